This design comes from an exercise in tuning for small area and a short achievable clock period on the open sky130 flow, not from production work. The RTL was checked by simulation tests, not by an equivalence proof against the original design. Runs are listed by start time; runs that overlapped did not see each other's results, and the first one shown may already differ from the original design. The series may have gaps, and a smaller design here may also do less where the tests do not look.

--- config.mk ---
export PLATFORM = sky130hd
export DESIGN_NAME = day1_solver
export DESIGN_NICKNAME = day1_solver
export VERILOG_FILES = /design/flow/design.v
export SDC_FILE = /design/flow/constraint.sdc
export NUM_CORES = 4
export LEC_CHECK = 0
export CAP_MARGIN = 20
export CORE_MARGIN = 2
export CORE_UTILIZATION = 40
export SLEW_MARGIN = 20
--- constraint.sdc ---
create_clock -name core_clock -period 50.0 [get_ports {clk}]
set_input_delay 10.0000 -clock core_clock [delete_from_list [all_inputs] [get_ports {clk}]]
set_output_delay 10.0000 -clock core_clock [all_outputs]
set_load 0.01 [all_outputs]
--- design.v ---
module day1_solver #(
    parameter W = 8
) (
    input wire clk,
    input wire reset,
    input wire valid_in,
    input wire [W*17-1:0] flat_data,  
    input wire [W-1:0] valid_mask,  
    output reg [31:0] part1_count,
    output reg [31:0] part2_count
);
    wire [16:0] items [0:W-1];
    genvar i;
    generate
        for (i=0; i<W; i=i+1) begin : unpack
            assign items[i] = flat_data[i*17 +: 17];
        end
    endgenerate
    reg [6:0] current_pos;  
    localparam OFFSET = 1100000;
    function [20:0] div100;
        input [31:0] x;
        begin
            div100 = x[20:0] / 21'd100;
        end
    endfunction
    function [6:0] mod100;
        input [31:0] x;
        begin
            mod100 = x[20:0] % 21'd100;
        end
    endfunction
    reg signed [31:0] displacements [0:W-1];
    integer j;
    always @(*) begin
        for (j=0; j<W; j=j+1) begin
            if (items[j][16]) begin  
                displacements[j] = {16'b0, items[j][15:0]};
            end else begin  
                displacements[j] = -{16'b0, items[j][15:0]};
            end
        end
    end
    reg signed [31:0] prefix_disp [0:W-1];
    always @(*) begin
        prefix_disp[0] = displacements[0];
        for (j=1; j<W; j=j+1) begin
            prefix_disp[j] = prefix_disp[j-1] + displacements[j];
        end
    end
    reg [4:0] batch_zeros;
    reg signed [31:0] batch_wraps;
    reg signed [31:0] abs_pos;
    reg signed [31:0] start_pos_ext;
    reg signed [31:0] prev_offset_sum;  
    reg signed [31:0] step_target;
    always @(*) begin
        batch_zeros = 0;
        start_pos_ext = current_pos;  
        for (j=0; j<W; j=j+1) begin
            step_target = start_pos_ext + prefix_disp[j];
            if (mod100(step_target + OFFSET) == 0) begin
                batch_zeros = batch_zeros + 1;
            end
        end
    end
    reg signed [31:0] p2_start;
    reg signed [31:0] p2_end;
    reg signed [31:0] dist_val;
    reg dir_right;
    always @(*) begin
        batch_wraps = 0;
        for (j=0; j<W; j=j+1) begin
             if (j == 0) p2_start = current_pos;
             else p2_start = current_pos + prefix_disp[j-1];
             p2_end = current_pos + prefix_disp[j];
             dist_val = displacements[j];  
             if (dist_val >= 0) begin  
                 batch_wraps = batch_wraps + ( div100(p2_end + OFFSET) - div100(p2_start + OFFSET) );
             end else begin  
                 batch_wraps = batch_wraps + ( div100(p2_start - 1 + OFFSET) - div100(p2_end - 1 + OFFSET) );
             end
        end
    end
    reg signed [31:0] next_target;
    always @(*) begin
        next_target = current_pos + prefix_disp[W-1];
    end
    always @(posedge clk or posedge reset) begin
        if (reset) begin
            current_pos <= 50;
            part1_count <= 0;
            part2_count <= 0;
        end else if (valid_in) begin
            part1_count <= part1_count + batch_zeros;
            part2_count <= part2_count + batch_wraps;
            current_pos <= mod100(next_target + OFFSET);
        end
    end
endmodule
--- run.sh ---
#!/bin/bash
# synth_recipe.tcl (not shown) runs the flow's synth.tcl, then flattens the netlist and writes it again
# the make line also repeats each setting of config.mk as NAME=value (left out here)
make -C /OpenROAD-flow-scripts/flow DESIGN_CONFIG=/design/flow/config.mk WORK_HOME=/design/flow/orfs CLKGATE_MAP_FILE= SYNTH_SCRIPT=/design/flow/synth_recipe.tcl finish
==> metrics.log, run 1 <==
[metrics] total count of max-transition violations in the final report: 0
[metrics] maximum number of pins on one net before global-route repair: 52
[metrics] kind of end point of the critical path: flop
[metrics] vias in the first global route: 123300
[metrics] Congestion Overflow GR: 0
[metrics] slowest cell on the critical path: xnor2_1
[metrics] count of nets left with antenna violations after detail routing: 0
[metrics] average cell area after synthesis: 6.78 um^2
[metrics] startpoint of the worst register-to-register path: current_pos[1]
[metrics] post-synth top area share: 9.09%
[metrics] post-synthesis cell count: 17871
[metrics] Reg2Reg Capture Point: part2_count[31]
[metrics] starting density of the core: 40.1%
[metrics] asr flop ratio synth: 100%
[metrics] top cells by area, synth: xnor2_1 9.1%, ha_1 8.9%, a21oi_1 5.8%, nor2_1 4.8%, o21ai_0 4.5%
[metrics] CP Launch Type: input port
[metrics] cell count of the worst reg-to-reg path: 109
[metrics] count of fill cells added during filler insertion: 31705
[metrics] cell count after placement: 21747
[metrics] FP Rows: 202
[metrics] share of layout cells above drive strength 1: 6.08%
[metrics] clock sink total: 71
[metrics] leading area contributor after synthesis: xnor2_1
[metrics] most instantiated cells after synthesis: 1538 x nor2_1, 1407 x a21oi_1, 1328 x nand2_1, 1257 x xnor2_1, 1084 x o21ai_0
[metrics] Post-CTS Setup Repair Bufs: 0
[metrics] detailed-route wire length per cell: 20.3 um
[metrics] Max Root-Sink Buffers: 2
[metrics] final hold vios: 0
[metrics] detailed-route vias per instance: 6.47
[metrics] Buffers on Ports: 202
[metrics] post-placement setup slack: 4.08 ns
[metrics] post-route worst setup slack: ~3.6 ns
[metrics] count of distinct cell types in the synthesized netlist: roughly 170
[metrics] count leader, synth: nor2_1
[metrics] main flop type after synthesis: dfrtp_1
[metrics] clock skew after layout: between 0.01 and 0.015 ns
[metrics] later-pin clock latency in the skew report: 0.36 ns
[metrics] final worst-path cycle share: 92.9%
[metrics] worst min-delay path startpoint: part1_count[31]
[metrics] overall fraction of global-route tracks in use: between 20 and 30%
[metrics] Synth Cell Area: ~0.12 mm^2
[metrics] worst slew margin relative to its limit: 20.4%
[metrics] Worst path max stage delay: slightly below 0.9 ns
[metrics] achievable frequency: roughly 0.022 GHz
[metrics] IO Count: between 200 and 250
[metrics] wire length of the first global-routing pass: slightly below 700000 um
[metrics] area of the die: 0.307 mm^2
[metrics] H-tree Lvls: 3
[metrics] Worst EP required: 50.24 ns
[metrics] number of nets at the end of the flow: roughly 19000
[metrics] Area Overhead vs Synth: 5.44%
[metrics] initial DRC count: approximately 14000
[metrics] arrival time at the worst endpoint: about 47 ns
[metrics] RSZ-0062 raised after global routing: false
[metrics] Least-Margin Pin Slew: 1.19 ns
[metrics] final setup violation count: 0
[metrics] detailed-router iteration count before antenna repair: 12
[metrics] kind of cell with the highest combined delay on the critical path: compound AO/OA/AOI/OAI gates
[metrics] Fin Hold WS: 0.483 ns
[metrics] non-filler cells in the finished layout: 21774
[metrics] MaxCap Viol Count: 0
[metrics] clock tree from TritonCTS: built
[metrics] crit-path max FO: 15
[metrics] count of yosys warnings during synthesis: 3
[metrics] EDFF count, synth: 0
[metrics] aggregate routed wire length: roughly 440000 um
[metrics] post-CTS resize count: 0
[metrics] Hold Path Sink: part1_count[31]
[metrics] sequential area share after synthesis: 1.47%
[metrics] final critical path time including I/O delays and setup: 46.43 ns
[metrics] synthesis-stage register bit count: 71
[metrics] status: timing/DRC/antenna clean
[metrics] clock transition at the registers of the reported paths: 0.07 ns
[metrics] Sum Neg Setup Slack: 0 ns
[metrics] residual DRC count: 0
[metrics] Crit path buffers/inverters: 9
[metrics] die width: 554 um
[metrics] hold-fix buffer count after cts: 0
[metrics] number of antenna violations at the first check in global routing: 18
[metrics] Worst Hold Depth: 1
[metrics] DP Wirelength: approximately 360000 um
[metrics] floorplan die height: 554 um
[metrics] clock tree root driver cell: clkbuf_16
[metrics] critical path start-end classification: in -> reg
[metrics] clock buffers created by TritonCTS: 9
[metrics] path type of the worst min-delay path: reg -> reg
[metrics] via total after detailed routing: 140849
[metrics] routability congestion estimate from global placement: between 0.9 and 1
[metrics] core outline area: 0.302 mm^2
[metrics] worst reg-to-reg setup slack: 20.45 ns
cell usage in the layout, fill, tap and decap left out, types with 192 or more instances in the layout:
| master | instances |
|---|---|
| or2_2 | 195 |
| o21a_1 | 245 |
| or3_1 | 255 |
| nor2_1 | 1535 |
| a31oi_1 | 336 |
| inv_1 | 913 |
| nand2b_1 | 260 |
| o21ai_0 | 1084 |
| nand4_1 | 192 |
| and2_1 | 408 |
| a21o_1 | 287 |
| a21oi_1 | 1407 |
| xor2_1 | 376 |
| xnor2_1 | 1254 |
| o211ai_1 | 331 |
| mux2i_1 | 241 |
| a211oi_1 | 330 |
| nand3_1 | 554 |
| o21bai_1 | 273 |
| o31ai_1 | 200 |
| nand2_1 | 1328 |
| nor3_1 | 632 |
| clkdlybuf4s50_1 | 201 |
| ha_1 | 858 |
final cells by class:
type,count,area [um^2],share of cell area (%)
Clock inverter,7,96.3,0.0754
Inverter,981,3680,2.88
Clock buffer,9,225,0.176
Antenna cell,9,22.5,0.0176
Sequential cell,71,1790,1.40
Multi-Input combinational cell,16358,114000,89.0
Tap cell,3978,4980,3.90
Timing Repair Buffer,361,3210,2.51
how the worst max path moves through the flow:
stage	start	to	slack, ns	cells past startpoint
2_1_floorplan	flat_data[33]	part2_count[31]	10.53	137
3_3_place_gp	flat_data[0]	part2_count[31]	4.19	132
3_5_place_dp	flat_data[0]	part2_count[31]	4.08	126
4_1_cts	flat_data[0]	part2_count[31]	4.31	130
5_1_grt	flat_data[0]	part2_count[31]	0.52	132
6_report	flat_data[0]	part2_count[31]	3.57	128
metrics by stage:
stage	util (%)	instance area (um^2)
6_report	42.3	128000
5_1_grt	42.3	128000
4_1_cts	42.3	128000
3_5_place_dp	42.2	127000
3_3_place_gp	42.2	127000
2_1_floorplan	-	121000
cells by family (layout without fill, tap and decap cells):
logic type | after synthesis | count (layout) | synth area share, %
other | 2 | 20 | 0.00620
multiplexers | 425 | 425 | 3.72
XOR/XNOR | 1680 | 1680 | 12.6
buffers and inverters | 1451 | 1358 | 4.76
AND/OR/NAND/NOR | 6287 | 6287 | 26.2
flip-flops | 71 | 71 | 1.47
adder cells (fa/ha/maj) | 1016 | 1016 | 10.8
AO/OA/AOI/OAI | 6939 | 6939 | 40.5
sequential cells by signal, summed over array words and instances (netlist names):
name and cells:
current_pos 7, part1_count 32, part2_count 32
routing by layer:
layer / up-vias / share of wire [%] / global-route usage, % / wire [um]
met5: - / 0.030 / 0 / 132
met4: 20 / 4.2 / 10.2 / 18500
met3: 582 / 7.5 / 2.77 / 32900
met2: 5196 / 43 / 42.0 / 190000
met1: 66427 / 45 / 37.3 / 200000
li1: 68624 / - / - / -
Power of run 1 is left out: the tool's default activity adds up to more than one toggle a clock period on the data nets, which glitch-free logic cannot reach.
==> run 2, diff against run 1 <==
==> design.v (replaced) <==
module day1_solver #(
    parameter W = 8
) (
    input wire clk,
    input wire reset,
    input wire valid_in,
    input wire [W*17-1:0] flat_data,
    input wire [W-1:0] valid_mask,
    output wire [31:0] part1_count,
    output wire [31:0] part2_count
);
    reg [31:0] tot1;             
    reg [31:0] tot2;             
    reg        vld;              
    reg [6:0]  xm;               
    reg        wm;               
    reg [12:0] yq;               
    reg [6:0]  rbq4;
    reg        dirq4;
    reg [6:0]  rbq5;
    reg        dirq5;
    reg [6:0]  rbq6;
    reg        dirq6;
    reg [6:0]  rbq7;
    reg        dirq7;
    reg        zq0;
    reg        cq0;
    reg        zq1;
    reg        cq1;
    reg        zq2;
    reg        cq2;
    reg        zq3;
    reg        cq3;
    wire t_0 = flat_data[2] ^ ~flat_data[6];
    wire t_1 = flat_data[2] & ~flat_data[6];
    wire t_2 = flat_data[3] ^ flat_data[7] ^ ~flat_data[8];
    wire t_3 = (flat_data[3] & flat_data[7]) | (flat_data[3] & ~flat_data[8]) | (flat_data[7] & ~flat_data[8]);
    wire t_4 = flat_data[4] ^ flat_data[7];
    wire t_5 = flat_data[4] & flat_data[7];
    wire t_6 = flat_data[5] ^ ~flat_data[6];
    wire t_7 = flat_data[5] & ~flat_data[6];
    wire t_8 = flat_data[7] ^ ~flat_data[8] ^ flat_data[9];
    wire t_9 = (flat_data[7] & ~flat_data[8]) | (flat_data[7] & flat_data[9]) | (~flat_data[8] & flat_data[9]);
    wire t_10 = flat_data[9] ^ flat_data[10] ^ ~flat_data[13];
    wire t_11 = (flat_data[9] & flat_data[10]) | (flat_data[9] & ~flat_data[13]) | (flat_data[10] & ~flat_data[13]);
    wire t_12 = 1'b1 ^ t_2;
    wire t_13 = 1'b1 & t_2;
    wire t_14 = flat_data[10] ^ flat_data[11] ^ ~flat_data[14];
    wire t_15 = (flat_data[10] & flat_data[11]) | (flat_data[10] & ~flat_data[14]) | (flat_data[11] & ~flat_data[14]);
    wire t_16 = 1'b1 ^ t_4 ^ t_3;
    wire t_17 = (1'b1 & t_4) | (1'b1 & t_3) | (t_4 & t_3);
    wire t_18 = ~flat_data[8] ^ flat_data[11] ^ ~flat_data[15];
    wire t_19 = (~flat_data[8] & flat_data[11]) | (~flat_data[8] & ~flat_data[15]) | (flat_data[11] & ~flat_data[15]);
    wire t_20 = 1'b1 ^ t_6 ^ t_5;
    wire t_21 = (1'b1 & t_6) | (1'b1 & t_5) | (t_6 & t_5);
    wire t_22 = ~flat_data[12] ^ 1'b1;
    wire t_23 = ~flat_data[12] & 1'b1;
    wire t_24 = t_1 ^ t_10 ^ t_12;
    wire t_25 = (t_1 & t_10) | (t_1 & t_12) | (t_10 & t_12);
    wire t_26 = t_14 ^ t_16 ^ t_11;
    wire t_27 = (t_14 & t_16) | (t_14 & t_11) | (t_16 & t_11);
    wire t_28 = t_18 ^ t_20 ^ t_15;
    wire t_29 = (t_18 & t_20) | (t_18 & t_15) | (t_20 & t_15);
    wire t_30 = t_7 ^ t_19;
    wire t_31 = t_7 & t_19;
    wire t_32 = t_0 ^ t_8;
    wire t_33 = t_0 & t_8;
    wire t_34 = t_9 ^ t_24 ^ t_23;
    wire t_35 = (t_9 & t_24) | (t_9 & t_23) | (t_24 & t_23);
    wire t_36 = t_13 ^ t_26 ^ t_25;
    wire t_37 = (t_13 & t_26) | (t_13 & t_25) | (t_26 & t_25);
    wire t_38 = t_17 ^ t_28 ^ t_27;
    wire t_39 = (t_17 & t_28) | (t_17 & t_27) | (t_28 & t_27);
    wire t_40 = t_21 ^ t_30 ^ t_29;
    wire t_41 = (t_21 & t_30) | (t_21 & t_29) | (t_30 & t_29);
    wire t_42 = t_22 ^ t_32;
    wire t_43 = t_22 & t_32;
    wire t_44 = t_34 ^ t_33 ^ t_43;
    wire t_45 = (t_34 & t_33) | (t_34 & t_43) | (t_33 & t_43);
    wire t_46 = t_36 ^ t_35 ^ t_45;
    wire t_47 = (t_36 & t_35) | (t_36 & t_45) | (t_35 & t_45);
    wire t_48 = t_38 ^ t_37 ^ t_47;
    wire t_49 = (t_38 & t_37) | (t_38 & t_47) | (t_37 & t_47);
    wire t_50 = t_40 ^ t_39 ^ t_49;
    wire t_51 = (t_40 & t_39) | (t_40 & t_49) | (t_39 & t_49);
    wire t_52 = t_31 ^ t_41 ^ t_51;
    wire t_53 = (t_31 & t_41) | (t_31 & t_51) | (t_41 & t_51);
    wire t_54 = 1'b0 ^ t_53;
    wire t_55 = 1'b0 & t_53;
    wire t_56 = s0[0] ^ kk0[0];
    wire t_57 = s0[0] & kk0[0];
    wire t_58 = s0[1] ^ kk0[1] ^ t_57;
    wire t_59 = (s0[1] & kk0[1]) | (s0[1] & t_57) | (kk0[1] & t_57);
    wire t_60 = s0[2] ^ kk0[2] ^ t_59;
    wire t_61 = (s0[2] & kk0[2]) | (s0[2] & t_59) | (kk0[2] & t_59);
    wire t_62 = s0[3] ^ kk0[3] ^ t_61;
    wire t_63 = (s0[3] & kk0[3]) | (s0[3] & t_61) | (kk0[3] & t_61);
    wire t_64 = s0[4] ^ kk0[4] ^ t_63;
    wire t_65 = (s0[4] & kk0[4]) | (s0[4] & t_63) | (kk0[4] & t_63);
    wire t_66 = rx0[0] ^ ld0;
    wire t_67 = rx0[0] & ld0;
    wire t_68 = rx0[1] ^ t_67;
    wire t_69 = rx0[1] & t_67;
    wire t_70 = rx0[2] ^ ld0 ^ t_69;
    wire t_71 = (rx0[2] & ld0) | (rx0[2] & t_69) | (ld0 & t_69);
    wire t_72 = rx0[3] ^ t_71;
    wire t_73 = rx0[3] & t_71;
    wire t_74 = rx0[4] ^ t_73;
    wire t_75 = rx0[4] & t_73;
    wire t_76 = rx0[5] ^ ld0 ^ t_75;
    wire t_77 = (rx0[5] & ld0) | (rx0[5] & t_75) | (ld0 & t_75);
    wire t_78 = rx0[6] ^ ld0 ^ t_77;
    wire t_79 = (rx0[6] & ld0) | (rx0[6] & t_77) | (ld0 & t_77);
    wire [6:0] s0 = {t_54, t_52, t_50, t_48, t_46, t_44, t_42};
    wire ge25_0 = (s0[6] | (s0[5] | (s0[4] & (s0[3] & (s0[2] | (s0[1] | s0[0]))))));
    wire ge50_0 = (s0[6] | (s0[5] & (s0[4] & (s0[3] | (s0[2] | s0[1])))));
    wire ge75_0 = (s0[6] & (s0[5] | (s0[4] | (s0[3] & (s0[2] | (s0[1] & s0[0]))))));
    wire k1_0 = ge50_0;
    wire k0_0 = ge75_0 | (ge25_0 & ~ge50_0);
    wire [4:0] kk0 = {k1_0 & k0_0, k1_0 & ~k0_0, k1_0 | k0_0, k1_0 ^ k0_0, k0_0};
    wire [4:0] m0 = {t_64, t_62, t_60, t_58, t_56};
    wire dir0 = flat_data[16];
    wire [1:0] v0 = flat_data[1:0];
    wire [6:0] rx0 = {m0, v0} ^ {7{~dir0}};
    wire ld0 = ~dir0;
    wire [6:0] rb0 = {t_78, t_76, t_74, t_72, t_70, t_68, t_66};
    wire t_80 = flat_data[19] ^ ~flat_data[23];
    wire t_81 = flat_data[19] & ~flat_data[23];
    wire t_82 = flat_data[20] ^ flat_data[24] ^ ~flat_data[25];
    wire t_83 = (flat_data[20] & flat_data[24]) | (flat_data[20] & ~flat_data[25]) | (flat_data[24] & ~flat_data[25]);
    wire t_84 = flat_data[21] ^ flat_data[24];
    wire t_85 = flat_data[21] & flat_data[24];
    wire t_86 = flat_data[22] ^ ~flat_data[23];
    wire t_87 = flat_data[22] & ~flat_data[23];
    wire t_88 = flat_data[24] ^ ~flat_data[25] ^ flat_data[26];
    wire t_89 = (flat_data[24] & ~flat_data[25]) | (flat_data[24] & flat_data[26]) | (~flat_data[25] & flat_data[26]);
    wire t_90 = flat_data[26] ^ flat_data[27] ^ ~flat_data[30];
    wire t_91 = (flat_data[26] & flat_data[27]) | (flat_data[26] & ~flat_data[30]) | (flat_data[27] & ~flat_data[30]);
    wire t_92 = 1'b1 ^ t_82;
    wire t_93 = 1'b1 & t_82;
    wire t_94 = flat_data[27] ^ flat_data[28] ^ ~flat_data[31];
    wire t_95 = (flat_data[27] & flat_data[28]) | (flat_data[27] & ~flat_data[31]) | (flat_data[28] & ~flat_data[31]);
    wire t_96 = 1'b1 ^ t_84 ^ t_83;
    wire t_97 = (1'b1 & t_84) | (1'b1 & t_83) | (t_84 & t_83);
    wire t_98 = ~flat_data[25] ^ flat_data[28] ^ ~flat_data[32];
    wire t_99 = (~flat_data[25] & flat_data[28]) | (~flat_data[25] & ~flat_data[32]) | (flat_data[28] & ~flat_data[32]);
    wire t_100 = 1'b1 ^ t_86 ^ t_85;
    wire t_101 = (1'b1 & t_86) | (1'b1 & t_85) | (t_86 & t_85);
    wire t_102 = ~flat_data[29] ^ 1'b1;
    wire t_103 = ~flat_data[29] & 1'b1;
    wire t_104 = t_81 ^ t_90 ^ t_92;
    wire t_105 = (t_81 & t_90) | (t_81 & t_92) | (t_90 & t_92);
    wire t_106 = t_94 ^ t_96 ^ t_91;
    wire t_107 = (t_94 & t_96) | (t_94 & t_91) | (t_96 & t_91);
    wire t_108 = t_98 ^ t_100 ^ t_95;
    wire t_109 = (t_98 & t_100) | (t_98 & t_95) | (t_100 & t_95);
    wire t_110 = t_87 ^ t_99;
    wire t_111 = t_87 & t_99;
    wire t_112 = t_80 ^ t_88;
    wire t_113 = t_80 & t_88;
    wire t_114 = t_89 ^ t_104 ^ t_103;
    wire t_115 = (t_89 & t_104) | (t_89 & t_103) | (t_104 & t_103);
    wire t_116 = t_93 ^ t_106 ^ t_105;
    wire t_117 = (t_93 & t_106) | (t_93 & t_105) | (t_106 & t_105);
    wire t_118 = t_97 ^ t_108 ^ t_107;
    wire t_119 = (t_97 & t_108) | (t_97 & t_107) | (t_108 & t_107);
    wire t_120 = t_101 ^ t_110 ^ t_109;
    wire t_121 = (t_101 & t_110) | (t_101 & t_109) | (t_110 & t_109);
    wire t_122 = t_102 ^ t_112;
    wire t_123 = t_102 & t_112;
    wire t_124 = t_114 ^ t_113 ^ t_123;
    wire t_125 = (t_114 & t_113) | (t_114 & t_123) | (t_113 & t_123);
    wire t_126 = t_116 ^ t_115 ^ t_125;
    wire t_127 = (t_116 & t_115) | (t_116 & t_125) | (t_115 & t_125);
    wire t_128 = t_118 ^ t_117 ^ t_127;
    wire t_129 = (t_118 & t_117) | (t_118 & t_127) | (t_117 & t_127);
    wire t_130 = t_120 ^ t_119 ^ t_129;
    wire t_131 = (t_120 & t_119) | (t_120 & t_129) | (t_119 & t_129);
    wire t_132 = t_111 ^ t_121 ^ t_131;
    wire t_133 = (t_111 & t_121) | (t_111 & t_131) | (t_121 & t_131);
    wire t_134 = 1'b0 ^ t_133;
    wire t_135 = 1'b0 & t_133;
    wire t_136 = s1[0] ^ kk1[0];
    wire t_137 = s1[0] & kk1[0];
    wire t_138 = s1[1] ^ kk1[1] ^ t_137;
    wire t_139 = (s1[1] & kk1[1]) | (s1[1] & t_137) | (kk1[1] & t_137);
    wire t_140 = s1[2] ^ kk1[2] ^ t_139;
    wire t_141 = (s1[2] & kk1[2]) | (s1[2] & t_139) | (kk1[2] & t_139);
    wire t_142 = s1[3] ^ kk1[3] ^ t_141;
    wire t_143 = (s1[3] & kk1[3]) | (s1[3] & t_141) | (kk1[3] & t_141);
    wire t_144 = s1[4] ^ kk1[4] ^ t_143;
    wire t_145 = (s1[4] & kk1[4]) | (s1[4] & t_143) | (kk1[4] & t_143);
    wire t_146 = rx1[0] ^ ld1;
    wire t_147 = rx1[0] & ld1;
    wire t_148 = rx1[1] ^ t_147;
    wire t_149 = rx1[1] & t_147;
    wire t_150 = rx1[2] ^ ld1 ^ t_149;
    wire t_151 = (rx1[2] & ld1) | (rx1[2] & t_149) | (ld1 & t_149);
    wire t_152 = rx1[3] ^ t_151;
    wire t_153 = rx1[3] & t_151;
    wire t_154 = rx1[4] ^ t_153;
    wire t_155 = rx1[4] & t_153;
    wire t_156 = rx1[5] ^ ld1 ^ t_155;
    wire t_157 = (rx1[5] & ld1) | (rx1[5] & t_155) | (ld1 & t_155);
    wire t_158 = rx1[6] ^ ld1 ^ t_157;
    wire t_159 = (rx1[6] & ld1) | (rx1[6] & t_157) | (ld1 & t_157);
    wire [6:0] s1 = {t_134, t_132, t_130, t_128, t_126, t_124, t_122};
    wire ge25_1 = (s1[6] | (s1[5] | (s1[4] & (s1[3] & (s1[2] | (s1[1] | s1[0]))))));
    wire ge50_1 = (s1[6] | (s1[5] & (s1[4] & (s1[3] | (s1[2] | s1[1])))));
    wire ge75_1 = (s1[6] & (s1[5] | (s1[4] | (s1[3] & (s1[2] | (s1[1] & s1[0]))))));
    wire k1_1 = ge50_1;
    wire k0_1 = ge75_1 | (ge25_1 & ~ge50_1);
    wire [4:0] kk1 = {k1_1 & k0_1, k1_1 & ~k0_1, k1_1 | k0_1, k1_1 ^ k0_1, k0_1};
    wire [4:0] m1 = {t_144, t_142, t_140, t_138, t_136};
    wire dir1 = flat_data[33];
    wire [1:0] v1 = flat_data[18:17];
    wire [6:0] rx1 = {m1, v1} ^ {7{~dir1}};
    wire ld1 = ~dir1;
    wire [6:0] rb1 = {t_158, t_156, t_154, t_152, t_150, t_148, t_146};
    wire t_160 = flat_data[36] ^ ~flat_data[40];
    wire t_161 = flat_data[36] & ~flat_data[40];
    wire t_162 = flat_data[37] ^ flat_data[41] ^ ~flat_data[42];
    wire t_163 = (flat_data[37] & flat_data[41]) | (flat_data[37] & ~flat_data[42]) | (flat_data[41] & ~flat_data[42]);
    wire t_164 = flat_data[38] ^ flat_data[41];
    wire t_165 = flat_data[38] & flat_data[41];
    wire t_166 = flat_data[39] ^ ~flat_data[40];
    wire t_167 = flat_data[39] & ~flat_data[40];
    wire t_168 = flat_data[41] ^ ~flat_data[42] ^ flat_data[43];
    wire t_169 = (flat_data[41] & ~flat_data[42]) | (flat_data[41] & flat_data[43]) | (~flat_data[42] & flat_data[43]);
    wire t_170 = flat_data[43] ^ flat_data[44] ^ ~flat_data[47];
    wire t_171 = (flat_data[43] & flat_data[44]) | (flat_data[43] & ~flat_data[47]) | (flat_data[44] & ~flat_data[47]);
    wire t_172 = 1'b1 ^ t_162;
    wire t_173 = 1'b1 & t_162;
    wire t_174 = flat_data[44] ^ flat_data[45] ^ ~flat_data[48];
    wire t_175 = (flat_data[44] & flat_data[45]) | (flat_data[44] & ~flat_data[48]) | (flat_data[45] & ~flat_data[48]);
    wire t_176 = 1'b1 ^ t_164 ^ t_163;
    wire t_177 = (1'b1 & t_164) | (1'b1 & t_163) | (t_164 & t_163);
    wire t_178 = ~flat_data[42] ^ flat_data[45] ^ ~flat_data[49];
    wire t_179 = (~flat_data[42] & flat_data[45]) | (~flat_data[42] & ~flat_data[49]) | (flat_data[45] & ~flat_data[49]);
    wire t_180 = 1'b1 ^ t_166 ^ t_165;
    wire t_181 = (1'b1 & t_166) | (1'b1 & t_165) | (t_166 & t_165);
    wire t_182 = ~flat_data[46] ^ 1'b1;
    wire t_183 = ~flat_data[46] & 1'b1;
    wire t_184 = t_161 ^ t_170 ^ t_172;
    wire t_185 = (t_161 & t_170) | (t_161 & t_172) | (t_170 & t_172);
    wire t_186 = t_174 ^ t_176 ^ t_171;
    wire t_187 = (t_174 & t_176) | (t_174 & t_171) | (t_176 & t_171);
    wire t_188 = t_178 ^ t_180 ^ t_175;
    wire t_189 = (t_178 & t_180) | (t_178 & t_175) | (t_180 & t_175);
    wire t_190 = t_167 ^ t_179;
    wire t_191 = t_167 & t_179;
    wire t_192 = t_160 ^ t_168;
    wire t_193 = t_160 & t_168;
    wire t_194 = t_169 ^ t_184 ^ t_183;
    wire t_195 = (t_169 & t_184) | (t_169 & t_183) | (t_184 & t_183);
    wire t_196 = t_173 ^ t_186 ^ t_185;
    wire t_197 = (t_173 & t_186) | (t_173 & t_185) | (t_186 & t_185);
    wire t_198 = t_177 ^ t_188 ^ t_187;
    wire t_199 = (t_177 & t_188) | (t_177 & t_187) | (t_188 & t_187);
    wire t_200 = t_181 ^ t_190 ^ t_189;
    wire t_201 = (t_181 & t_190) | (t_181 & t_189) | (t_190 & t_189);
    wire t_202 = t_182 ^ t_192;
    wire t_203 = t_182 & t_192;
    wire t_204 = t_194 ^ t_193 ^ t_203;
    wire t_205 = (t_194 & t_193) | (t_194 & t_203) | (t_193 & t_203);
    wire t_206 = t_196 ^ t_195 ^ t_205;
    wire t_207 = (t_196 & t_195) | (t_196 & t_205) | (t_195 & t_205);
    wire t_208 = t_198 ^ t_197 ^ t_207;
    wire t_209 = (t_198 & t_197) | (t_198 & t_207) | (t_197 & t_207);
    wire t_210 = t_200 ^ t_199 ^ t_209;
    wire t_211 = (t_200 & t_199) | (t_200 & t_209) | (t_199 & t_209);
    wire t_212 = t_191 ^ t_201 ^ t_211;
    wire t_213 = (t_191 & t_201) | (t_191 & t_211) | (t_201 & t_211);
    wire t_214 = 1'b0 ^ t_213;
    wire t_215 = 1'b0 & t_213;
    wire t_216 = s2[0] ^ kk2[0];
    wire t_217 = s2[0] & kk2[0];
    wire t_218 = s2[1] ^ kk2[1] ^ t_217;
    wire t_219 = (s2[1] & kk2[1]) | (s2[1] & t_217) | (kk2[1] & t_217);
    wire t_220 = s2[2] ^ kk2[2] ^ t_219;
    wire t_221 = (s2[2] & kk2[2]) | (s2[2] & t_219) | (kk2[2] & t_219);
    wire t_222 = s2[3] ^ kk2[3] ^ t_221;
    wire t_223 = (s2[3] & kk2[3]) | (s2[3] & t_221) | (kk2[3] & t_221);
    wire t_224 = s2[4] ^ kk2[4] ^ t_223;
    wire t_225 = (s2[4] & kk2[4]) | (s2[4] & t_223) | (kk2[4] & t_223);
    wire t_226 = rx2[0] ^ ld2;
    wire t_227 = rx2[0] & ld2;
    wire t_228 = rx2[1] ^ t_227;
    wire t_229 = rx2[1] & t_227;
    wire t_230 = rx2[2] ^ ld2 ^ t_229;
    wire t_231 = (rx2[2] & ld2) | (rx2[2] & t_229) | (ld2 & t_229);
    wire t_232 = rx2[3] ^ t_231;
    wire t_233 = rx2[3] & t_231;
    wire t_234 = rx2[4] ^ t_233;
    wire t_235 = rx2[4] & t_233;
    wire t_236 = rx2[5] ^ ld2 ^ t_235;
    wire t_237 = (rx2[5] & ld2) | (rx2[5] & t_235) | (ld2 & t_235);
    wire t_238 = rx2[6] ^ ld2 ^ t_237;
    wire t_239 = (rx2[6] & ld2) | (rx2[6] & t_237) | (ld2 & t_237);
    wire [6:0] s2 = {t_214, t_212, t_210, t_208, t_206, t_204, t_202};
    wire ge25_2 = (s2[6] | (s2[5] | (s2[4] & (s2[3] & (s2[2] | (s2[1] | s2[0]))))));
    wire ge50_2 = (s2[6] | (s2[5] & (s2[4] & (s2[3] | (s2[2] | s2[1])))));
    wire ge75_2 = (s2[6] & (s2[5] | (s2[4] | (s2[3] & (s2[2] | (s2[1] & s2[0]))))));
    wire k1_2 = ge50_2;
    wire k0_2 = ge75_2 | (ge25_2 & ~ge50_2);
    wire [4:0] kk2 = {k1_2 & k0_2, k1_2 & ~k0_2, k1_2 | k0_2, k1_2 ^ k0_2, k0_2};
    wire [4:0] m2 = {t_224, t_222, t_220, t_218, t_216};
    wire dir2 = flat_data[50];
    wire [1:0] v2 = flat_data[35:34];
    wire [6:0] rx2 = {m2, v2} ^ {7{~dir2}};
    wire ld2 = ~dir2;
    wire [6:0] rb2 = {t_238, t_236, t_234, t_232, t_230, t_228, t_226};
    wire t_240 = flat_data[53] ^ ~flat_data[57];
    wire t_241 = flat_data[53] & ~flat_data[57];
    wire t_242 = flat_data[54] ^ flat_data[58] ^ ~flat_data[59];
    wire t_243 = (flat_data[54] & flat_data[58]) | (flat_data[54] & ~flat_data[59]) | (flat_data[58] & ~flat_data[59]);
    wire t_244 = flat_data[55] ^ flat_data[58];
    wire t_245 = flat_data[55] & flat_data[58];
    wire t_246 = flat_data[56] ^ ~flat_data[57];
    wire t_247 = flat_data[56] & ~flat_data[57];
    wire t_248 = flat_data[58] ^ ~flat_data[59] ^ flat_data[60];
    wire t_249 = (flat_data[58] & ~flat_data[59]) | (flat_data[58] & flat_data[60]) | (~flat_data[59] & flat_data[60]);
    wire t_250 = flat_data[60] ^ flat_data[61] ^ ~flat_data[64];
    wire t_251 = (flat_data[60] & flat_data[61]) | (flat_data[60] & ~flat_data[64]) | (flat_data[61] & ~flat_data[64]);
    wire t_252 = 1'b1 ^ t_242;
    wire t_253 = 1'b1 & t_242;
    wire t_254 = flat_data[61] ^ flat_data[62] ^ ~flat_data[65];
    wire t_255 = (flat_data[61] & flat_data[62]) | (flat_data[61] & ~flat_data[65]) | (flat_data[62] & ~flat_data[65]);
    wire t_256 = 1'b1 ^ t_244 ^ t_243;
    wire t_257 = (1'b1 & t_244) | (1'b1 & t_243) | (t_244 & t_243);
    wire t_258 = ~flat_data[59] ^ flat_data[62] ^ ~flat_data[66];
    wire t_259 = (~flat_data[59] & flat_data[62]) | (~flat_data[59] & ~flat_data[66]) | (flat_data[62] & ~flat_data[66]);
    wire t_260 = 1'b1 ^ t_246 ^ t_245;
    wire t_261 = (1'b1 & t_246) | (1'b1 & t_245) | (t_246 & t_245);
    wire t_262 = ~flat_data[63] ^ 1'b1;
    wire t_263 = ~flat_data[63] & 1'b1;
    wire t_264 = t_241 ^ t_250 ^ t_252;
    wire t_265 = (t_241 & t_250) | (t_241 & t_252) | (t_250 & t_252);
    wire t_266 = t_254 ^ t_256 ^ t_251;
    wire t_267 = (t_254 & t_256) | (t_254 & t_251) | (t_256 & t_251);
    wire t_268 = t_258 ^ t_260 ^ t_255;
    wire t_269 = (t_258 & t_260) | (t_258 & t_255) | (t_260 & t_255);
    wire t_270 = t_247 ^ t_259;
    wire t_271 = t_247 & t_259;
    wire t_272 = t_240 ^ t_248;
    wire t_273 = t_240 & t_248;
    wire t_274 = t_249 ^ t_264 ^ t_263;
    wire t_275 = (t_249 & t_264) | (t_249 & t_263) | (t_264 & t_263);
    wire t_276 = t_253 ^ t_266 ^ t_265;
    wire t_277 = (t_253 & t_266) | (t_253 & t_265) | (t_266 & t_265);
    wire t_278 = t_257 ^ t_268 ^ t_267;
    wire t_279 = (t_257 & t_268) | (t_257 & t_267) | (t_268 & t_267);
    wire t_280 = t_261 ^ t_270 ^ t_269;
    wire t_281 = (t_261 & t_270) | (t_261 & t_269) | (t_270 & t_269);
    wire t_282 = t_262 ^ t_272;
    wire t_283 = t_262 & t_272;
    wire t_284 = t_274 ^ t_273 ^ t_283;
    wire t_285 = (t_274 & t_273) | (t_274 & t_283) | (t_273 & t_283);
    wire t_286 = t_276 ^ t_275 ^ t_285;
    wire t_287 = (t_276 & t_275) | (t_276 & t_285) | (t_275 & t_285);
    wire t_288 = t_278 ^ t_277 ^ t_287;
    wire t_289 = (t_278 & t_277) | (t_278 & t_287) | (t_277 & t_287);
    wire t_290 = t_280 ^ t_279 ^ t_289;
    wire t_291 = (t_280 & t_279) | (t_280 & t_289) | (t_279 & t_289);
    wire t_292 = t_271 ^ t_281 ^ t_291;
    wire t_293 = (t_271 & t_281) | (t_271 & t_291) | (t_281 & t_291);
    wire t_294 = 1'b0 ^ t_293;
    wire t_295 = 1'b0 & t_293;
    wire t_296 = s3[0] ^ kk3[0];
    wire t_297 = s3[0] & kk3[0];
    wire t_298 = s3[1] ^ kk3[1] ^ t_297;
    wire t_299 = (s3[1] & kk3[1]) | (s3[1] & t_297) | (kk3[1] & t_297);
    wire t_300 = s3[2] ^ kk3[2] ^ t_299;
    wire t_301 = (s3[2] & kk3[2]) | (s3[2] & t_299) | (kk3[2] & t_299);
    wire t_302 = s3[3] ^ kk3[3] ^ t_301;
    wire t_303 = (s3[3] & kk3[3]) | (s3[3] & t_301) | (kk3[3] & t_301);
    wire t_304 = s3[4] ^ kk3[4] ^ t_303;
    wire t_305 = (s3[4] & kk3[4]) | (s3[4] & t_303) | (kk3[4] & t_303);
    wire t_306 = rx3[0] ^ ld3;
    wire t_307 = rx3[0] & ld3;
    wire t_308 = rx3[1] ^ t_307;
    wire t_309 = rx3[1] & t_307;
    wire t_310 = rx3[2] ^ ld3 ^ t_309;
    wire t_311 = (rx3[2] & ld3) | (rx3[2] & t_309) | (ld3 & t_309);
    wire t_312 = rx3[3] ^ t_311;
    wire t_313 = rx3[3] & t_311;
    wire t_314 = rx3[4] ^ t_313;
    wire t_315 = rx3[4] & t_313;
    wire t_316 = rx3[5] ^ ld3 ^ t_315;
    wire t_317 = (rx3[5] & ld3) | (rx3[5] & t_315) | (ld3 & t_315);
    wire t_318 = rx3[6] ^ ld3 ^ t_317;
    wire t_319 = (rx3[6] & ld3) | (rx3[6] & t_317) | (ld3 & t_317);
    wire [6:0] s3 = {t_294, t_292, t_290, t_288, t_286, t_284, t_282};
    wire ge25_3 = (s3[6] | (s3[5] | (s3[4] & (s3[3] & (s3[2] | (s3[1] | s3[0]))))));
    wire ge50_3 = (s3[6] | (s3[5] & (s3[4] & (s3[3] | (s3[2] | s3[1])))));
    wire ge75_3 = (s3[6] & (s3[5] | (s3[4] | (s3[3] & (s3[2] | (s3[1] & s3[0]))))));
    wire k1_3 = ge50_3;
    wire k0_3 = ge75_3 | (ge25_3 & ~ge50_3);
    wire [4:0] kk3 = {k1_3 & k0_3, k1_3 & ~k0_3, k1_3 | k0_3, k1_3 ^ k0_3, k0_3};
    wire [4:0] m3 = {t_304, t_302, t_300, t_298, t_296};
    wire dir3 = flat_data[67];
    wire [1:0] v3 = flat_data[52:51];
    wire [6:0] rx3 = {m3, v3} ^ {7{~dir3}};
    wire ld3 = ~dir3;
    wire [6:0] rb3 = {t_318, t_316, t_314, t_312, t_310, t_308, t_306};
    wire t_320 = flat_data[70] ^ ~flat_data[74];
    wire t_321 = flat_data[70] & ~flat_data[74];
    wire t_322 = flat_data[71] ^ flat_data[75] ^ ~flat_data[76];
    wire t_323 = (flat_data[71] & flat_data[75]) | (flat_data[71] & ~flat_data[76]) | (flat_data[75] & ~flat_data[76]);
    wire t_324 = flat_data[72] ^ flat_data[75];
    wire t_325 = flat_data[72] & flat_data[75];
    wire t_326 = flat_data[73] ^ ~flat_data[74];
    wire t_327 = flat_data[73] & ~flat_data[74];
    wire t_328 = flat_data[75] ^ ~flat_data[76] ^ flat_data[77];
    wire t_329 = (flat_data[75] & ~flat_data[76]) | (flat_data[75] & flat_data[77]) | (~flat_data[76] & flat_data[77]);
    wire t_330 = flat_data[77] ^ flat_data[78] ^ ~flat_data[81];
    wire t_331 = (flat_data[77] & flat_data[78]) | (flat_data[77] & ~flat_data[81]) | (flat_data[78] & ~flat_data[81]);
    wire t_332 = 1'b1 ^ t_322;
    wire t_333 = 1'b1 & t_322;
    wire t_334 = flat_data[78] ^ flat_data[79] ^ ~flat_data[82];
    wire t_335 = (flat_data[78] & flat_data[79]) | (flat_data[78] & ~flat_data[82]) | (flat_data[79] & ~flat_data[82]);
    wire t_336 = 1'b1 ^ t_324 ^ t_323;
    wire t_337 = (1'b1 & t_324) | (1'b1 & t_323) | (t_324 & t_323);
    wire t_338 = ~flat_data[76] ^ flat_data[79] ^ ~flat_data[83];
    wire t_339 = (~flat_data[76] & flat_data[79]) | (~flat_data[76] & ~flat_data[83]) | (flat_data[79] & ~flat_data[83]);
    wire t_340 = 1'b1 ^ t_326 ^ t_325;
    wire t_341 = (1'b1 & t_326) | (1'b1 & t_325) | (t_326 & t_325);
    wire t_342 = ~flat_data[80] ^ 1'b1;
    wire t_343 = ~flat_data[80] & 1'b1;
    wire t_344 = t_321 ^ t_330 ^ t_332;
    wire t_345 = (t_321 & t_330) | (t_321 & t_332) | (t_330 & t_332);
    wire t_346 = t_334 ^ t_336 ^ t_331;
    wire t_347 = (t_334 & t_336) | (t_334 & t_331) | (t_336 & t_331);
    wire t_348 = t_338 ^ t_340 ^ t_335;
    wire t_349 = (t_338 & t_340) | (t_338 & t_335) | (t_340 & t_335);
    wire t_350 = t_327 ^ t_339;
    wire t_351 = t_327 & t_339;
    wire t_352 = t_320 ^ t_328;
    wire t_353 = t_320 & t_328;
    wire t_354 = t_329 ^ t_344 ^ t_343;
    wire t_355 = (t_329 & t_344) | (t_329 & t_343) | (t_344 & t_343);
    wire t_356 = t_333 ^ t_346 ^ t_345;
    wire t_357 = (t_333 & t_346) | (t_333 & t_345) | (t_346 & t_345);
    wire t_358 = t_337 ^ t_348 ^ t_347;
    wire t_359 = (t_337 & t_348) | (t_337 & t_347) | (t_348 & t_347);
    wire t_360 = t_341 ^ t_350 ^ t_349;
    wire t_361 = (t_341 & t_350) | (t_341 & t_349) | (t_350 & t_349);
    wire t_362 = t_342 ^ t_352;
    wire t_363 = t_342 & t_352;
    wire t_364 = t_354 ^ t_353 ^ t_363;
    wire t_365 = (t_354 & t_353) | (t_354 & t_363) | (t_353 & t_363);
    wire t_366 = t_356 ^ t_355 ^ t_365;
    wire t_367 = (t_356 & t_355) | (t_356 & t_365) | (t_355 & t_365);
    wire t_368 = t_358 ^ t_357 ^ t_367;
    wire t_369 = (t_358 & t_357) | (t_358 & t_367) | (t_357 & t_367);
    wire t_370 = t_360 ^ t_359 ^ t_369;
    wire t_371 = (t_360 & t_359) | (t_360 & t_369) | (t_359 & t_369);
    wire t_372 = t_351 ^ t_361 ^ t_371;
    wire t_373 = (t_351 & t_361) | (t_351 & t_371) | (t_361 & t_371);
    wire t_374 = 1'b0 ^ t_373;
    wire t_375 = 1'b0 & t_373;
    wire t_376 = s4[0] ^ kk4[0];
    wire t_377 = s4[0] & kk4[0];
    wire t_378 = s4[1] ^ kk4[1] ^ t_377;
    wire t_379 = (s4[1] & kk4[1]) | (s4[1] & t_377) | (kk4[1] & t_377);
    wire t_380 = s4[2] ^ kk4[2] ^ t_379;
    wire t_381 = (s4[2] & kk4[2]) | (s4[2] & t_379) | (kk4[2] & t_379);
    wire t_382 = s4[3] ^ kk4[3] ^ t_381;
    wire t_383 = (s4[3] & kk4[3]) | (s4[3] & t_381) | (kk4[3] & t_381);
    wire t_384 = s4[4] ^ kk4[4] ^ t_383;
    wire t_385 = (s4[4] & kk4[4]) | (s4[4] & t_383) | (kk4[4] & t_383);
    wire t_386 = rx4[0] ^ ld4;
    wire t_387 = rx4[0] & ld4;
    wire t_388 = rx4[1] ^ t_387;
    wire t_389 = rx4[1] & t_387;
    wire t_390 = rx4[2] ^ ld4 ^ t_389;
    wire t_391 = (rx4[2] & ld4) | (rx4[2] & t_389) | (ld4 & t_389);
    wire t_392 = rx4[3] ^ t_391;
    wire t_393 = rx4[3] & t_391;
    wire t_394 = rx4[4] ^ t_393;
    wire t_395 = rx4[4] & t_393;
    wire t_396 = rx4[5] ^ ld4 ^ t_395;
    wire t_397 = (rx4[5] & ld4) | (rx4[5] & t_395) | (ld4 & t_395);
    wire t_398 = rx4[6] ^ ld4 ^ t_397;
    wire t_399 = (rx4[6] & ld4) | (rx4[6] & t_397) | (ld4 & t_397);
    wire [6:0] s4 = {t_374, t_372, t_370, t_368, t_366, t_364, t_362};
    wire ge25_4 = (s4[6] | (s4[5] | (s4[4] & (s4[3] & (s4[2] | (s4[1] | s4[0]))))));
    wire ge50_4 = (s4[6] | (s4[5] & (s4[4] & (s4[3] | (s4[2] | s4[1])))));
    wire ge75_4 = (s4[6] & (s4[5] | (s4[4] | (s4[3] & (s4[2] | (s4[1] & s4[0]))))));
    wire k1_4 = ge50_4;
    wire k0_4 = ge75_4 | (ge25_4 & ~ge50_4);
    wire [4:0] kk4 = {k1_4 & k0_4, k1_4 & ~k0_4, k1_4 | k0_4, k1_4 ^ k0_4, k0_4};
    wire [4:0] m4 = {t_384, t_382, t_380, t_378, t_376};
    wire dir4 = flat_data[84];
    wire [1:0] v4 = flat_data[69:68];
    wire [6:0] rx4 = {m4, v4} ^ {7{~dir4}};
    wire ld4 = ~dir4;
    wire [6:0] rb4 = {t_398, t_396, t_394, t_392, t_390, t_388, t_386};
    wire t_400 = flat_data[87] ^ ~flat_data[91];
    wire t_401 = flat_data[87] & ~flat_data[91];
    wire t_402 = flat_data[88] ^ flat_data[92] ^ ~flat_data[93];
    wire t_403 = (flat_data[88] & flat_data[92]) | (flat_data[88] & ~flat_data[93]) | (flat_data[92] & ~flat_data[93]);
    wire t_404 = flat_data[89] ^ flat_data[92];
    wire t_405 = flat_data[89] & flat_data[92];
    wire t_406 = flat_data[90] ^ ~flat_data[91];
    wire t_407 = flat_data[90] & ~flat_data[91];
    wire t_408 = flat_data[92] ^ ~flat_data[93] ^ flat_data[94];
    wire t_409 = (flat_data[92] & ~flat_data[93]) | (flat_data[92] & flat_data[94]) | (~flat_data[93] & flat_data[94]);
    wire t_410 = flat_data[94] ^ flat_data[95] ^ ~flat_data[98];
    wire t_411 = (flat_data[94] & flat_data[95]) | (flat_data[94] & ~flat_data[98]) | (flat_data[95] & ~flat_data[98]);
    wire t_412 = 1'b1 ^ t_402;
    wire t_413 = 1'b1 & t_402;
    wire t_414 = flat_data[95] ^ flat_data[96] ^ ~flat_data[99];
    wire t_415 = (flat_data[95] & flat_data[96]) | (flat_data[95] & ~flat_data[99]) | (flat_data[96] & ~flat_data[99]);
    wire t_416 = 1'b1 ^ t_404 ^ t_403;
    wire t_417 = (1'b1 & t_404) | (1'b1 & t_403) | (t_404 & t_403);
    wire t_418 = ~flat_data[93] ^ flat_data[96] ^ ~flat_data[100];
    wire t_419 = (~flat_data[93] & flat_data[96]) | (~flat_data[93] & ~flat_data[100]) | (flat_data[96] & ~flat_data[100]);
    wire t_420 = 1'b1 ^ t_406 ^ t_405;
    wire t_421 = (1'b1 & t_406) | (1'b1 & t_405) | (t_406 & t_405);
    wire t_422 = ~flat_data[97] ^ 1'b1;
    wire t_423 = ~flat_data[97] & 1'b1;
    wire t_424 = t_401 ^ t_410 ^ t_412;
    wire t_425 = (t_401 & t_410) | (t_401 & t_412) | (t_410 & t_412);
    wire t_426 = t_414 ^ t_416 ^ t_411;
    wire t_427 = (t_414 & t_416) | (t_414 & t_411) | (t_416 & t_411);
    wire t_428 = t_418 ^ t_420 ^ t_415;
    wire t_429 = (t_418 & t_420) | (t_418 & t_415) | (t_420 & t_415);
    wire t_430 = t_407 ^ t_419;
    wire t_431 = t_407 & t_419;
    wire t_432 = t_400 ^ t_408;
    wire t_433 = t_400 & t_408;
    wire t_434 = t_409 ^ t_424 ^ t_423;
    wire t_435 = (t_409 & t_424) | (t_409 & t_423) | (t_424 & t_423);
    wire t_436 = t_413 ^ t_426 ^ t_425;
    wire t_437 = (t_413 & t_426) | (t_413 & t_425) | (t_426 & t_425);
    wire t_438 = t_417 ^ t_428 ^ t_427;
    wire t_439 = (t_417 & t_428) | (t_417 & t_427) | (t_428 & t_427);
    wire t_440 = t_421 ^ t_430 ^ t_429;
    wire t_441 = (t_421 & t_430) | (t_421 & t_429) | (t_430 & t_429);
    wire t_442 = t_422 ^ t_432;
    wire t_443 = t_422 & t_432;
    wire t_444 = t_434 ^ t_433 ^ t_443;
    wire t_445 = (t_434 & t_433) | (t_434 & t_443) | (t_433 & t_443);
    wire t_446 = t_436 ^ t_435 ^ t_445;
    wire t_447 = (t_436 & t_435) | (t_436 & t_445) | (t_435 & t_445);
    wire t_448 = t_438 ^ t_437 ^ t_447;
    wire t_449 = (t_438 & t_437) | (t_438 & t_447) | (t_437 & t_447);
    wire t_450 = t_440 ^ t_439 ^ t_449;
    wire t_451 = (t_440 & t_439) | (t_440 & t_449) | (t_439 & t_449);
    wire t_452 = t_431 ^ t_441 ^ t_451;
    wire t_453 = (t_431 & t_441) | (t_431 & t_451) | (t_441 & t_451);
    wire t_454 = 1'b0 ^ t_453;
    wire t_455 = 1'b0 & t_453;
    wire t_456 = s5[0] ^ kk5[0];
    wire t_457 = s5[0] & kk5[0];
    wire t_458 = s5[1] ^ kk5[1] ^ t_457;
    wire t_459 = (s5[1] & kk5[1]) | (s5[1] & t_457) | (kk5[1] & t_457);
    wire t_460 = s5[2] ^ kk5[2] ^ t_459;
    wire t_461 = (s5[2] & kk5[2]) | (s5[2] & t_459) | (kk5[2] & t_459);
    wire t_462 = s5[3] ^ kk5[3] ^ t_461;
    wire t_463 = (s5[3] & kk5[3]) | (s5[3] & t_461) | (kk5[3] & t_461);
    wire t_464 = s5[4] ^ kk5[4] ^ t_463;
    wire t_465 = (s5[4] & kk5[4]) | (s5[4] & t_463) | (kk5[4] & t_463);
    wire t_466 = rx5[0] ^ ld5;
    wire t_467 = rx5[0] & ld5;
    wire t_468 = rx5[1] ^ t_467;
    wire t_469 = rx5[1] & t_467;
    wire t_470 = rx5[2] ^ ld5 ^ t_469;
    wire t_471 = (rx5[2] & ld5) | (rx5[2] & t_469) | (ld5 & t_469);
    wire t_472 = rx5[3] ^ t_471;
    wire t_473 = rx5[3] & t_471;
    wire t_474 = rx5[4] ^ t_473;
    wire t_475 = rx5[4] & t_473;
    wire t_476 = rx5[5] ^ ld5 ^ t_475;
    wire t_477 = (rx5[5] & ld5) | (rx5[5] & t_475) | (ld5 & t_475);
    wire t_478 = rx5[6] ^ ld5 ^ t_477;
    wire t_479 = (rx5[6] & ld5) | (rx5[6] & t_477) | (ld5 & t_477);
    wire [6:0] s5 = {t_454, t_452, t_450, t_448, t_446, t_444, t_442};
    wire ge25_5 = (s5[6] | (s5[5] | (s5[4] & (s5[3] & (s5[2] | (s5[1] | s5[0]))))));
    wire ge50_5 = (s5[6] | (s5[5] & (s5[4] & (s5[3] | (s5[2] | s5[1])))));
    wire ge75_5 = (s5[6] & (s5[5] | (s5[4] | (s5[3] & (s5[2] | (s5[1] & s5[0]))))));
    wire k1_5 = ge50_5;
    wire k0_5 = ge75_5 | (ge25_5 & ~ge50_5);
    wire [4:0] kk5 = {k1_5 & k0_5, k1_5 & ~k0_5, k1_5 | k0_5, k1_5 ^ k0_5, k0_5};
    wire [4:0] m5 = {t_464, t_462, t_460, t_458, t_456};
    wire dir5 = flat_data[101];
    wire [1:0] v5 = flat_data[86:85];
    wire [6:0] rx5 = {m5, v5} ^ {7{~dir5}};
    wire ld5 = ~dir5;
    wire [6:0] rb5 = {t_478, t_476, t_474, t_472, t_470, t_468, t_466};
    wire t_480 = flat_data[104] ^ ~flat_data[108];
    wire t_481 = flat_data[104] & ~flat_data[108];
    wire t_482 = flat_data[105] ^ flat_data[109] ^ ~flat_data[110];
    wire t_483 = (flat_data[105] & flat_data[109]) | (flat_data[105] & ~flat_data[110]) | (flat_data[109] & ~flat_data[110]);
    wire t_484 = flat_data[106] ^ flat_data[109];
    wire t_485 = flat_data[106] & flat_data[109];
    wire t_486 = flat_data[107] ^ ~flat_data[108];
    wire t_487 = flat_data[107] & ~flat_data[108];
    wire t_488 = flat_data[109] ^ ~flat_data[110] ^ flat_data[111];
    wire t_489 = (flat_data[109] & ~flat_data[110]) | (flat_data[109] & flat_data[111]) | (~flat_data[110] & flat_data[111]);
    wire t_490 = flat_data[111] ^ flat_data[112] ^ ~flat_data[115];
    wire t_491 = (flat_data[111] & flat_data[112]) | (flat_data[111] & ~flat_data[115]) | (flat_data[112] & ~flat_data[115]);
    wire t_492 = 1'b1 ^ t_482;
    wire t_493 = 1'b1 & t_482;
    wire t_494 = flat_data[112] ^ flat_data[113] ^ ~flat_data[116];
    wire t_495 = (flat_data[112] & flat_data[113]) | (flat_data[112] & ~flat_data[116]) | (flat_data[113] & ~flat_data[116]);
    wire t_496 = 1'b1 ^ t_484 ^ t_483;
    wire t_497 = (1'b1 & t_484) | (1'b1 & t_483) | (t_484 & t_483);
    wire t_498 = ~flat_data[110] ^ flat_data[113] ^ ~flat_data[117];
    wire t_499 = (~flat_data[110] & flat_data[113]) | (~flat_data[110] & ~flat_data[117]) | (flat_data[113] & ~flat_data[117]);
    wire t_500 = 1'b1 ^ t_486 ^ t_485;
    wire t_501 = (1'b1 & t_486) | (1'b1 & t_485) | (t_486 & t_485);
    wire t_502 = ~flat_data[114] ^ 1'b1;
    wire t_503 = ~flat_data[114] & 1'b1;
    wire t_504 = t_481 ^ t_490 ^ t_492;
    wire t_505 = (t_481 & t_490) | (t_481 & t_492) | (t_490 & t_492);
    wire t_506 = t_494 ^ t_496 ^ t_491;
    wire t_507 = (t_494 & t_496) | (t_494 & t_491) | (t_496 & t_491);
    wire t_508 = t_498 ^ t_500 ^ t_495;
    wire t_509 = (t_498 & t_500) | (t_498 & t_495) | (t_500 & t_495);
    wire t_510 = t_487 ^ t_499;
    wire t_511 = t_487 & t_499;
    wire t_512 = t_480 ^ t_488;
    wire t_513 = t_480 & t_488;
    wire t_514 = t_489 ^ t_504 ^ t_503;
    wire t_515 = (t_489 & t_504) | (t_489 & t_503) | (t_504 & t_503);
    wire t_516 = t_493 ^ t_506 ^ t_505;
    wire t_517 = (t_493 & t_506) | (t_493 & t_505) | (t_506 & t_505);
    wire t_518 = t_497 ^ t_508 ^ t_507;
    wire t_519 = (t_497 & t_508) | (t_497 & t_507) | (t_508 & t_507);
    wire t_520 = t_501 ^ t_510 ^ t_509;
    wire t_521 = (t_501 & t_510) | (t_501 & t_509) | (t_510 & t_509);
    wire t_522 = t_502 ^ t_512;
    wire t_523 = t_502 & t_512;
    wire t_524 = t_514 ^ t_513 ^ t_523;
    wire t_525 = (t_514 & t_513) | (t_514 & t_523) | (t_513 & t_523);
    wire t_526 = t_516 ^ t_515 ^ t_525;
    wire t_527 = (t_516 & t_515) | (t_516 & t_525) | (t_515 & t_525);
    wire t_528 = t_518 ^ t_517 ^ t_527;
    wire t_529 = (t_518 & t_517) | (t_518 & t_527) | (t_517 & t_527);
    wire t_530 = t_520 ^ t_519 ^ t_529;
    wire t_531 = (t_520 & t_519) | (t_520 & t_529) | (t_519 & t_529);
    wire t_532 = t_511 ^ t_521 ^ t_531;
    wire t_533 = (t_511 & t_521) | (t_511 & t_531) | (t_521 & t_531);
    wire t_534 = 1'b0 ^ t_533;
    wire t_535 = 1'b0 & t_533;
    wire t_536 = s6[0] ^ kk6[0];
    wire t_537 = s6[0] & kk6[0];
    wire t_538 = s6[1] ^ kk6[1] ^ t_537;
    wire t_539 = (s6[1] & kk6[1]) | (s6[1] & t_537) | (kk6[1] & t_537);
    wire t_540 = s6[2] ^ kk6[2] ^ t_539;
    wire t_541 = (s6[2] & kk6[2]) | (s6[2] & t_539) | (kk6[2] & t_539);
    wire t_542 = s6[3] ^ kk6[3] ^ t_541;
    wire t_543 = (s6[3] & kk6[3]) | (s6[3] & t_541) | (kk6[3] & t_541);
    wire t_544 = s6[4] ^ kk6[4] ^ t_543;
    wire t_545 = (s6[4] & kk6[4]) | (s6[4] & t_543) | (kk6[4] & t_543);
    wire t_546 = rx6[0] ^ ld6;
    wire t_547 = rx6[0] & ld6;
    wire t_548 = rx6[1] ^ t_547;
    wire t_549 = rx6[1] & t_547;
    wire t_550 = rx6[2] ^ ld6 ^ t_549;
    wire t_551 = (rx6[2] & ld6) | (rx6[2] & t_549) | (ld6 & t_549);
    wire t_552 = rx6[3] ^ t_551;
    wire t_553 = rx6[3] & t_551;
    wire t_554 = rx6[4] ^ t_553;
    wire t_555 = rx6[4] & t_553;
    wire t_556 = rx6[5] ^ ld6 ^ t_555;
    wire t_557 = (rx6[5] & ld6) | (rx6[5] & t_555) | (ld6 & t_555);
    wire t_558 = rx6[6] ^ ld6 ^ t_557;
    wire t_559 = (rx6[6] & ld6) | (rx6[6] & t_557) | (ld6 & t_557);
    wire [6:0] s6 = {t_534, t_532, t_530, t_528, t_526, t_524, t_522};
    wire ge25_6 = (s6[6] | (s6[5] | (s6[4] & (s6[3] & (s6[2] | (s6[1] | s6[0]))))));
    wire ge50_6 = (s6[6] | (s6[5] & (s6[4] & (s6[3] | (s6[2] | s6[1])))));
    wire ge75_6 = (s6[6] & (s6[5] | (s6[4] | (s6[3] & (s6[2] | (s6[1] & s6[0]))))));
    wire k1_6 = ge50_6;
    wire k0_6 = ge75_6 | (ge25_6 & ~ge50_6);
    wire [4:0] kk6 = {k1_6 & k0_6, k1_6 & ~k0_6, k1_6 | k0_6, k1_6 ^ k0_6, k0_6};
    wire [4:0] m6 = {t_544, t_542, t_540, t_538, t_536};
    wire dir6 = flat_data[118];
    wire [1:0] v6 = flat_data[103:102];
    wire [6:0] rx6 = {m6, v6} ^ {7{~dir6}};
    wire ld6 = ~dir6;
    wire [6:0] rb6 = {t_558, t_556, t_554, t_552, t_550, t_548, t_546};
    wire t_560 = flat_data[121] ^ ~flat_data[125];
    wire t_561 = flat_data[121] & ~flat_data[125];
    wire t_562 = flat_data[122] ^ flat_data[126] ^ ~flat_data[127];
    wire t_563 = (flat_data[122] & flat_data[126]) | (flat_data[122] & ~flat_data[127]) | (flat_data[126] & ~flat_data[127]);
    wire t_564 = flat_data[123] ^ flat_data[126];
    wire t_565 = flat_data[123] & flat_data[126];
    wire t_566 = flat_data[124] ^ ~flat_data[125];
    wire t_567 = flat_data[124] & ~flat_data[125];
    wire t_568 = flat_data[126] ^ ~flat_data[127] ^ flat_data[128];
    wire t_569 = (flat_data[126] & ~flat_data[127]) | (flat_data[126] & flat_data[128]) | (~flat_data[127] & flat_data[128]);
    wire t_570 = flat_data[128] ^ flat_data[129] ^ ~flat_data[132];
    wire t_571 = (flat_data[128] & flat_data[129]) | (flat_data[128] & ~flat_data[132]) | (flat_data[129] & ~flat_data[132]);
    wire t_572 = 1'b1 ^ t_562;
    wire t_573 = 1'b1 & t_562;
    wire t_574 = flat_data[129] ^ flat_data[130] ^ ~flat_data[133];
    wire t_575 = (flat_data[129] & flat_data[130]) | (flat_data[129] & ~flat_data[133]) | (flat_data[130] & ~flat_data[133]);
    wire t_576 = 1'b1 ^ t_564 ^ t_563;
    wire t_577 = (1'b1 & t_564) | (1'b1 & t_563) | (t_564 & t_563);
    wire t_578 = ~flat_data[127] ^ flat_data[130] ^ ~flat_data[134];
    wire t_579 = (~flat_data[127] & flat_data[130]) | (~flat_data[127] & ~flat_data[134]) | (flat_data[130] & ~flat_data[134]);
    wire t_580 = 1'b1 ^ t_566 ^ t_565;
    wire t_581 = (1'b1 & t_566) | (1'b1 & t_565) | (t_566 & t_565);
    wire t_582 = ~flat_data[131] ^ 1'b1;
    wire t_583 = ~flat_data[131] & 1'b1;
    wire t_584 = t_561 ^ t_570 ^ t_572;
    wire t_585 = (t_561 & t_570) | (t_561 & t_572) | (t_570 & t_572);
    wire t_586 = t_574 ^ t_576 ^ t_571;
    wire t_587 = (t_574 & t_576) | (t_574 & t_571) | (t_576 & t_571);
    wire t_588 = t_578 ^ t_580 ^ t_575;
    wire t_589 = (t_578 & t_580) | (t_578 & t_575) | (t_580 & t_575);
    wire t_590 = t_567 ^ t_579;
    wire t_591 = t_567 & t_579;
    wire t_592 = t_560 ^ t_568;
    wire t_593 = t_560 & t_568;
    wire t_594 = t_569 ^ t_584 ^ t_583;
    wire t_595 = (t_569 & t_584) | (t_569 & t_583) | (t_584 & t_583);
    wire t_596 = t_573 ^ t_586 ^ t_585;
    wire t_597 = (t_573 & t_586) | (t_573 & t_585) | (t_586 & t_585);
    wire t_598 = t_577 ^ t_588 ^ t_587;
    wire t_599 = (t_577 & t_588) | (t_577 & t_587) | (t_588 & t_587);
    wire t_600 = t_581 ^ t_590 ^ t_589;
    wire t_601 = (t_581 & t_590) | (t_581 & t_589) | (t_590 & t_589);
    wire t_602 = t_582 ^ t_592;
    wire t_603 = t_582 & t_592;
    wire t_604 = t_594 ^ t_593 ^ t_603;
    wire t_605 = (t_594 & t_593) | (t_594 & t_603) | (t_593 & t_603);
    wire t_606 = t_596 ^ t_595 ^ t_605;
    wire t_607 = (t_596 & t_595) | (t_596 & t_605) | (t_595 & t_605);
    wire t_608 = t_598 ^ t_597 ^ t_607;
    wire t_609 = (t_598 & t_597) | (t_598 & t_607) | (t_597 & t_607);
    wire t_610 = t_600 ^ t_599 ^ t_609;
    wire t_611 = (t_600 & t_599) | (t_600 & t_609) | (t_599 & t_609);
    wire t_612 = t_591 ^ t_601 ^ t_611;
    wire t_613 = (t_591 & t_601) | (t_591 & t_611) | (t_601 & t_611);
    wire t_614 = 1'b0 ^ t_613;
    wire t_615 = 1'b0 & t_613;
    wire t_616 = s7[0] ^ kk7[0];
    wire t_617 = s7[0] & kk7[0];
    wire t_618 = s7[1] ^ kk7[1] ^ t_617;
    wire t_619 = (s7[1] & kk7[1]) | (s7[1] & t_617) | (kk7[1] & t_617);
    wire t_620 = s7[2] ^ kk7[2] ^ t_619;
    wire t_621 = (s7[2] & kk7[2]) | (s7[2] & t_619) | (kk7[2] & t_619);
    wire t_622 = s7[3] ^ kk7[3] ^ t_621;
    wire t_623 = (s7[3] & kk7[3]) | (s7[3] & t_621) | (kk7[3] & t_621);
    wire t_624 = s7[4] ^ kk7[4] ^ t_623;
    wire t_625 = (s7[4] & kk7[4]) | (s7[4] & t_623) | (kk7[4] & t_623);
    wire t_626 = rx7[0] ^ ld7;
    wire t_627 = rx7[0] & ld7;
    wire t_628 = rx7[1] ^ t_627;
    wire t_629 = rx7[1] & t_627;
    wire t_630 = rx7[2] ^ ld7 ^ t_629;
    wire t_631 = (rx7[2] & ld7) | (rx7[2] & t_629) | (ld7 & t_629);
    wire t_632 = rx7[3] ^ t_631;
    wire t_633 = rx7[3] & t_631;
    wire t_634 = rx7[4] ^ t_633;
    wire t_635 = rx7[4] & t_633;
    wire t_636 = rx7[5] ^ ld7 ^ t_635;
    wire t_637 = (rx7[5] & ld7) | (rx7[5] & t_635) | (ld7 & t_635);
    wire t_638 = rx7[6] ^ ld7 ^ t_637;
    wire t_639 = (rx7[6] & ld7) | (rx7[6] & t_637) | (ld7 & t_637);
    wire [6:0] s7 = {t_614, t_612, t_610, t_608, t_606, t_604, t_602};
    wire ge25_7 = (s7[6] | (s7[5] | (s7[4] & (s7[3] & (s7[2] | (s7[1] | s7[0]))))));
    wire ge50_7 = (s7[6] | (s7[5] & (s7[4] & (s7[3] | (s7[2] | s7[1])))));
    wire ge75_7 = (s7[6] & (s7[5] | (s7[4] | (s7[3] & (s7[2] | (s7[1] & s7[0]))))));
    wire k1_7 = ge50_7;
    wire k0_7 = ge75_7 | (ge25_7 & ~ge50_7);
    wire [4:0] kk7 = {k1_7 & k0_7, k1_7 & ~k0_7, k1_7 | k0_7, k1_7 ^ k0_7, k0_7};
    wire [4:0] m7 = {t_624, t_622, t_620, t_618, t_616};
    wire dir7 = flat_data[135];
    wire [1:0] v7 = flat_data[120:119];
    wire [6:0] rx7 = {m7, v7} ^ {7{~dir7}};
    wire ld7 = ~dir7;
    wire [6:0] rb7 = {t_638, t_636, t_634, t_632, t_630, t_628, t_626};
    wire t_640 = flat_data[2] ^ ~m0[0] ^ flat_data[19];
    wire t_641 = (flat_data[2] & ~m0[0]) | (flat_data[2] & flat_data[19]) | (~m0[0] & flat_data[19]);
    wire t_642 = ~m1[0] ^ flat_data[36];
    wire t_643 = ~m1[0] & flat_data[36];
    wire t_644 = flat_data[3] ^ ~m0[1] ^ flat_data[20];
    wire t_645 = (flat_data[3] & ~m0[1]) | (flat_data[3] & flat_data[20]) | (~m0[1] & flat_data[20]);
    wire t_646 = ~m1[1] ^ flat_data[37] ^ ~m2[1];
    wire t_647 = (~m1[1] & flat_data[37]) | (~m1[1] & ~m2[1]) | (flat_data[37] & ~m2[1]);
    wire t_648 = flat_data[54] ^ ~m3[1];
    wire t_649 = flat_data[54] & ~m3[1];
    wire t_650 = flat_data[4] ^ ~m0[2] ^ flat_data[21];
    wire t_651 = (flat_data[4] & ~m0[2]) | (flat_data[4] & flat_data[21]) | (~m0[2] & flat_data[21]);
    wire t_652 = ~m1[2] ^ flat_data[38] ^ ~m2[2];
    wire t_653 = (~m1[2] & flat_data[38]) | (~m1[2] & ~m2[2]) | (flat_data[38] & ~m2[2]);
    wire t_654 = flat_data[55] ^ ~m3[2] ^ flat_data[72];
    wire t_655 = (flat_data[55] & ~m3[2]) | (flat_data[55] & flat_data[72]) | (~m3[2] & flat_data[72]);
    wire t_656 = flat_data[5] ^ ~m0[3] ^ flat_data[22];
    wire t_657 = (flat_data[5] & ~m0[3]) | (flat_data[5] & flat_data[22]) | (~m0[3] & flat_data[22]);
    wire t_658 = ~m1[3] ^ flat_data[39] ^ ~m2[3];
    wire t_659 = (~m1[3] & flat_data[39]) | (~m1[3] & ~m2[3]) | (flat_data[39] & ~m2[3]);
    wire t_660 = flat_data[56] ^ ~m3[3] ^ flat_data[73];
    wire t_661 = (flat_data[56] & ~m3[3]) | (flat_data[56] & flat_data[73]) | (~m3[3] & flat_data[73]);
    wire t_662 = ~m4[3] ^ flat_data[90];
    wire t_663 = ~m4[3] & flat_data[90];
    wire t_664 = flat_data[6] ^ ~m0[4] ^ flat_data[23];
    wire t_665 = (flat_data[6] & ~m0[4]) | (flat_data[6] & flat_data[23]) | (~m0[4] & flat_data[23]);
    wire t_666 = ~m1[4] ^ flat_data[40] ^ ~m2[4];
    wire t_667 = (~m1[4] & flat_data[40]) | (~m1[4] & ~m2[4]) | (flat_data[40] & ~m2[4]);
    wire t_668 = flat_data[57] ^ ~m3[4] ^ flat_data[74];
    wire t_669 = (flat_data[57] & ~m3[4]) | (flat_data[57] & flat_data[74]) | (~m3[4] & flat_data[74]);
    wire t_670 = ~m4[4] ^ flat_data[91];
    wire t_671 = ~m4[4] & flat_data[91];
    wire t_672 = ~m2[0] ^ flat_data[53] ^ ~m3[0];
    wire t_673 = (~m2[0] & flat_data[53]) | (~m2[0] & ~m3[0]) | (flat_data[53] & ~m3[0]);
    wire t_674 = flat_data[70] ^ ~m4[0] ^ flat_data[87];
    wire t_675 = (flat_data[70] & ~m4[0]) | (flat_data[70] & flat_data[87]) | (~m4[0] & flat_data[87]);
    wire t_676 = flat_data[71] ^ ~m4[1] ^ flat_data[88];
    wire t_677 = (flat_data[71] & ~m4[1]) | (flat_data[71] & flat_data[88]) | (~m4[1] & flat_data[88]);
    wire t_678 = ~m5[1] ^ flat_data[105] ^ ~m6[1];
    wire t_679 = (~m5[1] & flat_data[105]) | (~m5[1] & ~m6[1]) | (flat_data[105] & ~m6[1]);
    wire t_680 = flat_data[122] ^ ~m7[1] ^ t_644;
    wire t_681 = (flat_data[122] & ~m7[1]) | (flat_data[122] & t_644) | (~m7[1] & t_644);
    wire t_682 = ~m4[2] ^ flat_data[89] ^ ~m5[2];
    wire t_683 = (~m4[2] & flat_data[89]) | (~m4[2] & ~m5[2]) | (flat_data[89] & ~m5[2]);
    wire t_684 = flat_data[106] ^ ~m6[2] ^ flat_data[123];
    wire t_685 = (flat_data[106] & ~m6[2]) | (flat_data[106] & flat_data[123]) | (~m6[2] & flat_data[123]);
    wire t_686 = ~m7[2] ^ t_650 ^ t_652;
    wire t_687 = (~m7[2] & t_650) | (~m7[2] & t_652) | (t_650 & t_652);
    wire t_688 = t_654 ^ t_645;
    wire t_689 = t_654 & t_645;
    wire t_690 = ~m5[3] ^ flat_data[107] ^ ~m6[3];
    wire t_691 = (~m5[3] & flat_data[107]) | (~m5[3] & ~m6[3]) | (flat_data[107] & ~m6[3]);
    wire t_692 = flat_data[124] ^ ~m7[3] ^ 1'b1;
    wire t_693 = (flat_data[124] & ~m7[3]) | (flat_data[124] & 1'b1) | (~m7[3] & 1'b1);
    wire t_694 = t_656 ^ t_658 ^ t_660;
    wire t_695 = (t_656 & t_658) | (t_656 & t_660) | (t_658 & t_660);
    wire t_696 = t_662 ^ t_651 ^ t_653;
    wire t_697 = (t_662 & t_651) | (t_662 & t_653) | (t_651 & t_653);
    wire t_698 = ~m5[4] ^ flat_data[108] ^ ~m6[4];
    wire t_699 = (~m5[4] & flat_data[108]) | (~m5[4] & ~m6[4]) | (flat_data[108] & ~m6[4]);
    wire t_700 = flat_data[125] ^ ~m7[4] ^ t_664;
    wire t_701 = (flat_data[125] & ~m7[4]) | (flat_data[125] & t_664) | (~m7[4] & t_664);
    wire t_702 = t_666 ^ t_668 ^ t_670;
    wire t_703 = (t_666 & t_668) | (t_666 & t_670) | (t_668 & t_670);
    wire t_704 = t_657 ^ t_659 ^ t_661;
    wire t_705 = (t_657 & t_659) | (t_657 & t_661) | (t_659 & t_661);
    wire t_706 = flat_data[7] ^ flat_data[24] ^ flat_data[41];
    wire t_707 = (flat_data[7] & flat_data[24]) | (flat_data[7] & flat_data[41]) | (flat_data[24] & flat_data[41]);
    wire t_708 = flat_data[58] ^ flat_data[75] ^ flat_data[92];
    wire t_709 = (flat_data[58] & flat_data[75]) | (flat_data[58] & flat_data[92]) | (flat_data[75] & flat_data[92]);
    wire t_710 = flat_data[109] ^ flat_data[126] ^ t_665;
    wire t_711 = (flat_data[109] & flat_data[126]) | (flat_data[109] & t_665) | (flat_data[126] & t_665);
    wire t_712 = t_667 ^ t_669;
    wire t_713 = t_667 & t_669;
    wire t_714 = flat_data[8] ^ flat_data[25] ^ flat_data[42];
    wire t_715 = (flat_data[8] & flat_data[25]) | (flat_data[8] & flat_data[42]) | (flat_data[25] & flat_data[42]);
    wire t_716 = flat_data[59] ^ flat_data[76];
    wire t_717 = flat_data[59] & flat_data[76];
    wire t_718 = flat_data[9] ^ flat_data[26];
    wire t_719 = flat_data[9] & flat_data[26];
    wire t_720 = flat_data[10] ^ flat_data[27];
    wire t_721 = flat_data[10] & flat_data[27];
    wire t_722 = flat_data[11] ^ flat_data[28];
    wire t_723 = flat_data[11] & flat_data[28];
    wire t_724 = flat_data[12] ^ flat_data[29];
    wire t_725 = flat_data[12] & flat_data[29];
    wire t_726 = flat_data[13] ^ flat_data[30];
    wire t_727 = flat_data[13] & flat_data[30];
    wire t_728 = flat_data[14] ^ flat_data[31];
    wire t_729 = flat_data[14] & flat_data[31];
    wire t_730 = ~m5[0] ^ flat_data[104] ^ ~m6[0];
    wire t_731 = (~m5[0] & flat_data[104]) | (~m5[0] & ~m6[0]) | (flat_data[104] & ~m6[0]);
    wire t_732 = flat_data[121] ^ ~m7[0];
    wire t_733 = flat_data[121] & ~m7[0];
    wire t_734 = t_646 ^ t_648 ^ t_641;
    wire t_735 = (t_646 & t_648) | (t_646 & t_641) | (t_648 & t_641);
    wire t_736 = t_643 ^ t_676 ^ t_678;
    wire t_737 = (t_643 & t_676) | (t_643 & t_678) | (t_676 & t_678);
    wire t_738 = t_680 ^ t_673;
    wire t_739 = t_680 & t_673;
    wire t_740 = t_647 ^ t_649 ^ t_682;
    wire t_741 = (t_647 & t_649) | (t_647 & t_682) | (t_649 & t_682);
    wire t_742 = t_684 ^ t_686 ^ t_688;
    wire t_743 = (t_684 & t_686) | (t_684 & t_688) | (t_686 & t_688);
    wire t_744 = t_677 ^ t_679 ^ t_681;
    wire t_745 = (t_677 & t_679) | (t_677 & t_681) | (t_679 & t_681);
    wire t_746 = t_655 ^ t_690 ^ t_692;
    wire t_747 = (t_655 & t_690) | (t_655 & t_692) | (t_690 & t_692);
    wire t_748 = t_694 ^ t_696 ^ t_683;
    wire t_749 = (t_694 & t_696) | (t_694 & t_683) | (t_696 & t_683);
    wire t_750 = t_685 ^ t_687 ^ t_689;
    wire t_751 = (t_685 & t_687) | (t_685 & t_689) | (t_687 & t_689);
    wire t_752 = t_663 ^ t_698 ^ t_700;
    wire t_753 = (t_663 & t_698) | (t_663 & t_700) | (t_698 & t_700);
    wire t_754 = t_702 ^ t_704 ^ t_691;
    wire t_755 = (t_702 & t_704) | (t_702 & t_691) | (t_704 & t_691);
    wire t_756 = t_693 ^ t_695 ^ t_697;
    wire t_757 = (t_693 & t_695) | (t_693 & t_697) | (t_695 & t_697);
    wire t_758 = t_671 ^ t_706 ^ t_708;
    wire t_759 = (t_671 & t_706) | (t_671 & t_708) | (t_706 & t_708);
    wire t_760 = t_710 ^ t_712 ^ t_699;
    wire t_761 = (t_710 & t_712) | (t_710 & t_699) | (t_712 & t_699);
    wire t_762 = t_701 ^ t_703 ^ t_705;
    wire t_763 = (t_701 & t_703) | (t_701 & t_705) | (t_703 & t_705);
    wire t_764 = flat_data[93] ^ flat_data[110] ^ flat_data[127];
    wire t_765 = (flat_data[93] & flat_data[110]) | (flat_data[93] & flat_data[127]) | (flat_data[110] & flat_data[127]);
    wire t_766 = t_714 ^ t_716 ^ t_707;
    wire t_767 = (t_714 & t_716) | (t_714 & t_707) | (t_716 & t_707);
    wire t_768 = t_709 ^ t_711 ^ t_713;
    wire t_769 = (t_709 & t_711) | (t_709 & t_713) | (t_711 & t_713);
    wire t_770 = flat_data[43] ^ flat_data[60] ^ flat_data[77];
    wire t_771 = (flat_data[43] & flat_data[60]) | (flat_data[43] & flat_data[77]) | (flat_data[60] & flat_data[77]);
    wire t_772 = flat_data[94] ^ flat_data[111] ^ flat_data[128];
    wire t_773 = (flat_data[94] & flat_data[111]) | (flat_data[94] & flat_data[128]) | (flat_data[111] & flat_data[128]);
    wire t_774 = t_718 ^ t_715 ^ t_717;
    wire t_775 = (t_718 & t_715) | (t_718 & t_717) | (t_715 & t_717);
    wire t_776 = flat_data[44] ^ flat_data[61] ^ flat_data[78];
    wire t_777 = (flat_data[44] & flat_data[61]) | (flat_data[44] & flat_data[78]) | (flat_data[61] & flat_data[78]);
    wire t_778 = flat_data[95] ^ flat_data[112] ^ flat_data[129];
    wire t_779 = (flat_data[95] & flat_data[112]) | (flat_data[95] & flat_data[129]) | (flat_data[112] & flat_data[129]);
    wire t_780 = 1'b1 ^ t_720 ^ t_719;
    wire t_781 = (1'b1 & t_720) | (1'b1 & t_719) | (t_720 & t_719);
    wire t_782 = flat_data[45] ^ flat_data[62] ^ flat_data[79];
    wire t_783 = (flat_data[45] & flat_data[62]) | (flat_data[45] & flat_data[79]) | (flat_data[62] & flat_data[79]);
    wire t_784 = flat_data[96] ^ flat_data[113] ^ flat_data[130];
    wire t_785 = (flat_data[96] & flat_data[113]) | (flat_data[96] & flat_data[130]) | (flat_data[113] & flat_data[130]);
    wire t_786 = 1'b1 ^ t_722 ^ t_721;
    wire t_787 = (1'b1 & t_722) | (1'b1 & t_721) | (t_722 & t_721);
    wire t_788 = flat_data[46] ^ flat_data[63] ^ flat_data[80];
    wire t_789 = (flat_data[46] & flat_data[63]) | (flat_data[46] & flat_data[80]) | (flat_data[63] & flat_data[80]);
    wire t_790 = flat_data[97] ^ flat_data[114] ^ flat_data[131];
    wire t_791 = (flat_data[97] & flat_data[114]) | (flat_data[97] & flat_data[131]) | (flat_data[114] & flat_data[131]);
    wire t_792 = 1'b1 ^ t_724 ^ t_723;
    wire t_793 = (1'b1 & t_724) | (1'b1 & t_723) | (t_724 & t_723);
    wire t_794 = flat_data[47] ^ flat_data[64] ^ flat_data[81];
    wire t_795 = (flat_data[47] & flat_data[64]) | (flat_data[47] & flat_data[81]) | (flat_data[64] & flat_data[81]);
    wire t_796 = flat_data[98] ^ flat_data[115] ^ flat_data[132];
    wire t_797 = (flat_data[98] & flat_data[115]) | (flat_data[98] & flat_data[132]) | (flat_data[115] & flat_data[132]);
    wire t_798 = 1'b1 ^ t_726 ^ t_725;
    wire t_799 = (1'b1 & t_726) | (1'b1 & t_725) | (t_726 & t_725);
    wire t_800 = flat_data[48] ^ flat_data[65] ^ flat_data[82];
    wire t_801 = (flat_data[48] & flat_data[65]) | (flat_data[48] & flat_data[82]) | (flat_data[65] & flat_data[82]);
    wire t_802 = flat_data[99] ^ flat_data[116] ^ flat_data[133];
    wire t_803 = (flat_data[99] & flat_data[116]) | (flat_data[99] & flat_data[133]) | (flat_data[116] & flat_data[133]);
    wire t_804 = 1'b1 ^ t_728 ^ t_727;
    wire t_805 = (1'b1 & t_728) | (1'b1 & t_727) | (t_728 & t_727);
    wire t_806 = t_640 ^ t_642 ^ t_672;
    wire t_807 = (t_640 & t_642) | (t_640 & t_672) | (t_642 & t_672);
    wire t_808 = t_675 ^ t_734 ^ t_736;
    wire t_809 = (t_675 & t_734) | (t_675 & t_736) | (t_734 & t_736);
    wire t_810 = t_738 ^ t_731;
    wire t_811 = t_738 & t_731;
    wire t_812 = t_740 ^ t_742 ^ t_744;
    wire t_813 = (t_740 & t_742) | (t_740 & t_744) | (t_742 & t_744);
    wire t_814 = t_735 ^ t_737 ^ t_739;
    wire t_815 = (t_735 & t_737) | (t_735 & t_739) | (t_737 & t_739);
    wire t_816 = t_746 ^ t_748 ^ t_750;
    wire t_817 = (t_746 & t_748) | (t_746 & t_750) | (t_748 & t_750);
    wire t_818 = t_741 ^ t_743 ^ t_745;
    wire t_819 = (t_741 & t_743) | (t_741 & t_745) | (t_743 & t_745);
    wire t_820 = t_752 ^ t_754 ^ t_756;
    wire t_821 = (t_752 & t_754) | (t_752 & t_756) | (t_754 & t_756);
    wire t_822 = t_747 ^ t_749 ^ t_751;
    wire t_823 = (t_747 & t_749) | (t_747 & t_751) | (t_749 & t_751);
    wire t_824 = t_758 ^ t_760 ^ t_762;
    wire t_825 = (t_758 & t_760) | (t_758 & t_762) | (t_760 & t_762);
    wire t_826 = t_753 ^ t_755 ^ t_757;
    wire t_827 = (t_753 & t_755) | (t_753 & t_757) | (t_755 & t_757);
    wire t_828 = t_764 ^ t_766 ^ t_768;
    wire t_829 = (t_764 & t_766) | (t_764 & t_768) | (t_766 & t_768);
    wire t_830 = t_759 ^ t_761 ^ t_763;
    wire t_831 = (t_759 & t_761) | (t_759 & t_763) | (t_761 & t_763);
    wire t_832 = t_770 ^ t_772 ^ t_774;
    wire t_833 = (t_770 & t_772) | (t_770 & t_774) | (t_772 & t_774);
    wire t_834 = t_765 ^ t_767 ^ t_769;
    wire t_835 = (t_765 & t_767) | (t_765 & t_769) | (t_767 & t_769);
    wire t_836 = t_776 ^ t_778 ^ t_780;
    wire t_837 = (t_776 & t_778) | (t_776 & t_780) | (t_778 & t_780);
    wire t_838 = t_771 ^ t_773 ^ t_775;
    wire t_839 = (t_771 & t_773) | (t_771 & t_775) | (t_773 & t_775);
    wire t_840 = t_782 ^ t_784 ^ t_786;
    wire t_841 = (t_782 & t_784) | (t_782 & t_786) | (t_784 & t_786);
    wire t_842 = t_777 ^ t_779 ^ t_781;
    wire t_843 = (t_777 & t_779) | (t_777 & t_781) | (t_779 & t_781);
    wire t_844 = t_788 ^ t_790 ^ t_792;
    wire t_845 = (t_788 & t_790) | (t_788 & t_792) | (t_790 & t_792);
    wire t_846 = t_783 ^ t_785 ^ t_787;
    wire t_847 = (t_783 & t_785) | (t_783 & t_787) | (t_785 & t_787);
    wire t_848 = t_794 ^ t_796 ^ t_798;
    wire t_849 = (t_794 & t_796) | (t_794 & t_798) | (t_796 & t_798);
    wire t_850 = t_789 ^ t_791 ^ t_793;
    wire t_851 = (t_789 & t_791) | (t_789 & t_793) | (t_791 & t_793);
    wire t_852 = t_800 ^ t_802 ^ t_804;
    wire t_853 = (t_800 & t_802) | (t_800 & t_804) | (t_802 & t_804);
    wire t_854 = t_795 ^ t_797 ^ t_799;
    wire t_855 = (t_795 & t_797) | (t_795 & t_799) | (t_797 & t_799);
    wire t_856 = t_674 ^ t_730;
    wire t_857 = t_674 & t_730;
    wire t_858 = t_733 ^ t_808 ^ t_810;
    wire t_859 = (t_733 & t_808) | (t_733 & t_810) | (t_808 & t_810);
    wire t_860 = t_812 ^ t_814 ^ t_809;
    wire t_861 = (t_812 & t_814) | (t_812 & t_809) | (t_814 & t_809);
    wire t_862 = t_816 ^ t_818 ^ t_813;
    wire t_863 = (t_816 & t_818) | (t_816 & t_813) | (t_818 & t_813);
    wire t_864 = t_820 ^ t_822 ^ t_817;
    wire t_865 = (t_820 & t_822) | (t_820 & t_817) | (t_822 & t_817);
    wire t_866 = t_824 ^ t_826 ^ t_821;
    wire t_867 = (t_824 & t_826) | (t_824 & t_821) | (t_826 & t_821);
    wire t_868 = t_828 ^ t_830 ^ t_825;
    wire t_869 = (t_828 & t_830) | (t_828 & t_825) | (t_830 & t_825);
    wire t_870 = t_832 ^ t_834 ^ t_829;
    wire t_871 = (t_832 & t_834) | (t_832 & t_829) | (t_834 & t_829);
    wire t_872 = t_836 ^ t_838 ^ t_833;
    wire t_873 = (t_836 & t_838) | (t_836 & t_833) | (t_838 & t_833);
    wire t_874 = t_840 ^ t_842 ^ t_837;
    wire t_875 = (t_840 & t_842) | (t_840 & t_837) | (t_842 & t_837);
    wire t_876 = t_844 ^ t_846 ^ t_841;
    wire t_877 = (t_844 & t_846) | (t_844 & t_841) | (t_846 & t_841);
    wire t_878 = t_848 ^ t_850 ^ t_845;
    wire t_879 = (t_848 & t_850) | (t_848 & t_845) | (t_850 & t_845);
    wire t_880 = t_852 ^ t_854 ^ t_849;
    wire t_881 = (t_852 & t_854) | (t_852 & t_849) | (t_854 & t_849);
    wire t_882 = t_732 ^ t_806;
    wire t_883 = t_732 & t_806;
    wire t_884 = t_807 ^ t_858 ^ t_857;
    wire t_885 = (t_807 & t_858) | (t_807 & t_857) | (t_858 & t_857);
    wire t_886 = t_811 ^ t_860 ^ t_859;
    wire t_887 = (t_811 & t_860) | (t_811 & t_859) | (t_860 & t_859);
    wire t_888 = t_815 ^ t_862 ^ t_861;
    wire t_889 = (t_815 & t_862) | (t_815 & t_861) | (t_862 & t_861);
    wire t_890 = t_819 ^ t_864 ^ t_863;
    wire t_891 = (t_819 & t_864) | (t_819 & t_863) | (t_864 & t_863);
    wire t_892 = t_823 ^ t_866 ^ t_865;
    wire t_893 = (t_823 & t_866) | (t_823 & t_865) | (t_866 & t_865);
    wire t_894 = t_827 ^ t_868 ^ t_867;
    wire t_895 = (t_827 & t_868) | (t_827 & t_867) | (t_868 & t_867);
    wire t_896 = t_831 ^ t_870 ^ t_869;
    wire t_897 = (t_831 & t_870) | (t_831 & t_869) | (t_870 & t_869);
    wire t_898 = t_835 ^ t_872 ^ t_871;
    wire t_899 = (t_835 & t_872) | (t_835 & t_871) | (t_872 & t_871);
    wire t_900 = t_839 ^ t_874 ^ t_873;
    wire t_901 = (t_839 & t_874) | (t_839 & t_873) | (t_874 & t_873);
    wire t_902 = t_843 ^ t_876 ^ t_875;
    wire t_903 = (t_843 & t_876) | (t_843 & t_875) | (t_876 & t_875);
    wire t_904 = t_847 ^ t_878 ^ t_877;
    wire t_905 = (t_847 & t_878) | (t_847 & t_877) | (t_878 & t_877);
    wire t_906 = t_851 ^ t_880 ^ t_879;
    wire t_907 = (t_851 & t_880) | (t_851 & t_879) | (t_880 & t_879);
    wire t_908 = t_856 ^ t_882;
    wire t_909 = t_856 & t_882;
    wire t_910 = t_884 ^ t_883 ^ t_909;
    wire t_911 = (t_884 & t_883) | (t_884 & t_909) | (t_883 & t_909);
    wire t_912 = t_886 ^ t_885 ^ t_911;
    wire t_913 = (t_886 & t_885) | (t_886 & t_911) | (t_885 & t_911);
    wire t_914 = t_888 ^ t_887 ^ t_913;
    wire t_915 = (t_888 & t_887) | (t_888 & t_913) | (t_887 & t_913);
    wire t_916 = t_890 ^ t_889 ^ t_915;
    wire t_917 = (t_890 & t_889) | (t_890 & t_915) | (t_889 & t_915);
    wire t_918 = t_892 ^ t_891 ^ t_917;
    wire t_919 = (t_892 & t_891) | (t_892 & t_917) | (t_891 & t_917);
    wire t_920 = t_894 ^ t_893 ^ t_919;
    wire t_921 = (t_894 & t_893) | (t_894 & t_919) | (t_893 & t_919);
    wire t_922 = t_896 ^ t_895 ^ t_921;
    wire t_923 = (t_896 & t_895) | (t_896 & t_921) | (t_895 & t_921);
    wire t_924 = t_898 ^ t_897 ^ t_923;
    wire t_925 = (t_898 & t_897) | (t_898 & t_923) | (t_897 & t_923);
    wire t_926 = t_900 ^ t_899 ^ t_925;
    wire t_927 = (t_900 & t_899) | (t_900 & t_925) | (t_899 & t_925);
    wire t_928 = t_902 ^ t_901 ^ t_927;
    wire t_929 = (t_902 & t_901) | (t_902 & t_927) | (t_901 & t_927);
    wire t_930 = t_904 ^ t_903 ^ t_929;
    wire t_931 = (t_904 & t_903) | (t_904 & t_929) | (t_903 & t_929);
    wire t_932 = t_906 ^ t_905 ^ t_931;
    wire t_933 = (t_906 & t_905) | (t_906 & t_931) | (t_905 & t_931);
    wire [12:0] y = {t_932, t_930, t_928, t_926, t_924, t_922, t_920, t_918, t_916, t_914, t_912, t_910, t_908};
    wire zm = wm ? (xm == 7'd0) : (xm == 7'd28);
    wire t_934 = xm[2] ^ rbq4[2];
    wire t_935 = xm[2] & rbq4[2];
    wire t_936 = xm[3] ^ rbq4[3] ^ wm;
    wire t_937 = (xm[3] & rbq4[3]) | (xm[3] & wm) | (rbq4[3] & wm);
    wire t_938 = xm[4] ^ rbq4[4] ^ wm;
    wire t_939 = (xm[4] & rbq4[4]) | (xm[4] & wm) | (rbq4[4] & wm);
    wire t_940 = xm[5] ^ rbq4[5];
    wire t_941 = xm[5] & rbq4[5];
    wire t_942 = xm[6] ^ rbq4[6];
    wire t_943 = xm[6] & rbq4[6];
    wire [7:0] oX4 = {t_943, t_942, t_940, t_938, t_936, wm, xm[1], xm[0]} + {1'b0, t_941, t_939, t_937, t_935, t_934, rbq4[1], rbq4[0]};
    wire [6:0] ox5 = oX4[6:0];
    wire ow5 = oX4[7];
    wire oz5 = ow5 ? (ox5 == 7'd0) : (ox5 == 7'd28);
    wire oc4 = dirq4 ? ow5 : (~zm & (~ow5 | oz5));
    wire t_944 = ox5[2] ^ rbq5[2];
    wire t_945 = ox5[2] & rbq5[2];
    wire t_946 = ox5[3] ^ rbq5[3] ^ ow5;
    wire t_947 = (ox5[3] & rbq5[3]) | (ox5[3] & ow5) | (rbq5[3] & ow5);
    wire t_948 = ox5[4] ^ rbq5[4] ^ ow5;
    wire t_949 = (ox5[4] & rbq5[4]) | (ox5[4] & ow5) | (rbq5[4] & ow5);
    wire t_950 = ox5[5] ^ rbq5[5];
    wire t_951 = ox5[5] & rbq5[5];
    wire t_952 = ox5[6] ^ rbq5[6];
    wire t_953 = ox5[6] & rbq5[6];
    wire [7:0] oX5 = {t_953, t_952, t_950, t_948, t_946, ow5, ox5[1], ox5[0]} + {1'b0, t_951, t_949, t_947, t_945, t_944, rbq5[1], rbq5[0]};
    wire [6:0] ox6 = oX5[6:0];
    wire ow6 = oX5[7];
    wire oz6 = ow6 ? (ox6 == 7'd0) : (ox6 == 7'd28);
    wire oc5 = dirq5 ? ow6 : (~oz5 & (~ow6 | oz6));
    wire t_954 = ox6[2] ^ rbq6[2];
    wire t_955 = ox6[2] & rbq6[2];
    wire t_956 = ox6[3] ^ rbq6[3] ^ ow6;
    wire t_957 = (ox6[3] & rbq6[3]) | (ox6[3] & ow6) | (rbq6[3] & ow6);
    wire t_958 = ox6[4] ^ rbq6[4] ^ ow6;
    wire t_959 = (ox6[4] & rbq6[4]) | (ox6[4] & ow6) | (rbq6[4] & ow6);
    wire t_960 = ox6[5] ^ rbq6[5];
    wire t_961 = ox6[5] & rbq6[5];
    wire t_962 = ox6[6] ^ rbq6[6];
    wire t_963 = ox6[6] & rbq6[6];
    wire [7:0] oX6 = {t_963, t_962, t_960, t_958, t_956, ow6, ox6[1], ox6[0]} + {1'b0, t_961, t_959, t_957, t_955, t_954, rbq6[1], rbq6[0]};
    wire [6:0] ox7 = oX6[6:0];
    wire ow7 = oX6[7];
    wire oz7 = ow7 ? (ox7 == 7'd0) : (ox7 == 7'd28);
    wire oc6 = dirq6 ? ow7 : (~oz6 & (~ow7 | oz7));
    wire t_964 = ox7[2] ^ rbq7[2];
    wire t_965 = ox7[2] & rbq7[2];
    wire t_966 = ox7[3] ^ rbq7[3] ^ ow7;
    wire t_967 = (ox7[3] & rbq7[3]) | (ox7[3] & ow7) | (rbq7[3] & ow7);
    wire t_968 = ox7[4] ^ rbq7[4] ^ ow7;
    wire t_969 = (ox7[4] & rbq7[4]) | (ox7[4] & ow7) | (rbq7[4] & ow7);
    wire t_970 = ox7[5] ^ rbq7[5];
    wire t_971 = ox7[5] & rbq7[5];
    wire t_972 = ox7[6] ^ rbq7[6];
    wire t_973 = ox7[6] & rbq7[6];
    wire [7:0] oX7 = {t_973, t_972, t_970, t_968, t_966, ow7, ox7[1], ox7[0]} + {1'b0, t_971, t_969, t_967, t_965, t_964, rbq7[1], rbq7[0]};
    wire [6:0] ox8 = oX7[6:0];
    wire ow8 = oX7[7];
    wire oz8 = ow8 ? (ox8 == 7'd0) : (ox8 == 7'd28);
    wire oc7 = dirq7 ? ow8 : (~oz7 & (~ow8 | oz8));
    wire [6:0] xc = vld ? ox8 : xm;
    wire wc = vld ? ow8 : wm;
    wire zc = vld ? oz8 : zm;
    wire t_974 = xc[2] ^ rb0[2];
    wire t_975 = xc[2] & rb0[2];
    wire t_976 = xc[3] ^ rb0[3] ^ wc;
    wire t_977 = (xc[3] & rb0[3]) | (xc[3] & wc) | (rb0[3] & wc);
    wire t_978 = xc[4] ^ rb0[4] ^ wc;
    wire t_979 = (xc[4] & rb0[4]) | (xc[4] & wc) | (rb0[4] & wc);
    wire t_980 = xc[5] ^ rb0[5];
    wire t_981 = xc[5] & rb0[5];
    wire t_982 = xc[6] ^ rb0[6];
    wire t_983 = xc[6] & rb0[6];
    wire [7:0] iX0 = {t_983, t_982, t_980, t_978, t_976, wc, xc[1], xc[0]} + {1'b0, t_981, t_979, t_977, t_975, t_974, rb0[1], rb0[0]};
    wire [6:0] ix1 = iX0[6:0];
    wire iw1 = iX0[7];
    wire iz1 = iw1 ? (ix1 == 7'd0) : (ix1 == 7'd28);
    wire ic0 = dir0 ? iw1 : (~zc & (~iw1 | iz1));
    wire t_984 = ix1[2] ^ rb1[2];
    wire t_985 = ix1[2] & rb1[2];
    wire t_986 = ix1[3] ^ rb1[3] ^ iw1;
    wire t_987 = (ix1[3] & rb1[3]) | (ix1[3] & iw1) | (rb1[3] & iw1);
    wire t_988 = ix1[4] ^ rb1[4] ^ iw1;
    wire t_989 = (ix1[4] & rb1[4]) | (ix1[4] & iw1) | (rb1[4] & iw1);
    wire t_990 = ix1[5] ^ rb1[5];
    wire t_991 = ix1[5] & rb1[5];
    wire t_992 = ix1[6] ^ rb1[6];
    wire t_993 = ix1[6] & rb1[6];
    wire [7:0] iX1 = {t_993, t_992, t_990, t_988, t_986, iw1, ix1[1], ix1[0]} + {1'b0, t_991, t_989, t_987, t_985, t_984, rb1[1], rb1[0]};
    wire [6:0] ix2 = iX1[6:0];
    wire iw2 = iX1[7];
    wire iz2 = iw2 ? (ix2 == 7'd0) : (ix2 == 7'd28);
    wire ic1 = dir1 ? iw2 : (~iz1 & (~iw2 | iz2));
    wire t_994 = ix2[2] ^ rb2[2];
    wire t_995 = ix2[2] & rb2[2];
    wire t_996 = ix2[3] ^ rb2[3] ^ iw2;
    wire t_997 = (ix2[3] & rb2[3]) | (ix2[3] & iw2) | (rb2[3] & iw2);
    wire t_998 = ix2[4] ^ rb2[4] ^ iw2;
    wire t_999 = (ix2[4] & rb2[4]) | (ix2[4] & iw2) | (rb2[4] & iw2);
    wire t_1000 = ix2[5] ^ rb2[5];
    wire t_1001 = ix2[5] & rb2[5];
    wire t_1002 = ix2[6] ^ rb2[6];
    wire t_1003 = ix2[6] & rb2[6];
    wire [7:0] iX2 = {t_1003, t_1002, t_1000, t_998, t_996, iw2, ix2[1], ix2[0]} + {1'b0, t_1001, t_999, t_997, t_995, t_994, rb2[1], rb2[0]};
    wire [6:0] ix3 = iX2[6:0];
    wire iw3 = iX2[7];
    wire iz3 = iw3 ? (ix3 == 7'd0) : (ix3 == 7'd28);
    wire ic2 = dir2 ? iw3 : (~iz2 & (~iw3 | iz3));
    wire t_1004 = ix3[2] ^ rb3[2];
    wire t_1005 = ix3[2] & rb3[2];
    wire t_1006 = ix3[3] ^ rb3[3] ^ iw3;
    wire t_1007 = (ix3[3] & rb3[3]) | (ix3[3] & iw3) | (rb3[3] & iw3);
    wire t_1008 = ix3[4] ^ rb3[4] ^ iw3;
    wire t_1009 = (ix3[4] & rb3[4]) | (ix3[4] & iw3) | (rb3[4] & iw3);
    wire t_1010 = ix3[5] ^ rb3[5];
    wire t_1011 = ix3[5] & rb3[5];
    wire t_1012 = ix3[6] ^ rb3[6];
    wire t_1013 = ix3[6] & rb3[6];
    wire [7:0] iX3 = {t_1013, t_1012, t_1010, t_1008, t_1006, iw3, ix3[1], ix3[0]} + {1'b0, t_1011, t_1009, t_1007, t_1005, t_1004, rb3[1], rb3[0]};
    wire [6:0] ix4 = iX3[6:0];
    wire iw4 = iX3[7];
    wire iz4 = iw4 ? (ix4 == 7'd0) : (ix4 == 7'd28);
    wire ic3 = dir3 ? iw4 : (~iz3 & (~iw4 | iz4));
    wire t_1014 = zq0 ^ zq1 ^ zq2;
    wire t_1015 = (zq0 & zq1) | (zq0 & zq2) | (zq1 & zq2);
    wire t_1016 = zq3 ^ oz5 ^ oz6;
    wire t_1017 = (zq3 & oz5) | (zq3 & oz6) | (oz5 & oz6);
    wire t_1018 = oz7 ^ oz8;
    wire t_1019 = oz7 & oz8;
    wire t_1020 = t_1014 ^ t_1016;
    wire t_1021 = t_1014 & t_1016;
    wire t_1022 = t_1015 ^ t_1017 ^ t_1019;
    wire t_1023 = (t_1015 & t_1017) | (t_1015 & t_1019) | (t_1017 & t_1019);
    wire t_1024 = t_1018 ^ t_1020;
    wire t_1025 = t_1018 & t_1020;
    wire t_1026 = t_1022 ^ t_1021 ^ t_1025;
    wire t_1027 = (t_1022 & t_1021) | (t_1022 & t_1025) | (t_1021 & t_1025);
    wire t_1028 = t_1023 ^ t_1027;
    wire t_1029 = t_1023 & t_1027;
    wire t_1030 = 1'b0 ^ t_1029;
    wire t_1031 = 1'b0 & t_1029;
    wire [3:0] n1 = {t_1030, t_1028, t_1026, t_1024};
    wire t_1032 = yq[0] ^ cq0 ^ cq1;
    wire t_1033 = (yq[0] & cq0) | (yq[0] & cq1) | (cq0 & cq1);
    wire t_1034 = cq2 ^ cq3;
    wire t_1035 = cq2 & cq3;
    wire t_1036 = oc4 ^ oc5 ^ oc6;
    wire t_1037 = (oc4 & oc5) | (oc4 & oc6) | (oc5 & oc6);
    wire t_1038 = yq[10] ^ yq[7];
    wire t_1039 = yq[10] & yq[7];
    wire t_1040 = yq[11] ^ yq[8];
    wire t_1041 = yq[11] & yq[8];
    wire t_1042 = yq[12] ^ yq[9];
    wire t_1043 = yq[12] & yq[9];
    wire t_1044 = oc7 ^ t_1032;
    wire t_1045 = oc7 & t_1032;
    wire t_1046 = yq[1] ^ t_1033 ^ t_1035;
    wire t_1047 = (yq[1] & t_1033) | (yq[1] & t_1035) | (t_1033 & t_1035);
    wire t_1048 = yq[5] ^ ~yq[0];
    wire t_1049 = yq[5] & ~yq[0];
    wire t_1050 = yq[6] ^ ~yq[1] ^ t_1040;
    wire t_1051 = (yq[6] & ~yq[1]) | (yq[6] & t_1040) | (~yq[1] & t_1040);
    wire t_1052 = yq[7] ^ ~yq[2] ^ t_1042;
    wire t_1053 = (yq[7] & ~yq[2]) | (yq[7] & t_1042) | (~yq[2] & t_1042);
    wire t_1054 = t_1034 ^ t_1036;
    wire t_1055 = t_1034 & t_1036;
    wire t_1056 = t_1037 ^ t_1046 ^ t_1045;
    wire t_1057 = (t_1037 & t_1046) | (t_1037 & t_1045) | (t_1046 & t_1045);
    wire t_1058 = yq[2] ^ t_1047;
    wire t_1059 = yq[2] & t_1047;
    wire t_1060 = yq[3] ^ yq[0];
    wire t_1061 = yq[3] & yq[0];
    wire t_1062 = yq[4] ^ yq[1];
    wire t_1063 = yq[4] & yq[1];
    wire t_1064 = yq[5] ^ yq[2] ^ yq[0];
    wire t_1065 = (yq[5] & yq[2]) | (yq[5] & yq[0]) | (yq[2] & yq[0]);
    wire t_1066 = yq[6] ^ yq[3] ^ yq[1];
    wire t_1067 = (yq[6] & yq[3]) | (yq[6] & yq[1]) | (yq[3] & yq[1]);
    wire t_1068 = yq[7] ^ yq[4] ^ yq[2];
    wire t_1069 = (yq[7] & yq[4]) | (yq[7] & yq[2]) | (yq[4] & yq[2]);
    wire t_1070 = yq[8] ^ yq[5] ^ yq[3];
    wire t_1071 = (yq[8] & yq[5]) | (yq[8] & yq[3]) | (yq[5] & yq[3]);
    wire t_1072 = yq[9] ^ yq[6] ^ yq[4];
    wire t_1073 = (yq[9] & yq[6]) | (yq[9] & yq[4]) | (yq[6] & yq[4]);
    wire t_1074 = 1'b1 ^ t_1038 ^ t_1048;
    wire t_1075 = (1'b1 & t_1038) | (1'b1 & t_1048) | (t_1038 & t_1048);
    wire t_1076 = t_1039 ^ t_1050 ^ t_1049;
    wire t_1077 = (t_1039 & t_1050) | (t_1039 & t_1049) | (t_1050 & t_1049);
    wire t_1078 = t_1041 ^ t_1052 ^ t_1051;
    wire t_1079 = (t_1041 & t_1052) | (t_1041 & t_1051) | (t_1052 & t_1051);
    wire t_1080 = t_1044 ^ t_1054;
    wire t_1081 = t_1044 & t_1054;
    wire t_1082 = t_1056 ^ t_1055 ^ t_1081;
    wire t_1083 = (t_1056 & t_1055) | (t_1056 & t_1081) | (t_1055 & t_1081);
    wire t_1084 = t_1058 ^ t_1057 ^ t_1083;
    wire t_1085 = (t_1058 & t_1057) | (t_1058 & t_1083) | (t_1057 & t_1083);
    wire t_1086 = t_1060 ^ t_1059 ^ t_1085;
    wire t_1087 = (t_1060 & t_1059) | (t_1060 & t_1085) | (t_1059 & t_1085);
    wire t_1088 = t_1062 ^ t_1061 ^ t_1087;
    wire t_1089 = (t_1062 & t_1061) | (t_1062 & t_1087) | (t_1061 & t_1087);
    wire t_1090 = t_1064 ^ t_1063 ^ t_1089;
    wire t_1091 = (t_1064 & t_1063) | (t_1064 & t_1089) | (t_1063 & t_1089);
    wire t_1092 = t_1066 ^ t_1065 ^ t_1091;
    wire t_1093 = (t_1066 & t_1065) | (t_1066 & t_1091) | (t_1065 & t_1091);
    wire t_1094 = t_1068 ^ t_1067 ^ t_1093;
    wire t_1095 = (t_1068 & t_1067) | (t_1068 & t_1093) | (t_1067 & t_1093);
    wire t_1096 = t_1070 ^ t_1069 ^ t_1095;
    wire t_1097 = (t_1070 & t_1069) | (t_1070 & t_1095) | (t_1069 & t_1095);
    wire t_1098 = t_1072 ^ t_1071 ^ t_1097;
    wire t_1099 = (t_1072 & t_1071) | (t_1072 & t_1097) | (t_1071 & t_1097);
    wire t_1100 = t_1074 ^ t_1073 ^ t_1099;
    wire t_1101 = (t_1074 & t_1073) | (t_1074 & t_1099) | (t_1073 & t_1099);
    wire t_1102 = t_1076 ^ t_1075 ^ t_1101;
    wire t_1103 = (t_1076 & t_1075) | (t_1076 & t_1101) | (t_1075 & t_1101);
    wire t_1104 = t_1078 ^ t_1077 ^ t_1103;
    wire t_1105 = (t_1078 & t_1077) | (t_1078 & t_1103) | (t_1077 & t_1103);
    wire [12:0] n2 = {t_1104, t_1102, t_1100, t_1098, t_1096, t_1094, t_1092, t_1090, t_1088, t_1086, t_1084, t_1082, t_1080};
    wire [3:0] n1v = vld ? n1 : 4'd0;
    wire [12:0] n2v = vld ? n2 : 13'd0;
    wire t_1106 = tot1[0] ^ n1v[0];
    wire t_1107 = tot1[0] & n1v[0];
    wire t_1108 = tot1[1] ^ n1v[1] ^ t_1107;
    wire t_1109 = (tot1[1] & n1v[1]) | (tot1[1] & t_1107) | (n1v[1] & t_1107);
    wire t_1110 = tot1[2] ^ n1v[2] ^ t_1109;
    wire t_1111 = (tot1[2] & n1v[2]) | (tot1[2] & t_1109) | (n1v[2] & t_1109);
    wire t_1112 = tot1[3] ^ n1v[3] ^ t_1111;
    wire t_1113 = (tot1[3] & n1v[3]) | (tot1[3] & t_1111) | (n1v[3] & t_1111);
    wire [3:0] part1_count_lo = {t_1112, t_1110, t_1108, t_1106};
    wire part1_count_c = t_1113;
    wire [27:0] part1_count_all;
    assign part1_count_all[0] = 1'b1;
    genvar part1_count_i;
    generate for (part1_count_i = 1; part1_count_i < 28; part1_count_i = part1_count_i + 1) begin : part1_count_g
        assign part1_count_all[part1_count_i] = part1_count_all[part1_count_i - 1] & tot1[4 + part1_count_i - 1];
    end endgenerate
    assign part1_count = {tot1[31:4] ^ (part1_count_all & {28{part1_count_c}}), part1_count_lo};
    wire t_1114 = tot2[0] ^ n2v[0];
    wire t_1115 = tot2[0] & n2v[0];
    wire t_1116 = tot2[1] ^ n2v[1] ^ t_1115;
    wire t_1117 = (tot2[1] & n2v[1]) | (tot2[1] & t_1115) | (n2v[1] & t_1115);
    wire t_1118 = tot2[2] ^ n2v[2] ^ t_1117;
    wire t_1119 = (tot2[2] & n2v[2]) | (tot2[2] & t_1117) | (n2v[2] & t_1117);
    wire t_1120 = tot2[3] ^ n2v[3] ^ t_1119;
    wire t_1121 = (tot2[3] & n2v[3]) | (tot2[3] & t_1119) | (n2v[3] & t_1119);
    wire t_1122 = tot2[4] ^ n2v[4] ^ t_1121;
    wire t_1123 = (tot2[4] & n2v[4]) | (tot2[4] & t_1121) | (n2v[4] & t_1121);
    wire t_1124 = tot2[5] ^ n2v[5] ^ t_1123;
    wire t_1125 = (tot2[5] & n2v[5]) | (tot2[5] & t_1123) | (n2v[5] & t_1123);
    wire t_1126 = tot2[6] ^ n2v[6] ^ t_1125;
    wire t_1127 = (tot2[6] & n2v[6]) | (tot2[6] & t_1125) | (n2v[6] & t_1125);
    wire t_1128 = tot2[7] ^ n2v[7] ^ t_1127;
    wire t_1129 = (tot2[7] & n2v[7]) | (tot2[7] & t_1127) | (n2v[7] & t_1127);
    wire t_1130 = tot2[8] ^ n2v[8] ^ t_1129;
    wire t_1131 = (tot2[8] & n2v[8]) | (tot2[8] & t_1129) | (n2v[8] & t_1129);
    wire t_1132 = tot2[9] ^ n2v[9] ^ t_1131;
    wire t_1133 = (tot2[9] & n2v[9]) | (tot2[9] & t_1131) | (n2v[9] & t_1131);
    wire t_1134 = tot2[10] ^ n2v[10] ^ t_1133;
    wire t_1135 = (tot2[10] & n2v[10]) | (tot2[10] & t_1133) | (n2v[10] & t_1133);
    wire t_1136 = tot2[11] ^ n2v[11] ^ t_1135;
    wire t_1137 = (tot2[11] & n2v[11]) | (tot2[11] & t_1135) | (n2v[11] & t_1135);
    wire t_1138 = tot2[12] ^ n2v[12] ^ t_1137;
    wire t_1139 = (tot2[12] & n2v[12]) | (tot2[12] & t_1137) | (n2v[12] & t_1137);
    wire [12:0] part2_count_lo = {t_1138, t_1136, t_1134, t_1132, t_1130, t_1128, t_1126, t_1124, t_1122, t_1120, t_1118, t_1116, t_1114};
    wire part2_count_c = t_1139;
    wire [18:0] part2_count_all;
    assign part2_count_all[0] = 1'b1;
    genvar part2_count_i;
    generate for (part2_count_i = 1; part2_count_i < 19; part2_count_i = part2_count_i + 1) begin : part2_count_g
        assign part2_count_all[part2_count_i] = part2_count_all[part2_count_i - 1] & tot2[13 + part2_count_i - 1];
    end endgenerate
    assign part2_count = {tot2[31:13] ^ (part2_count_all & {19{part2_count_c}}), part2_count_lo};
    always @(posedge clk or posedge reset) begin
        if (reset) begin
            tot1 <= 32'd0;
            tot2 <= 32'd0;
            vld <= 1'b0;
            xm <= 7'd78;
            wm <= 1'b0;
        end else begin
            tot1 <= part1_count;
            tot2 <= part2_count;
            vld <= valid_in;
            xm <= valid_in ? ix4 : xc;
            wm <= valid_in ? iw4 : wc;
        end
    end
    always @(posedge clk) begin
        yq <= y;
        rbq4 <= rb4;
        dirq4 <= dir4;
        rbq5 <= rb5;
        dirq5 <= dir5;
        rbq6 <= rb6;
        dirq6 <= dir6;
        rbq7 <= rb7;
        dirq7 <= dir7;
        zq0 <= iz1;
        cq0 <= ic0;
        zq1 <= iz2;
        cq1 <= ic1;
        zq2 <= iz3;
        cq2 <= ic2;
        zq3 <= iz4;
        cq3 <= ic3;
    end
endmodule
==> metrics.log, run 2 <==
[metrics] core outline area: 0.0474 mm^2
[metrics] count of fill cells added during filler insertion: 4424
[metrics] post-synth top area share: between 30% and 40%
[metrics] post-CTS resize count: 0
[metrics] residual DRC count: 0
[metrics] clock sink total: ~130
[metrics] clock tree from TritonCTS: built
[metrics] cell count after placement: around 2700
[metrics] kind of end point of the critical path: output pin
[metrics] clock transition at the registers of the reported paths: 0.06 ns
[metrics] asr flop ratio synth: roughly 58%
[metrics] Seq. cell area: just under 0.003 mm^2
[metrics] synthesis-stage register bit count: 126
[metrics] Multi-input gate area: 0.0140 mm^2
[metrics] count of distinct cell types in the synthesized netlist: 60
[metrics] average cell area after synthesis: 10.2 um^2
[metrics] Least-Margin Pin Slew: 0.920 ns
[metrics] most instantiated cells after synthesis: 521 x inv_1, 334 x fa_1, 252 x ha_1, 109 x xnor2_1, 77 x xor2_1
[metrics] worst slew margin relative to its limit: between 30% and 40%
[metrics] Fin Hold WS: 0.471 ns
[metrics] status: timing/DRC/antenna clean
[metrics] floorplan die height: between 200 and 250 um
[metrics] detailed-router iteration count before antenna repair: 5
[metrics] sequential area share after synthesis: between 10% and 20%
[metrics] final setup violation count: 0
[metrics] via total after detailed routing: 12648
[metrics] die width: 222 um
[metrics] Max Root-Sink Buffers: 2
[metrics] clock buffers created by TritonCTS: 17
[metrics] EDFF count, synth: 0
[metrics] commonest non-fill, non-tap cell in the layout: inv_1
[metrics] crit-path max FO: 11
[metrics] Synth Cell Area: about 0.019 mm^2
[metrics] Diodes inserted: 0
[metrics] non-filler cells in the finished layout: between 2000 and 3000
[metrics] final critical path time including I/O delays and setup: roughly 27 ns
[metrics] Worst path max stage delay: 0.62 ns
[metrics] later-pin clock latency in the skew report: 0.42 ns
[metrics] arrival time at the worst endpoint: 16.73 ns
[metrics] slowest cell on the critical path: nor2_1
[metrics] number of antenna violations at the first check in global routing: 2
[metrics] initial DRC count: 388
[metrics] Sum Neg Setup Slack: 0 ns
[metrics] achievable frequency: around 0.037 GHz
[metrics] maximum number of pins on one net before global-route repair: 74
[metrics] count of yosys warnings during synthesis: 1
[metrics] leading area contributor after synthesis: fa_1
[metrics] total count of max-transition violations in the final report: 0
[metrics] final worst-path cycle share: 53.5%
[metrics] FP Rows: 80
[metrics] path type of the worst min-delay path: reg -> reg
[metrics] detailed-route wire length per cell: 16.4 um
[metrics] starting density of the core: 40.2%
[metrics] number of nets at the end of the flow: roughly 2800
[metrics] RSZ-0062 raised after global routing: false
[metrics] top cells by area, synth: fa_1 35%, ha_1 17%, inv_1 10%, dfrtp_1 9.1%, dfxtp_1 5.6%
[metrics] H-tree Lvls: 4
[metrics] detailed-route vias per instance: roughly 4.7
[metrics] clock tree root driver cell: clkbuf_16
[metrics] Largest regs: tot1 x32, tot2 x32, yq x13
[metrics] post-synthesis cell count: between 1500 and 2000
[metrics] share of layout cells above drive strength 1: under 10%
[metrics] most used cells in the layout excluding fill and tap cells: 520 x inv_1, 334 x fa_1, 252 x ha_1, 202 x clkdlybuf4s50_1, 109 x xnor2_1
[metrics] critical path start-end classification: reg -> out
[metrics] IO Count: 211
[metrics] worst min-delay path startpoint: tot2[31]
[metrics] DP Wirelength: 40400 um
[metrics] Area Overhead vs Synth: 17.0%
[metrics] Buffers on Ports: 202
[metrics] vias in the first global route: 13917
[metrics] area of the die: 0.0495 mm^2
[metrics] Congestion Overflow GR: 0
[metrics] count leader, synth: inv_1
[metrics] overall fraction of global-route tracks in use: 18.8%
[metrics] routability congestion estimate from global placement: ~0.88
[metrics] final standard cell utilization of the core: 47.1%
[metrics] main flop type after synthesis: dfrtp_1
[metrics] wire length of the first global-routing pass: roughly 72000 um
[metrics] clock skew after layout: between 0.01 and 0.015 ns
[metrics] CP Launch Type: flop
[metrics] Post-CTS Setup Repair Bufs: 0
[metrics] final hold vios: 0
[metrics] most frequent cell on the critical path: fa_1
[metrics] MaxCap Viol Count: 0
[metrics] origin of the worst setup path: xm[3]
[metrics] hold-fix buffer count after cts: 0
[metrics] startpoint of the worst register-to-register path: xm[3]
[metrics] Worst EP required: around 40 ns
[metrics] count of nets left with antenna violations after detail routing: 0
[metrics] aggregate routed wire length: 44200 um
[run 2: changes by cell type after synthesis, moves of 323 or more]
cell,previous run,this run
o211ai_1,331,8
nor3_1,633,16
nor2_1,1538,37
ha_1,858,252
a21oi_1,1407,40
and2_1,408,16
o21ai_0,1084,47
inv_1,920,521
xnor2_1,1257,109
nand3_1,554,14
a31oi_1,336,3
nand2_1,1328,70
a211oi_1,333,2
[run 2: final timing paths]
path	to	slack [ns]	cells after the start
min reg2reg	tot2[31]	0.47	1
max in group asynchronous	tot1[9]	39.22	3
min	tot2[31]	0.47	1
max	part2_count[27]	23.27	57
min in group asynchronous	tot2[18]	10.20	3
max reg2reg	cq3	33.33	59
[run 2: per-stage QoR]
step	instance area, um^2	worst slack [ns]
floorplan	19100	25.61
global placement	21700	23.76
detailed placement	21700	23.70
CTS	22300	23.15
global route	22300	22.30
finish	22300	23.27
[run 2: area by class of cell]
class,count,share of cell area [%]
Clock buffer,21,2.06
Clock inverter,11,0.734
Inverter,522,8.78
Multi-Input combinational cell,1200,62.9
Sequential cell,126,13.0
Tap cell,615,3.45
Timing Repair Buffer,203,9.09
[run 2: per-layer routing]
layer	track usage (%)	vias to the layer above	wire length [um]
met2	33.5	271	22000
met5	0	-	0
met3	1.89	41	1420
met1	24.6	6228	20100
met4	4.44	0	778
li1	-	6108	-
[run 2: worst max-delay path, delay by kind of cell, from the launching register on]
kind | cells | cell delay [ns]
adders and majority gates | 20 | 7.96
DFF | 1 | 0.57
xor gates and xnor gates | 6 | 1.37
and+or+nand+nor | 13 | 3.20
AOI/OAI and AO/OA | 13 | 2.29
buffers and inverters | 5 | 0.90
[run 2: kinds of logic (layout without fill, tap and decap cells)]
kind of cell	Yosys count	count (layout)	share of synthesized area [%]
multiplexers	17	17	0.944
buffers and inverters	551	757	11.2
flip-flops	126	126	15.2
adder cells (fa/ha/maj)	586	586	51.6
AO/OA/AOI/OAI	162	162	5.54
XOR/XNOR	188	188	8.71
AND/OR/NAND/NOR	247	247	6.87
Power of run 2 is left out for the same reason.
--- run 3: outline of the changes from run 2 ---
design.v: 1379 -> 1297 lines; modules unchanged: 0
  day1_solver: edited, 1379 -> 1289 lines, shown in part
  fa3: new, 4 lines
  ha2: new, 4 lines
==> module day1_solver, changes in run 3, first 42 of 2521 lines <==
@@ -15,1118 +15,1023 @@
     reg [6:0]  xm;               
     reg        wm;               
     reg [12:0] yq;               
-    reg [6:0]  rbq4;
+    reg [6:0]  rbq4;           
     reg        dirq4;
-    reg [6:0]  rbq5;
+    reg [6:0]  rbq5;           
     reg        dirq5;
-    reg [6:0]  rbq6;
+    reg [6:0]  rbq6;           
     reg        dirq6;
-    reg [6:0]  rbq7;
+    reg [6:0]  rbq7;           
     reg        dirq7;
-    reg        zq0;
-    reg        cq0;
-    reg        zq1;
-    reg        cq1;
-    reg        zq2;
-    reg        cq2;
-    reg        zq3;
-    reg        cq3;
-    wire t_0 = flat_data[2] ^ ~flat_data[6];
-    wire t_1 = flat_data[2] & ~flat_data[6];
-    wire t_2 = flat_data[3] ^ flat_data[7] ^ ~flat_data[8];
-    wire t_3 = (flat_data[3] & flat_data[7]) | (flat_data[3] & ~flat_data[8]) | (flat_data[7] & ~flat_data[8]);
-    wire t_4 = flat_data[4] ^ flat_data[7];
-    wire t_5 = flat_data[4] & flat_data[7];
-    wire t_6 = flat_data[5] ^ ~flat_data[6];
-    wire t_7 = flat_data[5] & ~flat_data[6];
-    wire t_8 = flat_data[7] ^ ~flat_data[8] ^ flat_data[9];
-    wire t_9 = (flat_data[7] & ~flat_data[8]) | (flat_data[7] & flat_data[9]) | (~flat_data[8] & flat_data[9]);
-    wire t_10 = flat_data[9] ^ flat_data[10] ^ ~flat_data[13];
-    wire t_11 = (flat_data[9] & flat_data[10]) | (flat_data[9] & ~flat_data[13]) | (flat_data[10] & ~flat_data[13]);
-    wire t_12 = 1'b1 ^ t_2;
-    wire t_13 = 1'b1 & t_2;
-    wire t_14 = flat_data[10] ^ flat_data[11] ^ ~flat_data[14];
-    wire t_15 = (flat_data[10] & flat_data[11]) | (flat_data[10] & ~flat_data[14]) | (flat_data[11] & ~flat_data[14]);
-    wire t_16 = 1'b1 ^ t_4 ^ t_3;
-    wire t_17 = (1'b1 & t_4) | (1'b1 & t_3) | (t_4 & t_3);
==> module fa3 as of run 3 <==
module fa3 (input wire a, input wire b, input wire c, output wire s, output wire co);
    assign s = a ^ b ^ c;
    assign co = (a & b) | (a & c) | (b & c);
endmodule
==> module ha2 as of run 3 <==
module ha2 (input wire a, input wire b, output wire s, output wire co);
    assign s = a ^ b;
    assign co = a & b;
endmodule
--- a/config.mk
+++ b/config.mk
@@ -9,3 +9,4 @@
 export CORE_MARGIN = 2
 export CORE_UTILIZATION = 40
 export SLEW_MARGIN = 20
+export SYNTH_HIERARCHICAL = 1
==> metrics.log, run 3 <==
[metrics] Largest regs: tot1 x32, tot2 x32, yq x13
[metrics] asr flop ratio synth: 57.9%
[metrics] cell count of the worst reg-to-reg path: 53
[metrics] Buffers on Ports: between 200 and 250
[metrics] cell count after placement: 2397
[metrics] Area Overhead vs Synth: 17.7%
[metrics] final worst-path cycle share: 48.5%
[metrics] most used cells in the layout excluding fill and tap cells: 356 x fa_1, 213 x ha_1, 202 x clkdlybuf4s50_1, 159 x inv_1, 120 x xnor2_1
[metrics] residual DRC count: 0
[metrics] via total after detailed routing: ~12000
[metrics] Worst EP required: 50.30 ns
[metrics] average cell area after synthesis: 11.3 um^2
[metrics] hold-fix buffer count after cts: 0
[metrics] number of nets at the end of the flow: 2532
[metrics] total count of max-transition violations in the final report: 0
[metrics] non-filler cells in the finished layout: 2429
[metrics] FP Rows: 78
[metrics] Sum Neg Setup Slack: 0 ns
[metrics] post-synthesis cell count: 1610
[metrics] worst min-delay path startpoint: tot2[31]
[metrics] count of nets left with antenna violations after detail routing: 0
[metrics] crit-path max FO: 5
[metrics] clock transition at the registers of the reported paths: ~0.060 ns
[metrics] wire length of the first global-routing pass: 71200 um
[metrics] most frequent cell on the critical path: fa_1
[metrics] post-CTS resize count: 0
[metrics] count leader, synth: fa_1
[metrics] aggregate routed wire length: 44000 um
[metrics] core outline area: 0.0452 mm^2
[metrics] clock tree root driver cell: clkbuf_16
[metrics] Diodes inserted: 0
[metrics] detailed-router iteration count before antenna repair: 5
[metrics] count of fill cells added during filler insertion: 4124
[metrics] final setup violation count: 0
[metrics] kind of cell with the highest combined delay on the critical path: adder cells
[metrics] RSZ-0062 raised after global routing: false
[metrics] number of antenna violations at the first check in global routing: 0
[metrics] Synth Cell Area: 0.0183 mm^2
[metrics] Worst Hold Depth: 1
[metrics] Post-CTS Setup Repair Bufs: 0
[metrics] starting density of the core: 40.4%
[metrics] count of yosys warnings during synthesis: 7
[metrics] IO Count: 211
[metrics] arrival time at the worst endpoint: 24.54 ns
[metrics] count of distinct cell types in the synthesized netlist: 75
[metrics] floorplan die height: 218 um
[metrics] Crit path buffers/inverters: 2
[metrics] die width: 218 um
[metrics] CP Launch Type: input port
[metrics] top cells by area, synth: fa_1 39%, ha_1 15%, dfrtp_1 9.5%, dfxtp_1 5.8%, xnor2_1 5.8%
[metrics] Reg2Reg Capture Point: cq3
[metrics] EDFF count, synth: 0
[metrics] clock tree from TritonCTS: built
[metrics] maximum number of pins on one net before global-route repair: 74
[metrics] final critical path time including I/O delays and setup: 24.23 ns
[metrics] H-tree Lvls: 4
[metrics] clock buffers created by TritonCTS: 17
[metrics] main flop type after synthesis: dfrtp_1
[metrics] leading area contributor after synthesis: fa_1
[metrics] detailed-route vias per instance: between 5 and 6
[metrics] initial DRC count: 530
[metrics] MaxCap Viol Count: 0
[metrics] worst reg-to-reg setup slack: roughly 33 ns
[metrics] slowest cell on the critical path: clkdlybuf4s50_1
[metrics] sequential area share after synthesis: 15.8%
[metrics] area of the die: about 0.047 mm^2
[metrics] path type of the worst min-delay path: reg -> reg
[metrics] Hold Path Sink: tot2[31]
[metrics] vias in the first global route: 13456
[metrics] Congestion Overflow GR: 0
[metrics] detailed-route wire length per cell: 18.1 um
[metrics] status: timing/DRC/antenna clean
[metrics] worst slew margin relative to its limit: between 30% and 40%
[metrics] most instantiated cells after synthesis: 356 x fa_1, 213 x ha_1, 160 x inv_1, 120 x xnor2_1, 76 x nor2_1
[metrics] Max Root-Sink Buffers: 2
[metrics] commonest non-fill, non-tap cell in the layout: fa_1
[metrics] routability congestion estimate from global placement: 0.905
[metrics] final standard cell utilization of the core: 47.6%
[metrics] critical path start-end classification: in -> reg
[metrics] post-synth top area share: 39.0%
[metrics] clock sink total: 126
[metrics] DP Wirelength: ~40000 um
[metrics] startpoint of the worst register-to-register path: xm[3]
[metrics] share of layout cells above drive strength 1: 3.66%
[metrics] achievable frequency: about 0.041 GHz
[metrics] final hold vios: 0
[metrics] clock skew after layout: 0.0181 ns
[metrics] Fin Hold WS: 0.468 ns
[metrics] later-pin clock latency in the skew report: between 0.4 and 0.5 ns
[metrics] kind of end point of the critical path: flop
[metrics] synthesis-stage register bit count: 126
[metrics] Least-Margin Pin Slew: 0.934 ns
[metrics] Worst path max stage delay: 0.67 ns
[metrics] overall fraction of global-route tracks in use: 19.4%
-- run 3: cell type report --
| cell class | instances | area [um^2] | area share [%] |
|---|---|---|---|
| Multi-Input combinational cell | 1306 | 14700 | 68.2 |
| Clock buffer | 18 | 429 | 2.00 |
| Clock inverter | 14 | 106 | 0.495 |
| Tap cell | 600 | 751 | 3.49 |
| Timing Repair Buffer | 205 | 2040 | 9.51 |
| Inverter | 160 | 601 | 2.79 |
| Sequential cell | 126 | 2890 | 13.5 |
-- run 3: Yosys stat by module, one instance, submodules excluded --
module,flip-flops and latches,area [um^2],cells inside,times used
day1_solver,126,10100,1162,1
fa3,0,20.0,1,342
ha2,0,12.5,1,106
-- run 3: cell families after synthesis --
family / share of synthesized area, %
fa+ha+maj: 53.7
flops: 15.8
mux: 1.25
xor+xnor: 8.25
buf+inv: 3.97
compound gates: 7.99
other cells: 0.0205
simple gates: 8.99
-- run 3: how the worst max path moves through the flow --
stage,startpoint,endpoint,slack [ns],cells after the start
6_report,flat_data[58],yq[12],25.77,33
5_1_grt,flat_data[58],yq[12],25.26,33
4_1_cts,flat_data[58],yq[12],25.69,33
3_5_place_dp,flat_data[58],yq[12],25.29,33
3_3_place_gp,flat_data[58],yq[12],25.39,33
2_1_floorplan,flat_data[54],yq[12],26.76,32
-- run 3: routing by layer --
layer,vias to the layer above,global-route usage [%],wire [um]
li1,5777,-,-
met1,6116,25.7,19600
met2,352,32.7,20800
met3,57,2.51,2130
met4,0,7.19,1470
met5,-,0,0
-- run 3: worst reg2reg max path, delay by kind of cell, from the launching register on --
kind            cells  cell delay, ns
flops               1            0.57
mux                 1            0.23
fa+ha+maj          16            7.12
xor+xnor            7            3.10
compound gates     24            4.91
simple gates        5            1.06
-- run 3: metrics by stage --
step / setup slack [ns] / cell area (um^2)
after floorplan: 26.76 / 18300
after global placement: 25.39 / 21000
after detailed placement: 25.29 / 21000
after CTS: 25.69 / 21500
after global routing: 25.26 / 21500
final: 25.77 / 21500
Power of run 3 is left out for the same reason.
==> run 4: too many edits to list; what changed since run 3 <==
design.v: 1297 -> 1005 lines; modules unchanged: 2
  day1_solver: edited, 1289 -> 997 lines, shown in part
==> module day1_solver, changes in run 4, first 41 of 1990 lines <==
@@ -12,8 +12,7 @@
     reg [31:0] tot1;             
     reg [31:0] tot2;             
     reg        vld;              
-    reg [6:0]  xm;               
-    reg        wm;               
+    reg [6:0]  pm;               
     reg [12:0] yq;               
     reg [6:0]  rbq4;           
     reg        dirq4;
@@ -31,1240 +30,949 @@
     reg        cq2;             
     reg        zq3;             
     reg        cq3;             
-    wire t_0, t_1;
-    fa3 ut_0 (.a(flat_data[6]), .b(flat_data[8]), .c(flat_data[12]), .s(t_0), .co(t_1));
-    wire t_2, t_3;
-    fa3 ut_2 (.a(flat_data[3]), .b(flat_data[7]), .c(flat_data[9]), .s(t_2), .co(t_3));
-    wire t_4 = flat_data[8] ^ flat_data[13];
-    wire t_5 = flat_data[8] | flat_data[13];
+    wire t_0 = ~flat_data[6];
+    wire t_1, t_2;
+    fa3 ut_1 (.a(flat_data[2]), .b(t_0), .c(flat_data[7]), .s(t_1), .co(t_2));
+    wire t_3 = ~flat_data[9];
+    wire t_4, t_5;
+    fa3 ut_4 (.a(flat_data[8]), .b(t_3), .c(flat_data[12]), .s(t_4), .co(t_5));
     wire t_6, t_7;
-    fa3 ut_6 (.a(flat_data[4]), .b(flat_data[7]), .c(flat_data[10]), .s(t_6), .co(t_7));
-    wire t_8, t_9;
-    ha2 ut_8 (.a(flat_data[11]), .b(t_6), .s(t_8), .co(t_9));
-    wire t_10, t_11;
-    fa3 ut_10 (.a(flat_data[6]), .b(flat_data[8]), .c(flat_data[15]), .s(t_10), .co(t_11));
+    fa3 ut_6 (.a(flat_data[3]), .b(flat_data[7]), .c(flat_data[9]), .s(t_6), .co(t_7));
+    wire t_8 = ~flat_data[10];
+    wire t_9, t_10;
+    fa3 ut_9 (.a(flat_data[8]), .b(t_8), .c(flat_data[13]), .s(t_9), .co(t_10));
+    wire t_11 = ~t_5;
     wire t_12, t_13;
-    ha2 ut_12 (.a(flat_data[5]), .b(flat_data[11]), .s(t_12), .co(t_13));
+    fa3 ut_12 (.a(t_6), .b(t_2), .c(t_11), .s(t_12), .co(t_13));
     wire t_14, t_15;
removed: run.sh
==> flow/run.sh (new file) <==
#!/bin/bash
# Layout flow: the standard flow (standard.sh, with config.mk's settings),
# except that the port buffers use the smallest buffer cell
# (sky130_fd_sc_hd__buf_1) rather than the delay buffer buffer_ports picks.
# Every input and output port still gets its own buffer. The make output is
# kept in standard_flow.log; ORFS keeps each step's log under orfs/logs/.
set -euo pipefail
bash standard.sh "BUFFER_PORTS_ARGS=-buffer_cell sky130_fd_sc_hd__buf_1" finish > standard_flow.log 2>&1
==> standard.sh (new file) <==
#!/bin/bash
# synth_recipe.tcl (not shown) runs the flow's synth.tcl, then flattens the netlist and writes it again
# the make line also repeats each setting of config.mk as NAME=value (left out here)
make -C /OpenROAD-flow-scripts/flow DESIGN_CONFIG=/design/flow/config.mk WORK_HOME=/design/flow/orfs CLKGATE_MAP_FILE= SYNTH_SCRIPT=/design/flow/synth_recipe.tcl "${@:-finish}"
--- a/config.mk
+++ b/config.mk
@@ -8,5 +8,6 @@
 export CAP_MARGIN = 20
 export CORE_MARGIN = 2
 export CORE_UTILIZATION = 40
+export CTS_BUF_LIST = sky130_fd_sc_hd__clkbuf_8
 export SLEW_MARGIN = 20
 export SYNTH_HIERARCHICAL = 1
==> metrics.log, run 4 <==
[metrics] count leader, synth: fa_1
[metrics] kind of end point of the critical path: flop
[metrics] detailed-route vias per instance: between 4 and 5
[metrics] startpoint of the worst register-to-register path: pm[2]
[metrics] cell count after placement: 2838
[metrics] later-pin clock latency in the skew report: between 0.4 and 0.5 ns
[metrics] count of yosys warnings during synthesis: 7
[metrics] worst slew margin relative to its limit: 39.4%
[metrics] count of nets left with antenna violations after detail routing: 0
[metrics] Post-CTS Setup Repair Bufs: 0
[metrics] most frequent cell on the critical path: fa_1
[metrics] average cell area after synthesis: 9.95 um^2
[metrics] most instantiated cells after synthesis: 327 x fa_1, 291 x inv_1, 178 x ha_1, 175 x xnor2_1, 112 x a21oi_1
[metrics] Area Overhead vs Synth: 9.40%
[metrics] Max Root-Sink Buffers: 2
[metrics] Sum Neg Setup Slack: 0 ns
[metrics] sequential area share after synthesis: about 14%
[metrics] vias in the first global route: 14885
[metrics] detailed-route wire length per cell: 17.3 um
[metrics] area of the die: 0.0513 mm^2
[metrics] final critical path time including I/O delays and setup: roughly 20 ns
[metrics] routability congestion estimate from global placement: 0.929
[metrics] Hold Path Sink: tot1[31]
[metrics] EDFF count, synth: 0
[metrics] Reg2Reg Capture Point: pm[6]
[metrics] achievable frequency: 0.0502 GHz
[metrics] asr flop ratio synth: 57.6%
[metrics] number of nets at the end of the flow: 2845
[metrics] hold-fix buffer count after cts: 0
[metrics] commonest non-fill, non-tap cell in the layout: fa_1
[metrics] initial DRC count: roughly 760
[metrics] overall fraction of global-route tracks in use: between 10% and 20%
[metrics] DP Wirelength: 44800 um
[metrics] arrival time at the worst endpoint: between 20 and 25 ns
[metrics] post-CTS resize count: 0
[metrics] Synth Cell Area: approximately 0.02 mm^2
[metrics] most used cells in the layout excluding fill and tap cells: 327 x fa_1, 290 x inv_1, 202 x buf_1, 178 x ha_1, 175 x xnor2_1
[metrics] wire length of the first global-routing pass: around 80000 um
[metrics] non-filler cells in the finished layout: between 2000 and 3000
[metrics] clock skew after layout: 0.0129 ns
[metrics] MaxCap Viol Count: 0
[metrics] final setup violation count: 0
[metrics] residual DRC count: 0
[metrics] critical path start-end classification: in -> reg
[metrics] count of distinct cell types in the synthesized netlist: 96
[metrics] Congestion Overflow GR: 0
[metrics] Diodes inserted: 0
[metrics] cell count of the worst reg-to-reg path: 40
[metrics] clock transition at the registers of the reported paths: 0.08 ns
[metrics] clock tree root driver cell: clkbuf_8
[metrics] clock sink total: between 100 and 150
[metrics] Worst Hold Depth: 1
[metrics] detailed-router iteration count before antenna repair: 6
[metrics] crit-path max FO: 7
[metrics] Buffers on Ports: 202
[metrics] H-tree Lvls: 4
[metrics] maximum number of pins on one net before global-route repair: 73
[metrics] synthesis-stage register bit count: 125
[metrics] FP Rows: 81
[metrics] die width: roughly 230 um
[metrics] post-placement setup slack: 29.66 ns
[metrics] Largest regs: tot1 x32, tot2 x32, yq x13
[metrics] CP Launch Type: input port
[metrics] Worst path max stage delay: 0.56 ns
[metrics] via total after detailed routing: 14232
[metrics] IO Count: 211
[metrics] post-synthesis cell count: 1989
[metrics] leading area contributor after synthesis: fa_1
[metrics] slowest cell on the critical path: fa_1
[metrics] final standard cell utilization of the core: 44.3%
[metrics] total count of max-transition violations in the final report: 0
[metrics] status: timing/DRC/antenna clean
[metrics] floorplan die height: 226 um
[metrics] Least-Margin Pin Slew: 0.909 ns
[metrics] final worst-path cycle share: 39.9%
[metrics] share of layout cells above drive strength 1: 3.63%
[metrics] path type of the worst min-delay path: reg -> reg
[metrics] clock buffers created by TritonCTS: 17
[metrics] top cells by area, synth: fa_1 33%, ha_1 11%, dfrtp_1 8.7%, xnor2_1 7.7%, inv_1 5.5%
[metrics] Worst EP required: 50.32 ns
[metrics] post-route worst setup slack: 30.07 ns
[metrics] final hold vios: 0
[metrics] starting density of the core: 40.5%
[metrics] worst reg-to-reg setup slack: 39.65 ns
[metrics] clock tree from TritonCTS: built
[metrics] core outline area: 0.0488 mm^2
[metrics] aggregate routed wire length: 49700 um
[metrics] post-synth top area share: around 33%
[metrics] count of fill cells added during filler insertion: 4838
[metrics] number of antenna violations at the first check in global routing: 0
[metrics] RSZ-0062 raised after global routing: false
[metrics] main flop type after synthesis: dfrtp_1
[metrics] worst min-delay path startpoint: tot1[31]
run 4: cell type report:
type / count / area (um^2) / share of cell area [%]
Clock inverter: 14 / 135 / 0.624
Inverter: 291 / 1090 / 5.05
Sequential cell: 125 / 2870 / 13.2
Multi-Input combinational cell: 1554 / 15700 / 72.6
Clock buffer: 17 / 234 / 1.08
Tap cell: 664 / 831 / 3.84
Timing Repair Buffer: 204 / 773 / 3.57
run 4: Yosys stat by module, one instance, submodules excluded:
module       cells inside  times used  cell area, um^2  flip-flops and latches
ha2                     1           5             12.5                       0
day1_solver          1689           1            13800                     125
fa3                     1         295             20.0                       0
run 4: cell families after synthesis:
| logic type | Yosys count | synth area share (%) |
|---|---|---|
| muxes | 20 | 1.09 |
| adders and majority gates | 506 | 44.4 |
| DFF | 125 | 14.5 |
| AOI/OAI and AO/OA | 338 | 11.2 |
| other | 1 | 0.0189 |
| and+or+nand+nor | 429 | 11.2 |
| xor gates and xnor gates | 255 | 11.5 |
| buffers and inverters | 315 | 6.18 |
run 4: worst max-delay path: cells and delay by family:
family	cells	cell delay, ns
xor gates and xnor gates	5	1.40
buffers and inverters	5	0.50
and+or+nand+nor	4	0.56
adders and majority gates	12	4.67
AOI/OAI and AO/OA	13	3.12
run 4: how the worst max path moves through the flow:
| stage | from | end | cells after the start |
|---|---|---|---|
| finish | flat_data[7] | pm[6] | 39 |
| global route | flat_data[7] | pm[6] | 39 |
| CTS | flat_data[7] | pm[6] | 38 |
| detailed placement | flat_data[7] | pm[6] | 38 |
| global placement | flat_data[7] | pm[6] | 38 |
| floorplan | flat_data[4] | pm[6] | 38 |
run 4: stage by stage:
| stage | hold WS (ns) | area, um^2 |
|---|---|---|
| 3_5_place_dp | 0.463 | 21300 |
| 3_3_place_gp | 0.458 | 21300 |
| 5_1_grt | 0.500 | 21600 |
| 2_1_floorplan | 0.478 | 19800 |
| 6_report | 0.473 | 21600 |
| 4_1_cts | 0.476 | 21600 |
run 4: per-layer routing:
layer / GRT usage [%] / part of all wire (%)
met4: 5.98 / 2.9
met1: 25.8 / 45
met3: 2.16 / 3.4
met2: 34.7 / 49
met5: 0 / 0
Power of run 4 is left out for the same reason.
## Run 5: large edit since run 4, in outline
design.v: 1005 -> 1109 lines; modules unchanged: 2
  day1_solver: edited, 997 -> 1101 lines, shown in part
==> module day1_solver, changes in run 5, first 34 of 1307 lines <==
@@ -259,7 +259,23 @@
     wire t_162 = ~t_155;
     wire t_163, t_164;
     fa3 ut_163 (.a(t_162), .b(t_158), .c(t_161), .s(t_163), .co(t_164));
-    wire [6:0] s4 = {1'b0, t_164, t_163, ~t_152, t_145, ~t_141, t_133} + {1'b0, 1'b0, 1'b0, t_160, ~t_151, t_144, ~t_136};
+    wire t_165 = ~t_136;
+    wire t_166, t_167;
+    ha2 ut_166 (.a(t_133), .b(t_165), .s(t_166), .co(t_167));
+    wire t_168 = ~t_141;
+    wire t_169, t_170;
+    fa3 ut_169 (.a(t_168), .b(t_144), .c(t_167), .s(t_169), .co(t_170));
+    wire t_171 = ~t_151;
+    wire t_172, t_173;
+    fa3 ut_172 (.a(t_145), .b(t_171), .c(t_170), .s(t_172), .co(t_173));
+    wire t_174 = ~t_152;
+    wire t_175, t_176;
+    fa3 ut_175 (.a(t_174), .b(t_160), .c(t_173), .s(t_175), .co(t_176));
+    wire t_177, t_178;
+    ha2 ut_177 (.a(t_163), .b(t_176), .s(t_177), .co(t_178));
+    wire t_179, t_180;
+    ha2 ut_179 (.a(t_164), .b(t_178), .s(t_179), .co(t_180));
+    wire [6:0] s4 = {t_180, t_179, t_177, t_175, t_172, t_169, t_166};
     wire g10_4 = (s4[6] | (s4[5] | (s4[4] | (s4[3] & (s4[2] | s4[1])))));
     wire g35_4 = (s4[6] | (s4[5] & (s4[4] | (s4[3] | (s4[2] | (s4[1] & s4[0]))))));
     wire g60_4 = (s4[6] | (s4[5] & (s4[4] & (s4[3] & s4[2]))));
@@ -272,43 +288,69 @@
     wire [4:0] kb4 = {(g35_4 & ~g60_4 | g60_4), (~g10_4 | g35_4 & ~g60_4), (g35_4 & ~g60_4 | g60_4), (~g10_4 | g10_4 & ~g35_4), (g10_4 & ~g35_4 | g60_4)};
     wire [4:0] kx4 = dir4 ? kr4 : (vz4 ? ka4 : kb4);
     wire [4:0] sx4 = s4[4:0] ^ {5{~dir4}};
-    wire [4:0] rh4 = {sx4[4], sx4[3], sx4[2], sx4[1], sx4[0]} + {kx4[4], kx4[3], kx4[2], kx4[1], kx4[0]};
-    wire [1:0] rl4 = {flat_data[69] ^ (~dir4 & flat_data[68]), flat_data[68]};
-    wire [6:0] rb4 = {rh4, rl4};    
-    wire t_165 = ~flat_data[91];
-    wire t_166, t_167;
==> metrics.log, run 5 <==
[metrics] sequential area share after synthesis: 14.8%
[metrics] post-placement setup slack: 29.95 ns
[metrics] main flop type after synthesis: dfrtp_1
[metrics] starting density of the core: 40.6%
[metrics] post-synth top area share: 35.8%
[metrics] most frequent cell on the critical path: fa_1
[metrics] MaxCap Viol Count: 0
[metrics] count of distinct cell types in the synthesized netlist: 84
[metrics] average cell area after synthesis: a little over 10 um^2
[metrics] RSZ-0062 raised after global routing: false
[metrics] leading area contributor after synthesis: fa_1
[metrics] Area Overhead vs Synth: 9.55%
[metrics] commonest non-fill, non-tap cell in the layout: fa_1
[metrics] routability congestion estimate from global placement: 0.917
[metrics] detailed-router iteration count before antenna repair: 6
[metrics] top cells by area, synth: fa_1 36%, ha_1 11%, dfrtp_1 8.9%, xnor2_1 6.9%, dfxtp_1 5.5%
[metrics] aggregate routed wire length: 48400 um
[metrics] worst slew margin relative to its limit: 28.0%
[metrics] Buffers on Ports: 202
[metrics] GR Util met1: a little over a quarter
[metrics] Worst EP required: 40.00 ns
[metrics] detailed-route wire length per cell: 17.8 um
[metrics] post-synthesis cell count: 1889
[metrics] overall fraction of global-route tracks in use: 19.7%
[metrics] critical path start-end classification: reg -> out
[metrics] EDFF count, synth: 0
[metrics] achievable frequency: 0.0504 GHz
[metrics] cell count of the worst reg-to-reg path: 38
[metrics] count of yosys warnings during synthesis: 7
[metrics] number of antenna violations at the first check in global routing: 1
[metrics] met3 Resource Use GR: approximately 2.2%
[metrics] H-tree Lvls: 4
[metrics] hold-fix buffer count after cts: 0
[metrics] kind of end point of the critical path: output pin
[metrics] final hold vios: 0
[metrics] residual DRC count: 0
[metrics] total count of max-transition violations in the final report: 0
[metrics] clock skew after layout: approximately 0.016 ns
[metrics] Max Root-Sink Buffers: 2
[metrics] startpoint of the worst register-to-register path: pm[2]
[metrics] number of nets at the end of the flow: 2748
[metrics] Reg2Reg Capture Point: pm[6]
[metrics] Post-CTS Setup Repair Bufs: 0
[metrics] final setup violation count: 0
[metrics] slowest cell on the critical path: fa_1
[metrics] floorplan die height: 224 um
[metrics] most instantiated cells after synthesis: 346 x fa_1, 244 x inv_1, 164 x ha_1, 152 x xnor2_1, 97 x nor2_1
[metrics] via total after detailed routing: 13823
[metrics] status: timing/DRC/antenna clean
[metrics] maximum number of pins on one net before global-route repair: between 60 and 70
[metrics] count of nets left with antenna violations after detail routing: 0
[metrics] asr flop ratio synth: 57.6%
[metrics] Least-Margin Pin Slew: 1.07 ns
[metrics] Sum Neg Setup Slack: 0 ns
[metrics] Worst Hold Depth: 1
[metrics] final standard cell utilization of the core: 44.4%
[metrics] origin of the worst setup path: pm[2]
[metrics] final worst-path cycle share: 39.7%
[metrics] clock buffers created by TritonCTS: 17
[metrics] core outline area: approximately 0.048 mm^2
[metrics] synthesis-stage register bit count: around 130
[metrics] DP Wirelength: around 43000 um
[metrics] share of layout cells above drive strength 1: around 3.5%
[metrics] Fin Hold WS: 0.471 ns
[metrics] clock tree root driver cell: clkbuf_8
[metrics] count of fill cells added during filler insertion: 4558
[metrics] worst min-delay path startpoint: tot1[31]
[metrics] post-CTS resize count: 0
[metrics] area of the die: approximately 0.050 mm^2
[metrics] IO Count: 211
[metrics] post-route worst setup slack: 30.17 ns
[metrics] count leader, synth: fa_1
[metrics] vias in the first global route: between 10000 and 15000
[metrics] busiest layer in global routing: met2
[metrics] clock sink total: around 130
[metrics] clock transition at the registers of the reported paths: 0.09 ns
[metrics] Hold Path Sink: tot1[31]
[metrics] detailed-route vias per instance: roughly 5.1
[metrics] clock tree from TritonCTS: built
[metrics] FP Rows: 80
[metrics] most used cells in the layout excluding fill and tap cells: 346 x fa_1, 243 x inv_1, 202 x buf_1, 164 x ha_1, 152 x xnor2_1
[metrics] initial DRC count: 732
[metrics] later-pin clock latency in the skew report: about 0.45 ns
[metrics] wire length of the first global-routing pass: a little under 80000 um
[metrics] path type of the worst min-delay path: reg -> reg
[metrics] Worst path max stage delay: 0.67 ns
[metrics] final critical path time including I/O delays and setup: about 20 ns
[metrics] Congestion Overflow GR: 0
[metrics] CP Launch Type: flop
[metrics] met2 global-route usage: 33.8%
[metrics] crit-path max FO: 11
[metrics] worst reg-to-reg setup slack: between 30 and 40 ns
[metrics] Synth Cell Area: slightly below 0.02 mm^2
[metrics] Diodes inserted: 0
[metrics] Largest regs: tot1 x32, tot2 x32, yq x13
[metrics] die width: 224 um
[metrics] arrival time at the worst endpoint: 9.83 ns
-- run 5: layout make-up --
type                    count  area [um^2]  share of cell area [%]
multi-input cells        1498        15500                    72.8
inverters                 246          923                    4.35
flip-flops and latches    125         2870                    13.5
repair buffers            203          766                    3.61
clock buffers              17          234                    1.10
well taps                 615          769                    3.63
clock inverters            15          200                   0.944
-- run 5: critical path, delay by kind of cell (launching register included) --
family	cells	cell delay [ns]
adders and majority gates	10	4.28
and+or+nand+nor	15	2.92
xor gates and xnor gates	2	0.90
AOI/OAI and AO/OA	4	0.55
DFF	1	0.49
buffers and inverters	2	0.25
-- run 5: how the worst max path moves through the flow --
| stage | cells past startpoint | endpoint | slack [ns] |
|---|---|---|---|
| final | 33 | part1_count[28] | 30.17 |
| after CTS | 33 | part1_count[28] | 30.10 |
| after floorplan | 39 | pm[6] | 31.28 |
| after global routing | 33 | part1_count[31] | 29.56 |
| after global placement | 40 | pm[6] | 29.97 |
| after detailed placement | 40 | pm[6] | 29.95 |
-- run 5: cell families after synthesis --
kind of cell / share of synthesized area, %
other: 0.0194
flip-flops: 14.8
multiplexers: 0.892
AO/OA/AOI/OAI: 11.3
buffers and inverters: 5.51
XOR/XNOR: 10.2
AND/OR/NAND/NOR: 10.9
adder cells (fa/ha/maj): 46.4
-- run 5: through the flow --
step / cells / cell area [um^2]
2_1_floorplan: 1895 / 19400
3_3_place_gp: 2687 / 20800
3_5_place_dp: 2687 / 20800
4_1_cts: 2719 / 21200
5_1_grt: 2719 / 21200
6_report: 2719 / 21200
-- run 5: modules after synthesis (local to each module, per instance) --
module / copies in the design / cells inside
day1_solver: 1 / 1545
fa3: 323 / 1
ha2: 21 / 1
-- run 5: routing by layer --
layer | part of all wire [%] | vias to the layer above
li1 | - | 6649
met1 | 45 | 6756
met2 | 48 | 354
met3 | 4.0 | 64
met4 | 3.0 | 0
met5 | 0 | -
Power of run 5 is left out for the same reason.
--- run 6: outline of the changes from run 5 ---
design.v: 1109 -> 1058 lines; modules unchanged: 2
  day1_solver: edited, 1101 -> 1050 lines, shown in part
==> module day1_solver, changes in run 6, first 38 of 1761 lines <==
@@ -30,755 +30,751 @@
     reg        cq2;             
     reg        zq3;             
     reg        cq3;             
-    wire t_0 = ~flat_data[6];
+    wire t_0 = ~flat_data[12];
     wire t_1, t_2;
-    fa3 ut_1 (.a(flat_data[2]), .b(t_0), .c(flat_data[7]), .s(t_1), .co(t_2));
-    wire t_3 = ~flat_data[9];
-    wire t_4, t_5;
-    fa3 ut_4 (.a(flat_data[8]), .b(t_3), .c(flat_data[12]), .s(t_4), .co(t_5));
-    wire t_6, t_7;
-    fa3 ut_6 (.a(flat_data[3]), .b(flat_data[7]), .c(flat_data[9]), .s(t_6), .co(t_7));
-    wire t_8 = ~flat_data[10];
+    fa3 ut_1 (.a(flat_data[2]), .b(flat_data[9]), .c(t_0), .s(t_1), .co(t_2));
+    wire t_3, t_4;
+    fa3 ut_3 (.a(flat_data[3]), .b(flat_data[8]), .c(flat_data[9]), .s(t_3), .co(t_4));
+    wire t_5, t_6;
+    fa3 ut_5 (.a(flat_data[10]), .b(t_3), .c(t_2), .s(t_5), .co(t_6));
+    wire t_7, t_8;
+    fa3 ut_7 (.a(flat_data[4]), .b(flat_data[8]), .c(flat_data[10]), .s(t_7), .co(t_8));
     wire t_9, t_10;
-    fa3 ut_9 (.a(flat_data[8]), .b(t_8), .c(flat_data[13]), .s(t_9), .co(t_10));
-    wire t_11 = ~t_5;
+    fa3 ut_9 (.a(flat_data[11]), .b(t_4), .c(t_7), .s(t_9), .co(t_10));
+    wire t_11 = ~flat_data[14];
     wire t_12, t_13;
-    fa3 ut_12 (.a(t_6), .b(t_2), .c(t_11), .s(t_12), .co(t_13));
+    fa3 ut_12 (.a(t_11), .b(t_9), .c(t_6), .s(t_12), .co(t_13));
     wire t_14, t_15;
-    fa3 ut_14 (.a(flat_data[4]), .b(flat_data[7]), .c(flat_data[10]), .s(t_14), .co(t_15));
-    wire t_16, t_17;
-    fa3 ut_16 (.a(flat_data[11]), .b(t_7), .c(t_14), .s(t_16), .co(t_17));
-    wire t_18 = ~t_16;
+    fa3 ut_14 (.a(flat_data[5]), .b(flat_data[8]), .c(flat_data[11]), .s(t_14), .co(t_15));
+    wire t_16 = ~flat_data[15];
+    wire t_17, t_18;
+    fa3 ut_17 (.a(t_16), .b(t_8), .c(t_14), .s(t_17), .co(t_18));
==> metrics.log, run 6 <==
[metrics] arrival time at the worst endpoint: 20.04 ns
[metrics] commonest non-fill, non-tap cell in the layout: fa_1
[metrics] DP Wirelength: ~43000 um
[metrics] Least-Margin Pin Slew: 0.949 ns
[metrics] floorplan die height: 218 um
[metrics] CP Launch Type: input port
[metrics] top cells by area, synth: fa_1 37%, dfrtp_1 9.4%, ha_1 8.7%, dfxtp_1 5.8%, xnor2_1 5.7%
[metrics] post-placement setup slack: roughly 30 ns
[metrics] via total after detailed routing: roughly 14000
[metrics] sequential area share after synthesis: 15.6%
[metrics] cell count of the worst reg-to-reg path: 37
[metrics] clock tree from TritonCTS: built
[metrics] aggregate routed wire length: 48400 um
[metrics] Largest regs: tot1 x32, tot2 x32, yq x13
[metrics] final worst-path cycle share: between 30% and 40%
[metrics] Worst Hold Depth: 1
[metrics] Multi-input gate area: 0.0149 mm^2
[metrics] Area Overhead vs Synth: 9.57%
[metrics] most used cells in the layout excluding fill and tap cells: 343 x fa_1, 202 x buf_1, 128 x ha_1, 119 x xnor2_1, 109 x inv_1
[metrics] Crit path buffers/inverters: 4
[metrics] path type of the worst min-delay path: reg -> reg
[metrics] critical path start-end classification: in -> reg
[metrics] hold-fix buffer count after cts: 0
[metrics] Sum Neg Setup Slack: 0 ns
[metrics] core outline area: 0.0453 mm^2
[metrics] Max Root-Sink Buffers: 2
[metrics] starting density of the core: 40.5%
[metrics] worst min-delay path startpoint: tot2[31]
[metrics] status: timing/DRC/antenna clean
[metrics] final hold vios: 0
[metrics] maximum number of pins on one net before global-route repair: 73
[metrics] Seq. cell area: 0.00287 mm^2
[metrics] post-synth top area share: 37.4%
[metrics] Worst path max stage delay: 0.62 ns
[metrics] crit-path max FO: 5
[metrics] leading area contributor after synthesis: fa_1
[metrics] post-synthesis cell count: 1719
[metrics] detailed-route vias per instance: 5.40
[metrics] Congestion Overflow GR: 0
[metrics] count of distinct cell types in the synthesized netlist: between 80 and 90
[metrics] area of the die: 0.0476 mm^2
[metrics] slowest cell on the critical path: fa_1
[metrics] number of nets at the end of the flow: roughly 2500
[metrics] vias in the first global route: 14014
[metrics] count of nets left with antenna violations after detail routing: 0
[metrics] count leader, synth: fa_1
[metrics] kind of end point of the critical path: flop
[metrics] synthesis-stage register bit count: 125
[metrics] routability congestion estimate from global placement: 0.915
[metrics] clock skew after layout: roughly 0.019 ns
[metrics] EDFF count, synth: 0
[metrics] Synth Cell Area: 0.0183 mm^2
[metrics] share of layout cells above drive strength 1: 4.16%
[metrics] later-pin clock latency in the skew report: 0.46 ns
[metrics] average cell area after synthesis: 10.7 um^2
[metrics] final critical path time including I/O delays and setup: 19.73 ns
[metrics] H-tree Lvls: 4
[metrics] count of fill cells added during filler insertion: 4368
[metrics] achievable frequency: 0.0507 GHz
[metrics] MaxCap Viol Count: 0
[metrics] number of antenna violations at the first check in global routing: 1
[metrics] FP Rows: 78
[metrics] worst reg-to-reg setup slack: 39.30 ns
[metrics] clock tree root driver cell: clkbuf_8
[metrics] total count of max-transition violations in the final report: 0
[metrics] most frequent cell on the critical path: fa_1
[metrics] kind of cell with the highest combined delay on the critical path: adder cells
[metrics] clock sink total: approximately 130
[metrics] count of yosys warnings during synthesis: 7
[metrics] post-CTS resize count: 0
[metrics] IO Count: 211
[metrics] Post-CTS Setup Repair Bufs: 0
[metrics] most instantiated cells after synthesis: 343 x fa_1, 128 x ha_1, 119 x xnor2_1, 110 x inv_1, 99 x nor2_1
[metrics] Hold Path Sink: tot2[31]
[metrics] worst slew margin relative to its limit: around 37%
[metrics] Worst EP required: 50.31 ns
[metrics] post-route worst setup slack: 30.27 ns
[metrics] die width: 218 um
[metrics] asr flop ratio synth: about 58%
[metrics] overall fraction of global-route tracks in use: between 20% and 30%
[metrics] Buffers on Ports: 202
[metrics] detailed-router iteration count before antenna repair: 5
[metrics] wire length of the first global-routing pass: 76600 um
[metrics] Reg2Reg Capture Point: pm[6]
[metrics] initial DRC count: a little over 800
[metrics] residual DRC count: 0
[metrics] main flop type after synthesis: dfrtp_1
[metrics] RSZ-0062 raised after global routing: false
[metrics] clock transition at the registers of the reported paths: 0.09 ns
[metrics] final setup violation count: 0
[metrics] cell count along the critical path: 36
[metrics] clock buffers created by TritonCTS: 17
[metrics] detailed-route wire length per cell: ~19 um
[metrics] startpoint of the worst register-to-register path: pm[2]
-- run 6: per-layer routing --
metal | routed length, um | GRT usage [%] | vias up
li1 | - | - | 6348
met1 | 21700 | 28.4 | 6819
met2 | 23200 | 35.1 | 402
met5 | 0 | 0 | -
met4 | 1120 | 5.31 | 0
met3 | 2270 | 2.76 | 54
-- run 6: worst max path at each step --
stage,from,end,slack (ns)
2_1_floorplan,flat_data[21],pm[6],31.05
5_1_grt,flat_data[27],pm[6],29.60
3_5_place_dp,flat_data[27],pm[6],29.86
6_report,flat_data[27],pm[6],30.27
3_3_place_gp,flat_data[27],pm[6],29.99
4_1_cts,flat_data[27],pm[6],30.32
-- run 6: through the flow --
step | std cells | cell area [um^2] | util, % | hold WS, ns
after detailed placement | 2492 | 19700 | 43.5 | 0.463
after global routing | 2525 | 20100 | 44.4 | 0.500
after CTS | 2524 | 20100 | 44.4 | 0.475
final | 2525 | 20100 | 44.4 | 0.477
after global placement | 2492 | 19700 | 43.5 | 0.459
after floorplan | 1719 | 18300 | - | 0.478
-- run 6: cell families (layout without fill, tap and decap cells) --
group	after synthesis	after routing	share of synthesized area, %
adder cells (fa/ha/maj)	472	472	46.2
AND/OR/NAND/NOR	439	439	12.4
AO/OA/AOI/OAI	335	335	12.6
XOR/XNOR	188	188	9.06
buffers and inverters	142	347	3.12
flip-flops	125	125	15.6
multiplexers	18	18	1.04
other	0	1	0
-- run 6: cell type report --
class / instances / share of cell area, %
flip-flops and latches: 125 / 14.3
diodes: 1 / 0.0124
clock inverters: 15 / 0.728
well taps: 600 / 3.73
inverters: 110 / 2.06
repair buffers: 205 / 3.88
multi-input cells: 1452 / 74.2
clock buffers: 17 / 1.16
-- run 6: modules after synthesis (local to each module, per instance) --
module,flip-flops and latches,area (um^2),cells inside
day1_solver,125,11500,1373
fa3,0,20.0,1
ha2,0,12.5,1
-- run 6: worst reg2reg max path, delay by kind of cell, from the launching register on --
family	cells	cell delay (ns)
fa+ha+maj	13	5.34
buf+inv	4	0.34
compound gates	9	2.05
mux	2	0.37
flops	1	0.47
simple gates	6	1.26
xor+xnor	3	0.76
Power of run 6 is left out for the same reason.
==> run 7, diff against run 6 <==
--- a/design.v
+++ b/design.v
@@ -431,350 +431,221 @@
     wire [1:0] rl7 = {flat_data[120] ^ (~dir7 & flat_data[119]), flat_data[119]};
     wire [6:0] rb7 = {rh7, rl7};    
     wire t_272, t_273;
-    fa3 ut_272 (.a(flat_data[9]), .b(flat_data[12]), .c(flat_data[26]), .s(t_272), .co(t_273));
+    fa3 ut_272 (.a(flat_data[9]), .b(flat_data[26]), .c(flat_data[43]), .s(t_272), .co(t_273));
     wire t_274, t_275;
-    fa3 ut_274 (.a(flat_data[29]), .b(flat_data[43]), .c(flat_data[46]), .s(t_274), .co(t_275));
+    fa3 ut_274 (.a(flat_data[60]), .b(flat_data[77]), .c(flat_data[94]), .s(t_274), .co(t_275));
     wire t_276, t_277;
-    fa3 ut_276 (.a(flat_data[60]), .b(flat_data[63]), .c(flat_data[77]), .s(t_276), .co(t_277));
+    fa3 ut_276 (.a(flat_data[111]), .b(flat_data[128]), .c(t_272), .s(t_276), .co(t_277));
     wire t_278, t_279;
-    fa3 ut_278 (.a(flat_data[80]), .b(flat_data[94]), .c(flat_data[97]), .s(t_278), .co(t_279));
+    fa3 ut_278 (.a(flat_data[10]), .b(flat_data[27]), .c(flat_data[44]), .s(t_278), .co(t_279));
     wire t_280, t_281;
-    fa3 ut_280 (.a(flat_data[111]), .b(flat_data[114]), .c(flat_data[128]), .s(t_280), .co(t_281));
+    fa3 ut_280 (.a(flat_data[61]), .b(flat_data[78]), .c(flat_data[95]), .s(t_280), .co(t_281));
     wire t_282, t_283;
-    fa3 ut_282 (.a(flat_data[131]), .b(t_272), .c(t_274), .s(t_282), .co(t_283));
+    fa3 ut_282 (.a(flat_data[112]), .b(flat_data[129]), .c(t_273), .s(t_282), .co(t_283));
     wire t_284, t_285;
-    fa3 ut_284 (.a(t_276), .b(t_278), .c(t_280), .s(t_284), .co(t_285));
+    fa3 ut_284 (.a(t_275), .b(t_278), .c(t_280), .s(t_284), .co(t_285));
     wire t_286, t_287;
-    fa3 ut_286 (.a(t_282), .b(t_284), .c(cl0[0]), .s(t_286), .co(t_287));
+    fa3 ut_286 (.a(t_277), .b(t_282), .c(t_284), .s(t_286), .co(t_287));
     wire t_288, t_289;
-    fa3 ut_288 (.a(cl1[0]), .b(cl2[0]), .c(cl3[0]), .s(t_288), .co(t_289));
+    fa3 ut_288 (.a(flat_data[11]), .b(flat_data[28]), .c(flat_data[45]), .s(t_288), .co(t_289));
     wire t_290, t_291;
-    fa3 ut_290 (.a(t_286), .b(t_288), .c(cl4[0]), .s(t_290), .co(t_291));
+    fa3 ut_290 (.a(flat_data[62]), .b(flat_data[79]), .c(flat_data[96]), .s(t_290), .co(t_291));
     wire t_292, t_293;
-    fa3 ut_292 (.a(cl5[0]), .b(cl6[0]), .c(cl7[0]), .s(t_292), .co(t_293));
+    fa3 ut_292 (.a(flat_data[113]), .b(flat_data[130]), .c(t_279), .s(t_292), .co(t_293));
     wire t_294, t_295;
-    fa3 ut_294 (.a(flat_data[8]), .b(flat_data[10]), .c(flat_data[13]), .s(t_294), .co(t_295));
+    fa3 ut_294 (.a(t_281), .b(t_288), .c(t_290), .s(t_294), .co(t_295));
     wire t_296, t_297;
-    fa3 ut_296 (.a(flat_data[25]), .b(flat_data[27]), .c(flat_data[30]), .s(t_296), .co(t_297));
+    fa3 ut_296 (.a(t_283), .b(t_285), .c(t_292), .s(t_296), .co(t_297));
     wire t_298, t_299;
-    fa3 ut_298 (.a(flat_data[42]), .b(flat_data[44]), .c(flat_data[47]), .s(t_298), .co(t_299));
+    fa3 ut_298 (.a(t_294), .b(t_287), .c(t_296), .s(t_298), .co(t_299));
     wire t_300, t_301;
-    fa3 ut_300 (.a(flat_data[59]), .b(flat_data[61]), .c(flat_data[64]), .s(t_300), .co(t_301));
+    fa3 ut_300 (.a(t_289), .b(t_291), .c(t_293), .s(t_300), .co(t_301));
     wire t_302, t_303;
-    fa3 ut_302 (.a(flat_data[76]), .b(flat_data[78]), .c(flat_data[81]), .s(t_302), .co(t_303));
+    fa3 ut_302 (.a(t_295), .b(t_297), .c(t_300), .s(t_302), .co(t_303));
     wire t_304, t_305;
-    fa3 ut_304 (.a(flat_data[93]), .b(flat_data[95]), .c(flat_data[98]), .s(t_304), .co(t_305));
+    ha2 ut_304 (.a(t_274), .b(t_276), .s(t_304), .co(t_305));
     wire t_306, t_307;
-    fa3 ut_306 (.a(flat_data[110]), .b(flat_data[112]), .c(flat_data[115]), .s(t_306), .co(t_307));
+    ha2 ut_306 (.a(t_286), .b(t_305), .s(t_306), .co(t_307));
     wire t_308, t_309;
-    fa3 ut_308 (.a(flat_data[127]), .b(flat_data[129]), .c(flat_data[132]), .s(t_308), .co(t_309));
+    ha2 ut_308 (.a(t_298), .b(t_307), .s(t_308), .co(t_309));
     wire t_310, t_311;
-    fa3 ut_310 (.a(t_273), .b(t_275), .c(t_277), .s(t_310), .co(t_311));
+    fa3 ut_310 (.a(t_299), .b(t_302), .c(t_309), .s(t_310), .co(t_311));
     wire t_312, t_313;
-    fa3 ut_312 (.a(t_279), .b(t_281), .c(t_294), .s(t_312), .co(t_313));
+    fa3 ut_312 (.a(t_301), .b(t_303), .c(t_311), .s(t_312), .co(t_313));
+    wire [5:0] f5 = {t_313, t_312, t_310, t_308, t_306, t_304};
     wire t_314, t_315;
-    fa3 ut_314 (.a(t_296), .b(t_298), .c(t_300), .s(t_314), .co(t_315));
+    fa3 ut_314 (.a(flat_data[12]), .b(flat_data[29]), .c(flat_data[46]), .s(t_314), .co(t_315));
     wire t_316, t_317;
-    fa3 ut_316 (.a(t_302), .b(t_304), .c(t_306), .s(t_316), .co(t_317));
+    fa3 ut_316 (.a(flat_data[63]), .b(flat_data[80]), .c(flat_data[97]), .s(t_316), .co(t_317));
     wire t_318, t_319;
-    fa3 ut_318 (.a(t_308), .b(t_283), .c(t_285), .s(t_318), .co(t_319));
+    fa3 ut_318 (.a(flat_data[114]), .b(flat_data[131]), .c(t_314), .s(t_318), .co(t_319));
     wire t_320, t_321;
-    fa3 ut_320 (.a(t_310), .b(t_312), .c(t_314), .s(t_320), .co(t_321));
+    fa3 ut_320 (.a(flat_data[13]), .b(flat_data[30]), .c(flat_data[47]), .s(t_320), .co(t_321));
     wire t_322, t_323;
-    fa3 ut_322 (.a(t_316), .b(t_318), .c(t_320), .s(t_322), .co(t_323));
+    fa3 ut_322 (.a(flat_data[64]), .b(flat_data[81]), .c(flat_data[98]), .s(t_322), .co(t_323));
     wire t_324, t_325;
-    fa3 ut_324 (.a(t_322), .b(cl0[1]), .c(cl1[1]), .s(t_324), .co(t_325));
+    fa3 ut_324 (.a(flat_data[115]), .b(flat_data[132]), .c(t_315), .s(t_324), .co(t_325));
     wire t_326, t_327;
-    fa3 ut_326 (.a(cl2[1]), .b(cl3[1]), .c(t_287), .s(t_326), .co(t_327));
+    fa3 ut_326 (.a(t_317), .b(t_320), .c(t_322), .s(t_326), .co(t_327));
     wire t_328, t_329;
-    fa3 ut_328 (.a(t_289), .b(t_324), .c(t_326), .s(t_328), .co(t_329));
+    fa3 ut_328 (.a(t_319), .b(t_324), .c(t_326), .s(t_328), .co(t_329));
     wire t_330, t_331;
-    fa3 ut_330 (.a(t_328), .b(cl4[1]), .c(cl5[1]), .s(t_330), .co(t_331));
+    fa3 ut_330 (.a(flat_data[14]), .b(flat_data[31]), .c(flat_data[48]), .s(t_330), .co(t_331));
     wire t_332, t_333;
-    fa3 ut_332 (.a(cl6[1]), .b(cl7[1]), .c(t_291), .s(t_332), .co(t_333));
+    fa3 ut_332 (.a(flat_data[65]), .b(flat_data[82]), .c(flat_data[99]), .s(t_332), .co(t_333));
     wire t_334, t_335;
-    fa3 ut_334 (.a(t_293), .b(t_330), .c(t_332), .s(t_334), .co(t_335));
+    fa3 ut_334 (.a(flat_data[116]), .b(flat_data[133]), .c(t_321), .s(t_334), .co(t_335));
     wire t_336, t_337;
-    fa3 ut_336 (.a(flat_data[9]), .b(flat_data[11]), .c(flat_data[14]), .s(t_336), .co(t_337));
+    fa3 ut_336 (.a(t_323), .b(t_330), .c(t_332), .s(t_336), .co(t_337));
     wire t_338, t_339;
-    fa3 ut_338 (.a(flat_data[26]), .b(flat_data[28]), .c(flat_data[31]), .s(t_338), .co(t_339));
+    fa3 ut_338 (.a(t_325), .b(t_327), .c(t_334), .s(t_338), .co(t_339));
     wire t_340, t_341;
-    fa3 ut_340 (.a(flat_data[43]), .b(flat_data[45]), .c(flat_data[48]), .s(t_340), .co(t_341));
+    fa3 ut_340 (.a(t_336), .b(t_329), .c(t_338), .s(t_340), .co(t_341));
     wire t_342, t_343;
-    fa3 ut_342 (.a(flat_data[60]), .b(flat_data[62]), .c(flat_data[65]), .s(t_342), .co(t_343));
+    fa3 ut_342 (.a(flat_data[15]), .b(flat_data[32]), .c(flat_data[49]), .s(t_342), .co(t_343));
     wire t_344, t_345;
-    fa3 ut_344 (.a(flat_data[77]), .b(flat_data[79]), .c(flat_data[82]), .s(t_344), .co(t_345));
+    fa3 ut_344 (.a(flat_data[66]), .b(flat_data[83]), .c(flat_data[100]), .s(t_344), .co(t_345));
     wire t_346, t_347;
-    fa3 ut_346 (.a(flat_data[94]), .b(flat_data[96]), .c(flat_data[99]), .s(t_346), .co(t_347));
+    fa3 ut_346 (.a(flat_data[117]), .b(flat_data[134]), .c(t_331), .s(t_346), .co(t_347));
     wire t_348, t_349;
-    fa3 ut_348 (.a(flat_data[111]), .b(flat_data[113]), .c(flat_data[116]), .s(t_348), .co(t_349));
+    fa3 ut_348 (.a(t_333), .b(t_342), .c(t_344), .s(t_348), .co(t_349));
     wire t_350, t_351;
-    fa3 ut_350 (.a(flat_data[128]), .b(flat_data[130]), .c(flat_data[133]), .s(t_350), .co(t_351));
+    fa3 ut_350 (.a(t_335), .b(t_337), .c(t_346), .s(t_350), .co(t_351));
     wire t_352, t_353;
-    fa3 ut_352 (.a(t_295), .b(t_297), .c(t_299), .s(t_352), .co(t_353));
+    fa3 ut_352 (.a(t_348), .b(t_339), .c(t_350), .s(t_352), .co(t_353));
     wire t_354, t_355;
-    fa3 ut_354 (.a(t_301), .b(t_303), .c(t_305), .s(t_354), .co(t_355));
+    fa3 ut_354 (.a(t_343), .b(t_345), .c(t_347), .s(t_354), .co(t_355));
     wire t_356, t_357;
-    fa3 ut_356 (.a(t_307), .b(t_309), .c(t_336), .s(t_356), .co(t_357));
+    fa3 ut_356 (.a(t_349), .b(t_351), .c(t_354), .s(t_356), .co(t_357));
     wire t_358, t_359;
-    fa3 ut_358 (.a(t_338), .b(t_340), .c(t_342), .s(t_358), .co(t_359));
+    ha2 ut_358 (.a(t_316), .b(t_318), .s(t_358), .co(t_359));
     wire t_360, t_361;
-    fa3 ut_360 (.a(t_344), .b(t_346), .c(t_348), .s(t_360), .co(t_361));
+    ha2 ut_360 (.a(t_328), .b(t_359), .s(t_360), .co(t_361));
     wire t_362, t_363;
-    fa3 ut_362 (.a(t_350), .b(t_311), .c(t_313), .s(t_362), .co(t_363));
+    ha2 ut_362 (.a(t_340), .b(t_361), .s(t_362), .co(t_363));
     wire t_364, t_365;
-    fa3 ut_364 (.a(t_315), .b(t_317), .c(t_352), .s(t_364), .co(t_365));
+    fa3 ut_364 (.a(t_341), .b(t_352), .c(t_363), .s(t_364), .co(t_365));
     wire t_366, t_367;
-    fa3 ut_366 (.a(t_354), .b(t_356), .c(t_358), .s(t_366), .co(t_367));
+    fa3 ut_366 (.a(t_353), .b(t_356), .c(t_365), .s(t_366), .co(t_367));
     wire t_368, t_369;
-    fa3 ut_368 (.a(t_360), .b(t_319), .c(t_321), .s(t_368), .co(t_369));
+    fa3 ut_368 (.a(t_355), .b(t_357), .c(t_367), .s(t_368), .co(t_369));
+    wire [6:0] f41 = {t_369, t_368, t_366, t_364, t_362, t_360, t_358};
     wire t_370, t_371;
-    fa3 ut_370 (.a(t_362), .b(t_364), .c(t_366), .s(t_370), .co(t_371));
+    fa3 ut_370 (.a(f5[0]), .b(f41[0]), .c(cl0[0]), .s(t_370), .co(t_371));
     wire t_372, t_373;
-    fa3 ut_372 (.a(t_323), .b(t_368), .c(t_370), .s(t_372), .co(t_373));
+    fa3 ut_372 (.a(cl1[0]), .b(cl2[0]), .c(cl3[0]), .s(t_372), .co(t_373));
     wire t_374, t_375;
-    fa3 ut_374 (.a(t_372), .b(cl0[2]), .c(cl1[2]), .s(t_374), .co(t_375));
+    fa3 ut_374 (.a(t_370), .b(t_372), .c(cl4[0]), .s(t_374), .co(t_375));
     wire t_376, t_377;
-    fa3 ut_376 (.a(cl2[2]), .b(cl3[2]), .c(t_325), .s(t_376), .co(t_377));
+    fa3 ut_376 (.a(cl5[0]), .b(cl6[0]), .c(cl7[0]), .s(t_376), .co(t_377));
     wire t_378, t_379;
-    fa3 ut_378 (.a(t_374), .b(t_327), .c(t_376), .s(t_378), .co(t_379));
+    fa3 ut_378 (.a(flat_data[8]), .b(flat_data[25]), .c(flat_data[42]), .s(t_378), .co(t_379));
     wire t_380, t_381;
-    fa3 ut_380 (.a(t_329), .b(t_378), .c(cl4[2]), .s(t_380), .co(t_381));
+    fa3 ut_380 (.a(flat_data[59]), .b(flat_data[76]), .c(flat_data[93]), .s(t_380), .co(t_381));
     wire t_382, t_383;
-    fa3 ut_382 (.a(cl5[2]), .b(cl6[2]), .c(cl7[2]), .s(t_382), .co(t_383));
+    fa3 ut_382 (.a(flat_data[110]), .b(flat_data[127]), .c(t_378), .s(t_382), .co(t_383));
     wire t_384, t_385;
-    fa3 ut_384 (.a(t_331), .b(t_380), .c(t_382), .s(t_384), .co(t_385));
+    fa3 ut_384 (.a(t_380), .b(t_382), .c(f5[1]), .s(t_384), .co(t_385));
     wire t_386, t_387;
-    fa3 ut_386 (.a(t_333), .b(t_384), .c(t_335), .s(t_386), .co(t_387));
-    wire t_388 = flat_data[10] ^ flat_data[12];
-    wire t_389 = flat_data[10] | flat_data[12];
+    fa3 ut_386 (.a(f41[1]), .b(t_384), .c(cl0[1]), .s(t_386), .co(t_387));
+    wire t_388, t_389;
+    fa3 ut_388 (.a(cl1[1]), .b(cl2[1]), .c(cl3[1]), .s(t_388), .co(t_389));
     wire t_390, t_391;
-    fa3 ut_390 (.a(flat_data[15]), .b(flat_data[27]), .c(flat_data[29]), .s(t_390), .co(t_391));
+    fa3 ut_390 (.a(t_371), .b(t_373), .c(t_386), .s(t_390), .co(t_391));
     wire t_392, t_393;
-    fa3 ut_392 (.a(flat_data[32]), .b(flat_data[44]), .c(flat_data[46]), .s(t_392), .co(t_393));
+    fa3 ut_392 (.a(t_388), .b(t_390), .c(cl4[1]), .s(t_392), .co(t_393));
     wire t_394, t_395;
-    fa3 ut_394 (.a(flat_data[49]), .b(flat_data[61]), .c(flat_data[63]), .s(t_394), .co(t_395));
+    fa3 ut_394 (.a(cl5[1]), .b(cl6[1]), .c(cl7[1]), .s(t_394), .co(t_395));
     wire t_396, t_397;
-    fa3 ut_396 (.a(flat_data[66]), .b(flat_data[78]), .c(flat_data[80]), .s(t_396), .co(t_397));
+    fa3 ut_396 (.a(t_375), .b(t_377), .c(t_392), .s(t_396), .co(t_397));
     wire t_398, t_399;
-    fa3 ut_398 (.a(flat_data[83]), .b(flat_data[95]), .c(flat_data[97]), .s(t_398), .co(t_399));
+    fa3 ut_398 (.a(t_379), .b(t_381), .c(t_383), .s(t_398), .co(t_399));
     wire t_400, t_401;
-    fa3 ut_400 (.a(flat_data[100]), .b(flat_data[112]), .c(flat_data[114]), .s(t_400), .co(t_401));
+    fa3 ut_400 (.a(f5[0]), .b(t_398), .c(f5[2]), .s(t_400), .co(t_401));
     wire t_402, t_403;
-    fa3 ut_402 (.a(flat_data[117]), .b(flat_data[129]), .c(flat_data[131]), .s(t_402), .co(t_403));
+    fa3 ut_402 (.a(f41[2]), .b(t_385), .c(t_400), .s(t_402), .co(t_403));
     wire t_404, t_405;
-    fa3 ut_404 (.a(flat_data[134]), .b(t_337), .c(t_339), .s(t_404), .co(t_405));
+    fa3 ut_404 (.a(t_402), .b(cl0[2]), .c(cl1[2]), .s(t_404), .co(t_405));
     wire t_406, t_407;
-    fa3 ut_406 (.a(t_341), .b(t_343), .c(t_345), .s(t_406), .co(t_407));
+    fa3 ut_406 (.a(cl2[2]), .b(cl3[2]), .c(t_387), .s(t_406), .co(t_407));
     wire t_408, t_409;
-    fa3 ut_408 (.a(t_347), .b(t_349), .c(t_351), .s(t_408), .co(t_409));
+    fa3 ut_408 (.a(t_389), .b(t_404), .c(t_391), .s(t_408), .co(t_409));
     wire t_410, t_411;
-    fa3 ut_410 (.a(t_390), .b(t_392), .c(t_394), .s(t_410), .co(t_411));
+    fa3 ut_410 (.a(t_406), .b(t_408), .c(cl4[2]), .s(t_410), .co(t_411));
     wire t_412, t_413;
-    fa3 ut_412 (.a(t_396), .b(t_398), .c(t_400), .s(t_412), .co(t_413));
+    fa3 ut_412 (.a(cl5[2]), .b(cl6[2]), .c(cl7[2]), .s(t_412), .co(t_413));
     wire t_414, t_415;
-    fa3 ut_414 (.a(t_402), .b(t_353), .c(t_355), .s(t_414), .co(t_415));
+    fa3 ut_414 (.a(t_393), .b(t_395), .c(t_410), .s(t_414), .co(t_415));
     wire t_416, t_417;
-    fa3 ut_416 (.a(t_357), .b(t_359), .c(t_361), .s(t_416), .co(t_417));
-    wire t_418, t_419;
-    fa3 ut_418 (.a(t_404), .b(t_406), .c(t_408), .s(t_418), .co(t_419));
-    wire t_420 = ~t_388;
-    wire t_421, t_422;
-    fa3 ut_421 (.a(t_420), .b(t_410), .c(t_412), .s(t_421), .co(t_422));
-    wire t_423, t_424;
-    fa3 ut_423 (.a(t_363), .b(t_365), .c(t_414), .s(t_423), .co(t_424));
+    fa3 ut_416 (.a(t_412), .b(t_397), .c(t_414), .s(t_416), .co(t_417));
+    wire t_418 = f41[0] ^ t_399;
+    wire t_419 = f41[0] | t_399;
+    wire t_420, t_421;
+    fa3 ut_420 (.a(f5[1]), .b(f5[3]), .c(f41[3]), .s(t_420), .co(t_421));
+    wire t_422, t_423;
+    fa3 ut_422 (.a(t_401), .b(t_420), .c(t_403), .s(t_422), .co(t_423));
+    wire t_424 = ~t_418;
     wire t_425, t_426;
-    fa3 ut_425 (.a(t_367), .b(t_416), .c(t_418), .s(t_425), .co(t_426));
+    fa3 ut_425 (.a(t_424), .b(t_422), .c(t_405), .s(t_425), .co(t_426));
     wire t_427, t_428;
-    fa3 ut_427 (.a(t_421), .b(t_369), .c(t_423), .s(t_427), .co(t_428));
+    fa3 ut_427 (.a(t_407), .b(t_425), .c(t_409), .s(t_427), .co(t_428));
     wire t_429, t_430;
-    fa3 ut_429 (.a(t_371), .b(t_425), .c(t_427), .s(t_429), .co(t_430));
+    fa3 ut_429 (.a(t_427), .b(t_411), .c(t_413), .s(t_429), .co(t_430));
     wire t_431, t_432;
-    fa3 ut_431 (.a(t_373), .b(t_429), .c(t_375), .s(t_431), .co(t_432));
-    wire t_433, t_434;
-    fa3 ut_433 (.a(t_377), .b(t_431), .c(t_379), .s(t_433), .co(t_434));
+    fa3 ut_431 (.a(t_415), .b(t_429), .c(t_417), .s(t_431), .co(t_432));
+    wire t_433 = t_419 ^ f41[1];
+    wire t_434 = t_419 | f41[1];
     wire t_435, t_436;
-    fa3 ut_435 (.a(t_433), .b(t_381), .c(t_383), .s(t_435), .co(t_436));
+    fa3 ut_435 (.a(f5[2]), .b(f5[4]), .c(f41[4]), .s(t_435), .co(t_436));
     wire t_437, t_438;
-    fa3 ut_437 (.a(t_385), .b(t_435), .c(t_387), .s(t_437), .co(t_438));
-    wire t_439 = flat_data[11] ^ flat_data[13];
-    wire t_440 = flat_data[11] | flat_data[13];
-    wire t_441, t_442;
-    fa3 ut_441 (.a(flat_data[28]), .b(flat_data[30]), .c(flat_data[45]), .s(t_441), .co(t_442));
-    wire t_443, t_444;
-    fa3 ut_443 (.a(flat_data[47]), .b(flat_data[62]), .c(flat_data[64]), .s(t_443), .co(t_444));
-    wire t_445, t_446;
-    fa3 ut_445 (.a(flat_data[79]), .b(flat_data[81]), .c(flat_data[96]), .s(t_445), .co(t_446));
+    fa3 ut_437 (.a(t_421), .b(t_435), .c(t_423), .s(t_437), .co(t_438));
+    wire t_439 = ~t_433;
+    wire t_440, t_441;
+    fa3 ut_440 (.a(t_439), .b(t_437), .c(t_426), .s(t_440), .co(t_441));
+    wire t_442, t_443;
+    fa3 ut_442 (.a(t_440), .b(t_428), .c(t_430), .s(t_442), .co(t_443));
+    wire t_444 = f41[0] ^ t_434;
+    wire t_445 = f41[0] | t_434;
+    wire t_446 = ~t_444;
     wire t_447, t_448;
-    fa3 ut_447 (.a(flat_data[98]), .b(flat_data[113]), .c(flat_data[115]), .s(t_447), .co(t_448));
+    fa3 ut_447 (.a(f41[2]), .b(t_446), .c(f5[3]), .s(t_447), .co(t_448));
     wire t_449, t_450;
-    fa3 ut_449 (.a(flat_data[130]), .b(flat_data[132]), .c(t_389), .s(t_449), .co(t_450));
+    fa3 ut_449 (.a(f5[5]), .b(t_447), .c(f41[5]), .s(t_449), .co(t_450));
     wire t_451, t_452;
-    fa3 ut_451 (.a(t_391), .b(t_393), .c(t_395), .s(t_451), .co(t_452));
+    fa3 ut_451 (.a(t_436), .b(t_449), .c(t_438), .s(t_451), .co(t_452));
     wire t_453, t_454;
-    fa3 ut_453 (.a(t_397), .b(t_399), .c(t_401), .s(t_453), .co(t_454));
-    wire t_455, t_456;
-    fa3 ut_455 (.a(t_403), .b(t_441), .c(t_443), .s(t_455), .co(t_456));
-    wire t_457 = ~t_439;
-    wire t_458, t_459;
-    fa3 ut_458 (.a(t_457), .b(t_445), .c(t_447), .s(t_458), .co(t_459));
+    fa3 ut_453 (.a(t_451), .b(t_441), .c(t_443), .s(t_453), .co(t_454));
+    wire t_455 = f41[1] ^ t_445;
+    wire t_456 = f41[1] | t_445;
+    wire t_457, t_458;
+    fa3 ut_457 (.a(f41[3]), .b(f5[4]), .c(t_448), .s(t_457), .co(t_458));
+    wire t_459 = ~t_455;
     wire t_460, t_461;
-    fa3 ut_460 (.a(t_449), .b(t_405), .c(t_407), .s(t_460), .co(t_461));
+    fa3 ut_460 (.a(t_459), .b(f41[6]), .c(t_457), .s(t_460), .co(t_461));
     wire t_462, t_463;
-    fa3 ut_462 (.a(t_409), .b(t_411), .c(t_413), .s(t_462), .co(t_463));
-    wire t_464, t_465;
-    fa3 ut_464 (.a(t_451), .b(t_453), .c(t_455), .s(t_464), .co(t_465));
-    wire t_466, t_467;
-    fa3 ut_466 (.a(t_458), .b(t_415), .c(t_417), .s(t_466), .co(t_467));
-    wire t_468, t_469;
-    fa3 ut_468 (.a(t_419), .b(t_460), .c(t_422), .s(t_468), .co(t_469));
-    wire t_470, t_471;
-    fa3 ut_470 (.a(t_462), .b(t_464), .c(t_424), .s(t_470), .co(t_471));
-    wire t_472, t_473;
-    fa3 ut_472 (.a(t_426), .b(t_466), .c(t_468), .s(t_472), .co(t_473));
+    fa3 ut_462 (.a(t_450), .b(t_460), .c(t_452), .s(t_462), .co(t_463));
+    wire t_464 = f41[2] ^ t_456;
+    wire t_465 = f41[2] | t_456;
+    wire t_466 = ~t_464;
+    wire t_467, t_468;
+    fa3 ut_467 (.a(t_466), .b(f5[5]), .c(f41[4]), .s(t_467), .co(t_468));
+    wire t_469, t_470;
+    fa3 ut_469 (.a(t_458), .b(t_467), .c(t_461), .s(t_469), .co(t_470));
+    wire t_471 = f41[3] ^ t_465;
+    wire t_472 = f41[3] | t_465;
+    wire t_473 = ~t_471;
     wire t_474, t_475;
-    fa3 ut_474 (.a(t_428), .b(t_470), .c(t_472), .s(t_474), .co(t_475));
-    wire t_476, t_477;
-    fa3 ut_476 (.a(t_430), .b(t_474), .c(t_432), .s(t_476), .co(t_477));
-    wire t_478, t_479;
-    fa3 ut_478 (.a(t_476), .b(t_434), .c(t_436), .s(t_478), .co(t_479));
-    wire t_480 = flat_data[12] ^ flat_data[14];
-    wire t_481 = flat_data[12] | flat_data[14];
-    wire t_482, t_483;
-    fa3 ut_482 (.a(flat_data[29]), .b(flat_data[31]), .c(flat_data[46]), .s(t_482), .co(t_483));
-    wire t_484, t_485;
-    fa3 ut_484 (.a(flat_data[48]), .b(flat_data[63]), .c(flat_data[65]), .s(t_484), .co(t_485));
-    wire t_486, t_487;
-    fa3 ut_486 (.a(flat_data[80]), .b(flat_data[82]), .c(flat_data[97]), .s(t_486), .co(t_487));
-    wire t_488, t_489;
-    fa3 ut_488 (.a(flat_data[99]), .b(flat_data[114]), .c(flat_data[116]), .s(t_488), .co(t_489));
-    wire t_490, t_491;
-    fa3 ut_490 (.a(flat_data[131]), .b(flat_data[133]), .c(t_440), .s(t_490), .co(t_491));
-    wire t_492, t_493;
-    fa3 ut_492 (.a(t_442), .b(t_444), .c(t_446), .s(t_492), .co(t_493));
-    wire t_494, t_495;
-    fa3 ut_494 (.a(t_448), .b(t_482), .c(t_484), .s(t_494), .co(t_495));
-    wire t_496, t_497;
-    fa3 ut_496 (.a(t_486), .b(t_488), .c(t_450), .s(t_496), .co(t_497));
-    wire t_498, t_499;
-    fa3 ut_498 (.a(t_490), .b(t_452), .c(t_454), .s(t_498), .co(t_499));
-    wire t_500, t_501;
-    fa3 ut_500 (.a(t_456), .b(t_459), .c(t_492), .s(t_500), .co(t_501));
-    wire t_502 = ~t_480;
-    wire t_503, t_504;
-    fa3 ut_503 (.a(t_502), .b(t_494), .c(t_496), .s(t_503), .co(t_504));
-    wire t_505, t_506;
-    fa3 ut_505 (.a(t_461), .b(t_463), .c(t_498), .s(t_505), .co(t_506));
-    wire t_507, t_508;
-    fa3 ut_507 (.a(t_465), .b(t_500), .c(t_503), .s(t_507), .co(t_508));
-    wire t_509, t_510;
-    fa3 ut_509 (.a(t_467), .b(t_469), .c(t_505), .s(t_509), .co(t_510));
-    wire t_511, t_512;
-    fa3 ut_511 (.a(t_507), .b(t_471), .c(t_473), .s(t_511), .co(t_512));
-    wire t_513, t_514;
-    fa3 ut_513 (.a(t_509), .b(t_475), .c(t_511), .s(t_513), .co(t_514));
-    wire t_515, t_516;
-    fa3 ut_515 (.a(t_513), .b(t_477), .c(t_479), .s(t_515), .co(t_516));
-    wire t_517 = flat_data[13] ^ flat_data[15];
-    wire t_518 = flat_data[13] | flat_data[15];
-    wire t_519, t_520;
-    fa3 ut_519 (.a(flat_data[30]), .b(flat_data[32]), .c(flat_data[47]), .s(t_519), .co(t_520));
-    wire t_521, t_522;
-    fa3 ut_521 (.a(flat_data[49]), .b(flat_data[64]), .c(flat_data[66]), .s(t_521), .co(t_522));
-    wire t_523, t_524;
-    fa3 ut_523 (.a(flat_data[81]), .b(flat_data[83]), .c(flat_data[98]), .s(t_523), .co(t_524));
-    wire t_525, t_526;
-    fa3 ut_525 (.a(flat_data[100]), .b(flat_data[115]), .c(flat_data[117]), .s(t_525), .co(t_526));
-    wire t_527, t_528;
-    fa3 ut_527 (.a(flat_data[132]), .b(flat_data[134]), .c(t_481), .s(t_527), .co(t_528));
-    wire t_529, t_530;
-    fa3 ut_529 (.a(t_483), .b(t_485), .c(t_487), .s(t_529), .co(t_530));
-    wire t_531, t_532;
-    fa3 ut_531 (.a(t_489), .b(t_519), .c(t_521), .s(t_531), .co(t_532));
-    wire t_533, t_534;
-    fa3 ut_533 (.a(t_523), .b(t_525), .c(t_491), .s(t_533), .co(t_534));
-    wire t_535, t_536;
-    fa3 ut_535 (.a(t_527), .b(t_493), .c(t_495), .s(t_535), .co(t_536));
-    wire t_537, t_538;
-    fa3 ut_537 (.a(t_529), .b(t_531), .c(t_497), .s(t_537), .co(t_538));
-    wire t_539, t_540;
-    fa3 ut_539 (.a(t_533), .b(t_499), .c(t_501), .s(t_539), .co(t_540));
-    wire t_541, t_542;
-    fa3 ut_541 (.a(t_535), .b(t_504), .c(t_537), .s(t_541), .co(t_542));
-    wire t_543 = ~t_517;
-    wire t_544, t_545;
-    fa3 ut_544 (.a(t_543), .b(t_506), .c(t_539), .s(t_544), .co(t_545));
-    wire t_546, t_547;
-    fa3 ut_546 (.a(t_508), .b(t_541), .c(t_510), .s(t_546), .co(t_547));
-    wire t_548, t_549;
-    fa3 ut_548 (.a(t_544), .b(t_512), .c(t_546), .s(t_548), .co(t_549));
-    wire t_550, t_551;
-    fa3 ut_550 (.a(t_514), .b(t_548), .c(t_516), .s(t_550), .co(t_551));
-    wire t_552 = flat_data[14] ^ flat_data[31];
-    wire t_553 = flat_data[14] | flat_data[31];
-    wire t_554, t_555;
-    fa3 ut_554 (.a(flat_data[48]), .b(flat_data[65]), .c(flat_data[82]), .s(t_554), .co(t_555));
-    wire t_556, t_557;
-    fa3 ut_556 (.a(flat_data[99]), .b(flat_data[116]), .c(flat_data[133]), .s(t_556), .co(t_557));
-    wire t_558, t_559;
-    fa3 ut_558 (.a(t_518), .b(t_520), .c(t_522), .s(t_558), .co(t_559));
-    wire t_560, t_561;
-    fa3 ut_560 (.a(t_524), .b(t_526), .c(t_554), .s(t_560), .co(t_561));
-    wire t_562 = ~t_552;
-    wire t_563, t_564;
-    fa3 ut_563 (.a(t_562), .b(t_556), .c(t_528), .s(t_563), .co(t_564));
-    wire t_565, t_566;
-    fa3 ut_565 (.a(t_530), .b(t_532), .c(t_558), .s(t_565), .co(t_566));
-    wire t_567, t_568;
-    fa3 ut_567 (.a(t_560), .b(t_534), .c(t_563), .s(t_567), .co(t_568));
-    wire t_569, t_570;
-    fa3 ut_569 (.a(t_536), .b(t_565), .c(t_538), .s(t_569), .co(t_570));
-    wire t_571, t_572;
-    fa3 ut_571 (.a(t_567), .b(t_540), .c(t_542), .s(t_571), .co(t_572));
-    wire t_573, t_574;
-    fa3 ut_573 (.a(t_569), .b(t_545), .c(t_571), .s(t_573), .co(t_574));
-    wire t_575, t_576;
-    fa3 ut_575 (.a(t_547), .b(t_573), .c(t_549), .s(t_575), .co(t_576));
-    wire t_577 = flat_data[15] ^ flat_data[32];
-    wire t_578 = flat_data[15] | flat_data[32];
-    wire t_579, t_580;
-    fa3 ut_579 (.a(flat_data[49]), .b(flat_data[66]), .c(flat_data[83]), .s(t_579), .co(t_580));
-    wire t_581, t_582;
-    fa3 ut_581 (.a(flat_data[100]), .b(flat_data[117]), .c(flat_data[134]), .s(t_581), .co(t_582));
-    wire t_583, t_584;
-    fa3 ut_583 (.a(t_553), .b(t_555), .c(t_557), .s(t_583), .co(t_584));
-    wire t_585 = ~t_577;
-    wire t_586, t_587;
-    fa3 ut_586 (.a(t_585), .b(t_579), .c(t_581), .s(t_586), .co(t_587));
-    wire t_588, t_589;
-    fa3 ut_588 (.a(t_559), .b(t_561), .c(t_583), .s(t_588), .co(t_589));
-    wire t_590, t_591;
-    fa3 ut_590 (.a(t_586), .b(t_564), .c(t_566), .s(t_590), .co(t_591));
-    wire t_592, t_593;
-    fa3 ut_592 (.a(t_588), .b(t_568), .c(t_590), .s(t_592), .co(t_593));
-    wire t_594, t_595;
-    fa3 ut_594 (.a(t_570), .b(t_592), .c(t_572), .s(t_594), .co(t_595));
-    wire t_596, t_597;
-    fa3 ut_596 (.a(t_574), .b(t_594), .c(t_576), .s(t_596), .co(t_597));
-    wire t_598 = t_578 ^ t_580;
-    wire t_599 = t_578 | t_580;
-    wire t_600, t_601;
-    fa3 ut_600 (.a(t_582), .b(t_584), .c(t_587), .s(t_600), .co(t_601));
-    wire t_602 = ~t_598;
-    wire t_603, t_604;
-    fa3 ut_603 (.a(t_602), .b(t_589), .c(t_600), .s(t_603), .co(t_604));
-    wire t_605, t_606;
-    fa3 ut_605 (.a(t_591), .b(t_603), .c(t_593), .s(t_605), .co(t_606));
-    wire t_607, t_608;
-    fa3 ut_607 (.a(t_605), .b(t_595), .c(t_597), .s(t_607), .co(t_608));
-    wire t_609 = t_599 ^ t_601;
-    wire t_610 = t_599 | t_601;
-    wire t_611 = ~t_609;
-    wire t_612, t_613;
-    fa3 ut_612 (.a(t_611), .b(t_604), .c(t_606), .s(t_612), .co(t_613));
-    wire t_614 = t_610 ^ t_613;
-    wire t_615 = t_610 | t_613;
-    wire [12:0] y = {1'b1, ~t_614, t_608, t_607, t_596, t_551, t_550, t_515, t_438, t_437, t_386, t_334, t_290} + {t_615, 1'b0, t_612, 1'b0, 1'b0, t_575, 1'b0, 1'b0, t_478, 1'b0, 1'b0, 1'b0, t_292};
+    fa3 ut_474 (.a(t_473), .b(f41[5]), .c(t_468), .s(t_474), .co(t_475));
+    wire t_476 = t_472 ^ f41[4];
+    wire t_477 = t_472 | f41[4];
+    wire t_478 = ~t_476;
+    wire t_479, t_480;
+    fa3 ut_479 (.a(t_478), .b(f41[6]), .c(t_475), .s(t_479), .co(t_480));
+    wire t_481 = t_477 ^ f41[5];
+    wire t_482 = t_477 | f41[5];
+    wire t_483 = f41[6] ^ t_482;
+    wire t_484 = f41[6] | t_482;
+    wire [12:0] y = {1'b1, ~t_483, t_480, t_479, t_470, t_463, t_454, t_453, t_432, t_431, t_416, t_394, t_374} + {t_484, 1'b0, ~t_481, 1'b0, t_474, t_469, t_462, 1'b0, t_442, 1'b0, 1'b0, t_396, t_376};
     wire zm = (pm == 7'd0);
     wire [8:0] ou1 = {1'b0, 1'b0, pm[6], pm[5], pm[4], pm[3], pm[2], pm[1], pm[0]} + {1'b0, 1'b0, rbq4[6], rbq4[5], rbq4[4], rbq4[3], rbq4[2], rbq4[1], rbq4[0]};
     wire ot1_1 = (ou1[8] | (ou1[7] | (ou1[6] & (ou1[5] & (ou1[4] | (ou1[3] | ou1[2]))))));
@@ -784,21 +655,21 @@
     wire oz1 = (~ou1[0] & ~ou1[1] & ~ou1[2] & ~ou1[3] & ~ou1[4] & ~ou1[5] & ~ou1[6] & ~ou1[7] & ~ou1[8]) | (~ou1[0] & ~ou1[1] & ou1[2] & ~ou1[3] & ~ou1[4] & ou1[5] & ou1[6] & ~ou1[7] & ~ou1[8]);
     wire ok0 = (ot1_1 & ~1'b0);
     wire oc0 = dirq4 ? ok0 : (~zm & (~ok0 | oz1));
-    wire t_616, t_617;
-    fa3 ut_616 (.a(pm[0]), .b(rbq4[0]), .c(rbq5[0]), .s(t_616), .co(t_617));
-    wire t_618, t_619;
-    fa3 ut_618 (.a(pm[1]), .b(rbq4[1]), .c(rbq5[1]), .s(t_618), .co(t_619));
-    wire t_620, t_621;
-    fa3 ut_620 (.a(pm[2]), .b(rbq4[2]), .c(rbq5[2]), .s(t_620), .co(t_621));
-    wire t_622, t_623;
-    fa3 ut_622 (.a(pm[3]), .b(rbq4[3]), .c(rbq5[3]), .s(t_622), .co(t_623));
-    wire t_624, t_625;
-    fa3 ut_624 (.a(pm[4]), .b(rbq4[4]), .c(rbq5[4]), .s(t_624), .co(t_625));
-    wire t_626, t_627;
-    fa3 ut_626 (.a(pm[5]), .b(rbq4[5]), .c(rbq5[5]), .s(t_626), .co(t_627));
-    wire t_628, t_629;
-    fa3 ut_628 (.a(pm[6]), .b(rbq4[6]), .c(rbq5[6]), .s(t_628), .co(t_629));
-    wire [8:0] ou2 = {1'b0, t_629, t_627, t_625, t_623, t_621, t_619, t_617, t_616} + {1'b0, 1'b0, t_628, t_626, t_624, t_622, t_620, t_618, 1'b0};
+    wire t_485, t_486;
+    fa3 ut_485 (.a(pm[0]), .b(rbq4[0]), .c(rbq5[0]), .s(t_485), .co(t_486));
+    wire t_487, t_488;
+    fa3 ut_487 (.a(pm[1]), .b(rbq4[1]), .c(rbq5[1]), .s(t_487), .co(t_488));
+    wire t_489, t_490;
+    fa3 ut_489 (.a(pm[2]), .b(rbq4[2]), .c(rbq5[2]), .s(t_489), .co(t_490));
+    wire t_491, t_492;
+    fa3 ut_491 (.a(pm[3]), .b(rbq4[3]), .c(rbq5[3]), .s(t_491), .co(t_492));
+    wire t_493, t_494;
+    fa3 ut_493 (.a(pm[4]), .b(rbq4[4]), .c(rbq5[4]), .s(t_493), .co(t_494));
+    wire t_495, t_496;
+    fa3 ut_495 (.a(pm[5]), .b(rbq4[5]), .c(rbq5[5]), .s(t_495), .co(t_496));
+    wire t_497, t_498;
+    fa3 ut_497 (.a(pm[6]), .b(rbq4[6]), .c(rbq5[6]), .s(t_497), .co(t_498));
+    wire [8:0] ou2 = {1'b0, t_498, t_496, t_494, t_492, t_490, t_488, t_486, t_485} + {1'b0, 1'b0, t_497, t_495, t_493, t_491, t_489, t_487, 1'b0};
     wire ot2_1 = (ou2[8] | (ou2[7] | (ou2[6] & (ou2[5] & (ou2[4] | (ou2[3] | ou2[2]))))));
     wire ot2_2 = (ou2[8] | (ou2[7] & (ou2[6] & (ou2[5] | (ou2[4] | ou2[3])))));
     wire ot2_3 = 1'b0;
@@ -806,19 +677,19 @@
     wire oz2 = (~ou2[0] & ~ou2[1] & ~ou2[2] & ~ou2[3] & ~ou2[4] & ~ou2[5] & ~ou2[6] & ~ou2[7] & ~ou2[8]) | (~ou2[0] & ~ou2[1] & ou2[2] & ~ou2[3] & ~ou2[4] & ou2[5] & ou2[6] & ~ou2[7] & ~ou2[8]) | (~ou2[0] & ~ou2[1] & ~ou2[2] & ou2[3] & ~ou2[4] & ~ou2[5] & ou2[6] & ou2[7] & ~ou2[8]);
     wire ok1 = (ot2_1 & ~ot1_1) | (ot2_2 & ~ot1_2);
     wire oc1 = dirq5 ? ok1 : (~oz1 & (~ok1 | oz2));
-    wire t_630, t_631;
-    fa3 ut_630 (.a(rbq6[1]), .b(t_617), .c(t_618), .s(t_630), .co(t_631));
-    wire t_632, t_633;
-    fa3 ut_632 (.a(rbq6[2]), .b(t_619), .c(t_620), .s(t_632), .co(t_633));
-    wire t_634, t_635;
-    fa3 ut_634 (.a(rbq6[3]), .b(t_621), .c(t_622), .s(t_634), .co(t_635));
-    wire t_636, t_637;
-    fa3 ut_636 (.a(rbq6[4]), .b(t_623), .c(t_624), .s(t_636), .co(t_637));
-    wire t_638, t_639;
-    fa3 ut_638 (.a(rbq6[5]), .b(t_625), .c(t_626), .s(t_638), .co(t_639));
-    wire t_640, t_641;
-    fa3 ut_640 (.a(rbq6[6]), .b(t_627), .c(t_628), .s(t_640), .co(t_641));
-    wire [8:0] ou3 = {1'b0, t_629, t_639, t_637, t_635, t_633, t_631, t_630, t_616} + {1'b0, t_641, t_640, t_638, t_636, t_634, t_632, 1'b0, rbq6[0]};
+    wire t_499, t_500;
+    fa3 ut_499 (.a(rbq6[1]), .b(t_486), .c(t_487), .s(t_499), .co(t_500));
+    wire t_501, t_502;
+    fa3 ut_501 (.a(rbq6[2]), .b(t_488), .c(t_489), .s(t_501), .co(t_502));
+    wire t_503, t_504;
+    fa3 ut_503 (.a(rbq6[3]), .b(t_490), .c(t_491), .s(t_503), .co(t_504));
+    wire t_505, t_506;
+    fa3 ut_505 (.a(rbq6[4]), .b(t_492), .c(t_493), .s(t_505), .co(t_506));
+    wire t_507, t_508;
+    fa3 ut_507 (.a(rbq6[5]), .b(t_494), .c(t_495), .s(t_507), .co(t_508));
+    wire t_509, t_510;
+    fa3 ut_509 (.a(rbq6[6]), .b(t_496), .c(t_497), .s(t_509), .co(t_510));
+    wire [8:0] ou3 = {1'b0, t_498, t_508, t_506, t_504, t_502, t_500, t_499, t_485} + {1'b0, t_510, t_509, t_507, t_505, t_503, t_501, 1'b0, rbq6[0]};
     wire ot3_1 = (ou3[8] | (ou3[7] | (ou3[6] & (ou3[5] & (ou3[4] | (ou3[3] | ou3[2]))))));
     wire ot3_2 = (ou3[8] | (ou3[7] & (ou3[6] & (ou3[5] | (ou3[4] | ou3[3])))));
     wire ot3_3 = (ou3[8] & (ou3[7] | (ou3[6] | (ou3[5] & (ou3[4] | (ou3[3] & ou3[2]))))));
@@ -826,23 +697,23 @@
     wire oz3 = (~ou3[0] & ~ou3[1] & ~ou3[2] & ~ou3[3] & ~ou3[4] & ~ou3[5] & ~ou3[6] & ~ou3[7] & ~ou3[8]) | (~ou3[0] & ~ou3[1] & ou3[2] & ~ou3[3] & ~ou3[4] & ou3[5] & ou3[6] & ~ou3[7] & ~ou3[8]) | (~ou3[0] & ~ou3[1] & ~ou3[2] & ou3[3] & ~ou3[4] & ~ou3[5] & ou3[6] & ou3[7] & ~ou3[8]) | (~ou3[0] & ~ou3[1] & ou3[2] & ou3[3] & ~ou3[4] & ou3[5] & ~ou3[6] & ~ou3[7] & ou3[8]);
     wire ok2 = (ot3_1 & ~ot2_1) | (ot3_2 & ~ot2_2) | (ot3_3 & ~ot2_3);
     wire oc2 = dirq6 ? ok2 : (~oz2 & (~ok2 | oz3));
-    wire t_642, t_643;
-    fa3 ut_642 (.a(rbq6[0]), .b(rbq7[0]), .c(t_616), .s(t_642), .co(t_643));
-    wire t_644, t_645;
-    fa3 ut_644 (.a(rbq7[1]), .b(t_643), .c(t_630), .s(t_644), .co(t_645));
-    wire t_646, t_647;
-    fa3 ut_646 (.a(rbq7[2]), .b(t_631), .c(t_632), .s(t_646), .co(t_647));
-    wire t_648, t_649;
-    fa3 ut_648 (.a(rbq7[3]), .b(t_633), .c(t_634), .s(t_648), .co(t_649));
-    wire t_650, t_651;
-    fa3 ut_650 (.a(rbq7[4]), .b(t_635), .c(t_636), .s(t_650), .co(t_651));
-    wire t_652, t_653;
-    fa3 ut_652 (.a(rbq7[5]), .b(t_637), .c(t_638), .s(t_652), .co(t_653));
-    wire t_654, t_655;
-    fa3 ut_654 (.a(rbq7[6]), .b(t_639), .c(t_640), .s(t_654), .co(t_655));
-    wire t_656, t_657;
-    fa3 ut_656 (.a(t_629), .b(t_641), .c(t_655), .s(t_656), .co(t_657));
-    wire [8:0] ou4 = {t_657, t_656, t_653, t_651, t_649, t_647, t_645, t_644, t_642} + {1'b0, 1'b0, t_654, t_652, t_650, t_648, t_646, 1'b0, 1'b0};
+    wire t_511, t_512;
+    fa3 ut_511 (.a(rbq6[0]), .b(rbq7[0]), .c(t_485), .s(t_511), .co(t_512));
+    wire t_513, t_514;
+    fa3 ut_513 (.a(rbq7[1]), .b(t_512), .c(t_499), .s(t_513), .co(t_514));
+    wire t_515, t_516;
+    fa3 ut_515 (.a(rbq7[2]), .b(t_500), .c(t_501), .s(t_515), .co(t_516));
+    wire t_517, t_518;
+    fa3 ut_517 (.a(rbq7[3]), .b(t_502), .c(t_503), .s(t_517), .co(t_518));
+    wire t_519, t_520;
+    fa3 ut_519 (.a(rbq7[4]), .b(t_504), .c(t_505), .s(t_519), .co(t_520));
+    wire t_521, t_522;
+    fa3 ut_521 (.a(rbq7[5]), .b(t_506), .c(t_507), .s(t_521), .co(t_522));
+    wire t_523, t_524;
+    fa3 ut_523 (.a(rbq7[6]), .b(t_508), .c(t_509), .s(t_523), .co(t_524));
+    wire t_525, t_526;
+    fa3 ut_525 (.a(t_498), .b(t_510), .c(t_524), .s(t_525), .co(t_526));
+    wire [8:0] ou4 = {t_526, t_525, t_522, t_520, t_518, t_516, t_514, t_513, t_511} + {1'b0, 1'b0, t_523, t_521, t_519, t_517, t_515, 1'b0, 1'b0};
     wire ot4_1 = (ou4[8] | (ou4[7] | (ou4[6] & (ou4[5] & (ou4[4] | (ou4[3] | ou4[2]))))));
     wire ot4_2 = (ou4[8] | (ou4[7] & (ou4[6] & (ou4[5] | (ou4[4] | ou4[3])))));
     wire ot4_3 = (ou4[8] & (ou4[7] | (ou4[6] | (ou4[5] & (ou4[4] | (ou4[3] & ou4[2]))))));
@@ -863,21 +734,21 @@
     wire iz1 = (~iu1[0] & ~iu1[1] & ~iu1[2] & ~iu1[3] & ~iu1[4] & ~iu1[5] & ~iu1[6] & ~iu1[7] & ~iu1[8]) | (~iu1[0] & ~iu1[1] & iu1[2] & ~iu1[3] & ~iu1[4] & iu1[5] & iu1[6] & ~iu1[7] & ~iu1[8]);
     wire ik0 = (it1_1 & ~1'b0);
     wire ic0 = dir0 ? ik0 : (~zc & (~ik0 | iz1));
-    wire t_658, t_659;
-    fa3 ut_658 (.a(pc[0]), .b(rb0[0]), .c(rb1[0]), .s(t_658), .co(t_659));
-    wire t_660, t_661;
-    fa3 ut_660 (.a(pc[1]), .b(rb0[1]), .c(rb1[1]), .s(t_660), .co(t_661));
-    wire t_662, t_663;
-    fa3 ut_662 (.a(pc[2]), .b(rb0[2]), .c(rb1[2]), .s(t_662), .co(t_663));
-    wire t_664, t_665;
-    fa3 ut_664 (.a(pc[3]), .b(rb0[3]), .c(rb1[3]), .s(t_664), .co(t_665));
-    wire t_666, t_667;
-    fa3 ut_666 (.a(pc[4]), .b(rb0[4]), .c(rb1[4]), .s(t_666), .co(t_667));
-    wire t_668, t_669;
-    fa3 ut_668 (.a(pc[5]), .b(rb0[5]), .c(rb1[5]), .s(t_668), .co(t_669));
-    wire t_670, t_671;
-    fa3 ut_670 (.a(pc[6]), .b(rb0[6]), .c(rb1[6]), .s(t_670), .co(t_671));
-    wire [8:0] iu2 = {1'b0, t_671, t_669, t_667, t_665, t_663, t_661, t_659, t_658} + {1'b0, 1'b0, t_670, t_668, t_666, t_664, t_662, t_660, 1'b0};
+    wire t_527, t_528;
+    fa3 ut_527 (.a(pc[0]), .b(rb0[0]), .c(rb1[0]), .s(t_527), .co(t_528));
+    wire t_529, t_530;
+    fa3 ut_529 (.a(pc[1]), .b(rb0[1]), .c(rb1[1]), .s(t_529), .co(t_530));
+    wire t_531, t_532;
+    fa3 ut_531 (.a(pc[2]), .b(rb0[2]), .c(rb1[2]), .s(t_531), .co(t_532));
+    wire t_533, t_534;
+    fa3 ut_533 (.a(pc[3]), .b(rb0[3]), .c(rb1[3]), .s(t_533), .co(t_534));
+    wire t_535, t_536;
+    fa3 ut_535 (.a(pc[4]), .b(rb0[4]), .c(rb1[4]), .s(t_535), .co(t_536));
+    wire t_537, t_538;
+    fa3 ut_537 (.a(pc[5]), .b(rb0[5]), .c(rb1[5]), .s(t_537), .co(t_538));
+    wire t_539, t_540;
+    fa3 ut_539 (.a(pc[6]), .b(rb0[6]), .c(rb1[6]), .s(t_539), .co(t_540));
+    wire [8:0] iu2 = {1'b0, t_540, t_538, t_536, t_534, t_532, t_530, t_528, t_527} + {1'b0, 1'b0, t_539, t_537, t_535, t_533, t_531, t_529, 1'b0};
     wire it2_1 = (iu2[8] | (iu2[7] | (iu2[6] & (iu2[5] & (iu2[4] | (iu2[3] | iu2[2]))))));
     wire it2_2 = (iu2[8] | (iu2[7] & (iu2[6] & (iu2[5] | (iu2[4] | iu2[3])))));
     wire it2_3 = 1'b0;
@@ -885,19 +756,19 @@
     wire iz2 = (~iu2[0] & ~iu2[1] & ~iu2[2] & ~iu2[3] & ~iu2[4] & ~iu2[5] & ~iu2[6] & ~iu2[7] & ~iu2[8]) | (~iu2[0] & ~iu2[1] & iu2[2] & ~iu2[3] & ~iu2[4] & iu2[5] & iu2[6] & ~iu2[7] & ~iu2[8]) | (~iu2[0] & ~iu2[1] & ~iu2[2] & iu2[3] & ~iu2[4] & ~iu2[5] & iu2[6] & iu2[7] & ~iu2[8]);
     wire ik1 = (it2_1 & ~it1_1) | (it2_2 & ~it1_2);
     wire ic1 = dir1 ? ik1 : (~iz1 & (~ik1 | iz2));
-    wire t_672, t_673;
-    fa3 ut_672 (.a(rb2[1]), .b(t_659), .c(t_660), .s(t_672), .co(t_673));
-    wire t_674, t_675;
-    fa3 ut_674 (.a(rb2[2]), .b(t_661), .c(t_662), .s(t_674), .co(t_675));
-    wire t_676, t_677;
-    fa3 ut_676 (.a(rb2[3]), .b(t_663), .c(t_664), .s(t_676), .co(t_677));
-    wire t_678, t_679;
-    fa3 ut_678 (.a(rb2[4]), .b(t_665), .c(t_666), .s(t_678), .co(t_679));
-    wire t_680, t_681;
-    fa3 ut_680 (.a(rb2[5]), .b(t_667), .c(t_668), .s(t_680), .co(t_681));
-    wire t_682, t_683;
-    fa3 ut_682 (.a(rb2[6]), .b(t_669), .c(t_670), .s(t_682), .co(t_683));
-    wire [8:0] iu3 = {1'b0, t_671, t_681, t_679, t_677, t_675, t_673, t_672, t_658} + {1'b0, t_683, t_682, t_680, t_678, t_676, t_674, 1'b0, rb2[0]};
+    wire t_541, t_542;
+    fa3 ut_541 (.a(rb2[1]), .b(t_528), .c(t_529), .s(t_541), .co(t_542));
+    wire t_543, t_544;
+    fa3 ut_543 (.a(rb2[2]), .b(t_530), .c(t_531), .s(t_543), .co(t_544));
+    wire t_545, t_546;
+    fa3 ut_545 (.a(rb2[3]), .b(t_532), .c(t_533), .s(t_545), .co(t_546));
+    wire t_547, t_548;
+    fa3 ut_547 (.a(rb2[4]), .b(t_534), .c(t_535), .s(t_547), .co(t_548));
+    wire t_549, t_550;
+    fa3 ut_549 (.a(rb2[5]), .b(t_536), .c(t_537), .s(t_549), .co(t_550));
+    wire t_551, t_552;
+    fa3 ut_551 (.a(rb2[6]), .b(t_538), .c(t_539), .s(t_551), .co(t_552));
+    wire [8:0] iu3 = {1'b0, t_540, t_550, t_548, t_546, t_544, t_542, t_541, t_527} + {1'b0, t_552, t_551, t_549, t_547, t_545, t_543, 1'b0, rb2[0]};
     wire it3_1 = (iu3[8] | (iu3[7] | (iu3[6] & (iu3[5] & (iu3[4] | (iu3[3] | iu3[2]))))));
     wire it3_2 = (iu3[8] | (iu3[7] & (iu3[6] & (iu3[5] | (iu3[4] | iu3[3])))));
     wire it3_3 = (iu3[8] & (iu3[7] | (iu3[6] | (iu3[5] & (iu3[4] | (iu3[3] & iu3[2]))))));
@@ -905,23 +776,23 @@
     wire iz3 = (~iu3[0] & ~iu3[1] & ~iu3[2] & ~iu3[3] & ~iu3[4] & ~iu3[5] & ~iu3[6] & ~iu3[7] & ~iu3[8]) | (~iu3[0] & ~iu3[1] & iu3[2] & ~iu3[3] & ~iu3[4] & iu3[5] & iu3[6] & ~iu3[7] & ~iu3[8]) | (~iu3[0] & ~iu3[1] & ~iu3[2] & iu3[3] & ~iu3[4] & ~iu3[5] & iu3[6] & iu3[7] & ~iu3[8]) | (~iu3[0] & ~iu3[1] & iu3[2] & iu3[3] & ~iu3[4] & iu3[5] & ~iu3[6] & ~iu3[7] & iu3[8]);
     wire ik2 = (it3_1 & ~it2_1) | (it3_2 & ~it2_2) | (it3_3 & ~it2_3);
     wire ic2 = dir2 ? ik2 : (~iz2 & (~ik2 | iz3));
-    wire t_684, t_685;
-    fa3 ut_684 (.a(rb2[0]), .b(rb3[0]), .c(t_658), .s(t_684), .co(t_685));
-    wire t_686, t_687;
-    fa3 ut_686 (.a(rb3[1]), .b(t_685), .c(t_672), .s(t_686), .co(t_687));
-    wire t_688, t_689;
-    fa3 ut_688 (.a(rb3[2]), .b(t_673), .c(t_674), .s(t_688), .co(t_689));
-    wire t_690, t_691;
-    fa3 ut_690 (.a(rb3[3]), .b(t_675), .c(t_676), .s(t_690), .co(t_691));
-    wire t_692, t_693;
-    fa3 ut_692 (.a(rb3[4]), .b(t_677), .c(t_678), .s(t_692), .co(t_693));
-    wire t_694, t_695;
-    fa3 ut_694 (.a(rb3[5]), .b(t_679), .c(t_680), .s(t_694), .co(t_695));
-    wire t_696, t_697;
-    fa3 ut_696 (.a(rb3[6]), .b(t_681), .c(t_682), .s(t_696), .co(t_697));
-    wire t_698, t_699;
-    fa3 ut_698 (.a(t_671), .b(t_683), .c(t_697), .s(t_698), .co(t_699));
-    wire [8:0] iu4 = {t_699, t_698, t_695, t_693, t_691, t_689, t_687, t_686, t_684} + {1'b0, 1'b0, t_696, t_694, t_692, t_690, t_688, 1'b0, 1'b0};
+    wire t_553, t_554;
+    fa3 ut_553 (.a(rb2[0]), .b(rb3[0]), .c(t_527), .s(t_553), .co(t_554));
+    wire t_555, t_556;
+    fa3 ut_555 (.a(rb3[1]), .b(t_554), .c(t_541), .s(t_555), .co(t_556));
+    wire t_557, t_558;
+    fa3 ut_557 (.a(rb3[2]), .b(t_542), .c(t_543), .s(t_557), .co(t_558));
+    wire t_559, t_560;
+    fa3 ut_559 (.a(rb3[3]), .b(t_544), .c(t_545), .s(t_559), .co(t_560));
+    wire t_561, t_562;
+    fa3 ut_561 (.a(rb3[4]), .b(t_546), .c(t_547), .s(t_561), .co(t_562));
+    wire t_563, t_564;
+    fa3 ut_563 (.a(rb3[5]), .b(t_548), .c(t_549), .s(t_563), .co(t_564));
+    wire t_565, t_566;
+    fa3 ut_565 (.a(rb3[6]), .b(t_550), .c(t_551), .s(t_565), .co(t_566));
+    wire t_567, t_568;
+    fa3 ut_567 (.a(t_540), .b(t_552), .c(t_566), .s(t_567), .co(t_568));
+    wire [8:0] iu4 = {t_568, t_567, t_564, t_562, t_560, t_558, t_556, t_555, t_553} + {1'b0, 1'b0, t_565, t_563, t_561, t_559, t_557, 1'b0, 1'b0};
     wire it4_1 = (iu4[8] | (iu4[7] | (iu4[6] & (iu4[5] & (iu4[4] | (iu4[3] | iu4[2]))))));
     wire it4_2 = (iu4[8] | (iu4[7] & (iu4[6] & (iu4[5] | (iu4[4] | iu4[3])))));
     wire it4_3 = (iu4[8] & (iu4[7] | (iu4[6] | (iu4[5] & (iu4[4] | (iu4[3] & iu4[2]))))));
@@ -934,87 +805,87 @@
     wire [6:0] ipf = {iph, iu4[1:0]};
     wire [12:0] qsum = yq;
     wire [12:0] qv = vld ? qsum : 13'd0;
-    wire t_700, t_701;
-    ha2 ut_700 (.a(tot2[0]), .b(qv[0]), .s(t_700), .co(t_701));
-    wire t_702, t_703;
-    fa3 ut_702 (.a(tot2[1]), .b(qv[1]), .c(t_701), .s(t_702), .co(t_703));
-    wire t_704, t_705;
-    fa3 ut_704 (.a(tot2[2]), .b(qv[2]), .c(t_703), .s(t_704), .co(t_705));
-    wire t_706, t_707;
-    fa3 ut_706 (.a(tot2[3]), .b(qv[3]), .c(t_705), .s(t_706), .co(t_707));
-    wire t_708, t_709;
-    fa3 ut_708 (.a(tot2[4]), .b(qv[4]), .c(t_707), .s(t_708), .co(t_709));
-    wire t_710, t_711;
-    fa3 ut_710 (.a(tot2[5]), .b(qv[5]), .c(t_709), .s(t_710), .co(t_711));
-    wire t_712, t_713;
-    fa3 ut_712 (.a(tot2[6]), .b(qv[6]), .c(t_711), .s(t_712), .co(t_713));
-    wire t_714, t_715;
-    fa3 ut_714 (.a(tot2[7]), .b(qv[7]), .c(t_713), .s(t_714), .co(t_715));
-    wire t_716, t_717;
-    fa3 ut_716 (.a(tot2[8]), .b(qv[8]), .c(t_715), .s(t_716), .co(t_717));
-    wire t_718, t_719;
-    fa3 ut_718 (.a(tot2[9]), .b(qv[9]), .c(t_717), .s(t_718), .co(t_719));
-    wire t_720, t_721;
-    fa3 ut_720 (.a(tot2[10]), .b(qv[10]), .c(t_719), .s(t_720), .co(t_721));
-    wire t_722, t_723;
-    fa3 ut_722 (.a(tot2[11]), .b(qv[11]), .c(t_721), .s(t_722), .co(t_723));
-    wire t_724, t_725;
-    fa3 ut_724 (.a(tot2[12]), .b(qv[12]), .c(t_723), .s(t_724), .co(t_725));
+    wire t_569, t_570;
+    ha2 ut_569 (.a(tot2[0]), .b(qv[0]), .s(t_569), .co(t_570));
+    wire t_571, t_572;
+    fa3 ut_571 (.a(tot2[1]), .b(qv[1]), .c(t_570), .s(t_571), .co(t_572));
+    wire t_573, t_574;
+    fa3 ut_573 (.a(tot2[2]), .b(qv[2]), .c(t_572), .s(t_573), .co(t_574));
+    wire t_575, t_576;
+    fa3 ut_575 (.a(tot2[3]), .b(qv[3]), .c(t_574), .s(t_575), .co(t_576));
+    wire t_577, t_578;
+    fa3 ut_577 (.a(tot2[4]), .b(qv[4]), .c(t_576), .s(t_577), .co(t_578));
+    wire t_579, t_580;
+    fa3 ut_579 (.a(tot2[5]), .b(qv[5]), .c(t_578), .s(t_579), .co(t_580));
+    wire t_581, t_582;
+    fa3 ut_581 (.a(tot2[6]), .b(qv[6]), .c(t_580), .s(t_581), .co(t_582));
+    wire t_583, t_584;
+    fa3 ut_583 (.a(tot2[7]), .b(qv[7]), .c(t_582), .s(t_583), .co(t_584));
+    wire t_585, t_586;
+    fa3 ut_585 (.a(tot2[8]), .b(qv[8]), .c(t_584), .s(t_585), .co(t_586));
+    wire t_587, t_588;
+    fa3 ut_587 (.a(tot2[9]), .b(qv[9]), .c(t_586), .s(t_587), .co(t_588));
+    wire t_589, t_590;
+    fa3 ut_589 (.a(tot2[10]), .b(qv[10]), .c(t_588), .s(t_589), .co(t_590));
+    wire t_591, t_592;
+    fa3 ut_591 (.a(tot2[11]), .b(qv[11]), .c(t_590), .s(t_591), .co(t_592));
+    wire t_593, t_594;
+    fa3 ut_593 (.a(tot2[12]), .b(qv[12]), .c(t_592), .s(t_593), .co(t_594));
     wire [18:0] tq_all;       
     assign tq_all[0] = 1'b1;
     genvar tq_i;
     generate for (tq_i = 1; tq_i < 19; tq_i = tq_i + 1) begin : tq_g
         assign tq_all[tq_i] = tq_all[tq_i - 1] & tot2[13 + tq_i - 1];
     end endgenerate
-    wire [31:0] tq = {tot2[31:13] ^ (tq_all & {19{t_725}}), {t_724, t_722, t_720, t_718, t_716, t_714, t_712, t_710, t_708, t_706, t_704, t_702, t_700}};
+    wire [31:0] tq = {tot2[31:13] ^ (tq_all & {19{t_594}}), {t_593, t_591, t_589, t_587, t_585, t_583, t_581, t_579, t_577, t_575, t_573, t_571, t_569}};
     wire [7:0] cv = {oc3, oc2, oc1, oc0, cq3, cq2, cq1, cq0} & {8{vld}};
     wire [7:0] zv = {oz4, oz3, oz2, oz1, zq3, zq2, zq1, zq0} & {8{vld}};
-    wire t_726, t_727;
-    fa3 ut_726 (.a(tq[0]), .b(cv[0]), .c(cv[1]), .s(t_726), .co(t_727));
-    wire t_728, t_729;
-    fa3 ut_728 (.a(cv[2]), .b(cv[3]), .c(cv[4]), .s(t_728), .co(t_729));
-    wire t_730, t_731;
-    fa3 ut_730 (.a(cv[5]), .b(cv[6]), .c(cv[7]), .s(t_730), .co(t_731));
-    wire t_732, t_733;
-    fa3 ut_732 (.a(t_726), .b(t_728), .c(t_730), .s(t_732), .co(t_733));
-    wire t_734, t_735;
-    fa3 ut_734 (.a(tq[1]), .b(t_727), .c(t_729), .s(t_734), .co(t_735));
-    wire t_736, t_737;
-    fa3 ut_736 (.a(t_731), .b(t_733), .c(t_734), .s(t_736), .co(t_737));
-    wire t_738, t_739;
-    fa3 ut_738 (.a(tq[2]), .b(t_735), .c(t_737), .s(t_738), .co(t_739));
-    wire t_740, t_741;
-    ha2 ut_740 (.a(tq[3]), .b(t_739), .s(t_740), .co(t_741));
+    wire t_595, t_596;
+    fa3 ut_595 (.a(tq[0]), .b(cv[0]), .c(cv[1]), .s(t_595), .co(t_596));
+    wire t_597, t_598;
+    fa3 ut_597 (.a(cv[2]), .b(cv[3]), .c(cv[4]), .s(t_597), .co(t_598));
+    wire t_599, t_600;
+    fa3 ut_599 (.a(cv[5]), .b(cv[6]), .c(cv[7]), .s(t_599), .co(t_600));
+    wire t_601, t_602;
+    fa3 ut_601 (.a(t_595), .b(t_597), .c(t_599), .s(t_601), .co(t_602));
+    wire t_603, t_604;
+    fa3 ut_603 (.a(tq[1]), .b(t_596), .c(t_598), .s(t_603), .co(t_604));
+    wire t_605, t_606;
+    fa3 ut_605 (.a(t_600), .b(t_602), .c(t_603), .s(t_605), .co(t_606));
+    wire t_607, t_608;
+    fa3 ut_607 (.a(tq[2]), .b(t_604), .c(t_606), .s(t_607), .co(t_608));
+    wire t_609, t_610;
+    ha2 ut_609 (.a(tq[3]), .b(t_608), .s(t_609), .co(t_610));
     wire [27:0] p2_all;       
     assign p2_all[0] = 1'b1;
     genvar p2_i;
     generate for (p2_i = 1; p2_i < 28; p2_i = p2_i + 1) begin : p2_g
         assign p2_all[p2_i] = p2_all[p2_i - 1] & tq[4 + p2_i - 1];
     end endgenerate
-    assign part2_count = {tq[31:4] ^ (p2_all & {28{t_741}}), {t_740, t_738, t_736, t_732}};
-    wire t_742, t_743;
-    fa3 ut_742 (.a(tot1[0]), .b(zv[0]), .c(zv[1]), .s(t_742), .co(t_743));
-    wire t_744, t_745;
-    fa3 ut_744 (.a(zv[2]), .b(zv[3]), .c(zv[4]), .s(t_744), .co(t_745));
-    wire t_746, t_747;
-    fa3 ut_746 (.a(zv[5]), .b(zv[6]), .c(zv[7]), .s(t_746), .co(t_747));
-    wire t_748, t_749;
-    fa3 ut_748 (.a(t_742), .b(t_744), .c(t_746), .s(t_748), .co(t_749));
-    wire t_750, t_751;
-    fa3 ut_750 (.a(tot1[1]), .b(t_743), .c(t_745), .s(t_750), .co(t_751));
-    wire t_752, t_753;
-    fa3 ut_752 (.a(t_747), .b(t_749), .c(t_750), .s(t_752), .co(t_753));
-    wire t_754, t_755;
-    fa3 ut_754 (.a(tot1[2]), .b(t_751), .c(t_753), .s(t_754), .co(t_755));
-    wire t_756, t_757;
-    ha2 ut_756 (.a(tot1[3]), .b(t_755), .s(t_756), .co(t_757));
+    assign part2_count = {tq[31:4] ^ (p2_all & {28{t_610}}), {t_609, t_607, t_605, t_601}};
+    wire t_611, t_612;
+    fa3 ut_611 (.a(tot1[0]), .b(zv[0]), .c(zv[1]), .s(t_611), .co(t_612));
+    wire t_613, t_614;
+    fa3 ut_613 (.a(zv[2]), .b(zv[3]), .c(zv[4]), .s(t_613), .co(t_614));
+    wire t_615, t_616;
+    fa3 ut_615 (.a(zv[5]), .b(zv[6]), .c(zv[7]), .s(t_615), .co(t_616));
+    wire t_617, t_618;
+    fa3 ut_617 (.a(t_611), .b(t_613), .c(t_615), .s(t_617), .co(t_618));
+    wire t_619, t_620;
+    fa3 ut_619 (.a(tot1[1]), .b(t_612), .c(t_614), .s(t_619), .co(t_620));
+    wire t_621, t_622;
+    fa3 ut_621 (.a(t_616), .b(t_618), .c(t_619), .s(t_621), .co(t_622));
+    wire t_623, t_624;
+    fa3 ut_623 (.a(tot1[2]), .b(t_620), .c(t_622), .s(t_623), .co(t_624));
+    wire t_625, t_626;
+    ha2 ut_625 (.a(tot1[3]), .b(t_624), .s(t_625), .co(t_626));
     wire [27:0] p1_all;       
     assign p1_all[0] = 1'b1;
     genvar p1_i;
     generate for (p1_i = 1; p1_i < 28; p1_i = p1_i + 1) begin : p1_g
         assign p1_all[p1_i] = p1_all[p1_i - 1] & tot1[4 + p1_i - 1];
     end endgenerate
-    assign part1_count = {tot1[31:4] ^ (p1_all & {28{t_757}}), {t_756, t_754, t_752, t_748}};
+    assign part1_count = {tot1[31:4] ^ (p1_all & {28{t_626}}), {t_625, t_623, t_621, t_617}};
     always @(posedge clk or posedge reset) begin
         if (reset) begin
             tot1 <= 32'd0;
==> metrics.log, run 7 <==
[metrics] Critical Path Sink: pm[6]
[metrics] initial DRC count: 757
[metrics] vias in the first global route: around 14000
[metrics] Worst path max stage delay: 0.57 ns
[metrics] share of layout cells above drive strength 1: 5.09%
[metrics] kind of end point of the critical path: flop
[metrics] Reg2Reg Capture Point: pm[6]
[metrics] die width: 212 um
[metrics] top cells by area, synth: fa_1 31%, dfrtp_1 10%, ha_1 9.9%, xnor2_1 6.5%, dfxtp_1 6.1%
[metrics] status: timing/DRC/antenna clean
[metrics] count of distinct cell types in the synthesized netlist: just under 100
[metrics] count of fill cells added during filler insertion: roughly 4100
[metrics] maximum number of pins on one net before global-route repair: 73
[metrics] clock skew after layout: 0.0198 ns
[metrics] post-synth top area share: between 30% and 40%
[metrics] aggregate routed wire length: 44400 um
[metrics] crit-path max FO: 6
[metrics] post-CTS resize count: 0
[metrics] Post-CTS Setup Repair Bufs: 0
[metrics] worst reg-to-reg setup slack: 39.70 ns
[metrics] cell count of the worst reg-to-reg path: 36
[metrics] commonest non-fill, non-tap cell in the layout: fa_1
[metrics] number of antenna violations at the first check in global routing: 2
[metrics] area of the die: 0.0450 mm^2
[metrics] Worst EP required: 50.35 ns
[metrics] final hold vios: 0
[metrics] arrival time at the worst endpoint: 19.97 ns
[metrics] clock tree root driver cell: clkbuf_8
[metrics] H-tree Lvls: 4
[metrics] starting density of the core: approximately 40%
[metrics] post-synthesis cell count: 1675
[metrics] achievable frequency: a little over 0.05 GHz
[metrics] count leader, synth: fa_1
[metrics] detailed-route vias per instance: 5.31
[metrics] DP Wirelength: between 30000 and 40000 um
[metrics] critical path start-end classification: in -> reg
[metrics] origin of the worst setup path: flat_data[8]
[metrics] IO Count: 211
[metrics] clock transition at the registers of the reported paths: 0.08 ns
[metrics] clock sink total: 125
[metrics] residual DRC count: 0
[metrics] CP Launch Type: input port
[metrics] total count of max-transition violations in the final report: 0
[metrics] hold-fix buffer count after cts: 0
[metrics] Buffers on Ports: 202
[metrics] Largest regs: tot1 x32, tot2 x32, yq x13
[metrics] slowest cell on the critical path: fa_1
[metrics] most frequent cell on the critical path: fa_1
[metrics] most used cells in the layout excluding fill and tap cells: 272 x fa_1, 202 x buf_1, 137 x ha_1, 128 x xnor2_1, 117 x inv_1
[metrics] synthesis-stage register bit count: 125
[metrics] routability congestion estimate from global placement: 0.913
[metrics] most instantiated cells after synthesis: 272 x fa_1, 137 x ha_1, 128 x xnor2_1, 117 x inv_1, 93 x nor2_1
[metrics] final setup violation count: 0
[metrics] detailed-route wire length per cell: 18.0 um
[metrics] number of nets at the end of the flow: around 2400
[metrics] leading area contributor after synthesis: fa_1
[metrics] asr flop ratio synth: 57.6%
[metrics] RSZ-0062 raised after global routing: false
[metrics] Synth Cell Area: around 0.017 mm^2
[metrics] clock buffers created by TritonCTS: 17
[metrics] MaxCap Viol Count: 0
[metrics] Area Overhead vs Synth: 10.4%
[metrics] average cell area after synthesis: 10.3 um^2
[metrics] Sum Neg Setup Slack: 0 ns
[metrics] EDFF count, synth: 0
[metrics] path type of the worst min-delay path: reg -> reg
[metrics] worst slew margin relative to its limit: 44.8%
[metrics] count of nets left with antenna violations after detail routing: 0
[metrics] Least-Margin Pin Slew: between 0.8 and 0.9 ns
[metrics] later-pin clock latency in the skew report: 0.46 ns
[metrics] sequential area share after synthesis: between 15 and 20%
[metrics] core outline area: 0.0429 mm^2
[metrics] clock tree from TritonCTS: built
[metrics] startpoint of the worst register-to-register path: pm[3]
[metrics] overall fraction of global-route tracks in use: 20.6%
[metrics] FP Rows: 76
[metrics] main flop type after synthesis: dfrtp_1
[metrics] final critical path time including I/O delays and setup: 19.62 ns
[metrics] Max Root-Sink Buffers: 2
[metrics] floorplan die height: 212 um
[metrics] count of yosys warnings during synthesis: 7
[metrics] final worst-path cycle share: 39.2%
[metrics] via total after detailed routing: 13130
[metrics] wire length of the first global-routing pass: 71900 um
[metrics] Congestion Overflow GR: 0
[metrics] detailed-router iteration count before antenna repair: 7
run 7: changes by cell type in the layout (fill, tap and decap cells not counted), sizes merged, moves of 6 or more:
cell / delta
fa: -71
o21a: +17
nor3: +12
xnor2: +10
a21oi: -9
ha: +9
xor2: -9
a211oi: +7
and2: +7
nor2: -6
run 7: stage by stage:
step / instances / setup slack [ns] / hold WS, ns / cell area, um^2 / util [%]
finish: 2473 / 30.38 / 0.460 / 19100 / 44.6
global placement: 2439 / 30.12 / 0.447 / 18700 / 43.6
global route: 2472 / 29.53 / 0.489 / 19100 / 44.6
CTS: 2471 / 30.47 / 0.464 / 19100 / 44.5
detailed placement: 2439 / 29.94 / 0.448 / 18700 / 43.6
floorplan: 1675 / 31.40 / 0.478 / 17300 / -
run 7: logic make-up (layout without fill, tap and decap cells):
family	Yosys count	after routing	share of synthesized area [%]
flops	125	125	16.6
other cells	0	1	0
fa+ha+maj	410	410	41.4
xor+xnor	188	188	9.59
mux	18	18	1.09
buf+inv	148	360	3.41
compound gates	348	348	14.4
simple gates	438	438	13.6
run 7: critical path, delay by kind of cell:
| family | cells | cell delay, ns |
|---|---|---|
| AO/OA/AOI/OAI | 9 | 1.78 |
| buffers and inverters | 5 | 0.53 |
| AND/OR/NAND/NOR | 5 | 1.17 |
| XOR/XNOR | 4 | 0.84 |
| adder cells (fa/ha/maj) | 13 | 5.36 |
| multiplexers | 1 | 0.26 |
run 7: per-module statistics from Yosys, one instance, submodules excluded:
module	cell area, um^2	cells
day1_solver	11900	1394
fa3	20.0	1
ha2	12.5	1
run 7: cell type report:
type	count	area [um^2]	area share [%]
Inverter	122	459	2.40
Timing Repair Buffer	206	801	4.19
Antenna cell	1	2.50	0.0131
Tap cell	585	732	3.83
Clock buffer	18	248	1.30
Sequential cell	125	2870	15.0
Multi-Input combinational cell	1402	13900	72.5
Clock inverter	14	145	0.759
run 7: how the worst min path moves through the flow:
stage                   from  endpoint  cells past startpoint
floorplan            tot1[3]   tot1[3]                      1
global placement    tot1[31]  tot1[31]                      1
detailed placement  tot1[31]  tot1[31]                      1
CTS                 tot1[31]  tot1[31]                      1
global route        tot1[31]  tot1[31]                      1
finish              tot1[31]  tot1[31]                      1
run 7: metal layers:
metal | up-vias | GRT usage, % | share of wire (%)
li1 | 6293 | - | -
met1 | 6478 | 27.2 | 45
met5 | - | 0 | 0.025
met3 | 41 | 2.64 | 3.8
met4 | 2 | 4.64 | 1.8
met2 | 316 | 35.8 | 50
Power of run 7 is left out for the same reason.
==> run 8, diff against run 7 <==
==> flow/run.sh (replaced) <==
#!/bin/bash
# Layout flow: the standard flow (standard.sh, with config.mk's settings),
# with two changes to how the layout is made:
#  - the port buffers use the smallest buffer cell (sky130_fd_sc_hd__buf_1)
#    rather than the delay buffer buffer_ports picks; every input and output
#    port still gets its own buffer;
#  - the timing repair aims for 31.2 ns of setup slack (a shorter achieved
#    period), instead of 0. The clock period and constraints are unchanged.
# The make output is kept in standard_flow.log; ORFS keeps each step's log
# under orfs/logs/.
set -euo pipefail
bash standard.sh "BUFFER_PORTS_ARGS=-buffer_cell sky130_fd_sc_hd__buf_1" \
  SETUP_SLACK_MARGIN=31.2 finish > standard_flow.log 2>&1
==> metrics.log, run 8 <==
[metrics] Worst path max stage delay: about 0.64 ns
[metrics] later-pin clock latency in the skew report: 0.46 ns
[metrics] CP Launch Type: input port
[metrics] commonest non-fill, non-tap cell in the layout: fa_1
[metrics] detailed-router iteration count before antenna repair: 5
[metrics] clock skew after layout: a little under 0.02 ns
[metrics] area of the die: 0.0450 mm^2
[metrics] clock transition at the registers of the reported paths: 0.08 ns
[metrics] clock buffers created by TritonCTS: 17
[metrics] most instantiated cells after synthesis: 272 x fa_1, 137 x ha_1, 128 x xnor2_1, 117 x inv_1, 93 x nor2_1
[metrics] post-synth top area share: about a third
[metrics] Post-Place Cell Area: 0.0187 mm^2
[metrics] Synth Cell Area: 0.0173 mm^2
[metrics] share of layout cells above drive strength 1: 9.50%
[metrics] Worst EP required: 50.35 ns
[metrics] count of distinct cell types in the synthesized netlist: between 90 and 100
[metrics] Max Root-Sink Buffers: 2
[metrics] slowest cell on the critical path: fa_2
[metrics] Sum Neg Setup Slack: 0 ns
[metrics] status: timing/DRC/antenna clean
[metrics] RSZ-0062 raised after global routing: true
[metrics] routability congestion estimate from global placement: ~0.91
[metrics] final worst-path cycle share: between 30% and 40%
[metrics] asr flop ratio synth: 57.6%
[metrics] total count of max-transition violations in the final report: 0
[metrics] worst slew margin relative to its limit: 43.6%
[metrics] crit-path max FO: 6
[metrics] clock tree root driver cell: clkbuf_8
[metrics] clock sink total: roughly 130
[metrics] aggregate routed wire length: 44900 um
[metrics] count leader, synth: fa_1
[metrics] Least-Margin Pin Slew: 0.844 ns
[metrics] residual DRC count: 0
[metrics] path type of the worst min-delay path: reg -> reg
[metrics] maximum number of pins on one net before global-route repair: 73
[metrics] top cells by area, synth: fa_1 31%, dfrtp_1 10%, ha_1 9.9%, xnor2_1 6.5%, dfxtp_1 6.1%
[metrics] most frequent cell on the critical path: fa_2
[metrics] MaxCap Viol Count: 0
[metrics] wire length of the first global-routing pass: about 70000 um
[metrics] most used cells in the layout excluding fill and tap cells: 261 x fa_1, 193 x buf_1, 132 x ha_1, 120 x xnor2_1, 115 x inv_1
[metrics] final critical path time including I/O delays and setup: between 15 and 20 ns
[metrics] arrival time at the worst endpoint: 18.98 ns
[metrics] average cell area after synthesis: 10.3 um^2
[metrics] via total after detailed routing: 13238
[metrics] Congestion Overflow GR: 0
[metrics] number of nets at the end of the flow: 2449
[metrics] EDFF count, synth: 0
[metrics] final setup violation count: 0
[metrics] vias in the first global route: 13641
[metrics] die width: 212 um
[metrics] Buffers on Ports: 202
[metrics] number of antenna violations at the first check in global routing: 2
[metrics] cell count after placement: 2439
[metrics] final instance area: between 0.015 and 0.02 mm^2
[metrics] leading area contributor after synthesis: fa_1
[metrics] final standard cell utilization of the core: 45.8%
[metrics] final hold vios: 0
[metrics] Area Overhead vs Synth: 13.3%
[metrics] IO Count: about 210
[metrics] core outline area: 0.0429 mm^2
[metrics] overall fraction of global-route tracks in use: 20.6%
[metrics] post-synthesis cell count: roughly 1700
[metrics] sequential area share after synthesis: 16.6%
[metrics] clock tree from TritonCTS: built
[metrics] critical path start-end classification: in -> reg
[metrics] starting density of the core: 40.4%
[metrics] Largest regs: tot1 x32, tot2 x32, yq x13
[metrics] H-tree Lvls: 4
[metrics] non-filler cells in the finished layout: between 2000 and 2500
[metrics] cell count of the worst reg-to-reg path: 34
[metrics] count of yosys warnings during synthesis: 7
[metrics] kind of end point of the critical path: flop
[metrics] Worst Hold Depth: 1
[metrics] count of nets left with antenna violations after detail routing: 0
[metrics] main flop type after synthesis: dfrtp_1
[metrics] DP Wirelength: between 30000 and 40000 um
[metrics] synthesis-stage register bit count: roughly 130
[metrics] floorplan die height: 212 um
[metrics] initial DRC count: 729
[metrics] detailed-route wire length per cell: 18.0 um
[metrics] FP Rows: 76
[metrics] achievable frequency: 0.0537 GHz
[metrics] detailed-route vias per instance: approximately 5.3
run 8: cell type report:
class	count	area, um^2
diodes	2	5.00
clock buffers	18	248
clock inverters	14	145
fillers	4100	23300
inverters	122	459
multi-input cells	1402	14200
flip-flops and latches	125	2870
well taps	585	732
repair buffers	225	961
run 8: worst paths after layout:
kind	slack [ns]	endpoint	from
hold reg to reg	0.46	tot1[31]	tot1[31]
min in group asynchronous	9.62	tot1[31]	reset
setup / recovery	31.36	pm[6]	flat_data[25]
setup reg to reg	39.93	pm[6]	pm[4]
max in group asynchronous	39.78	tot2[1]	reset
hold / removal	0.46	tot1[31]	tot1[31]
run 8: Yosys stat by module, one instance, submodules excluded:
module	flip-flops and latches	copies in the design	cells inside	cell area, um^2
day1_solver	125	1	1394	11900
ha2	0	21	1	12.5
fa3	0	260	1	20.0
run 8: cell families after synthesis:
logic type	Yosys count	share of synthesized area (%)
compound gates	348	14.4
xor+xnor	188	9.59
fa+ha+maj	410	41.4
buf+inv	148	3.41
flops	125	16.6
mux	18	1.09
simple gates	438	13.6
run 8: worst max-delay path, delay by kind of cell:
kind / cells / cell delay, ns
mux: 1 / 0.26
buf+inv: 4 / 0.45
compound gates: 7 / 0.86
fa+ha+maj: 12 / 5.18
simple gates: 8 / 1.53
xor+xnor: 5 / 0.69
run 8: per-layer routing:
metal | GRT usage (%) | wire, um | vias up
met4 | 4.78 | 791 | 2
met5 | 0 | 11 | -
met3 | 2.67 | 1760 | 41
li1 | - | - | 6323
met2 | 35.8 | 22400 | 323
met1 | 27.2 | 19900 | 6549
run 8: repair_timing:
item                       CTS  global route
resized for setup           14            75
hold buffers                 0             0
setup endpoints to repair   18            18
pin swaps                    2            38
buffers inserted             4            15
run 8: through the flow:
step                      hold WS, ns  setup slack, ns
after floorplan                 0.478            31.40
after global placement          0.447            30.12
after detailed placement        0.448            29.94
after CTS                       0.464            31.16
after global routing            0.489            30.98
final                           0.460            31.36
Power of run 8 is left out for the same reason.
==> run 9, diff against run 8 <==
--- a/design.v
+++ b/design.v
@@ -647,7 +647,33 @@
     wire t_484 = f41[6] | t_482;
     wire [12:0] y = {1'b1, ~t_483, t_480, t_479, t_470, t_463, t_454, t_453, t_432, t_431, t_416, t_394, t_374} + {t_484, 1'b0, ~t_481, 1'b0, t_474, t_469, t_462, 1'b0, t_442, 1'b0, 1'b0, t_396, t_376};
     wire zm = (pm == 7'd0);
-    wire [8:0] ou1 = {1'b0, 1'b0, pm[6], pm[5], pm[4], pm[3], pm[2], pm[1], pm[0]} + {1'b0, 1'b0, rbq4[6], rbq4[5], rbq4[4], rbq4[3], rbq4[2], rbq4[1], rbq4[0]};
+    wire [8:0] ou1_p = {1'b0, 1'b0, pm[6], pm[5], pm[4], pm[3], pm[2], pm[1], pm[0]} ^ {1'b0, 1'b0, rbq4[6], rbq4[5], rbq4[4], rbq4[3], rbq4[2], rbq4[1], rbq4[0]};
+    wire [8:0] ou1_g = {1'b0, 1'b0, pm[6], pm[5], pm[4], pm[3], pm[2], pm[1], pm[0]} & {1'b0, 1'b0, rbq4[6], rbq4[5], rbq4[4], rbq4[3], rbq4[2], rbq4[1], rbq4[0]};
+    wire ou1_G1 = ou1_g[1] | (ou1_p[1] & ou1_g[0]);
+    wire ou1_P1 = ou1_p[1] & ou1_p[0];
+    wire ou1_G2 = ou1_g[3] | (ou1_p[3] & ou1_g[2]);
+    wire ou1_P2 = ou1_p[3] & ou1_p[2];
+    wire ou1_G3 = ou1_g[5] | (ou1_p[5] & ou1_g[4]);
+    wire ou1_P3 = ou1_p[5] & ou1_p[4];
+    wire ou1_G4 = ou1_g[7] | (ou1_p[7] & ou1_g[6]);
+    wire ou1_P4 = ou1_p[7] & ou1_p[6];
+    wire ou1_G5 = ou1_G2 | (ou1_P2 & ou1_G1);
+    wire ou1_P5 = ou1_P2 & ou1_P1;
+    wire ou1_G6 = ou1_G4 | (ou1_P4 & ou1_G3);
+    wire ou1_P6 = ou1_P4 & ou1_P3;
+    wire ou1_G7 = ou1_G6 | (ou1_P6 & ou1_G5);
+    wire ou1_P7 = ou1_P6 & ou1_P5;
+    wire ou1_G8 = ou1_G3 | (ou1_P3 & ou1_G5);
+    wire ou1_P8 = ou1_P3 & ou1_P5;
+    wire ou1_G9 = ou1_g[2] | (ou1_p[2] & ou1_G1);
+    wire ou1_P9 = ou1_p[2] & ou1_P1;
+    wire ou1_G10 = ou1_g[4] | (ou1_p[4] & ou1_G5);
+    wire ou1_P10 = ou1_p[4] & ou1_P5;
+    wire ou1_G11 = ou1_g[6] | (ou1_p[6] & ou1_G8);
+    wire ou1_P11 = ou1_p[6] & ou1_P8;
+    wire ou1_G12 = ou1_g[8] | (ou1_p[8] & ou1_G7);
+    wire ou1_P12 = ou1_p[8] & ou1_P7;
+    wire [8:0] ou1 = {ou1_p[8] ^ ou1_G7, ou1_p[7] ^ ou1_G11, ou1_p[6] ^ ou1_G8, ou1_p[5] ^ ou1_G10, ou1_p[4] ^ ou1_G5, ou1_p[3] ^ ou1_G9, ou1_p[2] ^ ou1_G1, ou1_p[1] ^ ou1_g[0], ou1_p[0]};
     wire ot1_1 = (ou1[8] | (ou1[7] | (ou1[6] & (ou1[5] & (ou1[4] | (ou1[3] | ou1[2]))))));
     wire ot1_2 = 1'b0;
     wire ot1_3 = 1'b0;
@@ -669,7 +695,33 @@
     fa3 ut_495 (.a(pm[5]), .b(rbq4[5]), .c(rbq5[5]), .s(t_495), .co(t_496));
     wire t_497, t_498;
     fa3 ut_497 (.a(pm[6]), .b(rbq4[6]), .c(rbq5[6]), .s(t_497), .co(t_498));
-    wire [8:0] ou2 = {1'b0, t_498, t_496, t_494, t_492, t_490, t_488, t_486, t_485} + {1'b0, 1'b0, t_497, t_495, t_493, t_491, t_489, t_487, 1'b0};
+    wire [8:0] ou2_p = {1'b0, t_498, t_496, t_494, t_492, t_490, t_488, t_486, t_485} ^ {1'b0, 1'b0, t_497, t_495, t_493, t_491, t_489, t_487, 1'b0};
+    wire [8:0] ou2_g = {1'b0, t_498, t_496, t_494, t_492, t_490, t_488, t_486, t_485} & {1'b0, 1'b0, t_497, t_495, t_493, t_491, t_489, t_487, 1'b0};
+    wire ou2_G1 = ou2_g[1] | (ou2_p[1] & ou2_g[0]);
+    wire ou2_P1 = ou2_p[1] & ou2_p[0];
+    wire ou2_G2 = ou2_g[3] | (ou2_p[3] & ou2_g[2]);
+    wire ou2_P2 = ou2_p[3] & ou2_p[2];
+    wire ou2_G3 = ou2_g[5] | (ou2_p[5] & ou2_g[4]);
+    wire ou2_P3 = ou2_p[5] & ou2_p[4];
+    wire ou2_G4 = ou2_g[7] | (ou2_p[7] & ou2_g[6]);
+    wire ou2_P4 = ou2_p[7] & ou2_p[6];
+    wire ou2_G5 = ou2_G2 | (ou2_P2 & ou2_G1);
+    wire ou2_P5 = ou2_P2 & ou2_P1;
+    wire ou2_G6 = ou2_G4 | (ou2_P4 & ou2_G3);
+    wire ou2_P6 = ou2_P4 & ou2_P3;
+    wire ou2_G7 = ou2_G6 | (ou2_P6 & ou2_G5);
+    wire ou2_P7 = ou2_P6 & ou2_P5;
+    wire ou2_G8 = ou2_G3 | (ou2_P3 & ou2_G5);
+    wire ou2_P8 = ou2_P3 & ou2_P5;
+    wire ou2_G9 = ou2_g[2] | (ou2_p[2] & ou2_G1);
+    wire ou2_P9 = ou2_p[2] & ou2_P1;
+    wire ou2_G10 = ou2_g[4] | (ou2_p[4] & ou2_G5);
+    wire ou2_P10 = ou2_p[4] & ou2_P5;
+    wire ou2_G11 = ou2_g[6] | (ou2_p[6] & ou2_G8);
+    wire ou2_P11 = ou2_p[6] & ou2_P8;
+    wire ou2_G12 = ou2_g[8] | (ou2_p[8] & ou2_G7);
+    wire ou2_P12 = ou2_p[8] & ou2_P7;
+    wire [8:0] ou2 = {ou2_p[8] ^ ou2_G7, ou2_p[7] ^ ou2_G11, ou2_p[6] ^ ou2_G8, ou2_p[5] ^ ou2_G10, ou2_p[4] ^ ou2_G5, ou2_p[3] ^ ou2_G9, ou2_p[2] ^ ou2_G1, ou2_p[1] ^ ou2_g[0], ou2_p[0]};
     wire ot2_1 = (ou2[8] | (ou2[7] | (ou2[6] & (ou2[5] & (ou2[4] | (ou2[3] | ou2[2]))))));
     wire ot2_2 = (ou2[8] | (ou2[7] & (ou2[6] & (ou2[5] | (ou2[4] | ou2[3])))));
     wire ot2_3 = 1'b0;
@@ -689,7 +741,33 @@
     fa3 ut_507 (.a(rbq6[5]), .b(t_494), .c(t_495), .s(t_507), .co(t_508));
     wire t_509, t_510;
     fa3 ut_509 (.a(rbq6[6]), .b(t_496), .c(t_497), .s(t_509), .co(t_510));
-    wire [8:0] ou3 = {1'b0, t_498, t_508, t_506, t_504, t_502, t_500, t_499, t_485} + {1'b0, t_510, t_509, t_507, t_505, t_503, t_501, 1'b0, rbq6[0]};
+    wire [8:0] ou3_p = {1'b0, t_498, t_508, t_506, t_504, t_502, t_500, t_499, t_485} ^ {1'b0, t_510, t_509, t_507, t_505, t_503, t_501, 1'b0, rbq6[0]};
+    wire [8:0] ou3_g = {1'b0, t_498, t_508, t_506, t_504, t_502, t_500, t_499, t_485} & {1'b0, t_510, t_509, t_507, t_505, t_503, t_501, 1'b0, rbq6[0]};
+    wire ou3_G1 = ou3_g[1] | (ou3_p[1] & ou3_g[0]);
+    wire ou3_P1 = ou3_p[1] & ou3_p[0];
+    wire ou3_G2 = ou3_g[3] | (ou3_p[3] & ou3_g[2]);
+    wire ou3_P2 = ou3_p[3] & ou3_p[2];
+    wire ou3_G3 = ou3_g[5] | (ou3_p[5] & ou3_g[4]);
+    wire ou3_P3 = ou3_p[5] & ou3_p[4];
+    wire ou3_G4 = ou3_g[7] | (ou3_p[7] & ou3_g[6]);
+    wire ou3_P4 = ou3_p[7] & ou3_p[6];
+    wire ou3_G5 = ou3_G2 | (ou3_P2 & ou3_G1);
+    wire ou3_P5 = ou3_P2 & ou3_P1;
+    wire ou3_G6 = ou3_G4 | (ou3_P4 & ou3_G3);
+    wire ou3_P6 = ou3_P4 & ou3_P3;
+    wire ou3_G7 = ou3_G6 | (ou3_P6 & ou3_G5);
+    wire ou3_P7 = ou3_P6 & ou3_P5;
+    wire ou3_G8 = ou3_G3 | (ou3_P3 & ou3_G5);
+    wire ou3_P8 = ou3_P3 & ou3_P5;
+    wire ou3_G9 = ou3_g[2] | (ou3_p[2] & ou3_G1);
+    wire ou3_P9 = ou3_p[2] & ou3_P1;
+    wire ou3_G10 = ou3_g[4] | (ou3_p[4] & ou3_G5);
+    wire ou3_P10 = ou3_p[4] & ou3_P5;
+    wire ou3_G11 = ou3_g[6] | (ou3_p[6] & ou3_G8);
+    wire ou3_P11 = ou3_p[6] & ou3_P8;
+    wire ou3_G12 = ou3_g[8] | (ou3_p[8] & ou3_G7);
+    wire ou3_P12 = ou3_p[8] & ou3_P7;
+    wire [8:0] ou3 = {ou3_p[8] ^ ou3_G7, ou3_p[7] ^ ou3_G11, ou3_p[6] ^ ou3_G8, ou3_p[5] ^ ou3_G10, ou3_p[4] ^ ou3_G5, ou3_p[3] ^ ou3_G9, ou3_p[2] ^ ou3_G1, ou3_p[1] ^ ou3_g[0], ou3_p[0]};
     wire ot3_1 = (ou3[8] | (ou3[7] | (ou3[6] & (ou3[5] & (ou3[4] | (ou3[3] | ou3[2]))))));
     wire ot3_2 = (ou3[8] | (ou3[7] & (ou3[6] & (ou3[5] | (ou3[4] | ou3[3])))));
     wire ot3_3 = (ou3[8] & (ou3[7] | (ou3[6] | (ou3[5] & (ou3[4] | (ou3[3] & ou3[2]))))));
@@ -713,7 +791,33 @@
     fa3 ut_523 (.a(rbq7[6]), .b(t_508), .c(t_509), .s(t_523), .co(t_524));
     wire t_525, t_526;
     fa3 ut_525 (.a(t_498), .b(t_510), .c(t_524), .s(t_525), .co(t_526));
-    wire [8:0] ou4 = {t_526, t_525, t_522, t_520, t_518, t_516, t_514, t_513, t_511} + {1'b0, 1'b0, t_523, t_521, t_519, t_517, t_515, 1'b0, 1'b0};
+    wire [8:0] ou4_p = {t_526, t_525, t_522, t_520, t_518, t_516, t_514, t_513, t_511} ^ {1'b0, 1'b0, t_523, t_521, t_519, t_517, t_515, 1'b0, 1'b0};
+    wire [8:0] ou4_g = {t_526, t_525, t_522, t_520, t_518, t_516, t_514, t_513, t_511} & {1'b0, 1'b0, t_523, t_521, t_519, t_517, t_515, 1'b0, 1'b0};
+    wire ou4_G1 = ou4_g[1] | (ou4_p[1] & ou4_g[0]);
+    wire ou4_P1 = ou4_p[1] & ou4_p[0];
+    wire ou4_G2 = ou4_g[3] | (ou4_p[3] & ou4_g[2]);
+    wire ou4_P2 = ou4_p[3] & ou4_p[2];
+    wire ou4_G3 = ou4_g[5] | (ou4_p[5] & ou4_g[4]);
+    wire ou4_P3 = ou4_p[5] & ou4_p[4];
+    wire ou4_G4 = ou4_g[7] | (ou4_p[7] & ou4_g[6]);
+    wire ou4_P4 = ou4_p[7] & ou4_p[6];
+    wire ou4_G5 = ou4_G2 | (ou4_P2 & ou4_G1);
+    wire ou4_P5 = ou4_P2 & ou4_P1;
+    wire ou4_G6 = ou4_G4 | (ou4_P4 & ou4_G3);
+    wire ou4_P6 = ou4_P4 & ou4_P3;
+    wire ou4_G7 = ou4_G6 | (ou4_P6 & ou4_G5);
+    wire ou4_P7 = ou4_P6 & ou4_P5;
+    wire ou4_G8 = ou4_G3 | (ou4_P3 & ou4_G5);
+    wire ou4_P8 = ou4_P3 & ou4_P5;
+    wire ou4_G9 = ou4_g[2] | (ou4_p[2] & ou4_G1);
+    wire ou4_P9 = ou4_p[2] & ou4_P1;
+    wire ou4_G10 = ou4_g[4] | (ou4_p[4] & ou4_G5);
+    wire ou4_P10 = ou4_p[4] & ou4_P5;
+    wire ou4_G11 = ou4_g[6] | (ou4_p[6] & ou4_G8);
+    wire ou4_P11 = ou4_p[6] & ou4_P8;
+    wire ou4_G12 = ou4_g[8] | (ou4_p[8] & ou4_G7);
+    wire ou4_P12 = ou4_p[8] & ou4_P7;
+    wire [8:0] ou4 = {ou4_p[8] ^ ou4_G7, ou4_p[7] ^ ou4_G11, ou4_p[6] ^ ou4_G8, ou4_p[5] ^ ou4_G10, ou4_p[4] ^ ou4_G5, ou4_p[3] ^ ou4_G9, ou4_p[2] ^ ou4_G1, ou4_p[1] ^ ou4_g[0], ou4_p[0]};
     wire ot4_1 = (ou4[8] | (ou4[7] | (ou4[6] & (ou4[5] & (ou4[4] | (ou4[3] | ou4[2]))))));
     wire ot4_2 = (ou4[8] | (ou4[7] & (ou4[6] & (ou4[5] | (ou4[4] | ou4[3])))));
     wire ot4_3 = (ou4[8] & (ou4[7] | (ou4[6] | (ou4[5] & (ou4[4] | (ou4[3] & ou4[2]))))));
@@ -726,7 +830,33 @@
     wire [6:0] opf = {oph, ou4[1:0]};
     wire [6:0] pc = vld ? opf : pm;
     wire zc = (pc == 7'd0);
-    wire [8:0] iu1 = {1'b0, 1'b0, pc[6], pc[5], pc[4], pc[3], pc[2], pc[1], pc[0]} + {1'b0, 1'b0, rb0[6], rb0[5], rb0[4], rb0[3], rb0[2], rb0[1], rb0[0]};
+    wire [8:0] iu1_p = {1'b0, 1'b0, pc[6], pc[5], pc[4], pc[3], pc[2], pc[1], pc[0]} ^ {1'b0, 1'b0, rb0[6], rb0[5], rb0[4], rb0[3], rb0[2], rb0[1], rb0[0]};
+    wire [8:0] iu1_g = {1'b0, 1'b0, pc[6], pc[5], pc[4], pc[3], pc[2], pc[1], pc[0]} & {1'b0, 1'b0, rb0[6], rb0[5], rb0[4], rb0[3], rb0[2], rb0[1], rb0[0]};
+    wire iu1_G1 = iu1_g[1] | (iu1_p[1] & iu1_g[0]);
+    wire iu1_P1 = iu1_p[1] & iu1_p[0];
+    wire iu1_G2 = iu1_g[3] | (iu1_p[3] & iu1_g[2]);
+    wire iu1_P2 = iu1_p[3] & iu1_p[2];
+    wire iu1_G3 = iu1_g[5] | (iu1_p[5] & iu1_g[4]);
+    wire iu1_P3 = iu1_p[5] & iu1_p[4];
+    wire iu1_G4 = iu1_g[7] | (iu1_p[7] & iu1_g[6]);
+    wire iu1_P4 = iu1_p[7] & iu1_p[6];
+    wire iu1_G5 = iu1_G2 | (iu1_P2 & iu1_G1);
+    wire iu1_P5 = iu1_P2 & iu1_P1;
+    wire iu1_G6 = iu1_G4 | (iu1_P4 & iu1_G3);
+    wire iu1_P6 = iu1_P4 & iu1_P3;
+    wire iu1_G7 = iu1_G6 | (iu1_P6 & iu1_G5);
+    wire iu1_P7 = iu1_P6 & iu1_P5;
+    wire iu1_G8 = iu1_G3 | (iu1_P3 & iu1_G5);
+    wire iu1_P8 = iu1_P3 & iu1_P5;
+    wire iu1_G9 = iu1_g[2] | (iu1_p[2] & iu1_G1);
+    wire iu1_P9 = iu1_p[2] & iu1_P1;
+    wire iu1_G10 = iu1_g[4] | (iu1_p[4] & iu1_G5);
+    wire iu1_P10 = iu1_p[4] & iu1_P5;
+    wire iu1_G11 = iu1_g[6] | (iu1_p[6] & iu1_G8);
+    wire iu1_P11 = iu1_p[6] & iu1_P8;
+    wire iu1_G12 = iu1_g[8] | (iu1_p[8] & iu1_G7);
+    wire iu1_P12 = iu1_p[8] & iu1_P7;
+    wire [8:0] iu1 = {iu1_p[8] ^ iu1_G7, iu1_p[7] ^ iu1_G11, iu1_p[6] ^ iu1_G8, iu1_p[5] ^ iu1_G10, iu1_p[4] ^ iu1_G5, iu1_p[3] ^ iu1_G9, iu1_p[2] ^ iu1_G1, iu1_p[1] ^ iu1_g[0], iu1_p[0]};
     wire it1_1 = (iu1[8] | (iu1[7] | (iu1[6] & (iu1[5] & (iu1[4] | (iu1[3] | iu1[2]))))));
     wire it1_2 = 1'b0;
     wire it1_3 = 1'b0;
@@ -748,7 +878,33 @@
     fa3 ut_537 (.a(pc[5]), .b(rb0[5]), .c(rb1[5]), .s(t_537), .co(t_538));
     wire t_539, t_540;
     fa3 ut_539 (.a(pc[6]), .b(rb0[6]), .c(rb1[6]), .s(t_539), .co(t_540));
-    wire [8:0] iu2 = {1'b0, t_540, t_538, t_536, t_534, t_532, t_530, t_528, t_527} + {1'b0, 1'b0, t_539, t_537, t_535, t_533, t_531, t_529, 1'b0};
+    wire [8:0] iu2_p = {1'b0, t_540, t_538, t_536, t_534, t_532, t_530, t_528, t_527} ^ {1'b0, 1'b0, t_539, t_537, t_535, t_533, t_531, t_529, 1'b0};
+    wire [8:0] iu2_g = {1'b0, t_540, t_538, t_536, t_534, t_532, t_530, t_528, t_527} & {1'b0, 1'b0, t_539, t_537, t_535, t_533, t_531, t_529, 1'b0};
+    wire iu2_G1 = iu2_g[1] | (iu2_p[1] & iu2_g[0]);
+    wire iu2_P1 = iu2_p[1] & iu2_p[0];
+    wire iu2_G2 = iu2_g[3] | (iu2_p[3] & iu2_g[2]);
+    wire iu2_P2 = iu2_p[3] & iu2_p[2];
+    wire iu2_G3 = iu2_g[5] | (iu2_p[5] & iu2_g[4]);
+    wire iu2_P3 = iu2_p[5] & iu2_p[4];
+    wire iu2_G4 = iu2_g[7] | (iu2_p[7] & iu2_g[6]);
+    wire iu2_P4 = iu2_p[7] & iu2_p[6];
+    wire iu2_G5 = iu2_G2 | (iu2_P2 & iu2_G1);
+    wire iu2_P5 = iu2_P2 & iu2_P1;
+    wire iu2_G6 = iu2_G4 | (iu2_P4 & iu2_G3);
+    wire iu2_P6 = iu2_P4 & iu2_P3;
+    wire iu2_G7 = iu2_G6 | (iu2_P6 & iu2_G5);
+    wire iu2_P7 = iu2_P6 & iu2_P5;
+    wire iu2_G8 = iu2_G3 | (iu2_P3 & iu2_G5);
+    wire iu2_P8 = iu2_P3 & iu2_P5;
+    wire iu2_G9 = iu2_g[2] | (iu2_p[2] & iu2_G1);
+    wire iu2_P9 = iu2_p[2] & iu2_P1;
+    wire iu2_G10 = iu2_g[4] | (iu2_p[4] & iu2_G5);
+    wire iu2_P10 = iu2_p[4] & iu2_P5;
+    wire iu2_G11 = iu2_g[6] | (iu2_p[6] & iu2_G8);
+    wire iu2_P11 = iu2_p[6] & iu2_P8;
+    wire iu2_G12 = iu2_g[8] | (iu2_p[8] & iu2_G7);
+    wire iu2_P12 = iu2_p[8] & iu2_P7;
+    wire [8:0] iu2 = {iu2_p[8] ^ iu2_G7, iu2_p[7] ^ iu2_G11, iu2_p[6] ^ iu2_G8, iu2_p[5] ^ iu2_G10, iu2_p[4] ^ iu2_G5, iu2_p[3] ^ iu2_G9, iu2_p[2] ^ iu2_G1, iu2_p[1] ^ iu2_g[0], iu2_p[0]};
     wire it2_1 = (iu2[8] | (iu2[7] | (iu2[6] & (iu2[5] & (iu2[4] | (iu2[3] | iu2[2]))))));
     wire it2_2 = (iu2[8] | (iu2[7] & (iu2[6] & (iu2[5] | (iu2[4] | iu2[3])))));
     wire it2_3 = 1'b0;
@@ -768,7 +924,33 @@
     fa3 ut_549 (.a(rb2[5]), .b(t_536), .c(t_537), .s(t_549), .co(t_550));
     wire t_551, t_552;
     fa3 ut_551 (.a(rb2[6]), .b(t_538), .c(t_539), .s(t_551), .co(t_552));
-    wire [8:0] iu3 = {1'b0, t_540, t_550, t_548, t_546, t_544, t_542, t_541, t_527} + {1'b0, t_552, t_551, t_549, t_547, t_545, t_543, 1'b0, rb2[0]};
+    wire [8:0] iu3_p = {1'b0, t_540, t_550, t_548, t_546, t_544, t_542, t_541, t_527} ^ {1'b0, t_552, t_551, t_549, t_547, t_545, t_543, 1'b0, rb2[0]};
+    wire [8:0] iu3_g = {1'b0, t_540, t_550, t_548, t_546, t_544, t_542, t_541, t_527} & {1'b0, t_552, t_551, t_549, t_547, t_545, t_543, 1'b0, rb2[0]};
+    wire iu3_G1 = iu3_g[1] | (iu3_p[1] & iu3_g[0]);
+    wire iu3_P1 = iu3_p[1] & iu3_p[0];
+    wire iu3_G2 = iu3_g[3] | (iu3_p[3] & iu3_g[2]);
+    wire iu3_P2 = iu3_p[3] & iu3_p[2];
+    wire iu3_G3 = iu3_g[5] | (iu3_p[5] & iu3_g[4]);
+    wire iu3_P3 = iu3_p[5] & iu3_p[4];
+    wire iu3_G4 = iu3_g[7] | (iu3_p[7] & iu3_g[6]);
+    wire iu3_P4 = iu3_p[7] & iu3_p[6];
+    wire iu3_G5 = iu3_G2 | (iu3_P2 & iu3_G1);
+    wire iu3_P5 = iu3_P2 & iu3_P1;
+    wire iu3_G6 = iu3_G4 | (iu3_P4 & iu3_G3);
+    wire iu3_P6 = iu3_P4 & iu3_P3;
+    wire iu3_G7 = iu3_G6 | (iu3_P6 & iu3_G5);
+    wire iu3_P7 = iu3_P6 & iu3_P5;
+    wire iu3_G8 = iu3_G3 | (iu3_P3 & iu3_G5);
+    wire iu3_P8 = iu3_P3 & iu3_P5;
+    wire iu3_G9 = iu3_g[2] | (iu3_p[2] & iu3_G1);
+    wire iu3_P9 = iu3_p[2] & iu3_P1;
+    wire iu3_G10 = iu3_g[4] | (iu3_p[4] & iu3_G5);
+    wire iu3_P10 = iu3_p[4] & iu3_P5;
+    wire iu3_G11 = iu3_g[6] | (iu3_p[6] & iu3_G8);
+    wire iu3_P11 = iu3_p[6] & iu3_P8;
+    wire iu3_G12 = iu3_g[8] | (iu3_p[8] & iu3_G7);
+    wire iu3_P12 = iu3_p[8] & iu3_P7;
+    wire [8:0] iu3 = {iu3_p[8] ^ iu3_G7, iu3_p[7] ^ iu3_G11, iu3_p[6] ^ iu3_G8, iu3_p[5] ^ iu3_G10, iu3_p[4] ^ iu3_G5, iu3_p[3] ^ iu3_G9, iu3_p[2] ^ iu3_G1, iu3_p[1] ^ iu3_g[0], iu3_p[0]};
     wire it3_1 = (iu3[8] | (iu3[7] | (iu3[6] & (iu3[5] & (iu3[4] | (iu3[3] | iu3[2]))))));
     wire it3_2 = (iu3[8] | (iu3[7] & (iu3[6] & (iu3[5] | (iu3[4] | iu3[3])))));
     wire it3_3 = (iu3[8] & (iu3[7] | (iu3[6] | (iu3[5] & (iu3[4] | (iu3[3] & iu3[2]))))));
@@ -792,7 +974,33 @@
     fa3 ut_565 (.a(rb3[6]), .b(t_550), .c(t_551), .s(t_565), .co(t_566));
     wire t_567, t_568;
     fa3 ut_567 (.a(t_540), .b(t_552), .c(t_566), .s(t_567), .co(t_568));
-    wire [8:0] iu4 = {t_568, t_567, t_564, t_562, t_560, t_558, t_556, t_555, t_553} + {1'b0, 1'b0, t_565, t_563, t_561, t_559, t_557, 1'b0, 1'b0};
+    wire [8:0] iu4_p = {t_568, t_567, t_564, t_562, t_560, t_558, t_556, t_555, t_553} ^ {1'b0, 1'b0, t_565, t_563, t_561, t_559, t_557, 1'b0, 1'b0};
+    wire [8:0] iu4_g = {t_568, t_567, t_564, t_562, t_560, t_558, t_556, t_555, t_553} & {1'b0, 1'b0, t_565, t_563, t_561, t_559, t_557, 1'b0, 1'b0};
+    wire iu4_G1 = iu4_g[1] | (iu4_p[1] & iu4_g[0]);
+    wire iu4_P1 = iu4_p[1] & iu4_p[0];
+    wire iu4_G2 = iu4_g[3] | (iu4_p[3] & iu4_g[2]);
+    wire iu4_P2 = iu4_p[3] & iu4_p[2];
+    wire iu4_G3 = iu4_g[5] | (iu4_p[5] & iu4_g[4]);
+    wire iu4_P3 = iu4_p[5] & iu4_p[4];
+    wire iu4_G4 = iu4_g[7] | (iu4_p[7] & iu4_g[6]);
+    wire iu4_P4 = iu4_p[7] & iu4_p[6];
+    wire iu4_G5 = iu4_G2 | (iu4_P2 & iu4_G1);
+    wire iu4_P5 = iu4_P2 & iu4_P1;
+    wire iu4_G6 = iu4_G4 | (iu4_P4 & iu4_G3);
+    wire iu4_P6 = iu4_P4 & iu4_P3;
+    wire iu4_G7 = iu4_G6 | (iu4_P6 & iu4_G5);
+    wire iu4_P7 = iu4_P6 & iu4_P5;
+    wire iu4_G8 = iu4_G3 | (iu4_P3 & iu4_G5);
+    wire iu4_P8 = iu4_P3 & iu4_P5;
+    wire iu4_G9 = iu4_g[2] | (iu4_p[2] & iu4_G1);
+    wire iu4_P9 = iu4_p[2] & iu4_P1;
+    wire iu4_G10 = iu4_g[4] | (iu4_p[4] & iu4_G5);
+    wire iu4_P10 = iu4_p[4] & iu4_P5;
+    wire iu4_G11 = iu4_g[6] | (iu4_p[6] & iu4_G8);
+    wire iu4_P11 = iu4_p[6] & iu4_P8;
+    wire iu4_G12 = iu4_g[8] | (iu4_p[8] & iu4_G7);
+    wire iu4_P12 = iu4_p[8] & iu4_P7;
+    wire [8:0] iu4 = {iu4_p[8] ^ iu4_G7, iu4_p[7] ^ iu4_G11, iu4_p[6] ^ iu4_G8, iu4_p[5] ^ iu4_G10, iu4_p[4] ^ iu4_G5, iu4_p[3] ^ iu4_G9, iu4_p[2] ^ iu4_G1, iu4_p[1] ^ iu4_g[0], iu4_p[0]};
     wire it4_1 = (iu4[8] | (iu4[7] | (iu4[6] & (iu4[5] & (iu4[4] | (iu4[3] | iu4[2]))))));
     wire it4_2 = (iu4[8] | (iu4[7] & (iu4[6] & (iu4[5] | (iu4[4] | iu4[3])))));
     wire it4_3 = (iu4[8] & (iu4[7] | (iu4[6] | (iu4[5] & (iu4[4] | (iu4[3] & iu4[2]))))));
==> metrics.log, run 9 <==
[metrics] Max Root-Sink Buffers: 2
[metrics] Multi-input gate area: 0.0135 mm^2
[metrics] EDFF count, synth: 0
[metrics] count of yosys warnings during synthesis: 7
[metrics] number of nets at the end of the flow: 2343
[metrics] asr flop ratio synth: a little under three fifths
[metrics] share of layout cells above drive strength 1: 10.4%
[metrics] worst slew margin relative to its limit: 31.1%
[metrics] count leader, synth: fa_1
[metrics] top cells by area, synth: fa_1 35%, dfrtp_1 10%, ha_1 9.8%, dfxtp_1 6.4%, xnor2_1 6.1%
[metrics] leading area contributor after synthesis: fa_1
[metrics] final hold vios: 0
[metrics] arrival time at the worst endpoint: 18.85 ns
[metrics] critical path start-end classification: in -> reg
[metrics] CP Launch Type: input port
[metrics] Seq. cell area: approximately 0.0029 mm^2
[metrics] clock sink total: 125
[metrics] Worst EP required: 50.32 ns
[metrics] starting density of the core: between 40% and 50%
[metrics] maximum number of pins on one net before global-route repair: 73
[metrics] DP Wirelength: 35800 um
[metrics] H-tree Lvls: 4
[metrics] most frequent cell on the critical path: fa_1
[metrics] synthesis-stage register bit count: 125
[metrics] clock buffers created by TritonCTS: 17
[metrics] Worst path max stage delay: 0.62 ns
[metrics] slowest cell on the critical path: fa_2
[metrics] post-synth top area share: 35.3%
[metrics] main flop type after synthesis: dfrtp_1
[metrics] Largest regs: tot1 x32, tot2 x32, yq x13
[metrics] detailed-route wire length per cell: 17.8 um
[metrics] status: timing/DRC/antenna clean
[metrics] Congestion Overflow GR: 0
[metrics] commonest non-fill, non-tap cell in the layout: fa_1
[metrics] IO Count: 211
[metrics] cell count after placement: roughly 2300
[metrics] post-synthesis cell count: 1547
[metrics] final standard cell utilization of the core: 46.1%
[metrics] number of antenna violations at the first check in global routing: 0
[metrics] kind of end point of the critical path: flop
[metrics] non-filler cells in the finished layout: 2318
[metrics] final critical path time including I/O delays and setup: 18.53 ns
[metrics] clock transition at the registers of the reported paths: 0.09 ns
[metrics] Diodes inserted: 0
[metrics] clock tree root driver cell: clkbuf_8
[metrics] detailed-route vias per instance: 5.19
[metrics] most instantiated cells after synthesis: 293 x fa_1, 130 x ha_1, 120 x inv_1, 116 x xnor2_1, 92 x nor2_1
[metrics] floorplan die height: 208 um
[metrics] crit-path max FO: 6
[metrics] achievable frequency: ~0.054 GHz
[metrics] Least-Margin Pin Slew: slightly above 1 ns
[metrics] core outline area: 0.0409 mm^2
[metrics] final setup violation count: 0
[metrics] count of distinct cell types in the synthesized netlist: 80
[metrics] MaxCap Viol Count: 0
[metrics] RSZ-0062 raised after global routing: false
[metrics] Area Overhead vs Synth: 13.6%
[metrics] aggregate routed wire length: 41400 um
[metrics] sequential area share after synthesis: 17.2%
[metrics] initial DRC count: 656
[metrics] most used cells in the layout excluding fill and tap cells: 272 x fa_1, 190 x buf_1, 127 x ha_1, 120 x inv_1, 111 x xnor2_1
[metrics] total count of max-transition violations in the final report: 0
[metrics] residual DRC count: 0
[metrics] detailed-router iteration count before antenna repair: 5
[metrics] routability congestion estimate from global placement: a little over 0.9
[metrics] count of nets left with antenna violations after detail routing: 0
[metrics] overall fraction of global-route tracks in use: 19.4%
[metrics] Synth Cell Area: 0.0166 mm^2
[metrics] Sum Neg Setup Slack: 0 ns
[metrics] path type of the worst min-delay path: reg -> reg
[metrics] vias in the first global route: approximately 13000
[metrics] die width: 208 um
[metrics] final instance area: between 0.015 and 0.02 mm^2
[metrics] FP Rows: 74
[metrics] Post-Place Cell Area: approximately 0.018 mm^2
[metrics] area of the die: ~0.043 mm^2
[metrics] clock tree from TritonCTS: built
[metrics] via total after detailed routing: 12026
[metrics] wire length of the first global-routing pass: 67100 um
[metrics] final worst-path cycle share: 37.1%
[metrics] Buffers on Ports: slightly above 200
[metrics] clock skew after layout: 0.0177 ns
[metrics] later-pin clock latency in the skew report: approximately 0.45 ns
[metrics] average cell area after synthesis: 10.7 um^2
[metrics] count of fill cells added during filler insertion: 3908
## run 9: cell count changes in the layout (fill, tap and decap cells not counted), sizes merged, moves of 8 or more
| cell | delta |
|---|---|
| a211oi | -15 |
| nor3 | -16 |
| and2 | -8 |
| o21a | -19 |
| xnor2 | -11 |
| nand4 | -8 |
| fa | +21 |
| o21ai | -11 |
## run 9: modules after synthesis, one instance, submodules excluded
module / cell area [um^2] / cells inside / flops+latches / copies in the design
day1_solver: 11200 / 1266 / 125 / 1
fa3: 20.0 / 1 / 0 / 260
ha2: 12.5 / 1 / 0 / 21
## run 9: layer usage
layer  routed length (um)  GRT usage, %  vias to the layer above
li1                     -             -                     5761
met1                19500          27.0                     5909
met2                19400          32.1                      311
met3                 1550          2.51                       45
met4                  912          4.94                        0
met5                    0             0                        -
## run 9: repair_timing
action                                  CTS  global route
endpoints found under the setup margin   27            31
gates resized for setup                  25            66
buffers inserted                         13            15
gates cloned                              0             1
hold buffers                              0             0
pin swaps                                 8            25
## run 9: logic make-up after synthesis
| group | share of synthesized area, % |
|---|---|
| flip-flops | 17.2 |
| buffers and inverters | 3.58 |
| adder cells (fa/ha/maj) | 45.1 |
| XOR/XNOR | 9.59 |
| AO/OA/AOI/OAI | 11.2 |
| AND/OR/NAND/NOR | 12.3 |
| multiplexers | 1.05 |
## run 9: per-stage QoR
| step | setup WS, ns | hold WS, ns |
|---|---|---|
| 5_1_grt | 31.13 | 0.495 |
| 3_5_place_dp | 30.11 | 0.460 |
| 2_1_floorplan | 31.26 | 0.478 |
| 4_1_cts | 31.21 | 0.480 |
| 6_report | 31.47 | 0.477 |
| 3_3_place_gp | 30.23 | 0.457 |
## run 9: worst max-delay path, delay by kind of cell
family                   cells  cell delay, ns
adder cells (fa/ha/maj)     14            5.93
AO/OA/AOI/OAI                8            1.09
AND/OR/NAND/NOR              5            0.61
XOR/XNOR                     3            0.48
buffers and inverters        4            0.44
multiplexers                 1            0.28
## run 9: path summary, 6_finish.rpt
path	startpoint	to	slack [ns]	depth (start not counted)
max in group asynchronous	reset	pm[2]	39.53	3
max reg2reg	pm[2]	pm[6]	39.58	40
min	tot1[31]	tot1[31]	0.48	1
min reg2reg	tot1[31]	tot1[31]	0.48	1
max	flat_data[8]	pm[6]	31.47	35
min in group asynchronous	reset	tot1[31]	9.82	3
## run 9: area by class of cell
type | count | area share (%)
Inverter | 121 | 2.41
Clock inverter | 15 | 0.729
Sequential cell | 125 | 15.2
Clock buffer | 17 | 1.24
Multi-Input combinational cell | 1277 | 71.7
Tap cell | 532 | 3.53
Timing Repair Buffer | 231 | 5.24
Power of run 9 is left out for the same reason.
==> run 10, diff against run 9 <==
--- a/design.v
+++ b/design.v
@@ -645,7 +645,47 @@
     wire t_482 = t_477 | f41[5];
     wire t_483 = f41[6] ^ t_482;
     wire t_484 = f41[6] | t_482;
-    wire [12:0] y = {1'b1, ~t_483, t_480, t_479, t_470, t_463, t_454, t_453, t_432, t_431, t_416, t_394, t_374} + {t_484, 1'b0, ~t_481, 1'b0, t_474, t_469, t_462, 1'b0, t_442, 1'b0, 1'b0, t_396, t_376};
+    wire [12:0] y_p = {1'b1, ~t_483, t_480, t_479, t_470, t_463, t_454, t_453, t_432, t_431, t_416, t_394, t_374} ^ {t_484, 1'b0, ~t_481, 1'b0, t_474, t_469, t_462, 1'b0, t_442, 1'b0, 1'b0, t_396, t_376};
+    wire [12:0] y_g = {1'b1, ~t_483, t_480, t_479, t_470, t_463, t_454, t_453, t_432, t_431, t_416, t_394, t_374} & {t_484, 1'b0, ~t_481, 1'b0, t_474, t_469, t_462, 1'b0, t_442, 1'b0, 1'b0, t_396, t_376};
+    wire y_G1 = y_g[1] | (y_p[1] & y_g[0]);
+    wire y_P1 = y_p[1] & y_p[0];
+    wire y_G2 = y_g[3] | (y_p[3] & y_g[2]);
+    wire y_P2 = y_p[3] & y_p[2];
+    wire y_G3 = y_g[5] | (y_p[5] & y_g[4]);
+    wire y_P3 = y_p[5] & y_p[4];
+    wire y_G4 = y_g[7] | (y_p[7] & y_g[6]);
+    wire y_P4 = y_p[7] & y_p[6];
+    wire y_G5 = y_g[9] | (y_p[9] & y_g[8]);
+    wire y_P5 = y_p[9] & y_p[8];
+    wire y_G6 = y_g[11] | (y_p[11] & y_g[10]);
+    wire y_P6 = y_p[11] & y_p[10];
+    wire y_G7 = y_G2 | (y_P2 & y_G1);
+    wire y_P7 = y_P2 & y_P1;
+    wire y_G8 = y_G4 | (y_P4 & y_G3);
+    wire y_P8 = y_P4 & y_P3;
+    wire y_G9 = y_G6 | (y_P6 & y_G5);
+    wire y_P9 = y_P6 & y_P5;
+    wire y_G10 = y_G8 | (y_P8 & y_G7);
+    wire y_P10 = y_P8 & y_P7;
+    wire y_G11 = y_G9 | (y_P9 & y_G10);
+    wire y_P11 = y_P9 & y_P10;
+    wire y_G12 = y_G3 | (y_P3 & y_G7);
+    wire y_P12 = y_P3 & y_P7;
+    wire y_G13 = y_G5 | (y_P5 & y_G10);
+    wire y_P13 = y_P5 & y_P10;
+    wire y_G14 = y_g[2] | (y_p[2] & y_G1);
+    wire y_P14 = y_p[2] & y_P1;
+    wire y_G15 = y_g[4] | (y_p[4] & y_G7);
+    wire y_P15 = y_p[4] & y_P7;
+    wire y_G16 = y_g[6] | (y_p[6] & y_G12);
+    wire y_P16 = y_p[6] & y_P12;
+    wire y_G17 = y_g[8] | (y_p[8] & y_G10);
+    wire y_P17 = y_p[8] & y_P10;
+    wire y_G18 = y_g[10] | (y_p[10] & y_G13);
+    wire y_P18 = y_p[10] & y_P13;
+    wire y_G19 = y_g[12] | (y_p[12] & y_G11);
+    wire y_P19 = y_p[12] & y_P11;
+    wire [12:0] y = {y_p[12] ^ y_G11, y_p[11] ^ y_G18, y_p[10] ^ y_G13, y_p[9] ^ y_G17, y_p[8] ^ y_G10, y_p[7] ^ y_G16, y_p[6] ^ y_G12, y_p[5] ^ y_G15, y_p[4] ^ y_G7, y_p[3] ^ y_G14, y_p[2] ^ y_G1, y_p[1] ^ y_g[0], y_p[0]};
     wire zm = (pm == 7'd0);
     wire [8:0] ou1_p = {1'b0, 1'b0, pm[6], pm[5], pm[4], pm[3], pm[2], pm[1], pm[0]} ^ {1'b0, 1'b0, rbq4[6], rbq4[5], rbq4[4], rbq4[3], rbq4[2], rbq4[1], rbq4[0]};
     wire [8:0] ou1_g = {1'b0, 1'b0, pm[6], pm[5], pm[4], pm[3], pm[2], pm[1], pm[0]} & {1'b0, 1'b0, rbq4[6], rbq4[5], rbq4[4], rbq4[3], rbq4[2], rbq4[1], rbq4[0]};
==> metrics.log, run 10 <==
[metrics] status: timing/DRC/antenna clean
[metrics] GR Util met1: 26.9%
[metrics] overall fraction of global-route tracks in use: 20.0%
[metrics] main flop type after synthesis: dfrtp_1
[metrics] achievable frequency: ~0.054 GHz
[metrics] EDFF count, synth: 0
[metrics] residual DRC count: 0
[metrics] detailed-route vias per instance: 5.28
[metrics] Max Root-Sink Buffers: 2
[metrics] Buffers on Ports: 202
[metrics] crit-path max FO: 6
[metrics] clock skew after layout: around 0.032 ns
[metrics] final hold vios: 0
[metrics] DP Wirelength: 37400 um
[metrics] clock sink total: 125
[metrics] total count of max-transition violations in the final report: 0
[metrics] detailed-router iteration count before antenna repair: 5
[metrics] met3 Resource Use GR: 2.84%
[metrics] Largest regs: tot1 x32, tot2 x32, yq x13
[metrics] MaxCap Viol Count: 0
[metrics] final setup violation count: 0
[metrics] top cells by area, synth: fa_1 36%, dfrtp_1 10%, ha_1 9.8%, dfxtp_1 6.4%, xnor2_1 6.3%
[metrics] path type of the worst min-delay path: reg -> reg
[metrics] Least-Margin Pin Slew: between 0.9 and 1 ns
[metrics] RSZ-0062 raised after global routing: true
[metrics] Sum Neg Setup Slack: 0 ns
[metrics] most instantiated cells after synthesis: 297 x fa_1, 130 x ha_1, 128 x inv_1, 119 x xnor2_1, 84 x nand2_1
[metrics] most used cells in the layout excluding fill and tap cells: 280 x fa_1, 193 x buf_1, 128 x inv_1, 124 x ha_1, 111 x xnor2_1
[metrics] count of yosys warnings during synthesis: 7
[metrics] synthesis-stage register bit count: 125
[metrics] Worst path max stage delay: 0.57 ns
[metrics] count of nets left with antenna violations after detail routing: 0
[metrics] via total after detailed routing: approximately 12000
[metrics] busiest layer in global routing: met2
[metrics] Critical Path Sink: pm[6]
[metrics] final worst-path cycle share: a little under two fifths
[metrics] clock tree from TritonCTS: built
[metrics] average cell area after synthesis: 10.7 um^2
[metrics] FP Rows: 74
[metrics] count leader, synth: fa_1
[metrics] initial DRC count: slightly below 700
[metrics] origin of the worst setup path: flat_data[25]
[metrics] worst reg-to-reg setup slack: about 39 ns
[metrics] aggregate routed wire length: around 43000 um
[metrics] CP Launch Type: input port
[metrics] vias in the first global route: 12742
[metrics] startpoint of the worst register-to-register path: pm[2]
[metrics] H-tree Lvls: 4
[metrics] post-synth top area share: a little over a third
[metrics] Congestion Overflow GR: 0
[metrics] clock buffers created by TritonCTS: 17
[metrics] core outline area: 0.0409 mm^2
[metrics] area of the die: 0.0433 mm^2
[metrics] number of nets at the end of the flow: 2353
[metrics] asr flop ratio synth: 57.6%
[metrics] later-pin clock latency in the skew report: ~0.47 ns
[metrics] clock tree root driver cell: clkbuf_8
[metrics] critical path start-end classification: in -> reg
[metrics] detailed-route wire length per cell: roughly 19 um
[metrics] clock transition at the registers of the reported paths: approximately 0.09 ns
[metrics] Worst EP required: 50.32 ns
[metrics] worst slew margin relative to its limit: 36.9%
[metrics] Synth Cell Area: 0.0166 mm^2
[metrics] cell count of the worst reg-to-reg path: 40
[metrics] IO Count: 211
[metrics] routability congestion estimate from global placement: about 0.95
[metrics] final critical path time including I/O delays and setup: ~19 ns
[metrics] wire length of the first global-routing pass: 68000 um
[metrics] commonest non-fill, non-tap cell in the layout: fa_1
[metrics] slowest cell on the critical path: fa_2
[metrics] count of distinct cell types in the synthesized netlist: 74
[metrics] arrival time at the worst endpoint: about 19 ns
[metrics] met2 global-route usage: 33.6%
[metrics] leading area contributor after synthesis: fa_1
[metrics] kind of end point of the critical path: flop
[metrics] Worst Hold Depth: 1
[metrics] number of antenna violations at the first check in global routing: 3
[metrics] share of layout cells above drive strength 1: under 10%
[metrics] sequential area share after synthesis: about 17%
[metrics] post-synthesis cell count: 1560
[metrics] Area Overhead vs Synth: 14.2%
[metrics] maximum number of pins on one net before global-route repair: 73
[metrics] Reg2Reg Capture Point: pm[6]
[metrics] die width: 208 um
[metrics] starting density of the core: around 41%
[metrics] floorplan die height: 208 um
==> run 10: cell types whose count changed in the layout (fill, tap and decap cells not counted), moves of 8 or more <==
cell,previous run,this run
nor2_1,87,77
fa_1,272,280
nand3_1,38,46
inv_1,120,128
==> run 10: per-stage QoR <==
stage / hold WS [ns] / area [um^2] / instances / worst slack (ns) / utilization [%]
final: 0.477 / 19000 / 2326 / 31.49 / 46.4
after global routing: 0.497 / 19000 / 2326 / 31.07 / 46.4
after CTS: 0.480 / 18600 / 2303 / 31.17 / 45.3
after detailed placement: 0.462 / 18000 / 2268 / 29.93 / 43.9
after global placement: 0.457 / 18000 / 2268 / 30.12 / 43.9
after floorplan: 0.478 / 16600 / 1560 / 31.22 / -
==> run 10: repair_timing <==
| item | CTS | global route |
|---|---|---|
| setup endpoints to repair | 16 | 31 |
| setup buffers | 3 | 21 |
| pin swaps | 5 | 31 |
| hold buffers | 0 | 0 |
| resized for setup | 31 | 61 |
==> run 10: kinds of logic after synthesis <==
logic type,synth area share [%]
buf+inv,3.74
simple gates,12.0
mux,1.09
compound gates,11.2
xor+xnor,9.32
fa+ha+maj,45.5
flops,17.2
==> run 10: area by class of cell <==
class / count / area [um^2]
diodes: 2 / 5.00
well taps: 532 / 666
multi-input cells: 1277 / 13600
repair buffers: 228 / 965
flip-flops and latches: 125 / 2870
clock buffers: 17 / 234
inverters: 130 / 489
clock inverters: 15 / 209
fillers: 3875 / 21900
==> run 10: modules after synthesis, one instance, submodules excluded <==
| module | flops+latches | area, um^2 | cells inside | copies in the design |
|---|---|---|---|---|
| day1_solver | 125 | 11200 | 1279 | 1 |
| fa3 | 0 | 20.0 | 1 | 260 |
| ha2 | 0 | 12.5 | 1 | 21 |
==> run 10: worst max-delay path, delay by kind of cell <==
kind / cells / cell delay [ns]
compound gates: 11 / 1.81
xor+xnor: 5 / 0.84
fa+ha+maj: 13 / 5.21
buf+inv: 3 / 0.28
mux: 1 / 0.09
simple gates: 2 / 0.59
==> run 10: worst min path at each step <==
stage | slack, ns | end | start
4_1_cts | 0.48 | tot2[31] | tot2[31]
3_5_place_dp | 0.46 | tot2[31] | tot2[31]
6_report | 0.48 | tot2[31] | tot2[31]
2_1_floorplan | 0.48 | tot1[3] | tot1[3]
3_3_place_gp | 0.46 | tot1[31] | tot1[31]
5_1_grt | 0.50 | tot2[31] | tot2[31]
==> run 10: routing by layer <==
metal,part of all wire (%),up-vias
met3,4.2,50
met1,45,6093
met2,48,354
li1,-,5786
met5,0.030,-
met4,2.8,2
Power of run 10 is left out for the same reason.

## what the ideal ports hide
In the flow no input, the clock included, has a driving cell. The finished layouts below were timed again as built, in two steps.
Step 1 (the two cells are an assumption about what drives the block):
set clk [get_ports {clk}]
set_driving_cell -lib_cell sky130_fd_sc_hd__clkbuf_16 $clk
set_driving_cell -lib_cell sky130_fd_sc_hd__buf_2 [delete_from_list [all_inputs] $clk]
Step 2 times the ports against the registers' clock, not the clock port: input delays grow and output delays shrink by t, the midpoint of the rising clock arrivals with the driver on.
Slacks: ideal / step 1 / step 2; pairs: ideal / step 1.
run | t, ns | setup WS [ns] | worst hold slack (ns) | worst data-port slew with drivers (ns)
run 1 | 0.409 | 3.575 / 3.570 / 3.161 | 0.483 / 0.483 / 0.483 | 0.21
run 2 | 0.460 | 23.267 / 23.221 / 23.681 | 0.471 / 0.471 / 0.471 | 0.07
run 3 | 0.473 | 25.766 / 25.793 / 25.321 | 0.468 / 0.468 / 0.468 | 0.08
run 4 | 0.487 | 30.071 / 30.086 / 29.599 | 0.473 / 0.473 / 0.473 | 0.07
run 5 | 0.476 | 30.171 / 30.139 / 29.862 | 0.471 / 0.471 / 0.471 | 0.08
run 6 | 0.493 | 30.269 / 30.293 / 29.800 | 0.477 / 0.477 / 0.477 | 0.10
run 7 | 0.492 | 30.379 / 30.399 / 29.907 | 0.460 / 0.460 / 0.460 | 0.10
run 8 | 0.492 | 31.365 / 31.376 / 30.884 | 0.460 / 0.460 / 0.460 | 0.09
run 9 | 0.484 | 31.474 / 31.443 / 31.013 | 0.477 / 0.477 / 0.477 | 0.09
run 10 | 0.495 | 31.495 / 31.514 / 31.019 | 0.477 / 0.477 / 0.477 | 0.12
After both steps every run listed still meets setup and hold. The setup slack of run 8, which loses most, moves by +0.011 ns with the drivers and by -0.481 ns with both steps.
